Context: an optimization exercise on an open-source flow, tuned for small area, a short achievable clock period and few clock cycles per item. The choices shown serve that exercise and are no tape-out recipe. Where RTL was checked, it was by simulation tests only, not by an equivalence proof against the original. The runs stand in the order in which they began. Some may have run side by side, so a run need not build on the results above it, and the first need not be the original design. Some runs may be left out. An edit can pass the tests and still lose a function that they never use. No functional check of the RTL was part of runs 3 to 13, 15, 16, 18 to 23, 30, 31, 33 and 35 to 37.

==> flow/design.v <==
`timescale 1ns / 1ps
module ACC(
    clock,
    reset,
    ACCInEn,
    ACCDataIn,
    ACCNeg,
    ACCZero,
    ACCDataOut
);
parameter DataWidth = 32;
input  clock;
input  reset;
input  ACCInEn;
input  [DataWidth - 1 : 0] ACCDataIn;
output  ACCNeg;
output  ACCZero;
output [DataWidth - 1 : 0] ACCDataOut;
reg [DataWidth - 1 : 0] rACCDataOut;
assign ACCDataOut = rACCDataOut;
assign ACCNeg = rACCDataOut[31]; 
assign ACCZero = ~(((((((((((((((
    (ACCDataOut[0]  | ACCDataOut[1])   |
    (ACCDataOut[2]  | ACCDataOut[3]))  |
    (ACCDataOut[4]  | ACCDataOut[5]))  |
    (ACCDataOut[6]  | ACCDataOut[7]))  |
    (ACCDataOut[8]  | ACCDataOut[9]))  |
    (ACCDataOut[10] | ACCDataOut[11])) |
    (ACCDataOut[12] | ACCDataOut[13])) |
    (ACCDataOut[14] | ACCDataOut[15])) |
    (ACCDataOut[16] | ACCDataOut[17])) |
    (ACCDataOut[18] | ACCDataOut[19])) |
    (ACCDataOut[20] | ACCDataOut[21])) |
    (ACCDataOut[22] | ACCDataOut[23])) |
    (ACCDataOut[24] | ACCDataOut[25])) |
    (ACCDataOut[26] | ACCDataOut[27])) |
    (ACCDataOut[28] | ACCDataOut[29])) |
    (ACCDataOut[30] | ACCDataOut[31]));
always @(posedge reset or posedge clock)
begin
    if(reset == 1'b1)
        rACCDataOut <= 32'h0000;
    else if(ACCInEn == 1'b1)
        rACCDataOut <= ACCDataIn;
    else
        rACCDataOut <= rACCDataOut;
end
endmodule
`timescale 1ns / 1ps
module PC (     
                clock,
                reset,
                PCInEn,
                PCDataIn,
                PCDataOut
                );
parameter AddrWidth = 24;
input clock;
input reset;
input PCInEn;
input [AddrWidth - 1 : 0] PCDataIn;
output [AddrWidth - 1 : 0] PCDataOut;
reg [AddrWidth - 1 : 0] PCDataOut;
always @ (posedge reset or posedge clock)
begin
    if(reset == 1'b1)
         PCDataOut <= 24'h000;
    else
     if (PCInEn == 1'b1)
       PCDataOut <= PCDataIn;
    else
       PCDataOut <= PCDataOut;
end
endmodule
`timescale 1ns / 1ps
module  IR # (
    parameter DataWidth = 32,
              AddrWidth = 24,
              OpcodeSize = 8
) (
    input clock,
          reset,
          IRInEn,
    input [DataWidth - 1 : 0] IRDataIn,
    output reg [AddrWidth - 1 : 0] OperandOut,
    output reg [OpcodeSize - 1 : 0] OpCodeOut
);
always @ (posedge reset or posedge clock) begin
    if(reset == 1'b1) begin
        OperandOut <= 24'h00_0000;
        OpCodeOut  <= 8'h00;
    end else if(IRInEn == 1'b1) begin
        OperandOut <= IRDataIn [23:0];
        OpCodeOut  <= IRDataIn [31:24];
    end else begin
        OperandOut <= OperandOut;
        OpCodeOut  <= OpCodeOut;
    end
end
endmodule
`timescale 1ns / 1ps
module MUX12 # (
    parameter AddrWidth = 24
) (
    input [AddrWidth - 1 : 0] A_in,
                              B_in,
    input A_Select,
    output [AddrWidth - 1 : 0] Out
);
assign Out = A_Select ? A_in : B_in;
endmodule
`timescale 1ns / 1ps
module MUX16 (     
                    A_in,
                    B_in,
                    A_Select,
                    Out
                    );
parameter DataWidth = 32;
parameter AddrWidth = 24;
input  [AddrWidth - 1 : 0]  A_in;
input  [DataWidth - 1 : 0]  B_in;
input  A_Select;
output [DataWidth - 1 : 0]  Out;
assign Out = A_Select ? B_in : {8'b0, A_in};
endmodule
`timescale 1ns / 1ps
module ALU # (
   parameter DataWidth = 32,
             OpcodeSize = 8,
             StateSize = 2,
             FunctionSize = 8,
             LDA = 8'h0,
             STO = 8'h1,
             ADD = 8'h2,
             SUB = 8'h3,
             JMP = 8'h4,
             JGE = 8'h5,
             JNE = 8'h6,
             STP = 8'h7,
             SHR = 8'h8,
             SHL = 8'h9,
             AND = 8'ha,
             OR  = 8'hb,
             XOR = 8'hc,
             COM = 8'hd,
             SWP = 8'he,
             NOP = 8'hf,
             MAP = 9'h64,
             Init = 2'b00,
             InstrFetch = 2'b01,
             InstrExec  = 2'b10,
             FnAdd    = 8'b0000_0000,
             FnSub    = 8'b0000_0001,
             FnPassB = 8'b0000_0010,
             FnIncB    = 8'b0000_0011,
             FnShtR    = 8'b0000_0100,
             FnShtL    = 8'b0000_0101,
             FnAnd    = 8'b0000_0110,
             FnOr     = 8'b0000_0111,
             FnXor    = 8'b0000_1000,
             FnCom    = 8'b0000_1001,
             FnSwp    = 8'b0000_1010,
             FnNop   = 8'b0000_1011
) (
   input [DataWidth - 1 : 0] ALUSrcA,
                             ALUSrcB,
   input [OpcodeSize - 1 : 0] OpCode,
   input [StateSize - 1 : 0] CurrentState,
   output reg [DataWidth - 1 : 0] ALUDataOut
);
reg [FunctionSize - 1 : 0] FunctSel;
reg CIn;
wire [DataWidth - 1 : 0] AIn, BIn;
assign AIn = ALUSrcA;
assign BIn = ALUSrcB;
always @(OpCode or CurrentState) begin
   FunctSel <= FnPassB;
   CIn <= 0;
   if (CurrentState == InstrFetch) begin
      if (OpCode != STP) begin  
         FunctSel <= FnIncB;
         CIn <= 1;
      end else begin
         FunctSel <= FnPassB;
         CIn <= 0;
      end
   end else if(CurrentState == InstrExec) begin
      case (OpCode)
         LDA : begin
            FunctSel <= FnPassB;
            CIn <= 0;
         end
         STO : begin
            FunctSel <= FnAdd;
            CIn <= 0;
         end
         ADD : begin
            FunctSel <= FnAdd;
            CIn <= 0;
         end
         SUB : begin
            FunctSel <= FnSub;
            CIn <= 0;
         end
         JMP : begin
            FunctSel <= FnPassB;
            CIn <= 0;
         end
         JGE : begin
            FunctSel <= FnPassB;
            CIn <= 0;
         end
         JNE : begin
            FunctSel <= FnPassB;
            CIn <= 0;
         end
         STP : begin
            FunctSel <= FnPassB;
            CIn <= 0;
         end
         SHR : begin
            FunctSel <= FnShtR;
            CIn <= 0;
         end
         SHL : begin
            FunctSel <= FnShtL;
            CIn <= 0;
         end
         AND : begin
            FunctSel <= FnAnd;
            CIn <= 0;
         end
         OR : begin
            FunctSel <= FnOr;
            CIn <= 0;
         end
         XOR : begin
            FunctSel <= FnXor;
            CIn <= 0;
         end
         COM : begin
            FunctSel <= FnCom;
            CIn <= 0;
         end
         SWP : begin
            FunctSel <= FnSwp;
            CIn <= 0;
         end
         NOP : begin
            FunctSel <= FnNop;
            CIn <= 0;
         end
         default : ;
      endcase
   end
end
always @(AIn or BIn or CIn or FunctSel) begin
   case (FunctSel)
      FnAdd    :  ALUDataOut <= AIn + BIn;
      FnSub    :  ALUDataOut <= AIn - BIn;
      FnPassB  :  ALUDataOut <= BIn;
      FnIncB   :  ALUDataOut <= BIn + CIn;
      FnShtR   :  ALUDataOut <= AIn >> 1;
      FnShtL   :  ALUDataOut <= AIn << 1;
      FnAnd    :  ALUDataOut <= AIn & BIn;
      FnOr     :  ALUDataOut <= AIn | BIn;
      FnXor    :  ALUDataOut <= AIn ^ BIn;
      FnCom    :  ALUDataOut <= ~BIn;
      FnSwp    :  ALUDataOut <= {BIn[15:0],BIn[31:16]};
      FnNop    :  ALUDataOut <= BIn;
      default  :  ALUDataOut <= AIn + BIn;
   endcase
end
endmodule
`timescale 1ns / 1ps
module CNTRL # (
    parameter OpcodeSize = 8,
              StateSize = 2,
              Low = 1'b0,
              High = 1'b1,
              SelInstrAddr = 1'b0,
              SelOperandAddr = 1'b1,
              SelAddress = 1'b0,
              SelData = 1'b1,
              LDA = 8'h0,
              STO = 8'h1,
              ADD = 8'h2,
              SUB = 8'h3,
              JMP = 8'h4,
              JGE = 8'h5,
              JNE = 8'h6,
              STP = 8'h7,
              SHR = 8'h8, 
              SHL = 8'h9, 
              AND = 8'ha,
              OR  = 8'hb,
              XOR = 8'hc,
              COM = 8'hd,
              SWP = 8'he,
              NOP = 8'hf,
              MAP = 8'h64,
              Init = 2'b00,
              InstrFetch = 2'b01,
              InstrExec = 2'b10,
              InstrStop = 2'b11
) (
    input clock,
    input reset,
    input [OpcodeSize - 1 : 0] OpCode,
    input ACCNeg,
    input ACCZero,
    input Grant,
    output [StateSize - 1 : 0] NextState,
    output reg PCInEn,
    output reg IRInEn,
    output reg ACCInEn,
    output reg ACCOutEn,
    output reg MemReq,
    output reg RdWrBar,
    output reg AddressSel,
    output reg ALUSrcBSel
);
reg [1:0] state;
assign NextState = state;
always @(posedge reset or posedge clock) begin
    if(reset == 1'b1) begin
        state <= Init;        
    end else begin  
        casex ({Grant, OpCode, state})
            11'b0_xxxxxxxx_00 : state <= Init;
            11'b1_00000000_00 : state <= InstrFetch;
            11'b1_00000000_01 : state <= InstrExec;
            11'b1_00000001_01 : state <= InstrExec;
            11'b1_00000010_01 : state <= InstrExec;
            11'b1_00000011_01 : state <= InstrExec;
            11'b1_00000100_01 : state <= InstrExec;
            11'b1_00000101_01 : state <= InstrExec;
            11'b1_00000110_01 : state <= InstrExec;
            11'b1_00000111_01 : state <= InstrExec;
            11'b1_00001000_01 : state <= InstrExec;
            11'b1_00001001_01 : state <= InstrExec;
            11'b1_00001010_01 : state <= InstrExec;
            11'b1_00001011_01 : state <= InstrExec;
            11'b1_00001100_01 : state <= InstrExec;
            11'b1_00001101_01 : state <= InstrExec;
            11'b1_00001110_01 : state <= InstrExec;
            11'b1_00001111_01 : state <= InstrExec;
            11'b1_00010000_01 : state <= InstrExec;
            11'b1_00010001_01 : state <= InstrExec;
            11'b1_00010010_01 : state <= InstrExec;
            11'b1_00010011_01 : state <= InstrExec;
            11'b1_00010100_01 : state <= InstrExec;
            11'b1_00010101_01 : state <= InstrExec;
            11'b1_00010110_01 : state <= InstrExec;
            11'b1_00010111_01 : state <= InstrExec;
            11'b1_00011000_01 : state <= InstrExec;
            11'b1_00011001_01 : state <= InstrExec;
            11'b1_00011010_01 : state <= InstrExec;
            11'b1_00011011_01 : state <= InstrExec;
            11'b1_00011100_01 : state <= InstrExec;
            11'b1_00011101_01 : state <= InstrExec;
            11'b1_00011110_01 : state <= InstrExec;
            11'b1_00011111_01 : state <= InstrExec;
            11'b1_00100000_01 : state <= InstrExec;
            11'b1_00100001_01 : state <= InstrExec;
            11'b1_00100010_01 : state <= InstrExec;
            11'b1_00100011_01 : state <= InstrExec;
            11'b1_00100100_01 : state <= InstrExec;
            11'b1_00100101_01 : state <= InstrExec;
            11'b1_00100110_01 : state <= InstrExec;
            11'b1_00100111_01 : state <= InstrExec;
            11'b1_00101000_01 : state <= InstrExec;
            11'b1_00101001_01 : state <= InstrExec;
            11'b1_00101010_01 : state <= InstrExec;
            11'b1_00101011_01 : state <= InstrExec;
            11'b1_00101100_01 : state <= InstrExec;
            11'b1_00101101_01 : state <= InstrExec;
            11'b1_00101110_01 : state <= InstrExec;
            11'b1_00101111_01 : state <= InstrExec;
            11'b1_00110000_01 : state <= InstrExec;
            11'b1_00110001_01 : state <= InstrExec;
            11'b1_00110010_01 : state <= InstrExec;
            11'b1_00110011_01 : state <= InstrExec;
            11'b1_00110100_01 : state <= InstrExec;
            11'b1_00110101_01 : state <= InstrExec;
            11'b1_00110110_01 : state <= InstrExec;
            11'b1_00110111_01 : state <= InstrExec;
            11'b1_00111000_01 : state <= InstrExec;
            11'b1_00111001_01 : state <= InstrExec;
            11'b1_00111010_01 : state <= InstrExec;
            11'b1_00111011_01 : state <= InstrExec;
            11'b1_00111100_01 : state <= InstrExec;
            11'b1_00111101_01 : state <= InstrExec;
            11'b1_00111110_01 : state <= InstrExec;
            11'b1_00111111_01 : state <= InstrExec;
            11'b1_01000000_01 : state <= InstrExec;
            11'b1_01000001_01 : state <= InstrExec;
            11'b1_01000010_01 : state <= InstrExec;
            11'b1_01000011_01 : state <= InstrExec;
            11'b1_01000100_01 : state <= InstrExec;
            11'b1_01000101_01 : state <= InstrExec;
            11'b1_01000110_01 : state <= InstrExec;
            11'b1_01000111_01 : state <= InstrExec;
            11'b1_01001000_01 : state <= InstrExec;
            11'b1_01001001_01 : state <= InstrExec;
            11'b1_01001010_01 : state <= InstrExec;
            11'b1_01001011_01 : state <= InstrExec;
            11'b1_01001100_01 : state <= InstrExec;
            11'b1_01001101_01 : state <= InstrExec;
            11'b1_01001110_01 : state <= InstrExec;
            11'b1_01001111_01 : state <= InstrExec;
            11'b1_01010000_01 : state <= InstrExec;
            11'b1_01010001_01 : state <= InstrExec;
            11'b1_01010010_01 : state <= InstrExec;
            11'b1_01010011_01 : state <= InstrExec;
            11'b1_01010100_01 : state <= InstrExec;
            11'b1_01010101_01 : state <= InstrExec;
            11'b1_01010110_01 : state <= InstrExec;
            11'b1_01010111_01 : state <= InstrExec;
            11'b1_01011000_01 : state <= InstrExec;
            11'b1_01011001_01 : state <= InstrExec;
            11'b1_01011010_01 : state <= InstrExec;
            11'b1_01011011_01 : state <= InstrExec;
            11'b1_01011100_01 : state <= InstrExec;
            11'b1_01011101_01 : state <= InstrExec;
            11'b1_01011110_01 : state <= InstrExec;
            11'b1_01011111_01 : state <= InstrExec;
            11'b1_01100000_01 : state <= InstrExec;
            11'b1_01100001_01 : state <= InstrExec;
            11'b1_01100010_01 : state <= InstrExec;
            11'b1_01100011_01 : state <= InstrExec;
            11'b1_01100100_01 : state <= InstrExec;
            11'b1_01100101_01 : state <= InstrExec;
            11'b1_01100110_01 : state <= InstrExec;
            11'b1_01100111_01 : state <= InstrExec;
            11'b1_01101000_01 : state <= InstrExec;
            11'b1_01101001_01 : state <= InstrExec;
            11'b1_01101010_01 : state <= InstrExec;
            11'b1_01101011_01 : state <= InstrExec;
            11'b1_01101100_01 : state <= InstrExec;
            11'b1_01101101_01 : state <= InstrExec;
            11'b1_01101110_01 : state <= InstrExec;
            11'b1_01101111_01 : state <= InstrExec;
            11'b1_01110000_01 : state <= InstrExec;
            11'b1_01110001_01 : state <= InstrExec;
            11'b1_01110010_01 : state <= InstrExec;
            11'b1_01110011_01 : state <= InstrExec;
            11'b1_01110100_01 : state <= InstrExec;
            11'b1_01110101_01 : state <= InstrExec;
            11'b1_01110110_01 : state <= InstrExec;
            11'b1_01110111_01 : state <= InstrExec;
            11'b1_01111000_01 : state <= InstrExec;
            11'b1_01111001_01 : state <= InstrExec;
            11'b1_01111010_01 : state <= InstrExec;
            11'b1_01111011_01 : state <= InstrExec;
            11'b1_01111100_01 : state <= InstrExec;
            11'b1_01111101_01 : state <= InstrExec;
            11'b1_01111110_01 : state <= InstrExec;
            11'b1_01111111_01 : state <= InstrExec;
            11'b1_10000000_01 : state <= InstrExec;
            11'b1_10000001_01 : state <= InstrExec;
            11'b1_10000010_01 : state <= InstrExec;
            11'b1_10000011_01 : state <= InstrExec;
            11'b1_10000100_01 : state <= InstrExec;
            11'b1_10000101_01 : state <= InstrExec;
            11'b1_10000110_01 : state <= InstrExec;
            11'b1_10000111_01 : state <= InstrExec;
            11'b1_10001000_01 : state <= InstrExec;
            11'b1_10001001_01 : state <= InstrExec;
            11'b1_10001010_01 : state <= InstrExec;
            11'b1_10001011_01 : state <= InstrExec;
            11'b1_10001100_01 : state <= InstrExec;
            11'b1_10001101_01 : state <= InstrExec;
            11'b1_10001110_01 : state <= InstrExec;
            11'b1_10001111_01 : state <= InstrExec;
            11'b1_10010000_01 : state <= InstrExec;
            11'b1_10010001_01 : state <= InstrExec;
            11'b1_10010010_01 : state <= InstrExec;
            11'b1_10010011_01 : state <= InstrExec;
            11'b1_10010100_01 : state <= InstrExec;
            11'b1_10010101_01 : state <= InstrExec;
            11'b1_10010110_01 : state <= InstrExec;
            11'b1_10010111_01 : state <= InstrExec;
            11'b1_10011000_01 : state <= InstrExec;
            11'b1_10011001_01 : state <= InstrExec;
            11'b1_10011010_01 : state <= InstrExec;
            11'b1_10011011_01 : state <= InstrExec;
            11'b1_10011100_01 : state <= InstrExec;
            11'b1_10011101_01 : state <= InstrExec;
            11'b1_10011110_01 : state <= InstrExec;
            11'b1_10011111_01 : state <= InstrExec;
            11'b1_10100000_01 : state <= InstrExec;
            11'b1_10100001_01 : state <= InstrExec;
            11'b1_10100010_01 : state <= InstrExec;
            11'b1_10100011_01 : state <= InstrExec;
            11'b1_10100100_01 : state <= InstrExec;
            11'b1_10100101_01 : state <= InstrExec;
            11'b1_10100110_01 : state <= InstrExec;
            11'b1_10100111_01 : state <= InstrExec;
            11'b1_10101000_01 : state <= InstrExec;
            11'b1_10101001_01 : state <= InstrExec;
            11'b1_10101010_01 : state <= InstrExec;
            11'b1_10101011_01 : state <= InstrExec;
            11'b1_10101100_01 : state <= InstrExec;
            11'b1_10101101_01 : state <= InstrExec;
            11'b1_10101110_01 : state <= InstrExec;
            11'b1_10101111_01 : state <= InstrExec;
            11'b1_10110000_01 : state <= InstrExec;
            11'b1_10110001_01 : state <= InstrExec;
            11'b1_10110010_01 : state <= InstrExec;
            11'b1_10110011_01 : state <= InstrExec;
            11'b1_10110100_01 : state <= InstrExec;
            11'b1_10110101_01 : state <= InstrExec;
            11'b1_10110110_01 : state <= InstrExec;
            11'b1_10110111_01 : state <= InstrExec;
            11'b1_10111000_01 : state <= InstrExec;
            11'b1_10111001_01 : state <= InstrExec;
            11'b1_10111010_01 : state <= InstrExec;
            11'b1_10111011_01 : state <= InstrExec;
            11'b1_10111100_01 : state <= InstrExec;
            11'b1_10111101_01 : state <= InstrExec;
            11'b1_10111110_01 : state <= InstrExec;
            11'b1_10111111_01 : state <= InstrExec;
            11'b1_11000000_01 : state <= InstrExec;
            11'b1_11000001_01 : state <= InstrExec;
            11'b1_11000010_01 : state <= InstrExec;
            11'b1_11000011_01 : state <= InstrExec;
            11'b1_11000100_01 : state <= InstrExec;
            11'b1_11000101_01 : state <= InstrExec;
            11'b1_11000110_01 : state <= InstrExec;
            11'b1_11000111_01 : state <= InstrExec;
            11'b1_11001000_01 : state <= InstrExec;
            11'b1_11001001_01 : state <= InstrExec;
            11'b1_11001010_01 : state <= InstrExec;
            11'b1_11001011_01 : state <= InstrExec;
            11'b1_11001100_01 : state <= InstrExec;
            11'b1_11001101_01 : state <= InstrExec;
            11'b1_11001110_01 : state <= InstrExec;
            11'b1_11001111_01 : state <= InstrExec;
            11'b1_11010000_01 : state <= InstrExec;
            11'b1_11010001_01 : state <= InstrExec;
            11'b1_11010010_01 : state <= InstrExec;
            11'b1_11010011_01 : state <= InstrExec;
            11'b1_11010100_01 : state <= InstrExec;
            11'b1_11010101_01 : state <= InstrExec;
            11'b1_11010110_01 : state <= InstrExec;
            11'b1_11010111_01 : state <= InstrExec;
            11'b1_11011000_01 : state <= InstrExec;
            11'b1_11011001_01 : state <= InstrExec;
            11'b1_11011010_01 : state <= InstrExec;
            11'b1_11011011_01 : state <= InstrExec;
            11'b1_11011100_01 : state <= InstrExec;
            11'b1_11011101_01 : state <= InstrExec;
            11'b1_11011110_01 : state <= InstrExec;
            11'b1_11011111_01 : state <= InstrExec;
            11'b1_11100000_01 : state <= InstrExec;
            11'b1_11100001_01 : state <= InstrExec;
            11'b1_11100010_01 : state <= InstrExec;
            11'b1_11100011_01 : state <= InstrExec;
            11'b1_11100100_01 : state <= InstrExec;
            11'b1_11100101_01 : state <= InstrExec;
            11'b1_11100110_01 : state <= InstrExec;
            11'b1_11100111_01 : state <= InstrExec;
            11'b1_11101000_01 : state <= InstrExec;
            11'b1_11101001_01 : state <= InstrExec;
            11'b1_11101010_01 : state <= InstrExec;
            11'b1_11101011_01 : state <= InstrExec;
            11'b1_11101100_01 : state <= InstrExec;
            11'b1_11101101_01 : state <= InstrExec;
            11'b1_11101110_01 : state <= InstrExec;
            11'b1_11101111_01 : state <= InstrExec;
            11'b1_11110000_01 : state <= InstrExec;
            11'b1_11110001_01 : state <= InstrExec;
            11'b1_11110010_01 : state <= InstrExec;
            11'b1_11110011_01 : state <= InstrExec;
            11'b1_11110100_01 : state <= InstrExec;
            11'b1_11110101_01 : state <= InstrExec;
            11'b1_11110110_01 : state <= InstrExec;
            11'b1_11110111_01 : state <= InstrExec;
            11'b1_11111000_01 : state <= InstrExec;
            11'b1_11111001_01 : state <= InstrExec;
            11'b1_11111010_01 : state <= InstrExec;
            11'b1_11111011_01 : state <= InstrExec;
            11'b1_11111100_01 : state <= InstrExec;
            11'b1_11111101_01 : state <= InstrExec;
            11'b1_11111110_01 : state <= InstrExec;
            11'b1_11111111_01 : state <= InstrExec;
            11'b1_00000111_10 : state <= InstrStop;
            11'b1_xxxxxxxx_10 : state <= InstrFetch;
            11'b1_00000111_11 : state <= Init;
            default : state <= Init;
        endcase
    end
end
always @(reset or state or ACCNeg or ACCZero or OpCode) begin
    if (reset == 1'b1) begin
        PCInEn          <= Low;
        IRInEn          <= Low;
        ACCInEn         <= Low;
        ACCOutEn        <= Low;
        MemReq          <= Low;
        RdWrBar         <= Low;
        AddressSel      <= Low;
        ALUSrcBSel      <= Low;
    end else if (state == InstrFetch) begin
        PCInEn          <= High;
        IRInEn          <= High;
        ACCInEn         <= Low;
        ACCOutEn        <= Low;
        MemReq          <= High;
        RdWrBar         <= High;
        AddressSel      <= SelInstrAddr;
        ALUSrcBSel      <= SelAddress;
    end else if (state == InstrExec) begin
        case (OpCode)
            LDA : begin
                PCInEn          <= Low;
                IRInEn          <= Low;
                ACCInEn         <= High;
                ACCOutEn        <= Low;
                MemReq          <= High;
                RdWrBar         <= High;
                AddressSel      <= SelOperandAddr;
                ALUSrcBSel      <= SelData;
            end
            STO : begin
                PCInEn          <= Low;
                IRInEn          <= Low;
                ACCInEn         <= Low;
                ACCOutEn        <= High;
                MemReq          <= High;
                RdWrBar         <= Low;
                AddressSel      <= SelOperandAddr;
                ALUSrcBSel      <= SelAddress;
            end
            ADD : begin
                PCInEn          <= Low;
                IRInEn          <= Low;
                ACCInEn         <= High;
                ACCOutEn        <= Low;
                MemReq          <= High;
                RdWrBar         <= High;
                AddressSel      <= SelOperandAddr;
                ALUSrcBSel      <= SelData;
            end
            SUB : begin
                PCInEn          <= Low;
                IRInEn          <= Low;
                ACCInEn         <= High;
                ACCOutEn        <= Low;
                MemReq          <= High;
                RdWrBar         <= High;
                AddressSel      <= SelOperandAddr;
                ALUSrcBSel      <= SelData;
            end
            JMP : begin
                PCInEn          <= High;
                IRInEn          <= Low;
                ACCInEn         <= Low;
                ACCOutEn        <= Low;
                MemReq          <= Low;
                RdWrBar         <= High;
                AddressSel      <= SelOperandAddr;
                ALUSrcBSel      <= SelAddress;
            end
            JGE : begin
                PCInEn          <= ~ACCNeg;
                IRInEn          <= Low;
                ACCInEn         <= Low;
                ACCOutEn        <= Low;
                MemReq          <= Low;
                RdWrBar         <= High;
                AddressSel      <= SelOperandAddr;
                ALUSrcBSel      <= SelAddress;
            end
            JNE : begin
                PCInEn          <= ~ACCZero;
                IRInEn          <= Low;
                ACCInEn         <= Low;
                ACCOutEn        <= Low;
                MemReq          <= Low;
                RdWrBar         <= High;
                AddressSel      <= SelOperandAddr;
                ALUSrcBSel      <= SelAddress;
            end
            STP : begin
                PCInEn          <= Low;
                IRInEn          <= Low;
                ACCInEn         <= Low;
                ACCOutEn        <= Low;
                MemReq          <= Low;
                RdWrBar         <= High;
                AddressSel      <= SelAddress;
                ALUSrcBSel      <= SelAddress;
            end
            SHR : begin
                PCInEn          <= Low;
                IRInEn          <= Low;
                ACCInEn         <= High;
                ACCOutEn        <= Low;
                MemReq          <= Low;
                RdWrBar         <= Low;
                AddressSel      <= SelOperandAddr;
                ALUSrcBSel      <= SelAddress;
            end
            SHL : begin
                PCInEn          <= Low;
                IRInEn          <= Low;
                ACCInEn         <= High;
                ACCOutEn        <= Low;
                MemReq          <= Low;
                RdWrBar         <= Low;
                AddressSel      <= SelOperandAddr;
                ALUSrcBSel      <= SelAddress;
            end
            AND : begin
                PCInEn          <= Low;
                IRInEn          <= Low;
                ACCInEn         <= High;
                ACCOutEn        <= Low;
                MemReq          <= High;
                RdWrBar         <= High;
                AddressSel      <= SelOperandAddr;
                ALUSrcBSel      <= SelData;
            end
            OR : begin
                PCInEn          <= Low;
                IRInEn          <= Low;
                ACCInEn         <= High;
                ACCOutEn        <= Low;
                MemReq          <= High;
                RdWrBar         <= High;
                AddressSel      <= SelOperandAddr;
                ALUSrcBSel      <= SelData;
            end
            XOR : begin
                PCInEn          <= Low;
                IRInEn          <= Low;
                ACCInEn         <= High;
                ACCOutEn        <= Low;
                MemReq          <= High;
                RdWrBar         <= High;
                AddressSel      <= SelOperandAddr;
                ALUSrcBSel      <= SelData;
            end
            COM : begin
                PCInEn          <= Low;
                IRInEn          <= Low;
                ACCInEn         <= High;
                ACCOutEn        <= Low;
                MemReq          <= High;
                RdWrBar         <= High;
                AddressSel      <= SelOperandAddr;
                ALUSrcBSel      <= SelData;
            end
            SWP : begin
                PCInEn          <= Low;
                IRInEn          <= Low;
                ACCInEn         <= High;
                ACCOutEn        <= Low;
                MemReq          <= High;
                RdWrBar         <= High;
                AddressSel      <= SelOperandAddr;
                ALUSrcBSel      <= SelData;
            end
            NOP : begin
                PCInEn          <= Low;
                IRInEn          <= Low;
                ACCInEn         <= Low;
                ACCOutEn        <= Low;
                MemReq          <= Low;
                RdWrBar         <= High;
                AddressSel      <= SelOperandAddr;
                ALUSrcBSel      <= SelAddress;
            end
            default : begin
                PCInEn          <= Low;
                IRInEn          <= Low;
                ACCInEn         <= Low;
                ACCOutEn        <= Low;
                MemReq          <= Low;
                RdWrBar         <= High;
                AddressSel      <= SelOperandAddr;
                ALUSrcBSel      <= SelAddress;
            end
        endcase
    end else begin  
        PCInEn                  <= Low;
        IRInEn                  <= Low;
        ACCInEn                 <= Low;
        ACCOutEn                <= Low;
        MemReq                  <= Low;
        RdWrBar                 <= High;
        AddressSel              <= SelAddress;
        ALUSrcBSel              <= SelAddress;
    end
end
endmodule
`timescale 1ns / 10ps
module risc( 
                reset,
                clk0,
                mem_datain,
                paddr,
                mem_dataout,
                mem_req,
                mem_rdwr,
                halted
                );
parameter padd_size    = 24;
parameter data_size    = 32;
parameter DataWidth = 32;
parameter AddrWidth = 24;
parameter OpcodeWidth = 8;
parameter StateSize = 2;
input reset;
input clk0;
input [data_size - 1 : 0]mem_datain;
output [padd_size - 1 : 0]paddr;
output halted;
output [data_size - 1 : 0]mem_dataout;
output mem_req;
output mem_rdwr;
wire reset;
wire clk0;
wire [data_size - 1 : 0]mem_datain;
wire [padd_size - 1 : 0]paddr;
wire halted;
wire [data_size - 1 : 0]mem_dataout;
wire mem_req;
wire mem_rdwr;
wire [AddrWidth - 1 : 0] instraddress;
wire [DataWidth - 1 : 0] aludataout;
wire pcinen;
wire [AddrWidth - 1 : 0] operandaddress;
wire [OpcodeWidth - 1 : 0] opcode;
wire irinen;
wire [DataWidth - 1 : 0] accdataout;
wire accneg;
wire acczero;
wire accinen;
wire [StateSize - 1 : 0] currentstate;
wire [DataWidth - 1 : 0] mux16out;
wire [AddrWidth - 1 : 0] address;
wire addresssel;
wire alusrcbsel;
wire walusrcbsel;
wire accouten;
wire memreq;
wire rdwrbar;
wire Halted;
assign halted = Halted;
assign paddr = address;
assign mem_dataout = accouten? accdataout: 32'h0;
assign Halted = (opcode == 7) ? 1'b1 : 1'b0;
assign walusrcbsel = alusrcbsel;
assign mem_req = memreq;
assign mem_rdwr = rdwrbar;
PC ProgramCounter (     
                            .clock(clk0),
                            .reset(reset),
                            .PCInEn(pcinen),
                            .PCDataIn(aludataout[23:0]),
                            .PCDataOut(instraddress)
                            );
IR InstructionRegister (     
                                    .clock(clk0),
                                    .reset(reset),
                                    .IRInEn(irinen),
                                    .IRDataIn(mem_datain),
                                    .OperandOut(operandaddress),
                                    .OpCodeOut(opcode)
                                    );
ACC Accumulator (     
                        .clock(clk0),
                        .reset(reset),
                        .ACCInEn(accinen),
                        .ACCDataIn(aludataout),
                        .ACCNeg(accneg),
                        .ACCZero(acczero),
                        .ACCDataOut(accdataout)
                    );
ALU ALU             (     
                        .ALUSrcA(accdataout),
                        .ALUSrcB(mux16out),
                        .OpCode(opcode),
                        .CurrentState(currentstate),
                        .ALUDataOut(aludataout)
                    );
MUX12 Mux12         (     
                            .A_in(operandaddress),
                            .B_in(instraddress),
                            .A_Select(addresssel),
                            .Out(address)
                        );
MUX16 Mux16         (     
                            .A_in(address),
                            .B_in(mem_datain),
                            .A_Select(walusrcbsel),
                            .Out(mux16out)
                        );
CNTRL ControlUnit (     
                            .clock(clk0),
                            .reset(reset),
                            .OpCode(opcode),
                            .ACCNeg(accneg),
                            .ACCZero(acczero),
                            .Grant(1'b1),
                            .NextState(currentstate),
                            .PCInEn(pcinen),
                            .IRInEn(irinen),
                            .ACCInEn(accinen),
                            .ACCOutEn(accouten),
                            .MemReq(memreq),
                            .RdWrBar(rdwrbar),
                            .AddressSel(addresssel),
                            .ALUSrcBSel(alusrcbsel)
                            );
endmodule
==> flow/run.sh <==
#!/bin/bash
# synth_recipe.tcl (not shown) runs the flow's synth.tcl, then flattens the netlist and writes it again
# the make line also repeats each setting of config.mk as NAME=value (left out here)
make -C /OpenROAD-flow-scripts/flow DESIGN_CONFIG=/design/flow/config.mk WORK_HOME=/design/flow/orfs CLKGATE_MAP_FILE= SYNTH_SCRIPT=/design/flow/synth_recipe.tcl finish
==> flow/config.mk <==
export PLATFORM = sky130hd
export DESIGN_NAME = risc
export DESIGN_NICKNAME = risc
export VERILOG_FILES = /design/flow/design.v
export SDC_FILE = /design/flow/constraint.sdc
export NUM_CORES = 4
export LEC_CHECK = 0
export CAP_MARGIN = 20
export CORE_MARGIN = 2
export CORE_UTILIZATION = 40
export SLEW_MARGIN = 20
==> flow/constraint.sdc <==
create_clock -name core_clock -period 6.5 [get_ports {clk0}]
set_input_delay 1.3000 -clock core_clock [delete_from_list [all_inputs] [get_ports {clk0}]]
set_output_delay 1.3000 -clock core_clock [all_outputs]
set_load 0.01 [all_outputs]
==> reports/qor.yml, run 1 <==
via_per_inst: 6.50
tns_ps: 0
max_cap_viol_count: 0
synth_top_flop_cell: "dfrtp_1"
wl_per_cell_um: 26.6
postCtsSetupBuffers: 0
crit_chain: "clkdlybuf4s50_1 > clkinvlp_4 > o211ai_2 > buf_12 > mux2_2 > mux2i_1 > inv_1 > ha_1 > o211ai_1 > o21ai_0 > o2111ai_1 > buf_4 > a2111oi_0 > o31ai_1 > mux2_2 > nor3_1 > a211o_1"
synth_top_area_share_pct: 19.3
syn-cell-area_um2: 11700
syn_nets: 1594
ctsHoldBuffers: 0
fmax_ghz: 0.170
rows: 62
worst_path_largest_cell_delay_ps: 610
syn_avg_cell_area_um2: 8.21
period_share_pct: 90.4
synth-edff-count: 0
post-synth-top-count-cell: "ha_1"
run_status: "no timing/DRC/antenna violations"
endpoint_kind: "register"
clock_skew_ps: 13.6
worst-slew-pin-transition_ps: 1210
met2_usage_pct: 49.0
die_area_um2: 30600
async_flop_share_pct: 100
syn_inst: 1424
critical_path.most_common_cell: "mux2_2"
drt_first_iter_violations: 1569
ys_seq_area_share_pct: 19.3
synth.area.top_cells: "dfrtp_1, ha_1, mux2_2, a21oi_1, nor2_1"
fin_crit_ps: 5870
fin_ws_ps: 627
cts.sinks: 90
ctsResizeCount: 0
ys_ff_latch: 90
setup_viol: 0
grt_first_pass_wirelength_mm: 73.9
ios: 93
first_pass_iters: 7
use_met1_pct: 43.1
use_met3_pct: 6.20
insertion_delay_ps: 370
die_y_um: 175
report.final.hold_viol_count: 0
start_util_pct: 40.7
critPathKind: "input port to register"
arrival_ps: 6130
root_buffer: "clkbuf_16"
hp-class: "register to register"
ys_top_cells_by_count: "ha_1, nor2_1, inv_1"
yosys_warnings: 5
cts.clk_slew.worst_paths_ps: 80
grt_max_degree: 66
cp.required_ps: 6750
critPathLaunchType: "input port"
grt_use_total_pct: 32.2
preCtsSetupSlack_ps: 402
grt_pass1_vias: 11600
cts_inserted_buffers: 9
final_nets: 1676
place_inst: 1879
die_w_um: 175
clock_path_buffers: 2
ant_nets: 0
core_area_um2: 28700
place_congestion: 1.06
relSlewSlack_pct: 19.6
drt-total-wl_mm: 50.4
final-max-slew-violation-count: 0
stdcell_area_um2: 13500
h-tree-depth: 3
rsz0062_at_grt: "no"
portBuffers: 92
areaGrowthSynthToFinish_pct: 15.8
grt-ovfl-total: 0
cts_tree: "yes"
synth_cell_types: 96
antenna_found_initial: 2
busiest_layer: "met2"
placed_cell_area_um2: 13200
drive_gt1_share_pct: 14.0
dr_total_vias: 12300
dpl.hpwl_mm: 37.9
yosysTopAreaCell: "dfrtp_1"
path_max_fanout: 10
drc: 0
instances_no_fill: 1896
slowest_stage: "a2111oi_0"
## worst paths after layout
kind / cells after the start / start / to / slack (ps)
min in group asynchronous: 3 / reset / InstructionRegister.OperandOut[23]$_DFFE_PP0P_ / 1430
max reg2reg: 16 / InstructionRegister.OpCodeOut[5]$_DFFE_PP0P_ / Accumulator.rACCDataOut[25]$_DFFE_PP0P_ / 670
max in group asynchronous: 4 / reset / Accumulator.rACCDataOut[10]$_DFFE_PP0P_ / 3850
max: 17 / reset / Accumulator.rACCDataOut[25]$_DFFE_PP0P_ / 630
min reg2reg: 1 / ControlUnit.state[0]$_DFF_PP0_ / ControlUnit.state[0]$_DFF_PP0_ / 490
min: 1 / ControlUnit.state[0]$_DFF_PP0_ / ControlUnit.state[0]$_DFF_PP0_ / 490
## cells in the final DEF, fill, tap and decap left out, drive strengths merged, types with 12 or more instances in the layout
cell | netlist | routed
dfrtp | 90 | 90
o211ai | 24 | 24
nand2b | 12 | 12
ha | 134 | 134
a211oi | 16 | 16
mux2 | 88 | 88
clkdlybuf4s50 | 0 | 92
nor2 | 123 | 123
mux2i | 49 | 49
nor4 | 19 | 19
buf | 24 | 46
nor3 | 31 | 31
a2111oi | 12 | 12
and2 | 40 | 40
a31oi | 24 | 24
nand3 | 21 | 21
o21ai | 85 | 85
o22ai | 13 | 13
a221oi | 12 | 12
xnor2 | 15 | 15
a21oi | 101 | 101
nand2 | 101 | 101
a21o | 16 | 16
o21bai | 16 | 16
inv | 115 | 117
nand4 | 14 | 14
## kinds of logic (layout without fill, tap and decap cells)
group,Yosys count,in the layout,share of synthesized area (%)
buffers and inverters,184,271,6.47
other,0,1,0
AOI/OAI and AO/OA,433,433,25.2
and+or+nand+nor,414,414,17.9
adders and majority gates,136,136,14.7
muxes,143,143,14.7
xor gates and xnor gates,24,24,1.80
DFF,90,90,19.3
## worst max-delay path, delay by kind of cell
kind,cells,cell delay (ps)
mux,3,920
buf+inv,5,1230
fa+ha+maj,1,310
simple gates,1,40
compound gates,7,2310
## per-stage QoR
step / utilization (%) / hold slack (ps)
after floorplan: - / 439
after global placement: 46.1 / 461
after detailed placement: 46.2 / 476
after CTS: 47.1 / 493
after global routing: 47.1 / 502
final: 47.1 / 495
## layout make-up
| type | instances | area [um^2] |
|---|---|---|
| Multi-Input combinational cell | 1150 | 8780 |
| Sequential cell | 90 | 2250 |
| Inverter | 117 | 443 |
| Clock inverter | 6 | 48.8 |
| Clock buffer | 10 | 229 |
| Fill cell | 2843 | 15200 |
| Timing Repair Buffer | 138 | 1290 |
| Antenna cell | 1 | 2.50 |
| Tap cell | 384 | 480 |
## metal layers
layer,up-vias,routed length [um],part of all wire (%)
met2,794,21700,43
met3,149,5200,10
met4,0,2800,5.6
met5,-,0,0
li1,5418,-,-
met1,5962,20800,41
## flip-flops by register name (all words and copies together), names as in the netlist
signal                          count
ControlUnit.state                   2
InstructionRegister.OpCodeOut       8
Accumulator.rACCDataOut            32
ProgramCounter.PCDataOut           24
InstructionRegister.OperandOut     24
Testbench counts, summed over its fixed seeds: cycles 74,054, instructions 36,867.
Power of run 1 is not shown: the default activity estimate is doubtful for this run.
==> run 2: changes to the inputs <==
==> flow/design.v (replaced) <==
`timescale 1ns / 10ps
module risc (
    input         reset,
    input         clk0,
    input  [31:0] mem_datain,
    output [23:0] paddr,
    output [31:0] mem_dataout,
    output        mem_req,
    output        mem_rdwr,
    output        halted
);
reg  [23:0] pc;     
reg  [31:0] acc;
reg  [31:0] ir;     
reg  [3:0]  op;     
reg         e;      
wire       run  = (op != 4'h7);
wire       fcyc = ~e & run;
wire acc_nz = |acc;
wire take   = (op == 4'h4) | ((op == 4'h5) & ~acc[31]) | ((op == 4'h6) & acc_nz);
wire [23:0] faddr = take ? ir[23:0] : pc;
assign paddr       = e ? ir[23:0] : faddr;
assign mem_dataout = acc;
assign mem_req     = run;
assign mem_rdwr    = ~(e & (op == 4'h1));
assign halted      = ~run;
wire [3:0] nop  = (mem_datain[31:28] == 4'h0) ? mem_datain[27:24] : 4'hf;
wire       nmem = (nop <= 4'h3) | ((nop >= 4'ha) & (nop <= 4'he));
reg [31:0] acc_n;
always @* begin
    case (op)
        4'h0: acc_n = ir;
        4'h2: acc_n = acc + ir;
        4'h3: acc_n = acc - ir;
        4'h8: acc_n = {1'b0, acc[31:1]};
        4'h9: acc_n = {acc[30:0], 1'b0};
        4'ha: acc_n = acc & ir;
        4'hb: acc_n = acc | ir;
        4'hc: acc_n = acc ^ ir;
        4'hd: acc_n = ~ir;
        4'he: acc_n = {ir[15:0], ir[31:16]};
        default: acc_n = acc;
    endcase
end
always @(posedge clk0)
    ir <= mem_datain;
always @(posedge clk0 or posedge reset) begin
    if (reset) begin
        pc  <= 24'h0;
        acc <= 32'h0;
        op  <= 4'hf;
        e   <= 1'b0;
    end else if (fcyc) begin
        pc  <= faddr + 24'h1;
        acc <= acc_n;
        op  <= nop;
        e   <= nmem;
    end else begin
        e   <= 1'b0;
    end
end
endmodule
==> run 2 against run 1 <==
Routed wire length down 28%; clock skew down 2.4 ps; flip-flop and latch count up 3; area after synthesis down 19%; first-iteration DRC count down 44%; cell count down 15%; design area down 19%; register-to-register slack better by 710 ps; non-clock buffer count down 27; sequential share of layout area up 3.3 points; setup slack better by 750 ps; critical path type is now register to register; critical endpoint is now acc[31]$_DFFE_PP0P_.
==> reports/qor.yml, run 2 <==
final-max-slew-violation-count: 0
endpoint_kind: "register"
final_nets: 1417
syn_avg_cell_area_um2: 7.56
arrival_ps: 5410
synth.area.top_cells: "dfrtp_1, ha_1, dfxtp_1, a21oi_1, o21ai_0"
drive_gt1_share_pct: 6.74
die_w_um: 158
die_y_um: 158
ys_seq_area_share_pct: 23.0
syn-cell-area_um2: 9450
worst-slew-pin-transition_ps: 1140
grt_first_pass_wirelength_mm: 55.6
first_pass_iters: 6
ctsResizeCount: 0
final_common_cell: "nand2_1"
period_share_pct: 78.8
h-tree-depth: 3
postCtsSetupBuffers: 0
synth_top_flop_cell: "dfrtp_1"
antenna_found_initial: 0
reg_top3: "acc: 32 flops, ir: 32 flops, pc: 24 flops"
report.final.hold_viol_count: 0
dr_total_vias: 9951
setup_viol: 0
root_buffer: "clkbuf_16"
ant_nets: 0
grt_pass1_vias: 9556
wl_per_cell_um: 22.5
synth_cell_types: 76
fin_crit_ps: 5120
grt-ovfl-total: 0
portBuffers: 92
rows: 56
drc: 0
holdWs_ps: 545
place_congestion: 0.967
async_flop_share_pct: 65.6
yosys_warnings: 1
cts_inserted_buffers: 9
path_max_fanout: 30
synth-edff-count: 0
post-synth-top-count-cell: "nand2_1"
ys_top_cells_by_count: "nand2_1, a21oi_1, nor2_1"
ys_ff_latch: 93
core_area_um2: 23300
drt_first_iter_violations: 871
syn_inst: 1249
start_util_pct: 40.5
tns_ps: 0
die_area_um2: 24900
relSlewSlack_pct: 23.6
critPathKind: "register to register"
critPathLaunchType: "register"
run_status: "no timing/DRC/antenna violations"
final_cell_mix: "nand2_1, a21oi_1, nor2_1"
grt_max_degree: 60
num_antenna_cells: 0
synth_top_area_share_pct: 15.1
clock_path_buffers: 2
syn_nets: 1381
insertion_delay_ps: 360
hp-class: "register to register"
cts.clk_slew.worst_paths_ps: 80
via_per_inst: 6.18
ios: 93
cts.sinks: 93
dpl.hpwl_mm: 26.2
cts_tree: "yes"
cp.required_ps: 6790
drt-total-wl_mm: 36.3
ctsHoldBuffers: 0
grt_use_total_pct: 29.3
areaGrowthSynthToFinish_pct: 15.5
max_cap_viol_count: 0
yosysTopAreaCell: "dfrtp_1"
rsz0062_at_grt: "no"
clock_skew_ps: 11.2
fmax_ghz: 0.195
## run 2: cell families after synthesis
logic type | synth area share (%)
AOI/OAI and AO/OA | 29.1
muxes | 4.28
buffers and inverters | 6.90
adders and majority gates | 13.1
xor gates and xnor gates | 5.09
DFF | 23.0
and+or+nand+nor | 18.6
## run 2: cell type report
class                      count  area [um^2]
clock inverter                 5         60.1
inverter                      83          312
clock buffer                  11          233
fill                        2365        12400
timing repair buffer         111         1060
sequential                    93         2170
multi-input combinational    987         6670
tap                          319          399
## run 2: stage by stage
step                std cells  cell area (um^2)  setup slack [ps]  util (%)
floorplan                1249              9450              2620         -
global placement         1593             10600              1690      45.5
detailed placement       1593             10600              1520      45.5
CTS                      1609             10900              1490      46.8
global route             1609             10900              1070      46.8
finish                   1609             10900              1380      46.8
## run 2: path summary, 6_finish.rpt
check	to	cells after the start	from	slack (ps)
worst max-delay path	acc[31]$_DFFE_PP0P_	13	op[0]$_DFFE_PP1P_	1380
worst min-delay path	pc[1]$_DFFE_PP0P_	2	pc[1]$_DFFE_PP0P_	550
worst max register to register	acc[31]$_DFFE_PP0P_	13	op[0]$_DFFE_PP1P_	1380
worst min register to register	pc[1]$_DFFE_PP0P_	2	pc[1]$_DFFE_PP0P_	550
max in group asynchronous	pc[6]$_DFFE_PP0P_	3	reset	4130
min in group asynchronous	acc[15]$_DFFE_PP0P_	2	reset	1370
## run 2: worst max-delay path, cell delays in order (launching register included)
cell and delay (ps):
dfstp_2 900, nand3_1 670, o21ai_0 540, inv_1 90
ha_1 280, nand2b_1 70, a21oi_1 360, o21ai_1 240
o41ai_2 700, a31oi_1 310, o21ai_1 400, a21oi_1 110
a31o_1 200, a32oi_1 170
## run 2: layer usage
metal	GRT usage, %	vias to the layer above	part of all wire [%]
li1	-	4651	-
met1	38.3	4730	43
met2	46.9	479	45
met3	5.72	91	7.7
met4	13.1	0	4.2
met5	0	-	0
Testbench counts for the RTL of run 2, summed over its fixed seeds: cycles 64,339, instructions 36,867.
Power of run 2 is not shown: the default activity estimate is doubtful for this run.
==> run 3: changes to the inputs <==
==> flow/design.v (replaced) <==
module inc24 (input [23:0] a, output [23:0] s);
wire c_1 = a[1] & a[0];
wire c_2 = a[3] & a[2];
wire c_3 = a[5] & a[4];
wire c_4 = a[7] & a[6];
wire c_5 = a[9] & a[8];
wire c_6 = a[11] & a[10];
wire c_7 = a[13] & a[12];
wire c_8 = a[15] & a[14];
wire c_9 = a[17] & a[16];
wire c_10 = a[19] & a[18];
wire c_11 = a[21] & a[20];
wire c_12 = a[23] & a[22];
wire c_13 = c_2 & c_1;
wire c_14 = c_4 & c_3;
wire c_15 = c_6 & c_5;
wire c_16 = c_8 & c_7;
wire c_17 = c_10 & c_9;
wire c_18 = c_12 & c_11;
wire c_19 = c_14 & c_13;
wire c_20 = c_16 & c_15;
wire c_21 = c_18 & c_17;
wire c_22 = c_20 & c_19;
wire c_23 = c_21 & c_22;
wire c_24 = c_15 & c_19;
wire c_25 = c_17 & c_22;
wire c_26 = c_3 & c_13;
wire c_27 = c_5 & c_19;
wire c_28 = c_7 & c_24;
wire c_29 = c_9 & c_22;
wire c_30 = c_11 & c_25;
wire c_31 = a[2] & c_1;
wire c_32 = a[4] & c_13;
wire c_33 = a[6] & c_26;
wire c_34 = a[8] & c_19;
wire c_35 = a[10] & c_27;
wire c_36 = a[12] & c_24;
wire c_37 = a[14] & c_28;
wire c_38 = a[16] & c_22;
wire c_39 = a[18] & c_29;
wire c_40 = a[20] & c_25;
wire c_41 = a[22] & c_30;
assign s[0] = ~a[0];
assign s[1] = a[1] ^ a[0];
assign s[2] = a[2] ^ c_1;
assign s[3] = a[3] ^ c_31;
assign s[4] = a[4] ^ c_13;
assign s[5] = a[5] ^ c_32;
assign s[6] = a[6] ^ c_26;
assign s[7] = a[7] ^ c_33;
assign s[8] = a[8] ^ c_19;
assign s[9] = a[9] ^ c_34;
assign s[10] = a[10] ^ c_27;
assign s[11] = a[11] ^ c_35;
assign s[12] = a[12] ^ c_24;
assign s[13] = a[13] ^ c_36;
assign s[14] = a[14] ^ c_28;
assign s[15] = a[15] ^ c_37;
assign s[16] = a[16] ^ c_22;
assign s[17] = a[17] ^ c_38;
assign s[18] = a[18] ^ c_29;
assign s[19] = a[19] ^ c_39;
assign s[20] = a[20] ^ c_25;
assign s[21] = a[21] ^ c_40;
assign s[22] = a[22] ^ c_30;
assign s[23] = a[23] ^ c_41;
endmodule
module add32 (input [31:0] a, input [31:0] b, input ci, output [31:0] s);
wire [31:0] p = a ^ b;
wire [31:0] g0 = a & b;
wire gc0 = g0[0] | (p[0] & ci);
wire g_1 = g0[1] | (p[1] & gc0);
wire g_2 = g0[3] | (p[3] & g0[2]);
wire p_2 = p[3] & p[2];
wire g_3 = g0[5] | (p[5] & g0[4]);
wire p_3 = p[5] & p[4];
wire g_4 = g0[7] | (p[7] & g0[6]);
wire p_4 = p[7] & p[6];
wire g_5 = g0[9] | (p[9] & g0[8]);
wire p_5 = p[9] & p[8];
wire g_6 = g0[11] | (p[11] & g0[10]);
wire p_6 = p[11] & p[10];
wire g_7 = g0[13] | (p[13] & g0[12]);
wire p_7 = p[13] & p[12];
wire g_8 = g0[15] | (p[15] & g0[14]);
wire p_8 = p[15] & p[14];
wire g_9 = g0[17] | (p[17] & g0[16]);
wire p_9 = p[17] & p[16];
wire g_10 = g0[19] | (p[19] & g0[18]);
wire p_10 = p[19] & p[18];
wire g_11 = g0[21] | (p[21] & g0[20]);
wire p_11 = p[21] & p[20];
wire g_12 = g0[23] | (p[23] & g0[22]);
wire p_12 = p[23] & p[22];
wire g_13 = g0[25] | (p[25] & g0[24]);
wire p_13 = p[25] & p[24];
wire g_14 = g0[27] | (p[27] & g0[26]);
wire p_14 = p[27] & p[26];
wire g_15 = g0[29] | (p[29] & g0[28]);
wire p_15 = p[29] & p[28];
wire g_16 = g0[31] | (p[31] & g0[30]);
wire p_16 = p[31] & p[30];
wire g_17 = g_2 | (p_2 & g_1);
wire g_18 = g_4 | (p_4 & g_3);
wire p_18 = p_4 & p_3;
wire g_19 = g_6 | (p_6 & g_5);
wire p_19 = p_6 & p_5;
wire g_20 = g_8 | (p_8 & g_7);
wire p_20 = p_8 & p_7;
wire g_21 = g_10 | (p_10 & g_9);
wire p_21 = p_10 & p_9;
wire g_22 = g_12 | (p_12 & g_11);
wire p_22 = p_12 & p_11;
wire g_23 = g_14 | (p_14 & g_13);
wire p_23 = p_14 & p_13;
wire g_24 = g_16 | (p_16 & g_15);
wire p_24 = p_16 & p_15;
wire g_25 = g_18 | (p_18 & g_17);
wire g_26 = g_20 | (p_20 & g_19);
wire p_26 = p_20 & p_19;
wire g_27 = g_22 | (p_22 & g_21);
wire p_27 = p_22 & p_21;
wire g_28 = g_24 | (p_24 & g_23);
wire p_28 = p_24 & p_23;
wire g_29 = g_26 | (p_26 & g_25);
wire g_30 = g_28 | (p_28 & g_27);
wire p_30 = p_28 & p_27;
wire g_31 = g_30 | (p_30 & g_29);
wire g_32 = g_27 | (p_27 & g_29);
wire g_33 = g_19 | (p_19 & g_25);
wire g_34 = g_21 | (p_21 & g_29);
wire g_35 = g_23 | (p_23 & g_32);
wire g_36 = g_3 | (p_3 & g_17);
wire g_37 = g_5 | (p_5 & g_25);
wire g_38 = g_7 | (p_7 & g_33);
wire g_39 = g_9 | (p_9 & g_29);
wire g_40 = g_11 | (p_11 & g_34);
wire g_41 = g_13 | (p_13 & g_32);
wire g_42 = g_15 | (p_15 & g_35);
wire g_43 = g0[2] | (p[2] & g_1);
wire g_44 = g0[4] | (p[4] & g_17);
wire g_45 = g0[6] | (p[6] & g_36);
wire g_46 = g0[8] | (p[8] & g_25);
wire g_47 = g0[10] | (p[10] & g_37);
wire g_48 = g0[12] | (p[12] & g_33);
wire g_49 = g0[14] | (p[14] & g_38);
wire g_50 = g0[16] | (p[16] & g_29);
wire g_51 = g0[18] | (p[18] & g_39);
wire g_52 = g0[20] | (p[20] & g_34);
wire g_53 = g0[22] | (p[22] & g_40);
wire g_54 = g0[24] | (p[24] & g_32);
wire g_55 = g0[26] | (p[26] & g_41);
wire g_56 = g0[28] | (p[28] & g_35);
wire g_57 = g0[30] | (p[30] & g_42);
assign s[0] = p[0] ^ ci;
assign s[1] = p[1] ^ gc0;
assign s[2] = p[2] ^ g_1;
assign s[3] = p[3] ^ g_43;
assign s[4] = p[4] ^ g_17;
assign s[5] = p[5] ^ g_44;
assign s[6] = p[6] ^ g_36;
assign s[7] = p[7] ^ g_45;
assign s[8] = p[8] ^ g_25;
assign s[9] = p[9] ^ g_46;
assign s[10] = p[10] ^ g_37;
assign s[11] = p[11] ^ g_47;
assign s[12] = p[12] ^ g_33;
assign s[13] = p[13] ^ g_48;
assign s[14] = p[14] ^ g_38;
assign s[15] = p[15] ^ g_49;
assign s[16] = p[16] ^ g_29;
assign s[17] = p[17] ^ g_50;
assign s[18] = p[18] ^ g_39;
assign s[19] = p[19] ^ g_51;
assign s[20] = p[20] ^ g_34;
assign s[21] = p[21] ^ g_52;
assign s[22] = p[22] ^ g_40;
assign s[23] = p[23] ^ g_53;
assign s[24] = p[24] ^ g_32;
assign s[25] = p[25] ^ g_54;
assign s[26] = p[26] ^ g_41;
assign s[27] = p[27] ^ g_55;
assign s[28] = p[28] ^ g_35;
assign s[29] = p[29] ^ g_56;
assign s[30] = p[30] ^ g_42;
assign s[31] = p[31] ^ g_57;
endmodule
`timescale 1ns / 10ps
module risc (
    input         reset,
    input         clk0,
    input  [31:0] mem_datain,
    output [23:0] paddr,
    output [31:0] mem_dataout,
    output        mem_req,
    output        mem_rdwr,
    output        halted
);
reg  [23:0] pc;     
reg  [31:0] acc;
reg  [31:0] ir;     
reg         e;      
reg         hlt;    
reg         c_jmp, c_jge, c_jne, c_sto, c_inv;
reg         c_ld, c_add, c_sub, c_and, c_or, c_xor, c_swp, c_shr, c_shl;
wire take = c_jmp | (c_jge & ~acc[31]) | (c_jne & (|acc));
assign paddr       = (e | take) ? ir[23:0] : pc;
assign mem_dataout = acc;
assign mem_req     = ~hlt;
assign mem_rdwr    = ~(e & c_sto);
assign halted      = hlt;
wire [7:0] o   = mem_datain[31:24];
wire       def = (o[7:4] == 4'h0);
wire       d_lda = def & (o[3:0] == 4'h0);
wire       d_sto = def & (o[3:0] == 4'h1);
wire       d_add = def & (o[3:0] == 4'h2);
wire       d_sub = def & (o[3:0] == 4'h3);
wire       d_jmp = def & (o[3:0] == 4'h4);
wire       d_jge = def & (o[3:0] == 4'h5);
wire       d_jne = def & (o[3:0] == 4'h6);
wire       d_stp = def & (o[3:0] == 4'h7);
wire       d_shr = def & (o[3:0] == 4'h8);
wire       d_shl = def & (o[3:0] == 4'h9);
wire       d_and = def & (o[3:0] == 4'ha);
wire       d_or  = def & (o[3:0] == 4'hb);
wire       d_xor = def & (o[3:0] == 4'hc);
wire       d_com = def & (o[3:0] == 4'hd);
wire       d_swp = def & (o[3:0] == 4'he);
wire       d_mem = d_lda | d_sto | d_add | d_sub | d_and | d_or | d_xor | d_com | d_swp;
wire [31:0] sum;
add32 adder (.a(acc), .b(ir), .ci(c_sub), .s(sum));
wire acc_we = c_ld | c_add | c_shr | c_shl | c_and | c_or | c_xor | c_swp;
wire [31:0] acc_n =
      ({32{c_ld}}  & ir)
    | ({32{c_add}} & sum)
    | ({32{c_shr}} & {1'b0, acc[31:1]})
    | ({32{c_shl}} & {acc[30:0], 1'b0})
    | ({32{c_and}} & (acc & ir))
    | ({32{c_or }} & (acc | ir))
    | ({32{c_xor}} & (acc ^ ir))
    | ({32{c_swp}} & {ir[15:0], ir[31:16]})
    | ({32{~acc_we}} & acc);
wire [23:0] paddr1;
inc24 incr (.a(paddr), .s(paddr1));
always @(posedge clk0)
    ir <= mem_datain ^ {32{e & c_inv}};
always @(posedge clk0 or posedge reset) begin
    if (reset) begin
        pc    <= 24'h0;
        acc   <= 32'h0;
        e     <= 1'b0;
        hlt   <= 1'b0;
        c_jmp <= 1'b0; c_jge <= 1'b0; c_jne <= 1'b0; c_sto <= 1'b0; c_inv <= 1'b0;
        c_ld  <= 1'b0; c_add <= 1'b0; c_sub <= 1'b0; c_and <= 1'b0;
        c_or  <= 1'b0; c_xor <= 1'b0; c_swp <= 1'b0;
        c_shr <= 1'b0; c_shl <= 1'b0;
    end else if (e) begin
        e     <= 1'b0;
    end else if (~hlt) begin
        pc    <= paddr1;
        acc   <= acc_n;
        e     <= d_mem;
        hlt   <= d_stp;
        c_jmp <= d_jmp; c_jge <= d_jge; c_jne <= d_jne; c_sto <= d_sto;
        c_inv <= d_sub | d_com;
        c_ld  <= d_lda | d_com;
        c_add <= d_add | d_sub; c_sub <= d_sub;
        c_and <= d_and; c_or  <= d_or;  c_xor <= d_xor; c_swp <= d_swp;
        c_shr <= d_shr; c_shl <= d_shl;
    end
end
endmodule
==> run 3 against run 2 <==
Still clean on timing, DRC and antenna; cell count shrank 25%; critical path depth fell by 6; global-route usage down 3.5 points; die area fell by 17%; sequential share of layout area up 6.5 points; routed wire length decreased by 29%; area after synthesis shrank 18%; setup slack gained 330 ps; core utilization up 1.2 points; critical endpoint is now paddr[19]; highest routed layer unchanged.
==> reports/qor.yml, run 3 <==
portBuffers: 92
fin_crit_ps: 4790
root_buffer: "clkbuf_16"
dpl.hpwl_mm: 17.8
reg2reg_depth: 16
critPathLaunchType: "register"
wl_met2_mm: 11.6
rows: 51
multiInputGateArea_um2: 4840
final-max-slew-violation-count: 0
syn_nets: 1009
drc: 0
synth.area.top_cells: "dfrtp_1, ha_1, dfxtp_1, nand2_1, xnor2_1"
post-synth-top-count-cell: "nand2_1"
cts.sinks: 104
first_pass_iters: 8
start_util_pct: 40.4
cts.clk_slew.worst_paths_ps: 80
insertion_delay_ps: 360
clock_skew_ps: 9.68
endpoint_kind: "primary output"
ctsHoldBuffers: 0
drt_first_iter_violations: 640
final_nets: 1070
grt_max_degree: 53
arrival_ps: 3490
yosys_warnings: 1
wl_per_cell_um: 21.3
clock_path_buffers: 2
seq_area_um2: 2440
synth_compound_area_share_pct: 21.9
instances_no_fill: 1213
h-tree-depth: 3
rsz0062_at_grt: "no"
place_congestion: 0.921
reg2reg_from: "acc[0]$_DFFE_PP0P_"
final_cell_mix: "nand2_1, clkdlybuf4s50_1, inv_1"
cts_tree: "yes"
worst-slew-pin-transition_ps: 1100
final_common_cell: "nand2_1"
path_max_fanout: 32
ctsResizeCount: 0
relSlewSlack_pct: 26.4
synth_cell_types: 64
run_status: "no timing/DRC/antenna violations"
cts_inserted_buffers: 9
cp.required_ps: 5200
fillCellCount: 1896
die_w_um: 143
critPathKind: "register to primary output"
areaGrowthSynthToFinish_pct: 18.9
die_area_um2: 20600
core_area_um2: 19300
wl_met1_mm: 11.3
die_y_um: 143
synth_top_area_share_pct: 23.2
grt_use_total_pct: 25.8
drt-total-wl_mm: 25.8
drive_gt1_share_pct: 6.65
tns_ps: 0
dr_total_vias: 7011
met3_length_mm: 2.01
async_flop_share_pct: 69.2
ys_ff_latch: 104
ios: 93
syn-cell-area_um2: 7780
num_antenna_cells: 0
fmax_ghz: 0.209
top_layer: "met4"
synth_mux_area_share_pct: 3.89
ys_seq_area_share_pct: 31.4
syn_inst: 882
synthXorXnorAreaFrac_pct: 6.53
hp-class: "register to register"
synthAdderAreaFrac_pct: 16.6
grt_pass1_vias: 6872
ys_top_cells_by_count: "nand2_1, inv_1, ha_1"
setup_viol: 0
grt_first_pass_wirelength_mm: 40.4
cp-startpoint: "acc[18]$_DFFE_PP0P_"
syn_avg_cell_area_um2: 8.82
synth-edff-count: 0
postCtsSetupBuffers: 0
antenna_found_initial: 0
hp-start: "pc[22]$_DFFE_PP0P_"
synth_top_flop_cell: "dfrtp_1"
yosysTopAreaCell: "dfrtp_1"
report.final.hold_viol_count: 0
synth_top_family_by_area: "compound AO/OA/AOI/OAI gates"
reg_top3: "acc: 32 flops, ir: 32 flops, pc: 24 flops"
ant_nets: 0
via_per_inst: 5.78
period_share_pct: 73.7
place_inst: 1197
whs_path_depth: 2
synth-simple-area-share_pct: 13.1
grt-ovfl-total: 0
max_cap_viol_count: 0
## run 3: per-stage QoR
stage | utilization (%) | setup slack [ps] | instance area (um^2) | hold WS [ps]
after floorplan | - | 2900 | 7780 | 439
after detailed placement | 46.3 | 2140 | 8930 | 459
after global routing | 48.0 | 1430 | 9250 | 494
after CTS | 48.0 | 1740 | 9250 | 478
after global placement | 46.3 | 2150 | 8930 | 456
final | 48.0 | 1710 | 9250 | 476
## run 3: worst max-delay path, stage by stage (launching register included)
cell	delay (ps)
dfrtp_1	510
nor4_1	420
nand4_1	300
o21ai_2	340
nand2_2	500
mux2i_1	490
inv_1	70
clkdlybuf4s50_1	480
## run 3: routing by layer
layer,GRT usage (%),up-vias
li1,-,3262
met1,35.0,3386
met2,40.2,309
met3,4.50,54
met4,12.0,0
met5,0,-
## run 3: cell type report
cell class                      instances  share of cell area, %
Sequential cell                       104                   26.4
Clock buffer                            9                   2.43
Inverter                               82                   3.33
Tap cell                              265                   3.58
Multi-Input combinational cell        643                   52.4
Clock inverter                          7                   1.05
Timing Repair Buffer                  103                   10.8
## run 3: cell families (layout without fill, tap and decap cells)
| family | Yosys count | after routing |
|---|---|---|
| AO/OA/AOI/OAI | 240 | 240 |
| XOR/XNOR | 58 | 58 |
| adder cells (fa/ha/maj) | 93 | 93 |
| buffers and inverters | 135 | 201 |
| flip-flops | 104 | 104 |
| multiplexers | 27 | 27 |
| AND/OR/NAND/NOR | 225 | 225 |
## run 3: final timing paths
path | end | slack (ps)
min in group asynchronous | pc[1]$_DFFE_PP0P_ | 1350
worst min register to register | pc[22]$_DFFE_PP0P_ | 480
worst max-delay path | paddr[19] | 1710
max in group asynchronous | acc[12]$_DFFE_PP0P_ | 4050
worst max register to register | acc[30]$_DFFE_PP0P_ | 2330
worst min-delay path | pc[22]$_DFFE_PP0P_ | 480
Power of run 3 is not shown: the default activity estimate is doubtful for this run.
==> run 4: changes to the inputs <==
--- a/flow/config.mk
+++ b/flow/config.mk
@@ -6,6 +6,8 @@
 export NUM_CORES = 4
 export LEC_CHECK = 0
+export ABC_AREA = 1
 export CAP_MARGIN = 20
 export CORE_MARGIN = 2
 export CORE_UTILIZATION = 40
+export SETUP_SLACK_MARGIN = 2.5
 export SLEW_MARGIN = 20
==> run 4 against run 3 <==
Still clean; hold slack better by 13 ps; design area down 0.97%; core utilization grew 0.81 points; non-clock buffer count unchanged; first-iteration DRC count grew 13%; fmax rose by 24%; sequential share of layout area grew 0.38 points; count of clock-buffer cells in the layout unchanged.
==> reports/qor.yml, run 4 <==
run_status: "no timing/DRC/antenna violations"
fmax_ghz: 0.258
areaGrowthSynthToFinish_pct: 19.4
report.final.hold_viol_count: 0
ys_seq_area_share_pct: 31.8
reg_top3: "acc: 32 flops, ir: 32 flops, pc: 24 flops"
rsz0062_at_grt: "yes"
final-max-slew-violation-count: 0
rows: 50
post-synth-top-count-cell: "nand2_1"
first_pass_iters: 5
syn_avg_cell_area_um2: 7.85
ios: 93
ys_ff_latch: 104
ys_top_cells_by_count: "nand2_1, inv_1, o21ai_0"
synth_cell_types: 44
critPathLaunchType: "register"
synth_top_flop_cell: "dfrtp_1"
cp.required_ps: 5200
synth.area.top_cells: "dfrtp_1, ha_1, nand2_1, dfxtp_1, inv_1"
drt_first_iter_violations: 723
final_nets: 1174
core_area_um2: 18800
cts.clk_slew.worst_paths_ps: 80
antenna_found_initial: 1
drive_gt1_share_pct: 6.27
period_share_pct: 59.6
place_congestion: 0.954
max_cap_viol_count: 0
portBuffers: 92
cts.sinks: 104
start_util_pct: 40.9
ant_nets: 0
cts_inserted_buffers: 9
clock_path_buffers: 2
via_per_inst: 5.64
critPathKind: "register to primary output"
yosys_warnings: 1
insertion_delay_ps: 370
drt-total-wl_mm: 25.8
hp-class: "register to register"
tns_ps: 0
setup_viol: 0
die_area_um2: 20300
yosysTopAreaCell: "dfrtp_1"
relSlewSlack_pct: 34.6
syn-cell-area_um2: 7670
endpoint_kind: "primary output"
final_cell_mix: "nand2_1, inv_1, o21ai_0"
syn_inst: 978
dr_total_vias: 7267
cts_tree: "yes"
grt_use_total_pct: 25.9
root_buffer: "clkbuf_16"
h-tree-depth: 3
wl_per_cell_um: 20.0
synth-edff-count: 0
grt_max_degree: 73
drc: 0
syn_nets: 1105
ctsHoldBuffers: 0
fin_crit_ps: 3870
async_flop_share_pct: 69.2
final_common_cell: "nand2_1"
die_w_um: 143
grt-ovfl-total: 0
worst-slew-pin-transition_ps: 979
path_max_fanout: 17
synth_top_area_share_pct: 23.5
die_y_um: 143
dpl.hpwl_mm: 17.6
arrival_ps: 2570
clock_skew_ps: 13.3
grt_pass1_vias: 7009
grt_first_pass_wirelength_mm: 40.4
run 4: cell types whose count changed after synthesis, sizes merged, moves of 28 or more:
cell / change
nand2: +44
inv: +55
a22oi: -28
o22ai: +39
nor2: +38
o21ai: +29
a21oi: +29
run 4: worst paths after layout:
| path | from | end | slack, ps | depth (start not counted) |
|---|---|---|---|---|
| min | pc[2]$_DFFE_PP0P_ | pc[2]$_DFFE_PP0P_ | 490 | 2 |
| max | acc[30]$_DFFE_PP0P_ | paddr[0] | 2630 | 9 |
| max in group asynchronous | reset | acc[18]$_DFFE_PP0P_ | 4510 | 3 |
| min in group asynchronous | reset | pc[5]$_DFFE_PP0P_ | 1430 | 3 |
| max reg2reg | acc[0]$_DFFE_PP0P_ | acc[30]$_DFFE_PP0P_ | 2770 | 23 |
| min reg2reg | pc[2]$_DFFE_PP0P_ | pc[2]$_DFFE_PP0P_ | 490 | 2 |
run 4: metrics by stage:
step           instance area (um^2)  utilization (%)  hold WS [ps]  setup slack (ps)  std cells
2_1_floorplan                  7670                -           443              3230        978
3_3_place_gp                   8780             46.8           465              2530       1266
3_5_place_dp                   8780             46.8           471              2480       1266
4_1_cts                        9090             48.5           491              2520       1284
5_1_grt                        9160             48.8           510              2470       1286
6_report                       9160             48.8           489              2630       1288
run 4: what timing repair did:
item	in CTS	in global routing
pin swaps	2	2
gates cloned	0	1
resized for setup	3	16
buffers inserted	2	1
setup endpoints to repair	24	28
hold endpoints to repair	0	0
run 4: cell type report:
class	count	area, um^2
fill	1867	9610
multi-input combinational	691	4580
antenna	2	5.00
tap	234	293
sequential	104	2450
clock inverter	7	67.6
clock buffer	9	225
inverter	138	518
timing repair buffer	103	1020
run 4: cells by family after synthesis:
kind of cell	share of synthesized area, %
AO/OA/AOI/OAI	20.6
AND/OR/NAND/NOR	16.6
XOR/XNOR	4.91
flip-flops	31.8
adder cells (fa/ha/maj)	16.8
buffers and inverters	9.23
run 4: critical path, cell delays in order, from the launching register on:
cell and delay (ps):
dfrtp_1 490, nor2_1 140, nand2_1 70, nor2_1 100
nand2_1 90, o21ai_4 210, buf_12 150, nand2_8 100
a21oi_1 280, clkdlybuf4s50_1 580
run 4: layer usage:
layer | part of all wire (%) | up-vias | global-route usage [%]
met2 | 45 | 327 | 40.6
met3 | 7.7 | 52 | 6.02
li1 | - | 3437 | -
met1 | 44 | 3451 | 35.0
met4 | 3.0 | 0 | 9.02
met5 | 0 | - | 0
Power of run 4 is not shown: the default activity estimate is doubtful for this run.
==> run 5: changes to the inputs <==
==> flow/flow/run.sh (new file) <==
#!/bin/bash
# Own flow: the standard layout (standard.sh, ORFS make) with the ports
# buffered by the smallest buffer instead of the default delay buffer. The
# resizer still upsizes any port buffer that timing or slew needs.
set -euo pipefail
bash standard.sh BUFFER_PORTS_ARGS="-buffer_cell sky130_fd_sc_hd__buf_1" finish > make_finish.log 2>&1
==> flow/standard.sh (new file) <==
#!/bin/bash
# synth_recipe.tcl (not shown) runs the flow's synth.tcl, then flattens the netlist and writes it again
# the make line also repeats each setting of config.mk as NAME=value (left out here)
make -C /OpenROAD-flow-scripts/flow DESIGN_CONFIG=/design/flow/config.mk WORK_HOME=/design/flow/orfs CLKGATE_MAP_FILE= SYNTH_SCRIPT=/design/flow/synth_recipe.tcl "${@:-finish}"
removed: flow/run.sh
==> run 5 against run 4 <==
Fmax rose by 4.5%; sequential share of layout area increased by 1.9 points; hold slack gained 2.1 ps; critical endpoint is now acc[30]$_DFFE_PP0P_; highest routed layer unchanged.
==> reports/qor.yml, run 5 <==
run_status: "no timing/DRC/antenna violations"
worst-slew-pin-transition_ps: 1030
async_flop_share_pct: 69.2
die_y_um: 143
holdPathEnd: "pc[3]$_DFFE_PP0P_"
dr_total_vias: 7308
grt-ovfl-total: 0
top_layer: "met4"
areaGrowthSynthToFinish_pct: 11.1
die_area_um2: 20300
cts.sinks: 104
insertion_delay_ps: 360
syn_nets: 1105
whs_path_depth: 2
stdcell_area_um2: 8530
rsz0062_at_grt: "no"
dpl.hpwl_mm: 17.3
worst-path-buf-inv: 3
hp-start: "pc[3]$_DFFE_PP0P_"
relSlewSlack_pct: 31.3
period_share_pct: 57.0
r2r_slack_ps: 2800
reg_top3: "acc: 32 flops, ir: 32 flops, pc: 24 flops"
wl_met2_mm: 11.3
setup_viol: 0
ys_seq_area_share_pct: 31.8
synth-edff-count: 0
yosysTopAreaCell: "dfrtp_1"
num_antenna_cells: 0
antenna_found_initial: 0
drt_first_iter_violations: 628
report.final.hold_viol_count: 0
ys_ff_latch: 104
cp.required_ps: 6710
worst_path_largest_cell_delay_ps: 410
h-tree-depth: 3
critPathLaunchType: "register"
place_congestion: 0.947
post-synth-top-count-cell: "nand2_1"
clock_path_buffers: 2
drive_gt1_share_pct: 4.75
critical_path.most_common_cell: "nand2_1"
rows: 50
clock_skew_ps: 10.4
ant_nets: 0
reg2reg_depth: 23
drc: 0
portBuffers: 92
ctsHoldBuffers: 0
grt_pass1_vias: 6975
first_pass_iters: 5
synth_cell_types: 44
syn_inst: 978
cts_inserted_buffers: 9
via_per_inst: 5.68
grt_first_pass_wirelength_mm: 39.6
slowest_stage: "dfrtp_2"
met3_length_mm: 1.82
yosys_warnings: 1
final_nets: 1174
fin_crit_ps: 3700
fmax_ghz: 0.270
root_buffer: "clkbuf_16"
endpoint_kind: "register"
ys_top_cells_by_count: "nand2_1, inv_1, o21ai_0"
core_area_um2: 18800
arrival_ps: 3910
wl_met1_mm: 11.1
cts_tree: "yes"
syn_avg_cell_area_um2: 7.85
critPathTopFamily: "simple AND/OR/NAND/NOR gates"
die_w_um: 143
reg2reg_from: "acc[0]$_DFFE_PP0P_"
max_cap_viol_count: 0
final-max-slew-violation-count: 0
drt-total-wl_mm: 25.2
synth.area.top_cells: "dfrtp_1, ha_1, nand2_1, dfxtp_1, inv_1"
final_common_cell: "nand2_1"
grt_max_degree: 73
start_util_pct: 40.9
grt_use_total_pct: 25.3
ios: 93
tns_ps: 0
crit_chain: "fa_1 > inv_1 > fa_1 > inv_1 > nand3_1 > o211ai_1 > inv_1 > o21ai_1 > nand2_1 > nand2_1 > nand2_1 > nand2_2 > nand2_1 > nand2_1 > nand2_1 > nand2_1 > nand2_1 > nand2_1 > fa_1 > nand2_1 > o21ai_0 > nor4_1 > o22ai_1"
critPathKind: "register to register"
placed_cell_area_um2: 8190
synth_top_area_share_pct: 23.5
final_cell_mix: "nand2_1, inv_1, o21ai_0"
hp-class: "register to register"
path_max_fanout: 5
wl_per_cell_um: 19.6
syn-cell-area_um2: 7670
reg2reg_to: "acc[30]$_DFFE_PP0P_"
synth_top_flop_cell: "dfrtp_1"
cts.clk_slew.worst_paths_ps: 70
==> run 5: cell count changes in the layout (fill, tap and decap cells not counted), sizes merged <==
cell	delta
buf	+93
clkdlybuf4s50	-92
inv	-6
clkbuf	+4
clkinv	+2
diode	-2
nand2	-1
==> run 5: tightest hold or removal path, stage by stage, from the launching register on <==
cell,delay (ps)
dfrtp_1,340
nand2_1,50
o21ai_0,60
==> run 5: final cells by class <==
class | count | area, um^2
Fill cell | 1917 | 10200
Inverter | 138 | 519
Timing Repair Buffer | 104 | 452
Multi-Input combinational cell | 690 | 4550
Clock buffer | 13 | 250
Clock inverter | 3 | 21.3
Sequential cell | 104 | 2440
Tap cell | 234 | 293
==> run 5: repair_timing <==
action / CTS / global route
pin swaps: 1 / 1
buffers inserted: 1 / 4
gates resized for setup: 0 / 3
setup endpoints to repair: 1 / 21
==> run 5: how the worst max path moves through the flow <==
stage,from,end,slack [ps],cells after the start
floorplan,acc[0]$_DFFE_PP0P_,acc[30]$_DFFE_PP0P_,3230,23
global placement,acc[0]$_DFFE_PP0P_,acc[22]$_DFFE_PP0P_,2840,23
detailed placement,acc[0]$_DFFE_PP0P_,acc[30]$_DFFE_PP0P_,2700,23
CTS,acc[31]$_DFFE_PP0P_,paddr[20],2520,5
global route,ir[0]$_DFF_P_,acc[30]$_DFFE_PP0P_,2510,23
finish,acc[0]$_DFFE_PP0P_,acc[30]$_DFFE_PP0P_,2800,23
==> run 5: kinds of logic (layout without fill, tap and decap cells) <==
family,after synthesis,after routing,synth area share [%]
DFF,104,104,31.8
adders and majority gates,93,93,16.8
buffers and inverters,184,258,9.23
xor gates and xnor gates,43,43,4.91
and+or+nand+nor,297,297,16.6
AOI/OAI and AO/OA,257,257,20.6
==> run 5: routing by layer <==
layer,global-route usage [%],up-vias
met5,0,-
met4,10.5,0
met1,35.3,3481
li1,-,3430
met3,2.99,56
met2,39.7,341
==> run 5: stage by stage <==
step           std cells  setup slack (ps)  utilization [%]  hold WS (ps)
3_3_place_gp        1264              2840             43.6           464
5_1_grt             1286              2510             45.4           506
4_1_cts             1281              2520             45.1           487
6_report            1286              2800             45.4           491
3_5_place_dp        1264              2700             43.6           472
2_1_floorplan        978              3230                -           443
Power of run 5 is not shown: the default activity estimate is doubtful for this run.
==> run 6: changes to the inputs <==
--- a/flow/design.v
+++ b/flow/design.v
@@ -66,7 +66,7 @@
 assign s[23] = a[23] ^ c_41;
 endmodule
-module add32 (input [31:0] a, input [31:0] b, input ci, output [31:0] s);
-wire [31:0] p = a ^ b;
-wire [31:0] g0 = a & b;
+module add32 (input [31:0] a, input [31:0] b, input ci, output [31:0] s, output [31:0] p, output [31:0] g0);
+assign p = a ^ b;
+assign g0 = a & b;
 wire gc0 = g0[0] | (p[0] & ci);
 wire g_1 = g0[1] | (p[1] & gc0);
@@ -202,6 +202,10 @@
 reg         e;      
 reg         hlt;    
-reg         c_jmp, c_jge, c_jne, c_sto, c_inv;
-reg         c_ld, c_add, c_sub, c_and, c_or, c_xor, c_swp, c_shr, c_shl;
+reg         c_jmp, c_jge, c_jne;    
+reg         c_sto;                  
+reg         c_inv, c_sub;           
+reg         c_we;                   
+reg         c_ld, c_add, c_swp, c_shr, c_shl;
+reg         c_g, c_p;               
 wire take = c_jmp | (c_jge & ~acc[31]) | (c_jne & (|acc));
 assign paddr       = (e | take) ? ir[23:0] : pc;
@@ -228,21 +232,26 @@
 wire       d_swp = def & (o[3:0] == 4'he);
 wire       d_mem = d_lda | d_sto | d_add | d_sub | d_and | d_or | d_xor | d_com | d_swp;
-wire [31:0] sum;
-add32 adder (.a(acc), .b(ir), .ci(c_sub), .s(sum));
-wire acc_we = c_ld | c_add | c_shr | c_shl | c_and | c_or | c_xor | c_swp;
+wire [31:0] sum, p, g;
+add32 adder (.a(acc), .b(ir), .ci(c_sub), .s(sum), .p(p), .g0(g));
 wire [31:0] acc_n =
       ({32{c_ld}}  & ir)
     | ({32{c_add}} & sum)
+    | ({32{c_g}}   & g)
+    | ({32{c_p}}   & p)
     | ({32{c_shr}} & {1'b0, acc[31:1]})
     | ({32{c_shl}} & {acc[30:0], 1'b0})
-    | ({32{c_and}} & (acc & ir))
-    | ({32{c_or }} & (acc | ir))
-    | ({32{c_xor}} & (acc ^ ir))
     | ({32{c_swp}} & {ir[15:0], ir[31:16]})
-    | ({32{~acc_we}} & acc);
+    | ({32{~c_we}} & acc);
 wire [23:0] paddr1;
 inc24 incr (.a(paddr), .s(paddr1));
 always @(posedge clk0)
     ir <= mem_datain ^ {32{e & c_inv}};
+always @(posedge clk0) begin
+    if (~e & ~hlt) begin
+        c_sto <= d_sto;
+        c_inv <= d_sub | d_com;
+        c_sub <= d_sub;
+    end
+end
 always @(posedge clk0 or posedge reset) begin
     if (reset) begin
@@ -251,8 +260,8 @@
         e     <= 1'b0;
         hlt   <= 1'b0;
-        c_jmp <= 1'b0; c_jge <= 1'b0; c_jne <= 1'b0; c_sto <= 1'b0; c_inv <= 1'b0;
-        c_ld  <= 1'b0; c_add <= 1'b0; c_sub <= 1'b0; c_and <= 1'b0;
-        c_or  <= 1'b0; c_xor <= 1'b0; c_swp <= 1'b0;
-        c_shr <= 1'b0; c_shl <= 1'b0;
+        c_jmp <= 1'b0; c_jge <= 1'b0; c_jne <= 1'b0;
+        c_we  <= 1'b0;
+        c_ld  <= 1'b0; c_add <= 1'b0; c_swp <= 1'b0; c_shr <= 1'b0; c_shl <= 1'b0;
+        c_g   <= 1'b0; c_p   <= 1'b0;
     end else if (e) begin
         e     <= 1'b0;
@@ -262,10 +271,11 @@
         e     <= d_mem;
         hlt   <= d_stp;
-        c_jmp <= d_jmp; c_jge <= d_jge; c_jne <= d_jne; c_sto <= d_sto;
-        c_inv <= d_sub | d_com;
+        c_jmp <= d_jmp; c_jge <= d_jge; c_jne <= d_jne;
+        c_we  <= d_lda | d_com | d_add | d_sub | d_and | d_or | d_xor | d_swp | d_shr | d_shl;
         c_ld  <= d_lda | d_com;
-        c_add <= d_add | d_sub; c_sub <= d_sub;
-        c_and <= d_and; c_or  <= d_or;  c_xor <= d_xor; c_swp <= d_swp;
-        c_shr <= d_shr; c_shl <= d_shl;
+        c_add <= d_add | d_sub;
+        c_swp <= d_swp; c_shr <= d_shr; c_shl <= d_shl;
+        c_g   <= d_and | d_or;
+        c_p   <= d_or  | d_xor;
     end
 end
==> run 6 against run 5 <==
Routed wire length down 9.6%; via count fell by 8.1%; cell count shrank 5.6%; critical path type is now register to primary output; critical endpoint is now paddr[20]; highest routed layer unchanged.
==> reports/qor.yml, run 6 <==
run_status: "no timing/DRC/antenna violations"
grt-ovfl-total: 0
yosys_warnings: 1
critPathTopFamily: "simple AND/OR/NAND/NOR gates"
relSlewSlack_pct: 35.0
drt-total-wl_mm: 22.7
drc: 0
ys_ff_latch: 104
syn_inst: 910
place_inst: 1197
dpl.hpwl_mm: 15.7
first_pass_iters: 5
endpoint_kind: "primary output"
synth_cell_types: 46
ys_top_cells_by_count: "nand2_1, inv_1, o21ai_0"
slowest_stage: "dfrtp_1"
reg_top3: "acc: 32 flops, ir: 32 flops, pc: 24 flops"
wl_per_cell_um: 18.7
core_area_um2: 17400
fillCellCount: 1791
cts_tree: "yes"
final_common_cell: "nand2_1"
grt_max_degree: 70
start_util_pct: 41.0
hp-class: "register to register"
path_max_fanout: 30
antenna_found_initial: 0
synth-edff-count: 3
cts_inserted_buffers: 9
synth_top_flop_cell: "dfrtp_1"
clock_path_buffers: 2
fmax_ghz: 0.271
setup_viol: 0
grt_first_pass_wirelength_mm: 35.2
syn_nets: 1005
die_y_um: 137
ys_seq_area_share_pct: 34.6
fin_crit_ps: 3690
drt_first_iter_violations: 658
worst-path-buf-inv: 1
place_congestion: 0.893
ios: 93
preCtsSetupSlack_ps: 2550
drive_gt1_share_pct: 5.76
die_w_um: 137
post-synth-top-count-cell: "nand2_1"
period_share_pct: 56.7
cts.sinks: 104
fin_ws_ps: 2810
cp.required_ps: 5200
insertion_delay_ps: 360
arrival_ps: 2390
dr_total_vias: 6716
tns_ps: 0
grt_use_total_pct: 24.7
final_cell_mix: "nand2_1, inv_1, o21ai_0"
max_cap_viol_count: 0
seq_area_um2: 2460
portBuffers: 92
cts.clk_slew.worst_paths_ps: 70
final_nets: 1079
grt_pass1_vias: 6354
ant_nets: 0
clock_skew_ps: 9.83
die_area_um2: 18900
synth.area.top_cells: "dfrtp_1, nand2_1, dfxtp_1, ha_1, o21ai_0"
via_per_inst: 5.53
report.final.hold_viol_count: 0
critPathKind: "register to primary output"
instances_no_fill: 1214
final-max-slew-violation-count: 0
areaGrowthSynthToFinish_pct: 12.5
crit_chain: "nor2_1 > nand2_1 > nor2_1 > nand2_1 > o21ai_4 > nand2_4 > o21ai_0 > buf_1"
h-tree-depth: 3
async_flop_share_pct: 66.3
synth_top_area_share_pct: 24.3
num_antenna_cells: 0
syn_avg_cell_area_um2: 7.81
syn-cell-area_um2: 7110
root_buffer: "clkbuf_16"
worst_path_largest_cell_delay_ps: 450
rows: 48
critPathLaunchType: "register"
yosysTopAreaCell: "dfrtp_1"
rsz0062_at_grt: "no"
holdWs_ps: 478
worst-slew-pin-transition_ps: 975
multiInputGateArea_um2: 4030
## run 6: area by class of cell
class | instances | share of cell area (%)
timing repair buffer | 104 | 5.44
tap | 225 | 3.52
inverter | 123 | 5.77
clock inverter | 6 | 1.14
clock buffer | 10 | 2.99
sequential | 104 | 30.7
multi-input combinational | 642 | 50.4
## run 6: worst paths after layout
path	from	cells after the start	slack (ps)	endpoint
min in group asynchronous	reset	3	1190	pc[14]$_DFFE_PP0P_
worst max register to register	ir[0]$_DFF_P_	20	2850	acc[30]$_DFFE_PP0P_
worst min-delay path	pc[5]$_DFFE_PP0P_	2	480	pc[5]$_DFFE_PP0P_
worst max-delay path	acc[14]$_DFFE_PP0P_	8	2810	paddr[20]
worst min register to register	pc[5]$_DFFE_PP0P_	2	480	pc[5]$_DFFE_PP0P_
max in group asynchronous	reset	3	4600	acc[0]$_DFFE_PP0P_
## run 6: cells by family after synthesis
group                      share of synthesized area, %
buffers and inverters                              9.01
adders and majority gates                          12.5
AOI/OAI and AO/OA                                  20.7
xor gates and xnor gates                           5.30
DFF                                                34.6
and+or+nand+nor                                    17.8
muxes                                             0.158
## run 6: stage by stage
step | util, % | cell area, um^2
floorplan | - | 7110
global route | 46.1 | 8000
finish | 46.1 | 8000
detailed placement | 44.1 | 7650
CTS | 46.0 | 7990
global placement | 44.1 | 7650
## run 6: layer usage
layer  GRT usage [%]  part of all wire, %  up-vias  wire length [um]
met5               0                    0        -                 0
met3            4.93                  8.0       42              1830
met1            34.6                   44     3168             10000
li1                -                    -     3233                 -
met2            38.4                   46      273             10400
met4            7.45                  2.5        0               561
## run 6: timing repair
action	4_1_cts	5_1_grt
setup buffers	1	0
gates cloned	0	0
hold buffers	0	0
pin swaps	1	1
resized for setup	0	4
setup endpoints to repair	15	5
## run 6: worst reg2reg max path, cell delays in order, from the launching register on
cell,delay (ps)
dfxtp_1,420
fa_1,210
inv_1,50
fa_1,410
o21ai_2,220
nand2_1,80
o211ai_1,190
nand3b_1,140
nand2_2,150
nand2_1,60
nand2_1,130
nand2_1,70
nand2_1,90
nand2_1,50
nand2_1,70
fa_1,410
a22o_1,200
a221oi_1,200
o211ai_1,130
a21oi_1,140
o22ai_1,70
Power of run 6 is not shown: the default activity estimate is doubtful for this run.
==> run 7: changes to the inputs <==
--- a/flow/config.mk
+++ b/flow/config.mk
@@ -10,4 +10,4 @@
 export CORE_MARGIN = 2
 export CORE_UTILIZATION = 40
-export SETUP_SLACK_MARGIN = 2.5
+export SETUP_SLACK_MARGIN = 3.0
 export SLEW_MARGIN = 20
==> run 7 against run 6 <==
Still clean; first-iteration DRC count up 0.76%; clock skew down 0.52 ps; cell count up 2.6%; global-route usage up 0.33 points; fmax rose by 7.2%; design area rose by 6.0%; area after synthesis unchanged; routed wire length rose by 3.8%; critical path depth increased by 4; core utilization increased by 2.8 points.
==> reports/qor.yml, run 7 <==
run_status: "no timing/DRC/antenna violations"
critPathTopFamily: "buffers and inverters"
post-synth-top-count-cell: "nand2_1"
place_congestion: 0.893
portBuffers: 92
drt_first_iter_violations: 663
final_nets: 1110
cp-startpoint: "acc[0]$_DFFE_PP0P_"
hp-class: "register to register"
period_share_pct: 52.9
num_antenna_cells: 0
final_common_cell: "nand2_1"
drt-total-wl_mm: 23.6
core_area_um2: 17400
worst_path_largest_cell_delay_ps: 420
clock_skew_ps: 9.31
setup_viol: 0
wl_met1_mm: 10.3
syn_nets: 1005
die_area_um2: 18900
ant_nets: 0
ios: 93
insertion_delay_ps: 360
tns_ps: 0
drc: 0
top_layer: "met4"
fin_crit_ps: 3440
reg2reg_from: "acc[17]$_DFFE_PP0P_"
synth_cell_types: 46
yosysTopAreaCell: "dfrtp_1"
async_flop_share_pct: 66.3
synth_top_area_share_pct: 24.3
seq_area_um2: 2480
final-max-slew-violation-count: 0
h-tree-depth: 3
final_core_util_pct: 48.9
syn_avg_cell_area_um2: 7.81
ys_top_cells_by_count: "nand2_1, inv_1, o21ai_0"
grt_pass1_vias: 6439
met3_length_mm: 1.88
antenna_found_initial: 0
wl_met2_mm: 10.9
rows: 48
syn-cell-area_um2: 7110
slowest_stage: "dfrtp_2"
die_w_um: 137
dpl.hpwl_mm: 15.7
synth-edff-count: 3
dr_total_vias: 6899
report.final.hold_viol_count: 0
ys_seq_area_share_pct: 34.6
grt-ovfl-total: 0
cp.required_ps: 5200
grt_first_pass_wirelength_mm: 35.7
rsz0062_at_grt: "yes"
arrival_ps: 2140
synth.area.top_cells: "dfrtp_1, nand2_1, dfxtp_1, ha_1, o21ai_0"
die_y_um: 137
yosys_warnings: 1
final_cell_mix: "nand2_1, inv_1, o21ai_0"
syn_inst: 910
wl_per_cell_um: 19.0
fmax_ghz: 0.291
clock_path_buffers: 2
root_buffer: "clkbuf_16"
drive_gt1_share_pct: 13.9
worst-path-buf-inv: 5
areaGrowthSynthToFinish_pct: 19.3
critPathLaunchType: "register"
grt_use_total_pct: 25.0
crit_chain: "buf_6 > nor2_4 > nand2_4 > nor2_4 > nand2_2 > o21ai_4 > buf_12 > clkbuf_16 > nand3_1 > nand2_2 > inv_1 > buf_1"
via_per_inst: 5.54
relSlewSlack_pct: 33.8
place_inst: 1197
critPathKind: "register to primary output"
worst-slew-pin-transition_ps: 993
cts.clk_slew.worst_paths_ps: 70
cts_tree: "yes"
cts_inserted_buffers: 9
instances_no_fill: 1245
ys_ff_latch: 104
multiInputGateArea_um2: 4210
grt_max_degree: 70
hp-start: "pc[5]$_DFFE_PP0P_"
path_max_fanout: 8
fillCellCount: 1733
synth_top_flop_cell: "dfrtp_1"
first_pass_iters: 5
reg_top3: "acc: 32 flops, ir: 32 flops, pc: 24 flops"
max_cap_viol_count: 0
endpoint_kind: "primary output"
start_util_pct: 41.0
cts.sinks: 104
[run 7: changes by cell type in the layout (fill, tap and decap cells not counted), sizes merged]
| cell | change |
|---|---|
| buf | +20 |
| nand2 | +2 |
| clkbuf | +9 |
[run 7: final cells by class]
| type | count | area share, % |
|---|---|---|
| clock buffer | 10 | 2.82 |
| clock inverter | 6 | 1.08 |
| inverter | 123 | 5.44 |
| multi-input combinational | 644 | 49.7 |
| sequential | 104 | 29.2 |
| tap | 225 | 3.32 |
| timing repair buffer | 133 | 8.49 |
[run 7: layer usage]
| metal | up-vias | track usage [%] |
|---|---|---|
| li1 | 3297 | - |
| met1 | 3303 | 35.2 |
| met2 | 266 | 38.7 |
| met3 | 33 | 5.00 |
| met4 | 0 | 7.56 |
| met5 | - | 0 |
[run 7: what timing repair did]
item	4_1_cts	5_1_grt
gates cloned	1	2
pin swaps	5	18
hold buffers	0	0
setup endpoints to repair	46	32
gates resized for setup	17	67
setup buffers	7	22
[run 7: kinds of logic after synthesis]
kind of cell	Yosys count	synth area share, %
and+or+nand+nor	294	17.8
buffers and inverters	164	9.01
DFF	104	34.6
muxes	1	0.158
adders and majority gates	61	12.5
xor gates and xnor gates	43	5.30
AOI/OAI and AO/OA	243	20.7
[run 7: through the flow]
| stage | cell area (um^2) | setup WS, ps | hold WS [ps] |
|---|---|---|---|
| floorplan | 7110 | 3090 | 443 |
| global placement | 7650 | 2670 | 458 |
| detailed placement | 7650 | 2550 | 464 |
| CTS | 8100 | 2990 | 482 |
| global route | 8480 | 2910 | 508 |
| finish | 8480 | 3060 | 481 |
[run 7: final timing paths]
check | end | slack, ps | cells after the start
hold / removal | pc[5]$_DFFE_PP0P_ | 480 | 2
hold reg to reg | pc[5]$_DFFE_PP0P_ | 480 | 2
min in group asynchronous | pc[14]$_DFFE_PP0P_ | 1190 | 3
setup reg to reg | acc[27]$_DFFE_PP0P_ | 3180 | 17
max in group asynchronous | acc[24]$_DFFE_PP0P_ | 4550 | 3
setup / recovery | paddr[7] | 3060 | 12
[run 7: worst reg2reg max path: cells and delay by family (launching register included)]
family,cells,cell delay [ps]
buf+inv,1,150
flops,1,470
fa+ha+maj,2,780
simple gates,6,590
compound gates,8,1190
Power of run 7 is not shown: the default activity estimate is doubtful for this run.
==> run 8: changes to the inputs <==
--- a/flow/design.v
+++ b/flow/design.v
@@ -66,7 +66,6 @@
 assign s[23] = a[23] ^ c_41;
 endmodule
-module add32 (input [31:0] a, input [31:0] b, input ci, output [31:0] s, output [31:0] p, output [31:0] g0);
-assign p = a ^ b;
-assign g0 = a & b;
+module add32 (input [31:0] a, input [31:0] p, input ci, output [31:0] s);
+wire [31:0] g0 = a & ~p;
 wire gc0 = g0[0] | (p[0] & ci);
 wire g_1 = g0[1] | (p[1] & gc0);
@@ -202,12 +201,14 @@
 reg         e;      
 reg         hlt;    
-reg         c_jmp, c_jge, c_jne;    
+reg         sel;                    
+reg         chk;                    
+reg         c_jge, c_jne;           
 reg         c_sto;                  
-reg         c_inv, c_sub;           
 reg         c_we;                   
-reg         c_ld, c_add, c_swp, c_shr, c_shl;
-reg         c_g, c_p;               
-wire take = c_jmp | (c_jge & ~acc[31]) | (c_jne & (|acc));
-assign paddr       = (e | take) ? ir[23:0] : pc;
+reg         c_ld, c_add, c_sub, c_shr, c_shl;
+reg  [3:0]  k;
+reg         k_swp;
+wire squash = chk & ((c_jge & ~acc[31]) | (c_jne & (|acc)));
+assign paddr       = sel ? ir[23:0] : pc;
 assign mem_dataout = acc;
 assign mem_req     = ~hlt;
@@ -232,24 +233,43 @@
 wire       d_swp = def & (o[3:0] == 4'he);
 wire       d_mem = d_lda | d_sto | d_add | d_sub | d_and | d_or | d_xor | d_com | d_swp;
-wire [31:0] sum, p, g;
-add32 adder (.a(acc), .b(ir), .ci(c_sub), .s(sum), .p(p), .g0(g));
+wire [3:0] k_e = {d_lda | d_and | d_or | d_sub,           
+                  d_com | d_or | d_xor | d_add,           
+                  d_lda | d_or | d_xor | d_add,           
+                  d_com | d_sub};                         
+localparam [3:0] K_PASS = 4'b1010;                        
+wire [31:0] d  = mem_datain;
+wire [31:0] dl = (acc & d & {32{k[3]}}) | (acc & ~d & {32{k[2]}})
+               | (~acc & d & {32{k[1]}}) | (~acc & ~d & {32{k[0]}});
+wire [31:0] ir_n = k_swp ? {d[15:0], d[31:16]} : dl;
+wire [31:0] sum;
+add32 adder (.a(acc), .p(ir), .ci(c_sub), .s(sum));
 wire [31:0] acc_n =
       ({32{c_ld}}  & ir)
     | ({32{c_add}} & sum)
-    | ({32{c_g}}   & g)
-    | ({32{c_p}}   & p)
     | ({32{c_shr}} & {1'b0, acc[31:1]})
     | ({32{c_shl}} & {acc[30:0], 1'b0})
-    | ({32{c_swp}} & {ir[15:0], ir[31:16]})
     | ({32{~c_we}} & acc);
 wire [23:0] paddr1;
 inc24 incr (.a(paddr), .s(paddr1));
+wire fcyc = ~e & ~hlt;
+wire sign_n = c_ld ? ir[31] : c_shr ? 1'b0 : c_shl ? acc[30] : acc[31];
+wire nz_n   = c_ld ? |ir : ((|acc[30:1]) | (acc[31] & ~c_shl) | (acc[0] & ~c_shr));
+wire d_cj   = d_jge | d_jne;
+wire cond_n = (d_jge & ~sign_n) | (d_jne & nz_n);
 always @(posedge clk0)
-    ir <= mem_datain ^ {32{e & c_inv}};
+    ir <= ir_n;
 always @(posedge clk0) begin
-    if (~e & ~hlt) begin
+    if (fcyc & ~squash) begin
         c_sto <= d_sto;
-        c_inv <= d_sub | d_com;
         c_sub <= d_sub;
+    end
+end
+always @(posedge clk0 or posedge reset) begin
+    if (reset) begin
+        k     <= K_PASS;
+        k_swp <= 1'b0;
+    end else begin
+        k     <= (fcyc & ~squash & d_mem & ~d_swp) ? k_e : K_PASS;
+        k_swp <= fcyc & ~squash & d_swp;
     end
 end
@@ -260,10 +280,17 @@
         e     <= 1'b0;
         hlt   <= 1'b0;
-        c_jmp <= 1'b0; c_jge <= 1'b0; c_jne <= 1'b0;
+        sel   <= 1'b0; chk   <= 1'b0;
+        c_jge <= 1'b0; c_jne <= 1'b0;
         c_we  <= 1'b0;
-        c_ld  <= 1'b0; c_add <= 1'b0; c_swp <= 1'b0; c_shr <= 1'b0; c_shl <= 1'b0;
-        c_g   <= 1'b0; c_p   <= 1'b0;
+        c_ld  <= 1'b0; c_add <= 1'b0; c_shr <= 1'b0; c_shl <= 1'b0;
     end else if (e) begin
         e     <= 1'b0;
+        sel   <= 1'b0;
+    end else if (squash) begin
+        pc    <= ir[23:0];
+        sel   <= 1'b0; chk   <= 1'b0;
+        c_jge <= 1'b0; c_jne <= 1'b0;
+        c_we  <= 1'b0;
+        c_ld  <= 1'b0; c_add <= 1'b0; c_shr <= 1'b0; c_shl <= 1'b0;
     end else if (~hlt) begin
         pc    <= paddr1;
@@ -271,11 +298,11 @@
         e     <= d_mem;
         hlt   <= d_stp;
-        c_jmp <= d_jmp; c_jge <= d_jge; c_jne <= d_jne;
+        sel   <= d_mem | d_jmp | (~c_add & cond_n);
+        chk   <= d_cj & c_add;
+        c_jge <= d_jge; c_jne <= d_jne;
         c_we  <= d_lda | d_com | d_add | d_sub | d_and | d_or | d_xor | d_swp | d_shr | d_shl;
-        c_ld  <= d_lda | d_com;
+        c_ld  <= d_lda | d_com | d_and | d_or | d_xor | d_swp;
         c_add <= d_add | d_sub;
-        c_swp <= d_swp; c_shr <= d_shr; c_shl <= d_shl;
-        c_g   <= d_and | d_or;
-        c_p   <= d_or  | d_xor;
+        c_shr <= d_shr; c_shl <= d_shl;
     end
 end
==> run 8 against run 7 <==
Still clean on timing, DRC and antenna; routed wire length grew 25%; flip-flop and latch count grew 2; first-iteration DRC count grew 31%; non-clock buffer count shrank 29; clock skew grew 4.2 ps; core utilization shrank 3.5 points; cell count grew 21%; synthesized cell count grew 31%; setup slack gained 130 ps; largest cell class unchanged; highest routed layer unchanged.
==> reports/qor.yml, run 8 <==
worst_path_largest_cell_delay_ps: 580
worst-path-buf-inv: 3
drt_first_iter_violations: 870
reg_top3: "acc: 32 flops, ir: 32 flops, pc: 24 flops"
reg2reg_depth: 20
ys_ff_latch: 106
h-tree-depth: 3
arrival_ps: 2000
synth-edff-count: 2
hp-class: "register to register"
cp.required_ps: 5200
whs_path_depth: 2
ant_nets: 0
via_per_inst: 5.64
ios: 93
place_congestion: 0.952
place_inst: 1487
cts.sinks: 106
first_pass_iters: 6
dpl.hpwl_mm: 21.1
rows: 50
syn_inst: 1189
grt_pass1_vias: 7628
synth_cell_types: 52
fin_crit_ps: 3300
grt-ovfl-total: 0
tns_ps: 0
critPathKind: "register to primary output"
synth_top_area_share_pct: 22.6
r2r_slack_ps: 3340
async_flop_share_pct: 67.9
critPathLaunchType: "register"
syn-cell-area_um2: 7740
yosys_warnings: 1
final-max-slew-violation-count: 0
path_max_fanout: 27
relSlewSlack_pct: 33.8
die_area_um2: 20500
critPathTopFamily: "flip-flops"
grt_max_degree: 73
crit_chain: "buf_4 > o21ai_0 > inv_1 > buf_1"
worst-slew-pin-transition_ps: 992
max_cap_viol_count: 0
endpoint_kind: "primary output"
drc: 0
ys_top_cells_by_count: "nand2_1, inv_1, nand3_1, o21ai_0, dfrtp_1"
cts.clk_slew.worst_paths_ps: 70
grt_use_total_pct: 29.3
start_util_pct: 41.1
die_y_um: 143
fmax_ghz: 0.303
drt-total-wl_mm: 29.5
final_cell_mix: "nand2_1, inv_1, nand3_1"
syn_avg_cell_area_um2: 6.51
slowest_stage: "dfrtp_2"
final_nets: 1290
insertion_delay_ps: 360
rsz0062_at_grt: "no"
instances_no_fill: 1509
clock_path_buffers: 2
clock_skew_ps: 13.5
wl_per_cell_um: 19.6
synth.area.top_cells: "dfrtp_1, nand2_1, dfxtp_1, nand3_1, o21ai_0"
report.final.hold_viol_count: 0
root_buffer: "clkbuf_16"
drive_gt1_share_pct: 6.41
cts_tree: "yes"
ys_seq_area_share_pct: 32.3
core_area_um2: 18800
grt_first_pass_wirelength_mm: 45.6
die_w_um: 143
synth_top_flop_cell: "dfrtp_1"
cp.depth: 4
run_status: "no timing/DRC/antenna violations"
post-synth-top-count-cell: "nand2_1"
areaGrowthSynthToFinish_pct: 10.4
portBuffers: 92
dr_total_vias: 8516
final_common_cell: "nand2_1"
antenna_found_initial: 0
yosysTopAreaCell: "dfrtp_1"
ctsHoldBuffers: 0
period_share_pct: 50.8
cts_inserted_buffers: 9
setup_viol: 0
num_antenna_cells: 0
syn_nets: 1235
fillCellCount: 2027
run 8: final timing paths:
kind,from,end
min in group asynchronous,reset,pc[5]$_DFFE_PP0P_
max in group asynchronous,reset,k[1]$_DFF_PP1_
hold reg to reg,pc[0]$_DFFE_PP0P_,pc[0]$_DFFE_PP0P_
hold / removal,pc[0]$_DFFE_PP0P_,pc[0]$_DFFE_PP0P_
setup / recovery,sel$_DFFE_PP0P_,paddr[19]
setup reg to reg,sel$_DFFE_PP0P_,pc[23]$_DFFE_PP0P_
run 8: metrics by stage:
| stage | util, % | area, um^2 | worst slack [ps] | hold slack [ps] |
|---|---|---|---|---|
| final | 45.4 | 8550 | 3200 | 515 |
| after global routing | 45.4 | 8550 | 3040 | 527 |
| after CTS | 45.1 | 8490 | 3120 | 506 |
| after detailed placement | 43.5 | 8200 | 2340 | 489 |
| after global placement | 43.5 | 8200 | 2300 | 475 |
| after floorplan | - | 7740 | 3060 | 448 |
run 8: routing by layer:
metal | share of wire [%] | vias up | GRT usage, %
li1 | - | 4079 | -
met1 | 43 | 3916 | 42.0
met2 | 43 | 460 | 43.0
met3 | 9.4 | 61 | 5.20
met4 | 4.2 | 0 | 12.8
met5 | 0 | - | 0
run 8: timing repair:
item | 4_1_cts | 5_1_grt
resized for setup | 2 | 2
pin swaps | 1 | 1
setup endpoints to repair | 38 | 33
buffers inserted | 0 | 3
endpoints found under the hold margin | 0 | 0
gates cloned | 2 | 0
run 8: final cells by class:
| class | count | area (um^2) | share of cell area, % |
|---|---|---|---|
| tap | 260 | 325 | 3.80 |
| clock inverter | 2 | 11.3 | 0.132 |
| sequential | 106 | 2510 | 29.3 |
| inverter | 153 | 576 | 6.73 |
| clock buffer | 14 | 264 | 3.09 |
| multi-input combinational | 870 | 4420 | 51.6 |
| timing repair buffer | 104 | 455 | 5.32 |
run 8: cells by family after synthesis:
group,after synthesis,share of synthesized area [%]
adders and majority gates,12,1.94
and+or+nand+nor,565,32.1
AOI/OAI and AO/OA,280,21.3
xor gates and xnor gates,11,1.24
buffers and inverters,215,11.1
DFF,106,32.3
run 8: worst register-to-register path, delay by kind of cell, from the launching register on:
kind	cells	cell delay [ps]
AOI/OAI and AO/OA	3	310
xor gates and xnor gates	1	140
adders and majority gates	2	380
DFF	1	670
buffers and inverters	2	240
and+or+nand+nor	12	1330
Power of run 8 is not shown: the default activity estimate is doubtful for this run.
==> run 9: changes to the inputs <==
--- a/flow/design.v
+++ b/flow/design.v
@@ -201,7 +201,5 @@
 reg         e;      
 reg         hlt;    
-reg         sel;                    
-reg         chk;                    
-reg         c_jge, c_jne;           
+reg         c_jmp, c_jge, c_jne;    
 reg         c_sto;                  
 reg         c_we;                   
@@ -209,6 +207,6 @@
 reg  [3:0]  k;
 reg         k_swp;
-wire squash = chk & ((c_jge & ~acc[31]) | (c_jne & (|acc)));
-assign paddr       = sel ? ir[23:0] : pc;
+wire take = c_jmp | (c_jge & ~acc[31]) | (c_jne & (|acc));
+assign paddr       = (e | take) ? ir[23:0] : pc;
 assign mem_dataout = acc;
 assign mem_req     = ~hlt;
@@ -253,12 +251,8 @@
 inc24 incr (.a(paddr), .s(paddr1));
 wire fcyc = ~e & ~hlt;
-wire sign_n = c_ld ? ir[31] : c_shr ? 1'b0 : c_shl ? acc[30] : acc[31];
-wire nz_n   = c_ld ? |ir : ((|acc[30:1]) | (acc[31] & ~c_shl) | (acc[0] & ~c_shr));
-wire d_cj   = d_jge | d_jne;
-wire cond_n = (d_jge & ~sign_n) | (d_jne & nz_n);
 always @(posedge clk0)
     ir <= ir_n;
 always @(posedge clk0) begin
-    if (fcyc & ~squash) begin
+    if (fcyc) begin
         c_sto <= d_sto;
         c_sub <= d_sub;
@@ -270,6 +264,6 @@
         k_swp <= 1'b0;
     end else begin
-        k     <= (fcyc & ~squash & d_mem & ~d_swp) ? k_e : K_PASS;
-        k_swp <= fcyc & ~squash & d_swp;
+        k     <= (fcyc & d_mem & ~d_swp) ? k_e : K_PASS;
+        k_swp <= fcyc & d_swp;
     end
 end
@@ -280,17 +274,9 @@
         e     <= 1'b0;
         hlt   <= 1'b0;
-        sel   <= 1'b0; chk   <= 1'b0;
-        c_jge <= 1'b0; c_jne <= 1'b0;
+        c_jmp <= 1'b0; c_jge <= 1'b0; c_jne <= 1'b0;
         c_we  <= 1'b0;
         c_ld  <= 1'b0; c_add <= 1'b0; c_shr <= 1'b0; c_shl <= 1'b0;
     end else if (e) begin
         e     <= 1'b0;
-        sel   <= 1'b0;
-    end else if (squash) begin
-        pc    <= ir[23:0];
-        sel   <= 1'b0; chk   <= 1'b0;
-        c_jge <= 1'b0; c_jne <= 1'b0;
-        c_we  <= 1'b0;
-        c_ld  <= 1'b0; c_add <= 1'b0; c_shr <= 1'b0; c_shl <= 1'b0;
     end else if (~hlt) begin
         pc    <= paddr1;
@@ -298,7 +284,5 @@
         e     <= d_mem;
         hlt   <= d_stp;
-        sel   <= d_mem | d_jmp | (~c_add & cond_n);
-        chk   <= d_cj & c_add;
-        c_jge <= d_jge; c_jne <= d_jne;
+        c_jmp <= d_jmp; c_jge <= d_jge; c_jne <= d_jne;
         c_we  <= d_lda | d_com | d_add | d_sub | d_and | d_or | d_xor | d_swp | d_shr | d_shl;
         c_ld  <= d_lda | d_com | d_and | d_or | d_xor | d_swp;
==> run 9 against run 8 <==
Largest cell class unchanged; critical path type unchanged; clock skew decreased by 3.5 ps; non-clock buffer count increased by 28; core utilization up 3.3 points; synthesized cell count decreased by 9.4%; via count down 8.2%; critical path depth rose by 6; fmax is 4.2% lower; still clean.
==> reports/qor.yml, run 9 <==
die_area_um2: 19000
multiInputGateArea_um2: 4100
endpoint_kind: "primary output"
synth-edff-count: 2
synthAdderAreaFrac_pct: 2.10
rsz0062_at_grt: "yes"
grt-ovfl-total: 0
grt_pass1_vias: 7197
critPathKind: "register to primary output"
critPathLaunchType: "register"
arrival_ps: 2150
cp-startpoint: "acc[26]$_DFFE_PP0P_"
grt_use_total_pct: 28.2
fin_crit_ps: 3450
start_util_pct: 41.2
worst-slew-pin-transition_ps: 1130
reg2reg_from: "acc[26]$_DFFE_PP0P_"
ant_nets: 0
synth_top_area_share_pct: 24.2
stdcell_area_um2: 8460
cp.required_ps: 5200
wl_per_cell_um: 18.9
async_flop_share_pct: 67.6
final_core_util_pct: 48.7
fillCellCount: 1786
die_y_um: 138
cts.clk_slew.worst_paths_ps: 70
cts.sinks: 105
hp-class: "register to register"
crit_end: "paddr[8]"
placed_cell_area_um2: 7660
clock_skew_ps: 10.0
syn_avg_cell_area_um2: 6.64
path_max_fanout: 5
drc: 0
place_congestion: 0.917
ys_top_cells_by_count: "nand2_1, o21ai_0, inv_1"
synth_compound_area_share_pct: 25.1
synth_top_family_by_area: "simple AND/OR/NAND/NOR gates"
synth.area.top_cells: "dfrtp_1, o21ai_0, nand2_1, dfxtp_1, a21oi_1"
run_status: "no timing/DRC/antenna violations"
synth_top_flop_cell: "dfrtp_1"
synth_mux_area_share_pct: 0
report.final.hold_viol_count: 0
cts_inserted_buffers: 9
h-tree-depth: 3
busiest_layer: "met2"
num_antenna_cells: 0
syn_nets: 1123
cts_tree: "yes"
reg_top3: "acc: 32 flops, ir: 32 flops, pc: 24 flops"
reg2reg_depth: 18
ios: 93
grt_first_pass_wirelength_mm: 40.2
antenna_found_initial: 1
root_buffer: "clkbuf_16"
fmax_ghz: 0.290
drive_gt1_share_pct: 14.7
final_cell_mix: "nand2_1, o21ai_0, inv_1"
drt_first_iter_violations: 748
ys_ff_latch: 105
final_nets: 1223
r2r_slack_ps: 3320
use_met3_pct: 5.11
seq_area_um2: 2500
synth_cell_types: 51
post-synth-top-count-cell: "nand2_1"
ys_seq_area_share_pct: 34.7
max_cap_viol_count: 0
insertion_delay_ps: 370
areaGrowthSynthToFinish_pct: 18.3
synthXorXnorAreaFrac_pct: 1.35
syn-cell-area_um2: 7150
clock_path_buffers: 2
period_share_pct: 53.1
drt-total-wl_mm: 26.6
dr_total_vias: 7818
core_area_um2: 17400
use_met1_pct: 38.8
yosysTopAreaCell: "dfrtp_1"
final-max-slew-violation-count: 0
setup_viol: 0
syn_inst: 1077
relSlewSlack_pct: 24.3
dpl.hpwl_mm: 17.6
die_w_um: 138
portBuffers: 92
synth-simple-area-share_pct: 26.2
rows: 48
grt_max_degree: 72
tns_ps: 0
via_per_inst: 5.56
ctsHoldBuffers: 0
reg2reg_to: "pc[22]$_DFFE_PP0P_"
final_common_cell: "nand2_1"
first_pass_iters: 6
met2_usage_pct: 44.4
yosys_warnings: 1
## run 9: worst max-delay path, stage by stage (launching register included)
cell      delay [ps]
dfrtp_2          440
inv_2             90
nand4_1          110
nor2_2           180
nand4_1          160
nand2_4          150
buf_12           150
nand2_4           90
o21a_1           200
inv_1             70
clkbuf_2         130
## run 9: logic make-up (layout without fill, tap and decap cells)
kind of cell / Yosys count / count (layout)
AND/OR/NAND/NOR: 424 / 430
flip-flops: 105 / 105
buffers and inverters: 196 / 295
adder cells (fa/ha/maj): 12 / 12
AO/OA/AOI/OAI: 329 / 329
XOR/XNOR: 11 / 11
## run 9: how the worst min path moves through the flow
stage                            start  slack (ps)                 end  depth (start not counted)
CTS                 pc[16]$_DFFE_PP0P_         480  pc[16]$_DFFE_PP0P_                          2
detailed placement  pc[16]$_DFFE_PP0P_         470  pc[16]$_DFFE_PP0P_                          2
finish              pc[18]$_DFFE_PP0P_         490  pc[18]$_DFFE_PP0P_                          2
floorplan           pc[16]$_DFFE_PP0P_         440  pc[16]$_DFFE_PP0P_                          2
global placement    pc[18]$_DFFE_PP0P_         450  pc[18]$_DFFE_PP0P_                          2
global route        pc[21]$_DFFE_PP0P_         510  pc[21]$_DFFE_PP0P_                          2
## run 9: final cells by class
cell class	instances	share of cell area [%]
Clock buffer	10	2.71
Multi-Input combinational cell	782	48.5
Sequential cell	105	29.6
Timing Repair Buffer	132	8.48
Clock inverter	6	0.799
Inverter	147	6.63
Tap cell	225	3.33
## run 9: metrics by stage
step / hold WS [ps] / cells / worst slack, ps
final: 492 / 1407 / 3050
after global routing: 514 / 1407 / 2950
after CTS: 485 / 1378 / 3000
after detailed placement: 467 / 1355 / 3020
after global placement: 447 / 1355 / 3110
after floorplan: 437 / 1077 / 3350
## run 9: what timing repair did
action / in CTS / in global routing
cloned: 1 / 5
resized for setup: 22 / 55
endpoints found under the hold margin: 0 / 0
pin swaps: 3 / 7
setup endpoints to repair: 25 / 30
setup buffers: 6 / 23
## run 9: per-layer routing
metal / wire length (um) / share of wire (%) / up-vias
met5: 0 / 0 / -
met4: 704 / 2.6 / 0
met3: 2030 / 7.6 / 46
met2: 12100 / 45 / 325
met1: 11800 / 44 / 3622
li1: - / - / 3825
Power of run 9 is not shown: the default activity estimate is doubtful for this run.
==> run 10: changes to the inputs <==
--- a/flow/design.v
+++ b/flow/design.v
@@ -201,5 +201,7 @@
 reg         e;      
 reg         hlt;    
-reg         c_jmp, c_jge, c_jne;    
+reg         sel;                    
+reg         chk;                    
+reg         c_jge, c_jne;           
 reg         c_sto;                  
 reg         c_we;                   
@@ -207,6 +209,6 @@
 reg  [3:0]  k;
 reg         k_swp;
-wire take = c_jmp | (c_jge & ~acc[31]) | (c_jne & (|acc));
-assign paddr       = (e | take) ? ir[23:0] : pc;
+wire squash = chk & ((c_jge & ~acc[31]) | (c_jne & (|acc)));
+assign paddr       = sel ? ir[23:0] : pc;
 assign mem_dataout = acc;
 assign mem_req     = ~hlt;
@@ -251,8 +253,12 @@
 inc24 incr (.a(paddr), .s(paddr1));
 wire fcyc = ~e & ~hlt;
+wire sign_n = c_ld ? ir[31] : c_shr ? 1'b0 : c_shl ? acc[30] : acc[31];
+wire nz_n   = c_ld ? |ir : ((|acc[30:1]) | (acc[31] & ~c_shl) | (acc[0] & ~c_shr));
+wire d_cj   = d_jge | d_jne;
+wire cond_n = (d_jge & ~sign_n) | (d_jne & nz_n);
 always @(posedge clk0)
     ir <= ir_n;
 always @(posedge clk0) begin
-    if (fcyc) begin
+    if (fcyc & ~squash) begin
         c_sto <= d_sto;
         c_sub <= d_sub;
@@ -264,6 +270,6 @@
         k_swp <= 1'b0;
     end else begin
-        k     <= (fcyc & d_mem & ~d_swp) ? k_e : K_PASS;
-        k_swp <= fcyc & d_swp;
+        k     <= (fcyc & ~squash & d_mem & ~d_swp) ? k_e : K_PASS;
+        k_swp <= fcyc & ~squash & d_swp;
     end
 end
@@ -274,9 +280,17 @@
         e     <= 1'b0;
         hlt   <= 1'b0;
-        c_jmp <= 1'b0; c_jge <= 1'b0; c_jne <= 1'b0;
+        sel   <= 1'b0; chk   <= 1'b0;
+        c_jge <= 1'b0; c_jne <= 1'b0;
         c_we  <= 1'b0;
         c_ld  <= 1'b0; c_add <= 1'b0; c_shr <= 1'b0; c_shl <= 1'b0;
     end else if (e) begin
         e     <= 1'b0;
+        sel   <= 1'b0;
+    end else if (squash) begin
+        pc    <= ir[23:0];
+        sel   <= 1'b0; chk   <= 1'b0;
+        c_jge <= 1'b0; c_jne <= 1'b0;
+        c_we  <= 1'b0;
+        c_ld  <= 1'b0; c_add <= 1'b0; c_shr <= 1'b0; c_shl <= 1'b0;
     end else if (~hlt) begin
         pc    <= paddr1;
@@ -284,5 +298,7 @@
         e     <= d_mem;
         hlt   <= d_stp;
-        c_jmp <= d_jmp; c_jge <= d_jge; c_jne <= d_jne;
+        sel   <= d_mem | d_jmp | (~c_add & cond_n);
+        chk   <= d_cj & c_add;
+        c_jge <= d_jge; c_jne <= d_jne;
         c_we  <= d_lda | d_com | d_add | d_sub | d_and | d_or | d_xor | d_swp | d_shr | d_shl;
         c_ld  <= d_lda | d_com | d_and | d_or | d_xor | d_swp;
--- a/flow/config.mk
+++ b/flow/config.mk
@@ -10,4 +10,4 @@
 export CORE_MARGIN = 2
 export CORE_UTILIZATION = 40
-export SETUP_SLACK_MARGIN = 3.0
+export SETUP_SLACK_MARGIN = 3.5
 export SLEW_MARGIN = 20
==> run 10 against run 9 <==
Non-clock buffer count shrank 8; routed wire length grew 9.1%; die area grew 8.1%; critical path depth shrank 4; hold slack gained 35 ps; count of clock-buffer cells in the layout is the same; flip-flop and latch count grew 1; design area grew 6.7%; sequential share of layout area shrank 1.8 points.
==> reports/qor.yml, run 10 <==
synth_top_area_share_pct: 22.6
dr_total_vias: 8533
setup_viol: 0
rsz0062_at_grt: "yes"
hp-class: "register to register"
start_util_pct: 41.1
antenna_found_initial: 0
ctsHoldBuffers: 0
syn_avg_cell_area_um2: 6.51
endpoint_kind: "primary output"
report.final.hold_viol_count: 0
worst_path_largest_cell_delay_ps: 500
syn-cell-area_um2: 7740
die_w_um: 143
critPathTopFamily: "buffers and inverters"
final_nets: 1311
preCtsSetupSlack_ps: 2190
drt_first_iter_violations: 768
drive_gt1_share_pct: 10.6
max_cap_viol_count: 0
fmax_ghz: 0.333
critPathLaunchType: "register"
syn_nets: 1235
yosys_warnings: 1
tns_ps: 0
clock_skew_ps: 10.1
arrival_ps: 1700
grt_max_degree: 73
ios: 93
core_area_um2: 18800
drc: 0
synth_cell_types: 52
worst-path-buf-inv: 5
grt_use_total_pct: 28.5
cts.sinks: 106
run_status: "no timing/DRC/antenna violations"
fin_crit_ps: 3000
root_buffer: "clkbuf_16"
final_common_cell: "nand2_1"
die_y_um: 143
crit_chain: "buf_12 > buf_16 > buf_6 > o21ai_1 > inv_1 > buf_1"
synth.area.top_cells: "dfrtp_1, nand2_1, dfxtp_1, nand3_1, o21ai_0"
cts_inserted_buffers: 9
critPathKind: "register to primary output"
async_flop_share_pct: 67.9
drt-total-wl_mm: 29.1
post-synth-top-count-cell: "nand2_1"
fillCellCount: 1979
insertion_delay_ps: 360
final_cell_mix: "nand2_1, inv_1, nand3_1"
ant_nets: 0
synth-edff-count: 2
syn_inst: 1189
cts.clk_slew.worst_paths_ps: 70
cp.required_ps: 5200
place_congestion: 0.903
fin_ws_ps: 3500
cts_tree: "yes"
yosysTopAreaCell: "dfrtp_1"
grt-ovfl-total: 0
clock_path_buffers: 2
ys_ff_latch: 106
portBuffers: 92
period_share_pct: 46.2
reg_top3: "acc: 32 flops, ir: 32 flops, pc: 24 flops"
grt_pass1_vias: 7712
relSlewSlack_pct: 32.3
ys_top_cells_by_count: "nand2_1, inv_1, nand3_1, o21ai_0, dfrtp_1"
path_max_fanout: 5
worst-slew-pin-transition_ps: 1020
final-max-slew-violation-count: 0
areaGrowthSynthToFinish_pct: 16.5
ys_seq_area_share_pct: 32.3
num_antenna_cells: 0
slowest_stage: "dfrtp_2"
via_per_inst: 5.58
synth_top_flop_cell: "dfrtp_1"
first_pass_iters: 5
h-tree-depth: 3
rows: 50
die_area_um2: 20500
grt_first_pass_wirelength_mm: 44.8
dpl.hpwl_mm: 19.7
wl_per_cell_um: 19.0
[run 10: cell types whose count changed after synthesis, moves of 16 or more]
cell,previous run,this run
a21oi_1,97,63
nor4_1,1,17
nor2_1,41,60
nand3_1,97,117
a22o_1,0,17
nand2_1,239,324
o21ai_0,184,117
[run 10: tightest hold or removal path: stages (launching register included)]
cell,delay [ps]
dfrtp_1,380
nand2_1,60
o21ai_0,60
[run 10: layout make-up]
cell class	count	area, um^2	share of cell area [%]
Clock inverter	6	57.6	0.638
Timing Repair Buffer	124	732	8.11
Inverter	153	578	6.40
Tap cell	260	325	3.60
Clock buffer	10	229	2.54
Multi-Input combinational cell	871	4600	50.9
Sequential cell	106	2510	27.8
[run 10: final timing paths]
| path | startpoint | end | slack (ps) | cells after the start |
|---|---|---|---|---|
| hold / removal | pc[0]$_DFFE_PP0P_ | pc[0]$_DFFE_PP0P_ | 530 | 2 |
| setup / recovery | sel$_DFFE_PP0P_ | paddr[9] | 3500 | 6 |
| min in group asynchronous | reset | pc[6]$_DFFE_PP0P_ | 1260 | 3 |
| setup reg to reg | sel$_DFFE_PP0P_ | pc[23]$_DFFE_PP0P_ | 3530 | 22 |
| hold reg to reg | pc[0]$_DFFE_PP0P_ | pc[0]$_DFFE_PP0P_ | 530 | 2 |
| max in group asynchronous | reset | c_add$_DFFE_PP0P_ | 4510 | 3 |
[run 10: layer usage]
layer  vias up  GRT usage [%]  share of wire (%)
li1       4135              -                  -
met1      3952           42.0                 45
met2       404           42.7                 44
met3        42           4.73                8.9
met4         0           8.49                2.0
met5         -              0                  0
[run 10: cells by family after synthesis]
logic type / Yosys count / synth area share [%]
AND/OR/NAND/NOR: 565 / 32.1
AO/OA/AOI/OAI: 280 / 21.3
buffers and inverters: 215 / 11.1
flip-flops: 106 / 32.3
adder cells (fa/ha/maj): 12 / 1.94
XOR/XNOR: 11 / 1.24
[run 10: timing repair]
| action | 4_1_cts | 5_1_grt |
|---|---|---|
| gates cloned | 6 | 0 |
| setup endpoints to repair | 77 | 39 |
| pin swaps | 7 | 2 |
| resized for setup | 30 | 42 |
| buffers inserted | 15 | 8 |
[run 10: per-stage QoR]
stage          std cells  area, um^2  utilization, %  hold slack, ps
3_3_place_gp        1485        8230            43.7             473
2_1_floorplan       1189        7820               -             453
6_report            1530        9030            47.9             526
3_5_place_dp        1485        8230            43.7             479
5_1_grt             1530        9030            47.9             544
4_1_cts             1522        8830            46.9             510
Power of run 10 is not shown: the default activity estimate is doubtful for this run.
==> run 11: changes to the inputs <==
--- a/flow/config.mk
+++ b/flow/config.mk
@@ -10,4 +10,4 @@
 export CORE_MARGIN = 2
 export CORE_UTILIZATION = 40
-export SETUP_SLACK_MARGIN = 3.5
+export SETUP_SLACK_MARGIN = 4.0
 export SLEW_MARGIN = 20
==> run 11 against run 10 <==
First-iteration DRC count is 12% higher; fmax is 0.53% higher; critical path depth stayed put; design area is 12% higher; routed wire length is 4.4% higher; die area stayed put; flip-flop and latch count stayed put; cell count is 3.9% higher; clock skew is 4.2 ps lower; count of clock-buffer cells in the layout stayed put; setup slack better by 16 ps; hold slack better by 6.0 ps.
==> reports/qor.yml, run 11 <==
run_status: "no timing/DRC/antenna violations"
synth.area.top_cells: "dfrtp_1, nand2_1, dfxtp_1, nand3_1, o21ai_0"
use_met1_pct: 41.3
cts_inserted_buffers: 9
die_y_um: 143
use_met3_pct: 5.03
endpoint_kind: "primary output"
h-tree-depth: 3
rows: 50
antenna_found_initial: 0
first_pass_iters: 5
async_flop_share_pct: 67.9
tns_ps: 0
cts.sinks: 106
dr_total_vias: 8961
path_max_fanout: 5
syn_avg_cell_area_um2: 6.51
syn-cell-area_um2: 7740
grt_first_pass_wirelength_mm: 45.1
max_cap_viol_count: 0
synth-edff-count: 2
relSlewSlack_pct: 31.5
yosys_warnings: 1
fmax_ghz: 0.335
ios: 93
worst-slew-pin-transition_ps: 1030
areaGrowthSynthToFinish_pct: 30.8
dpl.hpwl_mm: 19.5
final_common_cell: "nand2_1"
met2_usage_pct: 43.9
ys_ff_latch: 106
grt_pass1_vias: 7904
clock_path_buffers: 2
core_area_um2: 18800
syn_inst: 1189
die_w_um: 143
num_antenna_cells: 0
final-max-slew-violation-count: 0
hp-class: "register to register"
rsz0062_at_grt: "yes"
grt_max_degree: 73
cp.required_ps: 5200
critPathLaunchType: "register"
final_cell_mix: "nand2_1, inv_1, nand3_1"
drt_first_iter_violations: 859
report.final.hold_viol_count: 0
setup_viol: 0
root_buffer: "clkbuf_16"
critPathKind: "register to primary output"
place_congestion: 0.907
synth_top_area_share_pct: 22.6
busiest_layer: "met2"
arrival_ps: 1690
reg_top3: "acc: 32 flops, ir: 32 flops, pc: 24 flops"
fin_crit_ps: 2990
final_nets: 1370
period_share_pct: 45.9
cts_tree: "yes"
syn_nets: 1235
drc: 0
wl_per_cell_um: 19.1
grt-ovfl-total: 0
synth_cell_types: 52
ctsHoldBuffers: 0
cts.clk_slew.worst_paths_ps: 70
yosysTopAreaCell: "dfrtp_1"
portBuffers: 92
ys_top_cells_by_count: "nand2_1, inv_1, nand3_1, o21ai_0, dfrtp_1"
start_util_pct: 41.1
via_per_inst: 5.64
ant_nets: 0
insertion_delay_ps: 370
grt_use_total_pct: 28.8
synth_top_flop_cell: "dfrtp_1"
post-synth-top-count-cell: "nand2_1"
drive_gt1_share_pct: 21.9
clock_skew_ps: 5.94
die_area_um2: 20500
ys_seq_area_share_pct: 32.3
drt-total-wl_mm: 30.3
-- run 11: cell types whose count changed in the layout (fill, tap and decap cells not counted), moves of 9 or more --
cell,delta
buf_4,+42
nand2_1,-24
buf_6,+20
buf_1,-16
nand2_2,+16
inv_1,-12
nor2_1,-11
dfrtp_1,-10
dfrtp_2,+10
o21ai_4,+9
-- run 11: worst max-delay path, stage by stage, from the launching register on --
cell	delay (ps)
dfrtp_2	500
buf_12	170
buf_4	130
buf_6	120
buf_8	130
o21ai_4	140
buf_6	120
-- run 11: worst paths after layout --
kind                              startpoint                 end  slack [ps]  depth (start not counted)
hold / removal             pc[0]$_DFFE_PP0P_   pc[0]$_DFFE_PP0P_         530                          2
setup reg to reg             sel$_DFFE_PP0P_  pc[23]$_DFFE_PP0P_        3620                         21
setup / recovery             sel$_DFFE_PP0P_           paddr[22]        3510                          6
min in group asynchronous              reset  pc[20]$_DFFE_PP0P_        1120                          3
max in group asynchronous              reset  acc[5]$_DFFE_PP0P_        4780                          3
hold reg to reg            pc[0]$_DFFE_PP0P_   pc[0]$_DFFE_PP0P_         530                          2
-- run 11: final cells by class --
class / count / area (um^2)
clock inverter: 6 / 81.3
sequential: 106 / 2530
timing repair buffer: 182 / 1370
fill: 1888 / 8700
tap: 260 / 325
multi-input combinational: 872 / 4990
clock buffer: 10 / 229
inverter: 153 / 599
-- run 11: stage by stage --
stage | setup WS, ps | hold WS, ps | utilization, % | instance area, um^2 | instances
after floorplan | 3270 | 453 | - | 7840 | 1189
after global placement | 2780 | 477 | 43.9 | 8270 | 1487
after detailed placement | 2720 | 488 | 43.9 | 8270 | 1487
after CTS | 3550 | 528 | 49.6 | 9340 | 1542
after global routing | 3440 | 555 | 53.8 | 10100 | 1589
final | 3510 | 532 | 53.8 | 10100 | 1589
-- run 11: cells by family (layout without fill, tap and decap cells) --
family / count (synthesis) / after routing / share of synthesized area (%)
flip-flops: 106 / 106 / 32.3
adder cells (fa/ha/maj): 12 / 12 / 1.94
XOR/XNOR: 11 / 11 / 1.24
buffers and inverters: 215 / 351 / 11.1
AND/OR/NAND/NOR: 565 / 569 / 32.1
AO/OA/AOI/OAI: 280 / 280 / 21.3
-- run 11: what timing repair did --
action                                 in CTS  in global routing
setup buffers                              33                 43
resized for setup                         112                122
pin swaps                                  22                 26
gates cloned                                6                  4
setup endpoints to repair                  99                 91
endpoints found under the hold margin       0                  0
-- run 11: per-layer routing --
metal / wire length, um / vias to the layer above / part of all wire (%)
met5: 0 / - / 0
met4: 692 / 0 / 2.3
met3: 2750 / 60 / 9.0
met2: 13600 / 436 / 45
met1: 13300 / 4214 / 44
li1: - / 4251 / -
Power of run 11 is not shown: the default activity estimate is doubtful for this run.
==> run 12: changes to the inputs <==
--- a/flow/design.v
+++ b/flow/design.v
@@ -196,24 +196,24 @@
     output        halted
 );
-reg  [23:0] pc;     
+reg  [23:0] ar;     
 reg  [31:0] acc;
 reg  [31:0] ir;     
 reg         e;      
 reg         hlt;    
-reg         sel;                    
-reg         chk;                    
+reg         chk;    
 reg         c_jge, c_jne;           
 reg         c_sto;                  
+reg         c_sub;                  
 reg         c_we;                   
-reg         c_ld, c_add, c_sub, c_shr, c_shl;
+reg         c_ld, c_add, c_shr, c_shl;
 reg  [3:0]  k;
 reg         k_swp;
-wire squash = chk & ((c_jge & ~acc[31]) | (c_jne & (|acc)));
-assign paddr       = sel ? ir[23:0] : pc;
+assign paddr       = ar;
 assign mem_dataout = acc;
 assign mem_req     = ~hlt;
 assign mem_rdwr    = ~(e & c_sto);
 assign halted      = hlt;
-wire [7:0] o   = mem_datain[31:24];
+wire [31:0] d  = mem_datain;
+wire [7:0] o   = d[31:24];
 wire       def = (o[7:4] == 4'h0);
 wire       d_lda = def & (o[3:0] == 4'h0);
@@ -233,4 +233,5 @@
 wire       d_swp = def & (o[3:0] == 4'he);
 wire       d_mem = d_lda | d_sto | d_add | d_sub | d_and | d_or | d_xor | d_com | d_swp;
+wire       d_cj  = d_jge | d_jne;
 wire [3:0] k_e = {d_lda | d_and | d_or | d_sub,           
                   d_com | d_or | d_xor | d_add,           
@@ -238,8 +239,9 @@
                   d_com | d_sub};                         
 localparam [3:0] K_PASS = 4'b1010;                        
-wire [31:0] d  = mem_datain;
-wire [31:0] dl = (acc & d & {32{k[3]}}) | (acc & ~d & {32{k[2]}})
-               | (~acc & d & {32{k[1]}}) | (~acc & ~d & {32{k[0]}});
-wire [31:0] ir_n = k_swp ? {d[15:0], d[31:16]} : dl;
+wire fcyc = ~e & ~hlt;
+wire sign_n = c_ld ? ir[31] : c_shr ? 1'b0 : c_shl ? acc[30] : acc[31];
+wire nz_n   = c_ld ? |ir : ((|acc[30:1]) | (acc[31] & ~c_shl) | (acc[0] & ~c_shr));
+wire cond_n = (d_jge & ~sign_n) | (d_jne & nz_n);
+wire squash = chk & ((c_jge & ~acc[31]) | (c_jne & (|acc)));
 wire [31:0] sum;
 add32 adder (.a(acc), .p(ir), .ci(c_sub), .s(sum));
@@ -250,11 +252,13 @@
     | ({32{c_shl}} & {acc[30:0], 1'b0})
     | ({32{~c_we}} & acc);
-wire [23:0] paddr1;
-inc24 incr (.a(paddr), .s(paddr1));
-wire fcyc = ~e & ~hlt;
-wire sign_n = c_ld ? ir[31] : c_shr ? 1'b0 : c_shl ? acc[30] : acc[31];
-wire nz_n   = c_ld ? |ir : ((|acc[30:1]) | (acc[31] & ~c_shl) | (acc[0] & ~c_shr));
-wire d_cj   = d_jge | d_jne;
-wire cond_n = (d_jge & ~sign_n) | (d_jne & nz_n);
+wire [23:0] ar1;
+inc24 incr (.a(ar), .s(ar1));
+wire [31:0] dl = (acc & d & {32{k[3]}}) | (acc & ~d & {32{k[2]}})
+               | (~acc & d & {32{k[1]}}) | (~acc & ~d & {32{k[0]}});
+wire        park = fcyc & d_mem;        
+wire [31:0] ir_n = k_swp ? {d[15:0], d[31:16]} :
+                   park  ? {dl[31:24], ar1} : dl;
+wire        jump = d_mem | d_jmp | (d_cj & ~c_add & cond_n);
+wire [23:0] ar_n = (e | squash) ? ir[23:0] : jump ? d[23:0] : ar1;
 always @(posedge clk0)
     ir <= ir_n;
@@ -276,27 +280,26 @@
 always @(posedge clk0 or posedge reset) begin
     if (reset) begin
-        pc    <= 24'h0;
+        ar    <= 24'h0;
         acc   <= 32'h0;
         e     <= 1'b0;
         hlt   <= 1'b0;
-        sel   <= 1'b0; chk   <= 1'b0;
+        chk   <= 1'b0;
         c_jge <= 1'b0; c_jne <= 1'b0;
         c_we  <= 1'b0;
         c_ld  <= 1'b0; c_add <= 1'b0; c_shr <= 1'b0; c_shl <= 1'b0;
     end else if (e) begin
+        ar    <= ar_n;
         e     <= 1'b0;
-        sel   <= 1'b0;
     end else if (squash) begin
-        pc    <= ir[23:0];
-        sel   <= 1'b0; chk   <= 1'b0;
+        ar    <= ar_n;
+        chk   <= 1'b0;
         c_jge <= 1'b0; c_jne <= 1'b0;
         c_we  <= 1'b0;
         c_ld  <= 1'b0; c_add <= 1'b0; c_shr <= 1'b0; c_shl <= 1'b0;
     end else if (~hlt) begin
-        pc    <= paddr1;
+        ar    <= ar_n;
         acc   <= acc_n;
         e     <= d_mem;
         hlt   <= d_stp;
-        sel   <= d_mem | d_jmp | (~c_add & cond_n);
         chk   <= d_cj & c_add;
         c_jge <= d_jge; c_jne <= d_jne;
--- a/flow/config.mk
+++ b/flow/config.mk
@@ -10,4 +10,4 @@
 export CORE_MARGIN = 2
 export CORE_UTILIZATION = 40
-export SETUP_SLACK_MARGIN = 4.0
+export SETUP_SLACK_MARGIN = 3.0
 export SLEW_MARGIN = 20
==> run 12 against run 11 <==
Critical endpoint is now ir[9]$_DFF_P_; critical path depth grew 7; global-route usage is 1.9 points higher; cell count fell by 4.8%; fmax shrank 10%; hold slack lost 42 ps; clock skew rose by 6.5 ps; critical path type is now input port to register; setup slack lost 330 ps.
==> reports/qor.yml, run 12 <==
hp-class: "register to register"
multiInputGateArea_um2: 4550
setup_viol: 0
fillCellCount: 1992
run_status: "no timing/DRC/antenna violations"
holdPathEnd: "chk$_DFFE_PP0P_"
rsz0062_at_grt: "yes"
antenna_found_initial: 0
final_nets: 1293
critPathLaunchType: "input port"
first_pass_iters: 8
endpoint_kind: "register"
synth-edff-count: 2
relSlewSlack_pct: 41.5
async_flop_share_pct: 67.6
final_cell_mix: "nand2_1, nand3_1, inv_1"
start_util_pct: 41.1
ys_ff_latch: 105
seq_area_um2: 2480
syn_nets: 1239
cp.required_ps: 6740
report.final.hold_viol_count: 0
areaGrowthSynthToFinish_pct: 11.3
final-max-slew-violation-count: 0
holdWs_ps: 490
dpl.hpwl_mm: 20.9
grt_max_degree: 72
synth_top_area_share_pct: 22.3
drive_gt1_share_pct: 4.87
place_congestion: 0.944
cts.clk_slew.worst_paths_ps: 80
yosys_warnings: 1
root_buffer: "clkbuf_16"
period_share_pct: 51.1
clock_path_buffers: 2
syn_avg_cell_area_um2: 6.49
synth_cell_types: 49
reg2reg_to: "ar[23]$_DFFE_PP0P_"
die_y_um: 143
grt-ovfl-total: 0
grt_use_total_pct: 30.7
synth_top_flop_cell: "dfrtp_1"
ys_seq_area_share_pct: 32.0
core_area_um2: 18800
fmax_ghz: 0.301
cts_tree: "yes"
ant_nets: 0
dr_total_vias: 8871
reg2reg_from: "c_ld$_DFFE_PP0P_"
h-tree-depth: 3
whs_path_depth: 2
portBuffers: 92
hp-start: "chk$_DFFE_PP0P_"
cts_inserted_buffers: 9
num_antenna_cells: 0
reg_top3: "acc: 32 flops, ir: 32 flops, ar: 24 flops"
rows: 50
ctsHoldBuffers: 0
yosysTopAreaCell: "dfrtp_1"
drc: 0
critPathKind: "input port to register"
r2r_slack_ps: 3220
synth.area.top_cells: "dfrtp_1, nand2_1, nand3_1, dfxtp_1, o21ai_0"
path_max_fanout: 18
worst-slew-pin-transition_ps: 876
max_cap_viol_count: 0
fin_crit_ps: 3320
drt_first_iter_violations: 950
die_area_um2: 20500
final_common_cell: "nand2_1"
reg2reg_depth: 9
insertion_delay_ps: 370
drt-total-wl_mm: 31.4
ios: 93
ys_top_cells_by_count: "nand2_1, nand3_1, inv_1"
die_w_um: 143
grt_pass1_vias: 7884
via_per_inst: 5.87
clock_skew_ps: 12.4
arrival_ps: 3560
syn-cell-area_um2: 7750
syn_inst: 1193
cts.sinks: 105
grt_first_pass_wirelength_mm: 47.3
wl_per_cell_um: 20.8
tns_ps: 0
post-synth-top-count-cell: "nand2_1"
run 12: cell types whose count changed after synthesis, sizes merged, moves of 6 or more:
cell	before	now
inv	152	136
o21ai	138	120
a21oi	64	75
nand3b	1	12
nand2	336	326
o211ai	14	4
nand3	120	153
nor3	11	4
buf	26	17
a211oi	1	7
clkbuf	36	48
run 12: worst max-delay path, cell delays in order:
cell     delay, ps
buf_1          190
nor4_4         370
inv_2          100
nor2_2         220
inv_1           90
o22ai_2        160
a21oi_2         90
nand2_4        170
nand3_4        280
inv_6          270
nand2_1         70
nand3_1        120
o21ai_0        110
run 12: cells by family (layout without fill, tap and decap cells):
family                     Yosys count  in the layout  share of synthesized area [%]
and+or+nand+nor                    586            587                           33.2
adders and majority gates           12             12                           1.94
AOI/OAI and AO/OA                  278            279                           21.2
DFF                                105            105                           32.0
xor gates and xnor gates            11             11                           1.24
buffers and inverters              201            258                           10.4
run 12: through the flow:
stage	instance area [um^2]	utilization, %	cells	setup slack (ps)
final	8620	45.8	1512	3180
after global placement	8200	43.6	1489	2400
after floorplan	7750	-	1193	3410
after detailed placement	8200	43.6	1489	2280
after global routing	8620	45.8	1512	3000
after CTS	8530	45.3	1508	3030
run 12: worst max path at each step:
stage | startpoint | end | slack, ps | cells after the start
finish | mem_datain[31] | ir[9]$_DFF_P_ | 3180 | 13
global route | mem_datain[25] | ar[19]$_DFFE_PP0P_ | 3000 | 12
CTS | mem_datain[24] | ar[23]$_DFFE_PP0P_ | 3030 | 11
detailed placement | mem_datain[28] | ar[20]$_DFFE_PP0P_ | 2280 | 11
global placement | mem_datain[28] | ar[13]$_DFFE_PP0P_ | 2400 | 11
floorplan | reset | acc[0]$_DFFE_PP0P_ | 3410 | 1
run 12: cell type report:
| type | instances | share of cell area (%) |
|---|---|---|
| multi-input cells | 889 | 52.8 |
| flip-flops and latches | 105 | 28.8 |
| inverters | 136 | 5.99 |
| repair buffers | 106 | 5.43 |
| well taps | 260 | 3.77 |
| clock buffers | 9 | 2.61 |
| clock inverters | 7 | 0.624 |
run 12: what timing repair did:
action	in CTS	in global routing
gates cloned	1	1
endpoints found under the hold margin	0	0
setup buffers	2	3
endpoints found under the setup margin	64	47
gates resized for setup	7	12
pin swaps	1	0
run 12: layer usage:
metal	GRT usage (%)	vias to the layer above	wire length, um
li1	-	4166	-
met1	41.9	4141	12900
met2	47.0	493	13800
met3	7.58	71	3590
met4	11.3	0	1110
met5	0	-	0
Power of run 12 is not shown: the default activity estimate is doubtful for this run.
==> run 13: changes to the inputs <==
--- a/flow/config.mk
+++ b/flow/config.mk
@@ -10,4 +10,4 @@
 export CORE_MARGIN = 2
 export CORE_UTILIZATION = 40
-export SETUP_SLACK_MARGIN = 3.0
+export SETUP_SLACK_MARGIN = 3.5
 export SLEW_MARGIN = 20
==> run 13 against run 12 <==
Still clean on timing, DRC and antenna; clock skew rose by 5.1 ps; area after synthesis unchanged; fmax is 13% higher; critical endpoint is now ir[14]$_DFF_P_; sequential share of layout area down 1.2 points; non-clock buffer count is 21 higher; setup slack improved by 380 ps; cell count up 1.5%; die area stayed put.
==> reports/qor.yml, run 13 <==
ios: 93
drc: 0
synth_top_flop_cell: "dfrtp_1"
drt-total-wl_mm: 32.2
cts_tree: "yes"
critPathKind: "input port to register"
place_congestion: 0.993
grt-ovfl-total: 0
slowest_stage: "nor4_4"
fin_crit_ps: 2940
drive_gt1_share_pct: 8.39
antenna_found_initial: 1
ys_top_cells_by_count: "nand2_1, nand3_1, inv_1"
fmax_ghz: 0.340
h-tree-depth: 3
seq_area_um2: 2480
hp-class: "register to register"
fillCellCount: 1920
max_cap_viol_count: 0
dpl.hpwl_mm: 20.8
ys_ff_latch: 105
arrival_ps: 3180
ys_seq_area_share_pct: 32.0
final_cell_mix: "nand2_1, nand3_1, inv_1"
final_common_cell: "nand2_1"
syn_nets: 1239
cts.clk_slew.worst_paths_ps: 80
relSlewSlack_pct: 41.4
worst_path_largest_cell_delay_ps: 330
instances_no_fill: 1535
critPathLaunchType: "input port"
worst-path-buf-inv: 4
first_pass_iters: 5
grt_use_total_pct: 31.7
critical_path.most_common_cell: "inv_2"
portBuffers: 92
final_nets: 1316
die_w_um: 143
worst-slew-pin-transition_ps: 879
core_area_um2: 18800
grt_pass1_vias: 8315
cp.required_ps: 6740
syn_avg_cell_area_um2: 6.49
reg_top3: "acc: 32 flops, ir: 32 flops, ar: 24 flops"
report.final.hold_viol_count: 0
run_status: "no timing/DRC/antenna violations"
synth_top_area_share_pct: 22.3
yosysTopAreaCell: "dfrtp_1"
grt_max_degree: 72
endpoint_kind: "register"
tns_ps: 0
dr_total_vias: 9101
grt_first_pass_wirelength_mm: 48.8
die_area_um2: 20500
critPathTopFamily: "simple AND/OR/NAND/NOR gates"
clock_skew_ps: 17.5
multiInputGateArea_um2: 4690
setup_viol: 0
synth_cell_types: 49
yosys_warnings: 1
async_flop_share_pct: 67.6
cts.sinks: 105
syn_inst: 1193
place_inst: 1492
synth-edff-count: 2
path_max_fanout: 7
root_buffer: "clkbuf_16"
clock_path_buffers: 2
rsz0062_at_grt: "yes"
synth.area.top_cells: "dfrtp_1, nand2_1, nand3_1, dfxtp_1, o21ai_0"
areaGrowthSynthToFinish_pct: 16.4
ant_nets: 0
via_per_inst: 5.93
period_share_pct: 45.3
syn-cell-area_um2: 7750
cts_inserted_buffers: 9
num_antenna_cells: 0
post-synth-top-count-cell: "nand2_1"
rows: 50
wl_per_cell_um: 21.0
die_y_um: 143
insertion_delay_ps: 380
start_util_pct: 41.1
crit_chain: "buf_4 > nor4_4 > inv_2 > nor2_4 > inv_2 > o22ai_2 > a21oi_2 > nand2_4 > nand3_4 > buf_6 > o21ai_0 > o21ai_1"
final-max-slew-violation-count: 0
drt_first_iter_violations: 1027
run 13: cell families (layout without fill, tap and decap cells):
| family | count (synthesis) | in the layout | share of synthesized area, % |
|---|---|---|---|
| AO/OA/AOI/OAI | 278 | 279 | 21.2 |
| adder cells (fa/ha/maj) | 12 | 12 | 1.94 |
| XOR/XNOR | 11 | 11 | 1.24 |
| flip-flops | 105 | 105 | 32.0 |
| AND/OR/NAND/NOR | 586 | 589 | 33.2 |
| buffers and inverters | 201 | 279 | 10.4 |
run 13: cell type report:
type                            count  area share [%]
Clock buffer                        9            2.50
Clock inverter                      7           0.874
Inverter                          136            5.84
Timing Repair Buffer              127            7.60
Multi-Input combinational cell    891            52.0
Tap cell                          260            3.61
Sequential cell                   105            27.6
run 13: repair_timing:
action	CTS	global route
hold buffers	0	0
gates resized for setup	20	49
gates cloned	3	1
pin swaps	2	12
endpoints found under the setup margin	90	89
buffers inserted	10	13
run 13: path summary, 6_finish.rpt:
check	start	slack [ps]	cells after the start	to
min in group asynchronous	reset	1120	3	ar[2]$_DFFE_PP0P_
worst min-delay path	chk$_DFFE_PP0P_	500	2	chk$_DFFE_PP0P_
worst max register to register	c_shl$_DFFE_PP0P_	3620	11	ar[15]$_DFFE_PP0P_
max in group asynchronous	reset	4820	3	c_shl$_DFFE_PP0P_
worst max-delay path	mem_datain[31]	3560	12	ir[14]$_DFF_P_
worst min register to register	chk$_DFFE_PP0P_	500	2	chk$_DFFE_PP0P_
run 13: worst min-delay path: cells and delay by family (launching register included):
kind,cells,cell delay (ps)
flip-flops,1,360
AO/OA/AOI/OAI,1,60
AND/OR/NAND/NOR,1,50
run 13: routing by layer:
| metal | part of all wire [%] | GRT usage [%] | up-vias |
|---|---|---|---|
| li1 | - | - | 4218 |
| met1 | 41 | 43.1 | 4207 |
| met2 | 43 | 49.3 | 580 |
| met3 | 12 | 6.54 | 96 |
| met4 | 4.3 | 12.1 | 0 |
| met5 | 0 | 0 | - |
run 13: metrics by stage:
step / cell area, um^2 / hold slack (ps) / setup slack [ps] / util [%]
global placement: 8230 / 470 / 2580 / 43.7
floorplan: 7750 / 453 / 3520 / -
finish: 9020 / 497 / 3560 / 47.9
detailed placement: 8230 / 475 / 2550 / 43.7
CTS: 8720 / 495 / 3500 / 46.3
global route: 9020 / 531 / 3480 / 47.9
Power of run 13 is not shown: the default activity estimate is doubtful for this run.
==> run 14: changes to the inputs <==
--- a/flow/design.v
+++ b/flow/design.v
@@ -204,9 +204,11 @@
 reg         c_jge, c_jne;           
 reg         c_sto;                  
-reg         c_sub;                  
-reg         c_we;                   
-reg         c_ld, c_add, c_shr, c_shl;
-reg  [3:0]  k;
-reg         k_swp;
+reg         c_mem;                  
+reg  [2:0]  c_op;                   
+reg         c_shr, c_shl;
+localparam [2:0] OP_LDA = 3'b000, OP_COM = 3'b001, OP_AND = 3'b010, OP_OR  = 3'b011,
+                 OP_XOR = 3'b100, OP_SWP = 3'b101, OP_ADD = 3'b110, OP_SUB = 3'b111;
+wire        c_add = c_mem & c_op[2] & c_op[1];      
+wire        c_ld  = c_mem & ~(c_op[2] & c_op[1]);   
 assign paddr       = ar;
 assign mem_dataout = acc;
@@ -234,16 +236,29 @@
 wire       d_mem = d_lda | d_sto | d_add | d_sub | d_and | d_or | d_xor | d_com | d_swp;
 wire       d_cj  = d_jge | d_jne;
-wire [3:0] k_e = {d_lda | d_and | d_or | d_sub,           
-                  d_com | d_or | d_xor | d_add,           
-                  d_lda | d_or | d_xor | d_add,           
-                  d_com | d_sub};                         
-localparam [3:0] K_PASS = 4'b1010;                        
+wire [2:0] d_op = {d_xor | d_swp | d_add | d_sub,
+                   d_and | d_or  | d_add | d_sub,
+                   d_com | d_or  | d_swp | d_sub};
+reg [3:0] k;
+always @* begin
+    case (c_op)
+        OP_LDA:  k = 4'b1010;
+        OP_COM:  k = 4'b0101;
+        OP_AND:  k = 4'b1000;
+        OP_OR:   k = 4'b1110;
+        OP_XOR:  k = 4'b0110;
+        OP_ADD:  k = 4'b0110;
+        OP_SUB:  k = 4'b1001;
+        default: k = 4'b1010;
+    endcase
+    if (~e) k = 4'b1010;
+end
+wire k_swp = e & (c_op == OP_SWP);
 wire fcyc = ~e & ~hlt;
 wire sign_n = c_ld ? ir[31] : c_shr ? 1'b0 : c_shl ? acc[30] : acc[31];
 wire nz_n   = c_ld ? |ir : ((|acc[30:1]) | (acc[31] & ~c_shl) | (acc[0] & ~c_shr));
 wire cond_n = (d_jge & ~sign_n) | (d_jne & nz_n);
-wire squash = chk & ((c_jge & ~acc[31]) | (c_jne & (|acc)));
+wire squash = chk & ~((c_jge & ~acc[31]) | (c_jne & (|acc)));
 wire [31:0] sum;
-add32 adder (.a(acc), .p(ir), .ci(c_sub), .s(sum));
+add32 adder (.a(acc), .p(ir), .ci(c_op[0]), .s(sum));
 wire [31:0] acc_n =
       ({32{c_ld}}  & ir)
@@ -251,13 +266,12 @@
     | ({32{c_shr}} & {1'b0, acc[31:1]})
     | ({32{c_shl}} & {acc[30:0], 1'b0})
-    | ({32{~c_we}} & acc);
+    | ({32{~(c_mem | c_shr | c_shl)}} & acc);
 wire [23:0] ar1;
 inc24 incr (.a(ar), .s(ar1));
 wire [31:0] dl = (acc & d & {32{k[3]}}) | (acc & ~d & {32{k[2]}})
                | (~acc & d & {32{k[1]}}) | (~acc & ~d & {32{k[0]}});
-wire        park = fcyc & d_mem;        
 wire [31:0] ir_n = k_swp ? {d[15:0], d[31:16]} :
-                   park  ? {dl[31:24], ar1} : dl;
-wire        jump = d_mem | d_jmp | (d_cj & ~c_add & cond_n);
+                   e     ? dl : {d[31:24], ar1};
+wire        jump = d_mem | d_jmp | (d_cj & (c_add | cond_n));
 wire [23:0] ar_n = (e | squash) ? ir[23:0] : jump ? d[23:0] : ar1;
 always @(posedge clk0)
@@ -266,26 +280,21 @@
     if (fcyc & ~squash) begin
         c_sto <= d_sto;
-        c_sub <= d_sub;
+        c_op  <= d_op;
     end
 end
 always @(posedge clk0 or posedge reset) begin
-    if (reset) begin
-        k     <= K_PASS;
-        k_swp <= 1'b0;
-    end else begin
-        k     <= (fcyc & ~squash & d_mem & ~d_swp) ? k_e : K_PASS;
-        k_swp <= fcyc & ~squash & d_swp;
-    end
+    if (reset)
+        acc   <= 32'h0;
+    else if (fcyc)
+        acc   <= acc_n;
 end
 always @(posedge clk0 or posedge reset) begin
     if (reset) begin
         ar    <= 24'h0;
-        acc   <= 32'h0;
         e     <= 1'b0;
         hlt   <= 1'b0;
         chk   <= 1'b0;
         c_jge <= 1'b0; c_jne <= 1'b0;
-        c_we  <= 1'b0;
-        c_ld  <= 1'b0; c_add <= 1'b0; c_shr <= 1'b0; c_shl <= 1'b0;
+        c_mem <= 1'b0; c_shr <= 1'b0; c_shl <= 1'b0;
     end else if (e) begin
         ar    <= ar_n;
@@ -295,16 +304,12 @@
         chk   <= 1'b0;
         c_jge <= 1'b0; c_jne <= 1'b0;
-        c_we  <= 1'b0;
-        c_ld  <= 1'b0; c_add <= 1'b0; c_shr <= 1'b0; c_shl <= 1'b0;
+        c_mem <= 1'b0; c_shr <= 1'b0; c_shl <= 1'b0;
     end else if (~hlt) begin
         ar    <= ar_n;
-        acc   <= acc_n;
         e     <= d_mem;
         hlt   <= d_stp;
         chk   <= d_cj & c_add;
         c_jge <= d_jge; c_jne <= d_jne;
-        c_we  <= d_lda | d_com | d_add | d_sub | d_and | d_or | d_xor | d_swp | d_shr | d_shl;
-        c_ld  <= d_lda | d_com | d_and | d_or | d_xor | d_swp;
-        c_add <= d_add | d_sub;
+        c_mem <= d_mem & ~d_sto;
         c_shr <= d_shr; c_shl <= d_shl;
     end
--- a/flow/config.mk
+++ b/flow/config.mk
@@ -10,4 +10,4 @@
 export CORE_MARGIN = 2
 export CORE_UTILIZATION = 40
-export SETUP_SLACK_MARGIN = 3.5
+export SETUP_SLACK_MARGIN = 4.0
 export SLEW_MARGIN = 20
==> run 14 against run 13 <==
Still clean; first-iteration DRC count rose by 26%; design area rose by 4.2%; fmax rose by 5.2%; non-clock buffer count rose by 13; count of clock-buffer cells in the layout rose by 1; synthesized cell count fell by 5.0%; register-to-register slack improved by 80 ps; routed wire length rose by 4.6%; die area fell by 2.0%; clock skew fell by 2.1 ps; global-route usage rose by 1.9 points; largest cell class unchanged.
==> reports/qor.yml, run 14 <==
run_status: "no timing/DRC/antenna violations"
dpl.hpwl_mm: 22.1
first_pass_iters: 6
critPathLaunchType: "register"
syn_inst: 1133
antenna_found_initial: 1
ys_seq_area_share_pct: 31.1
die_y_um: 142
final_common_cell: "nand2_1"
ant_nets: 0
root_buffer: "clkbuf_16"
reg2reg_to: "ar[12]$_DFFE_PP0P_"
drc: 0
clock_path_buffers: 2
period_share_pct: 43.1
portBuffers: 92
grt_pass1_vias: 8294
drt_first_iter_violations: 1292
cp.depth: 9
place_inst: 1419
syn_nets: 1179
ys_ff_latch: 100
yosys_warnings: 1
synth.area.top_cells: "dfrtp_1, nand2_1, dfxtp_1, o21ai_0, nand3_1"
max_cap_viol_count: 0
reg_top3: "acc: 32 flops, ir: 32 flops, ar: 24 flops"
crit_end: "ar[12]$_DFFE_PP0P_"
ios: 93
via_per_inst: 6.19
critPathKind: "register to register"
async_flop_share_pct: 64.0
wl_per_cell_um: 22.8
grt_use_total_pct: 33.6
clock_skew_ps: 15.5
insertion_delay_ps: 370
start_util_pct: 40.7
grt-ovfl-total: 0
drt-total-wl_mm: 33.7
cts_inserted_buffers: 9
rsz0062_at_grt: "yes"
synth_top_flop_cell: "dfrtp_1"
place_congestion: 0.928
yosysTopAreaCell: "dfrtp_1"
h-tree-depth: 3
core_area_um2: 18600
hp-class: "register to register"
synth_top_family_by_area: "simple AND/OR/NAND/NOR gates"
report.final.hold_viol_count: 0
fmax_ghz: 0.357
synthAdderAreaFrac_pct: 1.98
worst_path_largest_cell_delay_ps: 720
synthXorXnorAreaFrac_pct: 1.27
critPathTopFamily: "simple AND/OR/NAND/NOR gates"
fillCellCount: 1877
cts_tree: "yes"
synth_cell_types: 51
syn_avg_cell_area_um2: 6.70
tns_ps: 0
dr_total_vias: 9162
reg2reg_from: "ir[7]$_DFF_P_"
syn-cell-area_um2: 7590
cts.clk_slew.worst_paths_ps: 80
final-max-slew-violation-count: 0
relSlewSlack_pct: 36.3
die_area_um2: 20100
drive_gt1_share_pct: 16.8
cp.required_ps: 6740
path_max_fanout: 11
setup_viol: 0
ys_top_cells_by_count: "nand2_1, inv_1, o21ai_0"
rows: 50
worst-path-buf-inv: 2
cp-startpoint: "ir[7]$_DFF_P_"
final_cell_mix: "nand2_1, inv_1, o21ai_0"
areaGrowthSynthToFinish_pct: 23.9
instances_no_fill: 1480
r2r_slack_ps: 3700
crit_chain: "inv_1 > nand4_1 > nor4_1 > nand4_1 > nand3_4 > buf_12 > nand2_8 > o211ai_1 > o211ai_1"
synth_compound_area_share_pct: 25.4
grt_first_pass_wirelength_mm: 50.5
synth-simple-area-share_pct: 30.1
worst-slew-pin-transition_ps: 955
endpoint_kind: "register"
synth_top_area_share_pct: 21.1
reg2reg_depth: 9
cts.sinks: 100
die_w_um: 142
final_core_util_pct: 50.4
arrival_ps: 3040
fin_crit_ps: 2800
synth_mux_area_share_pct: 0
post-synth-top-count-cell: "nand2_1"
final_nets: 1286
synth-edff-count: 4
slowest_stage: "nor4_1"
grt_max_degree: 65
==> run 14: cell types whose count changed in the layout (fill, tap and decap cells not counted), moves of 11 or more <==
cell,previous run,this run
nand3b_1,12,0
o211ai_1,4,51
nand2_4,1,12
inv_1,129,105
a21oi_1,74,61
nor2_1,50,69
inv_2,5,21
a22o_1,14,2
nand3_1,149,85
o22ai_1,10,35
nand2_1,322,232
nand2_2,1,28
==> run 14: worst min path at each step <==
stage                    startpoint  slack [ps]              end  cells past startpoint
finish              chk$_DFFE_PP0P_         520  chk$_DFFE_PP0P_                      2
floorplan           chk$_DFFE_PP0P_         450  chk$_DFFE_PP0P_                      2
CTS                 chk$_DFFE_PP0P_         520  chk$_DFFE_PP0P_                      2
detailed placement  chk$_DFFE_PP0P_         500  chk$_DFFE_PP0P_                      2
global route        chk$_DFFE_PP0P_         530  chk$_DFFE_PP0P_                      2
global placement    chk$_DFFE_PP0P_         500  chk$_DFFE_PP0P_                      2
==> run 14: stage by stage <==
step	area (um^2)	hold WS (ps)	worst slack (ps)
global placement	8080	496	2870
detailed placement	8080	501	2850
floorplan	7600	454	3720
CTS	9070	518	3790
finish	9400	517	3700
global route	9390	534	3660
==> run 14: worst min-delay path, cell delays in order, from the launching register on <==
cell and delay [ps]:
dfrtp_1 360, nand2_1 50, o21ai_0 70
==> run 14: logic make-up (layout without fill, tap and decap cells) <==
group                    count (synthesis)  after routing
flip-flops                             100            100
buffers and inverters                  191            298
other                                    0              1
AND/OR/NAND/NOR                        499            504
XOR/XNOR                                11             11
AO/OA/AOI/OAI                          320            320
adder cells (fa/ha/maj)                 12             12
==> run 14: routing by layer <==
layer	vias up	wire (um)	GRT usage, %
met2	626	14800	50.9
met5	-	0	2.51
li1	4153	-	-
met3	90	4070	8.13
met1	4293	13500	45.3
met4	0	1300	14.6
==> run 14: area by class of cell <==
| type | count | area, um^2 | share of cell area (%) |
|---|---|---|---|
| repair buffers | 140 | 843 | 8.97 |
| clock buffers | 10 | 239 | 2.54 |
| diodes | 1 | 2.50 | 0.0266 |
| repair inverters | 2 | 12.5 | 0.133 |
| well taps | 234 | 293 | 3.12 |
| inverters | 140 | 568 | 6.05 |
| flip-flops and latches | 100 | 2370 | 25.2 |
| clock inverters | 6 | 135 | 1.44 |
| multi-input cells | 847 | 4930 | 52.5 |
==> run 14: repair_timing <==
item	4_1_cts	5_1_grt
setup endpoints to repair	86	63
setup buffers	25	12
gates resized for setup	95	61
pin swaps	29	31
hold buffers	0	0
cloned	6	1
Testbench counts for the RTL of run 14, summed over its fixed seeds: cycles 64,424, instructions 36,867.
Power of run 14 is not shown: the default activity estimate is doubtful for this run.
==> run 15: changes to the inputs <==
--- a/flow/design.v
+++ b/flow/design.v
@@ -66,6 +66,6 @@
 assign s[23] = a[23] ^ c_41;
 endmodule
-module add32 (input [31:0] a, input [31:0] p, input ci, output [31:0] s);
-wire [31:0] g0 = a & ~p;
+module add32 (input [31:0] a, input [31:0] p, input ge, input ci, output [31:0] s);
+wire [31:0] g0 = a & ~p & {32{ge}};
 wire gc0 = g0[0] | (p[0] & ci);
 wire g_1 = g0[1] | (p[1] & gc0);
@@ -206,4 +206,5 @@
 reg         c_mem;                  
 reg  [2:0]  c_op;                   
+reg         c_ci;                   
 reg         c_shr, c_shl;
 localparam [2:0] OP_LDA = 3'b000, OP_COM = 3'b001, OP_AND = 3'b010, OP_OR  = 3'b011,
@@ -260,8 +261,7 @@
 wire squash = chk & ~((c_jge & ~acc[31]) | (c_jne & (|acc)));
 wire [31:0] sum;
-add32 adder (.a(acc), .p(ir), .ci(c_op[0]), .s(sum));
+add32 adder (.a(acc), .p(ir), .ge(c_add), .ci(c_ci), .s(sum));    
 wire [31:0] acc_n =
-      ({32{c_ld}}  & ir)
-    | ({32{c_add}} & sum)
+      ({32{c_mem}} & sum)
     | ({32{c_shr}} & {1'b0, acc[31:1]})
     | ({32{c_shl}} & {acc[30:0], 1'b0})
@@ -272,5 +272,5 @@
                | (~acc & d & {32{k[1]}}) | (~acc & ~d & {32{k[0]}});
 wire [31:0] ir_n = k_swp ? {d[15:0], d[31:16]} :
-                   e     ? dl : {d[31:24], ar1};
+                   e     ? dl : {dl[31:24], ar1};
 wire        jump = d_mem | d_jmp | (d_cj & (c_add | cond_n));
 wire [23:0] ar_n = (e | squash) ? ir[23:0] : jump ? d[23:0] : ar1;
@@ -281,4 +281,5 @@
         c_sto <= d_sto;
         c_op  <= d_op;
+        c_ci  <= d_sub;
     end
 end
--- a/flow/config.mk
+++ b/flow/config.mk
@@ -10,4 +10,4 @@
 export CORE_MARGIN = 2
 export CORE_UTILIZATION = 40
-export SETUP_SLACK_MARGIN = 4.0
+export SETUP_SLACK_MARGIN = 3.5
 export SLEW_MARGIN = 20
==> run 15 against run 14 <==
Routed wire length shrank 3.7%; global-route usage shrank 3.0 points; count of clock-buffer cells in the layout is the same; fmax shrank 5.0%; clock skew shrank 3.2 ps; non-clock buffer count shrank 18; cell count grew 4.6%; critical path type unchanged.
==> reports/qor.yml, run 15 <==
run_status: "no timing/DRC/antenna violations"
synth_top_area_share_pct: 20.3
endpoint_kind: "register"
final_core_util_pct: 46.6
die_y_um: 144
setup_viol: 0
arrival_ps: 3180
slowest_stage: "edfxtp_1"
grt_first_pass_wirelength_mm: 47.4
core_area_um2: 19400
antenna_found_initial: 0
async_flop_share_pct: 63.4
ios: 93
syn_inst: 1193
tns_ps: 0
syn_nets: 1256
rows: 51
worst_path_largest_cell_delay_ps: 550
dr_total_vias: 9013
final_cell_mix: "nand2_1, nand3_1, inv_1"
fin_crit_ps: 2950
wl_met1_mm: 13.2
reg2reg_from: "c_op[2]$_DFFE_PP_"
place_congestion: 0.931
holdWs_ps: 529
fmax_ghz: 0.339
relSlewSlack_pct: 39.2
reg2reg_depth: 19
critPathKind: "register to register"
synth_top_flop_cell: "dfrtp_1"
drc: 0
h-tree-depth: 3
rsz0062_at_grt: "yes"
clock_path_buffers: 2
drt-total-wl_mm: 32.4
grt_max_degree: 65
insertion_delay_ps: 370
post-synth-top-count-cell: "nand2_1"
cts_inserted_buffers: 9
worst-path-buf-inv: 2
hp-start: "c_jne$_DFFE_PP0P_"
path_max_fanout: 9
syn_avg_cell_area_um2: 6.60
max_cap_viol_count: 0
grt_pass1_vias: 7927
cp.required_ps: 6730
die_area_um2: 20800
synth.area.top_cells: "dfrtp_1, nand2_1, nand3_1, inv_1, dfxtp_1"
yosysTopAreaCell: "dfrtp_1"
final_common_cell: "nand2_1"
report.final.hold_viol_count: 0
start_util_pct: 40.6
final-max-slew-violation-count: 0
instances_no_fill: 1548
fillCellCount: 2086
ys_seq_area_share_pct: 30.4
cts.sinks: 101
met3_length_mm: 3.19
ctsHoldBuffers: 0
r2r_slack_ps: 3550
place_inst: 1505
root_buffer: "clkbuf_16"
top_layer: "met4"
drt_first_iter_violations: 1216
wl_per_cell_um: 20.9
synth_cell_types: 43
ys_ff_latch: 101
clock_skew_ps: 12.3
synth-edff-count: 5
grt_use_total_pct: 30.5
cts.clk_slew.worst_paths_ps: 80
wl_met2_mm: 14.6
first_pass_iters: 5
ys_top_cells_by_count: "nand2_1, nand3_1, inv_1"
die_w_um: 144
via_per_inst: 5.82
portBuffers: 92
critPathLaunchType: "register"
final_nets: 1338
areaGrowthSynthToFinish_pct: 14.8
dpl.hpwl_mm: 22.6
crit_chain: "nand2_2 > nor2_4 > buf_12 > buf_4 > nand4_1 > nand3_1 > a21oi_1 > nand2_4 > nand2_4 > nand2_4 > nand2_2 > nand2_2 > nand2_1 > nand2_1 > ha_2 > a31oi_1 > xor2_1 > a2bb2oi_1 > o22ai_1"
holdPathEnd: "c_jne$_DFFE_PP0P_"
worst-slew-pin-transition_ps: 912
critPathTopFamily: "simple AND/OR/NAND/NOR gates"
yosys_warnings: 1
drive_gt1_share_pct: 8.13
cts_tree: "yes"
reg_top3: "acc: 32 flops, ir: 32 flops, ar: 24 flops"
period_share_pct: 45.3
hp-class: "register to register"
whs_path_depth: 2
reg2reg_to: "acc[31]$_DFFE_PP0P_"
ant_nets: 0
syn-cell-area_um2: 7870
grt-ovfl-total: 0
-- run 15: cell types whose count changed in the layout (fill, tap and decap cells not counted), sizes merged, moves of 9 or more --
| cell | previous run | this run |
|---|---|---|
| nand2 | 277 | 257 |
| o22ai | 35 | 47 |
| buf | 137 | 120 |
| inv | 132 | 180 |
| nand3b | 0 | 10 |
| nor2 | 79 | 57 |
| o211ai | 51 | 21 |
| o21ai | 120 | 96 |
| o2111ai | 9 | 0 |
| nand4 | 22 | 42 |
| nand3 | 95 | 188 |
| ha | 12 | 29 |
| a31oi | 20 | 11 |
-- run 15: through the flow --
step / instance area [um^2] / worst slack (ps)
after detailed placement: 8370 / 2960
after floorplan: 7870 / 3600
after global placement: 8370 / 3010
final: 9040 / 3550
after global routing: 9030 / 3470
after CTS: 8720 / 3500
-- run 15: kinds of logic (layout without fill, tap and decap cells) --
logic type,Yosys count,count (layout),synth area share [%]
buf+inv,235,319,11.9
other cells,0,3,0
flops,101,101,30.4
xor+xnor,12,12,1.34
fa+ha+maj,29,29,4.61
compound gates,247,247,18.0
simple gates,569,572,33.7
-- run 15: layer usage --
| metal | GRT usage [%] | vias to the layer above |
|---|---|---|
| li1 | - | 4225 |
| met5 | 0 | - |
| met3 | 5.07 | 90 |
| met1 | 41.8 | 4200 |
| met4 | 13.1 | 0 |
| met2 | 47.7 | 498 |
-- run 15: worst reg2reg max path, delay by kind of cell, from the launching register on --
family                     cells  cell delay, ps
adders and majority gates      1             160
and+or+nand+nor               11             970
AOI/OAI and AO/OA              4             670
buffers and inverters          2             280
xor gates and xnor gates       1             180
DFF                            1             550
-- run 15: final cells by class --
type / count / area (um^2) / share of cell area (%)
clock buffer: 10 / 229 / 2.53
inverter: 180 / 682 / 7.54
clock inverter: 6 / 47.5 / 0.526
timing repair inverter: 1 / 5.00 / 0.0554
multi-input combinational: 860 / 4710 / 52.1
antenna: 3 / 7.51 / 0.0831
timing repair buffer: 122 / 634 / 7.02
tap: 265 / 332 / 3.67
sequential: 101 / 2400 / 26.5
-- run 15: timing repair --
item	CTS	global route
pin swaps	2	8
setup endpoints to repair	43	49
buffers inserted	2	16
gates resized for setup	8	28
gates cloned	3	2
-- run 15: how the worst max path moves through the flow --
stage / start / end / slack, ps / depth (start not counted)
final: c_op[2]$_DFFE_PP_ / acc[31]$_DFFE_PP0P_ / 3550 / 19
after global routing: c_op[2]$_DFFE_PP_ / acc[31]$_DFFE_PP0P_ / 3470 / 19
after CTS: c_op[2]$_DFFE_PP_ / acc[31]$_DFFE_PP0P_ / 3500 / 19
after detailed placement: mem_datain[25] / ar[19]$_DFFE_PP0P_ / 2960 / 8
after global placement: mem_datain[25] / ar[16]$_DFFE_PP0P_ / 3010 / 8
after floorplan: reset / acc[0]$_DFFE_PP0P_ / 3600 / 1
Power of run 15 is not shown: the default activity estimate is doubtful for this run.
==> run 16: changes to the inputs <==
--- a/flow/design.v
+++ b/flow/design.v
@@ -66,6 +66,6 @@
 assign s[23] = a[23] ^ c_41;
 endmodule
-module add32 (input [31:0] a, input [31:0] p, input ge, input ci, output [31:0] s);
-wire [31:0] g0 = a & ~p & {32{ge}};
+module add32 (input [31:0] a, input [31:0] p, input ci, output [31:0] s);
+wire [31:0] g0 = a & ~p;
 wire gc0 = g0[0] | (p[0] & ci);
 wire g_1 = g0[1] | (p[1] & gc0);
@@ -199,4 +199,5 @@
 reg  [31:0] acc;
 reg  [31:0] ir;     
+reg         ir_nz;  
 reg         e;      
 reg         hlt;    
@@ -206,5 +207,4 @@
 reg         c_mem;                  
 reg  [2:0]  c_op;                   
-reg         c_ci;                   
 reg         c_shr, c_shl;
 localparam [2:0] OP_LDA = 3'b000, OP_COM = 3'b001, OP_AND = 3'b010, OP_OR  = 3'b011,
@@ -257,11 +257,12 @@
 wire fcyc = ~e & ~hlt;
 wire sign_n = c_ld ? ir[31] : c_shr ? 1'b0 : c_shl ? acc[30] : acc[31];
-wire nz_n   = c_ld ? |ir : ((|acc[30:1]) | (acc[31] & ~c_shl) | (acc[0] & ~c_shr));
+wire nz_n   = c_ld ? ir_nz : ((|acc[30:1]) | (acc[31] & ~c_shl) | (acc[0] & ~c_shr));
 wire cond_n = (d_jge & ~sign_n) | (d_jne & nz_n);
 wire squash = chk & ~((c_jge & ~acc[31]) | (c_jne & (|acc)));
 wire [31:0] sum;
-add32 adder (.a(acc), .p(ir), .ge(c_add), .ci(c_ci), .s(sum));    
+add32 adder (.a(acc), .p(ir), .ci(c_op[0]), .s(sum));
 wire [31:0] acc_n =
-      ({32{c_mem}} & sum)
+      ({32{c_ld}}  & ir)
+    | ({32{c_add}} & sum)
     | ({32{c_shr}} & {1'b0, acc[31:1]})
     | ({32{c_shl}} & {acc[30:0], 1'b0})
@@ -272,14 +273,15 @@
                | (~acc & d & {32{k[1]}}) | (~acc & ~d & {32{k[0]}});
 wire [31:0] ir_n = k_swp ? {d[15:0], d[31:16]} :
-                   e     ? dl : {dl[31:24], ar1};
+                   e     ? dl : {d[31:24], ar1};
 wire        jump = d_mem | d_jmp | (d_cj & (c_add | cond_n));
 wire [23:0] ar_n = (e | squash) ? ir[23:0] : jump ? d[23:0] : ar1;
-always @(posedge clk0)
-    ir <= ir_n;
+always @(posedge clk0) begin
+    ir    <= ir_n;
+    ir_nz <= |ir_n;
+end
 always @(posedge clk0) begin
     if (fcyc & ~squash) begin
         c_sto <= d_sto;
         c_op  <= d_op;
-        c_ci  <= d_sub;
     end
 end
==> run 16 against run 15 <==
Critical path depth increased by 3; hold slack got worse by 26 ps; non-clock buffer count increased by 1; global-route usage is 1.9 points lower; die area grew 1.1%; setup slack better by 11 ps; via count shrank 0.19%; register-to-register slack barely moved; routed wire length down 4.8%; area after synthesis increased by 1.2%; first-iteration DRC count shrank 31%; highest routed layer unchanged.
==> reports/qor.yml, run 16 <==
run_status: "no timing/DRC/antenna violations"
clock_skew_ps: 11.6
endpoint_kind: "register"
hp-class: "register to register"
grt_pass1_vias: 8339
portBuffers: 92
fin_ws_ps: 3560
drt-total-wl_mm: 30.9
syn_inst: 1211
synth_top_area_share_pct: 20.1
yosys_warnings: 1
report.final.hold_viol_count: 0
dpl.hpwl_mm: 21.8
synth_top_flop_cell: "dfrtp_1"
arrival_ps: 3190
final-max-slew-violation-count: 0
rows: 51
syn_nets: 1257
final_cell_mix: "nand2_1, inv_1, o21ai_0"
drt_first_iter_violations: 833
critPathKind: "register to register"
cts.sinks: 101
drc: 0
start_util_pct: 40.8
ys_ff_latch: 101
ant_nets: 0
worst-slew-pin-transition_ps: 940
fin_crit_ps: 2940
syn_avg_cell_area_um2: 6.58
place_congestion: 0.929
final_nets: 1338
insertion_delay_ps: 370
grt_max_degree: 65
reg2reg_depth: 22
grt-ovfl-total: 0
core_area_um2: 19500
reg_top3: "acc: 32 flops, ir: 32 flops, ar: 24 flops"
critPathLaunchType: "register"
grt_first_pass_wirelength_mm: 47.6
setup_viol: 0
preCtsSetupSlack_ps: 3000
rsz0062_at_grt: "yes"
first_pass_iters: 6
ys_top_cells_by_count: "nand2_1, inv_1, o21ai_0"
areaGrowthSynthToFinish_pct: 13.5
slowest_stage: "dfrtp_1"
cp-startpoint: "ar[1]$_DFFE_PP0P_"
yosysTopAreaCell: "dfrtp_1"
wl_per_cell_um: 19.8
reg2reg_from: "ar[1]$_DFFE_PP0P_"
async_flop_share_pct: 63.4
cts_inserted_buffers: 9
max_cap_viol_count: 0
num_antenna_cells: 0
period_share_pct: 45.2
fmax_ghz: 0.341
ctsHoldBuffers: 0
antenna_found_initial: 0
ios: 93
ys_seq_area_share_pct: 29.9
post-synth-top-count-cell: "nand2_1"
holdWs_ps: 504
fillCellCount: 2096
grt_use_total_pct: 28.7
h-tree-depth: 3
dr_total_vias: 8996
final_common_cell: "nand2_1"
worst_path_largest_cell_delay_ps: 350
cp.required_ps: 6750
die_area_um2: 21100
via_per_inst: 5.76
clock_path_buffers: 2
crit_end: "ir_nz$_DFF_P_"
die_w_um: 145
synth_cell_types: 54
cts.clk_slew.worst_paths_ps: 80
path_max_fanout: 2
synth.area.top_cells: "dfrtp_1, nand2_1, dfxtp_1, inv_1, o21ai_0"
root_buffer: "clkbuf_16"
syn-cell-area_um2: 7960
crit_chain: "ha_2 > nand3_2 > inv_2 > nand3_2 > inv_2 > nand3_4 > nor2_4 > nand3_2 > nor2_4 > nand2_2 > nor2_4 > buf_4 > ha_1 > xnor2_1 > nand2_1 > nand3_1 > o21ai_0 > or2_1 > nor2_1 > nand2_1 > nor2_1 > nand2_1"
tns_ps: 0
drive_gt1_share_pct: 9.64
cts_tree: "yes"
r2r_slack_ps: 3560
relSlewSlack_pct: 37.3
synth-edff-count: 4
reg2reg_to: "ir_nz$_DFF_P_"
die_y_um: 145
==> run 16: cell type report <==
| type | instances | area, um^2 | area share, % |
|---|---|---|---|
| Clock inverter | 3 | 18.8 | 0.208 |
| Multi-Input combinational cell | 876 | 4750 | 52.6 |
| Clock buffer | 13 | 270 | 2.99 |
| Sequential cell | 101 | 2380 | 26.4 |
| Inverter | 181 | 687 | 7.60 |
| Tap cell | 265 | 332 | 3.67 |
| Timing Repair Buffer | 123 | 593 | 6.57 |
==> run 16: cell families (layout without fill, tap and decap cells) <==
group / after synthesis / count (layout) / share of synthesized area, %
buffers and inverters: 235 / 320 / 12.3
and+or+nand+nor: 504 / 505 / 28.2
DFF: 101 / 101 / 29.9
xor gates and xnor gates: 15 / 15 / 1.65
adders and majority gates: 12 / 12 / 1.89
AOI/OAI and AO/OA: 344 / 344 / 26.1
==> run 16: per-layer routing <==
metal / track usage (%) / routed length, um / vias up
li1: - / - / 4262
met1: 37.8 / 13000 / 4228
met2: 47.5 / 14500 / 429
met3: 3.71 / 2200 / 77
met4: 11.7 / 1230 / 0
met5: 0 / 0 / -
==> run 16: worst min path at each step <==
stage	startpoint	endpoint	slack, ps	cells after the start
after floorplan	chk$_DFFE_PP0P_	chk$_DFFE_PP0P_	450	2
after global placement	chk$_DFFE_PP0P_	chk$_DFFE_PP0P_	470	2
after detailed placement	chk$_DFFE_PP0P_	chk$_DFFE_PP0P_	480	2
after CTS	chk$_DFFE_PP0P_	chk$_DFFE_PP0P_	500	2
after global routing	c_jne$_DFFE_PP0P_	c_jne$_DFFE_PP0P_	540	1
final	chk$_DFFE_PP0P_	chk$_DFFE_PP0P_	500	2
==> run 16: worst max-delay path, delay by kind of cell (launching register included) <==
| kind | cells | cell delay, ps |
|---|---|---|
| and+or+nand+nor | 15 | 1600 |
| xor gates and xnor gates | 1 | 160 |
| DFF | 1 | 350 |
| buffers and inverters | 3 | 260 |
| AOI/OAI and AO/OA | 1 | 130 |
| adders and majority gates | 2 | 340 |
==> run 16: stage by stage <==
stage,cell area [um^2],utilization (%),std cells
2_1_floorplan,7960,-,1211
5_1_grt,9030,46.3,1562
6_report,9030,46.3,1562
3_3_place_gp,8440,43.2,1526
4_1_cts,8860,45.4,1552
3_5_place_dp,8440,43.2,1526
==> run 16: what timing repair did <==
item | in CTS | in global routing
gates resized for setup | 12 | 25
gates cloned | 1 | 0
pin swaps | 6 | 12
endpoints found under the setup margin | 13 | 36
setup buffers | 9 | 10
Power of run 16 is not shown: the default activity estimate is doubtful for this run.
==> run 17: changes to the inputs <==
--- a/flow/design.v
+++ b/flow/design.v
@@ -199,5 +199,4 @@
 reg  [31:0] acc;
 reg  [31:0] ir;     
-reg         ir_nz;  
 reg         e;      
 reg         hlt;    
@@ -257,5 +256,5 @@
 wire fcyc = ~e & ~hlt;
 wire sign_n = c_ld ? ir[31] : c_shr ? 1'b0 : c_shl ? acc[30] : acc[31];
-wire nz_n   = c_ld ? ir_nz : ((|acc[30:1]) | (acc[31] & ~c_shl) | (acc[0] & ~c_shr));
+wire nz_n   = c_ld ? |ir : ((|acc[30:1]) | (acc[31] & ~c_shl) | (acc[0] & ~c_shr));
 wire cond_n = (d_jge & ~sign_n) | (d_jne & nz_n);
 wire squash = chk & ~((c_jge & ~acc[31]) | (c_jne & (|acc)));
@@ -276,8 +275,6 @@
 wire        jump = d_mem | d_jmp | (d_cj & (c_add | cond_n));
 wire [23:0] ar_n = (e | squash) ? ir[23:0] : jump ? d[23:0] : ar1;
-always @(posedge clk0) begin
-    ir    <= ir_n;
-    ir_nz <= |ir_n;
-end
+always @(posedge clk0)
+    ir <= ir_n;
 always @(posedge clk0) begin
     if (fcyc & ~squash) begin
==> run 17 against run 16 <==
Non-clock buffer count is 6 lower; highest routed layer unchanged; area after synthesis fell by 4.7%; still clean on timing, DRC and antenna; fmax shrank 1.9%; cell count fell by 7.0%; via count shrank 0.83%; register-to-register slack got worse by 60 ps; clock skew down 1.2 ps; hold slack gained 5.1 ps; routed wire length rose by 6.4%; die area is 4.6% lower; critical endpoint is now ar[14]$_DFFE_PP0P_.
==> reports/qor.yml, run 17 <==
relSlewSlack_pct: 37.0
cts.sinks: 100
clock_path_buffers: 2
reg2reg_to: "ar[14]$_DFFE_PP0P_"
first_pass_iters: 8
holdPathEnd: "c_jge$_DFFE_PP0P_"
grt_max_degree: 65
ys_top_cells_by_count: "nand2_1, inv_1, o21ai_0"
run_status: "no timing/DRC/antenna violations"
fin_crit_ps: 2990
dpl.hpwl_mm: 22.3
slowest_stage: "dfrtp_2"
drt-total-wl_mm: 32.8
num_antenna_cells: 0
synth_top_family_by_area: "simple AND/OR/NAND/NOR gates"
post-synth-top-count-cell: "nand2_1"
die_w_um: 142
drc: 0
clock_skew_ps: 10.4
tns_ps: 0
grt_pass1_vias: 8092
synth-edff-count: 4
critPathLaunchType: "register"
syn-cell-area_um2: 7590
final-max-slew-violation-count: 0
period_share_pct: 46.0
wl_per_cell_um: 22.6
drive_gt1_share_pct: 10.1
worst-slew-pin-transition_ps: 945
syn_nets: 1179
synth-simple-area-share_pct: 30.1
grt-ovfl-total: 0
h-tree-depth: 3
insertion_delay_ps: 370
critPathKind: "register to register"
antenna_found_initial: 0
cts_inserted_buffers: 9
synth_top_area_share_pct: 21.1
crit_chain: "inv_1 > nor2_2 > inv_4 > nor3_1 > nand4_1 > nand3_4 > nand2_8 > o211ai_1 > o211ai_1"
critical_path.most_common_cell: "o211ai_1"
reg2reg_depth: 9
yosys_warnings: 1
synth.area.top_cells: "dfrtp_1, nand2_1, dfxtp_1, o21ai_0, nand3_1"
reg_top3: "acc: 32 flops, ir: 32 flops, ar: 24 flops"
ys_ff_latch: 100
synthXorXnorAreaFrac_pct: 1.27
arrival_ps: 3230
syn_inst: 1133
holdWs_ps: 509
seq_area_um2: 2360
start_util_pct: 40.7
areaGrowthSynthToFinish_pct: 13.7
root_buffer: "clkbuf_16"
ios: 93
setup_viol: 0
synth_compound_area_share_pct: 25.4
grt_first_pass_wirelength_mm: 49.4
hp-class: "register to register"
ys_seq_area_share_pct: 31.1
endpoint_kind: "register"
async_flop_share_pct: 64.0
hp-start: "c_jge$_DFFE_PP0P_"
synthAdderAreaFrac_pct: 1.98
cts_tree: "yes"
final_nets: 1260
whs_path_depth: 1
final_common_cell: "nand2_1"
final_cell_mix: "nand2_1, inv_1, o21ai_0"
reg2reg_from: "c_mem$_DFFE_PP0P_"
cp.required_ps: 6740
drt_first_iter_violations: 1350
r2r_slack_ps: 3510
ant_nets: 0
portBuffers: 92
worst_path_largest_cell_delay_ps: 670
core_area_um2: 18600
grt_use_total_pct: 32.4
via_per_inst: 6.14
yosysTopAreaCell: "dfrtp_1"
max_cap_viol_count: 0
synth_mux_area_share_pct: 0
syn_avg_cell_area_um2: 6.70
cts.clk_slew.worst_paths_ps: 80
rows: 50
synth_cell_types: 51
multiInputGateArea_um2: 4590
rsz0062_at_grt: "yes"
fillCellCount: 1996
path_max_fanout: 22
place_congestion: 0.960
fmax_ghz: 0.334
die_area_um2: 20100
die_y_um: 142
synth_top_flop_cell: "dfrtp_1"
report.final.hold_viol_count: 0
dr_total_vias: 8921
==> run 17: routing by layer <==
layer  vias to the layer above  part of all wire, %  track usage [%]  wire length [um]
li1                       4094                    -                -                 -
met1                      4111                   41             45.8             13500
met2                       605                   43             49.2             14300
met3                       111                   11             5.06              3740
met4                         0                  4.2             13.8              1370
met5                         -                    0                0                 0
==> run 17: layout make-up <==
type / instances / share of cell area, %
Sequential cell: 100 / 27.4
Timing Repair inverter: 2 / 0.145
Clock inverter: 7 / 0.508
Multi-Input combinational cell: 844 / 53.2
Inverter: 140 / 6.28
Timing Repair Buffer: 117 / 6.40
Tap cell: 234 / 3.39
Clock buffer: 9 / 2.61
==> run 17: logic make-up after synthesis <==
family | Yosys count
adder cells (fa/ha/maj) | 12
flip-flops | 100
buffers and inverters | 191
AND/OR/NAND/NOR | 499
XOR/XNOR | 11
AO/OA/AOI/OAI | 320
==> run 17: how the worst max path moves through the flow <==
stage | start | to | slack [ps] | cells after the start
after floorplan | reset | acc[0]$_DFFE_PP0P_ | 3600 | 1
after global placement | mem_datain[30] | ar[21]$_DFFE_PP0P_ | 2870 | 10
after detailed placement | mem_datain[30] | ar[21]$_DFFE_PP0P_ | 2890 | 10
after CTS | ar[1]$_DFFE_PP0P_ | ir[23]$_DFF_P_ | 3500 | 17
after global routing | ar[1]$_DFFE_PP0P_ | ir[23]$_DFF_P_ | 3420 | 17
final | c_mem$_DFFE_PP0P_ | ar[14]$_DFFE_PP0P_ | 3510 | 9
==> run 17: repair_timing <==
action,4_1_cts,5_1_grt
pin swaps,5,5
hold buffers,0,0
endpoints found under the setup margin,49,50
setup buffers,8,5
gates cloned,2,2
resized for setup,20,17
endpoints found under the hold margin,0,0
==> run 17: through the flow <==
stage                     instance area [um^2]  setup WS [ps]  std cells  util, %
after global placement                    8070           2870       1420     43.3
after floorplan                           7590           3600       1133        -
after CTS                                 8480           3500       1446     45.5
after global routing                      8630           3420       1453     46.3
final                                     8630           3510       1453     46.3
after detailed placement                  8070           2890       1420     43.3
==> run 17: critical path: cells and delay by family, from the launching register on <==
| kind | cells | cell delay (ps) |
|---|---|---|
| and+or+nand+nor | 5 | 1340 |
| DFF | 1 | 670 |
| buffers and inverters | 2 | 480 |
| AOI/OAI and AO/OA | 2 | 360 |
Testbench counts for the RTL of run 17, summed over its fixed seeds: cycles 64,424, instructions 36,867.
Power of run 17 is not shown: the default activity estimate is doubtful for this run.
==> run 18: changes to the inputs <==
--- a/flow/design.v
+++ b/flow/design.v
@@ -199,4 +199,5 @@
 reg  [31:0] acc;
 reg  [31:0] ir;     
+reg         ir_nz;  
 reg         e;      
 reg         hlt;    
@@ -207,4 +208,5 @@
 reg  [2:0]  c_op;                   
 reg         c_shr, c_shl;
+reg         c_clr;                  
 localparam [2:0] OP_LDA = 3'b000, OP_COM = 3'b001, OP_AND = 3'b010, OP_OR  = 3'b011,
                  OP_XOR = 3'b100, OP_SWP = 3'b101, OP_ADD = 3'b110, OP_SUB = 3'b111;
@@ -254,17 +256,17 @@
 end
 wire k_swp = e & (c_op == OP_SWP);
-wire fcyc = ~e & ~hlt;
-wire sign_n = c_ld ? ir[31] : c_shr ? 1'b0 : c_shl ? acc[30] : acc[31];
-wire nz_n   = c_ld ? |ir : ((|acc[30:1]) | (acc[31] & ~c_shl) | (acc[0] & ~c_shr));
+wire sign_n = ~c_clr & (c_ld ? ir[31] : c_shr ? 1'b0 : c_shl ? acc[30] : acc[31]);
+wire nz_n   = ~c_clr & (c_ld ? ir_nz : ((|acc[30:1]) | (acc[31] & ~c_shl) | (acc[0] & ~c_shr)));
 wire cond_n = (d_jge & ~sign_n) | (d_jne & nz_n);
 wire squash = chk & ~((c_jge & ~acc[31]) | (c_jne & (|acc)));
 wire [31:0] sum;
 add32 adder (.a(acc), .p(ir), .ci(c_op[0]), .s(sum));
+wire        x_ld  = c_ld & ~e, x_add = c_add & ~e, x_shr = c_shr & ~e, x_shl = c_shl & ~e;
 wire [31:0] acc_n =
-      ({32{c_ld}}  & ir)
-    | ({32{c_add}} & sum)
-    | ({32{c_shr}} & {1'b0, acc[31:1]})
-    | ({32{c_shl}} & {acc[30:0], 1'b0})
-    | ({32{~(c_mem | c_shr | c_shl)}} & acc);
+      ({32{x_ld}}  & ir)
+    | ({32{x_add}} & sum)
+    | ({32{x_shr}} & {1'b0, acc[31:1]})
+    | ({32{x_shl}} & {acc[30:0], 1'b0})
+    | ({32{~(x_ld | x_add | x_shr | x_shl | c_clr)}} & acc);
 wire [23:0] ar1;
 inc24 incr (.a(ar), .s(ar1));
@@ -275,18 +277,21 @@
 wire        jump = d_mem | d_jmp | (d_cj & (c_add | cond_n));
 wire [23:0] ar_n = (e | squash) ? ir[23:0] : jump ? d[23:0] : ar1;
-always @(posedge clk0)
-    ir <= ir_n;
 always @(posedge clk0) begin
-    if (fcyc & ~squash) begin
+    ir    <= ir_n;
+    ir_nz <= |ir_n;
+end
+always @(posedge clk0) begin
+    if (~e) begin
         c_sto <= d_sto;
         c_op  <= d_op;
     end
 end
-always @(posedge clk0 or posedge reset) begin
+always @(posedge clk0)
+    acc <= acc_n;
+always @(posedge clk0 or posedge reset)
     if (reset)
-        acc   <= 32'h0;
-    else if (fcyc)
-        acc   <= acc_n;
-end
+        c_clr <= 1'b1;
+    else if (~e)
+        c_clr <= 1'b0;
 always @(posedge clk0 or posedge reset) begin
     if (reset) begin
@@ -297,20 +302,18 @@
         c_jge <= 1'b0; c_jne <= 1'b0;
         c_mem <= 1'b0; c_shr <= 1'b0; c_shl <= 1'b0;
-    end else if (e) begin
-        ar    <= ar_n;
-        e     <= 1'b0;
-    end else if (squash) begin
-        ar    <= ar_n;
-        chk   <= 1'b0;
-        c_jge <= 1'b0; c_jne <= 1'b0;
-        c_mem <= 1'b0; c_shr <= 1'b0; c_shl <= 1'b0;
-    end else if (~hlt) begin
+    end else begin
         ar    <= ar_n;
-        e     <= d_mem;
-        hlt   <= d_stp;
-        chk   <= d_cj & c_add;
-        c_jge <= d_jge; c_jne <= d_jne;
-        c_mem <= d_mem & ~d_sto;
-        c_shr <= d_shr; c_shl <= d_shl;
+        if (e) begin
+            e     <= 1'b0;
+        end else begin
+            e     <= ~squash & ~hlt & d_mem;
+            hlt   <= hlt | (~squash & d_stp);
+            chk   <= ~squash & d_cj & c_add;
+            c_jge <= ~squash & d_jge;
+            c_jne <= ~squash & d_jne;
+            c_mem <= ~squash & d_mem & ~d_sto;
+            c_shr <= ~squash & d_shr;
+            c_shl <= ~squash & d_shl;
+        end
     end
 end
==> run 18 against run 17 <==
Clock skew hardly changed; register-to-register slack better by 60 ps; area after synthesis is 1.0% lower; design area is 0.87% lower; via count is 7.0% lower; flip-flop and latch count is 2 higher; global-route usage is 3.5 points lower; cell count hardly changed; core utilization is 0.25 points lower; count of clock-buffer cells in the layout is 3 higher; critical path type unchanged.
==> reports/qor.yml, run 18 <==
final_common_cell: "nand2_1"
die_w_um: 141
dpl.hpwl_mm: 21.3
cts.sinks: 102
tns_ps: 0
crit_chain: "nand3_2 > inv_1 > nand2_1 > nand3_1 > nand3_1 > nand3_1 > o21ai_1 > nand2_1 > nor2_1 > nand3_1 > nor2_1 > nand2_1"
drc: 0
fmax_ghz: 0.341
whs_path_depth: 1
slowest_stage: "dfrtp_4"
setup_viol: 0
ios: 93
ant_nets: 0
placed_cell_area_um2: 7950
synth_cell_types: 54
seq_area_um2: 2250
yosys_warnings: 1
place_congestion: 0.946
synth_top_flop_cell: "dfxtp_1"
clock_skew_ps: 10.7
reg2reg_depth: 12
hp-class: "register to register"
areaGrowthSynthToFinish_pct: 13.9
start_util_pct: 40.4
num_antenna_cells: 0
drive_gt1_share_pct: 11.5
drt-total-wl_mm: 29.3
fillCellCount: 2001
ys_top_cells_by_count: "nand2_1, inv_1, nor2_1"
worst-slew-pin-transition_ps: 1090
ys_ff_latch: 102
final_core_util_pct: 46.0
syn-cell-area_um2: 7510
syn_nets: 1185
final_nets: 1259
grt-ovfl-total: 0
path_max_fanout: 42
die_area_um2: 19900
h-tree-depth: 3
root_buffer: "clkbuf_16"
endpoint_kind: "register"
relSlewSlack_pct: 27.4
via_per_inst: 5.72
post-synth-top-count-cell: "nand2_1"
holdPathEnd: "e$_DFF_PP0_"
run_status: "no timing/DRC/antenna violations"
syn_inst: 1139
worst_path_largest_cell_delay_ps: 840
yosysTopAreaCell: "dfxtp_1"
stdcell_area_um2: 8550
cp.required_ps: 6820
hp-start: "hlt$_DFFE_PP0N_"
multiInputGateArea_um2: 4500
critPathLaunchType: "register"
critPathKind: "register to register"
cts_inserted_buffers: 9
insertion_delay_ps: 370
reg2reg_to: "ir_nz$_DFF_P_"
cts.clk_slew.worst_paths_ps: 70
antenna_found_initial: 1
portBuffers: 92
core_area_um2: 18600
reg2reg_from: "e$_DFF_PP0_"
synth.area.top_cells: "dfxtp_1, nand2_1, dfrtp_1, inv_1, nor2_1"
critPathTopFamily: "simple AND/OR/NAND/NOR gates"
synth-edff-count: 4
clock_path_buffers: 2
drt_first_iter_violations: 1071
ys_seq_area_share_pct: 30.0
cts_tree: "yes"
worst-path-buf-inv: 1
reg_top3: "acc: 32 flops, ir: 32 flops, ar: 24 flops"
fin_crit_ps: 2930
r2r_slack_ps: 3570
final-max-slew-violation-count: 0
first_pass_iters: 6
critical_path.most_common_cell: "nand3_1"
grt_first_pass_wirelength_mm: 43.8
async_flop_share_pct: 32.4
wl_per_cell_um: 20.2
rsz0062_at_grt: "yes"
rows: 50
synth_top_area_share_pct: 17.3
syn_avg_cell_area_um2: 6.59
arrival_ps: 3250
grt_max_degree: 49
dr_total_vias: 8300
max_cap_viol_count: 0
grt_pass1_vias: 7476
report.final.hold_viol_count: 0
ctsHoldBuffers: 0
holdWs_ps: 460
period_share_pct: 45.1
final_cell_mix: "nand2_1, inv_1, nor2_1"
grt_use_total_pct: 28.9
die_y_um: 141
==> run 18: worst max-delay path by stage <==
stage	from	to	slack [ps]	cells past startpoint
after floorplan	ar[0]$_DFF_PP0_	ir_nz$_DFF_P_	3740	22
after global placement	e$_DFF_PP0_	ir_nz$_DFF_P_	2540	11
after global routing	ar[0]$_DFF_PP0_	ir_nz$_DFF_P_	3340	25
final	e$_DFF_PP0_	ir_nz$_DFF_P_	3570	12
after detailed placement	e$_DFF_PP0_	ir_nz$_DFF_P_	2460	11
after CTS	ar[0]$_DFF_PP0_	ir_nz$_DFF_P_	3440	25
==> run 18: logic make-up after synthesis <==
logic type | count (synthesis) | synth area share, %
flops | 102 | 30.0
fa+ha+maj | 12 | 2.00
simple gates | 481 | 27.7
compound gates | 309 | 26.6
buf+inv | 224 | 12.4
xor+xnor | 11 | 1.28
==> run 18: per-stage QoR <==
| stage | instances | setup WS (ps) |
|---|---|---|
| 3_3_place_gp | 1422 | 2540 |
| 5_1_grt | 1452 | 3340 |
| 3_5_place_dp | 1422 | 2460 |
| 4_1_cts | 1445 | 3440 |
| 6_report | 1452 | 3570 |
| 2_1_floorplan | 1139 | 3740 |
==> run 18: what timing repair did <==
| item | in CTS | in global routing |
|---|---|---|
| setup endpoints to repair | 71 | 40 |
| gates cloned | 1 | 2 |
| pin swaps | 9 | 10 |
| gates resized for setup | 22 | 21 |
| setup buffers | 6 | 5 |
==> run 18: final cells by class <==
type                    instances  share of cell area (%)
well taps                     234                    3.42
flip-flops and latches        102                    26.4
clock inverters                 4                   0.337
repair buffers                111                    6.53
clock buffers                  12                    3.00
inverters                     175                    7.77
multi-input cells             814                    52.6
==> run 18: per-layer routing <==
| layer | global-route usage [%] | part of all wire (%) | vias to the layer above |
|---|---|---|---|
| met5 | 0 | 0.044 | - |
| met4 | 9.16 | 2.4 | 2 |
| met1 | 40.8 | 43 | 3812 |
| met3 | 6.35 | 11 | 47 |
| met2 | 44.1 | 44 | 468 |
| li1 | - | - | 3971 |
Power of run 18 is not shown: the default activity estimate is doubtful for this run.
==> run 19: changes to the inputs <==
==> flow/flow/run.sh (replaced) <==
#!/bin/bash
# Own flow: the standard layout (standard.sh, ORFS make) with two changes:
#  - synthesis maps the logic with ABC script flow/abc.script (registers are
#    mapped before ABC, so they are the standard synthesis's); flow/synth.tcl
#    is synth_recipe.tcl with ABC's script swapped;
#  - the ports are buffered by the smallest buffer instead of the default
#    delay buffer (the resizer still upsizes any that timing or slew needs).
set -euo pipefail
here=$(pwd)
export MY_ABC_SCRIPT=$here/flow/abc.script
bash standard.sh SYNTH_SCRIPT=$here/flow/synth.tcl \
  BUFFER_PORTS_ARGS="-buffer_cell sky130_fd_sc_hd__buf_1" finish > make_finish.log 2>&1
==> flow/flow/abc.script (new file) <==
strash
dch
amap
topo
stime -c
buffer -c
upsize -c
dnsize -c
==> flow/flow/synth.tcl (new file) <==
# synth_recipe.tcl (the standard synthesis) with ABC's -script replaced by $MY_ABC_SCRIPT.
proc synth {args} { yosys synth -nofsm -noshare {*}$args }
proc abc {args} {
  set i [lsearch -exact $args -script]
  if {$i >= 0 && [info exists ::env(MY_ABC_SCRIPT)] && $::env(MY_ABC_SCRIPT) ne ""} {
    lset args [expr {$i + 1}] $::env(MY_ABC_SCRIPT)
  }
  puts "MY_ABC: abc $args"
  yosys abc {*}$args
}
source $::env(SCRIPTS_DIR)/synth.tcl
# left out here: clear keep_hierarchy, flatten, clean up, hide names made inside functions, write 1_2_yosys.v
==> run 19 against run 18 <==
Still clean; register-to-register slack worse by 1600 ps; cell count down 19%; via count down 6.9%; global-route usage up 1.5 points; critical path depth up 8; area after synthesis down 13%; sequential share of layout area up 1.1 points; flip-flop and latch count unchanged; setup slack worse by 1600 ps; non-clock buffer count up 24; synthesized cell count down 24%; critical path type unchanged.
==> reports/qor.yml, run 19 <==
ys_ff_latch: 102
core_area_um2: 15900
synth_cell_types: 54
grt_use_total_pct: 30.5
clock_path_buffers: 2
drt-total-wl_mm: 27.3
clock_skew_ps: 11.5
fillCellCount: 1590
ys_seq_area_share_pct: 34.5
critPathTopFamily: "simple AND/OR/NAND/NOR gates"
h-tree-depth: 3
critPathKind: "register to register"
reg_top3: "acc: 32 flops, ir: 32 flops, ar: 24 flops"
cts_tree: "yes"
final_cell_mix: "inv_1, buf_1, nor2_1"
areaGrowthSynthToFinish_pct: 25.9
max_cap_viol_count: 0
run_status: "no timing/DRC/antenna violations"
setup_viol: 0
endpoint_kind: "register"
yosys_warnings: 1
drive_gt1_share_pct: 17.4
wl_per_cell_um: 23.1
ios: 93
cp.required_ps: 6750
num_antenna_cells: 0
fmax_ghz: 0.223
cts.clk_slew.worst_paths_ps: 80
synth_top_area_share_pct: 20.0
dpl.hpwl_mm: 18.5
drc: 0
cp.depth: 20
die_y_um: 132
report.final.hold_viol_count: 0
worst_path_largest_cell_delay_ps: 410
ctsHoldBuffers: 0
rows: 46
slowest_stage: "or4_1"
place_congestion: 0.923
fin_crit_ps: 4490
critPathLaunchType: "register"
insertion_delay_ps: 360
ys_top_cells_by_count: "inv_1, nor2_1, a21oi_1"
synth-edff-count: 4
dr_total_vias: 7730
holdPathEnd: "e$_DFF_PP0_"
via_per_inst: 6.53
syn-cell-area_um2: 6510
reg2reg_from: "ar[0]$_DFF_PP0_"
final-max-slew-violation-count: 0
grt_pass1_vias: 7111
async_flop_share_pct: 32.4
critical_path.most_common_cell: "and3_4"
period_share_pct: 69.1
crit_chain: "ha_2 > and3_4 > and3_4 > and3_4 > and3_4 > and3_4 > and3_4 > and3_4 > and3_4 > and3_4 > and3_4 > ha_4 > nand2_1 > o21ai_2 > a32o_1 > o22ai_2 > or4_1 > or3_1 > or3_1 > or4_1"
whs_path_depth: 1
grt_max_degree: 45
root_buffer: "clkbuf_16"
syn_avg_cell_area_um2: 7.56
yosysTopAreaCell: "dfxtp_1"
relSlewSlack_pct: 33.0
first_pass_iters: 8
grt-ovfl-total: 0
die_w_um: 132
final_nets: 1008
syn_nets: 908
r2r_slack_ps: 2010
tns_ps: 0
arrival_ps: 4740
start_util_pct: 41.0
synth_top_flop_cell: "dfxtp_1"
cts.sinks: 102
reg2reg_to: "ir_nz$_DFF_P_"
ant_nets: 0
final_common_cell: "inv_1"
drt_first_iter_violations: 1117
post-synth-top-count-cell: "inv_1"
portBuffers: 92
grt_first_pass_wirelength_mm: 41.2
reg2reg_depth: 20
hp-start: "hlt$_DFFE_PP0N_"
rsz0062_at_grt: "yes"
worst-path-buf-inv: 0
synth.area.top_cells: "dfxtp_1, dfrtp_1, inv_1, a21oi_1, nor2_1"
path_max_fanout: 2
antenna_found_initial: 0
hp-class: "register to register"
die_area_um2: 17300
cts_inserted_buffers: 9
worst-slew-pin-transition_ps: 1000
syn_inst: 862
==> run 19: cell types whose count changed after synthesis, sizes merged, moves of 9 or more <==
cell    previous run  this run
clkbuf            18        33
o221ai            18        43
nand2            270        48
inv              175       122
a222oi             0        20
o21ai            125        74
nand3             56         5
buf               31        13
o211ai            32        13
nor2             125       102
or4                0         9
a21oi             65        88
o22ai             30        48
==> run 19: area by class of cell <==
cell class,count,area [um^2],area share [%]
timing repair buffer,135,731,8.91
sequential,102,2250,27.4
clock inverter,2,60.1,0.732
clock buffer,14,295,3.60
multi-input combinational,589,4070,49.6
tap,216,270,3.29
inverter,125,526,6.41
==> run 19: layer usage <==
layer	global-route usage [%]	wire length, um	vias to the layer above
li1	-	-	3478
met3	6.37	2550	81
met2	48.9	12700	482
met5	0	0	-
met4	12.7	1010	0
met1	39.8	11100	3689
==> run 19: worst max path at each step <==
stage                                from  slack [ps]       endpoint
final                     ar[0]$_DFF_PP0_        2010  ir_nz$_DFF_P_
after global routing      ar[0]$_DFF_PP0_        1880  ir_nz$_DFF_P_
after CTS                 ar[0]$_DFF_PP0_        2090  ir_nz$_DFF_P_
after detailed placement  ar[0]$_DFF_PP0_        1980  ir_nz$_DFF_P_
after global placement    ar[0]$_DFF_PP0_        2050  ir_nz$_DFF_P_
after floorplan           ar[0]$_DFF_PP0_        2340  ir_nz$_DFF_P_
==> run 19: cells by family (layout without fill, tap and decap cells) <==
logic type	after synthesis	in the layout	share of synthesized area (%)
and+or+nand+nor	201	201	13.6
AOI/OAI and AO/OA	376	376	39.6
adders and majority gates	12	12	2.30
buffers and inverters	171	276	10.0
DFF	102	102	34.5
==> run 19: worst register-to-register path, stage by stage, from the launching register on <==
cell and delay, ps:
dfrtp_1 370, ha_2 200, and3_4 180, and3_4 190, and3_4 200, and3_4 190, and3_4 180, and3_4 180
and3_4 180, and3_4 170, and3_4 170, and3_4 200, ha_4 130, nand2_1 60, o21ai_2 80, a32o_1 170
o22ai_2 80, or4_1 410, or3_1 350, or3_1 300, or4_1 390
==> run 19: what timing repair did <==
action | 4_1_cts | 5_1_grt
resized for setup | 49 | 49
hold endpoints to repair | 0 | 0
cloned | 0 | 0
setup buffers | 18 | 9
pin swaps | 15 | 19
endpoints found under the setup margin | 48 | 61
==> run 19: per-stage QoR <==
stage / std cells / utilization (%) / setup slack, ps / hold WS, ps / cell area, um^2
floorplan: 862 / - / 2340 / 453 / 6730
global placement: 1139 / 45.8 / 2050 / 431 / 7280
detailed placement: 1139 / 45.8 / 1980 / 436 / 7280
CTS: 1173 / 50.1 / 2090 / 445 / 7960
global route: 1183 / 51.6 / 1880 / 468 / 8200
finish: 1183 / 51.6 / 2010 / 446 / 8200
Power of run 19 is not shown: the default activity estimate is doubtful for this run.
==> run 20: changes to the inputs <==
==> flow/flow/abc.script (replaced) <==
strash
dch
map -a
topo
stime -c
buffer -c
upsize -c
dnsize -c
==> run 20 against run 19 <==
Still clean on timing, DRC and antenna; die area increased by 4.3%; sequential share of layout area decreased by 0.47 points; count of clock-buffer cells in the layout decreased by 1; clock skew decreased by 2.6 ps; register-to-register slack improved by 1100 ps; area after synthesis increased by 4.5%; critical path depth unchanged; first-iteration DRC count decreased by 6.1%.
==> reports/qor.yml, run 20 <==
yosys_warnings: 1
final-max-slew-violation-count: 0
reg2reg_to: "ir_nz$_DFF_P_"
grt_first_pass_wirelength_mm: 44.0
die_w_um: 134
first_pass_iters: 11
cts.clk_slew.worst_paths_ps: 70
hp-start: "hlt$_DFFE_PP0N_"
hp-class: "register to register"
reg2reg_depth: 20
final_cell_mix: "inv_1, a21oi_1, nor2_1"
die_y_um: 134
reg_top3: "acc: 32 flops, ir: 32 flops, ar: 24 flops"
synth_top_area_share_pct: 19.1
yosysTopAreaCell: "dfxtp_1"
grt-ovfl-total: 0
root_buffer: "clkbuf_16"
synth_top_flop_cell: "dfxtp_1"
drc: 0
ys_ff_latch: 102
critPathLaunchType: "register"
rows: 47
path_max_fanout: 2
report.final.hold_viol_count: 0
drt-total-wl_mm: 29.6
holdWs_ps: 456
async_flop_share_pct: 32.4
relSlewSlack_pct: 25.1
antenna_found_initial: 0
cp.required_ps: 6710
cts_tree: "yes"
ant_nets: 0
syn_avg_cell_area_um2: 6.84
drt_first_iter_violations: 1049
num_antenna_cells: 0
die_area_um2: 18100
ios: 93
fin_crit_ps: 3370
final_nets: 1150
via_per_inst: 6.13
fillCellCount: 1695
ys_seq_area_share_pct: 33.0
critPathKind: "register to register"
endpoint_kind: "register"
synth_cell_types: 48
wl_per_cell_um: 22.3
reg2reg_from: "ar[1]$_DFF_PP0_"
core_area_um2: 16600
dpl.hpwl_mm: 20.4
insertion_delay_ps: 360
areaGrowthSynthToFinish_pct: 22.6
synth.area.top_cells: "dfxtp_1, dfrtp_1, a21oi_1, o21ai_0, inv_1"
syn-cell-area_um2: 6810
r2r_slack_ps: 3130
seq_area_um2: 2250
setup_viol: 0
grt_pass1_vias: 7204
place_congestion: 0.975
synth-edff-count: 4
portBuffers: 92
max_cap_viol_count: 0
grt_max_degree: 47
ys_top_cells_by_count: "a21oi_1, inv_1, nor2_1"
syn_inst: 995
start_util_pct: 41.0
drive_gt1_share_pct: 14.7
arrival_ps: 3580
rsz0062_at_grt: "yes"
h-tree-depth: 3
cts_inserted_buffers: 9
clock_skew_ps: 8.85
syn_nets: 1041
multiInputGateArea_um2: 4250
final_common_cell: "inv_1"
tns_ps: 0
holdPathEnd: "e$_DFF_PP0_"
fmax_ghz: 0.297
whs_path_depth: 1
dr_total_vias: 8148
cts.sinks: 102
period_share_pct: 51.8
grt_use_total_pct: 32.2
final_core_util_pct: 50.3
worst-slew-pin-transition_ps: 1120
clock_path_buffers: 2
run_status: "no timing/DRC/antenna violations"
-- run 20: changes by cell type after synthesis, sizes merged, moves of 29 or more --
cell	previous run	this run
o21ai	74	126
a21oi	88	134
nor2	102	135
nand2	48	80
nand3	5	34
-- run 20: cells by family (layout without fill, tap and decap cells) --
family | Yosys count | in the layout | synth area share [%]
simple gates | 297 | 297 | 19.2
buf+inv | 184 | 298 | 10.2
xor+xnor | 18 | 18 | 2.32
fa+ha+maj | 12 | 12 | 2.21
compound gates | 381 | 381 | 32.9
mux | 1 | 1 | 0.147
flops | 102 | 102 | 33.0
-- run 20: routing by layer --
layer	up-vias	wire (um)	GRT usage, %
met1	3789	12300	44.7
met2	537	13100	49.9
met3	84	2940	5.14
met5	-	0	0
met4	0	1180	13.2
li1	3738	-	-
-- run 20: worst max path at each step --
stage / startpoint / slack, ps / end
floorplan: mem_datain[24] / 3500 / ar[11]$_DFF_PP0_
global placement: mem_datain[24] / 2120 / ar[3]$_DFF_PP0_
detailed placement: mem_datain[24] / 2000 / ar[9]$_DFF_PP0_
CTS: ar[0]$_DFF_PP0_ / 3140 / ir_nz$_DFF_P_
global route: ar[1]$_DFF_PP0_ / 3040 / ir_nz$_DFF_P_
finish: ar[1]$_DFF_PP0_ / 3130 / ir_nz$_DFF_P_
-- run 20: stage by stage --
step / worst slack (ps) / instance area, um^2 / std cells
3_5_place_dp: 2000 / 7370 / 1275
4_1_cts: 3140 / 7980 / 1316
6_report: 3130 / 8340 / 1329
3_3_place_gp: 2120 / 7370 / 1275
2_1_floorplan: 3500 / 6810 / 995
5_1_grt: 3040 / 8340 / 1329
-- run 20: timing repair --
action | 4_1_cts | 5_1_grt
gates cloned | 2 | 0
pin swaps | 12 | 25
endpoints found under the setup margin | 38 | 44
setup buffers | 23 | 13
hold buffers | 0 | 0
gates resized for setup | 39 | 82
-- run 20: layout make-up --
type                            instances  share of cell area, %
Multi-Input combinational cell        709                   50.9
Sequential cell                       102                   27.0
Timing Repair inverter                  2                  0.150
Clock buffer                           13                   2.88
Clock inverter                          3                  0.180
Tap cell                              220                   3.30
Inverter                              139                   6.42
Timing Repair Buffer                  141                   9.17
-- run 20: worst max-delay path, cell delays in order (launching register included) --
cell,delay (ps)
dfrtp_1,400
ha_4,170
nand3_4,100
nor2_4,110
and3_4,190
and3_4,200
nand3_2,80
inv_2,100
nand3_4,80
nor2_4,100
and3_4,180
and3_4,180
and3_4,190
ha_4,140
xor2_2,80
a21oi_2,160
o21ai_2,110
nor4_2,230
nand2_1,110
nor4_2,150
nand4_1,160
Power of run 20 is not shown: the default activity estimate is doubtful for this run.
==> run 21: changes to the inputs <==
==> flow/flow/run.sh (replaced) <==
#!/bin/bash
# Own flow: the standard layout (standard.sh, ORFS make) with the ports
# buffered by the smallest buffer instead of the default delay buffer. The
# resizer still upsizes any port buffer that timing or slew needs.
set -euo pipefail
bash standard.sh BUFFER_PORTS_ARGS="-buffer_cell sky130_fd_sc_hd__buf_1" finish > make_finish.log 2>&1
--- a/flow/config.mk
+++ b/flow/config.mk
@@ -9,5 +9,6 @@
 export CAP_MARGIN = 20
 export CORE_MARGIN = 2
-export CORE_UTILIZATION = 40
+export CORE_UTILIZATION = 55
+export PLACE_DENSITY = 0.75
 export SETUP_SLACK_MARGIN = 3.5
 export SLEW_MARGIN = 20
removed: flow/flow/abc.script
removed: flow/flow/synth.tcl
==> run 21 against run 20 <==
Cell count grew 5.0%; routed wire length fell by 5.9%; via count grew 6.2%; hold slack better by 2.2 ps; non-clock buffer count decreased by 27; critical path type unchanged; critical endpoint unchanged.
==> reports/qor.yml, run 21 <==
grt_max_degree: 49
die_y_um: 121
worst_path_largest_cell_delay_ps: 740
final-max-slew-violation-count: 0
fin_crit_ps: 3030
grt_first_pass_wirelength_mm: 41.6
period_share_pct: 46.6
final_nets: 1261
areaGrowthSynthToFinish_pct: 14.0
cp.required_ps: 6770
h-tree-depth: 3
run_status: "no timing/DRC/antenna violations"
ys_ff_latch: 102
synth.area.top_cells: "dfxtp_1, nand2_1, dfrtp_1, inv_1, nor2_1"
drt_first_iter_violations: 1259
synth_top_flop_cell: "dfxtp_1"
critPathTopFamily: "buffers and inverters"
critPathLaunchType: "register"
syn_inst: 1139
tns_ps: 0
yosys_warnings: 1
antenna_found_initial: 0
wl_per_cell_um: 19.9
hp-start: "hlt$_DFFE_PP0N_"
via_per_inst: 6.20
max_cap_viol_count: 0
fillCellCount: 1249
critical_path.most_common_cell: "nand2_1"
synth-edff-count: 4
setup_viol: 0
synth_top_area_share_pct: 17.3
clock_skew_ps: 10.3
yosysTopAreaCell: "dfxtp_1"
dpl.hpwl_mm: 19.5
cts_inserted_buffers: 9
drive_gt1_share_pct: 11.0
place_congestion: 1.00
async_flop_share_pct: 32.4
arrival_ps: 3290
grt-ovfl-total: 0
portBuffers: 92
instances_no_fill: 1396
ctsHoldBuffers: 0
stdcell_area_um2: 8560
drt-total-wl_mm: 27.8
ios: 93
first_pass_iters: 8
cp-startpoint: "e$_DFF_PP0_"
report.final.hold_viol_count: 0
clock_path_buffers: 2
cts_tree: "yes"
insertion_delay_ps: 370
syn-cell-area_um2: 7510
worst-path-buf-inv: 4
drc: 0
r2r_slack_ps: 3470
slowest_stage: "dfrtp_4"
root_buffer: "clkbuf_16"
syn_nets: 1185
ant_nets: 0
cts.sinks: 102
post-synth-top-count-cell: "nand2_1"
rsz0062_at_grt: "yes"
reg_top3: "acc: 32 flops, ir: 32 flops, ar: 24 flops"
die_w_um: 121
crit_chain: "inv_2 > nor3_4 > buf_4 > inv_4 > nand2_1 > inv_1 > a22oi_2 > nand2_1 > nor2_1 > nand2_1 > nor2_1 > nand2_1"
endpoint_kind: "register"
syn_avg_cell_area_um2: 6.59
worst-slew-pin-transition_ps: 1130
rows: 42
cts.clk_slew.worst_paths_ps: 80
reg2reg_from: "e$_DFF_PP0_"
die_area_um2: 14600
core_area_um2: 13300
relSlewSlack_pct: 24.8
grt_pass1_vias: 7660
placed_cell_area_um2: 7880
place_inst: 1365
final_common_cell: "nand2_1"
fmax_ghz: 0.330
start_util_pct: 56.5
ys_top_cells_by_count: "nand2_1, inv_1, nor2_1"
multiInputGateArea_um2: 4470
critPathKind: "register to register"
num_antenna_cells: 0
ys_seq_area_share_pct: 30.0
final_cell_mix: "nand2_1, inv_1, nor2_1"
grt_use_total_pct: 37.2
path_max_fanout: 41
holdWs_ps: 458
dr_total_vias: 8651
hp-class: "register to register"
synth_cell_types: 54
seq_area_um2: 2250
## run 21: cell count changes after synthesis, sizes merged, moves of 6 or more
cell / change
buf: +27
nand2: +190
nand3: +22
nor2: -10
nor3: -11
clkbuf: -23
a22oi: -7
a21oi: -69
o211ai: +17
a221oi: +9
o311ai: -6
inv: +37
xor2: -10
## run 21: path summary, 6_finish.rpt
check / cells past startpoint / to
setup / recovery: 12 / ir_nz$_DFF_P_
hold / removal: 1 / e$_DFF_PP0_
setup reg to reg: 12 / ir_nz$_DFF_P_
hold reg to reg: 1 / e$_DFF_PP0_
max in group asynchronous: 3 / e$_DFF_PP0_
min in group asynchronous: 3 / ar[1]$_DFF_PP0_
## run 21: cells by family (layout without fill, tap and decap cells)
group / after synthesis / in the layout / share of synthesized area (%)
and+or+nand+nor: 481 / 481 / 27.7
AOI/OAI and AO/OA: 309 / 309 / 26.6
buffers and inverters: 224 / 305 / 12.4
DFF: 102 / 102 / 30.0
adders and majority gates: 12 / 12 / 2.00
xor gates and xnor gates: 11 / 11 / 1.28
## run 21: worst reg2reg max path, delay by kind of cell (launching register included)
family	cells	cell delay, ps
compound gates	1	170
buf+inv	4	1100
flops	1	740
simple gates	7	910
## run 21: cell type report
class	count	share of cell area (%)
sequential	102	26.3
inverter	175	7.76
timing repair buffer	114	7.16
multi-input combinational	813	52.2
tap	176	2.57
clock buffer	9	2.63
clock inverter	7	1.39
## run 21: timing repair
action                     4_1_cts  5_1_grt
resized for setup               11       23
setup buffers                    9        3
pin swaps                       10       14
setup endpoints to repair       60       26
gates cloned                     0        2
## run 21: metrics by stage
| step | util [%] | worst slack (ps) |
|---|---|---|
| 2_1_floorplan | - | 3740 |
| 3_3_place_gp | 59.3 | 2910 |
| 3_5_place_dp | 59.3 | 2950 |
| 4_1_cts | 62.8 | 3340 |
| 5_1_grt | 64.4 | 3290 |
| 6_report | 64.4 | 3470 |
## run 21: routing by layer
metal  vias to the layer above  global-route usage (%)  share of wire, %
met5                         -                       0                 0
li1                       3982                       -                 -
met1                      3971                    50.3                39
met4                         0                    15.4               4.4
met3                        98                    9.91                13
met2                       600                    55.9                43
Power of run 21 is not shown: the default activity estimate is doubtful for this run.
==> run 22: changes to the inputs <==
--- a/flow/config.mk
+++ b/flow/config.mk
@@ -9,6 +9,6 @@
 export CAP_MARGIN = 20
 export CORE_MARGIN = 2
-export CORE_UTILIZATION = 55
-export PLACE_DENSITY = 0.75
+export CORE_UTILIZATION = 40
+export CTS_BUF_LIST = sky130_fd_sc_hd__clkbuf_8
 export SETUP_SLACK_MARGIN = 3.5
 export SLEW_MARGIN = 20
==> run 22 against run 21 <==
Design area is 0.95% lower; critical endpoint unchanged; core utilization down 19 points; still clean on timing, DRC and antenna; hold slack better by 3.9 ps; count of clock-buffer cells in the layout up 2; clock skew rose by 5.0 ps; cell count up 3.9%; highest routed layer unchanged; via count shrank 3.4%; area after synthesis is the same; setup slack better by 75 ps; critical path depth did not move; die area up 36%; routed wire length up 5.3%.
==> reports/qor.yml, run 22 <==
run_status: "no timing/DRC/antenna violations"
cp.required_ps: 6860
async_flop_share_pct: 32.4
antenna_found_initial: 0
die_area_um2: 19900
rsz0062_at_grt: "yes"
fillCellCount: 2005
ios: 93
fin_ws_ps: 3550
start_util_pct: 40.4
synth_cell_types: 54
core_area_um2: 18600
yosys_warnings: 1
ys_top_cells_by_count: "nand2_1, inv_1, nor2_1"
hp-start: "hlt$_DFFE_PP0N_"
tns_ps: 0
ys_seq_area_share_pct: 30.0
yosysTopAreaCell: "dfxtp_1"
final_core_util_pct: 45.6
synth.area.top_cells: "dfxtp_1, nand2_1, dfrtp_1, inv_1, nor2_1"
critPathLaunchType: "register"
grt-ovfl-total: 0
synth_top_area_share_pct: 17.3
setup_viol: 0
reg2reg_to: "ir_nz$_DFF_P_"
syn_nets: 1185
die_y_um: 141
reg2reg_from: "e$_DFF_PP0_"
critPathKind: "register to register"
critical_path.most_common_cell: "nand3_1"
post-synth-top-count-cell: "nand2_1"
cts.sinks: 102
cts_inserted_buffers: 9
via_per_inst: 5.76
die_w_um: 141
final_nets: 1258
grt_first_pass_wirelength_mm: 43.6
ctsHoldBuffers: 0
dr_total_vias: 8361
path_max_fanout: 42
wl_per_cell_um: 20.2
placed_cell_area_um2: 7950
r2r_slack_ps: 3550
drive_gt1_share_pct: 11.6
place_congestion: 0.946
period_share_pct: 45.4
cts_tree: "yes"
fmax_ghz: 0.339
slowest_stage: "dfrtp_4"
grt_use_total_pct: 28.9
syn-cell-area_um2: 7510
arrival_ps: 3310
drt_first_iter_violations: 1149
clock_path_buffers: 2
grt_max_degree: 49
final_common_cell: "nand2_1"
report.final.hold_viol_count: 0
final-max-slew-violation-count: 0
grt_pass1_vias: 7499
whs_path_depth: 1
num_antenna_cells: 0
drc: 0
max_cap_viol_count: 0
hp-class: "register to register"
worst_path_largest_cell_delay_ps: 850
cts.clk_slew.worst_paths_ps: 110
drt-total-wl_mm: 29.3
syn_avg_cell_area_um2: 6.59
rows: 50
dpl.hpwl_mm: 21.3
syn_inst: 1139
insertion_delay_ps: 400
preCtsSetupSlack_ps: 2460
holdPathEnd: "e$_DFF_PP0_"
reg_top3: "acc: 32 flops, ir: 32 flops, ar: 24 flops"
root_buffer: "clkbuf_8"
stdcell_area_um2: 8480
crit_chain: "nand3_2 > inv_1 > nand2_1 > nand3_1 > nand3_1 > nand3_1 > o21ai_1 > nand2_1 > nor2_1 > nand3_1 > nor2_1 > nand2_1"
relSlewSlack_pct: 28.8
synth_top_flop_cell: "dfxtp_1"
portBuffers: 92
worst-slew-pin-transition_ps: 1070
areaGrowthSynthToFinish_pct: 12.9
fin_crit_ps: 2950
h-tree-depth: 3
ys_ff_latch: 102
ant_nets: 0
reg2reg_depth: 12
final_cell_mix: "nand2_1, inv_1, nor2_1"
first_pass_iters: 5
synth-edff-count: 4
endpoint_kind: "register"
clock_skew_ps: 15.2
## run 22: cell counts after synthesis
No cell type changed its count.
## run 22: repair_timing
item,4_1_cts,5_1_grt
gates cloned,1,2
hold endpoints to repair,0,0
setup endpoints to repair,71,40
buffers inserted,6,4
gates resized for setup,21,26
pin swaps,9,12
## run 22: logic make-up (layout without fill, tap and decap cells)
| family | Yosys count | count (layout) | share of synthesized area [%] |
|---|---|---|---|
| AND/OR/NAND/NOR | 481 | 482 | 27.7 |
| buffers and inverters | 224 | 301 | 12.4 |
| AO/OA/AOI/OAI | 309 | 309 | 26.6 |
| adder cells (fa/ha/maj) | 12 | 12 | 2.00 |
| XOR/XNOR | 11 | 11 | 1.28 |
| flip-flops | 102 | 102 | 30.0 |
## run 22: metrics by stage
stage	hold slack (ps)	cells
after floorplan	458	1139
after global placement	458	1422
after detailed placement	453	1422
after CTS	469	1445
after global routing	501	1451
final	462	1451
## run 22: layer usage
layer  wire, um  vias to the layer above  global-route usage, %
li1           -                     3963                      -
met1      13000                     3891                   40.9
met2      12600                      441                   44.2
met5          0                        -                      0
met3       2700                       66                   5.23
met4        908                        0                   10.1
## run 22: worst max-delay path: cells and delay by family (launching register included)
family,cells,cell delay [ps]
buf+inv,1,510
flops,1,850
simple gates,10,1450
compound gates,1,100
## run 22: how the worst max path moves through the flow
stage / startpoint / endpoint / cells after the start
floorplan: ar[0]$_DFF_PP0_ / ir_nz$_DFF_P_ / 22
global placement: e$_DFF_PP0_ / ir_nz$_DFF_P_ / 11
detailed placement: e$_DFF_PP0_ / ir_nz$_DFF_P_ / 11
CTS: ar[0]$_DFF_PP0_ / ir_nz$_DFF_P_ / 25
global route: ar[1]$_DFF_PP0_ / ir_nz$_DFF_P_ / 25
finish: e$_DFF_PP0_ / ir_nz$_DFF_P_ / 12
## run 22: final cells by class
| type | count | area (um^2) | share of cell area (%) |
|---|---|---|---|
| inverter | 175 | 664 | 7.84 |
| clock inverter | 5 | 32.5 | 0.384 |
| timing repair buffer | 110 | 549 | 6.48 |
| clock buffer | 11 | 151 | 1.79 |
| multi-input combinational | 814 | 4530 | 53.5 |
| tap | 234 | 293 | 3.45 |
| sequential | 102 | 2250 | 26.6 |
Power of run 22 is not shown: the default activity estimate is doubtful for this run.
==> run 23: changes to the inputs <==
==> flow/flow/run.sh (replaced) <==
#!/bin/bash
# Own flow: the standard layout (standard.sh, ORFS make) with two changes:
#  - synthesis maps the logic with ABC script flow/abc.script (registers are
#    mapped before ABC, so they are the standard synthesis's); flow/synth.tcl
#    is synth_recipe.tcl with ABC's script swapped;
#  - the ports are buffered by the smallest buffer instead of the default
#    delay buffer (the resizer still upsizes any that timing or slew needs).
set -euo pipefail
here=$(pwd)
export MY_ABC_SCRIPT=$here/flow/abc.script
bash standard.sh SYNTH_SCRIPT=$here/flow/synth.tcl \
  BUFFER_PORTS_ARGS="-buffer_cell sky130_fd_sc_hd__buf_1" finish > make_finish.log 2>&1
==> flow/flow/abc.script (new file) <==
strash
dch
map -B 0.5
topo
stime -c
buffer -c
upsize -c
dnsize -c
strash
dch
map -B 0.5
topo
stime -c
buffer -c
upsize -c
dnsize -c
==> flow/flow/synth.tcl (new file) <==
# synth_recipe.tcl (the standard synthesis) with ABC's -script replaced by $MY_ABC_SCRIPT.
proc synth {args} { yosys synth -nofsm -noshare {*}$args }
proc abc {args} {
  set i [lsearch -exact $args -script]
  if {$i >= 0 && [info exists ::env(MY_ABC_SCRIPT)] && $::env(MY_ABC_SCRIPT) ne ""} {
    lset args [expr {$i + 1}] $::env(MY_ABC_SCRIPT)
  }
  puts "MY_ABC: abc $args"
  yosys abc {*}$args
}
source $::env(SCRIPTS_DIR)/synth.tcl
# left out here: clear keep_hierarchy, flatten, clean up, hide names made inside functions, write 1_2_yosys.v
--- a/flow/config.mk
+++ b/flow/config.mk
@@ -10,5 +10,4 @@
 export CORE_MARGIN = 2
 export CORE_UTILIZATION = 40
-export CTS_BUF_LIST = sky130_fd_sc_hd__clkbuf_8
 export SETUP_SLACK_MARGIN = 3.5
 export SLEW_MARGIN = 20
==> run 23 against run 22 <==
Count of clock-buffer cells in the layout grew 1; largest cell class unchanged; via count shrank 6.1%; register-to-register slack lost 90 ps; clock skew shrank 0.92 ps; highest routed layer unchanged; still clean; critical path type unchanged.
==> reports/qor.yml, run 23 <==
run_status: "no timing/DRC/antenna violations"
insertion_delay_ps: 370
setup_viol: 0
rows: 48
endpoint_kind: "register"
placed_cell_area_um2: 7430
die_w_um: 136
synth-edff-count: 4
drc: 0
clock_skew_ps: 14.3
start_util_pct: 40.7
whs_path_depth: 2
cts_inserted_buffers: 9
grt_use_total_pct: 28.7
die_area_um2: 18600
ctsHoldBuffers: 0
cp.required_ps: 6740
syn_inst: 1002
yosysTopAreaCell: "dfxtp_1"
core_area_um2: 17200
ys_seq_area_share_pct: 32.0
drt-total-wl_mm: 27.1
clock_path_buffers: 2
areaGrowthSynthToFinish_pct: 17.1
synth_cell_types: 55
worst-slew-pin-transition_ps: 968
max_cap_viol_count: 0
report.final.hold_viol_count: 0
final_nets: 1142
reg2reg_to: "ir_nz$_DFF_P_"
synth_top_area_share_pct: 18.5
cts_tree: "yes"
place_congestion: 0.985
r2r_slack_ps: 3450
relSlewSlack_pct: 35.4
rsz0062_at_grt: "yes"
period_share_pct: 46.9
final-max-slew-violation-count: 0
syn-cell-area_um2: 7020
ant_nets: 0
path_max_fanout: 2
reg2reg_depth: 21
grt_pass1_vias: 7079
stdcell_area_um2: 8220
post-synth-top-count-cell: "nand2_1"
yosys_warnings: 1
cts.clk_slew.worst_paths_ps: 80
syn_avg_cell_area_um2: 7.01
holdPathEnd: "c_clr$_DFFE_PP1N_"
syn_nets: 1048
num_antenna_cells: 0
cts.sinks: 102
dr_total_vias: 7848
dpl.hpwl_mm: 19.4
final_common_cell: "nand2_1"
drive_gt1_share_pct: 14.4
ys_top_cells_by_count: "nand2_1, inv_1, a21oi_1"
tns_ps: 0
wl_per_cell_um: 20.4
grt_max_degree: 43
reg2reg_from: "ar[0]$_DFF_PP0_"
hp-class: "register to register"
ios: 93
arrival_ps: 3290
synth.area.top_cells: "dfxtp_1, dfrtp_1, nand2_1, inv_1, a21oi_1"
ys_ff_latch: 102
hp-start: "c_clr$_DFFE_PP1N_"
drt_first_iter_violations: 990
first_pass_iters: 10
fin_crit_ps: 3050
root_buffer: "clkbuf_16"
final_cell_mix: "nand2_1, inv_1, buf_1"
portBuffers: 92
grt-ovfl-total: 0
fmax_ghz: 0.328
antenna_found_initial: 0
critPathKind: "register to register"
synth_top_flop_cell: "dfxtp_1"
via_per_inst: 5.92
h-tree-depth: 3
reg_top3: "acc: 32 flops, ir: 32 flops, ar: 24 flops"
critPathLaunchType: "register"
grt_first_pass_wirelength_mm: 40.5
async_flop_share_pct: 32.4
die_y_um: 136
## run 23: cell types whose count changed in the layout (fill, tap and decap cells not counted), moves of 13 or more
cell	before	now
o21ai_1	55	42
nor2_1	116	67
nand2_1	248	161
o21ai_0	64	83
o211ai_1	21	8
buf_4	14	31
inv_1	165	121
a21oi_1	57	84
o22ai_1	29	48
## run 23: layout make-up
cell class	instances	area, um^2
multi-input cells	718	4240
fillers	1778	9010
clock inverters	4	47.5
flip-flops and latches	102	2250
clock buffers	12	246
inverters	140	551
well taps	225	282
repair buffers	125	613
## run 23: worst max-delay path: stages, from the launching register on
cell and delay [ps]:
dfrtp_1 360, ha_2 200, nand3_2 70, inv_2 90, nand3_4 80, nor2_4 110
nand3_2 80, inv_2 80, nand3_4 80, nor3_4 150, inv_1 70, nor2_2 130
and3_4 220, nand3_4 90, nor2_4 130, ha_4 210, a22oi_2 150, o21ai_2 110
nor4_2 210, nand2_1 90, nor2_2 120, nand3_1 70
## run 23: how the worst max path moves through the flow
stage,start,end,slack [ps],cells past startpoint
3_5_place_dp,ar[0]$_DFF_PP0_,ir_nz$_DFF_P_,2800,21
6_report,ar[0]$_DFF_PP0_,ir_nz$_DFF_P_,3450,21
5_1_grt,ar[1]$_DFF_PP0_,ir_nz$_DFF_P_,3280,21
4_1_cts,ar[0]$_DFF_PP0_,ir_nz$_DFF_P_,3220,22
3_3_place_gp,ar[0]$_DFF_PP0_,ir_nz$_DFF_P_,2830,21
2_1_floorplan,ar[0]$_DFF_PP0_,ir_nz$_DFF_P_,3580,21
## run 23: timing repair
action	in CTS	in global routing
buffers inserted	20	8
endpoints found under the setup margin	45	33
pin swaps	14	17
resized for setup	23	41
hold endpoints to repair	0	0
## run 23: kinds of logic after synthesis
logic type / synth area share (%)
AOI/OAI and AO/OA: 31.5
and+or+nand+nor: 21.7
buffers and inverters: 11.3
DFF: 32.0
adders and majority gates: 2.14
xor gates and xnor gates: 1.37
## run 23: through the flow
step | hold slack [ps] | utilization, % | cells | setup WS (ps)
floorplan | 440 | - | 1002 | 3580
global route | 516 | 47.7 | 1326 | 3280
detailed placement | 470 | 43.1 | 1282 | 2800
CTS | 482 | 46.3 | 1318 | 3220
finish | 478 | 47.7 | 1326 | 3450
global placement | 469 | 43.1 | 1282 | 2830
## run 23: layer usage
| layer | wire length, um | global-route usage (%) | vias to the layer above |
|---|---|---|---|
| met5 | 0 | 0 | - |
| met4 | 1050 | 13.0 | 0 |
| met3 | 2240 | 5.30 | 59 |
| met2 | 12100 | 43.6 | 404 |
| met1 | 11800 | 39.7 | 3687 |
| li1 | - | - | 3698 |
Power of run 23 is not shown: the default activity estimate is doubtful for this run.
==> run 24: changes to the inputs <==
--- a/flow/design.v
+++ b/flow/design.v
@@ -199,5 +199,5 @@
 reg  [31:0] acc;
 reg  [31:0] ir;     
-reg         ir_nz;  
+reg  [1:0]  ir_nz;  
 reg         e;      
 reg         hlt;    
@@ -257,5 +257,5 @@
 wire k_swp = e & (c_op == OP_SWP);
 wire sign_n = ~c_clr & (c_ld ? ir[31] : c_shr ? 1'b0 : c_shl ? acc[30] : acc[31]);
-wire nz_n   = ~c_clr & (c_ld ? ir_nz : ((|acc[30:1]) | (acc[31] & ~c_shl) | (acc[0] & ~c_shr)));
+wire nz_n   = ~c_clr & (c_ld ? (|ir_nz) : ((|acc[30:1]) | (acc[31] & ~c_shl) | (acc[0] & ~c_shr)));
 wire cond_n = (d_jge & ~sign_n) | (d_jne & nz_n);
 wire squash = chk & ~((c_jge & ~acc[31]) | (c_jne & (|acc)));
@@ -279,5 +279,5 @@
 always @(posedge clk0) begin
     ir    <= ir_n;
-    ir_nz <= |ir_n;
+    ir_nz <= {|ir_n[31:16], |ir_n[15:0]};
 end
 always @(posedge clk0) begin
==> flow/flow/run.sh (replaced) <==
#!/bin/bash
# Own flow: the standard layout (standard.sh, ORFS make) with the ports
# buffered by the smallest buffer instead of the default delay buffer. The
# resizer still upsizes any port buffer that timing or slew needs.
set -euo pipefail
bash standard.sh BUFFER_PORTS_ARGS="-buffer_cell sky130_fd_sc_hd__buf_1" finish > make_finish.log 2>&1
removed: flow/flow/abc.script
removed: flow/flow/synth.tcl
==> run 24 against run 23 <==
Area after synthesis is 0.64% higher; clock skew is 2.7 ps lower; sequential share of layout area is 0.39 points higher; highest routed layer unchanged; routed wire length is 4.5% higher; critical path type unchanged; setup slack better by 22 ps; design area is 0.53% lower; synthesized cell count is 5.6% higher; register-to-register slack better by 20 ps; still clean; cell count is 3.7% higher.
==> reports/qor.yml, run 24 <==
post-synth-top-count-cell: "nand2_1"
num_antenna_cells: 0
dpl.hpwl_mm: 19.8
run_status: "no timing/DRC/antenna violations"
dr_total_vias: 8209
ys_seq_area_share_pct: 32.1
die_area_um2: 18700
max_cap_viol_count: 0
async_flop_share_pct: 32.0
wl_per_cell_um: 20.6
synth_top_flop_cell: "dfxtp_1"
hp-class: "register to register"
syn_inst: 1058
clock_skew_ps: 11.6
die_y_um: 137
portBuffers: 92
arrival_ps: 3280
worst-slew-pin-transition_ps: 1060
fin_crit_ps: 3020
ant_nets: 0
synth-edff-count: 4
grt_max_degree: 56
ys_ff_latch: 103
grt-ovfl-total: 0
reg_top3: "acc: 32 flops, ir: 32 flops, ar: 24 flops"
grt_pass1_vias: 7275
yosys_warnings: 1
endpoint_kind: "register"
final_common_cell: "nand2_1"
yosysTopAreaCell: "dfxtp_1"
period_share_pct: 46.5
fmax_ghz: 0.331
critPathLaunchType: "register"
stdcell_area_um2: 8180
via_per_inst: 5.97
relSlewSlack_pct: 29.2
syn_nets: 1104
drive_gt1_share_pct: 9.65
first_pass_iters: 6
ctsHoldBuffers: 0
cts.clk_slew.worst_paths_ps: 70
final_cell_mix: "nand2_1, inv_1, a21oi_1, buf_1, nor2_1"
cts_inserted_buffers: 9
h-tree-depth: 3
root_buffer: "clkbuf_16"
core_area_um2: 17300
drt-total-wl_mm: 28.3
synth_cell_types: 51
rows: 48
preCtsSetupSlack_ps: 2660
ios: 93
syn_avg_cell_area_um2: 6.68
path_max_fanout: 2
synth.area.top_cells: "dfxtp_1, dfrtp_1, nand2_1, inv_1, a21oi_1"
final-max-slew-violation-count: 0
drc: 0
start_util_pct: 40.9
cts.sinks: 103
synth_top_area_share_pct: 18.7
insertion_delay_ps: 370
antenna_found_initial: 0
tns_ps: 0
cp.required_ps: 6760
areaGrowthSynthToFinish_pct: 15.7
rsz0062_at_grt: "yes"
cts_tree: "yes"
place_congestion: 0.939
report.final.hold_viol_count: 0
grt_first_pass_wirelength_mm: 42.0
syn-cell-area_um2: 7070
grt_use_total_pct: 29.9
fillCellCount: 1846
clock_path_buffers: 2
die_w_um: 137
ys_top_cells_by_count: "nand2_1, inv_1, a21oi_1"
critPathKind: "register to register"
drt_first_iter_violations: 1081
final_nets: 1191
fin_ws_ps: 3480
setup_viol: 0
placed_cell_area_um2: 7530
==> run 24: cell count changes in the layout (fill, tap and decap cells not counted), moves of 10 or more <==
| cell | delta |
|---|---|
| nand2_1 | +38 |
| o21ai_1 | +34 |
| a21oi_2 | -10 |
| nor2_1 | +12 |
| o221ai_1 | +13 |
| o21ai_0 | -11 |
==> run 24: per-layer routing <==
metal | track usage (%) | share of wire, %
met2 | 45.9 | 44
met5 | 0 | 0
met1 | 41.4 | 42
met3 | 6.00 | 11
met4 | 11.5 | 3.2
==> run 24: path summary, 6_finish.rpt <==
kind / slack [ps] / cells past startpoint / startpoint / endpoint
worst min-delay path: 480 / 1 / hlt$_DFFE_PP0N_ / e$_DFF_PP0_
max in group asynchronous: 5120 / 3 / reset / c_clr$_DFFE_PP1N_
worst max-delay path: 3480 / 22 / ar[0]$_DFF_PP0_ / ir_nz[1]$_DFF_P_
min in group asynchronous: 1010 / 3 / reset / ar[19]$_DFF_PP0_
worst min register to register: 480 / 1 / hlt$_DFFE_PP0N_ / e$_DFF_PP0_
worst max register to register: 3480 / 22 / ar[0]$_DFF_PP0_ / ir_nz[1]$_DFF_P_
==> run 24: layout make-up <==
cell class / instances / area (um^2) / share of cell area [%]
multi-input cells: 778 / 4240 / 51.9
flip-flops and latches: 103 / 2270 / 27.7
repair buffers: 121 / 578 / 7.07
inverters: 132 / 503 / 6.15
well taps: 225 / 282 / 3.44
clock buffers: 11 / 254 / 3.11
clock inverters: 5 / 52.6 / 0.642
==> run 24: metrics by stage <==
| stage | utilization, % | hold slack [ps] | cells |
|---|---|---|---|
| 6_report | 47.3 | 475 | 1375 |
| 4_1_cts | 46.5 | 476 | 1368 |
| 3_3_place_gp | 43.5 | 463 | 1335 |
| 2_1_floorplan | - | 453 | 1058 |
| 5_1_grt | 47.3 | 504 | 1375 |
| 3_5_place_dp | 43.5 | 463 | 1335 |
==> run 24: timing repair <==
action	CTS	global route
gates cloned	0	2
gates resized for setup	21	12
setup endpoints to repair	31	29
pin swaps	14	13
buffers inserted	17	5
==> run 24: kinds of logic (layout without fill, tap and decap cells) <==
kind of cell / count (synthesis) / count (layout) / share of synthesized area, %
DFF: 103 / 103 / 32.1
adders and majority gates: 12 / 12 / 2.12
buffers and inverters: 179 / 269 / 10.2
xor gates and xnor gates: 11 / 11 / 1.36
AOI/OAI and AO/OA: 360 / 360 / 29.9
and+or+nand+nor: 393 / 395 / 24.4
==> run 24: critical path, stage by stage, from the launching register on <==
cell	delay, ps
dfrtp_1	390
ha_2	230
nand3_4	100
nor3_4	150
and3_4	230
nand3_2	70
inv_2	80
nand3_4	80
nor2_4	120
nand3_2	70
inv_2	80
nand3_2	70
nor2_2	110
and3_4	190
ha_4	130
xnor2_2	120
nand2_1	70
nand3_1	100
o21ai_2	80
nor2_1	140
nand2_1	80
nor2_2	160
nand2_1	60
Testbench counts for the RTL of run 24, summed over its fixed seeds: cycles 64,424, instructions 36,867.
Power of run 24 is not shown: the default activity estimate is doubtful for this run.
==> run 25: changes to the inputs <==
==> flow/flow/run.sh (replaced) <==
#!/bin/bash
# Own flow: the standard layout (standard.sh, ORFS make) with two changes:
#  - synthesis maps the logic with ABC script flow/abc.script (registers are
#    mapped before ABC, so they are the standard synthesis's); flow/synth.tcl
#    is synth_recipe.tcl with ABC's script swapped;
#  - the ports are buffered by the smallest buffer instead of the default
#    delay buffer (the resizer still upsizes any that timing or slew needs).
set -euo pipefail
here=$(pwd)
export MY_ABC_SCRIPT=$here/flow/abc.script
bash standard.sh SYNTH_SCRIPT=$here/flow/synth.tcl \
  BUFFER_PORTS_ARGS="-buffer_cell sky130_fd_sc_hd__buf_1" finish > make_finish.log 2>&1
==> flow/flow/abc.script (new file) <==
strash
dch
map -B 0.5
topo
stime -c
buffer -c
upsize -c
dnsize -c
strash
dch
map -B 0.5
topo
stime -c
buffer -c
upsize -c
dnsize -c
==> flow/flow/synth.tcl (new file) <==
# synth_recipe.tcl (the standard synthesis) with ABC's -script replaced by $MY_ABC_SCRIPT.
proc synth {args} { yosys synth -nofsm -noshare {*}$args }
proc abc {args} {
  set i [lsearch -exact $args -script]
  if {$i >= 0 && [info exists ::env(MY_ABC_SCRIPT)] && $::env(MY_ABC_SCRIPT) ne ""} {
    lset args [expr {$i + 1}] $::env(MY_ABC_SCRIPT)
  }
  puts "MY_ABC: abc $args"
  yosys abc {*}$args
}
source $::env(SCRIPTS_DIR)/synth.tcl
# left out here: clear keep_hierarchy, flatten, clean up, hide names made inside functions, write 1_2_yosys.v
==> run 25 against run 24 <==
Still clean; first-iteration DRC count is 8.2% lower; critical endpoint unchanged; largest cell class unchanged; register-to-register slack lost 160 ps; cell count down 2.8%.
==> reports/qor.yml, run 25 <==
run_status: "no timing/DRC/antenna violations"
final_common_cell: "nand2_1"
grt_first_pass_wirelength_mm: 41.9
die_y_um: 136
fmax_ghz: 0.315
path_max_fanout: 31
reg2reg_from: "e$_DFF_PP0_"
clock_path_buffers: 2
via_per_inst: 6.02
tns_ps: 0
worst_path_largest_cell_delay_ps: 790
final_cell_mix: "nand2_1, inv_1, o21ai_0"
ys_ff_latch: 103
worst-slew-pin-transition_ps: 990
cts_inserted_buffers: 9
syn_nets: 1066
cts_tree: "yes"
synth.area.top_cells: "dfxtp_1, dfrtp_1, nand2_1, o21ai_0, a21oi_1"
grt-ovfl-total: 0
fillCellCount: 1791
syn_avg_cell_area_um2: 6.80
rows: 48
hp-class: "register to register"
start_util_pct: 40.5
ys_top_cells_by_count: "nand2_1, inv_1, o21ai_0"
drive_gt1_share_pct: 10.2
hp-start: "c_clr$_DFFE_PP1N_"
relSlewSlack_pct: 34.0
fin_crit_ps: 3180
synth_top_area_share_pct: 19.1
ctsHoldBuffers: 0
cp.required_ps: 6810
arrival_ps: 3490
grt_use_total_pct: 30.0
worst-path-buf-inv: 2
post-synth-top-count-cell: "nand2_1"
num_antenna_cells: 0
rsz0062_at_grt: "yes"
synth_cell_types: 55
areaGrowthSynthToFinish_pct: 17.5
antenna_found_initial: 0
cp-startpoint: "e$_DFF_PP0_"
grt_pass1_vias: 7243
ant_nets: 0
ios: 93
die_area_um2: 18400
report.final.hold_viol_count: 0
root_buffer: "clkbuf_16"
drt_first_iter_violations: 992
ys_seq_area_share_pct: 32.7
drt-total-wl_mm: 28.0
dr_total_vias: 8043
synth_top_flop_cell: "dfxtp_1"
grt_max_degree: 42
wl_per_cell_um: 20.9
period_share_pct: 48.9
async_flop_share_pct: 32.0
h-tree-depth: 3
crit_chain: "inv_4 > a21oi_2 > inv_2 > a21oi_1 > o21ai_0 > nand3_1 > o21ai_1 > o21ai_0 > nor4_2 > nand4_1"
max_cap_viol_count: 0
portBuffers: 92
critPathTopFamily: "compound AO/OA/AOI/OAI gates"
endpoint_kind: "register"
critical_path.most_common_cell: "o21ai_0"
die_w_um: 136
cts.clk_slew.worst_paths_ps: 80
synth-edff-count: 4
yosysTopAreaCell: "dfxtp_1"
final_nets: 1153
syn-cell-area_um2: 6930
critPathKind: "register to register"
drc: 0
dpl.hpwl_mm: 19.2
critPathLaunchType: "register"
final_core_util_pct: 47.6
insertion_delay_ps: 360
reg_top3: "acc: 32 flops, ir: 32 flops, ar: 24 flops"
cts.sinks: 103
place_congestion: 0.976
slowest_stage: "a21oi_2"
yosys_warnings: 1
core_area_um2: 17100
final-max-slew-violation-count: 0
setup_viol: 0
clock_skew_ps: 5.70
syn_inst: 1020
first_pass_iters: 5
[run 25: cell types whose count changed in the layout (fill, tap and decap cells not counted), moves of 12 or more]
cell      change
o221ai_1     -12
nor2_1       -14
a22oi_1      +14
nand2_1      -42
a21oi_1      +17
o21ai_1      -46
o21ai_0      +41
[run 25: per-stage QoR]
stage	area [um^2]	worst slack (ps)	hold slack [ps]	cells
after floorplan	6930	3710	440	1020
after global placement	7390	2770	458	1298
after detailed placement	7390	2700	460	1298
after CTS	7960	3270	472	1325
after global routing	8150	3170	492	1337
final	8150	3320	474	1337
[run 25: final timing paths]
path,endpoint,slack [ps],cells past startpoint
max,ir_nz[1]$_DFF_P_,3320,10
min,c_clr$_DFFE_PP1N_,470,2
max reg2reg,ir_nz[1]$_DFF_P_,3320,10
min reg2reg,c_clr$_DFFE_PP1N_,470,2
max in group asynchronous,c_clr$_DFFE_PP1N_,5100,3
min in group asynchronous,ar[3]$_DFF_PP0_,1030,3
[run 25: worst min-delay path, delay by kind of cell (launching register included)]
family	cells	cell delay, ps
flops	1	390
simple gates	1	60
buf+inv	1	40
[run 25: metal layers]
layer | GRT usage [%] | share of wire, % | wire length, um | vias up
met3 | 5.09 | 9.9 | 2780 | 72
met5 | 0 | 0 | 0 | -
met1 | 41.0 | 42 | 11600 | 3752
li1 | - | - | - | 3747
met2 | 47.1 | 45 | 12600 | 472
met4 | 12.3 | 3.6 | 997 | 0
[run 25: logic make-up (layout without fill, tap and decap cells)]
logic type / after synthesis / after routing / synth area share, %
adders and majority gates: 12 / 12 / 2.17
and+or+nand+nor: 328 / 329 / 21.1
xor gates and xnor gates: 11 / 11 / 1.39
buffers and inverters: 189 / 280 / 11.0
AOI/OAI and AO/OA: 377 / 377 / 31.6
DFF: 103 / 103 / 32.7
[run 25: area by class of cell]
class                      count  area, um^2  share of cell area (%)
sequential                   103        2270                    27.8
timing repair buffer         121         584                    7.17
clock buffer                  10         250                    3.07
tap                          225         282                    3.46
multi-input combinational    729        4150                    50.9
clock inverter                 6        66.3                   0.814
inverter                     143         551                    6.76
[run 25: what timing repair did]
action / CTS / global route
pin swaps: 9 / 15
setup endpoints to repair: 29 / 53
setup buffers: 11 / 11
resized for setup: 39 / 16
cloned: 0 / 1
Power of run 25 is not shown: the default activity estimate is doubtful for this run.
==> run 26: changes to the inputs <==
==> flow/flow/run.sh (replaced) <==
#!/bin/bash
# Own flow: the standard layout (standard.sh, ORFS make) with the ports
# buffered by the smallest buffer instead of the default delay buffer. The
# resizer still upsizes any port buffer that timing or slew needs.
set -euo pipefail
bash standard.sh BUFFER_PORTS_ARGS="-buffer_cell sky130_fd_sc_hd__buf_1" finish > make_finish.log 2>&1
--- a/flow/config.mk
+++ b/flow/config.mk
@@ -10,4 +10,4 @@
 export CORE_MARGIN = 2
 export CORE_UTILIZATION = 40
-export SETUP_SLACK_MARGIN = 3.5
+export SETUP_SLACK_MARGIN = 3.8
 export SLEW_MARGIN = 20
removed: flow/flow/abc.script
removed: flow/flow/synth.tcl
==> run 26 against run 25 <==
Still clean on timing, DRC and antenna; cell count increased by 4.3%; count of clock-buffer cells in the layout rose by 2; global-route usage is 0.73 points higher.
==> reports/qor.yml, run 26 <==
endpoint_kind: "register"
critPathLaunchType: "register"
busiest_layer: "met2"
first_pass_iters: 5
whs_path_depth: 1
syn_nets: 1104
fmax_ghz: 0.331
fin_crit_ps: 3020
cp.depth: 22
drive_gt1_share_pct: 15.5
insertion_delay_ps: 370
final-max-slew-violation-count: 0
multiInputGateArea_um2: 4590
die_area_um2: 18700
num_antenna_cells: 0
worst-slew-pin-transition_ps: 859
cts_tree: "yes"
post-synth-top-count-cell: "nand2_1"
relSlewSlack_pct: 42.7
drt-total-wl_mm: 29.3
stdcell_area_um2: 8790
async_flop_share_pct: 32.0
grt_pass1_vias: 7405
crit_chain: "ha_2 > nand3_4 > nor3_4 > and3_4 > nand3_2 > inv_2 > nand3_4 > nor2_4 > nand3_2 > inv_2 > nand3_4 > nor2_4 > and3_4 > ha_4 > xnor2_4 > nand2_2 > nand3_2 > o21ai_2 > nor2_1 > nand2_1 > nor2_2 > nand2_1"
worst-path-buf-inv: 2
drt_first_iter_violations: 886
clock_skew_ps: 12.4
met2_usage_pct: 46.2
die_w_um: 137
critPathKind: "register to register"
ys_ff_latch: 103
wl_per_cell_um: 21.0
use_met3_pct: 5.15
seq_area_um2: 2270
ctsHoldBuffers: 0
ios: 93
yosys_warnings: 1
final_nets: 1211
synth_top_flop_cell: "dfxtp_1"
rsz0062_at_grt: "yes"
rows: 48
cts.sinks: 103
setup_viol: 0
h-tree-depth: 3
yosysTopAreaCell: "dfxtp_1"
period_share_pct: 46.5
synth-edff-count: 4
synth_top_area_share_pct: 18.7
syn-cell-area_um2: 7070
final_cell_mix: "nand2_1, inv_1, buf_1"
cp.required_ps: 6750
core_area_um2: 17300
syn_avg_cell_area_um2: 6.68
antenna_found_initial: 0
ys_top_cells_by_count: "nand2_1, inv_1, a21oi_1"
final_common_cell: "nand2_1"
dpl.hpwl_mm: 19.9
max_cap_viol_count: 0
grt_max_degree: 56
worst_path_largest_cell_delay_ps: 380
run_status: "no timing/DRC/antenna violations"
place_congestion: 0.916
cts_inserted_buffers: 9
cts.clk_slew.worst_paths_ps: 70
reg2reg_depth: 22
start_util_pct: 40.9
syn_inst: 1058
areaGrowthSynthToFinish_pct: 24.5
synth_cell_types: 51
ant_nets: 0
drc: 0
critPathTopFamily: "simple AND/OR/NAND/NOR gates"
grt-ovfl-total: 0
grt_first_pass_wirelength_mm: 43.0
portBuffers: 92
report.final.hold_viol_count: 0
die_y_um: 137
clock_path_buffers: 2
use_met1_pct: 43.3
arrival_ps: 3270
slowest_stage: "dfrtp_1"
dr_total_vias: 8320
placed_cell_area_um2: 7560
synth.area.top_cells: "dfxtp_1, dfrtp_1, nand2_1, inv_1, a21oi_1"
grt_use_total_pct: 30.7
path_max_fanout: 2
via_per_inst: 5.96
reg_top3: "acc: 32 flops, ir: 32 flops, ar: 24 flops"
hp-class: "register to register"
root_buffer: "clkbuf_16"
ys_seq_area_share_pct: 32.1
tns_ps: 0
fillCellCount: 1774
run 26: path summary, 6_finish.rpt:
| path | startpoint | to | slack, ps |
|---|---|---|---|
| hold / removal | hlt$_DFFE_PP0N_ | e$_DFF_PP0_ | 470 |
| max in group asynchronous | reset | c_clr$_DFFE_PP1N_ | 5120 |
| setup reg to reg | ar[1]$_DFF_PP0_ | ir_nz[1]$_DFF_P_ | 3480 |
| setup / recovery | ar[1]$_DFF_PP0_ | ir_nz[1]$_DFF_P_ | 3480 |
| min in group asynchronous | reset | ar[18]$_DFF_PP0_ | 1010 |
| hold reg to reg | hlt$_DFFE_PP0N_ | e$_DFF_PP0_ | 470 |
run 26: logic make-up after synthesis:
| kind of cell | share of synthesized area (%) |
|---|---|
| and+or+nand+nor | 24.4 |
| AOI/OAI and AO/OA | 29.9 |
| buffers and inverters | 10.2 |
| DFF | 32.1 |
| adders and majority gates | 2.12 |
| xor gates and xnor gates | 1.36 |
run 26: timing repair:
| item | CTS | global route |
|---|---|---|
| endpoints found under the setup margin | 60 | 37 |
| buffers inserted | 18 | 16 |
| pin swaps | 19 | 36 |
| gates cloned | 3 | 5 |
| resized for setup | 48 | 81 |
run 26: layout make-up:
type	count	share of cell area, %
clock buffer	12	3.17
clock inverter	4	0.555
inverter	132	5.80
multi-input combinational	782	52.2
sequential	103	25.8
tap	225	3.20
timing repair buffer	137	9.23
run 26: routing by layer:
| layer | vias to the layer above | part of all wire (%) |
|---|---|---|
| met3 | 75 | 10 |
| met5 | - | 0 |
| li1 | 3900 | - |
| met2 | 508 | 44 |
| met4 | 0 | 3.8 |
| met1 | 3837 | 42 |
run 26: per-stage QoR:
stage          cells  utilization, %  hold WS, ps  setup slack, ps
2_1_floorplan   1058               -          453             3750
3_3_place_gp    1336            43.6          456             2670
3_5_place_dp    1337            43.7          457             2650
4_1_cts         1374            47.9          468             3430
5_1_grt         1395            50.8          501             3310
6_report        1395            50.8          472             3480
Power of run 26 is not shown: the default activity estimate is doubtful for this run.
==> run 27: changes to the inputs <==
--- a/flow/design.v
+++ b/flow/design.v
@@ -279,5 +279,5 @@
 always @(posedge clk0) begin
     ir    <= ir_n;
-    ir_nz <= {|ir_n[31:16], |ir_n[15:0]};
+    ir_nz <= {|dl[31:16], |dl[15:0]};    
 end
 always @(posedge clk0) begin
--- a/flow/config.mk
+++ b/flow/config.mk
@@ -10,4 +10,4 @@
 export CORE_MARGIN = 2
 export CORE_UTILIZATION = 40
-export SETUP_SLACK_MARGIN = 3.8
+export SETUP_SLACK_MARGIN = 3.5
 export SLEW_MARGIN = 20
==> run 27 against run 26 <==
Still clean; flip-flop and latch count unchanged; design area is 9.0% lower; cell count fell by 3.6%; via count is 5.8% lower; sequential share of layout area up 2.5 points.
==> reports/qor.yml, run 27 <==
synth_cell_types: 49
final_nets: 1156
grt_use_total_pct: 27.6
reg_top3: "acc: 32 flops, ir: 32 flops, ar: 24 flops"
syn_avg_cell_area_um2: 6.89
report.final.hold_viol_count: 0
clock_path_buffers: 2
wl_per_cell_um: 20.1
synth-edff-count: 4
fmax_ghz: 0.352
synth_top_area_share_pct: 18.3
synth_mux_area_share_pct: 0
h-tree-depth: 3
dpl.hpwl_mm: 19.5
ys_top_cells_by_count: "nand2_1, o21ai_0, inv_1"
yosysTopAreaCell: "dfxtp_1"
syn-cell-area_um2: 7200
slowest_stage: "edfxtp_1"
drive_gt1_share_pct: 9.69
relSlewSlack_pct: 29.4
areaGrowthSynthToFinish_pct: 11.1
final_cell_mix: "nand2_1, o21ai_0, inv_1"
top_layer: "met4"
ant_nets: 0
run_status: "no timing/DRC/antenna violations"
worst_path_largest_cell_delay_ps: 500
portBuffers: 92
ys_ff_latch: 103
syn_inst: 1045
antenna_found_initial: 0
drt_first_iter_violations: 941
via_per_inst: 5.83
tns_ps: 0
synth_top_family_by_area: "compound AO/OA/AOI/OAI gates"
wl_met2_mm: 12.4
final_common_cell: "nand2_1"
worst-slew-pin-transition_ps: 1050
max_cap_viol_count: 0
ios: 93
hp-class: "register to register"
clock_skew_ps: 12.7
cts_tree: "yes"
core_area_um2: 17800
drt-total-wl_mm: 27.0
start_util_pct: 40.4
crit_chain: "nand2_1 > o21a_1 > nand2_1 > nand2_2 > inv_1 > o21ai_0 > a21oi_1 > a21oi_1 > nand4_1 > nor2_1 > nand4_1"
cp.required_ps: 6730
final-max-slew-violation-count: 0
synth_compound_area_share_pct: 29.8
period_share_pct: 43.7
ctsHoldBuffers: 0
path_max_fanout: 21
die_y_um: 138
root_buffer: "clkbuf_16"
dr_total_vias: 7836
synth-simple-area-share_pct: 25.0
rsz0062_at_grt: "yes"
setup_viol: 0
post-synth-top-count-cell: "nand2_1"
arrival_ps: 3070
synthAdderAreaFrac_pct: 2.08
die_w_um: 138
grt_first_pass_wirelength_mm: 41.5
grt-ovfl-total: 0
synthXorXnorAreaFrac_pct: 1.34
first_pass_iters: 5
syn_nets: 1091
met3_length_mm: 2.07
grt_max_degree: 49
wl_met1_mm: 11.7
synth.area.top_cells: "dfxtp_1, dfrtp_1, nand2_1, o21ai_0, inv_1"
cts.clk_slew.worst_paths_ps: 70
drc: 0
die_area_um2: 19100
yosys_warnings: 1
endpoint_kind: "register"
cts.sinks: 103
place_congestion: 0.889
ys_seq_area_share_pct: 31.5
grt_pass1_vias: 7144
synth_top_flop_cell: "dfxtp_1"
async_flop_share_pct: 32.0
fin_crit_ps: 2840
critPathKind: "register to register"
fillCellCount: 1921
insertion_delay_ps: 370
cts_inserted_buffers: 9
rows: 49
critPathLaunchType: "register"
## run 27: changes by cell type in the layout (fill, tap and decap cells not counted), moves of 11 or more
cell      previous run  this run
a21oi_2             11         0
a22oi_1              0        12
buf_4               35        12
nand3_1             48        29
nand4_1              6        18
o211ai_2             1        19
o21ai_0             69       119
o21ai_1             70        25
o21ai_2             14         1
## run 27: cell type report
type	instances	area, um^2	area share (%)
clock buffer	11	233	2.91
clock inverter	5	48.8	0.610
sequential	103	2270	28.3
inverter	128	480	6.00
multi-input combinational	763	4230	52.8
tap	229	287	3.58
antenna	1	2.50	0.0313
timing repair buffer	105	455	5.69
## run 27: timing repair
action / 4_1_cts / 5_1_grt
buffers inserted: 0 / 2
setup endpoints to repair: 9 / 29
gates cloned: 0 / 0
pin swaps: 0 / 1
resized for setup: 3 / 8
## run 27: worst max-delay path: cells and delay by family, from the launching register on
| family | cells | cell delay [ps] |
|---|---|---|
| flip-flops | 1 | 500 |
| AND/OR/NAND/NOR | 6 | 1020 |
| AO/OA/AOI/OAI | 4 | 770 |
| buffers and inverters | 1 | 420 |
## run 27: per-layer routing
metal	GRT usage (%)	vias up
li1	-	3747
met1	37.6	3667
met2	44.7	370
met3	3.22	52
met4	11.1	0
met5	0	-
## run 27: path summary, 6_finish.rpt
kind                                    from                 to  slack (ps)  cells after the start
min in group asynchronous              reset    ar[4]$_DFF_PP0_        1020                      3
max reg2reg                c_op[2]$_DFFE_PN_   ir_nz[1]$_DFF_P_        3660                     11
max in group asynchronous              reset  c_clr$_DFFE_PP1N_        5110                      3
min                          hlt$_DFFE_PP0N_        e$_DFF_PP0_         460                      1
max                        c_op[2]$_DFFE_PN_   ir_nz[1]$_DFF_P_        3660                     11
min reg2reg                  hlt$_DFFE_PP0N_        e$_DFF_PP0_         460                      1
## run 27: cells by family (layout without fill, tap and decap cells)
logic type / Yosys count / in the layout
compound gates: 346 / 346
xor+xnor: 11 / 11
fa+ha+maj: 12 / 12
buf+inv: 179 / 249
flops: 103 / 103
other cells: 0 / 1
simple gates: 394 / 394
## run 27: through the flow
step	util, %	instance area [um^2]	hold slack (ps)	instances	worst slack, ps
after floorplan	-	7200	450	1045	3840
after global placement	43.0	7670	451	1326	3170
after detailed placement	43.0	7670	454	1326	3090
after CTS	44.6	7960	464	1342	3520
after global routing	44.8	8000	492	1344	3480
final	44.9	8000	458	1345	3660
Testbench counts for the RTL of run 27, summed over its fixed seeds: cycles 64,424, instructions 36,867.
Power of run 27 is not shown: the default activity estimate is doubtful for this run.
==> run 28: changes to the inputs <==
--- a/flow/config.mk
+++ b/flow/config.mk
@@ -10,4 +10,4 @@
 export CORE_MARGIN = 2
 export CORE_UTILIZATION = 40
-export SETUP_SLACK_MARGIN = 3.5
+export SETUP_SLACK_MARGIN = 4.1
 export SLEW_MARGIN = 20
==> run 28 against run 27 <==
Count of clock-buffer cells in the layout decreased by 2; critical path type is now input port to register; non-clock buffer count increased by 52; area after synthesis unchanged; global-route usage increased by 1.6 points; hold slack got worse by 5.6 ps; setup slack improved by 210 ps.
==> reports/qor.yml, run 28 <==
portBuffers: 92
final_core_util_pct: 51.2
slowest_stage: "a31oi_4"
final-max-slew-violation-count: 0
place_congestion: 0.941
relSlewSlack_pct: 53.8
ys_seq_area_share_pct: 31.5
reg2reg_depth: 18
final_nets: 1212
ctsHoldBuffers: 0
cts.sinks: 103
start_util_pct: 40.4
dpl.hpwl_mm: 19.5
worst-path-buf-inv: 6
synth-edff-count: 4
hp-start: "hlt$_DFFE_PP0N_"
ys_ff_latch: 103
multiInputGateArea_um2: 4690
synth.area.top_cells: "dfxtp_1, dfrtp_1, nand2_1, o21ai_0, inv_1"
root_buffer: "clkbuf_16"
num_antenna_cells: 0
clock_skew_ps: 8.03
critPathLaunchType: "input port"
core_area_um2: 17800
report.final.hold_viol_count: 0
drt_first_iter_violations: 1064
drt-total-wl_mm: 29.5
crit_chain: "buf_8 > clkinv_4 > nand4_1 > inv_2 > nand3_2 > nor2_2 > inv_2 > nand3_4 > a31oi_4 > nand3_4 > buf_12 > buf_12 > nand2_1 > o21ai_0 > nand2_1 > o21ai_0"
cp.depth: 16
path_max_fanout: 7
r2r_slack_ps: 3920
via_per_inst: 6.02
drc: 0
yosys_warnings: 1
die_area_um2: 19100
grt_use_total_pct: 29.2
reg2reg_to: "ir[23]$_DFF_P_"
die_y_um: 138
rsz0062_at_grt: "yes"
drive_gt1_share_pct: 20.8
run_status: "no timing/DRC/antenna violations"
syn_inst: 1045
clock_path_buffers: 2
ys_top_cells_by_count: "nand2_1, o21ai_0, inv_1"
fmax_ghz: 0.380
fin_crit_ps: 2630
reg2reg_from: "ar[0]$_DFF_PP0_"
tns_ps: 0
synth_top_flop_cell: "dfxtp_1"
async_flop_share_pct: 32.0
syn_nets: 1091
hp-class: "register to register"
cts_inserted_buffers: 9
insertion_delay_ps: 370
critPathKind: "input port to register"
h-tree-depth: 3
antenna_found_initial: 0
final_common_cell: "nand2_1"
synth_top_area_share_pct: 18.3
ios: 93
areaGrowthSynthToFinish_pct: 26.8
holdWs_ps: 452
grt_max_degree: 49
post-synth-top-count-cell: "nand2_1"
seq_area_um2: 2270
max_cap_viol_count: 0
grt-ovfl-total: 0
reg_top3: "acc: 32 flops, ir: 32 flops, ar: 24 flops"
grt_pass1_vias: 7757
synth_cell_types: 49
critPathTopFamily: "buffers and inverters"
wl_per_cell_um: 21.1
setup_viol: 0
worst_path_largest_cell_delay_ps: 200
cts_tree: "yes"
crit_end: "ar[3]$_DFF_PP0_"
yosysTopAreaCell: "dfxtp_1"
period_share_pct: 40.5
ant_nets: 0
die_w_um: 138
cp.required_ps: 6730
grt_first_pass_wirelength_mm: 44.0
syn-cell-area_um2: 7200
rows: 49
worst-slew-pin-transition_ps: 692
fillCellCount: 1814
cts.clk_slew.worst_paths_ps: 80
syn_avg_cell_area_um2: 6.89
arrival_ps: 2860
endpoint_kind: "register"
first_pass_iters: 6
dr_total_vias: 8426
cp-startpoint: "mem_datain[29]"
final_cell_mix: "nand2_1, o21ai_0, inv_1"
[run 28: cell counts after synthesis]
No cell type changed its count.
[run 28: timing repair]
action | in CTS | in global routing
buffers inserted | 26 | 21
gates resized for setup | 97 | 61
setup endpoints to repair | 60 | 63
pin swaps | 24 | 17
cloned | 7 | 1
[run 28: worst min-delay path by stage]
stage	to	slack [ps]	depth (start not counted)
3_5_place_dp	e$_DFF_PP0_	450	1
6_report	e$_DFF_PP0_	450	1
3_3_place_gp	e$_DFF_PP0_	440	1
2_1_floorplan	c_jge$_DFFE_PP0N_	450	2
5_1_grt	e$_DFF_PP0_	490	1
4_1_cts	e$_DFF_PP0_	460	1
[run 28: kinds of logic after synthesis]
family / share of synthesized area [%]
compound gates: 29.8
fa+ha+maj: 2.08
simple gates: 25.0
buf+inv: 10.3
xor+xnor: 1.34
flops: 31.5
[run 28: through the flow]
step / cell area (um^2) / worst slack [ps] / cells
finish: 9140 / 3870 / 1400
global route: 9140 / 3740 / 1400
CTS: 8710 / 3830 / 1378
detailed placement: 7710 / 2750 / 1329
global placement: 7690 / 2820 / 1328
floorplan: 7250 / 3940 / 1045
[run 28: area by class of cell]
class                   instances  share of cell area (%)
well taps                     229                    3.14
inverters                     128                    5.77
multi-input cells             766                    51.3
repair inverters                1                  0.0822
clock inverters                 7                   0.699
repair buffers                157                    11.7
clock buffers                   9                    2.47
flip-flops and latches        103                    24.8
[run 28: per-layer routing]
| layer | part of all wire [%] | vias to the layer above | global-route usage, % |
|---|---|---|---|
| met4 | 4.9 | 0 | 14.2 |
| met3 | 9.6 | 103 | 4.64 |
| met1 | 40 | 3913 | 38.6 |
| li1 | - | 3863 | - |
| met2 | 45 | 547 | 46.7 |
| met5 | 0 | - | 0 |
Power of run 28 is not shown: the default activity estimate is doubtful for this run.
==> run 29: changes to the inputs <==
--- a/flow/config.mk
+++ b/flow/config.mk
@@ -10,4 +10,4 @@
 export CORE_MARGIN = 2
 export CORE_UTILIZATION = 40
-export SETUP_SLACK_MARGIN = 4.1
+export SETUP_SLACK_MARGIN = 4.4
 export SLEW_MARGIN = 20
==> run 29 against run 28 <==
Still clean on timing, DRC and antenna; synthesized cell count is the same; area after synthesis stayed put; first-iteration DRC count up 6.0%; cell count up 6.4%; critical path type unchanged; critical endpoint is now ar[9]$_DFF_PP0_.
==> reports/qor.yml, run 29 <==
fillCellCount: 1563
reg2reg_depth: 18
final_common_cell: "nand2_1"
ctsHoldBuffers: 0
ys_seq_area_share_pct: 31.5
wl_met1_mm: 12.9
areaGrowthSynthToFinish_pct: 49.7
via_per_inst: 6.01
grt_max_degree: 49
synthXorXnorAreaFrac_pct: 1.34
instances_no_fill: 1490
synth_cell_types: 49
core_area_um2: 17800
num_antenna_cells: 0
critPathKind: "input port to register"
grt_first_pass_wirelength_mm: 48.0
drc: 0
final_cell_mix: "nand2_1, buf_4, inv_1"
arrival_ps: 2970
clock_skew_ps: 8.62
insertion_delay_ps: 360
root_buffer: "clkbuf_16"
synth_compound_area_share_pct: 29.8
synth_top_area_share_pct: 18.3
endpoint_kind: "register"
final-max-slew-violation-count: 0
synth_top_flop_cell: "dfxtp_1"
rows: 49
worst-slew-pin-transition_ps: 612
final_nets: 1302
synth-edff-count: 4
synth-simple-area-share_pct: 25.0
cts.sinks: 103
cts.clk_slew.worst_paths_ps: 80
report.final.hold_viol_count: 0
drt_first_iter_violations: 1128
die_w_um: 138
cts_tree: "yes"
cts_inserted_buffers: 9
clock_path_buffers: 2
synth_mux_area_share_pct: 0
antenna_found_initial: 0
die_area_um2: 19100
syn_inst: 1045
synthAdderAreaFrac_pct: 2.08
dpl.hpwl_mm: 19.0
final_core_util_pct: 60.4
cp.required_ps: 6740
synth_top_family_by_area: "compound AO/OA/AOI/OAI gates"
top_layer: "met4"
rsz0062_at_grt: "yes"
grt-ovfl-total: 0
period_share_pct: 42.1
yosys_warnings: 1
synth.area.top_cells: "dfxtp_1, dfrtp_1, nand2_1, o21ai_0, inv_1"
die_y_um: 138
dr_total_vias: 8951
start_util_pct: 40.4
place_inst: 1328
syn_nets: 1091
drive_gt1_share_pct: 38.8
hp-class: "register to register"
portBuffers: 92
ys_ff_latch: 103
critPathLaunchType: "input port"
path_max_fanout: 6
fin_crit_ps: 2740
ant_nets: 0
ys_top_cells_by_count: "nand2_1, o21ai_0, inv_1"
whs_path_depth: 1
tns_ps: 0
post-synth-top-count-cell: "nand2_1"
fmax_ghz: 0.366
max_cap_viol_count: 0
place_congestion: 0.901
reg_top3: "acc: 32 flops, ir: 32 flops, ar: 24 flops"
grt_pass1_vias: 8217
syn_avg_cell_area_um2: 6.89
run_status: "no timing/DRC/antenna violations"
wl_met2_mm: 15.0
ios: 93
syn-cell-area_um2: 7200
yosysTopAreaCell: "dfxtp_1"
async_flop_share_pct: 32.0
drt-total-wl_mm: 32.9
grt_use_total_pct: 32.1
first_pass_iters: 6
relSlewSlack_pct: 59.1
h-tree-depth: 3
setup_viol: 0
wl_per_cell_um: 22.1
met3_length_mm: 3.26
==> run 29: cells by family (layout without fill, tap and decap cells) <==
logic type               after synthesis  after routing
AND/OR/NAND/NOR                      394            396
adder cells (fa/ha/maj)               12             12
AO/OA/AOI/OAI                        346            346
buffers and inverters                179            393
XOR/XNOR                              11             11
flip-flops                           103            103
==> run 29: repair_timing <==
item,4_1_cts,5_1_grt
gates cloned,13,1
gates resized for setup,292,133
endpoints found under the setup margin,129,142
pin swaps,43,60
endpoints found under the hold margin,0,0
setup buffers,94,38
==> run 29: metrics by stage <==
step	hold slack (ps)	area, um^2	worst slack [ps]
after floorplan	449	7340	3940
final	485	10800	3760
after CTS	481	10000	3860
after global placement	439	7740	3160
after global routing	498	10800	3720
after detailed placement	455	7750	3060
==> run 29: cell type report <==
type / instances / area (um^2) / area share, %
clock buffer: 9 / 225 / 2.09
multi-input combinational: 765 / 4910 / 45.6
sequential: 103 / 2390 / 22.2
inverter: 128 / 538 / 4.99
clock inverter: 7 / 48.8 / 0.453
tap: 229 / 287 / 2.66
timing repair inverter: 1 / 7.51 / 0.0696
timing repair buffer: 248 / 2370 / 22.0
==> run 29: critical path, stage by stage <==
cell and delay (ps):
buf_8 90, inv_4 30, nand4_1 160, inv_2 100
nand3_2 80, nor2_1 50, inv_1 70, nand3_2 100
a31oi_4 190, nand3_4 120, buf_12 170, buf_12 130
buf_16 130, o211ai_2 140, o21ai_1 80
==> run 29: per-layer routing <==
layer | vias to the layer above | global-route usage [%]
li1 | 4053 | -
met5 | - | 0
met2 | 624 | 51.0
met1 | 4128 | 41.6
met4 | 0 | 16.2
met3 | 146 | 6.34
==> run 29: path summary, 6_finish.rpt <==
kind | from | endpoint | slack (ps)
worst max-delay path | mem_datain[28] | ar[9]$_DFF_PP0_ | 3760
worst min-delay path | hlt$_DFFE_PP0N_ | e$_DFF_PP0_ | 480
worst max register to register | ar[0]$_DFF_PP0_ | ir[23]$_DFF_P_ | 3830
worst min register to register | hlt$_DFFE_PP0N_ | e$_DFF_PP0_ | 480
max in group asynchronous | reset | ar[9]$_DFF_PP0_ | 5100
min in group asynchronous | reset | ar[2]$_DFF_PP0_ | 1020
Power of run 29 is not shown: the default activity estimate is doubtful for this run.
==> run 30: changes to the inputs <==
--- a/flow/design.v
+++ b/flow/design.v
@@ -204,5 +204,5 @@
 reg         chk;    
 reg         c_jge, c_jne;           
-reg         c_sto;                  
+reg         wr;                     
 reg         c_mem;                  
 reg  [2:0]  c_op;                   
@@ -216,5 +216,5 @@
 assign mem_dataout = acc;
 assign mem_req     = ~hlt;
-assign mem_rdwr    = ~(e & c_sto);
+assign mem_rdwr    = ~wr;
 assign halted      = hlt;
 wire [31:0] d  = mem_datain;
@@ -283,5 +283,4 @@
 always @(posedge clk0) begin
     if (~e) begin
-        c_sto <= d_sto;
         c_op  <= d_op;
     end
@@ -298,4 +297,5 @@
         ar    <= 24'h0;
         e     <= 1'b0;
+        wr    <= 1'b0;
         hlt   <= 1'b0;
         chk   <= 1'b0;
@@ -306,6 +306,8 @@
         if (e) begin
             e     <= 1'b0;
+            wr    <= 1'b0;
         end else begin
             e     <= ~squash & ~hlt & d_mem;
+            wr    <= ~squash & ~hlt & d_sto;
             hlt   <= hlt | (~squash & d_stp);
             chk   <= ~squash & d_cj & c_add;
--- a/flow/config.mk
+++ b/flow/config.mk
@@ -10,4 +10,4 @@
 export CORE_MARGIN = 2
 export CORE_UTILIZATION = 40
-export SETUP_SLACK_MARGIN = 4.4
+export SETUP_SLACK_MARGIN = 3.8
 export SLEW_MARGIN = 20
==> run 30 against run 29 <==
Non-clock buffer count is 122 lower; routed wire length decreased by 10%; sequential share of layout area rose by 3.9 points; hold slack improved by 9.8 ps; design area fell by 19%; cell count is 8.4% lower; fmax up 0.87%; flip-flop and latch count is the same; global-route usage down 1.1 points; critical endpoint is now ar[13]$_DFF_PP0_; largest cell class unchanged; highest routed layer unchanged.
==> reports/qor.yml, run 30 <==
root_buffer: "clkbuf_16"
dr_total_vias: 8417
synth_top_area_share_pct: 18.8
worst_path_largest_cell_delay_ps: 230
ys_ff_latch: 103
drive_gt1_share_pct: 15.4
synth_top_flop_cell: "dfxtp_1"
multiInputGateArea_um2: 4580
relSlewSlack_pct: 31.2
final-max-slew-violation-count: 0
final_nets: 1181
period_share_pct: 41.7
ys_seq_area_share_pct: 32.2
hp-class: "register to register"
setup_viol: 0
yosysTopAreaCell: "dfxtp_1"
ant_nets: 0
rows: 48
rsz0062_at_grt: "yes"
yosys_warnings: 1
reg_top3: "acc: 32 flops, ir: 32 flops, ar: 24 flops"
cts.sinks: 103
synth_cell_types: 51
drt-total-wl_mm: 29.5
grt_max_degree: 35
crit_chain: "buf_6 > inv_4 > nand4_4 > nor2_4 > nand3_4 > nor3_4 > o21ai_2 > nand3_4 > nand2_8 > nand2_8 > a21oi_1 > o21ai_1 > o21ai_1"
die_area_um2: 18700
seq_area_um2: 2260
syn_nets: 1081
endpoint_kind: "register"
h-tree-depth: 3
synth.area.top_cells: "dfxtp_1, dfrtp_1, nand2_1, o21ai_0, a21oi_1"
grt_pass1_vias: 7647
final_cell_mix: "nand2_1, inv_1, o21ai_0"
num_antenna_cells: 0
insertion_delay_ps: 360
critPathLaunchType: "input port"
fin_crit_ps: 2710
core_area_um2: 17200
clock_path_buffers: 2
die_y_um: 137
areaGrowthSynthToFinish_pct: 23.5
first_pass_iters: 6
ctsHoldBuffers: 0
start_util_pct: 40.8
post-synth-top-count-cell: "nand2_1"
path_max_fanout: 6
grt_first_pass_wirelength_mm: 43.6
via_per_inst: 6.17
final_common_cell: "nand2_1"
cts.clk_slew.worst_paths_ps: 80
syn_inst: 1035
critPathTopFamily: "simple AND/OR/NAND/NOR gates"
placed_cell_area_um2: 7540
clock_skew_ps: 7.68
synth-edff-count: 3
grt_use_total_pct: 30.9
cts_tree: "yes"
worst-path-buf-inv: 2
arrival_ps: 2960
antenna_found_initial: 1
worst-slew-pin-transition_ps: 1030
portBuffers: 92
async_flop_share_pct: 33.0
grt-ovfl-total: 0
wl_per_cell_um: 21.6
slowest_stage: "nor3_4"
stdcell_area_um2: 8690
tns_ps: 0
drc: 0
drt_first_iter_violations: 1316
die_w_um: 137
run_status: "no timing/DRC/antenna violations"
fmax_ghz: 0.369
critPathKind: "input port to register"
dpl.hpwl_mm: 19.9
cts_inserted_buffers: 9
syn_avg_cell_area_um2: 6.80
max_cap_viol_count: 0
syn-cell-area_um2: 7030
cp.required_ps: 6750
ios: 93
fillCellCount: 1727
ys_top_cells_by_count: "nand2_1, o21ai_0, inv_1"
place_congestion: 0.955
report.final.hold_viol_count: 0
[run 30: area by class of cell]
type                            instances  area share, %
Sequential cell                       103           26.0
Inverter                              124           5.73
Timing Repair Buffer                  126           8.15
Clock inverter                          7           1.37
Clock buffer                            9           2.59
Tap cell                              225           3.24
Timing Repair inverter                  2          0.144
Multi-Input combinational cell        769           52.7
[run 30: worst min-delay path: cells and delay by family, from the launching register on]
family	cells	cell delay [ps]
buffers and inverters	1	30
flip-flops	1	410
AND/OR/NAND/NOR	1	60
[run 30: what timing repair did]
action                     in CTS  in global routing
gates resized for setup        40                 81
gates cloned                    7                  3
setup endpoints to repair      50                 39
setup buffers                  12                 14
pin swaps                      16                 28
[run 30: final timing paths]
check / slack [ps] / from / cells after the start / to
worst max-delay path: 3790 / mem_datain[30] / 13 / ar[13]$_DFF_PP0_
worst min-delay path: 490 / c_clr$_DFFE_PP1N_ / 2 / c_clr$_DFFE_PP1N_
worst max register to register: 3800 / acc[5]$_DFF_P_ / 11 / ar[20]$_DFF_PP0_
worst min register to register: 490 / c_clr$_DFFE_PP1N_ / 2 / c_clr$_DFFE_PP1N_
max in group asynchronous: 5120 / reset / 3 / c_clr$_DFFE_PP1N_
min in group asynchronous: 1020 / reset / 3 / ar[1]$_DFF_PP0_
[run 30: logic make-up after synthesis]
family | share of synthesized area [%]
compound gates | 31.6
xor+xnor | 1.37
fa+ha+maj | 2.13
buf+inv | 9.71
flops | 32.2
simple gates | 23.0
[run 30: stage by stage]
step | hold slack (ps) | utilization, % | setup WS [ps] | cells
after floorplan | 443 | - | 3800 | 1035
final | 495 | 50.4 | 3790 | 1365
after global routing | 524 | 50.4 | 3710 | 1365
after global placement | 474 | 43.6 | 2780 | 1312
after detailed placement | 468 | 43.8 | 2760 | 1313
after CTS | 486 | 47.8 | 3740 | 1348
[run 30: routing by layer]
metal | track usage, % | wire length (um) | up-vias
met5 | 0 | 0 | -
met4 | 12.9 | 1320 | 0
met3 | 7.41 | 3610 | 124
met2 | 48.0 | 13000 | 599
met1 | 41.2 | 11600 | 3866
li1 | - | - | 3828
Power of run 30 is not shown: the default activity estimate is doubtful for this run.
==> run 31: changes to the inputs <==
--- a/flow/config.mk
+++ b/flow/config.mk
@@ -10,4 +10,4 @@
 export CORE_MARGIN = 2
 export CORE_UTILIZATION = 40
-export SETUP_SLACK_MARGIN = 3.8
+export SETUP_SLACK_MARGIN = 3.6
 export SLEW_MARGIN = 20
==> run 31 against run 30 <==
Largest cell class unchanged; setup slack got worse by 230 ps; global-route usage fell by 0.83 points; non-clock buffer count decreased by 16; synthesized cell count unchanged; via count is 2.1% lower; core utilization fell by 3.2 points.
==> reports/qor.yml, run 31 <==
num_antenna_cells: 0
whs_path_depth: 2
via_per_inst: 6.13
path_max_fanout: 6
final_cell_mix: "nand2_1, o21ai_0, inv_1"
root_buffer: "clkbuf_16"
reg2reg_from: "ar[0]$_DFF_PP0_"
synth-edff-count: 3
final_common_cell: "nand2_1"
critPathKind: "input port to register"
cts_inserted_buffers: 9
fin_crit_ps: 2940
critPathLaunchType: "input port"
antenna_found_initial: 0
reg2reg_to: "ir[21]$_DFF_P_"
insertion_delay_ps: 370
clock_skew_ps: 12.4
post-synth-top-count-cell: "nand2_1"
start_util_pct: 40.8
areaGrowthSynthToFinish_pct: 15.6
syn_inst: 1035
holdPathEnd: "c_jne$_DFFE_PP0N_"
dr_total_vias: 8238
rows: 48
async_flop_share_pct: 33.0
die_y_um: 137
drc: 0
syn_nets: 1081
final-max-slew-violation-count: 0
cts.clk_slew.worst_paths_ps: 70
fillCellCount: 1783
period_share_pct: 45.2
cts_tree: "yes"
cts.sinks: 103
hp-class: "register to register"
reg2reg_depth: 16
max_cap_viol_count: 0
syn_avg_cell_area_um2: 6.80
place_congestion: 0.949
yosys_warnings: 1
report.final.hold_viol_count: 0
die_area_um2: 18700
synth_top_area_share_pct: 18.8
syn-cell-area_um2: 7030
ys_ff_latch: 103
ios: 93
grt_first_pass_wirelength_mm: 42.2
setup_viol: 0
drive_gt1_share_pct: 11.1
relSlewSlack_pct: 36.6
hp-start: "c_jne$_DFFE_PP0N_"
r2r_slack_ps: 3700
grt_max_degree: 35
run_status: "no timing/DRC/antenna violations"
dpl.hpwl_mm: 19.7
arrival_ps: 3180
drt-total-wl_mm: 28.6
grt_pass1_vias: 7362
h-tree-depth: 3
grt_use_total_pct: 30.1
first_pass_iters: 8
reg_top3: "acc: 32 flops, ir: 32 flops, ar: 24 flops"
endpoint_kind: "register"
grt-ovfl-total: 0
wl_per_cell_um: 21.3
synth_cell_types: 51
die_w_um: 137
drt_first_iter_violations: 997
portBuffers: 92
final_nets: 1160
ys_seq_area_share_pct: 32.2
synth.area.top_cells: "dfxtp_1, dfrtp_1, nand2_1, o21ai_0, a21oi_1"
fmax_ghz: 0.340
core_area_um2: 17200
ys_top_cells_by_count: "nand2_1, o21ai_0, inv_1"
cp.required_ps: 6740
yosysTopAreaCell: "dfxtp_1"
worst-slew-pin-transition_ps: 949
clock_path_buffers: 2
ant_nets: 0
synth_top_flop_cell: "dfxtp_1"
tns_ps: 0
rsz0062_at_grt: "yes"
==> run 31: metal layers <==
layer	wire [um]	vias to the layer above	track usage, %
met1	11700	3827	40.9
met2	12800	540	46.9
met4	1080	0	14.1
met3	2950	89	4.59
met5	0	-	0
li1	-	3782	-
==> run 31: per-stage QoR <==
stage                     utilization [%]  cell area (um^2)  hold slack (ps)  instances  worst slack (ps)
after floorplan                         -              7030              443       1035              3800
after detailed placement             43.6              7520              466       1312              2850
after CTS                            45.9              7910              482       1334              3620
final                                47.2              8130              482       1344              3560
after global placement               43.6              7520              471       1312              2920
after global routing                 47.2              8130              507       1344              3530
==> run 31: worst max path at each step <==
stage | start | to | slack, ps | cells after the start
floorplan | mem_datain[28] | ar[17]$_DFF_PP0_ | 3800 | 13
global placement | e$_DFF_PP0_ | ir_nz[0]$_DFF_P_ | 2920 | 8
detailed placement | mem_datain[26] | ar[23]$_DFF_PP0_ | 2850 | 12
CTS | acc[23]$_DFF_P_ | c_shr$_DFFE_PP0N_ | 3620 | 10
global route | mem_datain[31] | ar[9]$_DFF_PP0_ | 3530 | 13
finish | mem_datain[31] | ar[20]$_DFF_PP0_ | 3560 | 12
==> run 31: final cells by class <==
cell class	instances	area, um^2	area share [%]
well taps	225	282	3.46
flip-flops and latches	103	2260	27.8
repair inverters	1	7.51	0.0923
repair buffers	110	512	6.29
multi-input cells	765	4310	53.0
inverters	124	472	5.80
clock buffers	14	274	3.37
clock inverters	2	13.8	0.169
==> run 31: cell families (layout without fill, tap and decap cells) <==
| logic type | count (synthesis) | count (layout) | synth area share (%) |
|---|---|---|---|
| flip-flops | 103 | 103 | 32.2 |
| buffers and inverters | 171 | 251 | 9.71 |
| AND/OR/NAND/NOR | 359 | 363 | 23.0 |
| XOR/XNOR | 11 | 11 | 1.37 |
| adder cells (fa/ha/maj) | 12 | 12 | 2.13 |
| AO/OA/AOI/OAI | 379 | 379 | 31.6 |
==> run 31: worst max-delay path: stages <==
cell     delay (ps)
buf_1           150
inv_2           130
nand4_4         190
nor2_4          140
nand3_2         120
nor3_4          220
o21ai_1         110
nand3_2         150
nand2_4         160
buf_4           190
a21oi_1         190
o22ai_1         120
==> run 31: repair_timing <==
action	4_1_cts	5_1_grt
setup buffers	3	8
pin swaps	1	12
hold buffers	0	0
cloned	3	2
setup endpoints to repair	56	32
gates resized for setup	10	32
Power of run 31 is not shown: the default activity estimate is doubtful for this run.
==> run 32: changes to the inputs <==
--- a/flow/design.v
+++ b/flow/design.v
@@ -204,5 +204,5 @@
 reg         chk;    
 reg         c_jge, c_jne;           
-reg         wr;                     
+reg         c_sto;                  
 reg         c_mem;                  
 reg  [2:0]  c_op;                   
@@ -216,5 +216,5 @@
 assign mem_dataout = acc;
 assign mem_req     = ~hlt;
-assign mem_rdwr    = ~wr;
+assign mem_rdwr    = ~(e & c_sto);
 assign halted      = hlt;
 wire [31:0] d  = mem_datain;
@@ -283,4 +283,5 @@
 always @(posedge clk0) begin
     if (~e) begin
+        c_sto <= d_sto;
         c_op  <= d_op;
     end
@@ -297,5 +298,4 @@
         ar    <= 24'h0;
         e     <= 1'b0;
-        wr    <= 1'b0;
         hlt   <= 1'b0;
         chk   <= 1'b0;
@@ -306,8 +306,6 @@
         if (e) begin
             e     <= 1'b0;
-            wr    <= 1'b0;
         end else begin
             e     <= ~squash & ~hlt & d_mem;
-            wr    <= ~squash & ~hlt & d_sto;
             hlt   <= hlt | (~squash & d_stp);
             chk   <= ~squash & d_cj & c_add;
--- a/flow/config.mk
+++ b/flow/config.mk
@@ -10,4 +10,4 @@
 export CORE_MARGIN = 2
 export CORE_UTILIZATION = 40
-export SETUP_SLACK_MARGIN = 3.6
+export SETUP_SLACK_MARGIN = 3.8
 export SLEW_MARGIN = 20
==> run 32 against run 31 <==
Flip-flop and latch count unchanged; critical path depth decreased by 2; via count decreased by 2.1%; largest cell class unchanged; setup slack improved by 300 ps; highest routed layer unchanged; area after synthesis increased by 2.4%; cell count increased by 1.6%; register-to-register slack improved by 200 ps; synthesized cell count increased by 0.97%; count of clock-buffer cells in the layout decreased by 3; design area increased by 4.3%; global-route usage decreased by 2.3 points; still clean; non-clock buffer count increased by 16.
==> reports/qor.yml, run 32 <==
run_status: "no timing/DRC/antenna violations"
final-max-slew-violation-count: 0
synth_cell_types: 49
rsz0062_at_grt: "yes"
grt_pass1_vias: 7253
synth_top_area_share_pct: 18.3
endpoint_kind: "register"
ys_ff_latch: 103
instances_no_fill: 1366
die_area_um2: 19100
relSlewSlack_pct: 27.8
async_flop_share_pct: 32.0
met2_usage_pct: 44.8
clock_skew_ps: 12.0
synth-edff-count: 4
rows: 49
use_met3_pct: 3.22
syn-cell-area_um2: 7200
critPathKind: "input port to register"
syn_nets: 1091
ios: 93
worst-slew-pin-transition_ps: 1080
core_area_um2: 17800
drt-total-wl_mm: 28.3
cts.clk_slew.worst_paths_ps: 70
cp.required_ps: 6730
ys_seq_area_share_pct: 31.5
arrival_ps: 2860
place_congestion: 0.889
ctsHoldBuffers: 0
post-synth-top-count-cell: "nand2_1"
cts_inserted_buffers: 9
drive_gt1_share_pct: 14.4
clock_path_buffers: 2
holdWs_ps: 457
die_w_um: 138
cts_tree: "yes"
syn_inst: 1045
insertion_delay_ps: 370
placed_cell_area_um2: 7670
antenna_found_initial: 0
stdcell_area_um2: 8480
dr_total_vias: 8067
report.final.hold_viol_count: 0
ys_top_cells_by_count: "nand2_1, o21ai_0, inv_1"
hp-class: "register to register"
final_nets: 1178
num_antenna_cells: 0
syn_avg_cell_area_um2: 6.89
place_inst: 1326
final_cell_mix: "nand2_1, o21ai_0, inv_1"
grt_max_degree: 49
grt_first_pass_wirelength_mm: 41.9
root_buffer: "clkbuf_16"
yosysTopAreaCell: "dfxtp_1"
drc: 0
critPathLaunchType: "input port"
path_max_fanout: 9
busiest_layer: "met2"
first_pass_iters: 5
use_met1_pct: 37.7
tns_ps: 0
fmax_ghz: 0.379
dpl.hpwl_mm: 19.5
grt_use_total_pct: 27.8
h-tree-depth: 3
cts.sinks: 103
grt-ovfl-total: 0
final_common_cell: "nand2_1"
fin_crit_ps: 2640
period_share_pct: 40.6
fillCellCount: 1869
yosys_warnings: 1
die_y_um: 138
portBuffers: 92
reg2reg_depth: 10
seq_area_um2: 2270
drt_first_iter_violations: 1071
via_per_inst: 5.91
wl_per_cell_um: 20.7
areaGrowthSynthToFinish_pct: 17.7
synth_top_flop_cell: "dfxtp_1"
ant_nets: 0
reg_top3: "acc: 32 flops, ir: 32 flops, ar: 24 flops"
start_util_pct: 40.4
multiInputGateArea_um2: 4410
synth.area.top_cells: "dfxtp_1, dfrtp_1, nand2_1, o21ai_0, inv_1"
max_cap_viol_count: 0
whs_path_depth: 1
setup_viol: 0
run 32: changes by cell type in the layout (fill, tap and decap cells not counted), moves of 6 or more:
cell,previous run,this run
nand4_1,12,18
buf_4,16,27
o211ai_2,1,19
nor2_1,63,84
a21oi_1,102,77
a21oi_2,8,1
o22ai_1,46,36
run 32: final timing paths:
check	from	end	slack (ps)
setup / recovery	mem_datain[25]	ar[2]$_DFF_PP0_	3860
hold / removal	hlt$_DFFE_PP0N_	e$_DFF_PP0_	460
setup reg to reg	c_op[1]$_DFFE_PN_	ir_nz[1]$_DFF_P_	3900
hold reg to reg	hlt$_DFFE_PP0N_	e$_DFF_PP0_	460
max in group asynchronous	reset	c_clr$_DFFE_PP1N_	5110
min in group asynchronous	reset	ar[4]$_DFF_PP0_	1010
run 32: repair_timing:
action                     4_1_cts  5_1_grt
pin swaps                        8       13
gates cloned                     0        7
setup endpoints to repair       39       39
resized for setup               25       63
buffers inserted                12        5
run 32: routing by layer:
| layer | part of all wire (%) | vias up |
|---|---|---|
| met4 | 3.5 | 0 |
| met1 | 42 | 3779 |
| met5 | 0 | - |
| li1 | - | 3800 |
| met3 | 8.0 | 74 |
| met2 | 46 | 414 |
run 32: worst max-delay path, cell delays in order:
cell and delay [ps]:
buf_2 150, inv_1 210, nor4_2 80, inv_1 90
nand3_2 110, a31oi_4 180, nand3_4 220, clkbuf_16 250
o211ai_1 180, o21ai_1 80
run 32: cell families (layout without fill, tap and decap cells):
group	after synthesis	count (layout)	synth area share, %
compound gates	346	346	29.8
xor+xnor	11	11	1.34
fa+ha+maj	12	12	2.08
buf+inv	179	271	10.3
flops	103	103	31.5
simple gates	394	394	25.0
run 32: final cells by class:
cell class              count  area share (%)
clock buffers              11            2.74
clock inverters             5           0.575
inverters                 128            5.90
multi-input cells         763            52.0
flip-flops and latches    103            26.8
well taps                 229            3.38
repair buffers            126            8.57
repair inverters            1          0.0885
run 32: per-stage QoR:
stage | utilization [%] | setup WS (ps)
global route | 47.5 | 3760
detailed placement | 43.0 | 3090
CTS | 45.7 | 3760
finish | 47.5 | 3860
floorplan | - | 3840
global placement | 43.0 | 3170
Testbench counts for the RTL of run 32, summed over its fixed seeds: cycles 64,424, instructions 36,867.
Power of run 32 is not shown: the default activity estimate is doubtful for this run.
==> run 33: changes to the inputs <==
--- a/flow/design.v
+++ b/flow/design.v
@@ -204,5 +204,5 @@
 reg         chk;    
 reg         c_jge, c_jne;           
-reg         c_sto;                  
+reg         wr;                     
 reg         c_mem;                  
 reg  [2:0]  c_op;                   
@@ -216,5 +216,5 @@
 assign mem_dataout = acc;
 assign mem_req     = ~hlt;
-assign mem_rdwr    = ~(e & c_sto);
+assign mem_rdwr    = ~wr;
 assign halted      = hlt;
 wire [31:0] d  = mem_datain;
@@ -275,6 +275,9 @@
 wire [31:0] ir_n = k_swp ? {d[15:0], d[31:16]} :
                    e     ? dl : {d[31:24], ar1};
-wire        jump = d_mem | d_jmp | (d_cj & (c_add | cond_n));
-wire [23:0] ar_n = (e | squash) ? ir[23:0] : jump ? d[23:0] : ar1;
+wire        jge_ok = c_add | ~sign_n, jne_ok = c_add | nz_n;
+wire        jump = def & ((o[3:0] <= 4'h4) | ((o[3:0] >= 4'ha) & (o[3:0] != 4'hf))
+                          | ((o[3:0] == 4'h5) & jge_ok) | ((o[3:0] == 4'h6) & jne_ok));
+wire        back = e | squash;
+wire [23:0] ar_n = (jump & ~back) ? d[23:0] : back ? ir[23:0] : ar1;
 always @(posedge clk0) begin
     ir    <= ir_n;
@@ -283,5 +286,4 @@
 always @(posedge clk0) begin
     if (~e) begin
-        c_sto <= d_sto;
         c_op  <= d_op;
     end
@@ -298,4 +300,5 @@
         ar    <= 24'h0;
         e     <= 1'b0;
+        wr    <= 1'b0;
         hlt   <= 1'b0;
         chk   <= 1'b0;
@@ -306,6 +309,8 @@
         if (e) begin
             e     <= 1'b0;
+            wr    <= 1'b0;
         end else begin
             e     <= ~squash & ~hlt & d_mem;
+            wr    <= ~squash & ~hlt & d_sto;
             hlt   <= hlt | (~squash & d_stp);
             chk   <= ~squash & d_cj & c_add;
==> run 33 against run 32 <==
Die area shrank 0.15%; count of clock-buffer cells in the layout shrank 1; non-clock buffer count grew 1; critical endpoint is now ir[11]$_DFF_P_.
==> reports/qor.yml, run 33 <==
rows: 49
synth_cell_types: 49
via_per_inst: 5.94
clock_path_buffers: 2
core_area_um2: 17800
ant_nets: 0
critical_path.most_common_cell: "buf_4"
crit_chain: "ha_4 > nand3_4 > nor3_4 > and3_4 > nand3_2 > inv_2 > buf_4 > buf_4 > buf_4 > buf_4 > buf_4 > buf_4 > buf_4 > ha_4 > xor2_4 > o21ai_0 > o22ai_1"
portBuffers: 92
cts.sinks: 103
arrival_ps: 2930
num_antenna_cells: 0
async_flop_share_pct: 33.0
tns_ps: 0
reg2reg_depth: 17
reg_top3: "acc: 32 flops, ir: 32 flops, ar: 24 flops"
r2r_slack_ps: 3830
synthAdderAreaFrac_pct: 2.09
cp-startpoint: "ar[0]$_DFF_PP0_"
worst-slew-pin-transition_ps: 1000
preCtsSetupSlack_ps: 3130
grt_max_degree: 54
synth_top_flop_cell: "dfxtp_1"
cp.depth: 17
root_buffer: "clkbuf_16"
clock_skew_ps: 18.3
final_nets: 1217
place_congestion: 0.993
synth_top_area_share_pct: 18.4
synth_compound_area_share_pct: 29.7
whs_path_depth: 1
syn_inst: 1078
synth-edff-count: 3
endpoint_kind: "register"
areaGrowthSynthToFinish_pct: 18.3
grt_first_pass_wirelength_mm: 44.3
met3_length_mm: 3.28
drc: 0
wl_per_cell_um: 21.2
worst-path-buf-inv: 8
die_w_um: 138
max_cap_viol_count: 0
reg2reg_from: "ar[0]$_DFF_PP0_"
ctsHoldBuffers: 0
dr_total_vias: 8351
synth_mux_area_share_pct: 0
wl_met1_mm: 12.8
drt-total-wl_mm: 29.8
slowest_stage: "dfrtp_1"
syn_nets: 1124
critPathTopFamily: "buffers and inverters"
final_common_cell: "nand2_1"
critPathKind: "register to register"
top_layer: "met4"
final-max-slew-violation-count: 0
setup_viol: 0
final_cell_mix: "nand2_1, o21ai_0, inv_1"
grt_use_total_pct: 30.0
antenna_found_initial: 0
fin_crit_ps: 2670
rsz0062_at_grt: "yes"
fmax_ghz: 0.375
cp.required_ps: 6770
drive_gt1_share_pct: 15.0
syn_avg_cell_area_um2: 6.67
grt_pass1_vias: 7473
place_inst: 1356
worst_path_largest_cell_delay_ps: 400
synth-simple-area-share_pct: 25.4
die_y_um: 138
fin_ws_ps: 3830
syn-cell-area_um2: 7190
post-synth-top-count-cell: "nand2_1"
path_max_fanout: 2
hp-start: "hlt$_DFFE_PP0N_"
instances_no_fill: 1405
period_share_pct: 41.0
grt-ovfl-total: 0
insertion_delay_ps: 370
cts_inserted_buffers: 9
first_pass_iters: 7
fillCellCount: 1889
hp-class: "register to register"
synthXorXnorAreaFrac_pct: 1.34
synth_top_family_by_area: "compound AO/OA/AOI/OAI gates"
report.final.hold_viol_count: 0
drt_first_iter_violations: 958
critPathLaunchType: "register"
run_status: "no timing/DRC/antenna violations"
dpl.hpwl_mm: 20.6
ys_ff_latch: 103
start_util_pct: 40.5
synth.area.top_cells: "dfxtp_1, nand2_1, dfrtp_1, o21ai_0, a21oi_1"
die_area_um2: 19100
yosys_warnings: 1
h-tree-depth: 3
ys_top_cells_by_count: "nand2_1, o21ai_0, inv_1"
ys_seq_area_share_pct: 31.5
cts_tree: "yes"
relSlewSlack_pct: 32.9
yosysTopAreaCell: "dfxtp_1"
cts.clk_slew.worst_paths_ps: 80
ios: 93
wl_met2_mm: 12.7
run 33: cell count changes in the layout (fill, tap and decap cells not counted), sizes merged, moves of 7 or more:
cell / delta
a21oi: +32
a221oi: -11
a22oi: -12
a31oi: +7
clkinvlp: +8
inv: -7
nand2: +25
o211ai: -11
run 33: cells by family after synthesis:
| group | Yosys count |
|---|---|
| xor gates and xnor gates | 11 |
| AOI/OAI and AO/OA | 362 |
| adders and majority gates | 12 |
| DFF | 103 |
| buffers and inverters | 173 |
| and+or+nand+nor | 417 |
run 33: final timing paths:
| path | endpoint |
|---|---|
| max in group asynchronous | e$_DFF_PP0_ |
| min reg2reg | e$_DFF_PP0_ |
| max | ir[11]$_DFF_P_ |
| max reg2reg | ir[11]$_DFF_P_ |
| min in group asynchronous | hlt$_DFFE_PP0N_ |
| min | e$_DFF_PP0_ |
run 33: timing repair:
action,4_1_cts,5_1_grt
setup endpoints to repair,84,75
pin swaps,12,15
gates cloned,5,1
setup buffers,15,12
gates resized for setup,34,45
run 33: cell type report:
cell class / count / area, um^2 / share of cell area (%)
Timing Repair Buffer: 127 / 626 / 7.35
Multi-Input combinational cell: 804 / 4520 / 53.1
Sequential cell: 103 / 2260 / 26.6
Inverter: 122 / 473 / 5.56
Clock inverter: 6 / 70.1 / 0.824
Tap cell: 229 / 287 / 3.37
Clock buffer: 10 / 239 / 2.81
Timing Repair inverter: 4 / 30.0 / 0.353
run 33: per-layer routing:
layer / vias up / track usage (%)
met5: - / 0
met4: 0 / 10.8
met3: 68 / 4.57
met2: 528 / 44.4
met1: 3852 / 44.2
li1: 3903 / -
run 33: stage by stage:
stage | area (um^2) | hold WS [ps] | utilization, %
2_1_floorplan | 7190 | 440 | -
3_3_place_gp | 7640 | 456 | 43.0
3_5_place_dp | 7640 | 461 | 43.0
4_1_cts | 8230 | 471 | 46.3
5_1_grt | 8510 | 490 | 47.8
6_report | 8510 | 471 | 47.8
Power of run 33 is not shown: the default activity estimate is doubtful for this run.
==> run 34: changes to the inputs <==
--- a/flow/design.v
+++ b/flow/design.v
@@ -204,5 +204,5 @@
 reg         chk;    
 reg         c_jge, c_jne;           
-reg         wr;                     
+reg         c_sto;                  
 reg         c_mem;                  
 reg  [2:0]  c_op;                   
@@ -216,5 +216,5 @@
 assign mem_dataout = acc;
 assign mem_req     = ~hlt;
-assign mem_rdwr    = ~wr;
+assign mem_rdwr    = ~(e & c_sto);
 assign halted      = hlt;
 wire [31:0] d  = mem_datain;
@@ -275,9 +275,6 @@
 wire [31:0] ir_n = k_swp ? {d[15:0], d[31:16]} :
                    e     ? dl : {d[31:24], ar1};
-wire        jge_ok = c_add | ~sign_n, jne_ok = c_add | nz_n;
-wire        jump = def & ((o[3:0] <= 4'h4) | ((o[3:0] >= 4'ha) & (o[3:0] != 4'hf))
-                          | ((o[3:0] == 4'h5) & jge_ok) | ((o[3:0] == 4'h6) & jne_ok));
-wire        back = e | squash;
-wire [23:0] ar_n = (jump & ~back) ? d[23:0] : back ? ir[23:0] : ar1;
+wire        jump = d_mem | d_jmp | (d_cj & (c_add | cond_n));
+wire [23:0] ar_n = (e | squash) ? ir[23:0] : jump ? d[23:0] : ar1;
 always @(posedge clk0) begin
     ir    <= ir_n;
@@ -286,4 +283,5 @@
 always @(posedge clk0) begin
     if (~e) begin
+        c_sto <= d_sto;
         c_op  <= d_op;
     end
@@ -300,5 +298,4 @@
         ar    <= 24'h0;
         e     <= 1'b0;
-        wr    <= 1'b0;
         hlt   <= 1'b0;
         chk   <= 1'b0;
@@ -309,8 +306,6 @@
         if (e) begin
             e     <= 1'b0;
-            wr    <= 1'b0;
         end else begin
             e     <= ~squash & ~hlt & d_mem;
-            wr    <= ~squash & ~hlt & d_sto;
             hlt   <= hlt | (~squash & d_stp);
             chk   <= ~squash & d_cj & c_add;
--- a/flow/config.mk
+++ b/flow/config.mk
@@ -10,4 +10,4 @@
 export CORE_MARGIN = 2
 export CORE_UTILIZATION = 40
-export SETUP_SLACK_MARGIN = 3.8
+export SETUP_SLACK_MARGIN = 3.9
 export SLEW_MARGIN = 20
==> run 34 against run 33 <==
Register-to-register slack better by 70 ps; die area is 0.15% higher; count of clock-buffer cells in the layout is 1 higher; flip-flop and latch count stayed put; routed wire length is 3.2% lower; core utilization is 1.5 points higher; clock skew is 8.6 ps lower; hold slack worse by 18 ps; area after synthesis is 0.16% higher; global-route usage is 0.41 points lower; design area is 3.5% higher; critical endpoint is now ar[2]$_DFF_PP0_.
==> reports/qor.yml, run 34 <==
run_status: "no timing/DRC/antenna violations"
grt_use_total_pct: 29.6
yosysTopAreaCell: "dfxtp_1"
cts_tree: "yes"
syn_nets: 1091
synth_cell_types: 49
hp-start: "hlt$_DFFE_PP0N_"
syn_avg_cell_area_um2: 6.89
period_share_pct: 41.8
synth_top_area_share_pct: 18.3
worst-slew-pin-transition_ps: 669
drt-total-wl_mm: 28.9
insertion_delay_ps: 370
fmax_ghz: 0.368
portBuffers: 92
grt_max_degree: 49
syn_inst: 1045
fin_crit_ps: 2720
cp.required_ps: 6740
syn-cell-area_um2: 7200
num_antenna_cells: 0
die_w_um: 138
grt-ovfl-total: 0
cp-startpoint: "mem_datain[31]"
path_max_fanout: 6
final_cell_mix: "nand2_1, o21ai_0, inv_1"
fillCellCount: 1788
ctsHoldBuffers: 0
final-max-slew-violation-count: 0
drive_gt1_share_pct: 17.0
report.final.hold_viol_count: 0
async_flop_share_pct: 32.0
grt_pass1_vias: 7562
arrival_ps: 2950
setup_viol: 0
core_area_um2: 17800
ant_nets: 0
dr_total_vias: 8263
root_buffer: "clkbuf_16"
cts.clk_slew.worst_paths_ps: 70
clock_skew_ps: 9.63
synth_top_flop_cell: "dfxtp_1"
via_per_inst: 5.99
critPathLaunchType: "input port"
drt_first_iter_violations: 1052
areaGrowthSynthToFinish_pct: 22.3
cts_inserted_buffers: 9
critPathKind: "input port to register"
synth-edff-count: 4
max_cap_viol_count: 0
post-synth-top-count-cell: "nand2_1"
place_congestion: 0.890
hp-class: "register to register"
clock_path_buffers: 2
ios: 93
ys_seq_area_share_pct: 31.5
antenna_found_initial: 0
wl_per_cell_um: 20.9
endpoint_kind: "register"
final_nets: 1191
drc: 0
yosys_warnings: 1
rsz0062_at_grt: "yes"
start_util_pct: 40.4
ys_top_cells_by_count: "nand2_1, o21ai_0, inv_1"
die_area_um2: 19100
reg2reg_from: "ar[0]$_DFF_PP0_"
grt_first_pass_wirelength_mm: 44.3
ys_ff_latch: 103
rows: 49
relSlewSlack_pct: 55.3
reg_top3: "acc: 32 flops, ir: 32 flops, ar: 24 flops"
tns_ps: 0
h-tree-depth: 3
final_common_cell: "nand2_1"
die_y_um: 138
dpl.hpwl_mm: 19.1
synth.area.top_cells: "dfxtp_1, dfrtp_1, nand2_1, o21ai_0, inv_1"
cts.sinks: 103
first_pass_iters: 6
run 34: through the flow:
stage	hold slack, ps	utilization, %	area, um^2	setup WS (ps)	cells
2_1_floorplan	450	-	7220	3910	1045
3_3_place_gp	442	43.0	7670	3170	1327
3_5_place_dp	450	43.0	7670	3090	1327
4_1_cts	456	48.1	8580	3780	1365
5_1_grt	492	49.4	8810	3700	1379
6_report	453	49.4	8810	3780	1379
run 34: cell type report:
cell class / instances / area, um^2 / share of cell area (%)
clock buffer: 11 / 264 / 3.00
clock inverter: 5 / 77.6 / 0.881
timing repair buffer: 139 / 932 / 10.6
sequential: 103 / 2270 / 25.8
timing repair inverter: 1 / 7.51 / 0.0852
inverter: 128 / 509 / 5.78
multi-input combinational: 763 / 4460 / 50.7
tap: 229 / 287 / 3.25
run 34: worst paths after layout:
check,to,slack [ps],cells after the start
min in group asynchronous,ar[3]$_DFF_PP0_,1010,3
max in group asynchronous,c_clr$_DFFE_PP1N_,5130,3
worst min register to register,e$_DFF_PP0_,450,1
worst min-delay path,e$_DFF_PP0_,450,1
worst max-delay path,ar[2]$_DFF_PP0_,3780,14
worst max register to register,ir[23]$_DFF_P_,3900,18
run 34: logic make-up (layout without fill, tap and decap cells):
family	count (synthesis)	count (layout)	synth area share (%)
and+or+nand+nor	394	394	25.0
AOI/OAI and AO/OA	346	346	29.8
buffers and inverters	179	284	10.3
DFF	103	103	31.5
xor gates and xnor gates	11	11	1.34
adders and majority gates	12	12	2.08
run 34: worst max-delay path, stage by stage:
cell	delay (ps)
buf_8	90
inv_6	30
nand4_1	140
inv_2	100
nand3_2	70
nor2_1	40
inv_1	80
nand3_2	120
a31oi_4	190
nand3_4	200
buf_6	200
buf_16	150
o211ai_1	150
o21ai_1	80
run 34: timing repair:
item | 4_1_cts | 5_1_grt
setup buffers | 15 | 13
gates resized for setup | 82 | 28
pin swaps | 15 | 11
cloned | 7 | 0
endpoints found under the setup margin | 47 | 70
hold endpoints to repair | 0 | 0
run 34: per-layer routing:
metal | GRT usage (%) | share of wire, % | vias to the layer above
met5 | 0 | 0 | -
met2 | 45.6 | 44 | 502
met3 | 5.47 | 9.6 | 92
li1 | - | - | 3825
met1 | 40.8 | 42 | 3844
met4 | 12.4 | 4.3 | 0
Testbench counts for the RTL of run 34, summed over its fixed seeds: cycles 64,424, instructions 36,867.
Power of run 34 is not shown: the default activity estimate is doubtful for this run.
==> run 35: changes to the inputs <==
--- a/flow/design.v
+++ b/flow/design.v
@@ -204,5 +204,5 @@
 reg         chk;    
 reg         c_jge, c_jne;           
-reg         c_sto;                  
+reg         wr;                     
 reg         c_mem;                  
 reg  [2:0]  c_op;                   
@@ -216,5 +216,5 @@
 assign mem_dataout = acc;
 assign mem_req     = ~hlt;
-assign mem_rdwr    = ~(e & c_sto);
+assign mem_rdwr    = ~wr;
 assign halted      = hlt;
 wire [31:0] d  = mem_datain;
@@ -275,6 +275,9 @@
 wire [31:0] ir_n = k_swp ? {d[15:0], d[31:16]} :
                    e     ? dl : {d[31:24], ar1};
-wire        jump = d_mem | d_jmp | (d_cj & (c_add | cond_n));
-wire [23:0] ar_n = (e | squash) ? ir[23:0] : jump ? d[23:0] : ar1;
+wire        jge_ok = c_add | ~sign_n, jne_ok = c_add | nz_n;
+wire        jump = def & ((o[3:0] <= 4'h4) | ((o[3:0] >= 4'ha) & (o[3:0] != 4'hf))
+                          | ((o[3:0] == 4'h5) & jge_ok) | ((o[3:0] == 4'h6) & jne_ok));
+wire        back = e | squash;
+wire [23:0] ar_n = (jump & ~back) ? d[23:0] : back ? ir[23:0] : ar1;
 always @(posedge clk0) begin
     ir    <= ir_n;
@@ -283,5 +286,4 @@
 always @(posedge clk0) begin
     if (~e) begin
-        c_sto <= d_sto;
         c_op  <= d_op;
     end
@@ -298,4 +300,5 @@
         ar    <= 24'h0;
         e     <= 1'b0;
+        wr    <= 1'b0;
         hlt   <= 1'b0;
         chk   <= 1'b0;
@@ -306,6 +309,8 @@
         if (e) begin
             e     <= 1'b0;
+            wr    <= 1'b0;
         end else begin
             e     <= ~squash & ~hlt & d_mem;
+            wr    <= ~squash & ~hlt & d_sto;
             hlt   <= hlt | (~squash & d_stp);
             chk   <= ~squash & d_cj & c_add;
--- a/flow/config.mk
+++ b/flow/config.mk
@@ -10,4 +10,4 @@
 export CORE_MARGIN = 2
 export CORE_UTILIZATION = 40
-export SETUP_SLACK_MARGIN = 3.9
+export SETUP_SLACK_MARGIN = 4.0
 export SLEW_MARGIN = 20
==> run 35 against run 34 <==
Still clean; design area is 1.2% lower; via count rose by 3.2%; setup slack better by 140 ps; critical endpoint is now ar[23]$_DFF_PP0_.
==> reports/qor.yml, run 35 <==
run_status: "no timing/DRC/antenna violations"
drc: 0
relSlewSlack_pct: 63.7
ctsHoldBuffers: 0
critPathTopFamily: "simple AND/OR/NAND/NOR gates"
period_share_pct: 39.6
ys_top_cells_by_count: "nand2_1, o21ai_0, inv_1"
dr_total_vias: 8528
final-max-slew-violation-count: 0
drive_gt1_share_pct: 16.3
insertion_delay_ps: 370
first_pass_iters: 8
critPathKind: "register to register"
max_cap_viol_count: 0
die_y_um: 138
place_congestion: 1.00
critical_path.most_common_cell: "nand3_4"
yosysTopAreaCell: "dfxtp_1"
via_per_inst: 6.03
final_common_cell: "nand2_1"
final_core_util_pct: 48.9
start_util_pct: 40.5
synth_top_flop_cell: "dfxtp_1"
final_cell_mix: "nand2_1, o21ai_0, inv_1"
holdWs_ps: 479
dpl.hpwl_mm: 20.6
cts.sinks: 103
grt_max_degree: 46
rsz0062_at_grt: "yes"
path_max_fanout: 2
yosys_warnings: 1
arrival_ps: 2880
die_area_um2: 19100
grt_pass1_vias: 7608
syn_nets: 1124
async_flop_share_pct: 33.0
h-tree-depth: 3
synth_top_area_share_pct: 18.4
drt_first_iter_violations: 1115
cts_tree: "yes"
slowest_stage: "dfrtp_1"
grt-ovfl-total: 0
post-synth-top-count-cell: "nand2_1"
hp-start: "hlt$_DFFE_PP0N_"
syn_inst: 1078
worst_path_largest_cell_delay_ps: 400
synth_cell_types: 49
cp-startpoint: "ar[0]$_DFF_PP0_"
reg_top3: "acc: 32 flops, ir: 32 flops, ar: 24 flops"
fin_crit_ps: 2580
areaGrowthSynthToFinish_pct: 21.0
portBuffers: 92
fmax_ghz: 0.388
worst-slew-pin-transition_ps: 545
ys_seq_area_share_pct: 31.5
wl_per_cell_um: 21.8
cp.required_ps: 6800
hp-class: "register to register"
grt_use_total_pct: 31.1
ios: 93
setup_viol: 0
core_area_um2: 17800
synth-edff-count: 3
syn-cell-area_um2: 7190
clock_path_buffers: 2
endpoint_kind: "register"
ys_ff_latch: 103
root_buffer: "clkbuf_16"
final_nets: 1226
reg2reg_from: "ar[0]$_DFF_PP0_"
crit_chain: "ha_4 > nand3_4 > nor3_4 > and3_4 > nand3_2 > inv_2 > nand3_4 > nor2_4 > nand3_2 > inv_2 > nand3_4 > nor2_4 > and3_4 > ha_4 > xor2_2 > o21ai_1 > a21oi_2"
drt-total-wl_mm: 30.9
worst-path-buf-inv: 2
ant_nets: 0
fillCellCount: 1836
tns_ps: 0
synth.area.top_cells: "dfxtp_1, nand2_1, dfrtp_1, o21ai_0, a21oi_1"
die_w_um: 138
antenna_found_initial: 0
critPathLaunchType: "register"
seq_area_um2: 2270
multiInputGateArea_um2: 4620
grt_first_pass_wirelength_mm: 45.9
clock_skew_ps: 8.70
cts_inserted_buffers: 9
syn_avg_cell_area_um2: 6.67
rows: 49
cts.clk_slew.worst_paths_ps: 80
report.final.hold_viol_count: 0
run 35: stage by stage:
step / setup WS, ps / area (um^2) / cells
6_report: 3920 / 8700 / 1415
5_1_grt: 3780 / 8700 / 1414
4_1_cts: 3800 / 8370 / 1397
3_5_place_dp: 3290 / 7670 / 1357
3_3_place_gp: 3380 / 7670 / 1357
2_1_floorplan: 4000 / 7220 / 1078
run 35: layout make-up:
cell class / count / area share [%]
Multi-Input combinational cell: 808 / 53.1
Antenna cell: 1 / 0.0288
Clock buffer: 9 / 2.59
Tap cell: 229 / 3.29
Timing Repair inverter: 4 / 0.345
Inverter: 122 / 5.61
Timing Repair Buffer: 132 / 7.82
Sequential cell: 103 / 26.1
Clock inverter: 7 / 1.12
run 35: cells by family after synthesis:
logic type | share of synthesized area [%]
XOR/XNOR | 1.34
AO/OA/AOI/OAI | 29.7
flip-flops | 31.5
AND/OR/NAND/NOR | 25.4
adder cells (fa/ha/maj) | 2.09
buffers and inverters | 9.97
run 35: timing repair:
action	in CTS	in global routing
gates resized for setup	53	54
buffers inserted	18	13
endpoints found under the setup margin	88	82
pin swaps	15	15
cloned	6	4
run 35: path summary, 6_finish.rpt:
| kind | endpoint | slack (ps) | cells after the start |
|---|---|---|---|
| setup / recovery | ar[23]$_DFF_PP0_ | 3920 | 17 |
| hold / removal | e$_DFF_PP0_ | 480 | 1 |
| setup reg to reg | ar[23]$_DFF_PP0_ | 3920 | 17 |
| hold reg to reg | e$_DFF_PP0_ | 480 | 1 |
| max in group asynchronous | ar[7]$_DFF_PP0_ | 5130 | 3 |
| min in group asynchronous | c_mem$_DFFE_PP0N_ | 1010 | 3 |
run 35: routing by layer:
layer | up-vias | wire [um] | track usage [%]
met4 | 0 | 1560 | 13.9
met5 | - | 0 | 0
li1 | 3923 | - | -
met3 | 98 | 3230 | 4.50
met2 | 546 | 13000 | 46.0
met1 | 3961 | 13100 | 45.0
Power of run 35 is not shown: the default activity estimate is doubtful for this run.
==> run 36: changes to the inputs <==
--- a/flow/config.mk
+++ b/flow/config.mk
@@ -10,4 +10,4 @@
 export CORE_MARGIN = 2
 export CORE_UTILIZATION = 40
-export SETUP_SLACK_MARGIN = 4.0
+export SETUP_SLACK_MARGIN = 4.2
 export SLEW_MARGIN = 20
==> run 36 against run 35 <==
Register-to-register slack worse by 90 ps; synthesized cell count stayed put; critical path type unchanged; global-route usage is 0.071 points lower; clock skew is 7.5 ps higher; count of clock-buffer cells in the layout is 1 higher; sequential share of layout area is 1.6 points lower; area after synthesis stayed put; die area stayed put; fmax is 3.4% lower; via count is 2.4% higher.
==> reports/qor.yml, run 36 <==
ys_seq_area_share_pct: 31.5
rsz0062_at_grt: "yes"
drive_gt1_share_pct: 24.9
critPathLaunchType: "register"
synth-edff-count: 3
path_max_fanout: 2
cts.sinks: 103
drt_first_iter_violations: 1077
root_buffer: "clkbuf_16"
clock_skew_ps: 16.2
crit_chain: "ha_4 > nand3_4 > nor3_4 > and3_4 > nand3_2 > inv_2 > nand3_4 > nor2_4 > nand3_2 > inv_2 > nand3_4 > nor2_4 > and3_4 > ha_4 > o21ai_1 > o21ai_1"
reg_top3: "acc: 32 flops, ir: 32 flops, ar: 24 flops"
cts_inserted_buffers: 9
drc: 0
slowest_stage: "dfrtp_1"
post-synth-top-count-cell: "nand2_1"
fillCellCount: 1738
yosysTopAreaCell: "dfxtp_1"
dpl.hpwl_mm: 20.2
wl_per_cell_um: 22.2
drt-total-wl_mm: 32.0
rows: 49
die_y_um: 138
busiest_layer: "met2"
ys_top_cells_by_count: "nand2_1, o21ai_0, inv_1"
grt_pass1_vias: 7723
met2_usage_pct: 45.6
via_per_inst: 6.05
report.final.hold_viol_count: 0
final_common_cell: "nand2_1"
run_status: "no timing/DRC/antenna violations"
async_flop_share_pct: 33.0
endpoint_kind: "register"
critPathKind: "register to register"
fin_ws_ps: 3830
final-max-slew-violation-count: 0
final_cell_mix: "nand2_1, o21ai_0, inv_1"
syn_nets: 1124
setup_viol: 0
hp-class: "register to register"
synth.area.top_cells: "dfxtp_1, nand2_1, dfrtp_1, o21ai_0, a21oi_1"
grt_use_total_pct: 31.1
ant_nets: 0
first_pass_iters: 7
yosys_warnings: 1
cp.required_ps: 6730
use_met1_pct: 44.2
synth_top_area_share_pct: 18.4
core_area_um2: 17800
synth_top_flop_cell: "dfxtp_1"
ys_ff_latch: 103
tns_ps: 0
start_util_pct: 40.5
grt-ovfl-total: 0
syn_avg_cell_area_um2: 6.67
clock_path_buffers: 2
dr_total_vias: 8736
syn-cell-area_um2: 7190
grt_max_degree: 46
die_w_um: 138
h-tree-depth: 3
die_area_um2: 19100
final_nets: 1255
arrival_ps: 2900
cts.clk_slew.worst_paths_ps: 80
critical_path.most_common_cell: "nand3_4"
max_cap_viol_count: 0
fin_crit_ps: 2670
syn_inst: 1078
fmax_ghz: 0.375
place_congestion: 0.951
worst_path_largest_cell_delay_ps: 410
grt_first_pass_wirelength_mm: 46.3
relSlewSlack_pct: 56.2
insertion_delay_ps: 370
synth_cell_types: 49
period_share_pct: 41.1
ios: 93
portBuffers: 92
areaGrowthSynthToFinish_pct: 31.4
cts_tree: "yes"
antenna_found_initial: 0
num_antenna_cells: 0
preCtsSetupSlack_ps: 3240
worst-slew-pin-transition_ps: 655
use_met3_pct: 5.92
-- run 36: through the flow --
stage,hold slack (ps),utilization [%],instance area (um^2),cells
after floorplan,440,-,7260,1078
after global placement,460,43.2,7680,1357
after detailed placement,461,43.2,7680,1357
after CTS,471,48.9,8690,1414
after global routing,503,53.2,9450,1443
final,489,53.2,9450,1443
-- run 36: final timing paths --
path                                 startpoint                end  slack, ps  cells after the start
worst max-delay path            ar[0]$_DFF_PP0_     ir[22]$_DFF_P_       3830                     16
worst min-delay path            hlt$_DFFE_PP0N_        e$_DFF_PP0_        490                      1
worst max register to register  ar[0]$_DFF_PP0_     ir[22]$_DFF_P_       3830                     16
worst min register to register  hlt$_DFFE_PP0N_        e$_DFF_PP0_        490                      1
max in group asynchronous                 reset   ar[14]$_DFF_PP0_       5090                      3
min in group asynchronous                 reset  c_shr$_DFFE_PP0N_       1000                      3
-- run 36: logic make-up after synthesis --
family,share of synthesized area (%)
flops,31.5
xor+xnor,1.34
fa+ha+maj,2.09
compound gates,29.7
buf+inv,9.97
simple gates,25.4
-- run 36: metal layers --
metal  wire length [um]  part of all wire, %  vias up
met1              13200                   41     4004
li1                   -                    -     3987
met5                  0                    0        -
met3               3370                   11      135
met4               1840                  5.7        0
met2              13500                   42      610
-- run 36: timing repair --
action                     CTS  global route
gates resized for setup    101           144
pin swaps                   19            27
hold buffers                 0             0
setup endpoints to repair  104           116
buffers inserted            32            23
gates cloned                 9             6
-- run 36: worst max-delay path, delay by kind of cell (launching register included) --
family          cells  cell delay (ps)
buf+inv             2              160
fa+ha+maj           2              380
simple gates       10             1220
compound gates      2              350
flops               1              410
-- run 36: cell type report --
type	instances	area (um^2)	share of cell area, %
timing repair buffer	157	1070	11.4
multi-input combinational	812	4950	52.4
timing repair inverter	4	30.0	0.318
clock inverter	6	60.1	0.636
inverter	122	500	5.30
sequential	103	2310	24.4
tap	229	287	3.03
clock buffer	10	239	2.53
Power of run 36 is not shown: the default activity estimate is doubtful for this run.
==> run 37: changes to the inputs <==
--- a/flow/config.mk
+++ b/flow/config.mk
@@ -10,4 +10,4 @@
 export CORE_MARGIN = 2
 export CORE_UTILIZATION = 40
-export SETUP_SLACK_MARGIN = 4.2
+export SETUP_SLACK_MARGIN = 3.9
 export SLEW_MARGIN = 20
==> run 37 against run 36 <==
Non-clock buffer count shrank 25; global-route usage shrank 1.2 points; critical path depth is 1 higher; cell count fell by 1.9%; die area unchanged; via count decreased by 3.7%; first-iteration DRC count down 4.1%; synthesized cell count stayed put; fmax increased by 1.6%; area after synthesis did not move.
==> reports/qor.yml, run 37 <==
synth_mux_area_share_pct: 0
grt_pass1_vias: 7350
syn_inst: 1078
synth_top_area_share_pct: 18.4
ant_nets: 0
tns_ps: 0
ys_top_cells_by_count: "nand2_1, o21ai_0, inv_1"
antenna_found_initial: 0
synth-edff-count: 3
die_y_um: 138
cts_tree: "yes"
holdPathEnd: "e$_DFF_PP0_"
worst_path_largest_cell_delay_ps: 400
synth.area.top_cells: "dfxtp_1, nand2_1, dfrtp_1, o21ai_0, a21oi_1"
dpl.hpwl_mm: 20.3
endpoint_kind: "register"
synth-simple-area-share_pct: 25.4
clock_path_buffers: 2
report.final.hold_viol_count: 0
grt_use_total_pct: 29.8
areaGrowthSynthToFinish_pct: 20.7
final_common_cell: "nand2_1"
die_w_um: 138
synthAdderAreaFrac_pct: 2.09
critical_path.most_common_cell: "nand3_4"
preCtsSetupSlack_ps: 3070
via_per_inst: 5.94
syn_nets: 1124
clock_skew_ps: 9.26
rsz0062_at_grt: "yes"
slowest_stage: "dfrtp_1"
arrival_ps: 2910
ys_ff_latch: 103
drt_first_iter_violations: 1033
cts.clk_slew.worst_paths_ps: 80
max_cap_viol_count: 0
root_buffer: "clkbuf_16"
synth_top_family_by_area: "compound AO/OA/AOI/OAI gates"
num_antenna_cells: 0
post-synth-top-count-cell: "nand2_1"
insertion_delay_ps: 370
critPathLaunchType: "register"
drive_gt1_share_pct: 15.3
stdcell_area_um2: 8680
syn_avg_cell_area_um2: 6.67
core_area_um2: 17800
reg2reg_to: "ir[23]$_DFF_P_"
grt-ovfl-total: 0
crit_chain: "ha_4 > nand3_4 > nor3_4 > and3_4 > nand3_2 > inv_2 > nand3_4 > nor2_4 > nand3_2 > inv_2 > nand3_4 > nor2_4 > and3_4 > ha_4 > xor2_4 > o21ai_2 > o22ai_2"
period_share_pct: 40.4
worst-slew-pin-transition_ps: 670
syn-cell-area_um2: 7190
drc: 0
cts_inserted_buffers: 9
whs_path_depth: 1
place_congestion: 0.933
final_nets: 1227
portBuffers: 92
path_max_fanout: 2
synth_compound_area_share_pct: 29.7
worst-path-buf-inv: 2
hp-start: "hlt$_DFFE_PP0N_"
die_area_um2: 19100
r2r_slack_ps: 3870
reg2reg_depth: 17
wl_per_cell_um: 21.7
reg2reg_from: "ar[0]$_DFF_PP0_"
relSlewSlack_pct: 55.2
cts.sinks: 103
setup_viol: 0
critPathKind: "register to register"
synthXorXnorAreaFrac_pct: 1.34
ios: 93
start_util_pct: 40.5
final_cell_mix: "nand2_1, o21ai_0, inv_1"
async_flop_share_pct: 33.0
synth_cell_types: 49
ys_seq_area_share_pct: 31.5
hp-class: "register to register"
rows: 49
grt_max_degree: 54
placed_cell_area_um2: 7640
yosysTopAreaCell: "dfxtp_1"
drt-total-wl_mm: 30.7
critPathTopFamily: "simple AND/OR/NAND/NOR gates"
fin_crit_ps: 2630
first_pass_iters: 6
run_status: "no timing/DRC/antenna violations"
dr_total_vias: 8412
grt_first_pass_wirelength_mm: 44.2
yosys_warnings: 1
h-tree-depth: 3
cp.required_ps: 6780
fin_ws_ps: 3870
fmax_ghz: 0.381
synth_top_flop_cell: "dfxtp_1"
final-max-slew-violation-count: 0
reg_top3: "acc: 32 flops, ir: 32 flops, ar: 24 flops"
==> run 37: how the worst max path moves through the flow <==
stage | startpoint | end | slack (ps) | cells after the start
2_1_floorplan | mem_datain[27] | ar[10]$_DFF_PP0_ | 3960 | 11
3_3_place_gp | e$_DFF_PP0_ | acc[31]$_DFF_P_ | 3110 | 9
3_5_place_dp | e$_DFF_PP0_ | acc[31]$_DFF_P_ | 3070 | 9
4_1_cts | ar[1]$_DFF_PP0_ | ir[23]$_DFF_P_ | 3810 | 17
5_1_grt | ar[0]$_DFF_PP0_ | ir[23]$_DFF_P_ | 3770 | 17
6_report | ar[0]$_DFF_PP0_ | ir[23]$_DFF_P_ | 3870 | 17
==> run 37: layout make-up <==
type                       count  area (um^2)
fill                        1906         9100
multi-input combinational    808         4640
sequential                   103         2260
timing repair buffer         132          673
inverter                     122          478
tap                          229          287
clock buffer                   9          225
clock inverter                 7         80.1
timing repair inverter         5         35.0
==> run 37: layer usage <==
metal  wire, um  GRT usage, %  vias to the layer above
li1           -             -                     3925
met1      12900          43.4                     3926
met2      13500          44.7                      502
met3       3310          5.09                       59
met4        953          10.5                        0
met5          0             0                        -
==> run 37: worst register-to-register path: stages, from the launching register on <==
cell and delay [ps]:
dfrtp_1 400, ha_4 160, nand3_4 110, nor3_4 180
and3_4 220, nand3_2 60, inv_2 80, nand3_4 80
nor2_4 110, nand3_2 80, inv_2 100, nand3_4 80
nor2_4 100, and3_4 190, ha_4 150, xor2_4 170
o21ai_2 90, o22ai_2 180
==> run 37: stage by stage <==
stage / std cells / hold slack (ps) / utilization [%]
2_1_floorplan: 1078 / 440 / -
3_3_place_gp: 1355 / 473 / 43.0
3_5_place_dp: 1355 / 463 / 43.0
4_1_cts: 1388 / 471 / 46.5
5_1_grt: 1415 / 487 / 48.8
6_report: 1415 / 473 / 48.8
==> run 37: kinds of logic (layout without fill, tap and decap cells) <==
family,Yosys count,in the layout
AO/OA/AOI/OAI,362,363
XOR/XNOR,11,11
adder cells (fa/ha/maj),12,12
buffers and inverters,173,275
flip-flops,103,103
AND/OR/NAND/NOR,417,422
==> run 37: what timing repair did <==
action / 4_1_cts / 5_1_grt
hold buffers: 0 / 0
setup buffers: 12 / 21
setup endpoints to repair: 87 / 55
resized for setup: 49 / 45
gates cloned: 5 / 6
pin swaps: 13 / 17
Power of run 37 is not shown: the default activity estimate is doubtful for this run.

==> static timing again, ports no longer ideal <==
How much do the figures lean on ideal ports? The routed layouts below were timed once more, with nothing changed but the port constraints. Step 1 assumes that a clkbuf_16 drives the clock port and a buf_2 every other input. Step 2, shift: input delay + t, output delay - t, t = (earliest + latest rising clock arrival at the registers) / 2. This alone moves slack from input paths to output paths. a / b / c = no drivers / after step 1 / after step 2; a / b = the first two.
| run | shift t [ns] | setup WS [ns] | worst setup path at the end | slew at the worst register clock pin (ns) | worst data-port slew with drivers (ns) |
|---|---|---|---|---|---|
| run 1 | 0.412 | 0.627 / 0.649 / 0.237 | input to register | 0.08 / 0.08 | 0.05 |
| run 2 | 0.405 | 1.379 / 1.379 / 1.379 | register to register | 0.08 / 0.08 | 0.04 |
| run 3 | 0.407 | 1.709 / 1.662 / 2.069 | register to output | 0.08 / 0.08 | 0.05 |
| run 4 | 0.410 | 2.628 / 2.585 / 2.773 | register to register | 0.08 / 0.08 | 0.04 |
| run 5 | 0.403 | 2.796 / 2.761 / 2.796 | register to register | 0.07 / 0.07 | 0.03 |
| run 6 | 0.399 | 2.814 / 2.769 / 2.847 | register to register | 0.07 / 0.07 | 0.03 |
| run 7 | 0.401 | 3.061 / 3.016 / 3.177 | register to register | 0.07 / 0.07 | 0.03 |
| run 8 | 0.402 | 3.196 / 3.151 / 3.108 | input to register | 0.08 / 0.08 | 0.04 |
| run 9 | 0.408 | 3.052 / 3.007 / 3.322 | register to register | 0.08 / 0.08 | 0.04 |
| run 10 | 0.404 | 3.498 / 3.452 / 3.382 | input to register | 0.08 / 0.08 | 0.06 |
| run 11 | 0.411 | 3.514 / 3.468 / 3.618 | register to register | 0.08 / 0.08 | 0.04 |
| run 12 | 0.404 | 3.180 / 3.202 / 2.798 | input to register | 0.08 / 0.08 | 0.04 |
| run 13 | 0.414 | 3.556 / 3.576 / 3.162 | input to register | 0.09 / 0.09 | 0.04 |
| run 14 | 0.406 | 3.701 / 3.701 / 3.405 | input to register | 0.08 / 0.08 | 0.05 |
| run 15 | 0.401 | 3.553 / 3.553 / 3.238 | input to register | 0.08 / 0.08 | 0.04 |
| run 16 | 0.406 | 3.564 / 3.564 / 3.261 | input to register | 0.08 / 0.08 | 0.04 |
| run 17 | 0.409 | 3.509 / 3.509 / 3.187 | input to register | 0.08 / 0.08 | 0.05 |
| run 18 | 0.408 | 3.566 / 3.566 / 3.191 | input to register | 0.08 / 0.08 | 0.04 |
| run 19 | 0.405 | 2.008 / 2.008 / 2.008 | register to register | 0.08 / 0.08 | 0.03 |
| run 20 | 0.400 | 3.132 / 3.132 / 3.017 | input to register | 0.07 / 0.07 | 0.06 |
| run 21 | 0.405 | 3.474 / 3.474 / 3.195 | input to register | 0.08 / 0.08 | 0.04 |
| run 22 | 0.435 | 3.549 / 3.549 / 3.185 | input to register | 0.11 / 0.11 | 0.04 |
| run 23 | 0.409 | 3.455 / 3.455 / 3.167 | input to register | 0.08 / 0.08 | 0.04 |
| run 24 | 0.403 | 3.477 / 3.477 / 3.265 | input to register | 0.08 / 0.08 | 0.05 |
| run 25 | 0.407 | 3.321 / 3.321 / 3.250 | input to register | 0.08 / 0.08 | 0.04 |
| run 26 | 0.406 | 3.476 / 3.476 / 3.333 | input to register | 0.08 / 0.08 | 0.05 |
| run 27 | 0.406 | 3.657 / 3.657 / 3.276 | input to register | 0.08 / 0.08 | 0.07 |
| run 28 | 0.408 | 3.866 / 3.838 / 3.430 | input to register | 0.08 / 0.08 | 0.08 |
| run 29 | 0.402 | 3.765 / 3.724 / 3.322 | input to register | 0.08 / 0.08 | 0.09 |
| run 30 | 0.403 | 3.789 / 3.798 / 3.396 | input to register | 0.08 / 0.08 | 0.06 |
| run 31 | 0.405 | 3.561 / 3.584 / 3.179 | input to register | 0.08 / 0.08 | 0.05 |
| run 32 | 0.408 | 3.864 / 3.841 / 3.433 | input to register | 0.08 / 0.08 | 0.08 |
| run 33 | 0.401 | 3.834 / 3.834 / 3.546 | input to register | 0.08 / 0.08 | 0.03 |
| run 34 | 0.405 | 3.785 / 3.735 / 3.330 | input to register | 0.08 / 0.08 | 0.09 |
| run 35 | 0.405 | 3.923 / 3.923 / 3.576 | input to register | 0.08 / 0.08 | 0.03 |
| run 36 | 0.404 | 3.831 / 3.831 / 3.679 | input to register | 0.08 / 0.08 | 0.06 |
| run 37 | 0.409 | 3.873 / 3.873 / 3.626 | input to register | 0.08 / 0.08 | 0.04 |
After both steps every run listed still meets setup and hold. For run 34, which loses most, drivers alone change the setup slack by -0.050 ns; drivers and shift together by -0.455 ns.
